Source: an optimization exercise on an open RTL-to-GDS flow (aim: small area). Production flows keep margins and buffers that such runs may drop.
At most, simulation tests tie the RTL to the original design; equivalence was not proved.
Order is by start time. A run may have started before the one above it ended, and the first run may already hold edits.
Some runs may be left out. An edit can pass the tests and still lose a function that they never use.
For runs 2 to 6, 9 to 11, 23 to 25, 28, 30, 31, 34, 36, 37, 40, 46 and 57, only the layout was checked, not whether the RTL still works.
No driver is modelled on the clock port, so clocking that relies on it looks cheaper here than on a real chip.
No activity file was given, so power comes from the tool's default toggle rates.

$ cat flow/design.v
module cordic_step ( clock, ce, sin_in, cos_in, angle_in, t_angle, atan,
sin_out, cos_out, angle_out, t_angle_out );
parameter integer step = 0;  
parameter integer W = 12;  
input clock, ce;
input signed [W-1:0] sin_in, cos_in, angle_in, t_angle, atan;
output reg signed [W-1:0] sin_out, cos_out, angle_out, t_angle_out;
always @ (posedge clock)
begin
if( ce == 1'b1 )
begin
if(t_angle >= angle_in)
begin
cos_out <= cos_in - (sin_in >>> step);
sin_out <= ((cos_in >>> step) + sin_in);
angle_out <= angle_in + atan;
end
else if (t_angle < angle_in)
begin
cos_out <= cos_in + (sin_in >>> step);
sin_out <= -(cos_in >>> step) + sin_in;
angle_out <= angle_in - atan;
end
t_angle_out <= t_angle;
end  
end
endmodule
module mul_Kn(clock, ce, value_in, value_out, t_angle );
parameter integer W = 12;  
parameter FXP_SHIFT = 10;  
input clock, ce;
input signed[W-1:0] value_in, t_angle;
output reg signed[W-1:0] value_out;
reg signed [2*W-1:0] val, val_0, val_2, val_4, val_5, val_7, val_7_9_d, val_9;  
reg signed [2*W-1:0] val_0_2, val_4_5, val_7_9, val_0_2_4_5, val_0_2_4_5_7_9;  
always @ (posedge clock)
begin
if( ce == 1'b1 )
begin
val = value_in; val_0 <= val; val_2 <= val << 2; val_4 <= val << 4;
val_5 <= val << 5; val_7 <= val << 7; val_9 <= val << 9;
val_0_2 <= val_0 - val_2; val_4_5 <= val_4 - val_5; val_7_9 <= val_7 + val_9;
val_0_2_4_5 <= val_0_2 + val_4_5;
val_7_9_d <= val_7_9;  
val_0_2_4_5_7_9 = val_0_2_4_5 + val_7_9_d;
value_out <= val_0_2_4_5_7_9 >>> FXP_SHIFT;
end
end
endmodule
module cordic_pipeline_rtl( clock, reset, ce, angle_in, sin_out, cos_out, valid_out );
parameter integer W = 12;  
parameter FXP_MUL = 1024;  
parameter PIPE_LATENCY = 15;  
input clock, reset, ce;
input signed [W-1:0] angle_in;  
output signed [W-1:0] sin_out, cos_out;
output valid_out;
wire signed [11:0] atan[0:10];  
assign atan[0] = 12'sd804;
assign atan[1] = 12'sd475;
assign atan[2] = 12'sd251;
assign atan[3] = 12'sd127;
assign atan[4] = 12'sd64;
assign atan[5] = 12'sd32;
assign atan[6] = 12'sd16;
assign atan[7] = 12'sd8;
assign atan[8] = 12'sd4;
assign atan[9] = 12'sd2;
assign atan[10] = 12'sd1;
wire signed [W-1:0] sin_tab [0:11];
wire signed [W-1:0] cos_tab [0:11];
wire signed [W-1:0] t_angle_tab [0:11];  
wire signed [W-1:0] angle_tab [0:11];
reg unsigned [4:0] valid_cnt;  
always@(posedge clock)
begin
if ( reset == 1'b0 )
valid_cnt <= PIPE_LATENCY;  
else
if( ( valid_cnt != 0 ) && ( ce == 1'b1 ) )
valid_cnt <= valid_cnt - 1;  
end
assign valid_out = ( valid_cnt == 0 )? 1'b1 : 1'b0;  
assign cos_tab[0] = 1.0 * FXP_MUL;
assign sin_tab[0] = 0;
assign angle_tab[0] = 0;
assign t_angle_tab[0] = angle_in;
cordic_step #(0) cordic_step_0 ( clock, ce, sin_tab[0], cos_tab[0], angle_tab[0], t_angle_tab[0], atan[0],
sin_tab[1], cos_tab[1], angle_tab[1], t_angle_tab[1] );
cordic_step #(1) cordic_step_1 ( clock, ce, sin_tab[1], cos_tab[1], angle_tab[1], t_angle_tab[1], atan[1],
sin_tab[2], cos_tab[2], angle_tab[2], t_angle_tab[2] );
cordic_step #(2) cordic_step_2 ( clock, ce, sin_tab[2], cos_tab[2], angle_tab[2], t_angle_tab[2], atan[2],
sin_tab[3], cos_tab[3], angle_tab[3], t_angle_tab[3] );
cordic_step #(3) cordic_step_3 ( clock, ce, sin_tab[3], cos_tab[3], angle_tab[3], t_angle_tab[3], atan[3],
sin_tab[4], cos_tab[4], angle_tab[4], t_angle_tab[4] );
cordic_step #(4) cordic_step_4 ( clock, ce, sin_tab[4], cos_tab[4], angle_tab[4], t_angle_tab[4], atan[4],
sin_tab[5], cos_tab[5], angle_tab[5], t_angle_tab[5] );
cordic_step #(5) cordic_step_5 ( clock, ce, sin_tab[5], cos_tab[5], angle_tab[5], t_angle_tab[5], atan[5],
sin_tab[6], cos_tab[6], angle_tab[6], t_angle_tab[6] );
cordic_step #(6) cordic_step_6 ( clock, ce, sin_tab[6], cos_tab[6], angle_tab[6], t_angle_tab[6], atan[6],
sin_tab[7], cos_tab[7], angle_tab[7], t_angle_tab[7] );
cordic_step #(7) cordic_step_7 ( clock, ce, sin_tab[7], cos_tab[7], angle_tab[7], t_angle_tab[7], atan[7],
sin_tab[8], cos_tab[8], angle_tab[8], t_angle_tab[8] );
cordic_step #(8) cordic_step_8 ( clock, ce, sin_tab[8], cos_tab[8], angle_tab[8], t_angle_tab[8], atan[8],
sin_tab[9], cos_tab[9], angle_tab[9], t_angle_tab[9] );
cordic_step #(9) cordic_step_9 ( clock, ce, sin_tab[9], cos_tab[9], angle_tab[9], t_angle_tab[9], atan[9],
sin_tab[10], cos_tab[10], angle_tab[10], t_angle_tab[10] );
cordic_step #(10)cordic_step_10( clock, ce, sin_tab[10], cos_tab[10], angle_tab[10], t_angle_tab[10],
atan[10], sin_tab[11], cos_tab[11], angle_tab[11], t_angle_tab[11] );
mul_Kn mul_Kn_sin ( clock, ce, sin_tab[11], sin_out, t_angle_tab[11] );
mul_Kn mul_Kn_cos ( clock, ce, cos_tab[11], cos_out, t_angle_tab[11] );
endmodule
$ cat flow/run.sh
#!/bin/bash
# synth_recipe.tcl (not shown) runs the flow's synth.tcl, then flattens the netlist and writes it again
# the make line also repeats each setting of config.mk as NAME=value (left out here)
make -C /OpenROAD-flow-scripts/flow DESIGN_CONFIG=/design/flow/config.mk WORK_HOME=/design/flow/orfs CLKGATE_MAP_FILE= SYNTH_SCRIPT=/design/flow/synth_recipe.tcl finish
$ cat flow/config.mk
export PLATFORM = sky130hd
export DESIGN_NAME = cordic_pipeline_rtl
export DESIGN_NICKNAME = cordic_pipeline_rtl
export VERILOG_FILES = /design/flow/design.v
export SDC_FILE = /design/flow/constraint.sdc
export NUM_CORES = 4
export LEC_CHECK = 0
export CAP_MARGIN = 20
export CORE_MARGIN = 2
export CORE_UTILIZATION = 40
export SLEW_MARGIN = 20
$ cat flow/constraint.sdc
create_clock -name core_clock -period 4.5 [get_ports {clock}]
set_input_delay 0.9000 -clock core_clock [delete_from_list [all_inputs] [get_ports {clock}]]
set_output_delay 0.9000 -clock core_clock [all_outputs]
set_load 0.01 [all_outputs]
==> qor.yml, run 1 <==
synthSimpleGateAreaFrac: 0.0726
synth_area_per_cell_sq_um: 11.9
hp-class: "flop to flop"
drc: 0
maxSlewViolCount: 0
cts_setup_buffers: 0
synth_top_family_by_area: "adder cells"
dp_slack_ns: 0.00841
clock_latency_ns: 0.62
dp_hpwl_um: 42800
slew_headroom: 0.499
yosysWarnings: 15
die_y_um: 301
vias_per_cell: 4.82
synth_area_sq_um: 35400
die_w_um: 301
synth_edf_count: 591
synth-xor-area-share: 0.0826
drt-pass1-iter-count: 5
cts_made_buffers: 70
clk_pin_slew_ns: 0.06
timing.fmax_mhz: 239
finalCritPeriodShare: 0.931
core_area_sq_um: 88000
rsz0062_at_grt: "yes"
path_cells: "ha_1 -> a21o_1 -> a21o_1 -> a2111oi_2 -> nor4b_1 -> o21ai_1 -> a31o_4 -> buf_4 -> nor2_1 -> a21oi_1 -> ha_1 -> inv_1 -> o21bai_1 -> a21oi_1 -> o21bai_1 -> nand4_1 -> a31oi_1 -> xnor3_1"
die-area_sq_um: 90800
synth.distinct_cells: 98
synth-main-ff-cell: "edfxtp_1"
cp_max_fo: 15
grt-ovfl-total: 0
synth_compound_area_frac: 0.114
ant_nets: 0
cts.sinks: 596
end_kind: "flop"
cp.arrival_ns: 4.53
first_global_vias: 21100
period_needed_ns: 4.19
dp.cells: 4186
cts_tree: "done"
worstMarginPinSlew_ns: 0.751
synthAdderAreaFrac: 0.178
stdcell_count: 4312
io_pins: 40
cp_data_required_time_ns: 4.84
grt_pass1_wl_um: 97000
syn_to_final_growth_pct: 12.3
fin_nets: 3592
port_buffers: 39
max_stage_delay_ns: 0.41
fin_ws_ns: 0.310
wl_per_cell_um: 13.3
cts_root_buffer: "clkbuf_16"
utilization: 0.451
grt.total_usage: 0.129
critPathSlowestCell: "edfxtp_1"
ys_async_sr_fraction: 0
cp-start-kind: "flop"
muxShareOfSynthArea: 0.00615
drt_iter0_drc: 771
antenna_found_initial: 0
synthCells: 2975
finalSetupViolCount: 0
gp_congestion: 0.805
rows: 109
hold_viol: 0
postRouteWirelength_um: 57100
max_cap_violations: 0
path_class: "flop to flop"
ys_seq_area_frac: 0.505
clockBufferDepth: 3
antennaDiodeCount: 0
skew_ns: 0.0263
synth-seq-cells: 596
drive_above_1_share: 0.0705
crit_buf_inv: 2
status: "no timing/DRC/antenna violations"
routed-via-count: 20800
grt_max_degree: 138
start_util: 0.402
ctsHtreeMaxLevel: 3
cp_top_family: "compound AO/OA/AOI/OAI gates"
synth_nets: 3474
-- metal layers --
layer  GRT usage  routed length, um
met3      0.0229               1620
met4      0.0477               1910
met1       0.141              23500
met5           0                  0
met2       0.248              30100
-- worst register-to-register path, delay by kind of cell (launching register included) --
kind | cells | cell delay (ns)
xor+xnor | 1 | 0.34
simple gates | 3 | 0.34
flops | 1 | 0.41
buf+inv | 2 | 0.28
compound gates | 10 | 2.07
fa+ha+maj | 2 | 0.51
-- final timing paths --
check                               start                   endpoint  slack [ns]  cells after the start
max          cordic_step_7.t_angle_out[1]  cordic_step_8.sin_out[11]        0.31                     18
max reg2reg  cordic_step_7.t_angle_out[1]  cordic_step_8.sin_out[11]        0.31                     18
min reg2reg     cordic_step_10.cos_out[0]        mul_Kn_cos.val_7[7]        0.40                      0
min             cordic_step_10.cos_out[0]        mul_Kn_cos.val_7[7]        0.40                      0
-- what timing repair did --
item | in CTS | in global routing
pin swaps | 0 | 4
resized for setup | 1 | 31
setup endpoints to repair | 1 | 30
gates cloned | 0 | 0
hold buffers | 0 | 0
-- cell usage after synthesis (4+ instances only) --
master | count | share of area
and3_1 | 10 | 0.0018
a21oi_1 | 197 | 0.028
o21ai_0 | 100 | 0.014
xor2_1 | 79 | 0.020
o21bai_1 | 63 | 0.013
nand2b_1 | 15 | 0.0027
mux2i_1 | 15 | 0.0042
o31ai_1 | 6 | 0.0013
dfxtp_1 | 5 | 0.0028
a21boi_0 | 21 | 0.0045
a21oi_2 | 4 | 0.00099
or3_1 | 7 | 0.0012
ha_1 | 455 | 0.16
a211oi_1 | 6 | 0.0013
a211o_1 | 5 | 0.0012
clkbuf_1 | 30 | 0.0032
mux2_2 | 6 | 0.0019
fa_1 | 29 | 0.016
nor4_1 | 4 | 0.00071
o21a_1 | 26 | 0.0055
nand3_1 | 29 | 0.0041
a21boi_1 | 4 | 0.00085
nand2_1 | 115 | 0.012
o211ai_1 | 5 | 0.0011
a221oi_1 | 7 | 0.0017
xnor2_1 | 240 | 0.059
inv_1 | 347 | 0.037
and3b_1 | 4 | 0.00099
nand4_1 | 11 | 0.0019
and2_1 | 9 | 0.0016
or2_2 | 11 | 0.0019
nor2_1 | 200 | 0.021
inv_2 | 5 | 0.00053
o2111ai_1 | 6 | 0.0015
and4_1 | 6 | 0.0015
nor3_1 | 70 | 0.0099
nor2b_1 | 37 | 0.0065
a31o_2 | 7 | 0.0017
a31oi_1 | 24 | 0.0042
a21o_1 | 72 | 0.015
o31a_1 | 6 | 0.0015
edfxtp_1 | 591 | 0.50
-- placed cells by master (no fill, tap or decap), drive strengths merged, types with 7 or more instances in the layout --
cell / Yosys / layout
nand2b: 15 / 15
a211oi: 7 / 7
nor2: 200 / 200
clkinv: 0 / 35
o21a: 26 / 26
nor3: 71 / 71
and3: 10 / 10
nor2b: 39 / 39
inv: 352 / 357
a31o: 9 / 9
o21bai: 64 / 64
a21o: 73 / 73
or2: 11 / 11
a221oi: 7 / 7
ha: 455 / 455
nand3: 29 / 29
or3: 8 / 8
a21boi: 25 / 25
a21oi: 201 / 201
buf: 7 / 45
and2: 12 / 12
fa: 29 / 29
xor2: 81 / 81
clkbuf: 30 / 81
nand4: 11 / 11
o31ai: 7 / 7
edfxtp: 591 / 591
clkdlybuf4s50: 0 / 38
xnor2: 241 / 241
o21ai: 105 / 105
a31oi: 25 / 25
mux2i: 15 / 15
nand2: 118 / 118
-- cell families after synthesis --
group / Yosys count
adder cells (fa/ha/maj): 486
buffers and inverters: 389
AND/OR/NAND/NOR: 545
flip-flops: 596
multiplexers: 21
XOR/XNOR: 325
AO/OA/AOI/OAI: 613
-- sequential cells by signal, indices dropped and copies added, names as in the netlist, 13 cells and up --
register,flops
mul_Kn_cos.val_4_5,13
mul_Kn_cos.val_7_9,13
mul_Kn_sin.val_7_9_d,13
mul_Kn_sin.val_7_9,13
mul_Kn_sin.val_4_5,13
mul_Kn_sin.val_0_2,13
mul_Kn_cos.val_0_2_4_5,14
mul_Kn_sin.val_0_2_4_5,14
mul_Kn_cos.val_7_9_d,13
mul_Kn_cos.val_0_2,13
-- metrics by stage --
stage | cell area, sq um | setup TNS [ns] | hold WS [ns]
6_report | 39700 | 0 | 0.397
3_5_place_dp | 37500 | 0 | 0.405
3_3_place_gp | 37500 | 0 | 0.401
2_1_floorplan | 35400 | 0 | 0.400
5_1_grt | 39700 | -0.319 | 0.399
4_1_cts | 39600 | 0 | 0.391
-- cell type report --
| class | count | area, sq um |
|---|---|---|
| Sequential cell | 596 | 17800 |
| Fill cell | 8026 | 48300 |
| Multi-Input combinational cell | 1990 | 16100 |
| Clock buffer | 81 | 1790 |
| Timing Repair Buffer | 83 | 776 |
| Inverter | 352 | 1320 |
| Tap cell | 1165 | 1460 |
| Clock inverter | 45 | 375 |
Power of run 1 is not shown: default switching activity piles up to over one toggle a cycle in this logic, so the estimate is an artifact.
==> inputs of run 2 (changes only) <==
==> flow/design.v (replaced) <==
module cordic_pipeline_rtl( clock, reset, ce, angle_in, sin_out, cos_out, valid_out );
input clock, reset, ce;
input signed [11:0] angle_in;
output signed [11:0] sin_out, cos_out;
output valid_out;
reg [3:0] valid_cnt;
always @(posedge clock)
  if (reset == 1'b0) valid_cnt <= 4'd15;
  else if (ce && valid_cnt != 4'd0) valid_cnt <= valid_cnt - 4'd1;
assign valid_out = (valid_cnt == 4'd0);
wire [10:0] d_1;
wire dd_2 = ~angle_in[11];
assign d_1[0] = dd_2;
wire signed [12:0] a_3 = 13'sd0 + (dd_2 ? 13'sd804 : -13'sd804);
wire dd_4 = ($signed(angle_in) >= a_3);
assign d_1[1] = dd_4;
wire signed [12:0] a_5 = a_3 + (dd_4 ? 13'sd475 : -13'sd475);
wire dd_6 = ($signed(angle_in) >= a_5);
assign d_1[2] = dd_6;
wire signed [12:0] a_7 = a_5 + (dd_6 ? 13'sd251 : -13'sd251);
wire dd_8 = ($signed(angle_in) >= a_7);
assign d_1[3] = dd_8;
wire signed [12:0] a_9 = a_7 + (dd_8 ? 13'sd127 : -13'sd127);
wire signed [13:0] z_10 = $signed(angle_in) - a_9 + 14'sd128;
wire [6:0] sv_11 = z_10[13] ? 7'd0 : (|z_10[12:8]) ? 7'd127 : z_10[7:1];
assign d_1[4] = sv_11[6];
assign d_1[5] = sv_11[5];
assign d_1[6] = sv_11[4];
assign d_1[7] = sv_11[3];
assign d_1[8] = sv_11[2];
assign d_1[9] = sv_11[1];
assign d_1[10] = sv_11[0];
reg [10:0] l1_d;
reg [10:0] l2_d;
reg [10:0] l3_d;
reg [10:0] l4_d;
reg [10:0] l5_d;
reg [10:0] l6_d;
reg [10:0] l7_d;
reg [10:0] l8_d;
reg [10:0] l9_d;
reg [10:0] l10_d;
reg [10:0] l11_d;
reg [10:0] l12_d;
reg signed [11:0] x_12, y_13;
always @* case (l12_d[3:0])
  4'd0: begin x_12 = 12'hfb0; y_13 = 12'h970; end
  4'd1: begin x_12 = 12'h690; y_13 = 12'hfb0; end
  4'd2: begin x_12 = 12'h510; y_13 = 12'hbd0; end
  4'd3: begin x_12 = 12'h430; y_13 = 12'h510; end
  4'd4: begin x_12 = 12'h2d0; y_13 = 12'ha10; end
  4'd5: begin x_12 = 12'h5f0; y_13 = 12'h2d0; end
  4'd6: begin x_12 = 12'h670; y_13 = 12'heb0; end
  4'd7: begin x_12 = 12'h150; y_13 = 12'h670; end
  4'd8: begin x_12 = 12'h150; y_13 = 12'h990; end
  4'd9: begin x_12 = 12'h670; y_13 = 12'h150; end
  4'd10: begin x_12 = 12'h5f0; y_13 = 12'hd30; end
  4'd11: begin x_12 = 12'h2d0; y_13 = 12'h5f0; end
  4'd12: begin x_12 = 12'h430; y_13 = 12'haf0; end
  4'd13: begin x_12 = 12'h510; y_13 = 12'h430; end
  4'd14: begin x_12 = 12'h690; y_13 = 12'h050; end
  4'd15: begin x_12 = 12'hfb0; y_13 = 12'h690; end
  default: begin x_12 = 12'h000; y_13 = 12'h000; end
endcase
wire signed [11:0] sy_x_14 = y_13 >>> 4;
wire signed [11:0] sx_x_14 = x_12 >>> 4;
wire [12:0] tx_16 = {x_12, l12_d[4]} + {sy_x_14 ^ {12{l12_d[4]}}, l12_d[4]};
wire [12:0] ty_17 = {y_13, ~l12_d[4]} + {sx_x_14 ^ {12{~l12_d[4]}}, ~l12_d[4]};
wire signed [11:0] x_14 = tx_16[12:1];
wire signed [11:0] y_15 = ty_17[12:1];
wire signed [11:0] sy_x_18 = y_15 >>> 5;
wire signed [11:0] sx_x_18 = x_14 >>> 5;
wire [12:0] tx_20 = {x_14, l12_d[5]} + {sy_x_18 ^ {12{l12_d[5]}}, l12_d[5]};
wire [12:0] ty_21 = {y_15, ~l12_d[5]} + {sx_x_18 ^ {12{~l12_d[5]}}, ~l12_d[5]};
wire signed [11:0] x_18 = tx_20[12:1];
wire signed [11:0] y_19 = ty_21[12:1];
wire signed [11:0] sy_x_22 = y_19 >>> 6;
wire signed [11:0] sx_x_22 = x_18 >>> 6;
wire [12:0] tx_24 = {x_18, l12_d[6]} + {sy_x_22 ^ {12{l12_d[6]}}, l12_d[6]};
wire [12:0] ty_25 = {y_19, ~l12_d[6]} + {sx_x_22 ^ {12{~l12_d[6]}}, ~l12_d[6]};
wire signed [11:0] x_22 = tx_24[12:1];
wire signed [11:0] y_23 = ty_25[12:1];
reg signed [11:0] l13_x;
reg signed [11:0] l13_y;
reg [10:7] l13_d;
wire [10:0] dw_26 = {l13_d, 7'd0};
wire signed [11:0] sy_x_27 = l13_y >>> 7;
wire signed [11:0] sx_x_27 = l13_x >>> 7;
wire [12:0] tx_29 = {l13_x, dw_26[7]} + {sy_x_27 ^ {12{dw_26[7]}}, dw_26[7]};
wire [12:0] ty_30 = {l13_y, ~dw_26[7]} + {sx_x_27 ^ {12{~dw_26[7]}}, ~dw_26[7]};
wire signed [11:0] x_27 = tx_29[12:1];
wire signed [11:0] y_28 = ty_30[12:1];
wire signed [11:0] sy_x_31 = y_28 >>> 8;
wire signed [11:0] sx_x_31 = x_27 >>> 8;
wire [12:0] tx_33 = {x_27, dw_26[8]} + {sy_x_31 ^ {12{dw_26[8]}}, dw_26[8]};
wire [12:0] ty_34 = {y_28, ~dw_26[8]} + {sx_x_31 ^ {12{~dw_26[8]}}, ~dw_26[8]};
wire signed [11:0] x_31 = tx_33[12:1];
wire signed [11:0] y_32 = ty_34[12:1];
wire signed [11:0] sy_x_35 = y_32 >>> 9;
wire signed [11:0] sx_x_35 = x_31 >>> 9;
wire [12:0] tx_37 = {x_31, dw_26[9]} + {sy_x_35 ^ {12{dw_26[9]}}, dw_26[9]};
wire [12:0] ty_38 = {y_32, ~dw_26[9]} + {sx_x_35 ^ {12{~dw_26[9]}}, ~dw_26[9]};
wire signed [11:0] x_35 = tx_37[12:1];
wire signed [11:0] y_36 = ty_38[12:1];
wire signed [11:0] sy_x_39 = y_36 >>> 10;
wire signed [11:0] sx_x_39 = x_35 >>> 10;
wire [12:0] tx_41 = {x_35, dw_26[10]} + {sy_x_39 ^ {12{dw_26[10]}}, dw_26[10]};
wire [12:0] ty_42 = {y_36, ~dw_26[10]} + {sx_x_39 ^ {12{~dw_26[10]}}, ~dw_26[10]};
wire signed [11:0] x_39 = tx_41[12:1];
wire signed [11:0] y_40 = ty_42[12:1];
reg signed [11:0] l14_x;
reg signed [11:0] l14_y;
wire signed [23:0] ex_43 = l14_x;
wire signed [23:0] px_44 = ex_43 - (ex_43<<<2) + (ex_43<<<4) - (ex_43<<<5) + (ex_43<<<7) + (ex_43<<<9);
wire signed [11:0] rx_45 = px_44[21:10];
wire signed [23:0] ey_46 = l14_y;
wire signed [23:0] py_47 = ey_46 - (ey_46<<<2) + (ey_46<<<4) - (ey_46<<<5) + (ey_46<<<7) + (ey_46<<<9);
wire signed [11:0] ry_48 = py_47[21:10];
reg signed [11:0] l15_c;
reg signed [11:0] l15_s;
assign cos_out = l15_c;
assign sin_out = l15_s;
always @(posedge clock)
  if (ce) begin
    l1_d <= d_1;
    l2_d <= l1_d;
    l3_d <= l2_d;
    l4_d <= l3_d;
    l5_d <= l4_d;
    l6_d <= l5_d;
    l7_d <= l6_d;
    l8_d <= l7_d;
    l9_d <= l8_d;
    l10_d <= l9_d;
    l11_d <= l10_d;
    l12_d <= l11_d;
    l13_x <= x_22;
    l13_y <= y_23;
    l13_d <= l12_d[10:7];
    l14_x <= x_39;
    l14_y <= y_40;
    l15_c <= rx_45;
    l15_s <= ry_48;
  end
endmodule
==> run 2 against run 1 <==
Net effect: the layout now fails its checks (negative setup slack); critical path depth up 35; via count down 24%; wire length down 20%; design area down 25%.
==> qor.yml, run 2 <==
status: "complete, but fails checks"
so_faults: "negative setup slack"
cp-start-kind: "input pin"
holdBufCountCts: 0
synth-main-ff-cell: "edfxtp_1"
finalCritPeriodShare: 2.04
slew_headroom: 0.344
hold_viol: 0
rows: 81
drt_iter0_drc: 498
hp-class: "flop to flop"
worstMarginPinSlew_ns: 0.985
cts_made_buffers: 26
die_y_um: 226
cp.arrival_ns: 9.49
synth.distinct_cells: 84
vias_per_cell: 4.82
synth_area_per_cell_sq_um: 10.8
drt-pass1-iter-count: 6
synth.most_common_cell: "ha_1"
rsz0062_at_grt: "yes"
max_stage_delay_ns: 0.52
max_cap_violations: 0
postRouteWirelength_um: 45800
clk_pin_slew_ns: 0.06
timing.fmax_mhz: 109
die-area_sq_um: 51300
yosysWarnings: 1
synth_area_leaders: "edfxtp_1 (32%), ha_1 (19%), fa_1 (8.8%)"
skew_ns: 0.0182
end_kind: "flop"
ant_nets: 0
cts.sinks: 226
multi_input_area_sq_um: 15000
ys_seq_area_frac: 0.334
ctsHtreeMaxLevel: 1
drc: 0
start_util: 0.405
dp_hpwl_um: 34000
clockBufferDepth: 3
antennaDiodeCount: 0
fillers: 3890
mostFrequentLayoutCell: "buf_4"
synthTopCellsByCount: "ha_1 (307), edfxtp_1 (208), xnor2_1 (177)"
fin_nets: 2997
synthCells: 1841
cts_root_buffer: "clkbuf_16"
io_pins: 40
synth_area_sq_um: 19800
crit_path_frequent_cell: "buf_4"
wl_per_cell_um: 14.0
grt_pass1_wl_um: 76000
fin_ws_ns: -4.68
ys_async_sr_fraction: 0
cts_tree: "done"
syn_to_final_growth_pct: 50.9
die_w_um: 226
crit_buf_inv: 16
period_needed_ns: 9.18
synth-seq-cells: 226
cp_max_fo: 10
synth_nets: 2250
seqCellArea_sq_um: 6610
core_area_sq_um: 49000
mostFrequentLayoutCells: "buf_4 (636), ha_1 (249), edfxtp_1 (208)"
grt.total_usage: 0.179
routed-via-count: 15800
gp_congestion: 0.846
drive_above_1_share: 0.430
clock_latency_ns: 0.57
timing.setup.tns_ns: -125.67
critPathSlowestCell: "fa_2"
maxSlewViolCount: 0
grt_max_degree: 170
path_class: "input pin to flop"
finalSetupViolCount: 55
cp_top_family: "compound AO/OA/AOI/OAI gates"
synth_edf_count: 208
first_global_vias: 16500
yosysTopAreaCellShare: 0.315
port_buffers: 39
grt-ovfl-total: 0
antenna_found_initial: 0
cp_data_required_time_ns: 4.81
yosys.area.top_type: "edfxtp_1"
==> run 2: cell count changes after synthesis, sizes merged, moves of 45 or more <==
| cell | delta |
|---|---|
| inv | -208 |
| fa | +58 |
| ha | -148 |
| a21oi | -84 |
| xnor2 | -64 |
| nor3 | -45 |
| nor2 | -78 |
| edfxtp | -383 |
==> run 2: cells by family after synthesis <==
| group | synth area share |
|---|---|
| multiplexers | 0.00676 |
| adder cells (fa/ha/maj) | 0.282 |
| AO/OA/AOI/OAI | 0.144 |
| flip-flops | 0.334 |
| buffers and inverters | 0.0314 |
| AND/OR/NAND/NOR | 0.0893 |
| XOR/XNOR | 0.113 |
==> run 2: metrics by stage <==
step | cell area (sq um) | hold slack [ns] | instances | util | worst slack, ns
after floorplan | 20800 | 0.400 | 1841 | - | -5.15
after global placement | 26000 | 0.401 | 3075 | 0.531 | -5.86
after detailed placement | 26000 | 0.405 | 3075 | 0.531 | -6.18
after CTS | 29000 | 0.415 | 3250 | 0.593 | -4.69
after global routing | 29900 | 0.420 | 3272 | 0.610 | -5.09
final | 29900 | 0.408 | 3272 | 0.610 | -4.68
==> run 2: metal layers <==
metal  track usage  routed length (um)
met4        0.0480                 944
met5             0                   0
met1         0.217               19900
met3        0.0184                 806
met2         0.338               24100
==> run 2: layout make-up <==
cell class                 instances  area share
multi-input combinational       1452       0.502
sequential                       226       0.221
timing repair buffer             737       0.198
tap                              664      0.0278
clock buffer                      29      0.0222
inverter                         145      0.0187
clock inverter                    19     0.00934
==> run 2: worst paths after layout <==
check               start        end  slack, ns  depth (start not counted)
max reg2reg      l13_d[7]  l14_y[11]      -3.84                         42
min reg2reg       l7_d[4]    l8_d[4]       0.41                          0
max          angle_in[11]    l1_d[4]      -4.68                         53
min               l7_d[4]    l8_d[4]       0.41                          0
==> run 2: repair_timing <==
action / 4_1_cts / 5_1_grt
endpoints found under the setup margin: 58 / 61
gates resized for setup: 243 / 157
buffers inserted: 155 / 51
pin swaps: 208 / 217
endpoints found under the hold margin: 0 / 0
Power of run 2 is left out for the same reason.
==> inputs of run 3 (changes only) <==
==> flow/design.v (replaced) <==
module cordic_pipeline_rtl( clock, reset, ce, angle_in, sin_out, cos_out, valid_out );
input clock, reset, ce;
input signed [11:0] angle_in;
output signed [11:0] sin_out, cos_out;
output valid_out;
reg [3:0] valid_cnt;
always @(posedge clock)
  if (reset == 1'b0) valid_cnt <= 4'd15;
  else if (ce && valid_cnt != 4'd0) valid_cnt <= valid_cnt - 4'd1;
assign valid_out = (valid_cnt == 4'd0);
reg signed [11:0] l1_t;
wire [10:0] d_1;
wire dd_2 = ~l1_t[11];
assign d_1[0] = dd_2;
wire signed [12:0] a_3 = 13'sd0 + (dd_2 ? 13'sd804 : -13'sd804);
wire dd_4 = ($signed(l1_t) >= a_3);
assign d_1[1] = dd_4;
wire signed [12:0] a_5 = a_3 + (dd_4 ? 13'sd475 : -13'sd475);
wire dd_6 = ($signed(l1_t) >= a_5);
assign d_1[2] = dd_6;
wire signed [12:0] a_7 = a_5 + (dd_6 ? 13'sd251 : -13'sd251);
wire dd_8 = ($signed(l1_t) >= a_7);
assign d_1[3] = dd_8;
wire signed [12:0] a_9 = a_7 + (dd_8 ? 13'sd127 : -13'sd127);
wire signed [13:0] z_10 = $signed(l1_t) - a_9 + 14'sd128;
wire [6:0] sv_11 = z_10[13] ? 7'd0 : (|z_10[12:8]) ? 7'd127 : z_10[7:1];
assign d_1[4] = sv_11[6];
assign d_1[5] = sv_11[5];
assign d_1[6] = sv_11[4];
assign d_1[7] = sv_11[3];
assign d_1[8] = sv_11[2];
assign d_1[9] = sv_11[1];
assign d_1[10] = sv_11[0];
reg [10:0] l2_d;
reg [10:0] l3_d;
reg [10:0] l4_d;
reg [10:0] l5_d;
reg [10:0] l6_d;
reg [10:0] l7_d;
reg [10:0] l8_d;
reg [10:0] l9_d;
reg [10:0] l10_d;
reg [10:0] l11_d;
reg signed [11:0] x_12, y_13;
always @* case (l11_d[3:0])
  4'd0: begin x_12 = 12'hfb0; y_13 = 12'h970; end
  4'd1: begin x_12 = 12'h690; y_13 = 12'hfb0; end
  4'd2: begin x_12 = 12'h510; y_13 = 12'hbd0; end
  4'd3: begin x_12 = 12'h430; y_13 = 12'h510; end
  4'd4: begin x_12 = 12'h2d0; y_13 = 12'ha10; end
  4'd5: begin x_12 = 12'h5f0; y_13 = 12'h2d0; end
  4'd6: begin x_12 = 12'h670; y_13 = 12'heb0; end
  4'd7: begin x_12 = 12'h150; y_13 = 12'h670; end
  4'd8: begin x_12 = 12'h150; y_13 = 12'h990; end
  4'd9: begin x_12 = 12'h670; y_13 = 12'h150; end
  4'd10: begin x_12 = 12'h5f0; y_13 = 12'hd30; end
  4'd11: begin x_12 = 12'h2d0; y_13 = 12'h5f0; end
  4'd12: begin x_12 = 12'h430; y_13 = 12'haf0; end
  4'd13: begin x_12 = 12'h510; y_13 = 12'h430; end
  4'd14: begin x_12 = 12'h690; y_13 = 12'h050; end
  4'd15: begin x_12 = 12'hfb0; y_13 = 12'h690; end
  default: begin x_12 = 12'h000; y_13 = 12'h000; end
endcase
wire signed [11:0] sy_x_14 = y_13 >>> 4;
wire signed [11:0] sx_x_14 = x_12 >>> 4;
wire [12:0] tx_16 = {x_12, l11_d[4]} + {sy_x_14 ^ {12{l11_d[4]}}, l11_d[4]};
wire [12:0] ty_17 = {y_13, ~l11_d[4]} + {sx_x_14 ^ {12{~l11_d[4]}}, ~l11_d[4]};
wire signed [11:0] x_14 = tx_16[12:1];
wire signed [11:0] y_15 = ty_17[12:1];
wire signed [11:0] sy_x_18 = y_15 >>> 5;
wire signed [11:0] sx_x_18 = x_14 >>> 5;
wire [12:0] tx_20 = {x_14, l11_d[5]} + {sy_x_18 ^ {12{l11_d[5]}}, l11_d[5]};
wire [12:0] ty_21 = {y_15, ~l11_d[5]} + {sx_x_18 ^ {12{~l11_d[5]}}, ~l11_d[5]};
wire signed [11:0] x_18 = tx_20[12:1];
wire signed [11:0] y_19 = ty_21[12:1];
reg signed [11:0] l12_x;
reg signed [11:0] l12_y;
reg [10:6] l12_d;
wire [10:0] dw_22 = {l12_d, 6'd0};
wire signed [11:0] sy_x_23 = l12_y >>> 6;
wire signed [11:0] sx_x_23 = l12_x >>> 6;
wire [12:0] tx_25 = {l12_x, dw_22[6]} + {sy_x_23 ^ {12{dw_22[6]}}, dw_22[6]};
wire [12:0] ty_26 = {l12_y, ~dw_22[6]} + {sx_x_23 ^ {12{~dw_22[6]}}, ~dw_22[6]};
wire signed [11:0] x_23 = tx_25[12:1];
wire signed [11:0] y_24 = ty_26[12:1];
wire signed [11:0] sy_x_27 = y_24 >>> 7;
wire signed [11:0] sx_x_27 = x_23 >>> 7;
wire [12:0] tx_29 = {x_23, dw_22[7]} + {sy_x_27 ^ {12{dw_22[7]}}, dw_22[7]};
wire [12:0] ty_30 = {y_24, ~dw_22[7]} + {sx_x_27 ^ {12{~dw_22[7]}}, ~dw_22[7]};
wire signed [11:0] x_27 = tx_29[12:1];
wire signed [11:0] y_28 = ty_30[12:1];
reg signed [11:0] l13_x;
reg signed [11:0] l13_y;
reg [10:8] l13_d;
wire [10:0] dw_31 = {l13_d, 8'd0};
wire signed [11:0] sy_x_32 = l13_y >>> 8;
wire signed [11:0] sx_x_32 = l13_x >>> 8;
wire [12:0] tx_34 = {l13_x, dw_31[8]} + {sy_x_32 ^ {12{dw_31[8]}}, dw_31[8]};
wire [12:0] ty_35 = {l13_y, ~dw_31[8]} + {sx_x_32 ^ {12{~dw_31[8]}}, ~dw_31[8]};
wire signed [11:0] x_32 = tx_34[12:1];
wire signed [11:0] y_33 = ty_35[12:1];
wire signed [11:0] sy_x_36 = y_33 >>> 9;
wire signed [11:0] sx_x_36 = x_32 >>> 9;
wire [12:0] tx_38 = {x_32, dw_31[9]} + {sy_x_36 ^ {12{dw_31[9]}}, dw_31[9]};
wire [12:0] ty_39 = {y_33, ~dw_31[9]} + {sx_x_36 ^ {12{~dw_31[9]}}, ~dw_31[9]};
wire signed [11:0] x_36 = tx_38[12:1];
wire signed [11:0] y_37 = ty_39[12:1];
wire signed [11:0] sy_x_40 = y_37 >>> 10;
wire signed [11:0] sx_x_40 = x_36 >>> 10;
wire [12:0] tx_42 = {x_36, dw_31[10]} + {sy_x_40 ^ {12{dw_31[10]}}, dw_31[10]};
wire [12:0] ty_43 = {y_37, ~dw_31[10]} + {sx_x_40 ^ {12{~dw_31[10]}}, ~dw_31[10]};
wire signed [11:0] x_40 = tx_42[12:1];
wire signed [11:0] y_41 = ty_43[12:1];
reg signed [11:0] l14_x;
reg signed [11:0] l14_y;
wire signed [23:0] ex_44 = l14_x;
wire signed [23:0] px_45 = ex_44 - (ex_44<<<2) + (ex_44<<<4) - (ex_44<<<5) + (ex_44<<<7) + (ex_44<<<9);
wire signed [11:0] rx_46 = px_45[21:10];
wire signed [23:0] ey_47 = l14_y;
wire signed [23:0] py_48 = ey_47 - (ey_47<<<2) + (ey_47<<<4) - (ey_47<<<5) + (ey_47<<<7) + (ey_47<<<9);
wire signed [11:0] ry_49 = py_48[21:10];
reg signed [11:0] l15_c;
reg signed [11:0] l15_s;
assign cos_out = l15_c;
assign sin_out = l15_s;
always @(posedge clock)
  if (ce) begin
    l1_t <= angle_in;
    l2_d <= d_1;
    l3_d <= l2_d;
    l4_d <= l3_d;
    l5_d <= l4_d;
    l6_d <= l5_d;
    l7_d <= l6_d;
    l8_d <= l7_d;
    l9_d <= l8_d;
    l10_d <= l9_d;
    l11_d <= l10_d;
    l12_x <= x_18;
    l12_y <= y_19;
    l12_d <= l11_d[10:6];
    l13_x <= x_27;
    l13_y <= y_28;
    l13_d <= dw_22[10:8];
    l14_x <= x_40;
    l14_y <= y_41;
    l15_c <= rx_46;
    l15_s <= ry_49;
  end
endmodule
==> run 3 against run 2 <==
Net effect: largest cell class unchanged; critical endpoint is now l2_d[5]; the layout still fails its checks (negative setup slack); sequential share of layout area increased by 3.2 points; non-clock buffer count decreased by 181; highest routed layer unchanged; clock skew decreased by 0.0093 ns; synthesized cell count increased by 1.7%; worst setup slack got worse by 0.37 ns.
==> qor.yml, run 3 <==
top_usage_layer: "met2"
wl_per_cell_um: 13.8
synth.distinct_cells: 69
dp_hpwl_um: 32400
cp_data_required_time_ns: 4.81
cts_made_buffers: 29
path_class: "flop to flop"
clock_latency_ns: 0.56
status: "complete, but fails checks"
grt.total_usage: 0.161
cp-start-kind: "flop"
clockBufferDepth: 3
cp_max_fo: 7
drt-pass1-iter-count: 5
synth_edf_count: 226
io_pins: 40
mostFrequentLayoutCells: "buf_4 (481), ha_1 (260), edfxtp_1 (226)"
finalCritPeriodShare: 2.12
antennaDiodeCount: 0
synthCells: 1872
routed-via-count: 15300
yosysWarnings: 1
ys_async_sr_fraction: 0
worstMarginPinSlew_ns: 1.12
synth.most_common_cell: "ha_1"
clk_pin_slew_ns: 0.06
start_util: 0.405
synth-main-ff-cell: "edfxtp_1"
ant_nets: 0
ctsHtreeMaxLevel: 1
port_buffers: 39
crit_buf_inv: 4
drt_iter0_drc: 531
mostFrequentLayoutCell: "buf_4"
drive_above_1_share: 0.340
yosys.area.top_type: "edfxtp_1"
yosysTopAreaCellShare: 0.335
seqCellArea_sq_um: 7150
rsz0062_at_grt: "yes"
gp_congestion: 0.823
timing.fmax_mhz: 105
hold_path_startpoint: "l8_d[5]"
cts_tree: "done"
timing.rr.start: "l1_t[11]"
cp.arrival_ns: 9.87
cts_root_buffer: "clkbuf_16"
hold_viol: 0
critPathSlowestCell: "a221o_2"
grt_pass1_wl_um: 71700
met3WireLength_um: 883
vias_per_cell: 4.85
crit_start: "l1_t[11]"
grt_use_met2: 0.312
postRouteWirelength_um: 43500
maxSlewViolCount: 0
antenna_found_initial: 0
cp_top_family: "compound AO/OA/AOI/OAI gates"
cts.sinks: 244
drc: 0
crit_path_frequent_cell: "a21oi_2"
end_kind: "flop"
synthTopCellsByCount: "ha_1 (307), edfxtp_1 (226), inv_1 (186)"
fillers: 4230
first_global_vias: 15800
finalSetupViolCount: 33
multi_input_area_sq_um: 14100
max_stage_delay_ns: 0.48
route.met2.wl_um: 23400
syn_to_final_growth_pct: 39.4
slew_headroom: 0.256
ys_seq_area_frac: 0.353
hp-class: "flop to flop"
grt_max_degree: 196
die-area_sq_um: 52500
wl_met1_um: 18100
fin_nets: 2857
die_y_um: 229
core_area_sq_um: 50100
timing.setup.tns_ns: -63.50
highest_layer: "met4"
synth-seq-cells: 244
synth_area_leaders: "edfxtp_1 (34%), ha_1 (19%), fa_1 (8.6%)"
synth_nets: 2281
so_faults: "negative setup slack"
synth_area_sq_um: 20300
die_w_um: 229
max_cap_violations: 0
period_needed_ns: 9.55
skew_ns: 0.00891
synth_area_per_cell_sq_um: 10.8
grtUsageMet1: 0.185
grt_use_met3: 0.0192
fin_ws_ns: -5.05
holdBufCountCts: 0
rows: 82
grt-ovfl-total: 0
==> run 3: cell types whose count changed after synthesis, moves of 7 or more <==
| cell | change |
|---|---|
| a21boi_0 | -12 |
| a21boi_1 | +8 |
| a21o_1 | -13 |
| edfxtp_1 | +18 |
| inv_1 | +43 |
| nand2_1 | -9 |
| nor2b_1 | +8 |
| o21a_1 | -10 |
| o21ai_0 | -29 |
| o21ai_1 | +30 |
| xnor2_1 | +7 |
==> run 3: what timing repair did <==
item	4_1_cts	5_1_grt
resized for setup	118	152
setup buffers	81	63
pin swaps	119	143
cloned	1	0
setup endpoints to repair	43	55
==> run 3: cells by family (layout without fill, tap and decap cells) <==
| kind of cell | count (synthesis) | after routing | share of synthesized area |
|---|---|---|---|
| AND/OR/NAND/NOR | 366 | 366 | 0.0881 |
| XOR/XNOR | 260 | 261 | 0.114 |
| multiplexers | 17 | 17 | 0.00858 |
| flip-flops | 244 | 244 | 0.353 |
| adder cells (fa/ha/maj) | 394 | 394 | 0.276 |
| buffers and inverters | 200 | 798 | 0.0374 |
| AO/OA/AOI/OAI | 391 | 391 | 0.124 |
==> run 3: area by class of cell <==
| cell class | count | share of cell area |
|---|---|---|
| well taps | 672 | 0.0298 |
| flip-flops and latches | 244 | 0.253 |
| repair buffers | 556 | 0.157 |
| inverters | 188 | 0.0253 |
| clock inverters | 21 | 0.00881 |
| multi-input cells | 1429 | 0.499 |
| clock buffers | 33 | 0.0262 |
==> run 3: worst paths after layout <==
path / slack [ns] / end / cells past startpoint
max: -5.05 / l2_d[5] / 53
min: 0.41 / l9_d[5] / 0
max reg2reg: -5.05 / l2_d[5] / 53
min reg2reg: 0.41 / l9_d[5] / 0
==> run 3: per-stage QoR <==
step           hold slack, ns   util  setup slack (ns)  std cells  area [sq um]
2_1_floorplan           0.400      -             -5.24       1872         20900
5_1_grt                 0.424  0.564             -5.63       3143         28200
6_report                0.414  0.564             -5.05       3143         28200
3_3_place_gp            0.403  0.501             -5.06       2967         25100
4_1_cts                 0.416  0.544             -4.98       3100         27200
3_5_place_dp            0.405  0.501             -5.30       2967         25100
Power of run 3 is left out for the same reason.
==> inputs of run 4 (changes only) <==
--- a/flow/design.v
+++ b/flow/design.v
@@ -64,12 +64,36 @@
 wire signed [11:0] sy_x_14 = y_13 >>> 4;
 wire signed [11:0] sx_x_14 = x_12 >>> 4;
-wire [12:0] tx_16 = {x_12, l11_d[4]} + {sy_x_14 ^ {12{l11_d[4]}}, l11_d[4]};
-wire [12:0] ty_17 = {y_13, ~l11_d[4]} + {sx_x_14 ^ {12{~l11_d[4]}}, ~l11_d[4]};
+wire [12:0] tx_16;
+wire [12:0] ty_17;
+wire [11:0] tx_16_b = (sy_x_14 ^ {12{l11_d[4]}});
+wire [12:0] tx_16_c;
+assign tx_16_c[0] = l11_d[4];
+assign tx_16[0] = 1'b0;
+assign tx_16[12:1] = x_12 ^ tx_16_b ^ tx_16_c[11:0];
+assign tx_16_c[12:1] = (x_12 & tx_16_b) | (x_12 & tx_16_c[11:0]) | (tx_16_b & tx_16_c[11:0]);
+wire [11:0] ty_17_b = (sx_x_14 ^ {12{~l11_d[4]}});
+wire [12:0] ty_17_c;
+assign ty_17_c[0] = ~l11_d[4];
+assign ty_17[0] = 1'b0;
+assign ty_17[12:1] = y_13 ^ ty_17_b ^ ty_17_c[11:0];
+assign ty_17_c[12:1] = (y_13 & ty_17_b) | (y_13 & ty_17_c[11:0]) | (ty_17_b & ty_17_c[11:0]);
 wire signed [11:0] x_14 = tx_16[12:1];
 wire signed [11:0] y_15 = ty_17[12:1];
 wire signed [11:0] sy_x_18 = y_15 >>> 5;
 wire signed [11:0] sx_x_18 = x_14 >>> 5;
-wire [12:0] tx_20 = {x_14, l11_d[5]} + {sy_x_18 ^ {12{l11_d[5]}}, l11_d[5]};
-wire [12:0] ty_21 = {y_15, ~l11_d[5]} + {sx_x_18 ^ {12{~l11_d[5]}}, ~l11_d[5]};
+wire [12:0] tx_20;
+wire [12:0] ty_21;
+wire [11:0] tx_20_b = (sy_x_18 ^ {12{l11_d[5]}});
+wire [12:0] tx_20_c;
+assign tx_20_c[0] = l11_d[5];
+assign tx_20[0] = 1'b0;
+assign tx_20[12:1] = x_14 ^ tx_20_b ^ tx_20_c[11:0];
+assign tx_20_c[12:1] = (x_14 & tx_20_b) | (x_14 & tx_20_c[11:0]) | (tx_20_b & tx_20_c[11:0]);
+wire [11:0] ty_21_b = (sx_x_18 ^ {12{~l11_d[5]}});
+wire [12:0] ty_21_c;
+assign ty_21_c[0] = ~l11_d[5];
+assign ty_21[0] = 1'b0;
+assign ty_21[12:1] = y_15 ^ ty_21_b ^ ty_21_c[11:0];
+assign ty_21_c[12:1] = (y_15 & ty_21_b) | (y_15 & ty_21_c[11:0]) | (ty_21_b & ty_21_c[11:0]);
 wire signed [11:0] x_18 = tx_20[12:1];
 wire signed [11:0] y_19 = ty_21[12:1];
@@ -80,12 +104,36 @@
 wire signed [11:0] sy_x_23 = l12_y >>> 6;
 wire signed [11:0] sx_x_23 = l12_x >>> 6;
-wire [12:0] tx_25 = {l12_x, dw_22[6]} + {sy_x_23 ^ {12{dw_22[6]}}, dw_22[6]};
-wire [12:0] ty_26 = {l12_y, ~dw_22[6]} + {sx_x_23 ^ {12{~dw_22[6]}}, ~dw_22[6]};
+wire [12:0] tx_25;
+wire [12:0] ty_26;
+wire [11:0] tx_25_b = (sy_x_23 ^ {12{dw_22[6]}});
+wire [12:0] tx_25_c;
+assign tx_25_c[0] = dw_22[6];
+assign tx_25[0] = 1'b0;
+assign tx_25[12:1] = l12_x ^ tx_25_b ^ tx_25_c[11:0];
+assign tx_25_c[12:1] = (l12_x & tx_25_b) | (l12_x & tx_25_c[11:0]) | (tx_25_b & tx_25_c[11:0]);
+wire [11:0] ty_26_b = (sx_x_23 ^ {12{~dw_22[6]}});
+wire [12:0] ty_26_c;
+assign ty_26_c[0] = ~dw_22[6];
+assign ty_26[0] = 1'b0;
+assign ty_26[12:1] = l12_y ^ ty_26_b ^ ty_26_c[11:0];
+assign ty_26_c[12:1] = (l12_y & ty_26_b) | (l12_y & ty_26_c[11:0]) | (ty_26_b & ty_26_c[11:0]);
 wire signed [11:0] x_23 = tx_25[12:1];
 wire signed [11:0] y_24 = ty_26[12:1];
 wire signed [11:0] sy_x_27 = y_24 >>> 7;
 wire signed [11:0] sx_x_27 = x_23 >>> 7;
-wire [12:0] tx_29 = {x_23, dw_22[7]} + {sy_x_27 ^ {12{dw_22[7]}}, dw_22[7]};
-wire [12:0] ty_30 = {y_24, ~dw_22[7]} + {sx_x_27 ^ {12{~dw_22[7]}}, ~dw_22[7]};
+wire [12:0] tx_29;
+wire [12:0] ty_30;
+wire [11:0] tx_29_b = (sy_x_27 ^ {12{dw_22[7]}});
+wire [12:0] tx_29_c;
+assign tx_29_c[0] = dw_22[7];
+assign tx_29[0] = 1'b0;
+assign tx_29[12:1] = x_23 ^ tx_29_b ^ tx_29_c[11:0];
+assign tx_29_c[12:1] = (x_23 & tx_29_b) | (x_23 & tx_29_c[11:0]) | (tx_29_b & tx_29_c[11:0]);
+wire [11:0] ty_30_b = (sx_x_27 ^ {12{~dw_22[7]}});
+wire [12:0] ty_30_c;
+assign ty_30_c[0] = ~dw_22[7];
+assign ty_30[0] = 1'b0;
+assign ty_30[12:1] = y_24 ^ ty_30_b ^ ty_30_c[11:0];
+assign ty_30_c[12:1] = (y_24 & ty_30_b) | (y_24 & ty_30_c[11:0]) | (ty_30_b & ty_30_c[11:0]);
 wire signed [11:0] x_27 = tx_29[12:1];
 wire signed [11:0] y_28 = ty_30[12:1];
@@ -96,18 +144,54 @@
 wire signed [11:0] sy_x_32 = l13_y >>> 8;
 wire signed [11:0] sx_x_32 = l13_x >>> 8;
-wire [12:0] tx_34 = {l13_x, dw_31[8]} + {sy_x_32 ^ {12{dw_31[8]}}, dw_31[8]};
-wire [12:0] ty_35 = {l13_y, ~dw_31[8]} + {sx_x_32 ^ {12{~dw_31[8]}}, ~dw_31[8]};
+wire [12:0] tx_34;
+wire [12:0] ty_35;
+wire [11:0] tx_34_b = (sy_x_32 ^ {12{dw_31[8]}});
+wire [12:0] tx_34_c;
+assign tx_34_c[0] = dw_31[8];
+assign tx_34[0] = 1'b0;
+assign tx_34[12:1] = l13_x ^ tx_34_b ^ tx_34_c[11:0];
+assign tx_34_c[12:1] = (l13_x & tx_34_b) | (l13_x & tx_34_c[11:0]) | (tx_34_b & tx_34_c[11:0]);
+wire [11:0] ty_35_b = (sx_x_32 ^ {12{~dw_31[8]}});
+wire [12:0] ty_35_c;
+assign ty_35_c[0] = ~dw_31[8];
+assign ty_35[0] = 1'b0;
+assign ty_35[12:1] = l13_y ^ ty_35_b ^ ty_35_c[11:0];
+assign ty_35_c[12:1] = (l13_y & ty_35_b) | (l13_y & ty_35_c[11:0]) | (ty_35_b & ty_35_c[11:0]);
 wire signed [11:0] x_32 = tx_34[12:1];
 wire signed [11:0] y_33 = ty_35[12:1];
 wire signed [11:0] sy_x_36 = y_33 >>> 9;
 wire signed [11:0] sx_x_36 = x_32 >>> 9;
-wire [12:0] tx_38 = {x_32, dw_31[9]} + {sy_x_36 ^ {12{dw_31[9]}}, dw_31[9]};
-wire [12:0] ty_39 = {y_33, ~dw_31[9]} + {sx_x_36 ^ {12{~dw_31[9]}}, ~dw_31[9]};
+wire [12:0] tx_38;
+wire [12:0] ty_39;
+wire [11:0] tx_38_b = (sy_x_36 ^ {12{dw_31[9]}});
+wire [12:0] tx_38_c;
+assign tx_38_c[0] = dw_31[9];
+assign tx_38[0] = 1'b0;
+assign tx_38[12:1] = x_32 ^ tx_38_b ^ tx_38_c[11:0];
+assign tx_38_c[12:1] = (x_32 & tx_38_b) | (x_32 & tx_38_c[11:0]) | (tx_38_b & tx_38_c[11:0]);
+wire [11:0] ty_39_b = (sx_x_36 ^ {12{~dw_31[9]}});
+wire [12:0] ty_39_c;
+assign ty_39_c[0] = ~dw_31[9];
+assign ty_39[0] = 1'b0;
+assign ty_39[12:1] = y_33 ^ ty_39_b ^ ty_39_c[11:0];
+assign ty_39_c[12:1] = (y_33 & ty_39_b) | (y_33 & ty_39_c[11:0]) | (ty_39_b & ty_39_c[11:0]);
 wire signed [11:0] x_36 = tx_38[12:1];
 wire signed [11:0] y_37 = ty_39[12:1];
 wire signed [11:0] sy_x_40 = y_37 >>> 10;
 wire signed [11:0] sx_x_40 = x_36 >>> 10;
-wire [12:0] tx_42 = {x_36, dw_31[10]} + {sy_x_40 ^ {12{dw_31[10]}}, dw_31[10]};
-wire [12:0] ty_43 = {y_37, ~dw_31[10]} + {sx_x_40 ^ {12{~dw_31[10]}}, ~dw_31[10]};
+wire [12:0] tx_42;
+wire [12:0] ty_43;
+wire [11:0] tx_42_b = (sy_x_40 ^ {12{dw_31[10]}});
+wire [12:0] tx_42_c;
+assign tx_42_c[0] = dw_31[10];
+assign tx_42[0] = 1'b0;
+assign tx_42[12:1] = x_36 ^ tx_42_b ^ tx_42_c[11:0];
+assign tx_42_c[12:1] = (x_36 & tx_42_b) | (x_36 & tx_42_c[11:0]) | (tx_42_b & tx_42_c[11:0]);
+wire [11:0] ty_43_b = (sx_x_40 ^ {12{~dw_31[10]}});
+wire [12:0] ty_43_c;
+assign ty_43_c[0] = ~dw_31[10];
+assign ty_43[0] = 1'b0;
+assign ty_43[12:1] = y_37 ^ ty_43_b ^ ty_43_c[11:0];
+assign ty_43_c[12:1] = (y_37 & ty_43_b) | (y_37 & ty_43_c[11:0]) | (ty_43_b & ty_43_c[11:0]);
 wire signed [11:0] x_40 = tx_42[12:1];
 wire signed [11:0] y_41 = ty_43[12:1];
==> run 4 against run 3 <==
Net effect: the layout still fails its checks (negative setup slack); highest routed layer unchanged; register-to-register slack worse by 2.7 ns; sequential share of layout area up 5.2 points; design area decreased by 17%; worst setup slack worse by 2.7 ns; die area decreased by 12%; first-iteration DRC count fell by 35%; count of clock-buffer cells in the layout is 2 higher.
==> qor.yml, run 4 <==
drc: 0
vias_per_cell: 4.63
synth_edf_count: 226
crit_path_frequent_cell: "fa_2"
max_cap_violations: 0
core_area_sq_um: 44000
so_faults: "negative setup slack"
yosysTopAreaCellShare: 0.382
fillers: 3759
die-area_sq_um: 46100
end_kind: "flop"
ant_nets: 0
drive_above_1_share: 0.358
timing.setup.tns_ns: -208.05
first_global_vias: 11800
cp-start-kind: "flop"
skew_ns: 0.0136
finalCritPeriodShare: 2.72
ys_seq_area_frac: 0.402
synth_nets: 1742
ys_async_sr_fraction: 0
cts_made_buffers: 28
crit_cells: 37
holdPathStages: 0
holdBufCountCts: 0
die_w_um: 215
crit_buf_inv: 2
fin_ws_ns: -7.72
cp_data_required_time_ns: 4.77
ctsHtreeMaxLevel: 1
utilization: 0.532
synth_area_leaders: "edfxtp_1 (38%), fa_1 (23%), ha_1 (11%)"
cts_root_buffer: "clkbuf_16"
critPathSlowestCell: "fa_2"
port_buffers: 39
drt-pass1-iter-count: 4
antennaDiodeCount: 0
path_class: "flop to flop"
cp_top_family: "adder cells"
clockBufferDepth: 3
seqCellArea_sq_um: 7150
worstMarginPinSlew_ns: 0.859
fin_area_sq_um: 23400
timing.fmax_mhz: 81.8
slew_headroom: 0.427
hp-class: "flop to flop"
syn_to_final_growth_pct: 31.9
cts_tree: "done"
fin_nets: 2110
maxSlewViolCount: 0
synth_area_per_cell_sq_um: 13.0
synth-main-ff-cell: "edfxtp_1"
yosysWarnings: 1
io_pins: 40
rsz0062_at_grt: "yes"
grt_max_degree: 163
routed-via-count: 10900
dp.cells: 2238
yosys.area.top_type: "edfxtp_1"
cp_max_fo: 3
grt.total_usage: 0.145
status: "complete, but fails checks"
drt_iter0_drc: 343
synth.distinct_cells: 73
antenna_found_initial: 0
mostFrequentLayoutCell: "buf_4"
synthTopCellsByCount: "edfxtp_1 (226), inv_1 (209), fa_1 (201)"
clk_pin_slew_ns: 0.06
max_stage_delay_ns: 0.58
period_needed_ns: 12.22
start_util: 0.404
clock_latency_ns: 0.55
cts.sinks: 244
placed_area_sq_um: 21500
reg2reg_depth: 37
hold_viol: 0
synthCells: 1363
mostFrequentLayoutCells: "buf_4 (297), edfxtp_1 (226), inv_1 (195)"
grt_pass1_wl_um: 55200
gp_congestion: 0.800
stdcell_count: 2345
synth-seq-cells: 244
grt-ovfl-total: 0
dp_hpwl_um: 25200
die_y_um: 215
synth.most_common_cell: "edfxtp_1"
cp.arrival_ns: 12.49
rows: 77
postRouteWirelength_um: 32500
finalSetupViolCount: 64
multi_input_area_sq_um: 10900
synth_area_sq_um: 17800
wl_per_cell_um: 13.8
## run 4: cell types whose count changed after synthesis, sizes merged, moves of 20 or more
cell   delta
o21ai    -55
nor2b    -25
xnor2    -77
o21a     -32
xor2     -21
nor2     -84
a21oi    -55
ha      -144
a21o     -20
inv      +23
nand2    -35
fa      +114
## run 4: path summary, 6_finish.rpt
path | startpoint | endpoint | slack, ns
min reg2reg | l6_d[10] | l7_d[10] | 0.42
max reg2reg | l13_d[8] | l14_x[11] | -7.72
max | l13_d[8] | l14_x[11] | -7.72
min | l6_d[10] | l7_d[10] | 0.42
## run 4: cell families after synthesis
logic type | Yosys count | synth area share
XOR/XNOR | 163 | 0.0827
multiplexers | 15 | 0.00859
flip-flops | 244 | 0.402
AO/OA/AOI/OAI | 188 | 0.0688
AND/OR/NAND/NOR | 162 | 0.0479
buffers and inverters | 227 | 0.0486
adder cells (fa/ha/maj) | 364 | 0.341
## run 4: final cells by class
cell class	count	share of cell area
clock buffers	35	0.0328
clock inverters	17	0.00673
inverters	211	0.0343
multi-input cells	892	0.467
flip-flops and latches	244	0.305
well taps	592	0.0316
repair buffers	354	0.123
## run 4: stage by stage
step / worst slack (ns) / hold slack (ns)
5_1_grt: -7.99 / 0.423
6_report: -7.72 / 0.415
2_1_floorplan: -7.62 / 0.400
3_5_place_dp: -7.84 / 0.405
4_1_cts: -7.76 / 0.411
3_3_place_gp: -7.75 / 0.401
## run 4: metal layers
layer / part of all wire / vias up / global-route usage
met3: 0.021 / 36 / 0.0167
met1: 0.41 / 5412 / 0.170
met5: 0 / - / 0
met4: 0.016 / 0 / 0.0322
li1: - / 5342 / -
met2: 0.55 / 62 / 0.283
## run 4: timing repair
action / 4_1_cts / 5_1_grt
pin swaps: 41 / 49
buffers inserted: 24 / 34
setup endpoints to repair: 64 / 69
resized for setup: 79 / 57
Power of run 4 is left out for the same reason.
==> inputs of run 5 (changes only) <==
==> flow/design.v (replaced) <==
module cordic_pipeline_rtl( clock, reset, ce, angle_in, sin_out, cos_out, valid_out );
input clock, reset, ce;
input signed [11:0] angle_in;
output signed [11:0] sin_out, cos_out;
output valid_out;
reg [3:0] valid_cnt;
always @(posedge clock)
  if (reset == 1'b0) valid_cnt <= 4'd15;
  else if (ce && valid_cnt != 4'd0) valid_cnt <= valid_cnt - 4'd1;
assign valid_out = (valid_cnt == 4'd0);
reg signed [11:0] l1_t;
wire [10:0] d_1;
wire sg_3 = l1_t[11];
wire [10:0] u_2 = l1_t[10:0] ^ {11{sg_3}};
wire e_4 = (u_2 >= 11'd804);
wire e_5 = e_4 ? (u_2 >= 11'd1279) : (u_2 >= 11'd329);
wire e_6 = e_4 ? (e_5 ? (u_2 >= 11'd1530) : (u_2 >= 11'd1028)) : (e_5 ? (u_2 >= 11'd580) : (u_2 >= 11'd78));
reg [9:0] k_7;
always @* case ({e_4,e_5,e_6})
  3'd0: k_7 = 10'd177;
  3'd1: k_7 = 10'd947;
  3'd2: k_7 = 10'd699;
  3'd3: k_7 = 10'd445;
  3'd4: k_7 = 10'd251;
  3'd5: k_7 = 10'd1021;
  3'd6: k_7 = 10'd773;
  3'd7: k_7 = 10'd519;
  default: k_7 = 10'd0;
endcase
wire [9:0] w_8 = u_2[9:0] + k_7;
wire [6:0] sv_9 = (|w_8[9:8]) ? 7'd127 : w_8[7:1];
assign d_1[0] = ~sg_3;
assign d_1[1] = e_4 ^ sg_3;
assign d_1[2] = e_5 ^ sg_3;
assign d_1[3] = e_6 ^ sg_3;
assign d_1[4] = sv_9[6] ^ sg_3;
assign d_1[5] = sv_9[5] ^ sg_3;
assign d_1[6] = sv_9[4] ^ sg_3;
assign d_1[7] = sv_9[3] ^ sg_3;
assign d_1[8] = sv_9[2] ^ sg_3;
assign d_1[9] = sv_9[1] ^ sg_3;
assign d_1[10] = sv_9[0] ^ sg_3;
reg [10:0] l2_d;
reg [10:0] l3_d;
reg [10:0] l4_d;
reg [10:0] l5_d;
reg [10:0] l6_d;
reg [10:0] l7_d;
reg [10:0] l8_d;
reg [10:0] l9_d;
reg [10:0] l10_d;
reg [10:0] l11_d;
reg signed [11:0] x_10, y_11;
always @* case (l11_d[4:0])
  5'd0: begin x_10 = 12'hf47; y_11 = 12'h975; end
  5'd1: begin x_10 = 12'h68b; y_11 = 12'hf47; end
  5'd2: begin x_10 = 12'h4cd; y_11 = 12'hb7f; end
  5'd3: begin x_10 = 12'h481; y_11 = 12'h4cd; end
  5'd4: begin x_10 = 12'h271; y_11 = 12'h9e3; end
  5'd5: begin x_10 = 12'h61d; y_11 = 12'h271; end
  5'd6: begin x_10 = 12'h65b; y_11 = 12'he49; end
  5'd7: begin x_10 = 12'h1b7; y_11 = 12'h65b; end
  5'd8: begin x_10 = 12'h0e9; y_11 = 12'h97b; end
  5'd9: begin x_10 = 12'h685; y_11 = 12'h0e9; end
  5'd10: begin x_10 = 12'h5c3; y_11 = 12'hcd1; end
  5'd11: begin x_10 = 12'h32f; y_11 = 12'h5c3; end
  5'd12: begin x_10 = 12'h3df; y_11 = 12'haad; end
  5'd13: begin x_10 = 12'h553; y_11 = 12'h3df; end
  5'd14: begin x_10 = 12'h695; y_11 = 12'hfe7; end
  5'd15: begin x_10 = 12'h019; y_11 = 12'h695; end
  5'd16: begin x_10 = 12'h019; y_11 = 12'h96b; end
  5'd17: begin x_10 = 12'h695; y_11 = 12'h019; end
  5'd18: begin x_10 = 12'h553; y_11 = 12'hc21; end
  5'd19: begin x_10 = 12'h3df; y_11 = 12'h553; end
  5'd20: begin x_10 = 12'h32f; y_11 = 12'ha3d; end
  5'd21: begin x_10 = 12'h5c3; y_11 = 12'h32f; end
  5'd22: begin x_10 = 12'h685; y_11 = 12'hf17; end
  5'd23: begin x_10 = 12'h0e9; y_11 = 12'h685; end
  5'd24: begin x_10 = 12'h1b7; y_11 = 12'h9a5; end
  5'd25: begin x_10 = 12'h65b; y_11 = 12'h1b7; end
  5'd26: begin x_10 = 12'h61d; y_11 = 12'hd8f; end
  5'd27: begin x_10 = 12'h271; y_11 = 12'h61d; end
  5'd28: begin x_10 = 12'h481; y_11 = 12'hb33; end
  5'd29: begin x_10 = 12'h4cd; y_11 = 12'h481; end
  5'd30: begin x_10 = 12'h68b; y_11 = 12'h0b9; end
  5'd31: begin x_10 = 12'hf47; y_11 = 12'h68b; end
  default: begin x_10 = 12'h000; y_11 = 12'h000; end
endcase
wire signed [11:0] sy_x_12 = y_11 >>> 5;
wire signed [11:0] sx_x_12 = x_10 >>> 5;
wire [12:0] tx_14 = {x_10, l11_d[5]} + {sy_x_12 ^ {12{l11_d[5]}}, l11_d[5]};
wire [12:0] ty_15 = {y_11, ~l11_d[5]} + {sx_x_12 ^ {12{~l11_d[5]}}, ~l11_d[5]};
wire signed [11:0] x_12 = tx_14[12:1];
wire signed [11:0] y_13 = ty_15[12:1];
wire signed [11:0] sy_x_16 = y_13 >>> 6;
wire signed [11:0] sx_x_16 = x_12 >>> 6;
wire [12:0] tx_18 = {x_12, l11_d[6]} + {sy_x_16 ^ {12{l11_d[6]}}, l11_d[6]};
wire [12:0] ty_19 = {y_13, ~l11_d[6]} + {sx_x_16 ^ {12{~l11_d[6]}}, ~l11_d[6]};
wire signed [11:0] x_16 = tx_18[12:1];
wire signed [11:0] y_17 = ty_19[12:1];
reg signed [11:0] l12_x;
reg signed [11:0] l12_y;
reg [10:7] l12_d;
wire [10:0] dw_20 = {l12_d, 7'd0};
wire signed [11:0] sy_x_21 = l12_y >>> 7;
wire signed [11:0] sx_x_21 = l12_x >>> 7;
wire [12:0] tx_23 = {l12_x, dw_20[7]} + {sy_x_21 ^ {12{dw_20[7]}}, dw_20[7]};
wire [12:0] ty_24 = {l12_y, ~dw_20[7]} + {sx_x_21 ^ {12{~dw_20[7]}}, ~dw_20[7]};
wire signed [11:0] x_21 = tx_23[12:1];
wire signed [11:0] y_22 = ty_24[12:1];
wire signed [11:0] sy_x_25 = y_22 >>> 8;
wire signed [11:0] sx_x_25 = x_21 >>> 8;
wire [12:0] tx_27 = {x_21, dw_20[8]} + {sy_x_25 ^ {12{dw_20[8]}}, dw_20[8]};
wire [12:0] ty_28 = {y_22, ~dw_20[8]} + {sx_x_25 ^ {12{~dw_20[8]}}, ~dw_20[8]};
wire signed [11:0] x_25 = tx_27[12:1];
wire signed [11:0] y_26 = ty_28[12:1];
reg signed [11:0] l13_x;
reg signed [11:0] l13_y;
reg [10:9] l13_d;
wire [10:0] dw_29 = {l13_d, 9'd0};
wire signed [11:0] sy_x_30 = l13_y >>> 9;
wire signed [11:0] sx_x_30 = l13_x >>> 9;
wire [12:0] tx_32 = {l13_x, dw_29[9]} + {sy_x_30 ^ {12{dw_29[9]}}, dw_29[9]};
wire [12:0] ty_33 = {l13_y, ~dw_29[9]} + {sx_x_30 ^ {12{~dw_29[9]}}, ~dw_29[9]};
wire signed [11:0] x_30 = tx_32[12:1];
wire signed [11:0] y_31 = ty_33[12:1];
wire signed [11:0] sy_x_34 = y_31 >>> 10;
wire signed [11:0] sx_x_34 = x_30 >>> 10;
wire [12:0] tx_36 = {x_30, dw_29[10]} + {sy_x_34 ^ {12{dw_29[10]}}, dw_29[10]};
wire [12:0] ty_37 = {y_31, ~dw_29[10]} + {sx_x_34 ^ {12{~dw_29[10]}}, ~dw_29[10]};
wire signed [11:0] x_34 = tx_36[12:1];
wire signed [11:0] y_35 = ty_37[12:1];
reg signed [11:0] l14_x;
reg signed [11:0] l14_y;
wire signed [23:0] ex_38 = l14_x;
wire signed [23:0] px_39 = ex_38 - (ex_38<<<2) + (ex_38<<<4) - (ex_38<<<5) + (ex_38<<<7) + (ex_38<<<9);
wire signed [11:0] rx_40 = px_39[21:10];
wire signed [23:0] ey_41 = l14_y;
wire signed [23:0] py_42 = ey_41 - (ey_41<<<2) + (ey_41<<<4) - (ey_41<<<5) + (ey_41<<<7) + (ey_41<<<9);
wire signed [11:0] ry_43 = py_42[21:10];
reg signed [11:0] l15_c;
reg signed [11:0] l15_s;
assign cos_out = l15_c;
assign sin_out = l15_s;
always @(posedge clock)
  if (ce) begin
    l1_t <= angle_in;
    l2_d <= d_1;
    l3_d <= l2_d;
    l4_d <= l3_d;
    l5_d <= l4_d;
    l6_d <= l5_d;
    l7_d <= l6_d;
    l8_d <= l7_d;
    l9_d <= l8_d;
    l10_d <= l9_d;
    l11_d <= l10_d;
    l12_x <= x_16;
    l12_y <= y_17;
    l12_d <= l11_d[10:7];
    l13_x <= x_25;
    l13_y <= y_26;
    l13_d <= dw_20[10:9];
    l14_x <= x_34;
    l14_y <= y_35;
    l15_c <= rx_40;
    l15_s <= ry_43;
  end
endmodule
==> run 5 against run 4 <==
Net effect: sequential share of layout area shrank 1.5 points; count of clock-buffer cells in the layout rose by 1; the layout still fails its checks (negative setup slack); register-to-register slack better by 6.9 ns; final cell count increased by 18%; sequential cell count up 6; via count is 29% higher; area after synthesis up 7.0%.
==> qor.yml, run 5 <==
mostFrequentLayoutCell: "buf_4"
grt_pass1_wl_um: 65100
synth_edf_count: 224
vias_per_cell: 5.08
maxSlewViolCount: 0
met3WireLength_um: 960
cp_max_fo: 8
cp-start-kind: "flop"
synthCells: 1743
port_buffers: 39
synth_area_leaders: "edfxtp_1 (35%), ha_1 (14%), fa_1 (8.5%)"
cp_data_required_time_ns: 4.82
holdBufCountCts: 0
core_area_sq_um: 46800
finalCritPeriodShare: 1.17
synth-main-ff-cell: "edfxtp_1"
die_w_um: 222
synth_nets: 2058
cts_tree: "done"
hold_path_startpoint: "l4_d[5]"
placed_area_sq_um: 22300
grt-ovfl-total: 0
dp_slack_ns: -0.805
synth_area_sq_um: 19000
drive_above_1_share: 0.283
end_kind: "flop"
die_y_um: 222
timing.rr.start: "l1_t[11]"
clockBufferDepth: 3
cts_made_buffers: 29
syn_to_final_growth_pct: 31.3
postRouteWirelength_um: 39800
yosys.area.top_type: "edfxtp_1"
highest_layer: "met4"
timing.fmax_mhz: 189
io_pins: 40
worst_r2r_endpoint: "l2_d[8]"
grt_use_met3: 0.0179
dp_hpwl_um: 29200
fin_ws_ns: -0.786
top_usage_layer: "met2"
synthTopCellsByCount: "edfxtp_1 (224), ha_1 (219), xnor2_1 (161)"
cts.sinks: 250
wl_per_cell_um: 14.4
min_to: "l5_d[5]"
stdcell_count: 2762
ys_async_sr_fraction: 0
grtUsageMet1: 0.191
grt_max_degree: 160
ys_seq_area_frac: 0.381
utilization: 0.534
rsz0062_at_grt: "yes"
route.met2.wl_um: 20800
synth.most_common_cell: "edfxtp_1"
skew_ns: 0.0148
hp-class: "flop to flop"
holdWs_ns: 0.410
rows: 79
drt_iter0_drc: 538
cp.arrival_ns: 5.61
so_faults: "negative setup slack"
first_global_vias: 14100
yosysTopAreaCellShare: 0.354
wl_met1_um: 17200
antennaDiodeCount: 0
synth.distinct_cells: 85
crit_start: "l1_t[11]"
path_class: "flop to flop"
clk_pin_slew_ns: 0.06
finalSetupViolCount: 8
clock_latency_ns: 0.59
slew_headroom: 0.351
max_cap_violations: 0
die-area_sq_um: 49300
worstMarginPinSlew_ns: 0.974
timing.setup.tns_ns: -5.44
routed-via-count: 14000
period_needed_ns: 5.29
fin_nets: 2448
reg2reg_setup_slack_ns: -0.79
synth-seq-cells: 250
yosysWarnings: 1
drc: 0
holdPathStages: 0
cts_root_buffer: "clkbuf_16"
antenna_found_initial: 0
grt_use_met2: 0.289
status: "complete, but fails checks"
reg2reg_depth: 25
synth_area_per_cell_sq_um: 10.9
ant_nets: 0
grt.total_usage: 0.156
fin_area_sq_um: 25000
start_util: 0.407
gp_congestion: 0.844
ctsHtreeMaxLevel: 1
drt-pass1-iter-count: 5
mostFrequentLayoutCells: "buf_4 (333), edfxtp_1 (224), ha_1 (200)"
dp.cells: 2639
hold_viol: 0
## run 5: cell types whose count changed in the layout (fill, tap and decap cells not counted), moves of 50 or more
cell	previous run	this run
inv_1	195	104
ha_1	144	200
fa_2	111	1
nand2_1	25	75
nor2_1	34	126
xnor2_1	87	140
## run 5: what timing repair did
action                     4_1_cts  5_1_grt
gates resized for setup         50      196
pin swaps                       27      130
setup endpoints to repair       28       42
setup buffers                   26       47
cloned                           0        0
## run 5: worst max-delay path, stage by stage, from the launching register on
cell and delay, ns:
edfxtp_1 0.38, or4_4 0.56, a32oi_4 0.27, buf_6 0.13, nor2_2 0.04, a221oi_2 0.31
o221ai_2 0.19, buf_4 0.17, nand2b_4 0.13, o311ai_4 0.09, a31oi_4 0.14, ha_4 0.31
inv_4 0.04, xnor2_4 0.12, fa_2 0.38, a21o_1 0.17, a21oi_2 0.15, o21bai_1 0.09
a21oi_2 0.17, o21ai_2 0.12, a2111oi_1 0.47, a211o_1 0.21, nor3_4 0.06, buf_6 0.14
nor2_1 0.12, xnor2_1 0.07
## run 5: cell families (layout without fill, tap and decap cells)
kind of cell | count (synthesis) | count (layout) | share of synthesized area
AOI/OAI and AO/OA | 352 | 352 | 0.123
xor gates and xnor gates | 238 | 238 | 0.110
adders and majority gates | 300 | 300 | 0.229
buffers and inverters | 138 | 550 | 0.0282
DFF | 250 | 250 | 0.381
muxes | 22 | 22 | 0.0126
and+or+nand+nor | 443 | 443 | 0.115
## run 5: worst max-delay path by stage
stage | depth (start not counted) | end
2_1_floorplan | 24 | l2_d[10]
3_3_place_gp | 23 | l2_d[10]
3_5_place_dp | 23 | l2_d[10]
4_1_cts | 23 | l2_d[7]
5_1_grt | 26 | l2_d[4]
6_report | 25 | l2_d[8]
## run 5: area by class of cell
| class | instances | area [sq um] |
|---|---|---|
| flip-flops and latches | 250 | 7250 |
| repair buffers | 387 | 3100 |
| inverters | 110 | 415 |
| well taps | 607 | 759 |
| clock inverters | 17 | 150 |
| fillers | 4036 | 21800 |
| multi-input cells | 1355 | 12500 |
| clock buffers | 36 | 827 |
Power of run 5 is left out for the same reason.
==> inputs of run 6 (changes only) <==
==> flow/design.v (replaced) <==
module cordic_pipeline_rtl( clock, reset, ce, angle_in, sin_out, cos_out, valid_out );
input clock, reset, ce;
input signed [11:0] angle_in;
output signed [11:0] sin_out, cos_out;
output valid_out;
reg [3:0] valid_cnt;
always @(posedge clock)
  if (reset == 1'b0) valid_cnt <= 4'd15;
  else if (ce && valid_cnt != 4'd0) valid_cnt <= valid_cnt - 4'd1;
assign valid_out = (valid_cnt == 4'd0);
reg signed [11:0] l1_t;
wire [10:0] d_1;
wire sg_3 = l1_t[11];
wire [10:0] u_2 = l1_t[10:0] ^ {11{sg_3}};
wire e_4 = (u_2 >= 11'd804);
wire e_5 = e_4 ? (u_2 >= 11'd1279) : (u_2 >= 11'd329);
wire e_6 = e_4 ? (e_5 ? (u_2 >= 11'd1530) : (u_2 >= 11'd1028)) : (e_5 ? (u_2 >= 11'd580) : (u_2 >= 11'd78));
reg [9:0] k_7;
always @* case ({e_4,e_5,e_6})
  3'd0: k_7 = 10'd177;
  3'd1: k_7 = 10'd947;
  3'd2: k_7 = 10'd699;
  3'd3: k_7 = 10'd445;
  3'd4: k_7 = 10'd251;
  3'd5: k_7 = 10'd1021;
  3'd6: k_7 = 10'd773;
  3'd7: k_7 = 10'd519;
  default: k_7 = 10'd0;
endcase
wire [9:0] w_8 = u_2[9:0] + k_7;
wire [6:0] sv_9 = (|w_8[9:8]) ? 7'd127 : w_8[7:1];
assign d_1[0] = ~sg_3;
assign d_1[1] = e_4 ^ sg_3;
assign d_1[2] = e_5 ^ sg_3;
assign d_1[3] = e_6 ^ sg_3;
assign d_1[4] = sv_9[6] ^ sg_3;
assign d_1[5] = sv_9[5] ^ sg_3;
assign d_1[6] = sv_9[4] ^ sg_3;
assign d_1[7] = sv_9[3] ^ sg_3;
assign d_1[8] = sv_9[2] ^ sg_3;
assign d_1[9] = sv_9[1] ^ sg_3;
assign d_1[10] = sv_9[0] ^ sg_3;
reg [10:0] l2_d;
reg [10:0] l3_d;
reg [10:0] l4_d;
reg [10:0] l5_d;
reg [10:0] l6_d;
reg [10:0] l7_d;
reg [10:0] l8_d;
reg [10:0] l9_d;
reg [10:0] l10_d;
reg [10:0] l11_d;
reg signed [11:0] x_10, y_11;
always @* case (l11_d[3:0])
  4'd0: begin x_10 = 12'hfb0; y_11 = 12'h970; end
  4'd1: begin x_10 = 12'h690; y_11 = 12'hfb0; end
  4'd2: begin x_10 = 12'h510; y_11 = 12'hbd0; end
  4'd3: begin x_10 = 12'h430; y_11 = 12'h510; end
  4'd4: begin x_10 = 12'h2d0; y_11 = 12'ha10; end
  4'd5: begin x_10 = 12'h5f0; y_11 = 12'h2d0; end
  4'd6: begin x_10 = 12'h670; y_11 = 12'heb0; end
  4'd7: begin x_10 = 12'h150; y_11 = 12'h670; end
  4'd8: begin x_10 = 12'h150; y_11 = 12'h990; end
  4'd9: begin x_10 = 12'h670; y_11 = 12'h150; end
  4'd10: begin x_10 = 12'h5f0; y_11 = 12'hd30; end
  4'd11: begin x_10 = 12'h2d0; y_11 = 12'h5f0; end
  4'd12: begin x_10 = 12'h430; y_11 = 12'haf0; end
  4'd13: begin x_10 = 12'h510; y_11 = 12'h430; end
  4'd14: begin x_10 = 12'h690; y_11 = 12'h050; end
  4'd15: begin x_10 = 12'hfb0; y_11 = 12'h690; end
  default: begin x_10 = 12'h000; y_11 = 12'h000; end
endcase
wire signed [11:0] sy_x_12 = y_11 >>> 4;
wire signed [11:0] sx_x_12 = x_10 >>> 4;
wire [12:0] tx_14 = {x_10, l11_d[4]} + {sy_x_12 ^ {12{l11_d[4]}}, l11_d[4]};
wire [12:0] ty_15 = {y_11, ~l11_d[4]} + {sx_x_12 ^ {12{~l11_d[4]}}, ~l11_d[4]};
wire signed [11:0] x_12 = tx_14[12:1];
wire signed [11:0] y_13 = ty_15[12:1];
wire signed [11:0] sy_x_16 = y_13 >>> 5;
wire signed [11:0] sx_x_16 = x_12 >>> 5;
wire [12:0] tx_18 = {x_12, l11_d[5]} + {sy_x_16 ^ {12{l11_d[5]}}, l11_d[5]};
wire [12:0] ty_19 = {y_13, ~l11_d[5]} + {sx_x_16 ^ {12{~l11_d[5]}}, ~l11_d[5]};
wire signed [11:0] x_16 = tx_18[12:1];
wire signed [11:0] y_17 = ty_19[12:1];
reg signed [11:0] l12_x;
reg signed [11:0] l12_y;
reg [10:6] l12_d;
wire [10:0] dw_20 = {l12_d, 6'd0};
wire signed [11:0] sy_x_21 = l12_y >>> 6;
wire signed [11:0] sx_x_21 = l12_x >>> 6;
wire [12:0] tx_23 = {l12_x, dw_20[6]} + {sy_x_21 ^ {12{dw_20[6]}}, dw_20[6]};
wire [12:0] ty_24 = {l12_y, ~dw_20[6]} + {sx_x_21 ^ {12{~dw_20[6]}}, ~dw_20[6]};
wire signed [11:0] x_21 = tx_23[12:1];
wire signed [11:0] y_22 = ty_24[12:1];
wire signed [11:0] sy_x_25 = y_22 >>> 7;
wire signed [11:0] sx_x_25 = x_21 >>> 7;
wire [12:0] tx_27 = {x_21, dw_20[7]} + {sy_x_25 ^ {12{dw_20[7]}}, dw_20[7]};
wire [12:0] ty_28 = {y_22, ~dw_20[7]} + {sx_x_25 ^ {12{~dw_20[7]}}, ~dw_20[7]};
wire signed [11:0] x_25 = tx_27[12:1];
wire signed [11:0] y_26 = ty_28[12:1];
reg signed [11:0] l13_x;
reg signed [11:0] l13_y;
reg [10:8] l13_d;
wire [10:0] dw_29 = {l13_d, 8'd0};
wire signed [11:0] sy_x_30 = l13_y >>> 8;
wire signed [11:0] sx_x_30 = l13_x >>> 8;
wire [12:0] tx_32 = {l13_x, dw_29[8]} + {sy_x_30 ^ {12{dw_29[8]}}, dw_29[8]};
wire [12:0] ty_33 = {l13_y, ~dw_29[8]} + {sx_x_30 ^ {12{~dw_29[8]}}, ~dw_29[8]};
wire signed [11:0] x_30 = tx_32[12:1];
wire signed [11:0] y_31 = ty_33[12:1];
wire signed [11:0] sy_x_34 = y_31 >>> 9;
wire signed [11:0] sx_x_34 = x_30 >>> 9;
wire [12:0] tx_36 = {x_30, dw_29[9]} + {sy_x_34 ^ {12{dw_29[9]}}, dw_29[9]};
wire [12:0] ty_37 = {y_31, ~dw_29[9]} + {sx_x_34 ^ {12{~dw_29[9]}}, ~dw_29[9]};
wire signed [11:0] x_34 = tx_36[12:1];
wire signed [11:0] y_35 = ty_37[12:1];
wire signed [11:0] sy_x_38 = y_35 >>> 10;
wire signed [11:0] sx_x_38 = x_34 >>> 10;
wire [12:0] tx_40 = {x_34, dw_29[10]} + {sy_x_38 ^ {12{dw_29[10]}}, dw_29[10]};
wire [12:0] ty_41 = {y_35, ~dw_29[10]} + {sx_x_38 ^ {12{~dw_29[10]}}, ~dw_29[10]};
wire signed [11:0] x_38 = tx_40[12:1];
wire signed [11:0] y_39 = ty_41[12:1];
reg signed [11:0] l14_x;
reg signed [11:0] l14_y;
wire signed [23:0] ex_42 = l14_x;
wire signed [23:0] px_43 = ex_42 - (ex_42<<<2) + (ex_42<<<4) - (ex_42<<<5) + (ex_42<<<7) + (ex_42<<<9);
wire signed [11:0] rx_44 = px_43[21:10];
wire signed [23:0] ey_45 = l14_y;
wire signed [23:0] py_46 = ey_45 - (ey_45<<<2) + (ey_45<<<4) - (ey_45<<<5) + (ey_45<<<7) + (ey_45<<<9);
wire signed [11:0] ry_47 = py_46[21:10];
reg signed [11:0] l15_c;
reg signed [11:0] l15_s;
assign cos_out = l15_c;
assign sin_out = l15_s;
always @(posedge clock)
  if (ce) begin
    l1_t <= angle_in;
    l2_d <= d_1;
    l3_d <= l2_d;
    l4_d <= l3_d;
    l5_d <= l4_d;
    l6_d <= l5_d;
    l7_d <= l6_d;
    l8_d <= l7_d;
    l9_d <= l8_d;
    l10_d <= l9_d;
    l11_d <= l10_d;
    l12_x <= x_16;
    l12_y <= y_17;
    l12_d <= l11_d[10:6];
    l13_x <= x_25;
    l13_y <= y_26;
    l13_d <= dw_20[10:8];
    l14_x <= x_38;
    l14_y <= y_39;
    l15_c <= rx_44;
    l15_s <= ry_47;
  end
endmodule
==> run 6 against run 5 <==
Net effect: still fails the layout checks on negative setup slack; synthesized cell count increased by 1.1%; via count grew 8.0%; die area increased by 2.1%; critical path type unchanged; global-route usage grew 1.4 points.
==> qor.yml, run 6 <==
die-area_sq_um: 50300
port_buffers: 39
fin_ws_ns: -1.47
io_pins: 40
yosys.area.top_type: "edfxtp_1"
multi_input_area_sq_um: 13100
holdPathStages: 0
die_y_um: 224
seqCellArea_sq_um: 7150
cp_top_family: "compound AO/OA/AOI/OAI gates"
cp_max_fo: 7
syn_to_final_growth_pct: 40.2
cp_data_required_time_ns: 4.95
muxShareOfSynthArea: 0.0108
cp.arrival_ns: 6.42
wl_per_cell_um: 14.8
synth-main-ff-cell: "edfxtp_1"
ys_async_sr_fraction: 0
hp-class: "flop to flop"
grt-ovfl-total: 0
drive_above_1_share: 0.370
cts_root_buffer: "clkbuf_16"
synthAdderAreaFrac: 0.229
synth.distinct_cells: 93
synth_edf_count: 226
cts_tree: "done"
core_area_sq_um: 47800
cp-start-kind: "flop"
fin_nets: 2672
ctsHtreeMaxLevel: 1
fillers: 3968
synth_nets: 2082
hold_path_startpoint: "l9_d[2]"
gp_congestion: 0.856
path_class: "flop to flop"
status: "complete, but fails checks"
reg2reg_depth: 30
drc: 0
maxSlewViolCount: 0
max_cap_violations: 0
synth.most_common_cell: "edfxtp_1"
rows: 80
vias_per_cell: 5.06
max_stage_delay_ns: 0.44
first_global_vias: 15600
timing.rr.start: "l13_d[8]"
grt.total_usage: 0.171
clockBufferDepth: 3
period_needed_ns: 5.97
hold_viol: 0
routed-via-count: 15100
dp_hpwl_um: 32400
grt_max_degree: 88
clock_latency_ns: 0.59
start_util: 0.406
ys_seq_area_frac: 0.368
postRouteWirelength_um: 44200
end_kind: "flop"
worstMarginPinSlew_ns: 1.04
mostFrequentLayoutCells: "buf_4 (511), edfxtp_1 (226), ha_1 (211)"
die_w_um: 224
synth_area_per_cell_sq_um: 11.0
drt_iter0_drc: 556
min_to: "l10_d[2]"
synth_compound_area_frac: 0.137
cts_made_buffers: 29
critPathSlowestCell: "edfxtp_1"
antenna_found_initial: 0
ant_nets: 0
synthCells: 1762
so_faults: "negative setup slack"
worst_r2r_endpoint: "l14_y[11]"
cts.sinks: 244
synthSimpleGateAreaFrac: 0.105
holdBufCountCts: 0
grt_pass1_wl_um: 71800
reg2reg_setup_slack_ns: -1.47
synth-seq-cells: 244
synth_top_family_by_area: "adder cells"
finalCritPeriodShare: 1.33
clk_pin_slew_ns: 0.06
synthTopCellsByCount: "edfxtp_1 (226), ha_1 (222), xnor2_1 (182)"
antennaDiodeCount: 0
rsz0062_at_grt: "yes"
drt-pass1-iter-count: 4
mostFrequentLayoutCell: "buf_4"
synth_area_sq_um: 19400
timing.setup.tns_ns: -34.00
crit_start: "l13_d[8]"
timing.fmax_mhz: 167
slew_headroom: 0.304
yosysTopAreaCellShare: 0.350
finalSetupViolCount: 38
synth_area_leaders: "edfxtp_1 (35%), ha_1 (14%), fa_1 (8.6%)"
synth-xor-area-share: 0.120
skew_ns: 0.00976
yosysWarnings: 1
crit_buf_inv: 3
==> run 6: cell count changes after synthesis, sizes merged, moves of 9 or more <==
cell / previous run / this run
a21o: 25 / 51
a21oi: 107 / 98
inv: 110 / 125
nor2: 135 / 114
nor3: 52 / 38
o21ai: 63 / 74
o21bai: 14 / 23
xnor2: 161 / 184
==> run 6: area by class of cell <==
type	count	area share
clock buffers	36	0.0284
clock inverters	18	0.00919
inverters	127	0.0181
multi-input cells	1368	0.482
flip-flops and latches	244	0.263
well taps	615	0.0283
repair buffers	582	0.171
==> run 6: worst max path at each step <==
stage,end,slack [ns],cells after the start
floorplan,l14_y[11],-1.40,32
global placement,l14_y[11],-1.49,30
detailed placement,l14_y[11],-1.64,30
CTS,l14_y[11],-1.41,30
global route,l14_y[11],-1.86,33
finish,l14_y[11],-1.47,30
==> run 6: timing repair <==
item,CTS,global route
pin swaps,94,191
resized for setup,115,155
hold endpoints to repair,0,0
cloned,1,0
buffers inserted,79,62
endpoints found under the setup margin,55,60
==> run 6: routing by layer <==
metal	vias to the layer above	GRT usage	wire [um]
met5	-	0	0
met1	7308	0.192	17800
met4	0	0.0577	1490
li1	7563	-	-
met2	171	0.330	23900
met3	99	0.0206	985
==> run 6: cell families after synthesis <==
group / count (synthesis)
and+or+nand+nor: 397
AOI/OAI and AO/OA: 385
DFF: 244
adders and majority gates: 306
xor gates and xnor gates: 260
buffers and inverters: 150
muxes: 20
==> run 6: per-stage QoR <==
| step | hold WS [ns] | utilization | cells | cell area (sq um) | setup WS (ns) |
|---|---|---|---|---|---|
| 4_1_cts | 0.413 | 0.546 | 2939 | 26100 | -1.41 |
| 3_3_place_gp | 0.401 | 0.501 | 2806 | 24000 | -1.49 |
| 5_1_grt | 0.418 | 0.569 | 2990 | 27200 | -1.86 |
| 3_5_place_dp | 0.405 | 0.501 | 2806 | 24000 | -1.64 |
| 2_1_floorplan | 0.400 | - | 1762 | 19800 | -1.40 |
| 6_report | 0.412 | 0.569 | 2990 | 27200 | -1.47 |
Power of run 6 is left out for the same reason.
==> inputs of run 7 (changes only) <==
==> flow/design.v (replaced) <==
module cordic_pipeline_rtl( clock, reset, ce, angle_in, sin_out, cos_out, valid_out );
input clock, reset, ce;
input signed [11:0] angle_in;
output signed [11:0] sin_out, cos_out;
output valid_out;
reg [3:0] valid_cnt;
always @(posedge clock)
  if (reset == 1'b0) valid_cnt <= 4'd15;
  else if (ce && valid_cnt != 4'd0) valid_cnt <= valid_cnt - 4'd1;
assign valid_out = (valid_cnt == 4'd0);
wire sg_1 = angle_in[11];
wire [10:0] u_2 = angle_in[10:0] ^ {11{sg_1}};
wire e_3 = (u_2 >= 11'd804);
wire e_4 = e_3 ? (u_2 >= 11'd1279) : (u_2 >= 11'd329);
wire e_5 = e_3 ? (e_4 ? (u_2 >= 11'd1530) : (u_2 >= 11'd1028)) : (e_4 ? (u_2 >= 11'd580) : (u_2 >= 11'd78));
wire [13:0] E_6 = {sg_1, e_3, e_4, e_5, u_2[9:0]};
reg [13:0] l1_e;
wire [10:0] d_7;
reg [9:0] k_8;
always @* case ({l1_e[12],l1_e[11],l1_e[10]})
  3'd0: k_8 = 10'd177;
  3'd1: k_8 = 10'd947;
  3'd2: k_8 = 10'd699;
  3'd3: k_8 = 10'd445;
  3'd4: k_8 = 10'd251;
  3'd5: k_8 = 10'd1021;
  3'd6: k_8 = 10'd773;
  3'd7: k_8 = 10'd519;
  default: k_8 = 10'd0;
endcase
wire [9:0] w_9 = l1_e[9:0] + k_8;
wire [6:0] sv_10 = (|w_9[9:8]) ? 7'd127 : w_9[7:1];
assign d_7[0] = ~l1_e[13];
assign d_7[1] = l1_e[12] ^ l1_e[13];
assign d_7[2] = l1_e[11] ^ l1_e[13];
assign d_7[3] = l1_e[10] ^ l1_e[13];
assign d_7[4] = sv_10[6] ^ l1_e[13];
assign d_7[5] = sv_10[5] ^ l1_e[13];
assign d_7[6] = sv_10[4] ^ l1_e[13];
assign d_7[7] = sv_10[3] ^ l1_e[13];
assign d_7[8] = sv_10[2] ^ l1_e[13];
assign d_7[9] = sv_10[1] ^ l1_e[13];
assign d_7[10] = sv_10[0] ^ l1_e[13];
reg [10:0] l2_d;
reg [10:0] l3_d;
reg [10:0] l4_d;
reg [10:0] l5_d;
reg [10:0] l6_d;
reg [10:0] l7_d;
reg [10:0] l8_d;
reg [10:0] l9_d;
reg [10:0] l10_d;
reg [10:0] l11_d;
reg signed [11:0] x_11, y_12;
always @* case (l11_d[4:0])
  5'd0: begin x_11 = 12'hf47; y_12 = 12'h975; end
  5'd1: begin x_11 = 12'h68b; y_12 = 12'hf47; end
  5'd2: begin x_11 = 12'h4cd; y_12 = 12'hb7f; end
  5'd3: begin x_11 = 12'h481; y_12 = 12'h4cd; end
  5'd4: begin x_11 = 12'h271; y_12 = 12'h9e3; end
  5'd5: begin x_11 = 12'h61d; y_12 = 12'h271; end
  5'd6: begin x_11 = 12'h65b; y_12 = 12'he49; end
  5'd7: begin x_11 = 12'h1b7; y_12 = 12'h65b; end
  5'd8: begin x_11 = 12'h0e9; y_12 = 12'h97b; end
  5'd9: begin x_11 = 12'h685; y_12 = 12'h0e9; end
  5'd10: begin x_11 = 12'h5c3; y_12 = 12'hcd1; end
  5'd11: begin x_11 = 12'h32f; y_12 = 12'h5c3; end
  5'd12: begin x_11 = 12'h3df; y_12 = 12'haad; end
  5'd13: begin x_11 = 12'h553; y_12 = 12'h3df; end
  5'd14: begin x_11 = 12'h695; y_12 = 12'hfe7; end
  5'd15: begin x_11 = 12'h019; y_12 = 12'h695; end
  5'd16: begin x_11 = 12'h019; y_12 = 12'h96b; end
  5'd17: begin x_11 = 12'h695; y_12 = 12'h019; end
  5'd18: begin x_11 = 12'h553; y_12 = 12'hc21; end
  5'd19: begin x_11 = 12'h3df; y_12 = 12'h553; end
  5'd20: begin x_11 = 12'h32f; y_12 = 12'ha3d; end
  5'd21: begin x_11 = 12'h5c3; y_12 = 12'h32f; end
  5'd22: begin x_11 = 12'h685; y_12 = 12'hf17; end
  5'd23: begin x_11 = 12'h0e9; y_12 = 12'h685; end
  5'd24: begin x_11 = 12'h1b7; y_12 = 12'h9a5; end
  5'd25: begin x_11 = 12'h65b; y_12 = 12'h1b7; end
  5'd26: begin x_11 = 12'h61d; y_12 = 12'hd8f; end
  5'd27: begin x_11 = 12'h271; y_12 = 12'h61d; end
  5'd28: begin x_11 = 12'h481; y_12 = 12'hb33; end
  5'd29: begin x_11 = 12'h4cd; y_12 = 12'h481; end
  5'd30: begin x_11 = 12'h68b; y_12 = 12'h0b9; end
  5'd31: begin x_11 = 12'hf47; y_12 = 12'h68b; end
  default: begin x_11 = 12'h000; y_12 = 12'h000; end
endcase
wire signed [11:0] sy_x_13 = y_12 >>> 5;
wire signed [11:0] sx_x_13 = x_11 >>> 5;
wire [12:0] tx_15 = {x_11, l11_d[5]} + {sy_x_13 ^ {12{l11_d[5]}}, l11_d[5]};
wire [12:0] ty_16 = {y_12, ~l11_d[5]} + {sx_x_13 ^ {12{~l11_d[5]}}, ~l11_d[5]};
wire signed [11:0] x_13 = tx_15[12:1];
wire signed [11:0] y_14 = ty_16[12:1];
wire signed [11:0] sy_x_17 = y_14 >>> 6;
wire signed [11:0] sx_x_17 = x_13 >>> 6;
wire [12:0] tx_19 = {x_13, l11_d[6]} + {sy_x_17 ^ {12{l11_d[6]}}, l11_d[6]};
wire [12:0] ty_20 = {y_14, ~l11_d[6]} + {sx_x_17 ^ {12{~l11_d[6]}}, ~l11_d[6]};
wire signed [11:0] x_17 = tx_19[12:1];
wire signed [11:0] y_18 = ty_20[12:1];
reg signed [11:0] l12_x;
reg signed [11:0] l12_y;
reg [10:7] l12_d;
wire [10:0] dw_21 = {l12_d, 7'd0};
wire signed [11:0] sy_x_22 = l12_y >>> 7;
wire signed [11:0] sx_x_22 = l12_x >>> 7;
wire [12:0] tx_24 = {l12_x, dw_21[7]} + {sy_x_22 ^ {12{dw_21[7]}}, dw_21[7]};
wire [12:0] ty_25 = {l12_y, ~dw_21[7]} + {sx_x_22 ^ {12{~dw_21[7]}}, ~dw_21[7]};
wire signed [11:0] x_22 = tx_24[12:1];
wire signed [11:0] y_23 = ty_25[12:1];
wire signed [11:0] sy_x_26 = y_23 >>> 8;
wire signed [11:0] sx_x_26 = x_22 >>> 8;
wire [12:0] tx_28 = {x_22, dw_21[8]} + {sy_x_26 ^ {12{dw_21[8]}}, dw_21[8]};
wire [12:0] ty_29 = {y_23, ~dw_21[8]} + {sx_x_26 ^ {12{~dw_21[8]}}, ~dw_21[8]};
wire signed [11:0] x_26 = tx_28[12:1];
wire signed [11:0] y_27 = ty_29[12:1];
reg signed [11:0] l13_x;
reg signed [11:0] l13_y;
reg [10:9] l13_d;
wire [10:0] dw_30 = {l13_d, 9'd0};
wire signed [11:0] sy_x_31 = l13_y >>> 9;
wire signed [11:0] sx_x_31 = l13_x >>> 9;
wire [12:0] tx_33 = {l13_x, dw_30[9]} + {sy_x_31 ^ {12{dw_30[9]}}, dw_30[9]};
wire [12:0] ty_34 = {l13_y, ~dw_30[9]} + {sx_x_31 ^ {12{~dw_30[9]}}, ~dw_30[9]};
wire signed [11:0] x_31 = tx_33[12:1];
wire signed [11:0] y_32 = ty_34[12:1];
wire signed [11:0] sy_x_35 = y_32 >>> 10;
wire signed [11:0] sx_x_35 = x_31 >>> 10;
wire [12:0] tx_37 = {x_31, dw_30[10]} + {sy_x_35 ^ {12{dw_30[10]}}, dw_30[10]};
wire [12:0] ty_38 = {y_32, ~dw_30[10]} + {sx_x_35 ^ {12{~dw_30[10]}}, ~dw_30[10]};
wire signed [11:0] x_35 = tx_37[12:1];
wire signed [11:0] y_36 = ty_38[12:1];
reg signed [11:0] l14_x;
reg signed [11:0] l14_y;
wire signed [23:0] ex_39 = l14_x;
wire signed [23:0] px_40 = ex_39 - (ex_39<<<2) + (ex_39<<<4) - (ex_39<<<5) + (ex_39<<<7) + (ex_39<<<9);
wire signed [11:0] rx_41 = px_40[21:10];
wire signed [23:0] ey_42 = l14_y;
wire signed [23:0] py_43 = ey_42 - (ey_42<<<2) + (ey_42<<<4) - (ey_42<<<5) + (ey_42<<<7) + (ey_42<<<9);
wire signed [11:0] ry_44 = py_43[21:10];
reg signed [11:0] l15_c;
reg signed [11:0] l15_s;
assign cos_out = l15_c;
assign sin_out = l15_s;
always @(posedge clock)
  if (ce) begin
    l1_e <= E_6;
    l2_d <= d_7;
    l3_d <= l2_d;
    l4_d <= l3_d;
    l5_d <= l4_d;
    l6_d <= l5_d;
    l7_d <= l6_d;
    l8_d <= l7_d;
    l9_d <= l8_d;
    l10_d <= l9_d;
    l11_d <= l10_d;
    l12_x <= x_17;
    l12_y <= y_18;
    l12_d <= l11_d[10:7];
    l13_x <= x_26;
    l13_y <= y_27;
    l13_d <= dw_21[10:9];
    l14_x <= x_35;
    l14_y <= y_36;
    l15_c <= rx_41;
    l15_s <= ry_44;
  end
endmodule
--- a/flow/config.mk
+++ b/flow/config.mk
@@ -6,6 +6,7 @@
 export NUM_CORES = 4
 export LEC_CHECK = 0
-export CAP_MARGIN = 20
+export CAP_MARGIN = 0
 export CORE_MARGIN = 2
-export CORE_UTILIZATION = 40
-export SLEW_MARGIN = 20
+export CORE_UTILIZATION = 60
+export GPL_TIMING_DRIVEN = 0
+export SLEW_MARGIN = 0
==> run 7 against run 6 <==
Net effect: still fails the layout checks on negative setup slack; sequential cell count up 15; sequential share of layout area up 5.4 points; wire length down 12%; highest routed layer unchanged.
==> qor.yml, run 7 <==
synth_nets: 2182
gp_congestion: 0.890
hp-class: "flop to flop"
fillers: 2358
io_pins: 40
rsz0062_at_grt: "yes"
cp_max_fo: 6
cts.sinks: 259
drt-pass1-iter-count: 5
die-area_sq_um: 34500
wl_per_cell_um: 15.4
hold_viol: 0
multi_input_area_sq_um: 12300
grt_pass1_wl_um: 63100
postRouteWirelength_um: 38800
utilization: 0.723
holdBufCountCts: 0
critPathSlowestCell: "edfxtp_1"
reg2reg_setup_slack_ns: -0.13
vias_per_cell: 5.52
fin_nets: 2358
cp.arrival_ns: 4.92
timing.rr.start: "l11_d[5]"
synth-seq-cells: 259
routed-via-count: 13900
ant_nets: 0
port_buffers: 33
clockBufferDepth: 3
yosysWarnings: 1
worst_r2r_endpoint: "l12_y[11]"
holdWs_ns: 0.416
reg2reg_depth: 23
grt.total_usage: 0.224
status: "complete, but fails checks"
drc: 0
holdPathStages: 0
grt-ovfl-total: 0
period_needed_ns: 4.63
synth_edf_count: 226
mostFrequentLayoutCell: "edfxtp_1"
synth-main-ff-cell: "edfxtp_1"
finalSetupViolCount: 6
cts_root_buffer: "clkbuf_16"
cp_top_family: "compound AO/OA/AOI/OAI gates"
largest_reg_flops: 14
yosysTopAreaCellShare: 0.343
first_global_vias: 13700
timing.fmax_mhz: 216
so_faults: "negative setup slack"
start_util: 0.609
synth.most_common_cell: "edfxtp_1"
top_register: "l1_e"
die_y_um: 186
cts_tree: "done"
die_w_um: 186
drt_iter0_drc: 638
path_cells: "buf_6 -> buf_12 -> buf_8 -> xor2_2 -> ha_1 -> o21a_1 -> a2bb2oi_4 -> a21o_1 -> a21oi_1 -> o21bai_1 -> a21oi_2 -> buf_4 -> xnor2_4 -> xnor2_2 -> ha_1 -> buf_6 -> nand2_2 -> or2_1 -> a31o_4 -> o21ai_4 -> nand3_2 -> o21a_1 -> xor2_1"
syn_to_final_growth_pct: 18.8
clk_pin_slew_ns: 0.06
cts_made_buffers: 28
end_kind: "flop"
hold_path_startpoint: "l8_d[5]"
max_cap_violations: 0
ys_seq_area_frac: 0.376
clock_latency_ns: 0.56
crit_buf_inv: 5
slew_headroom: 0.312
antennaDiodeCount: 0
grt_max_degree: 100
path_class: "flop to flop"
dp_hpwl_um: 27800
max_stage_delay_ns: 0.51
yosys.area.top_type: "edfxtp_1"
drive_above_1_share: 0.168
worstMarginPinSlew_ns: 1.00
cp-start-kind: "flop"
synthCells: 1880
finalCritPeriodShare: 1.03
fin_ws_ns: -0.127
min_to: "l9_d[5]"
antenna_found_initial: 0
maxSlewViolCount: 0
ys_async_sr_fraction: 0
rows: 66
synth_area_per_cell_sq_um: 10.5
synth_area_sq_um: 19800
mostFrequentLayoutCells: "edfxtp_1 (226), ha_1 (193), inv_1 (190)"
synth.distinct_cells: 96
synthTopCellsByCount: "edfxtp_1 (226), ha_1 (206), inv_1 (204)"
cp_data_required_time_ns: 4.79
synth_area_leaders: "edfxtp_1 (34%), ha_1 (13%), fa_1 (8.2%)"
ctsHtreeMaxLevel: 1
seqCellArea_sq_um: 7450
core_area_sq_um: 32500
skew_ns: 0.00797
==> run 7: how the worst max path moves through the flow <==
stage / startpoint / endpoint / slack (ns) / cells past startpoint
6_report: l11_d[5] / l12_y[11] / -0.13 / 23
5_1_grt: l12_d[7] / l13_y[11] / -0.30 / 18
4_1_cts: l12_d[7] / l13_x[10] / -0.08 / 21
3_5_place_dp: l11_d[5] / l12_y[10] / -0.73 / 21
3_3_place_gp: ce / sy_x_13[2] / -7.12 / 10
2_1_floorplan: l12_d[7] / l13_x[10] / 0.03 / 20
==> run 7: cell families after synthesis <==
kind of cell               after synthesis  share of synthesized area
DFF                                    259                      0.376
AOI/OAI and AO/OA                      394                      0.134
adders and majority gates              289                      0.213
and+or+nand+nor                        427                      0.108
xor gates and xnor gates               246                      0.110
muxes                                   22                     0.0115
buffers and inverters                  243                     0.0479
==> run 7: through the flow <==
step / instance area (sq um) / std cells / setup slack (ns) / setup TNS [ns]
after global placement: 20700 / 2355 / -7.12 / -1235.79
after global routing: 23500 / 2517 / -0.304 / -2.35
final: 23500 / 2517 / -0.127 / -0.309
after CTS: 22500 / 2462 / -0.0760 / -0.173
after detailed placement: 20800 / 2357 / -0.732 / -10.72
after floorplan: 19800 / 1880 / 0.0293 / 0
==> run 7: cell type report <==
cell class                      instances  share of cell area
Buffer                                 32             0.00792
Clock buffer                           36              0.0335
Clock inverter                         13             0.00745
Inverter                              208              0.0338
Multi-Input combinational cell       1378               0.523
Sequential cell                       259               0.317
Tap cell                              442              0.0235
Timing Repair Buffer                  149              0.0546
==> run 7: layer usage <==
| metal | part of all wire | vias up | track usage |
|---|---|---|---|
| li1 | - | 6996 | - |
| met1 | 0.43 | 6635 | 0.270 |
| met2 | 0.51 | 200 | 0.411 |
| met3 | 0.030 | 70 | 0.0288 |
| met4 | 0.030 | 0 | 0.0743 |
| met5 | 0 | - | 0 |
==> run 7: repair_timing <==
item,4_1_cts,5_1_grt
setup endpoints to repair,37,32
cloned,1,0
pin swaps,51,102
gates resized for setup,76,131
setup buffers,56,58
Power of run 7 is left out for the same reason.
==> inputs of run 8 (changes only) <==
--- a/flow/config.mk
+++ b/flow/config.mk
@@ -6,4 +6,5 @@
 export NUM_CORES = 4
 export LEC_CHECK = 0
+export ABC_AREA = 1
 export CAP_MARGIN = 0
 export CORE_MARGIN = 2
==> run 8 against run 7 <==
Net effect: the run now finishes clean; clock skew increased by 0.011 ns; synthesized cell count increased by 33%; first-iteration DRC count increased by 46%; wire length increased by 11%; count of clock-buffer cells in the layout increased by 6; critical path type unchanged; critical endpoint is now l15_s[10].
==> qor.yml, run 8 <==
antennaDiodeCount: 0
antenna_found_initial: 0
nonClockBufferCount: 81
hold_path_startpoint: "l3_d[1]"
layout.nonclk_buf_frac: 0.0316
min_to: "l4_d[1]"
grt-ovfl-total: 0
core_area_sq_um: 34600
cp_max_fo: 4
yosysTopAreaCellShare: 0.321
synth_nets: 2806
n_sequential_cell: 259
cp_top_family: "adder cells"
gp_congestion: 0.920
yosysWarnings: 1
grt_max_degree: 134
grt.total_usage: 0.239
holdWs_ns: 0.413
io_pins: 40
fin_ws_ns: 0.161
dp_hpwl_um: 34000
synth-seq-cells: 259
cp_data_required_time_ns: 4.83
clock_latency_ns: 0.58
synth.most_common_cell: "nand2_1"
cts_made_buffers: 29
start_util: 0.610
postRouteWirelength_um: 43100
holdPathStages: 0
syn_to_final_growth_pct: 10.7
drt_iter0_drc: 932
synthTopCellsByCount: "nand2_1 (628), inv_1 (402), edfxtp_1 (226)"
hp-class: "flop to flop"
reg2reg_depth: 18
cts_tree: "done"
synth.distinct_cells: 53
vias_per_cell: 5.25
rsz0062_at_grt: "no"
worstMarginPinSlew_ns: 0.794
synthCells: 2504
synth_area_leaders: "edfxtp_1 (32%), ha_1 (12%), nand2_1 (11%)"
dp_slack_ns: -0.0882
mostFrequentLayoutCells: "nand2_1 (628), inv_1 (401), edfxtp_1 (226)"
fin_nets: 2902
cp-start-kind: "flop"
clk_share: 0.0406
ctsHtreeMaxLevel: 1
nNonClkInverters: 412
top_register: "l1_e"
drc: 0
sh_seq_area: 0.318
timing.rr.start: "l14_y[4]"
port_buffers: 39
wl_per_cell_um: 14.0
crit_path_frequent_cell: "nand2_1"
end_kind: "flop"
max_cap_violations: 0
dp.cells: 3000
status: "no timing/DRC/antenna violations"
max_stage_delay_ns: 0.54
synth_area_per_cell_sq_um: 8.44
clk_pin_slew_ns: 0.06
slew_headroom: 0.465
stdcell_count: 3078
ys_async_sr_fraction: 0
period_needed_ns: 4.34
cts.sinks: 259
synth_area_sq_um: 21100
holdBufCountCts: 0
multi_input_gates: 1817
top_area_cell_class: "multi-input gates"
synth-main-ff-cell: "edfxtp_1"
utilization: 0.676
maxSlewViolCount: 0
skew_ns: 0.0190
multi_input_area_share: 0.519
grt_pass1_wl_um: 72000
seqCellArea_sq_um: 7450
die_w_um: 192
cp.arrival_ns: 4.67
die_y_um: 192
clockBufferCount: 42
cts_root_buffer: "clkbuf_16"
mostFrequentLayoutCell: "nand2_1"
path_cells: "buf_4 -> fa_1 -> inv_1 -> fa_1 -> inv_1 -> fa_1 -> inv_1 -> ha_1 -> a21o_1 -> a21boi_0 -> nand3_1 -> a21oi_2 -> o21ai_2 -> nand2_1 -> nand2_1 -> nand2_1 -> nand2_1 -> xor2_1"
reg2reg_setup_slack_ns: 0.16
critPathSlowestCell: "fa_1"
path_class: "flop to flop"
timing.fmax_mhz: 230
rows: 68
drive_above_1_share: 0.0541
finalSetupViolCount: 0
yosys.area.top_type: "edfxtp_1"
drt-pass1-iter-count: 6
ant_nets: 0
die-area_sq_um: 36700
ys_seq_area_frac: 0.352
routed-via-count: 16200
worst_r2r_endpoint: "l15_s[10]"
hold_viol: 0
finalCritPeriodShare: 0.964
multi_input_area_sq_um: 12100
fillers: 2835
crit_buf_inv: 4
clockBufferDepth: 3
synth_edf_count: 226
first_global_vias: 15600
n_tap_cell: 455
largest_reg_flops: 14
run 8: changes by cell type in the layout (fill, tap and decap cells not counted), moves of 40 or more:
cell	before	now
nor2_1	120	160
a21oi_1	83	135
xnor2_1	140	91
inv_1	190	401
buf_4	108	27
nand2_1	83	628
nand3_1	26	153
run 8: worst max path at each step:
stage,cells past startpoint,endpoint,slack (ns),startpoint
after floorplan,18,l15_s[10],0.47,l14_y[11]
after global placement,11,sx_x_13[2],-8.12,ce
after detailed placement,25,l12_x[10],-0.09,l11_d[5]
after CTS,19,l15_s[10],0.01,l14_y[10]
after global routing,18,l15_s[11],0.005,l14_y[4]
final,18,l15_s[10],0.16,l14_y[4]
run 8: worst register-to-register path, cell delays in order, from the launching register on:
cell,delay (ns)
edfxtp_1,0.47
buf_4,0.19
fa_1,0.51
inv_1,0.06
fa_1,0.54
inv_1,0.06
fa_1,0.53
inv_1,0.04
ha_1,0.33
a21o_1,0.19
a21boi_0,0.18
nand3_1,0.18
a21oi_2,0.27
o21ai_2,0.10
nand2_1,0.07
nand2_1,0.10
nand2_1,0.08
nand2_1,0.06
xor2_1,0.14
run 8: timing repair:
action / in CTS / in global routing
gates cloned: 0 / 0
gates resized for setup: 2 / 20
pin swaps: 0 / 4
hold endpoints to repair: 0 / 0
endpoints found under the setup margin: 7 / 19
buffers inserted: 2 / 22
run 8: logic make-up (layout without fill, tap and decap cells):
kind of cell	after synthesis	in the layout	synth area share
adder cells (fa/ha/maj)	287	287	0.199
buffers and inverters	428	547	0.0784
AND/OR/NAND/NOR	1055	1055	0.212
XOR/XNOR	211	211	0.0888
flip-flops	259	259	0.352
AO/OA/AOI/OAI	264	264	0.0704
run 8: layer usage:
metal  GRT usage  part of all wire  wire (um)
met1       0.295              0.44      19000
met3      0.0241             0.029       1250
met2       0.434              0.50      21400
met5           0                 0          0
met4      0.0852             0.032       1390
run 8: stage by stage:
stage	setup TNS, ns	cell area [sq um]
floorplan	0	21100
global placement	-1262.67	22100
detailed placement	-0.296	22200
CTS	0	23100
global route	0	23400
finish	0	23400
Power of run 8 is left out for the same reason.
## Run 9: large edit since run 8, in outline
flow/design.v: 170 -> 288 lines; modules unchanged: 0
  cordic_pipeline_rtl: edited, 170 -> 288 lines, not shown
==> run 9 against run 8 <==
Net effect: critical path depth decreased by 4; first-iteration DRC count is 36% lower; wire length down 17%; count of clock-buffer cells in the layout down 1; clock skew fell by 0.0045 ns; synthesized cell count fell by 17%; via count fell by 16%; die area fell by 5.8%; hold slack better by 0.00099 ns; maximum frequency up 1.2%; critical path type unchanged.
==> qor.yml, run 9 <==
status: "no timing/DRC/antenna violations"
antennaDiodeCount: 0
synth_nets: 2339
start_util: 0.609
drc: 0
rsz0062_at_grt: "yes"
synthCells: 2089
wl_per_cell_um: 13.6
cp.arrival_ns: 4.55
drt_iter0_drc: 593
hold_viol: 0
hp-class: "flop to flop"
synth_area_sq_um: 19900
io_pins: 40
stdcell_count: 2635
synth-main-ff-cell: "edfxtp_1"
yosysTopAreaCellShare: 0.393
fin_ws_ns: 0.210
top_register: "l1_e"
crit_path_frequent_cell: "fa_1"
syn_to_final_growth_pct: 10.4
grt-ovfl-total: 0
dp_hpwl_um: 27400
cts_tree: "done"
routed-via-count: 13500
die_y_um: 186
grt_max_degree: 137
gp_congestion: 0.894
die-area_sq_um: 34600
synth_edf_count: 260
die_w_um: 186
slew_headroom: 0.337
yosys.area.top_type: "edfxtp_1"
cts_made_buffers: 34
skew_ns: 0.0145
fillers: 2552
grt_pass1_wl_um: 60500
clock_latency_ns: 0.51
ys_async_sr_fraction: 0
cts.sinks: 293
ys_seq_area_frac: 0.426
mostFrequentLayoutCells: "nand2_1 (427), inv_1 (402), edfxtp_1 (260)"
path_cells: "clkbuf_4 -> xnor2_1 -> fa_1 -> fa_1 -> inv_1 -> fa_1 -> fa_1 -> fa_1 -> fa_1 -> inv_1 -> nand2_1 -> o41ai_1 -> xor2_1 -> inv_1"
port_buffers: 39
fin_area_sq_um: 21900
clockBufferDepth: 3
vias_per_cell: 5.13
first_global_vias: 13300
maxSlewViolCount: 0
utilization: 0.673
timing.setup.tns_ns: 0
period_needed_ns: 4.29
cp-start-kind: "flop"
placed_area_sq_um: 20900
crit_buf_inv: 4
ant_nets: 0
synth_area_per_cell_sq_um: 9.52
rows: 66
finalSetupViolCount: 0
dp_slack_ns: -0.207
antenna_found_initial: 0
synth_area_leaders: "edfxtp_1 (39%), fa_1 (12%), nand2_1 (8.1%)"
mostFrequentLayoutCell: "nand2_1"
core_area_sq_um: 32600
drt-pass1-iter-count: 5
synthTopCellsByCount: "nand2_1 (428), inv_1 (403), edfxtp_1 (260)"
dp.cells: 2571
clk_pin_slew_ns: 0.06
ctsHtreeMaxLevel: 2
cp_max_fo: 15
max_cap_violations: 0
worstMarginPinSlew_ns: 0.994
cp_top_family: "adder cells"
timing.fmax_mhz: 233
synth.distinct_cells: 52
yosysWarnings: 1
fin_nets: 2418
critPathSlowestCell: "edfxtp_1"
max_stage_delay_ns: 0.48
holdWs_ns: 0.414
postRouteWirelength_um: 35900
drive_above_1_share: 0.0579
synth.most_common_cell: "nand2_1"
cts_root_buffer: "clkbuf_16"
grt.total_usage: 0.216
cp_data_required_time_ns: 4.76
synth-seq-cells: 293
largest_reg_flops: 14
end_kind: "flop"
finalCritPeriodShare: 0.953
path_class: "flop to flop"
==> run 9: cell type report <==
type | count | area, sq um | area share
clock buffers | 41 | 898 | 0.0409
multi-input cells | 1354 | 9700 | 0.442
plain buffers | 28 | 188 | 0.00855
flip-flops and latches | 293 | 8470 | 0.386
repair buffers | 46 | 468 | 0.0213
inverters | 411 | 1540 | 0.0703
clock inverters | 20 | 126 | 0.00576
well taps | 442 | 553 | 0.0252
==> run 9: kinds of logic after synthesis <==
group / count (synthesis) / synth area share
AOI/OAI and AO/OA: 215 / 0.0629
muxes: 2 / 0.00107
xor gates and xnor gates: 158 / 0.0707
DFF: 293 / 0.426
adders and majority gates: 235 / 0.194
buffers and inverters: 442 / 0.0873
and+or+nand+nor: 744 / 0.158
==> run 9: per-layer routing <==
layer  global-route usage  share of wire
met5                    0              0
met4               0.0583          0.023
met3               0.0270          0.030
met2                0.415           0.53
met1                0.252           0.42
==> run 9: worst reg2reg max path: stages, from the launching register on <==
cell and delay (ns):
edfxtp_1 0.48, clkbuf_4 0.30, xnor2_1 0.25, fa_1 0.23
fa_1 0.19, inv_1 0.06, fa_1 0.38, fa_1 0.42
fa_1 0.39, fa_1 0.44, inv_1 0.16, nand2_1 0.10
o41ai_1 0.43, xor2_1 0.17, inv_1 0.05
==> run 9: final timing paths <==
| check | cells after the start | slack [ns] | from | endpoint |
|---|---|---|---|---|
| max | 14 | 0.21 | l9_d[5] | l10_y[10] |
| min | 0 | 0.41 | l6_d[0] | l7_d[0] |
| max reg2reg | 14 | 0.21 | l9_d[5] | l10_y[10] |
| min reg2reg | 0 | 0.41 | l6_d[0] | l7_d[0] |
==> run 9: timing repair <==
action / 4_1_cts / 5_1_grt
buffers inserted: 0 / 6
pin swaps: 0 / 1
setup endpoints to repair: 4 / 17
hold endpoints to repair: 0 / 0
gates resized for setup: 1 / 13
hold buffers: 0 / 0
Power of run 9 is left out for the same reason.
==> inputs of run 10 (changes only) <==
--- a/flow/config.mk
+++ b/flow/config.mk
@@ -6,5 +6,4 @@
 export NUM_CORES = 4
 export LEC_CHECK = 0
-export ABC_AREA = 1
 export CAP_MARGIN = 0
 export CORE_MARGIN = 2
==> run 10 against run 9 <==
Net effect: still clean; worst setup slack got worse by 0.0042 ns; wire length fell by 13%; clock skew fell by 0.0066 ns; core utilization rose by 0.54 points; via count fell by 15%; maximum frequency barely moved; register-to-register slack barely moved; count of clock-buffer cells in the layout rose by 6; die area fell by 4.6%; sequential share of layout area rose by 1.3 points; synthesized cell count fell by 21%; area after synthesis fell by 4.7%; critical path type unchanged; critical endpoint is now l15_c[10]; largest cell class unchanged; highest routed layer unchanged.
==> qor.yml, run 10 <==
status: "no timing/DRC/antenna violations"
top_register: "l1_e"
crit_path_frequent_cell: "inv_1"
drive_above_1_share: 0.0751
skew_ns: 0.00794
clk_pin_slew_ns: 0.06
port_buffers: 36
rows: 65
yosys.area.top_type: "edfxtp_1"
synth.most_common_cell: "edfxtp_1"
die_y_um: 182
cts_made_buffers: 34
synth_edf_count: 260
cp_data_required_time_ns: 4.74
max_stage_delay_ns: 0.56
route.met2.wl_um: 16800
path_class: "flop to flop"
synth_area_sq_um: 18900
mostFrequentLayoutCell: "edfxtp_1"
vias_per_cell: 5.34
io_pins: 40
die_w_um: 182
drt_iter0_drc: 428
clock_latency_ns: 0.50
yosysWarnings: 1
synthAdderAreaFrac: 0.205
ys_seq_area_frac: 0.447
synth_top_family_by_area: "adder cells"
cts.sinks: 293
ant_nets: 0
grt-ovfl-total: 0
clockBufferDepth: 3
synth.distinct_cells: 82
utilization: 0.678
hp-class: "flop to flop"
synth-xor-area-share: 0.0957
yosysTopAreaCellShare: 0.412
finalSetupViolCount: 0
antenna_found_initial: 0
synth_area_per_cell_sq_um: 11.5
die-area_sq_um: 33000
synthSimpleGateAreaFrac: 0.0961
synth_compound_area_frac: 0.0757
timing.fmax_mhz: 233
core_area_sq_um: 31300
cp_top_family: "adder cells"
highest_layer: "met4"
antennaDiodeCount: 0
max_cap_violations: 0
synthCells: 1646
fin_area_sq_um: 21200
worstMarginPinSlew_ns: 1.03
maxSlewViolCount: 0
wl_met1_um: 12800
rsz0062_at_grt: "no"
routed-via-count: 11500
synth-main-ff-cell: "edfxtp_1"
synth_nets: 1896
drt-pass1-iter-count: 5
grt_pass1_wl_um: 53000
drc: 0
finalCritPeriodShare: 0.954
cts_tree: "done"
ys_async_sr_fraction: 0
fin_ws_ns: 0.206
synth_area_leaders: "edfxtp_1 (41%), fa_1 (13%), ha_1 (7.4%)"
end_kind: "flop"
placed_area_sq_um: 19900
muxShareOfSynthArea: 0.0172
cp.arrival_ns: 4.54
synthTopCellsByCount: "edfxtp_1 (260), inv_1 (258), xnor2_1 (127)"
crit_buf_inv: 4
first_global_vias: 11500
mostFrequentLayoutCells: "edfxtp_1 (260), inv_1 (258), xnor2_1 (124)"
path_cells: "inv_1 -> fa_1 -> inv_1 -> fa_1 -> inv_1 -> fa_1 -> inv_1 -> ha_1 -> a211o_1 -> o31ai_4 -> a21oi_1 -> a21oi_2 -> o21bai_1 -> xor2_1"
cp-start-kind: "flop"
start_util: 0.605
synth-seq-cells: 293
cp_max_fo: 4
met3WireLength_um: 879
hold_viol: 0
wl_per_cell_um: 14.5
dp_slack_ns: -0.479
critPathSlowestCell: "fa_1"
grt_max_degree: 128
postRouteWirelength_um: 31400
dp_hpwl_um: 23200
syn_to_final_growth_pct: 12.1
fillers: 2342
ctsHtreeMaxLevel: 2
slew_headroom: 0.291
largest_reg_flops: 14
period_needed_ns: 4.29
timing.setup.tns_ns: 0
fin_nets: 1982
grt.total_usage: 0.196
gp_congestion: 0.862
cts_root_buffer: "clkbuf_16"
## run 10: cell types whose count changed after synthesis, sizes merged, moves of 11 or more
| cell | change |
|---|---|
| nor2 | -35 |
| o21ai | -46 |
| o21a | +15 |
| nor3 | +22 |
| nand3 | -96 |
| nand2 | -363 |
| xnor2 | +73 |
| nor4 | +15 |
| and3 | +13 |
| clkbuf | +26 |
| xor2 | -31 |
| inv | -151 |
| mux2i | +21 |
| nand2b | +11 |
## run 10: area by class of cell
class | count | area (sq um) | share of cell area
multi-input cells | 1040 | 9420 | 0.444
flip-flops and latches | 293 | 8470 | 0.399
inverters | 260 | 978 | 0.0461
clock buffers | 47 | 952 | 0.0448
repair buffers | 56 | 556 | 0.0262
well taps | 402 | 503 | 0.0237
plain buffers | 47 | 208 | 0.00978
clock inverters | 14 | 149 | 0.00701
## run 10: final timing paths
| kind | startpoint | slack, ns | endpoint | depth (start not counted) |
|---|---|---|---|---|
| max | l14_x[3] | 0.21 | l15_c[10] | 14 |
| min | l8_d[7] | 0.41 | l9_d[7] | 0 |
| max reg2reg | l14_x[3] | 0.21 | l15_c[10] | 14 |
| min reg2reg | l8_d[7] | 0.41 | l9_d[7] | 0 |
## run 10: stage by stage
stage / hold slack [ns] / std cells
3_5_place_dp: 0.405 / 2086
2_1_floorplan: 0.400 / 1646
4_1_cts: 0.417 / 2147
5_1_grt: 0.423 / 2159
3_3_place_gp: 0.400 / 2084
6_report: 0.414 / 2159
## run 10: cell families (layout without fill, tap and decap cells)
logic type	Yosys count	after routing
compound gates	218	218
xor+xnor	202	202
fa+ha+maj	237	237
buf+inv	313	424
flops	293	293
mux	31	31
simple gates	352	352
## run 10: what timing repair did
item / in CTS / in global routing
endpoints found under the setup margin: 25 / 22
pin swaps: 4 / 3
setup buffers: 5 / 13
gates resized for setup: 15 / 17
hold buffers: 0 / 0
## run 10: per-layer routing
layer  track usage  vias up
met5             0        -
met4        0.0611        0
met3        0.0263       65
met2         0.377      133
met1         0.225     5557
li1              -     5782
Power of run 10 is left out for the same reason.
==> inputs of run 11 (changes only) <==
--- a/flow/design.v
+++ b/flow/design.v
@@ -17,16 +17,5 @@
 reg [13:0] l1_e;
 wire [10:0] d_7;
-reg [9:0] k_8;
-always @* case ({l1_e[12],l1_e[11],l1_e[10]})
-  3'd0: k_8 = 10'd177;
-  3'd1: k_8 = 10'd947;
-  3'd2: k_8 = 10'd699;
-  3'd3: k_8 = 10'd445;
-  3'd4: k_8 = 10'd251;
-  3'd5: k_8 = 10'd1021;
-  3'd6: k_8 = 10'd773;
-  3'd7: k_8 = 10'd519;
-  default: k_8 = 10'd0;
-endcase
+wire [9:0] k_8 = (l1_e[12] ? (l1_e[11] ? (l1_e[10] ? 10'h207 : 10'h305) : (l1_e[10] ? 10'h3fd : 10'hfb)) : (l1_e[11] ? (l1_e[10] ? 10'h1bd : 10'h2bb) : (l1_e[10] ? 10'h3b3 : 10'hb1)));
 wire [9:0] w_9 = l1_e[9:0] + k_8;
 wire [6:0] sv_10 = (|w_9[9:8]) ? 7'd127 : w_9[7:1];
@@ -50,40 +39,6 @@
 reg [10:0] l8_d;
 reg [10:0] l9_d;
-reg signed [11:0] x_11, y_12;
-always @* case (l9_d[4:0])
-  5'd0: begin x_11 = 12'hf47; y_12 = 12'h975; end
-  5'd1: begin x_11 = 12'h68b; y_12 = 12'hf47; end
-  5'd2: begin x_11 = 12'h4cd; y_12 = 12'hb7f; end
-  5'd3: begin x_11 = 12'h481; y_12 = 12'h4cd; end
-  5'd4: begin x_11 = 12'h271; y_12 = 12'h9e3; end
-  5'd5: begin x_11 = 12'h61d; y_12 = 12'h271; end
-  5'd6: begin x_11 = 12'h65b; y_12 = 12'he49; end
-  5'd7: begin x_11 = 12'h1b7; y_12 = 12'h65b; end
-  5'd8: begin x_11 = 12'h0e9; y_12 = 12'h97b; end
-  5'd9: begin x_11 = 12'h685; y_12 = 12'h0e9; end
-  5'd10: begin x_11 = 12'h5c3; y_12 = 12'hcd1; end
-  5'd11: begin x_11 = 12'h32f; y_12 = 12'h5c3; end
-  5'd12: begin x_11 = 12'h3df; y_12 = 12'haad; end
-  5'd13: begin x_11 = 12'h553; y_12 = 12'h3df; end
-  5'd14: begin x_11 = 12'h695; y_12 = 12'hfe7; end
-  5'd15: begin x_11 = 12'h019; y_12 = 12'h695; end
-  5'd16: begin x_11 = 12'h019; y_12 = 12'h96b; end
-  5'd17: begin x_11 = 12'h695; y_12 = 12'h019; end
-  5'd18: begin x_11 = 12'h553; y_12 = 12'hc21; end
-  5'd19: begin x_11 = 12'h3df; y_12 = 12'h553; end
-  5'd20: begin x_11 = 12'h32f; y_12 = 12'ha3d; end
-  5'd21: begin x_11 = 12'h5c3; y_12 = 12'h32f; end
-  5'd22: begin x_11 = 12'h685; y_12 = 12'hf17; end
-  5'd23: begin x_11 = 12'h0e9; y_12 = 12'h685; end
-  5'd24: begin x_11 = 12'h1b7; y_12 = 12'h9a5; end
-  5'd25: begin x_11 = 12'h65b; y_12 = 12'h1b7; end
-  5'd26: begin x_11 = 12'h61d; y_12 = 12'hd8f; end
-  5'd27: begin x_11 = 12'h271; y_12 = 12'h61d; end
-  5'd28: begin x_11 = 12'h481; y_12 = 12'hb33; end
-  5'd29: begin x_11 = 12'h4cd; y_12 = 12'h481; end
-  5'd30: begin x_11 = 12'h68b; y_12 = 12'h0b9; end
-  5'd31: begin x_11 = 12'hf47; y_12 = 12'h68b; end
-  default: begin x_11 = 12'h000; y_12 = 12'h000; end
-endcase
+wire signed [11:0] x_11 = (l9_d[4] ? (l9_d[3] ? (l9_d[2] ? (l9_d[1] ? (l9_d[0] ? 12'hf47 : 12'h68b) : (l9_d[0] ? 12'h4cd : 12'h481)) : (l9_d[1] ? (l9_d[0] ? 12'h271 : 12'h61d) : (l9_d[0] ? 12'h65b : 12'h1b7))) : (l9_d[2] ? (l9_d[1] ? (l9_d[0] ? 12'he9 : 12'h685) : (l9_d[0] ? 12'h5c3 : 12'h32f)) : (l9_d[1] ? (l9_d[0] ? 12'h3df : 12'h553) : (l9_d[0] ? 12'h695 : 12'h19)))) : (l9_d[3] ? (l9_d[2] ? (l9_d[1] ? (l9_d[0] ? 12'h19 : 12'h695) : (l9_d[0] ? 12'h553 : 12'h3df)) : (l9_d[1] ? (l9_d[0] ? 12'h32f : 12'h5c3) : (l9_d[0] ? 12'h685 : 12'he9))) : (l9_d[2] ? (l9_d[1] ? (l9_d[0] ? 12'h1b7 : 12'h65b) : (l9_d[0] ? 12'h61d : 12'h271)) : (l9_d[1] ? (l9_d[0] ? 12'h481 : 12'h4cd) : (l9_d[0] ? 12'h68b : 12'hf47)))));
+wire signed [11:0] y_12 = (l9_d[4] ? (l9_d[3] ? (l9_d[2] ? (l9_d[1] ? (l9_d[0] ? 12'h68b : 12'hb9) : (l9_d[0] ? 12'h481 : 12'hb33)) : (l9_d[1] ? (l9_d[0] ? 12'h61d : 12'hd8f) : (l9_d[0] ? 12'h1b7 : 12'h9a5))) : (l9_d[2] ? (l9_d[1] ? (l9_d[0] ? 12'h685 : 12'hf17) : (l9_d[0] ? 12'h32f : 12'ha3d)) : (l9_d[1] ? (l9_d[0] ? 12'h553 : 12'hc21) : (l9_d[0] ? 12'h19 : 12'h96b)))) : (l9_d[3] ? (l9_d[2] ? (l9_d[1] ? (l9_d[0] ? 12'h695 : 12'hfe7) : (l9_d[0] ? 12'h3df : 12'haad)) : (l9_d[1] ? (l9_d[0] ? 12'h5c3 : 12'hcd1) : (l9_d[0] ? 12'he9 : 12'h97b))) : (l9_d[2] ? (l9_d[1] ? (l9_d[0] ? 12'h65b : 12'he49) : (l9_d[0] ? 12'h271 : 12'h9e3)) : (l9_d[1] ? (l9_d[0] ? 12'h4cd : 12'hb7f) : (l9_d[0] ? 12'hf47 : 12'h975)))));
 wire signed [11:0] sy_x_13 = y_12 >>> 5;
 wire signed [11:0] sx_x_13 = x_11 >>> 5;
==> run 11 against run 10 <==
Net effect: now fails the layout checks on negative setup slack; final cell count shrank 5.8%; core utilization grew 1.3 points; first-iteration DRC count grew 35%; via count shrank 3.2%; design area shrank 3.2%; sequential cell count shrank 29; die area shrank 4.2%.
==> qor.yml, run 11 <==
path_class: "flop to flop"
grtUsageMet1: 0.238
cts_root_buffer: "clkbuf_16"
finalCritPeriodShare: 1.00
seqCellArea_sq_um: 7890
fillers: 2205
start_util: 0.610
wl_per_cell_um: 15.1
yosysWarnings: 1
synth.most_common_cell: "edfxtp_1"
synth-main-ff-cell: "edfxtp_1"
critPathSlowestCell: "or4b_4"
met3WireLength_um: 857
fin_ws_ns: -0.00360
yosysTopAreaCellShare: 0.431
synthTopCellsByCount: "edfxtp_1 (260), inv_1 (168), xnor2_1 (128)"
ys_async_sr_fraction: 0
clk_pin_slew_ns: 0.07
drc: 0
drt-pass1-iter-count: 5
timing.fmax_mhz: 222
crit_start: "l13_d[9]"
skew_ns: 0.0198
port_buffers: 33
hp-class: "flop to flop"
postRouteWirelength_um: 30600
ys_seq_area_frac: 0.435
highest_layer: "met4"
cp-start-kind: "flop"
synth_nets: 1777
antenna_found_initial: 0
top_usage_layer: "met2"
clock_latency_ns: 0.54
ant_nets: 0
critPathCapture: "l14_y[10]"
grt_use_met2: 0.370
antennaDiodeCount: 0
synthSimpleGateAreaFrac: 0.0951
largest_reg_flops: 14
finalSetupViolCount: 1
io_pins: 40
synth_top_family_by_area: "adder cells"
path_cells: "buf_6 -> mux2i_4 -> fa_2 -> inv_2 -> fa_2 -> or4b_4 -> nor4_4 -> a21oi_2 -> xnor3_2 -> buf_6 -> inv_4 -> fa_2 -> buf_6 -> nand3b_1 -> or4_4 -> o32ai_4 -> xor2_1"
fin_nets: 1878
timing.rr.start: "l13_d[9]"
core_area_sq_um: 29700
multi_input_area_sq_um: 9640
reg2reg_setup_slack_ns: -0.004
cp_max_fo: 6
route.met2.wl_um: 16300
period_needed_ns: 4.50
muxShareOfSynthArea: 0.0116
reg2reg_depth: 17
dp_hpwl_um: 22500
slew_headroom: 0.401
ctsHtreeMaxLevel: 1
max_cap_violations: 0
cp.arrival_ns: 4.79
worstMarginPinSlew_ns: 0.892
maxSlewViolCount: 0
synthCells: 1521
die_y_um: 178
synth_edf_count: 260
synthAdderAreaFrac: 0.220
synth.distinct_cells: 83
rows: 63
mostFrequentLayoutCells: "edfxtp_1 (260), inv_1 (162), xnor2_1 (122)"
end_kind: "flop"
routed-via-count: 11200
clockBufferDepth: 3
grt-ovfl-total: 0
max_stage_delay_ns: 0.59
syn_to_final_growth_pct: 13.4
cts.sinks: 264
cts_tree: "done"
yosys.area.top_type: "edfxtp_1"
vias_per_cell: 5.49
grt_max_degree: 110
first_global_vias: 11000
grt.total_usage: 0.199
status: "complete, but fails checks"
grt_pass1_wl_um: 51300
synth_area_per_cell_sq_um: 11.9
worst_r2r_endpoint: "l14_y[10]"
so_faults: "negative setup slack"
synth-seq-cells: 264
gp_congestion: 0.861
hold_viol: 0
synth_area_sq_um: 18100
synth_compound_area_frac: 0.0865
wl_met1_um: 12700
rsz0062_at_grt: "yes"
die_w_um: 178
die-area_sq_um: 31600
holdWs_ns: 0.415
cp_data_required_time_ns: 4.79
drive_above_1_share: 0.115
synth-xor-area-share: 0.103
grt_use_met3: 0.0257
cts_made_buffers: 28
mostFrequentLayoutCell: "edfxtp_1"
drt_iter0_drc: 579
synth_area_leaders: "edfxtp_1 (43%), fa_1 (14%), ha_1 (8.1%)"
top_register: "l1_e"
## run 11: worst min-delay path by stage
stage / from / to / slack [ns] / depth (start not counted)
after floorplan: l9_d[10] / l10_d[10] / 0.40 / 0
after global placement: l6_d[9] / l7_d[9] / 0.40 / 0
after detailed placement: l5_d[7] / l6_d[7] / 0.40 / 0
after CTS: l8_d[9] / l9_d[9] / 0.42 / 0
after global routing: l4_d[8] / l5_d[8] / 0.42 / 0
final: l10_d[9] / l11_d[9] / 0.42 / 0
## run 11: cell type report
class	count	area share
multi-input cells	1034	0.469
flip-flops and latches	264	0.384
clock buffers	31	0.0346
repair buffers	75	0.0335
inverters	175	0.0330
well taps	390	0.0237
plain buffers	44	0.0124
clock inverters	21	0.00986
## run 11: repair_timing
action,4_1_cts,5_1_grt
pin swaps,5,24
setup buffers,11,28
resized for setup,42,49
endpoints found under the setup margin,28,26
endpoints found under the hold margin,0,0
hold buffers,0,0
cloned,0,1
## run 11: stage by stage
step,cells,setup slack (ns),TNS (ns),cell area (sq um),utilization
final,2034,-0.00360,-0.00360,20600,0.692
after global routing,2034,-0.178,-0.727,20600,0.692
after CTS,2005,-0.0171,-0.0171,20200,0.678
after detailed placement,1946,-0.756,-10.67,19000,0.640
after global placement,1944,-6.80,-1490.03,18900,0.638
after floorplan,1521,0.0254,0,18100,-
## run 11: critical path: cells and delay by family (launching register included)
family | cells | cell delay [ns]
adder cells (fa/ha/maj) | 3 | 1.00
XOR/XNOR | 2 | 0.36
AO/OA/AOI/OAI | 2 | 0.30
multiplexers | 1 | 0.17
buffers and inverters | 5 | 0.49
flip-flops | 1 | 0.38
AND/OR/NAND/NOR | 4 | 1.52
## run 11: logic make-up after synthesis
family                   count (synthesis)
AND/OR/NAND/NOR                        334
flip-flops                             264
multiplexers                            18
adder cells (fa/ha/maj)                246
buffers and inverters                  223
XOR/XNOR                               206
AO/OA/AOI/OAI                          230
Power of run 11 is left out for the same reason.
--- run 12: outline of the changes from run 11 ---
flow/design.v: 243 -> 433 lines; modules unchanged: 0
  cordic_pipeline_rtl: edited, 243 -> 433 lines, not shown
==> run 12 against run 11 <==
Net effect: count of clock-buffer cells in the layout increased by 3; core utilization increased by 0.17 points; design area decreased by 5.5%; clock skew is 0.0056 ns higher; non-clock buffer count decreased by 23; synthesized cell count shrank 3.0%; critical path depth grew 1; sequential cell count is the same; die area fell by 5.0%; critical endpoint is now l14_x[10]; the run now finishes clean; maximum frequency rose by 4.4%; hold slack worse by 0.00098 ns; highest routed layer unchanged.
==> qor.yml, run 12 <==
postRouteWirelength_um: 28800
start_util: 0.614
cp.arrival_ns: 4.63
top_usage_layer: "met2"
ys_seq_area_frac: 0.459
dp_slack_ns: -0.390
antenna_found_initial: 0
seqCellArea_sq_um: 7890
path_class: "flop to flop"
wl_per_cell_um: 14.6
dp.cells: 1893
synth_edf_count: 260
ant_nets: 0
synth.distinct_cells: 79
grt_use_met3: 0.0254
period_needed_ns: 4.32
gp_congestion: 0.887
status: "no timing/DRC/antenna violations"
crit_path_frequent_cell: "buf_4"
end_kind: "flop"
cts_tree: "done"
cp_max_fo: 10
port_buffers: 39
synth_area_leaders: "edfxtp_1 (45%), fa_1 (13%), xnor2_1 (7.2%)"
holdWs_ns: 0.414
reg2reg_depth: 18
finalCritPeriodShare: 0.959
cp-start-kind: "flop"
synth_nets: 1682
cp_top_family: "simple AND/OR/NAND/NOR gates"
fin_area_sq_um: 19400
synth.most_common_cell: "edfxtp_1"
rows: 61
grt_use_met2: 0.377
route.met2.wl_um: 15600
synth_area_per_cell_sq_um: 11.7
top_register: "l1_e"
synth-seq-cells: 264
io_pins: 40
die_w_um: 173
slew_headroom: 0.329
maxSlewViolCount: 0
hold_viol: 0
crit_buf_inv: 6
largest_reg_flops: 14
drt_iter0_drc: 383
finalSetupViolCount: 0
mostFrequentLayoutCells: "edfxtp_1 (260), inv_1 (197), xnor2_1 (140)"
max_cap_violations: 0
ctsHtreeMaxLevel: 1
drc: 0
die_y_um: 173
timing.rr.start: "l13_x[9]"
clock_latency_ns: 0.56
grt-ovfl-total: 0
grt_max_degree: 134
drt-pass1-iter-count: 5
grt_pass1_wl_um: 48700
vias_per_cell: 5.38
grtUsageMet1: 0.226
skew_ns: 0.0254
yosysTopAreaCellShare: 0.454
cp_data_required_time_ns: 4.81
antennaDiodeCount: 0
hp-class: "flop to flop"
core_area_sq_um: 28000
timing.fmax_mhz: 232
yosys.area.top_type: "edfxtp_1"
holdPathStages: 0
drive_above_1_share: 0.0895
cts_made_buffers: 30
placed_area_sq_um: 18100
worstMarginPinSlew_ns: 0.999
clk_pin_slew_ns: 0.06
routed-via-count: 10600
multi_input_area_sq_um: 8530
clockBufferDepth: 3
synth_area_sq_um: 17200
reg2reg_setup_slack_ns: 0.18
die-area_sq_um: 30000
critPathSlowestCell: "or4_4"
fin_ws_ns: 0.184
stdcell_count: 1964
fillers: 2029
dp_hpwl_um: 21200
first_global_vias: 10500
cts.sinks: 264
highest_layer: "met4"
hold_path_startpoint: "l11_d[10]"
met3WireLength_um: 915
worst_r2r_endpoint: "l14_x[10]"
wl_met1_um: 11600
yosysWarnings: 1
mostFrequentLayoutCell: "edfxtp_1"
cts_root_buffer: "clkbuf_16"
synthTopCellsByCount: "edfxtp_1 (260), inv_1 (204), xnor2_1 (142)"
timing.setup.tns_ns: 0
utilization: 0.693
grt.total_usage: 0.195
max_stage_delay_ns: 0.45
syn_to_final_growth_pct: 13.0
ys_async_sr_fraction: 0
path_cells: "buf_6 -> nand2_1 -> o21ai_0 -> fa_2 -> fa_1 -> clkbuf_4 -> nand2b_1 -> or4_4 -> a22oi_4 -> xnor3_2 -> buf_4 -> buf_4 -> buf_4 -> nor4_4 -> buf_4 -> nand3_2 -> a22oi_2 -> xor2_1"
synth-main-ff-cell: "edfxtp_1"
fin_nets: 1773
synthCells: 1475
min_to: "l12_d[10]"
run 12: changes by cell type after synthesis, sizes merged, moves of 8 or more:
cell | previous run | this run
nand4 | 20 | 11
ha | 118 | 82
xnor2 | 130 | 144
inv | 169 | 207
o32ai | 8 | 0
nand2 | 62 | 86
buf | 17 | 8
a21o | 16 | 7
fa | 123 | 110
run 12: cells by family (layout without fill, tap and decap cells):
group,Yosys count,after routing,share of synthesized area
XOR/XNOR,215,215,0.113
buffers and inverters,245,356,0.0551
AO/OA/AOI/OAI,195,195,0.0743
multiplexers,10,10,0.00612
AND/OR/NAND/NOR,349,349,0.102
adder cells (fa/ha/maj),197,197,0.191
flip-flops,264,264,0.459
run 12: worst register-to-register path, stage by stage (launching register included):
cell	delay (ns)
edfxtp_1	0.37
buf_6	0.15
nand2_1	0.07
o21ai_0	0.13
fa_2	0.37
fa_1	0.35
clkbuf_4	0.17
nand2b_1	0.15
or4_4	0.45
a22oi_4	0.25
xnor3_2	0.31
buf_4	0.15
buf_4	0.16
buf_4	0.16
nor4_4	0.32
buf_4	0.17
nand3_2	0.08
a22oi_2	0.20
xor2_1	0.08
run 12: area by class of cell:
type                       count  share of cell area
buffer                        31             0.00825
clock buffer                  34              0.0394
clock inverter                18              0.0108
inverter                     208              0.0403
multi-input combinational    966               0.439
sequential                   264               0.406
tap                          378              0.0244
timing repair buffer          65              0.0314
run 12: worst max-delay path by stage:
stage / depth (start not counted) / slack, ns / start / end
2_1_floorplan: 17 / 0.03 / l13_d[9] / l14_x[11]
5_1_grt: 16 / -0.009 / l14_x[8] / l15_c[10]
4_1_cts: 17 / 0.009 / l13_d[9] / l14_x[10]
6_report: 18 / 0.18 / l13_x[9] / l14_x[10]
3_5_place_dp: 17 / -0.39 / l13_d[9] / l14_x[11]
3_3_place_gp: 5 / -6.90 / ce / valid_cnt[3]
run 12: timing repair:
| action | in CTS | in global routing |
|---|---|---|
| pin swaps | 5 | 4 |
| gates resized for setup | 14 | 40 |
| buffers inserted | 12 | 13 |
| hold buffers | 0 | 0 |
| endpoints found under the setup margin | 26 | 30 |
Power of run 12 is not shown: the default activity estimate is doubtful for this run.
==> inputs of run 13 (changes only) <==
--- a/flow/config.mk
+++ b/flow/config.mk
@@ -8,5 +8,8 @@
 export CAP_MARGIN = 0
 export CORE_MARGIN = 2
-export CORE_UTILIZATION = 60
+export CORE_UTILIZATION = 70
+export CTS_CLUSTER_DIAMETER = 60
+export CTS_CLUSTER_SIZE = 36
 export GPL_TIMING_DRIVEN = 0
+export PLACE_DENSITY = 0.75
 export SLEW_MARGIN = 0
==> run 13 against run 12 <==
Net effect: hold slack got worse by 0.038 ns; core utilization increased by 11 points; via count increased by 3.7%; final cell count decreased by 3.0%; synthesized cell count unchanged; register-to-register slack got worse by 0.09 ns; critical path depth decreased by 3; area after synthesis unchanged; worst setup slack got worse by 0.093 ns; global-route usage increased by 5.5 points; sequential share of layout area about the same.
==> qor.yml, run 13 <==
status: "no timing/DRC/antenna violations"
mostFrequentLayoutCells: "edfxtp_1 (260), inv_1 (194), xnor2_1 (139)"
synth-xor-area-share: 0.113
synth_area_sq_um: 17200
period_needed_ns: 4.41
synth_compound_area_frac: 0.0743
port_buffers: 39
synth_area_per_cell_sq_um: 11.7
cts_resized: 33
critPathSlowestCell: "fa_1"
cp_data_required_time_ns: 4.81
syn_to_final_growth_pct: 13.1
vias_per_cell: 5.75
cts_made_buffers: 22
hp-class: "flop to flop"
clock_latency_ns: 0.56
grt_pass1_wl_um: 52100
synth.distinct_cells: 79
antenna_found_initial: 0
synth-main-ff-cell: "edfxtp_1"
grt_max_degree: 108
max_stage_delay_ns: 0.54
io_pins: 40
cp_max_fo: 5
postRouteWirelength_um: 32400
core_area_sq_um: 24200
end_kind: "flop"
finalCritPeriodShare: 0.980
synthAdderAreaFrac: 0.191
yosysWarnings: 1
drt_iter0_drc: 759
slew_headroom: 0.321
fillers: 1379
max_cap_violations: 0
ys_async_sr_fraction: 0
synth-seq-cells: 264
synth_top_family_by_area: "adder cells"
die_w_um: 161
multi_input_area_sq_um: 8570
die-area_sq_um: 25800
synth_nets: 1682
path_class: "flop to flop"
grt.total_usage: 0.250
synthTopCellsByCount: "edfxtp_1 (260), inv_1 (204), xnor2_1 (142)"
holdBufCountCts: 0
ctsHtreeMaxLevel: 1
finalSetupViolCount: 0
cp-start-kind: "flop"
synthCells: 1475
drive_above_1_share: 0.0980
gp_congestion: 0.897
routed-via-count: 11000
cts.sinks: 264
yosys.area.top_type: "edfxtp_1"
mostFrequentLayoutCell: "edfxtp_1"
worstMarginPinSlew_ns: 1.01
clk_pin_slew_ns: 0.11
drt-pass1-iter-count: 7
drc: 0
cp_top_family: "adder cells"
crit_buf_inv: 4
cts_root_buffer: "clkbuf_16"
start_util: 0.711
path_cells: "buf_4 -> fa_1 -> inv_1 -> fa_1 -> inv_1 -> fa_1 -> inv_1 -> fa_2 -> fa_2 -> nand3b_1 -> nor4_4 -> nor3_2 -> o21ba_2 -> or3_1 -> xnor2_1"
hold_viol: 0
cts_setup_buffers: 16
synthSimpleGateAreaFrac: 0.102
seqCellArea_sq_um: 7890
yosysTopAreaCellShare: 0.454
muxShareOfSynthArea: 0.00612
antennaDiodeCount: 0
die_y_um: 161
fin_nets: 1774
maxSlewViolCount: 0
clockBufferDepth: 3
wl_per_cell_um: 17.0
synth_area_leaders: "edfxtp_1 (45%), fa_1 (13%), xnor2_1 (7.2%)"
dp.cells: 1840
synth.most_common_cell: "edfxtp_1"
grt-ovfl-total: 0
timing.fmax_mhz: 227
cp.arrival_ns: 4.72
top_register: "l1_e"
stdcell_count: 1906
synth_edf_count: 260
rows: 57
cts_tree: "done"
ys_seq_area_frac: 0.459
ant_nets: 0
dp_hpwl_um: 21900
first_global_vias: 11000
largest_reg_flops: 14
skew_ns: 0.0615
## run 13: final timing paths
check | start | end | slack, ns | cells after the start
setup / recovery | l14_x[8] | l15_c[10] | 0.09 | 15
hold / removal | l2_d[0] | l3_d[0] | 0.38 | 0
setup reg to reg | l14_x[8] | l15_c[10] | 0.09 | 15
hold reg to reg | l2_d[0] | l3_d[0] | 0.38 | 0
## run 13: cell families (layout without fill, tap and decap cells)
kind of cell,after synthesis,count (layout)
simple gates,349,349
flops,264,264
buf+inv,245,352
xor+xnor,215,215
compound gates,195,195
mux,10,10
fa+ha+maj,197,197
## run 13: stage by stage
| step | hold WS, ns | setup WS (ns) | TNS (ns) | area (sq um) | utilization |
|---|---|---|---|---|---|
| finish | 0.376 | 0.0912 | 0 | 19400 | 0.804 |
| global route | 0.389 | -0.0381 | -0.0979 | 19400 | 0.804 |
| detailed placement | 0.405 | -0.441 | -3.89 | 18000 | 0.746 |
| global placement | 0.402 | -6.71 | -1463.00 | 18000 | 0.744 |
| CTS | 0.386 | 0.00158 | 0 | 19200 | 0.795 |
| floorplan | 0.400 | 0.0323 | 0 | 17200 | - |
## run 13: area by class of cell
type	instances	share of cell area
sequential	264	0.406
inverter	208	0.0404
clock inverter	17	0.0189
tap	324	0.0209
timing repair buffer	72	0.0354
multi-input combinational	966	0.441
buffer	33	0.00927
clock buffer	22	0.0283
## run 13: worst register-to-register path, cell delays in order, from the launching register on
cell and delay [ns]:
edfxtp_1 0.41, buf_4 0.17, fa_1 0.54, inv_1 0.05, fa_1 0.48, inv_1 0.05
fa_1 0.37, inv_1 0.11, fa_2 0.23, fa_2 0.46, nand3b_1 0.23, nor4_4 0.27
nor3_2 0.10, o21ba_2 0.23, or3_1 0.33, xnor2_1 0.14
## run 13: per-layer routing
| metal | global-route usage | vias to the layer above | share of wire |
|---|---|---|---|
| li1 | - | 5255 | - |
| met1 | 0.284 | 5361 | 0.38 |
| met2 | 0.492 | 262 | 0.56 |
| met3 | 0.0227 | 73 | 0.030 |
| met4 | 0.0803 | 0 | 0.030 |
| met5 | 0 | - | 0 |
Power of run 13 is left out: the tool's default activity adds up to more than one toggle a clock period on the data nets, which glitch-free logic cannot reach.
==> inputs of run 14 (changes only) <==
--- a/flow/config.mk
+++ b/flow/config.mk
@@ -9,6 +9,6 @@
 export CORE_MARGIN = 2
 export CORE_UTILIZATION = 70
-export CTS_CLUSTER_DIAMETER = 60
-export CTS_CLUSTER_SIZE = 36
+export CTS_CLUSTER_DIAMETER = 100
+export CTS_CLUSTER_SIZE = 30
 export GPL_TIMING_DRIVEN = 0
 export PLACE_DENSITY = 0.75
==> run 14 against run 13 <==
Net effect: maximum frequency fell by 0.59%; hold slack improved by 0.041 ns; critical path depth did not move; critical endpoint is now l14_y[10]; highest routed layer unchanged.
==> qor.yml, run 14 <==
status: "no timing/DRC/antenna violations"
synth-seq-cells: 264
synthTopCellsByCount: "edfxtp_1 (260), inv_1 (204), xnor2_1 (142)"
die-area_sq_um: 25800
synth.distinct_cells: 79
routed-via-count: 10700
timing.rr.start: "l13_d[9]"
yosys.area.top_type: "edfxtp_1"
vias_per_cell: 5.64
synth_compound_area_frac: 0.0743
critPathSlowestCell: "or4_1"
yosysWarnings: 1
reg2reg_setup_slack_ns: 0.07
io_pins: 40
holdPathStages: 0
fin_ws_ns: 0.0651
hp-class: "flop to flop"
hold_viol: 0
slew_headroom: 0.363
synth-xor-area-share: 0.113
synth-main-ff-cell: "edfxtp_1"
drive_above_1_share: 0.0796
clk_pin_slew_ns: 0.11
mostFrequentLayoutCells: "edfxtp_1 (260), inv_1 (199), xnor2_1 (139)"
synth_nets: 1682
ys_async_sr_fraction: 0
synthAdderAreaFrac: 0.191
cts_made_buffers: 13
synth_top_family_by_area: "adder cells"
clock_latency_ns: 0.50
grt-ovfl-total: 0
max_stage_delay_ns: 0.56
grt.total_usage: 0.236
maxSlewViolCount: 0
cp.arrival_ns: 4.67
hold_path_startpoint: "l2_d[5]"
top_register: "l1_e"
dp_slack_ns: -0.441
cts.sinks: 264
min_to: "l3_d[5]"
syn_to_final_growth_pct: 10.1
crit_path_frequent_cell: "fa_1"
yosysTopAreaCellShare: 0.454
fillers: 1459
antennaDiodeCount: 0
reg2reg_depth: 15
first_global_vias: 10700
cp-start-kind: "flop"
wl_per_cell_um: 15.9
ant_nets: 0
max_cap_violations: 0
synthCells: 1475
synth_area_per_cell_sq_um: 11.7
clockBufferDepth: 3
synth_edf_count: 260
period_needed_ns: 4.43
timing.setup.tns_ns: 0
ctsHtreeMaxLevel: 1
die_w_um: 161
synth_area_leaders: "edfxtp_1 (45%), fa_1 (13%), xnor2_1 (7.2%)"
holdBufCountCts: 0
postRouteWirelength_um: 30200
fin_nets: 1770
drc: 0
finalCritPeriodShare: 0.986
timing.fmax_mhz: 225
cp_data_required_time_ns: 4.74
grt_pass1_wl_um: 49500
path_cells: "buf_6 -> xnor2_1 -> fa_1 -> inv_1 -> fa_1 -> or4_1 -> nor2_1 -> a21oi_1 -> xnor2_2 -> mux2i_1 -> fa_1 -> nor2_1 -> nand3_1 -> o22ai_1 -> xor2_1"
core_area_sq_um: 24200
synth.most_common_cell: "edfxtp_1"
drt_iter0_drc: 616
rows: 57
skew_ns: 0.0359
worst_r2r_endpoint: "l14_y[10]"
end_kind: "flop"
path_class: "flop to flop"
grt_max_degree: 108
drt-pass1-iter-count: 4
synth_area_sq_um: 17200
port_buffers: 39
cts_tree: "done"
worstMarginPinSlew_ns: 0.948
largest_reg_flops: 14
die_y_um: 161
finalSetupViolCount: 0
synthSimpleGateAreaFrac: 0.102
ys_seq_area_frac: 0.459
dp_hpwl_um: 21900
start_util: 0.711
antenna_found_initial: 0
cp_max_fo: 7
muxShareOfSynthArea: 0.00612
cts_root_buffer: "clkbuf_16"
mostFrequentLayoutCell: "edfxtp_1"
gp_congestion: 0.897
rsz0062_at_grt: "yes"
[run 14: logic make-up after synthesis]
| logic type | after synthesis |
|---|---|
| AOI/OAI and AO/OA | 195 |
| xor gates and xnor gates | 215 |
| adders and majority gates | 197 |
| buffers and inverters | 245 |
| DFF | 264 |
| muxes | 10 |
| and+or+nand+nor | 349 |
[run 14: how the worst max path moves through the flow]
stage	slack [ns]	to	depth (start not counted)	startpoint
global placement	-6.71	valid_cnt[3]	5	ce
finish	0.07	l14_y[10]	15	l13_d[9]
detailed placement	-0.44	l15_s[11]	14	l14_y[5]
global route	-0.11	l15_c[10]	16	l14_x[9]
floorplan	0.03	l14_x[11]	17	l13_d[9]
CTS	0.003	l15_c[10]	14	l14_x[7]
[run 14: metal layers]
| layer | GRT usage | wire length, um |
|---|---|---|
| met1 | 0.272 | 11700 |
| met2 | 0.459 | 16800 |
| met3 | 0.0204 | 768 |
| met4 | 0.0807 | 886 |
| met5 | 0 | 0 |
[run 14: timing repair]
item,in CTS,in global routing
setup endpoints to repair,23,29
pin swaps,7,11
resized for setup,24,33
setup buffers,12,25
[run 14: area by class of cell]
cell class              instances  area, sq um  area share
plain buffers                  32          170     0.00900
clock buffers                  18          344      0.0182
clock inverters                 4         52.6     0.00278
inverters                     208          785      0.0415
multi-input cells             966         8530       0.451
flip-flops and latches        264         7890       0.417
well taps                     324          405      0.0214
repair buffers                 78          744      0.0394
[run 14: worst max-delay path, delay by kind of cell, from the launching register on]
family	cells	cell delay (ns)
simple gates	4	1.19
mux	1	0.14
flops	1	0.39
fa+ha+maj	3	1.21
xor+xnor	3	0.66
buf+inv	2	0.21
compound gates	2	0.37
[run 14: metrics by stage]
stage / hold WS, ns / std cells / utilization / instance area, sq um
3_3_place_gp: 0.402 / 1838 / 0.744 / 18000
3_5_place_dp: 0.405 / 1840 / 0.746 / 18000
4_1_cts: 0.425 / 1872 / 0.770 / 18600
6_report: 0.417 / 1894 / 0.782 / 18900
5_1_grt: 0.433 / 1894 / 0.782 / 18900
2_1_floorplan: 0.400 / 1475 / - / 17200
Power of run 14 is not shown: the default activity estimate is doubtful for this run.
--- run 15: outline of the changes from run 14 ---
flow/design.v: 433 -> 384 lines; modules unchanged: 0
  cordic_pipeline_rtl: edited, 433 -> 384 lines, not shown
==> run 15 against run 14 <==
Net effect: now fails the layout checks on negative setup slack; non-clock buffer count increased by 26; wire length increased by 8.0%; clock skew decreased by 0.012 ns.
==> qor.yml, run 15 <==
worst_r2r_endpoint: "l13_y[11]"
mostFrequentLayoutCell: "edfxtp_1"
rsz0062_at_grt: "yes"
start_util: 0.709
die_y_um: 158
die_w_um: 158
antenna_found_initial: 0
reg2reg_setup_slack_ns: -0.21
status: "complete, but fails checks"
drive_above_1_share: 0.128
first_global_vias: 10800
core_area_sq_um: 23300
min_to: "l10_d[3]"
vias_per_cell: 5.81
synth.most_common_cell: "edfxtp_1"
ys_async_sr_fraction: 0
synth_area_sq_um: 16600
cp-start-kind: "flop"
critPathCapture: "l13_y[11]"
drt-pass1-iter-count: 5
top_register: "l1_e"
cts_tree: "done"
maxSlewViolCount: 0
yosys.area.top_type: "edfxtp_1"
drc: 0
io_pins: 40
holdBufCountCts: 0
cp_data_required_time_ns: 4.74
fin_area_sq_um: 18900
cts_root_buffer: "clkbuf_16"
synth_nets: 1671
syn_to_final_growth_pct: 13.9
grt_pass1_wl_um: 49200
holdPathStages: 0
finalCritPeriodShare: 1.05
rows: 56
crit_start: "l12_d[7]"
cp_max_fo: 6
cts_made_buffers: 13
fin_ws_ns: -0.207
mostFrequentLayoutCells: "edfxtp_1 (244), inv_1 (165), xnor2_1 (139)"
placed_area_sq_um: 17400
synth_area_leaders: "edfxtp_1 (44%), fa_1 (9.1%), ha_1 (7.9%)"
hold_viol: 0
cp.arrival_ns: 4.95
routed-via-count: 11100
synth_edf_count: 244
gp_congestion: 0.901
reg2reg_depth: 20
grt_max_degree: 138
yosysWarnings: 1
hp-class: "flop to flop"
synth_area_per_cell_sq_um: 11.2
path_class: "flop to flop"
timing.rr.start: "l12_d[7]"
end_kind: "flop"
postRouteWirelength_um: 32600
so_faults: "negative setup slack"
period_needed_ns: 4.71
max_cap_violations: 0
worstMarginPinSlew_ns: 0.802
grt.total_usage: 0.246
antennaDiodeCount: 0
clk_pin_slew_ns: 0.11
hold_path_startpoint: "l9_d[3]"
dp_hpwl_um: 21800
slew_headroom: 0.462
ys_seq_area_frac: 0.447
synth.distinct_cells: 74
finalSetupViolCount: 16
clock_latency_ns: 0.49
fillers: 1325
synth-main-ff-cell: "edfxtp_1"
synthCells: 1477
clockBufferDepth: 3
drt_iter0_drc: 656
synthTopCellsByCount: "edfxtp_1 (244), inv_1 (171), xnor2_1 (141)"
grt-ovfl-total: 0
port_buffers: 38
timing.fmax_mhz: 212
cts.sinks: 248
ant_nets: 0
largest_reg_flops: 14
wl_per_cell_um: 17.0
fin_nets: 1784
synth-seq-cells: 248
skew_ns: 0.0238
ctsHtreeMaxLevel: 1
yosysTopAreaCellShare: 0.443
die-area_sq_um: 24900
run 15: area by class of cell:
cell class	instances	area, sq um	share of cell area
plain buffers	31	166	0.00882
clock buffers	17	340	0.0180
clock inverters	5	50.0	0.00265
inverters	173	649	0.0344
multi-input cells	1018	8880	0.471
flip-flops and latches	248	7410	0.393
well taps	319	399	0.0212
repair buffers	105	961	0.0510
run 15: worst max-delay path: stages, from the launching register on:
cell	delay, ns
edfxtp_1	0.48
buf_8	0.20
buf_12	0.15
xor2_4	0.18
ha_4	0.28
a2111o_1	0.40
a31oi_4	0.26
buf_6	0.15
nor2_4	0.04
mux2i_2	0.24
xor2_2	0.21
xnor2_1	0.14
ha_1	0.27
a21o_1	0.17
a21o_1	0.21
a21o_1	0.20
a21o_4	0.23
nor3_4	0.15
and3_4	0.22
a32oi_2	0.11
xnor2_1	0.15
run 15: kinds of logic (layout without fill, tap and decap cells):
family	Yosys count	after routing	share of synthesized area
compound gates	239	239	0.0921
xor+xnor	232	232	0.128
fa+ha+maj	179	179	0.169
buf+inv	211	331	0.0486
flops	248	248	0.447
mux	18	18	0.0113
simple gates	350	350	0.103
run 15: metrics by stage:
stage	setup TNS [ns]	hold WS, ns	instances	utilization	setup slack (ns)
5_1_grt	-4.53	0.401	1916	0.808	-0.346
3_5_place_dp	-12.86	0.405	1836	0.747	-0.744
3_3_place_gp	-1232.75	0.402	1834	0.744	-6.06
6_report	-1.27	0.411	1916	0.808	-0.207
4_1_cts	0	0.415	1880	0.785	0.00242
2_1_floorplan	0	0.400	1477	-	0.00467
run 15: repair_timing:
action,4_1_cts,5_1_grt
buffers inserted,27,37
pin swaps,15,31
resized for setup,63,59
gates cloned,0,1
endpoints found under the setup margin,49,42
run 15: per-layer routing:
layer  track usage  part of all wire
met5             0                 0
met1         0.270              0.38
met4         0.103             0.045
met3        0.0263             0.035
met2         0.480              0.54
Power of run 15 is left out: the tool's default activity adds up to more than one toggle a clock period on the data nets, which glitch-free logic cannot reach.
--- run 16: outline of the changes from run 15 ---
flow/design.v: 384 -> 409 lines; modules unchanged: 0
  cordic_pipeline_rtl: edited, 384 -> 409 lines, not shown
==> run 16 against run 15 <==
Net effect: highest routed layer unchanged; design area is 0.94% lower; area after synthesis is 3.0% higher; core utilization is 3.3 points lower; critical path type unchanged; via count is 2.5% lower; first-iteration DRC count is 1.5% higher; count of clock-buffer cells in the layout is 4 lower; now clean on timing, DRC and antenna.
==> qor.yml, run 16 <==
finalSetupViolCount: 0
crit_buf_inv: 3
postRouteWirelength_um: 30900
cp_max_fo: 10
mostFrequentLayoutCells: "edfxtp_1 (260), inv_1 (193), xnor2_1 (117)"
route.met2.wl_um: 16400
cp-start-kind: "flop"
placed_area_sq_um: 17900
mostFrequentLayoutCell: "edfxtp_1"
worstMarginPinSlew_ns: 0.928
fillers: 1568
wl_met1_um: 12600
antennaDiodeCount: 0
io_pins: 40
period_needed_ns: 4.42
start_util: 0.708
status: "no timing/DRC/antenna violations"
antenna_found_initial: 0
fin_area_sq_um: 18700
synthCells: 1477
die-area_sq_um: 25600
port_buffers: 33
cp.arrival_ns: 4.65
drt_iter0_drc: 666
end_kind: "flop"
yosysWarnings: 1
synth.distinct_cells: 80
gp_congestion: 0.921
synthAdderAreaFrac: 0.170
yosysTopAreaCellShare: 0.458
highest_layer: "met4"
synth-main-ff-cell: "edfxtp_1"
clockBufferDepth: 3
maxSlewViolCount: 0
max_stage_delay_ns: 0.53
clock_latency_ns: 0.48
timing.setup.tns_ns: 0
synth_area_leaders: "edfxtp_1 (46%), fa_1 (10%), ha_1 (6.3%)"
drt-pass1-iter-count: 5
grt-ovfl-total: 0
largest_reg_flops: 14
drc: 0
synth_compound_area_frac: 0.0854
crit_path_frequent_cell: "xnor2_1"
synth_nets: 1667
cts_tree: "done"
syn_to_final_growth_pct: 9.53
clk_pin_slew_ns: 0.11
routed-via-count: 10900
cp_data_required_time_ns: 4.74
path_cells: "buf_4 -> xnor2_1 -> clkinv_2 -> fa_1 -> or4b_4 -> nor4b_2 -> a31oi_2 -> xor3_2 -> buf_6 -> fa_2 -> nor3_4 -> nand4_1 -> o2bb2ai_1 -> xnor2_1"
critPathSlowestCell: "or4b_4"
dp_hpwl_um: 22100
hp-class: "flop to flop"
die_y_um: 160
grt.total_usage: 0.238
ant_nets: 0
grt_pass1_wl_um: 50100
fin_ws_ns: 0.0848
ctsHtreeMaxLevel: 1
synth_edf_count: 260
multi_input_area_sq_um: 8410
synthSimpleGateAreaFrac: 0.103
synth-xor-area-share: 0.112
vias_per_cell: 5.76
holdWs_ns: 0.421
met3WireLength_um: 987
path_class: "flop to flop"
slew_headroom: 0.377
first_global_vias: 10700
synth_area_per_cell_sq_um: 11.5
max_cap_violations: 0
cts_made_buffers: 13
synth_top_family_by_area: "adder cells"
core_area_sq_um: 24100
drive_above_1_share: 0.0833
finalCritPeriodShare: 0.981
rows: 57
fin_nets: 1747
muxShareOfSynthArea: 0.0103
top_register: "l1_e"
hold_viol: 0
synth_area_sq_um: 17100
grt_max_degree: 116
die_w_um: 160
synthTopCellsByCount: "edfxtp_1 (260), inv_1 (196), xnor2_1 (118)"
synth.most_common_cell: "edfxtp_1"
synth-seq-cells: 264
dp_slack_ns: -0.477
timing.fmax_mhz: 226
cts_root_buffer: "clkbuf_16"
ys_async_sr_fraction: 0
wl_per_cell_um: 16.4
cp_top_family: "simple AND/OR/NAND/NOR gates"
yosys.area.top_type: "edfxtp_1"
seqCellArea_sq_um: 7890
cts.sinks: 264
skew_ns: 0.0148
ys_seq_area_frac: 0.462
[run 16: cell count changes in the layout (fill, tap and decap cells not counted), moves of 10 or more]
cell and change:
inv_1 +28, buf_4 -26, nand2_1 -22, xnor2_1 -22
edfxtp_1 +16, nand3_1 -16, ha_1 -15, fa_1 +14
o21ai_0 -13, xor2_1 +11, clkbuf_1 +10
[run 16: cell type report]
class / instances / share of cell area
multi-input combinational: 963 / 0.450
sequential: 264 / 0.422
inverter: 202 / 0.0407
timing repair buffer: 69 / 0.0346
tap: 324 / 0.0217
clock buffer: 13 / 0.0174
buffer: 44 / 0.0106
clock inverter: 5 / 0.00261
[run 16: worst paths after layout]
path	startpoint	to	slack, ns	depth (start not counted)
min	l3_d[0]	l4_d[0]	0.42	0
max	l13_d[9]	l14_y[11]	0.08	14
max reg2reg	l13_d[9]	l14_y[11]	0.08	14
min reg2reg	l3_d[0]	l4_d[0]	0.42	0
[run 16: cell families after synthesis]
kind of cell,Yosys count
AO/OA/AOI/OAI,219
XOR/XNOR,211
adder cells (fa/ha/maj),180
buffers and inverters,250
flip-flops,264
multiplexers,17
AND/OR/NAND/NOR,336
[run 16: timing repair]
action                                  CTS  global route
buffers inserted                          4            31
hold buffers                              0             0
pin swaps                                 3            10
endpoints found under the setup margin   22            30
gates resized for setup                  16            32
[run 16: per-stage QoR]
step           utilization  instances
2_1_floorplan            -       1477
3_3_place_gp         0.738       1834
3_5_place_dp         0.741       1836
4_1_cts              0.760       1855
5_1_grt              0.775       1884
6_report             0.775       1884
[run 16: per-layer routing]
| metal | global-route usage | up-vias |
|---|---|---|
| li1 | - | 5291 |
| met1 | 0.293 | 5284 |
| met2 | 0.441 | 203 |
| met3 | 0.0294 | 73 |
| met4 | 0.0696 | 0 |
| met5 | 0 | - |
Power of run 16 is not shown: the default activity estimate is doubtful for this run.
==> inputs of run 17 (changes only) <==
==> flow/design.v: back to that of run 15 <==
--- a/flow/config.mk
+++ b/flow/config.mk
@@ -11,5 +11,5 @@
 export CTS_CLUSTER_DIAMETER = 100
 export CTS_CLUSTER_SIZE = 30
-export GPL_TIMING_DRIVEN = 0
+export GPL_TIMING_DRIVEN = 1
 export PLACE_DENSITY = 0.75
 export SLEW_MARGIN = 0
==> run 17 against run 16 <==
Net effect: via count shrank 0.56%; sequential share of layout area shrank 2.1 points; hold slack is essentially flat; final cell count grew 0.58%; count of clock-buffer cells in the layout grew 3; design area shrank 1.3%; clock skew grew 0.0072 ns.
==> qor.yml, run 17 <==
muxShareOfSynthArea: 0.0113
mostFrequentLayoutCell: "edfxtp_1"
timing.fmax_mhz: 227
slew_headroom: 0.411
path_cells: "buf_12 -> xor2_1 -> ha_1 -> a2111o_1 -> a31oi_4 -> nor2_2 -> mux2i_2 -> xor2_2 -> xnor2_1 -> ha_1 -> a21o_1 -> a21o_1 -> a21o_1 -> a21o_1 -> nand3_1 -> or3b_2 -> o21ai_1 -> xnor2_1"
antennaDiodeCount: 0
rsz0062_at_grt: "yes"
cp_max_fo: 9
end_kind: "flop"
max_cap_violations: 0
drt-pass1-iter-count: 5
drc: 0
cts_tree: "done"
rows: 56
port_buffers: 39
maxSlewViolCount: 0
top_register: "l1_e"
die_y_um: 158
cp-start-kind: "flop"
dp_slack_ns: 0.0260
cp_top_family: "compound AO/OA/AOI/OAI gates"
finalCritPeriodShare: 0.981
yosys.area.top_type: "edfxtp_1"
wl_per_cell_um: 16.0
fin_ws_ns: 0.0863
core_area_sq_um: 23300
ys_seq_area_frac: 0.447
gp_congestion: 0.892
die_w_um: 158
synth_compound_area_frac: 0.0921
crit_path_frequent_cell: "a21o_1"
clock_latency_ns: 0.49
status: "no timing/DRC/antenna violations"
worstMarginPinSlew_ns: 0.883
ys_async_sr_fraction: 0
antenna_found_initial: 0
synth-xor-area-share: 0.128
synthSimpleGateAreaFrac: 0.103
grt-ovfl-total: 0
postRouteWirelength_um: 30400
cp.arrival_ns: 4.67
synthTopCellsByCount: "edfxtp_1 (244), inv_1 (171), xnor2_1 (141)"
dp_hpwl_um: 22700
vias_per_cell: 5.69
synth_edf_count: 244
fin_nets: 1764
die-area_sq_um: 24900
synthCells: 1477
syn_to_final_growth_pct: 11.4
grt_max_degree: 123
synth_area_sq_um: 16600
synth-main-ff-cell: "edfxtp_1"
synth_area_leaders: "edfxtp_1 (44%), fa_1 (9.1%), ha_1 (7.9%)"
start_util: 0.709
drive_above_1_share: 0.100
skew_ns: 0.0221
drt_iter0_drc: 661
mostFrequentLayoutCells: "edfxtp_1 (244), inv_1 (170), xnor2_1 (138)"
crit_buf_inv: 1
ant_nets: 0
first_global_vias: 10500
routed-via-count: 10800
finalSetupViolCount: 0
cts_root_buffer: "clkbuf_16"
synth_nets: 1671
clk_pin_slew_ns: 0.11
grt.total_usage: 0.245
yosysWarnings: 1
path_class: "flop to flop"
synthAdderAreaFrac: 0.169
grt_pass1_wl_um: 49000
cts_made_buffers: 13
synth-seq-cells: 248
clockBufferDepth: 3
synth_top_family_by_area: "adder cells"
io_pins: 40
hold_viol: 0
period_needed_ns: 4.41
hp-class: "flop to flop"
cts.sinks: 248
ctsHtreeMaxLevel: 1
synth.most_common_cell: "edfxtp_1"
timing.setup.tns_ns: 0
yosysTopAreaCellShare: 0.443
largest_reg_flops: 14
fillers: 1481
synth.distinct_cells: 74
synth_area_per_cell_sq_um: 11.2
cp_data_required_time_ns: 4.75
max_stage_delay_ns: 0.49
critPathSlowestCell: "or3b_2"
[run 17: kinds of logic after synthesis]
family,after synthesis
compound gates,239
xor+xnor,232
flops,248
mux,18
fa+ha+maj,179
buf+inv,211
simple gates,350
[run 17: metrics by stage]
| stage | cell area (sq um) | instances | utilization | hold slack (ns) |
|---|---|---|---|---|
| floorplan | 16600 | 1477 | - | 0.400 |
| global placement | 17700 | 1854 | 0.758 | 0.401 |
| detailed placement | 17700 | 1854 | 0.758 | 0.405 |
| CTS | 18100 | 1875 | 0.775 | 0.424 |
| global route | 18400 | 1895 | 0.790 | 0.434 |
| finish | 18400 | 1895 | 0.790 | 0.421 |
[run 17: timing repair]
item	in CTS	in global routing
gates cloned	0	0
hold buffers	0	0
pin swaps	0	18
resized for setup	2	44
setup buffers	0	20
setup endpoints to repair	2	35
[run 17: final cells by class]
cell class,instances,area [sq um],share of cell area
Timing Repair Buffer,116,1010,0.0548
Clock buffer,16,337,0.0183
Sequential cell,248,7410,0.402
Tap cell,319,399,0.0216
Multi-Input combinational cell,1018,8570,0.465
Inverter,173,649,0.0352
Clock inverter,5,65.1,0.00353
[run 17: worst paths after layout]
kind	startpoint	to	slack, ns	cells after the start
worst max-delay path	l12_d[7]	l13_y[10]	0.09	18
worst min-delay path	l8_d[7]	l9_d[7]	0.42	0
worst max register to register	l12_d[7]	l13_y[10]	0.09	18
worst min register to register	l8_d[7]	l9_d[7]	0.42	0
[run 17: per-layer routing]
| layer | vias up | GRT usage | wire length [um] |
|---|---|---|---|
| li1 | 5321 | - | - |
| met1 | 5181 | 0.296 | 12500 |
| met2 | 231 | 0.461 | 16100 |
| met3 | 57 | 0.0285 | 1030 |
| met4 | 0 | 0.0732 | 756 |
| met5 | - | 0 | 0 |
Power of run 17 is left out: the tool's default activity adds up to more than one toggle a clock period on the data nets, which glitch-free logic cannot reach.
--- run 18: outline of the changes from run 17 ---
flow/design.v: 384 -> 469 lines; modules unchanged: 0
  cordic_pipeline_rtl: edited, 384 -> 469 lines, not shown
==> run 18 against run 17 <==
Net effect: still clean; maximum frequency up 2.9%; register-to-register slack improved by 0.12 ns; worst setup slack improved by 0.12 ns; clock skew shrank 0.0059 ns; final cell count fell by 5.5%; count of clock-buffer cells in the layout increased by 1; global-route usage fell by 1.6 points; die area rose by 2.1%; first-iteration DRC count shrank 12%; critical path type unchanged; largest cell class unchanged.
==> qor.yml, run 18 <==
status: "no timing/DRC/antenna violations"
ys_async_sr_fraction: 0
timing.fmax_mhz: 233
top_usage_layer: "met2"
placed_area_sq_um: 17700
yosysTopAreaCellShare: 0.462
timing.rr.start: "l13_d[9]"
die_w_um: 159
skew_ns: 0.0161
vias_per_cell: 5.68
timing.setup.tns_ns: 0
hp-class: "flop to flop"
finalCritPeriodShare: 0.953
holdWs_ns: 0.421
grtUsageMet1: 0.283
period_needed_ns: 4.29
grt_use_met2: 0.432
synth-seq-cells: 264
path_class: "flop to flop"
stdcell_count: 1791
rows: 56
highest_layer: "met4"
grt_use_met3: 0.0274
synth.distinct_cells: 88
dp_hpwl_um: 21100
synth-main-ff-cell: "edfxtp_1"
cts.sinks: 264
gp_congestion: 0.889
yosys.area.top_type: "edfxtp_1"
route.met2.wl_um: 15200
largest_reg_flops: 14
grt.total_usage: 0.230
start_util: 0.716
fin_nets: 1656
finalSetupViolCount: 0
mostFrequentLayoutCells: "edfxtp_1 (260), inv_1 (178), xnor2_1 (129)"
slew_headroom: 0.401
wl_met1_um: 11700
synth_edf_count: 260
end_kind: "flop"
postRouteWirelength_um: 28500
clockBufferDepth: 3
cp.arrival_ns: 4.52
holdPathStages: 0
antenna_found_initial: 0
first_global_vias: 10300
ant_nets: 0
cts_made_buffers: 13
fin_area_sq_um: 18100
synth_area_leaders: "edfxtp_1 (46%), fa_1 (11%), xnor2_1 (6.7%)"
ctsHtreeMaxLevel: 1
die-area_sq_um: 25400
holdBufCountCts: 0
hold_viol: 0
top_register: "l1_e"
routed-via-count: 10200
min_to: "l10_d[9]"
cp_max_fo: 4
dp.cells: 1765
syn_to_final_growth_pct: 7.28
mostFrequentLayoutCell: "edfxtp_1"
ys_seq_area_frac: 0.466
max_cap_violations: 0
synthTopCellsByCount: "edfxtp_1 (260), inv_1 (178), xnor2_1 (130)"
synthCells: 1433
grt_max_degree: 120
reg2reg_setup_slack_ns: 0.21
yosysWarnings: 1
clock_latency_ns: 0.49
cp-start-kind: "flop"
port_buffers: 39
hold_path_startpoint: "l9_d[9]"
worstMarginPinSlew_ns: 0.898
cts_tree: "done"
cts_root_buffer: "clkbuf_16"
wl_per_cell_um: 15.9
maxSlewViolCount: 0
drt_iter0_drc: 582
clk_pin_slew_ns: 0.11
synth_nets: 1623
core_area_sq_um: 23600
synth_area_per_cell_sq_um: 11.8
worst_r2r_endpoint: "l14_y[5]"
io_pins: 40
drc: 0
cp_data_required_time_ns: 4.74
synth.most_common_cell: "edfxtp_1"
antennaDiodeCount: 0
drt-pass1-iter-count: 5
grt_pass1_wl_um: 48200
drive_above_1_share: 0.0605
reg2reg_depth: 15
met3WireLength_um: 1030
die_y_um: 159
grt-ovfl-total: 0
synth_area_sq_um: 16900
-- run 18: per-stage QoR --
| step | setup slack [ns] | util |
|---|---|---|
| floorplan | 0.184 | - |
| global placement | 0.206 | 0.749 |
| detailed placement | 0.0882 | 0.749 |
| CTS | 0.0732 | 0.765 |
| global route | -0.0148 | 0.768 |
| finish | 0.210 | 0.768 |
-- run 18: worst max-delay path by stage --
stage          slack, ns  depth (start not counted)     start   endpoint
2_1_floorplan       0.18                         18  l13_d[9]  l14_y[10]
3_3_place_gp        0.21                         14  l13_d[9]   l14_y[7]
3_5_place_dp        0.09                         15  l13_d[9]  l14_x[10]
4_1_cts             0.07                         15  l13_d[9]  l14_x[10]
5_1_grt            -0.01                         15  l13_d[9]   l14_y[7]
6_report            0.21                         15  l13_d[9]   l14_y[5]
-- run 18: repair_timing --
item | CTS | global route
gates resized for setup | 0 | 10
setup buffers | 0 | 5
endpoints found under the setup margin | 0 | 15
-- run 18: cell families after synthesis --
logic type | Yosys count | share of synthesized area
mux | 22 | 0.0143
simple gates | 319 | 0.0963
xor+xnor | 217 | 0.119
flops | 264 | 0.466
buf+inv | 234 | 0.0543
fa+ha+maj | 176 | 0.170
compound gates | 201 | 0.0804
-- run 18: critical path, stage by stage, from the launching register on --
cell	delay [ns]
edfxtp_1	0.48
buf_4	0.20
mux2i_1	0.16
fa_1	0.19
inv_1	0.06
fa_1	0.38
or4_4	0.53
nor2_2	0.14
a31oi_1	0.17
xnor2_2	0.26
mux2i_1	0.13
fa_2	0.38
or3_1	0.45
or2_1	0.25
o22ai_1	0.17
xnor2_1	0.09
-- run 18: final cells by class --
| class | count | area (sq um) |
|---|---|---|
| Multi-Input combinational cell | 935 | 8150 |
| Sequential cell | 264 | 7890 |
| Fill cell | 1556 | 5470 |
| Inverter | 182 | 688 |
| Timing Repair Buffer | 70 | 641 |
| Tap cell | 319 | 399 |
| Clock buffer | 17 | 340 |
| Clock inverter | 4 | 40.0 |
Power of run 18 is not shown: the default activity estimate is doubtful for this run.
==> inputs of run 19 (changes only) <==
--- a/flow/config.mk
+++ b/flow/config.mk
@@ -8,8 +8,8 @@
 export CAP_MARGIN = 0
 export CORE_MARGIN = 2
-export CORE_UTILIZATION = 70
+export CORE_UTILIZATION = 80
 export CTS_CLUSTER_DIAMETER = 100
 export CTS_CLUSTER_SIZE = 30
 export GPL_TIMING_DRIVEN = 1
-export PLACE_DENSITY = 0.75
+export PLACE_DENSITY = 0.85
 export SLEW_MARGIN = 0
==> run 19 against run 18 <==
Net effect: still clean on timing, DRC and antenna; final cell count fell by 2.2%; wire length rose by 12%; core utilization rose by 10 points; area after synthesis did not move; register-to-register slack got worse by 0.06 ns; maximum frequency fell by 1.4%; sequential cell count did not move; worst setup slack got worse by 0.061 ns; clock skew fell by 0.0021 ns; first-iteration DRC count rose by 28%; via count rose by 6.0%.
==> qor.yml, run 19 <==
status: "no timing/DRC/antenna violations"
grt_pass1_wl_um: 52200
cts.sinks: 264
rows: 53
port_buffers: 39
route.met2.wl_um: 17500
maxSlewViolCount: 0
cts_tree: "done"
synth_area_leaders: "edfxtp_1 (46%), fa_1 (11%), xnor2_1 (6.7%)"
synth_edf_count: 260
finalCritPeriodShare: 0.967
antenna_found_initial: 0
holdWs_ns: 0.422
cp_data_required_time_ns: 4.73
fillers: 1003
drive_above_1_share: 0.0677
max_cap_violations: 0
fin_nets: 1662
first_global_vias: 11000
mostFrequentLayoutCell: "edfxtp_1"
clk_pin_slew_ns: 0.11
synth_area_sq_um: 16900
end_kind: "flop"
yosysTopAreaCellShare: 0.462
gp_congestion: 0.892
io_pins: 40
synth_nets: 1623
synthCells: 1433
grt.total_usage: 0.293
timing.fmax_mhz: 230
dp.cells: 1725
syn_to_final_growth_pct: 7.68
skew_ns: 0.0140
path_class: "flop to flop"
synth.distinct_cells: 88
routed-via-count: 10800
mostFrequentLayoutCells: "edfxtp_1 (260), inv_1 (178), xnor2_1 (128)"
cp-start-kind: "flop"
start_util: 0.810
met3WireLength_um: 1480
cp_max_fo: 5
wl_met1_um: 11800
stdcell_count: 1752
antennaDiodeCount: 0
die_w_um: 149
rsz0062_at_grt: "yes"
die-area_sq_um: 22300
cp.arrival_ns: 4.58
yosys.area.top_type: "edfxtp_1"
clockBufferDepth: 3
synth-seq-cells: 264
grt-ovfl-total: 0
cts_root_buffer: "clkbuf_16"
cts_made_buffers: 12
vias_per_cell: 6.15
ant_nets: 0
highest_layer: "met4"
drt_iter0_drc: 745
drc: 0
synth-main-ff-cell: "edfxtp_1"
ctsHtreeMaxLevel: 1
period_needed_ns: 4.35
slew_headroom: 0.392
ys_async_sr_fraction: 0
worstMarginPinSlew_ns: 0.912
drt-pass1-iter-count: 6
synth.most_common_cell: "edfxtp_1"
finalSetupViolCount: 0
dp_hpwl_um: 23800
grt_max_degree: 117
yosysWarnings: 1
largest_reg_flops: 14
top_register: "l1_e"
core_area_sq_um: 20900
synthTopCellsByCount: "edfxtp_1 (260), inv_1 (178), xnor2_1 (130)"
wl_per_cell_um: 18.3
die_y_um: 149
postRouteWirelength_um: 32000
hp-class: "flop to flop"
ys_seq_area_frac: 0.466
clock_latency_ns: 0.48
hold_viol: 0
synth_area_per_cell_sq_um: 11.8
==> run 19: cells by family after synthesis <==
group           share of synthesized area
mux                                0.0143
compound gates                     0.0804
buf+inv                            0.0543
xor+xnor                            0.119
simple gates                       0.0963
flops                               0.466
fa+ha+maj                           0.170
==> run 19: through the flow <==
stage	utilization	setup slack, ns	setup TNS (ns)	cell area (sq um)
4_1_cts	0.864	0.0226	0	18100
5_1_grt	0.872	-0.0568	-0.230	18200
2_1_floorplan	-	0.184	0	16900
3_5_place_dp	0.846	-0.106	-0.224	17700
3_3_place_gp	0.846	0.178	0	17700
6_report	0.872	0.149	0	18200
==> run 19: area by class of cell <==
type	instances	area, sq um	area share
Clock inverter	2	33.8	0.00186
Sequential cell	264	7890	0.433
Multi-Input combinational cell	935	8210	0.451
Clock buffer	17	340	0.0187
Inverter	182	688	0.0378
Timing Repair Buffer	77	709	0.0390
Tap cell	275	344	0.0189
==> run 19: final timing paths <==
path / cells past startpoint / slack, ns / endpoint / from
setup reg to reg: 14 / 0.15 / l15_s[11] / l14_y[3]
hold reg to reg: 0 / 0.42 / l5_d[5] / l4_d[5]
setup / recovery: 14 / 0.15 / l15_s[11] / l14_y[3]
hold / removal: 0 / 0.42 / l5_d[5] / l4_d[5]
==> run 19: what timing repair did <==
item / in CTS / in global routing
setup endpoints to repair: 5 / 18
gates resized for setup: 2 / 20
endpoints found under the hold margin: 0 / 0
setup buffers: 0 / 8
pin swaps: 0 / 7
hold buffers: 0 / 0
==> run 19: routing by layer <==
metal	global-route usage	up-vias
li1	-	5009
met1	0.338	5282
met2	0.556	392
met3	0.0318	100
met4	0.115	0
met5	0	-
==> run 19: worst max-delay path: stages, from the launching register on <==
cell and delay [ns]:
edfxtp_1 0.52, fa_1 0.61, fa_1 0.45, fa_1 0.42, fa_1 0.43, inv_1 0.06, ha_1 0.13, inv_1 0.04
ha_1 0.30, and3b_1 0.20, nand3_1 0.10, o21ai_2 0.23, a22oi_2 0.12, o31ai_1 0.35, a31oi_1 0.13
Power of run 19 is not shown: the default activity estimate is doubtful for this run.
==> inputs of run 20 (changes only) <==
==> flow/flow/run.sh (new file) <==
#!/bin/bash
# Own layout flow: the standard flow, with the port buffers made of the
# smallest buffer cell instead of the default choice.
cp standard.sh standard_sh_copy.log
export BUFFER_PORTS_ARGS="-buffer_cell sky130_fd_sc_hd__buf_1"
bash standard.sh > standard_run.log 2>&1
==> flow/standard.sh (new file) <==
#!/bin/bash
# synth_recipe.tcl (not shown) runs the flow's synth.tcl, then flattens the netlist and writes it again
# the make line also repeats each setting of config.mk as NAME=value (left out here)
make -C /OpenROAD-flow-scripts/flow DESIGN_CONFIG=/design/flow/config.mk WORK_HOME=/design/flow/orfs CLKGATE_MAP_FILE= SYNTH_SCRIPT=/design/flow/synth_recipe.tcl "${@:-finish}"
--- a/flow/config.mk
+++ b/flow/config.mk
@@ -8,8 +8,8 @@
 export CAP_MARGIN = 0
 export CORE_MARGIN = 2
-export CORE_UTILIZATION = 80
+export CORE_UTILIZATION = 70
 export CTS_CLUSTER_DIAMETER = 100
 export CTS_CLUSTER_SIZE = 30
 export GPL_TIMING_DRIVEN = 1
-export PLACE_DENSITY = 0.85
+export PLACE_DENSITY = 0.75
 export SLEW_MARGIN = 0
removed: flow/run.sh
==> run 20 against run 19 <==
Net effect: core utilization down 11 points; worst setup slack better by 0.027 ns; critical endpoint is now l14_y[5]; global-route usage down 6.5 points; critical path depth unchanged; count of clock-buffer cells in the layout down 1; register-to-register slack better by 0.03 ns; sequential cell count unchanged; sequential share of layout area up 0.63 points.
==> qor.yml, run 20 <==
status: "no timing/DRC/antenna violations"
placed_area_sq_um: 17500
cp_data_required_time_ns: 4.72
worstMarginPinSlew_ns: 0.890
synth_top_family_by_area: "adder cells"
ys_seq_area_frac: 0.466
synth.most_common_cell: "edfxtp_1"
dp_hpwl_um: 21400
vias_per_cell: 5.65
mostFrequentLayoutCell: "edfxtp_1"
syn_to_final_growth_pct: 6.13
skew_ns: 0.0122
wl_per_cell_um: 15.8
finalSetupViolCount: 0
antennaDiodeCount: 0
min_to: "l5_d[3]"
finalCritPeriodShare: 0.961
postRouteWirelength_um: 28300
holdBufCountCts: 0
holdPathStages: 0
synth_compound_area_frac: 0.0803
antenna_found_initial: 0
timing.rr.start: "l13_d[9]"
hp-class: "flop to flop"
seqCellArea_sq_um: 7890
dp.cells: 1768
synthSimpleGateAreaFrac: 0.0963
io_pins: 40
muxShareOfSynthArea: 0.0143
ys_async_sr_fraction: 0
maxSlewViolCount: 0
clock_latency_ns: 0.48
die_w_um: 159
clockBufferDepth: 3
grt.total_usage: 0.228
dp_slack_ns: 0.0347
rows: 56
synth-main-ff-cell: "edfxtp_1"
hold_viol: 0
fin_ws_ns: 0.176
fillers: 1573
largest_reg_flops: 14
cp_max_fo: 9
core_area_sq_um: 23600
cts.sinks: 264
clk_pin_slew_ns: 0.11
port_buffers: 39
cts_root_buffer: "clkbuf_16"
grt_pass1_wl_um: 47900
max_cap_violations: 0
synth_nets: 1623
synth-seq-cells: 264
reg2reg_depth: 14
cp-start-kind: "flop"
worst_r2r_endpoint: "l14_y[5]"
synth_area_sq_um: 16900
multi_input_area_sq_um: 8150
slew_headroom: 0.407
rsz0062_at_grt: "yes"
grt_max_degree: 99
reg2reg_setup_slack_ns: 0.18
ant_nets: 0
cts_tree: "done"
yosysTopAreaCellShare: 0.462
start_util: 0.716
cp.arrival_ns: 4.55
synth_edf_count: 260
stdcell_count: 1796
synthTopCellsByCount: "edfxtp_1 (260), inv_1 (178), xnor2_1 (130)"
period_needed_ns: 4.32
yosysWarnings: 1
utilization: 0.760
timing.fmax_mhz: 231
fin_area_sq_um: 17900
gp_congestion: 0.867
synthCells: 1433
synth_area_leaders: "edfxtp_1 (46%), fa_1 (11%), xnor2_1 (6.7%)"
end_kind: "flop"
synthAdderAreaFrac: 0.170
synth_area_per_cell_sq_um: 11.8
drt-pass1-iter-count: 5
ctsHtreeMaxLevel: 1
synth.distinct_cells: 88
drt_iter0_drc: 536
yosys.area.top_type: "edfxtp_1"
drc: 0
mostFrequentLayoutCells: "edfxtp_1 (260), inv_1 (178), xnor2_1 (129)"
die_y_um: 159
grt-ovfl-total: 0
synth-xor-area-share: 0.119
path_class: "flop to flop"
first_global_vias: 10300
cts_made_buffers: 13
fin_nets: 1663
hold_path_startpoint: "l4_d[3]"
routed-via-count: 10100
drive_above_1_share: 0.0650
top_register: "l1_e"
die-area_sq_um: 25400
-- run 20: cell counts after synthesis --
Identical to the previous run, type by type.
-- run 20: worst max-delay path: stages, from the launching register on --
cell      delay [ns]
edfxtp_1        0.48
buf_4           0.19
xnor2_4         0.29
inv_6           0.10
fa_1            0.42
or4_4           0.53
nor2_2          0.13
a31oi_1         0.14
xnor2_1         0.33
mux2i_1         0.15
fa_2            0.38
or3_4           0.41
or2_1           0.24
o22ai_1         0.17
xnor2_1         0.09
-- run 20: kinds of logic (layout without fill, tap and decap cells) --
family | Yosys count | after routing
and+or+nand+nor | 319 | 319
buffers and inverters | 234 | 278
AOI/OAI and AO/OA | 201 | 201
xor gates and xnor gates | 217 | 217
muxes | 22 | 22
adders and majority gates | 176 | 176
DFF | 264 | 264
-- run 20: cell type report --
class	count	area share
multi-input combinational	935	0.454
clock inverter	3	0.00237
inverter	182	0.0383
tap	319	0.0222
sequential	264	0.439
timing repair buffer	77	0.0250
clock buffer	16	0.0188
-- run 20: routing by layer --
metal,GRT usage,part of all wire
met1,0.278,0.41
met5,0,0
met3,0.0242,0.027
met4,0.0612,0.023
met2,0.433,0.54
-- run 20: stage by stage --
step / hold slack, ns / TNS, ns
floorplan: 0.400 / 0
global placement: 0.402 / 0
detailed placement: 0.405 / 0
CTS: 0.416 / 0
global route: 0.434 / -0.159
finish: 0.418 / 0
-- run 20: timing repair --
| item | CTS | global route |
|---|---|---|
| setup buffers | 0 | 9 |
| gates resized for setup | 0 | 9 |
| endpoints found under the setup margin | 0 | 17 |
-- run 20: worst max-delay path by stage --
stage	from	end	slack [ns]
2_1_floorplan	l13_d[9]	l14_y[10]	0.18
3_3_place_gp	l13_d[9]	l14_y[7]	0.18
3_5_place_dp	l13_x[10]	l14_x[10]	0.03
4_1_cts	l13_x[10]	l14_x[10]	0.01
5_1_grt	l13_d[9]	l14_y[10]	-0.05
6_report	l13_d[9]	l14_y[5]	0.18
Power of run 20 is not shown: the default activity estimate is doubtful for this run.
==> run 21: too many edits to list; what changed since run 20 <==
new, not shown: flow/flow/fixinv.py
new, not shown: flow/flow/remap.py
new, not shown: flow/flow/simcheck.py
==> flow/flow/run.sh (replaced) <==
#!/bin/bash
set -uo pipefail
export BUFFER_PORTS_ARGS="-buffer_cell sky130_fd_sc_hd__buf_1"
RES="$PWD/orfs/results/sky130hd/cordic_pipeline_rtl/base"
bash standard.sh "$RES/1_2_yosys.v" > standard_synth.log 2>&1 || exit 1
cp "$RES/1_2_yosys.v" "$PWD/netlist_standard.v"
CUR="$PWD/netlist_standard.v"
if python3 flow/remap.py "$CUR" "$PWD/netlist_remap.v" "$PWD" > remap.log 2>&1 \
   && python3 flow/simcheck.py "$PWD/netlist_standard.v" "$PWD/netlist_remap.v" > simcheck_remap.log 2>&1; then
  CUR="$PWD/netlist_remap.v"; echo "remap: used" >> remap.log
else
  echo "remap: dropped" >> remap.log
fi
if python3 flow/fixinv.py "$CUR" "$PWD/netlist_fixinv.v" > fixinv.log 2>&1 \
   && python3 flow/simcheck.py "$PWD/netlist_standard.v" "$PWD/netlist_fixinv.v" > simcheck_fixinv.log 2>&1; then
  CUR="$PWD/netlist_fixinv.v"; echo "fixinv: used" >> fixinv.log
else
  echo "fixinv: dropped" >> fixinv.log
fi
cp "$CUR" "$RES/1_2_yosys.v"
bash standard.sh > standard_layout.log 2>&1
==> run 21 against run 20 <==
Net effect: now fails the layout checks on negative setup slack; non-clock buffer count grew 60; largest cell class is now flip-flops and latches; critical endpoint is now l14_y[9]; critical path depth grew 5; design area shrank 5.0%; die area shrank 10%; via count shrank 6.2%; global-route usage grew 0.91 points; wire length shrank 3.5%; sequential share of layout area grew 2.3 points; maximum frequency shrank 11%; register-to-register slack lost 0.52 ns; count of clock-buffer cells in the layout grew 2.
==> qor.yml, run 21 <==
status: "complete, but fails checks"
so_faults: "negative setup slack"
cp-start-kind: "flop"
grt_pass1_wl_um: 43000
antenna_found_initial: 0
cp_data_required_time_ns: 4.74
ant_nets: 0
placed_area_sq_um: 16300
path_cells: "buf_4 -> buf_6 -> mux2i_1 -> inv_1 -> fa_2 -> fa_2 -> nor2_4 -> nand4bb_1 -> or4_4 -> or2_4 -> mux2i_4 -> xnor3_2 -> fa_2 -> nor3b_2 -> nand2b_1 -> buf_4 -> nor2_4 -> o21ai_1 -> xnor2_1"
hp-class: "flop to flop"
grt.total_usage: 0.237
ctsHtreeMaxLevel: 1
fin_nets: 1480
drc: 0
max_cap_violations: 0
die_w_um: 151
maxSlewViolCount: 0
vias_per_cell: 5.74
cts_made_buffers: 12
clockBufferDepth: 3
synth_nets: 1329
clk_pin_slew_ns: 0.11
rsz0062_at_grt: "yes"
rows: 53
syn_to_final_growth_pct: 12.3
drive_above_1_share: 0.120
cts_root_buffer: "clkbuf_16"
die_y_um: 151
fillers: 1205
cts.sinks: 264
crit_path_frequent_cell: "fa_2"
yosysWarnings: 1
critPathSlowestCell: "edfxtp_1"
top_register: "l1_e"
antennaDiodeCount: 0
dp_hpwl_um: 19100
cp.arrival_ns: 5.08
port_buffers: 39
start_util: 0.718
timing.fmax_mhz: 206
core_area_sq_um: 21200
mostFrequentLayoutCells: "edfxtp_1 (260), xnor2_1 (133), nor2_1 (96)"
holdWs_ns: 0.422
die-area_sq_um: 22900
worstMarginPinSlew_ns: 1.12
holdBufCountCts: 0
finalCritPeriodShare: 1.08
period_needed_ns: 4.85
skew_ns: 0.0185
wl_per_cell_um: 16.5
cp_max_fo: 5
max_stage_delay_ns: 0.52
io_pins: 40
synth_area_per_cell_sq_um: 12.4
synth_area_sq_um: 15200
drt-pass1-iter-count: 6
dp.cells: 1602
mostFrequentLayoutCell: "edfxtp_1"
cts_tree: "done"
slew_headroom: 0.244
synthCells: 1225
routed-via-count: 9513
end_kind: "flop"
postRouteWirelength_um: 27300
grt_max_degree: 148
cp_top_family: "simple AND/OR/NAND/NOR gates"
reg2reg_setup_slack_ns: -0.35
hold_viol: 0
stdcell_count: 1656
fin_area_sq_um: 17000
crit_buf_inv: 4
gp_congestion: 0.881
drt_iter0_drc: 578
utilization: 0.806
fin_ws_ns: -0.347
path_class: "flop to flop"
finalSetupViolCount: 16
clock_latency_ns: 0.49
largest_reg_flops: 14
first_global_vias: 9263
grt-ovfl-total: 0
[run 21: path summary, 6_finish.rpt]
path	from	end	depth (start not counted)
worst max-delay path	l13_d[9]	l14_y[9]	19
worst min-delay path	l2_d[3]	l3_d[3]	0
worst max register to register	l13_d[9]	l14_y[9]	19
worst min register to register	l2_d[3]	l3_d[3]	0
[run 21: per-layer routing]
layer / GRT usage / share of wire
met1: 0.277 / 0.39
met2: 0.463 / 0.55
met3: 0.0250 / 0.033
met4: 0.0621 / 0.027
met5: 0 / 0
[run 21: through the flow]
stage	TNS, ns	setup WS (ns)
4_1_cts	-0.350	-0.0870
3_5_place_dp	-0.986	-0.209
5_1_grt	-5.98	-0.467
2_1_floorplan	-0.134	-0.0875
6_report	-3.21	-0.347
3_3_place_gp	0	0.0100
[run 21: what timing repair did]
| action | 4_1_cts | 5_1_grt |
|---|---|---|
| gates resized for setup | 16 | 31 |
| pin swaps | 13 | 14 |
| buffers inserted | 26 | 10 |
| endpoints found under the setup margin | 11 | 24 |
[run 21: area by class of cell]
type | count | area [sq um] | area share
sequential | 264 | 7890 | 0.463
tap | 275 | 344 | 0.0202
clock inverter | 1 | 5.00 | 0.000294
multi-input combinational | 878 | 7220 | 0.424
timing repair buffer | 137 | 918 | 0.0539
inverter | 83 | 312 | 0.0183
clock buffer | 18 | 354 | 0.0208
[run 21: worst reg2reg max path: stages, from the launching register on]
cell	delay, ns
edfxtp_1	0.52
buf_4	0.19
buf_6	0.11
mux2i_1	0.12
inv_1	0.11
fa_2	0.39
fa_2	0.39
nor2_4	0.11
nand4bb_1	0.14
or4_4	0.45
or2_4	0.28
mux2i_4	0.18
xnor3_2	0.32
fa_2	0.41
nor3b_2	0.23
nand2b_1	0.14
buf_4	0.17
nor2_4	0.11
o21ai_1	0.10
xnor2_1	0.14
Power of run 21 is not shown: the default activity estimate is doubtful for this run.
==> inputs of run 22 (changes only) <==
==> flow/flow/run.sh (replaced) <==
#!/bin/bash
# Own layout flow: the standard flow (standard.sh) with two changes:
#  1. the port buffers use the smallest buffer cell (buf_1);
#  2. after the standard synthesis, full adders are flipped in polarity
#     (FA(~a,~b,~c) = ~FA(a,b,c)) where that removes inverters. The registers are
#     untouched; the rewritten netlist is checked against the original one by
#     bit-parallel random simulation of every register input and output port, and
#     the original netlist is kept if the check fails.
set -uo pipefail
export BUFFER_PORTS_ARGS="-buffer_cell sky130_fd_sc_hd__buf_1"
RES="$PWD/orfs/results/sky130hd/cordic_pipeline_rtl/base"
bash standard.sh "$RES/1_2_yosys.v" > standard_synth.log 2>&1 || exit 1
cp "$RES/1_2_yosys.v" "$PWD/yosys_standard_netlist.v"
if python3 flow/fixinv.py "$RES/1_2_yosys.v" "$PWD/fixinv_netlist.v" > fixinv.log 2>&1 \
   && python3 flow/simcheck.py "$RES/1_2_yosys.v" "$PWD/fixinv_netlist.v" > simcheck.log 2>&1; then
  cp "$PWD/fixinv_netlist.v" "$RES/1_2_yosys.v"
  echo "using the rewritten netlist" >> fixinv.log
else
  echo "keeping the standard netlist" >> fixinv.log
fi
bash standard.sh > standard_layout.log 2>&1
removed: flow/flow/remap.py
==> run 22 against run 21 <==
Net effect: maximum frequency rose by 12%; critical path depth fell by 3; now clean on timing, DRC and antenna; hold slack improved by 0.0048 ns; non-clock buffer count fell by 66; synthesized cell count rose by 12%; area after synthesis rose by 9.8%; first-iteration DRC count fell by 7.3%; wire length rose by 3.2%.
==> qor.yml, run 22 <==
slew_headroom: 0.469
gp_congestion: 0.893
antennaDiodeCount: 0
end_kind: "flop"
drt-pass1-iter-count: 5
synth_area_sq_um: 16700
reg2reg_setup_slack_ns: 0.19
grt-ovfl-total: 0
die_y_um: 158
worstMarginPinSlew_ns: 0.796
cts.sinks: 264
yosysWarnings: 1
start_util: 0.712
cp.arrival_ns: 4.58
top_register: "l1_e"
die-area_sq_um: 25100
grt_max_degree: 123
timing.fmax_mhz: 232
wl_per_cell_um: 16.3
clk_pin_slew_ns: 0.11
maxSlewViolCount: 0
cts_root_buffer: "clkbuf_16"
path_cells: "xnor2_1 -> inv_1 -> fa_1 -> fa_1 -> or4_4 -> nor2_2 -> a31oi_1 -> xnor2_2 -> mux2i_1 -> fa_2 -> o31ai_1 -> nor4_1 -> buf_4 -> nand3_1 -> a2bb2oi_1 -> xnor2_1"
die_w_um: 158
grt.total_usage: 0.229
drive_above_1_share: 0.0631
rows: 56
synth_nets: 1560
io_pins: 40
grt_pass1_wl_um: 45800
dp_hpwl_um: 21000
skew_ns: 0.0376
synthCells: 1370
placed_area_sq_um: 17200
largest_reg_flops: 14
vias_per_cell: 5.79
mostFrequentLayoutCell: "edfxtp_1"
fin_ws_ns: 0.186
hold_path_startpoint: "l9_d[9]"
routed-via-count: 10000
ctsHtreeMaxLevel: 1
period_needed_ns: 4.31
fin_area_sq_um: 17700
cts_made_buffers: 13
max_cap_violations: 0
port_buffers: 39
finalSetupViolCount: 0
cts_tree: "done"
finalCritPeriodShare: 0.959
cp-start-kind: "flop"
cp_data_required_time_ns: 4.76
holdPathStages: 0
clockBufferDepth: 3
rsz0062_at_grt: "yes"
reg2reg_depth: 16
timing.rr.start: "l13_d[9]"
max_stage_delay_ns: 0.53
drt_iter0_drc: 536
syn_to_final_growth_pct: 6.34
ant_nets: 0
hp-class: "flop to flop"
postRouteWirelength_um: 28200
core_area_sq_um: 23400
status: "no timing/DRC/antenna violations"
clock_latency_ns: 0.50
first_global_vias: 9713
utilization: 0.757
mostFrequentLayoutCells: "edfxtp_1 (260), xnor2_1 (128), inv_1 (119)"
hold_viol: 0
antenna_found_initial: 0
synth_area_per_cell_sq_um: 12.2
worst_r2r_endpoint: "l14_y[9]"
critPathSlowestCell: "or4_4"
min_to: "l10_d[9]"
drc: 0
path_class: "flop to flop"
fin_nets: 1594
cp_max_fo: 4
dp_slack_ns: 0.0293
## run 22: timing repair
action | in CTS | in global routing
buffers inserted | 0 | 2
setup endpoints to repair | 0 | 17
hold buffers | 0 | 0
gates resized for setup | 0 | 12
## run 22: worst max path at each step
stage,startpoint,endpoint,slack (ns),cells after the start
2_1_floorplan,l13_d[9],l14_y[10],0.008,18
3_3_place_gp,l13_d[9],l14_y[7],0.16,14
3_5_place_dp,l13_d[9],l14_y[7],0.03,14
4_1_cts,l13_d[9],l14_y[7],0.007,14
5_1_grt,l13_d[9],l14_x[6],-0.02,15
6_report,l13_d[9],l14_y[9],0.19,16
## run 22: cell type report
class	count	area (sq um)
Multi-Input combinational cell	935	8150
Sequential cell	264	7890
Fill cell	1555	5680
Inverter	119	447
Timing Repair Buffer	71	415
Tap cell	319	399
Clock buffer	18	344
Clock inverter	4	85.1
## run 22: per-layer routing
metal	vias to the layer above	GRT usage	wire length, um
met3	44	0.0245	879
met1	4914	0.281	11600
met2	185	0.432	15100
met4	0	0.0592	616
li1	4877	-	-
met5	-	0	0
## run 22: critical path, delay by kind of cell, from the launching register on
family | cells | cell delay (ns)
adders and majority gates | 3 | 1.07
and+or+nand+nor | 4 | 1.03
xor gates and xnor gates | 3 | 0.54
DFF | 1 | 0.46
AOI/OAI and AO/OA | 3 | 0.43
muxes | 1 | 0.28
buffers and inverters | 2 | 0.26
## run 22: stage by stage
| step | hold slack [ns] | instances | setup TNS, ns |
|---|---|---|---|
| floorplan | 0.400 | 1370 | 0 |
| global placement | 0.401 | 1706 | 0 |
| detailed placement | 0.405 | 1706 | 0 |
| CTS | 0.425 | 1728 | 0 |
| global route | 0.435 | 1730 | -0.0430 |
| finish | 0.427 | 1730 | 0 |
Power of run 22 is not shown: the default activity estimate is doubtful for this run.
--- run 23: outline of the changes from run 22 ---
flow/design.v: 469 -> 452 lines; modules unchanged: 0
  cordic_pipeline_rtl: edited, 469 -> 452 lines, not shown
==> flow/flow/run.sh (replaced) <==
#!/bin/bash
set -uo pipefail
export BUFFER_PORTS_ARGS="-buffer_cell sky130_fd_sc_hd__buf_1"
RES="$PWD/orfs/results/sky130hd/cordic_pipeline_rtl/base"
bash standard.sh "$RES/1_2_yosys.v" > standard_synth.log 2>&1 || exit 1
cp "$RES/1_2_yosys.v" "$PWD/netlist_standard.v"
CUR="$PWD/netlist_standard.v"
if python3 flow/remap.py "$CUR" "$PWD/netlist_remap.v" "$PWD" > remap.log 2>&1 \
   && python3 flow/simcheck.py "$PWD/netlist_standard.v" "$PWD/netlist_remap.v" > simcheck_remap.log 2>&1; then
  CUR="$PWD/netlist_remap.v"; echo "remap: used" >> remap.log
else
  echo "remap: dropped" >> remap.log
fi
if python3 flow/fixinv.py "$CUR" "$PWD/netlist_fixinv.v" > fixinv.log 2>&1 \
   && python3 flow/simcheck.py "$PWD/netlist_standard.v" "$PWD/netlist_fixinv.v" > simcheck_fixinv.log 2>&1; then
  CUR="$PWD/netlist_fixinv.v"; echo "fixinv: used" >> fixinv.log
else
  echo "fixinv: dropped" >> fixinv.log
fi
cp "$CUR" "$RES/1_2_yosys.v"
bash standard.sh > standard_layout.log 2>&1
==> flow/flow/remap.py: back to that of run 21 <==
==> run 23 against run 22 <==
Net effect: the layout now fails its checks (negative setup slack); final cell count fell by 5.8%; count of clock-buffer cells in the layout fell by 5; die area fell by 8.9%; clock skew fell by 0.018 ns; first-iteration DRC count fell by 6.3%; hold slack got worse by 0.0069 ns; core utilization rose by 4.1 points; critical path type unchanged.
==> qor.yml, run 23 <==
status: "complete, but fails checks"
grtUsageMet1: 0.280
cp.arrival_ns: 4.79
vias_per_cell: 5.71
antenna_found_initial: 0
holdBufCountCts: 0
syn_to_final_growth_pct: 11.5
path_class: "flop to flop"
cp-start-kind: "flop"
grt.total_usage: 0.230
hp-class: "flop to flop"
timing.fmax_mhz: 220
finalSetupViolCount: 1
grt_max_degree: 122
routed-via-count: 9304
dp_slack_ns: -0.153
clockBufferDepth: 3
core_area_sq_um: 21200
clock_latency_ns: 0.48
slew_headroom: 0.317
cts_setup_buffers: 4
drt_iter0_drc: 502
max_cap_violations: 0
start_util: 0.716
ant_nets: 0
so_faults: "negative setup slack"
synth_area_per_cell_sq_um: 12.3
wl_per_cell_um: 16.0
die_w_um: 151
grt_pass1_wl_um: 41700
postRouteWirelength_um: 26100
die-area_sq_um: 22800
synthCells: 1227
grt_use_met2: 0.443
mostFrequentLayoutCells: "edfxtp_1 (260), xnor2_1 (108), nor2_1 (93)"
yosysWarnings: 1
drc: 0
mostFrequentLayoutCell: "edfxtp_1"
dp.cells: 1597
cts_resized: 9
die_y_um: 151
worstMarginPinSlew_ns: 1.02
grt-ovfl-total: 0
gp_congestion: 0.888
cp_data_required_time_ns: 4.75
cts_tree: "done"
cp_max_fo: 5
cts_made_buffers: 12
cts_root_buffer: "clkbuf_16"
drive_above_1_share: 0.0982
clk_pin_slew_ns: 0.12
top_register: "l1_e"
finalCritPeriodShare: 1.01
first_global_vias: 9075
stdcell_count: 1630
antennaDiodeCount: 0
top_usage_layer: "met2"
rsz0062_at_grt: "yes"
largest_reg_flops: 14
dp_hpwl_um: 18800
io_pins: 40
end_kind: "flop"
cts.sinks: 264
ctsHtreeMaxLevel: 1
synth_area_sq_um: 15200
fin_ws_ns: -0.0390
fin_nets: 1459
hold_viol: 0
rows: 53
maxSlewViolCount: 0
period_needed_ns: 4.54
fillers: 1240
grt_use_met3: 0.0211
drt-pass1-iter-count: 4
port_buffers: 39
synth_nets: 1332
skew_ns: 0.0197
run 23: changes by cell type in the layout (fill, tap and decap cells not counted), moves of 9 or more:
cell / change
nand2_1: +14
a31oi_1: -16
nor2_1: +14
a21oi_1: +12
and2_0: +18
nor2b_1: +9
xor2_1: +9
inv_1: -33
buf_4: +42
nor3_1: -10
ha_1: -86
or2_0: +15
xnor2_1: -20
run 23: worst max-delay path, cell delays in order (launching register included):
cell       delay [ns]
edfxtp_1         0.48
o21ai_4          0.29
xnor2_4          0.11
a22o_1           0.29
a2111oi_4        0.43
nor3_2           0.13
or3_4            0.36
and2_4           0.17
o21bai_4         0.16
fa_1             0.48
and2_4           0.18
fa_2             0.39
a211o_4          0.39
o31a_1           0.29
xnor2_2          0.15
run 23: cell type report:
type / instances / area, sq um / area share
Clock inverter: 2 / 33.8 / 0.00200
Multi-Input combinational cell: 874 / 7230 / 0.428
Timing Repair Buffer: 113 / 731 / 0.0433
Inverter: 89 / 334 / 0.0198
Sequential cell: 264 / 7890 / 0.467
Clock buffer: 13 / 325 / 0.0193
Tap cell: 275 / 344 / 0.0204
run 23: through the flow:
step	util	hold slack [ns]	instance area, sq um	setup TNS [ns]
2_1_floorplan	-	0.400	15200	-0.0339
3_3_place_gp	0.763	0.401	16100	0
3_5_place_dp	0.763	0.405	16100	-1.20
4_1_cts	0.783	0.421	16600	-0.0178
5_1_grt	0.798	0.424	16900	-0.721
6_report	0.798	0.420	16900	-0.0390
run 23: layer usage:
layer	wire, um	vias up
li1	-	4600
met2	14300	185
met3	782	43
met1	10500	4476
met5	0	-
met4	554	0
run 23: worst paths after layout:
| check | start | endpoint | slack (ns) | cells after the start |
|---|---|---|---|---|
| setup / recovery | l13_y[10] | l14_y[6] | -0.04 | 14 |
| hold / removal | l7_d[10] | l8_d[10] | 0.42 | 0 |
| setup reg to reg | l13_y[10] | l14_y[6] | -0.04 | 14 |
| hold reg to reg | l7_d[10] | l8_d[10] | 0.42 | 0 |
Power of run 23 is not shown: the default activity estimate is doubtful for this run.
==> inputs of run 24 (changes only) <==
--- a/flow/config.mk
+++ b/flow/config.mk
@@ -13,3 +13,4 @@
 export GPL_TIMING_DRIVEN = 1
 export PLACE_DENSITY = 0.75
+export SETUP_SLACK_MARGIN = 0.3
 export SLEW_MARGIN = 0
==> run 24 against run 23 <==
Net effect: now clean on timing, DRC and antenna; clock skew barely moved; synthesized cell count did not move; core utilization rose by 2.1 points; critical path type unchanged; maximum frequency rose by 2.4%.
==> qor.yml, run 24 <==
routed-via-count: 9664
clock_latency_ns: 0.48
start_util: 0.716
status: "no timing/DRC/antenna violations"
clk_pin_slew_ns: 0.12
placed_area_sq_um: 16100
postRouteWirelength_um: 27400
vias_per_cell: 5.82
hold_viol: 0
timing.fmax_mhz: 226
cts_made_buffers: 12
rsz0062_at_grt: "yes"
largest_reg_flops: 14
finalCritPeriodShare: 0.985
synth_area_per_cell_sq_um: 12.3
antennaDiodeCount: 0
ctsHtreeMaxLevel: 1
drive_above_1_share: 0.152
hp-class: "flop to flop"
ant_nets: 0
first_global_vias: 9288
max_cap_violations: 0
end_kind: "flop"
fin_area_sq_um: 17300
drc: 0
rows: 53
dp_hpwl_um: 19000
die_w_um: 151
synthCells: 1227
slew_headroom: 0.312
core_area_sq_um: 21200
io_pins: 40
grt.total_usage: 0.237
yosysWarnings: 1
drt-pass1-iter-count: 5
cp_data_required_time_ns: 4.75
antenna_found_initial: 0
timing.setup.tns_ns: 0
cts_root_buffer: "clkbuf_16"
maxSlewViolCount: 0
synth_nets: 1332
top_register: "l1_e"
skew_ns: 0.0199
cp_max_fo: 5
mostFrequentLayoutCells: "edfxtp_1 (260), xnor2_1 (108), buf_4 (95)"
wl_per_cell_um: 16.5
grt_max_degree: 154
period_needed_ns: 4.43
drt_iter0_drc: 429
holdWs_ns: 0.413
worstMarginPinSlew_ns: 1.03
cts.sinks: 264
mostFrequentLayoutCell: "edfxtp_1"
clockBufferDepth: 3
utilization: 0.819
die_y_um: 151
cp-start-kind: "flop"
cts_tree: "done"
synth_area_sq_um: 15200
syn_to_final_growth_pct: 14.3
fillers: 1207
fin_nets: 1485
gp_congestion: 0.891
finalSetupViolCount: 0
grt_pass1_wl_um: 43000
grt-ovfl-total: 0
path_class: "flop to flop"
port_buffers: 39
cp.arrival_ns: 4.68
die-area_sq_um: 22800
[run 24: layer usage]
layer	global-route usage	part of all wire	vias up
met5	0	0	-
met4	0.0645	0.022	0
met3	0.0295	0.038	56
met2	0.451	0.54	217
met1	0.285	0.40	4740
li1	-	-	4651
[run 24: critical path, cell delays in order, from the launching register on]
cell and delay, ns:
edfxtp_1 0.48, o21ai_4 0.27, xnor2_4 0.13, o211ai_1 0.41
a2111oi_4 0.15, o21a_1 0.27, or3_4 0.38, and2_4 0.17
o21bai_4 0.16, fa_1 0.46, and2_4 0.18, fa_2 0.39
a211o_4 0.38, o31a_1 0.26, xnor2_1 0.12
[run 24: through the flow]
stage                     instances  setup slack [ns]
after floorplan                1227            0.0943
after global placement         1592             0.137
after detailed placement       1592           -0.0828
after CTS                      1637             0.148
after global routing           1661           -0.0709
final                          1661            0.0687
[run 24: path summary, 6_finish.rpt]
| check | start | cells past startpoint | slack, ns | to |
|---|---|---|---|---|
| max reg2reg | l13_y[10] | 14 | 0.07 | l14_y[6] |
| max | l13_y[10] | 14 | 0.07 | l14_y[6] |
| min | l9_d[9] | 0 | 0.41 | l10_d[9] |
| min reg2reg | l9_d[9] | 0 | 0.41 | l10_d[9] |
[run 24: final cells by class]
cell class / instances / area [sq um] / share of cell area
sequential: 264 / 7890 / 0.455
multi-input combinational: 875 / 7450 / 0.430
timing repair buffer: 138 / 926 / 0.0534
clock buffer: 19 / 348 / 0.0201
tap: 275 / 344 / 0.0199
inverter: 89 / 334 / 0.0193
clock inverter: 1 / 30.0 / 0.00173
[run 24: repair_timing]
action	in CTS	in global routing
setup endpoints to repair	28	36
buffers inserted	25	23
pin swaps	19	23
hold buffers	0	0
gates resized for setup	55	50
gates cloned	0	1
Power of run 24 is not shown: the default activity estimate is doubtful for this run.
==> inputs of run 25 (changes only) <==
--- a/flow/config.mk
+++ b/flow/config.mk
@@ -13,4 +13,4 @@
 export GPL_TIMING_DRIVEN = 1
 export PLACE_DENSITY = 0.75
-export SETUP_SLACK_MARGIN = 0.3
+export SETUP_SLACK_MARGIN = 0.15
 export SLEW_MARGIN = 0
==> run 25 against run 24 <==
Net effect: the layout now fails its checks (negative setup slack); via count shrank 3.9%; first-iteration DRC count grew 21%; register-to-register slack lost 0.11 ns; non-clock buffer count shrank 23; hold slack gained 0.0055 ns; die area is the same; synthesized cell count is the same; maximum frequency shrank 2.5%; area after synthesis is the same; core utilization shrank 1.5 points.
==> qor.yml, run 25 <==
mostFrequentLayoutCell: "edfxtp_1"
critPathCapture: "l14_y[6]"
worst_r2r_endpoint: "l14_y[6]"
mostFrequentLayoutCells: "edfxtp_1 (260), xnor2_1 (108), nor2_1 (92)"
reg2reg_depth: 14
vias_per_cell: 5.68
crit_cells: 14
grt-ovfl-total: 0
seqCellArea_sq_um: 7890
top_usage_layer: "met2"
syn_to_final_growth_pct: 12.2
cp_data_required_time_ns: 4.74
antenna_found_initial: 0
utilization: 0.804
synth_area_sq_um: 15200
max_stage_delay_ns: 0.51
synth_area_per_cell_sq_um: 12.3
dp_hpwl_um: 19000
grt_use_met3: 0.0235
period_needed_ns: 4.54
crit_start: "l13_y[10]"
antennaDiodeCount: 0
rows: 53
fin_ws_ns: -0.0431
drc: 0
die_w_um: 151
crit_path_frequent_cell: "and2_4"
ctsHtreeMaxLevel: 1
path_cells: "o21ai_4 -> xnor2_4 -> o211ai_1 -> a211oi_2 -> o21a_1 -> o41ai_2 -> and2_4 -> o21bai_4 -> fa_1 -> and2_4 -> fa_2 -> a211o_4 -> o31a_1 -> xnor2_1"
holdWs_ns: 0.418
skew_ns: 0.0152
cts.sinks: 264
die-area_sq_um: 22800
cp_top_family: "compound AO/OA/AOI/OAI gates"
worstMarginPinSlew_ns: 1.03
rsz0062_at_grt: "yes"
max_cap_violations: 0
cts_tree: "done"
hp-class: "flop to flop"
synthCells: 1227
hold_path_startpoint: "l8_d[7]"
drive_above_1_share: 0.116
hold_viol: 0
routed-via-count: 9286
fin_nets: 1461
ant_nets: 0
end_kind: "flop"
reg2reg_setup_slack_ns: -0.04
clock_latency_ns: 0.48
grt.total_usage: 0.234
finalSetupViolCount: 5
grt_use_met2: 0.445
grt_max_degree: 181
path_class: "flop to flop"
grtUsageMet1: 0.285
cts_made_buffers: 12
fillers: 1214
maxSlewViolCount: 0
cp_max_fo: 5
core_area_sq_um: 21200
grt_pass1_wl_um: 42400
cp-start-kind: "flop"
status: "complete, but fails checks"
first_global_vias: 9256
cp.arrival_ns: 4.78
drt_iter0_drc: 520
holdBufCountCts: 0
largest_reg_flops: 14
top_register: "l1_e"
so_faults: "negative setup slack"
wl_per_cell_um: 16.2
io_pins: 40
finalCritPeriodShare: 1.01
clockBufferDepth: 3
start_util: 0.716
crit_buf_inv: 0
port_buffers: 39
timing.setup.tns_ns: -0.105
critPathSlowestCell: "edfxtp_1"
timing.rr.start: "l13_y[10]"
multi_input_area_sq_um: 7330
drt-pass1-iter-count: 5
slew_headroom: 0.314
cts_root_buffer: "clkbuf_16"
postRouteWirelength_um: 26500
timing.fmax_mhz: 220
dp_slack_ns: -0.102
gp_congestion: 0.898
synth_nets: 1332
die_y_um: 151
yosysWarnings: 1
clk_pin_slew_ns: 0.12
run 25: cell count changes in the layout (fill, tap and decap cells not counted), moves of 4 or more:
cell and change:
buf_4 -22, fa_1 +7, fa_2 -7, nor2_1 +4, nor2_2 -4
run 25: area by class of cell:
class,instances,share of cell area
Clock buffer,17,0.0200
Clock inverter,2,0.00199
Inverter,89,0.0196
Multi-Input combinational cell,874,0.431
Sequential cell,264,0.464
Tap cell,275,0.0202
Timing Repair Buffer,115,0.0436
run 25: stage by stage:
stage               std cells  instance area [sq um]
finish                   1636                  17000
global route             1636                  17000
CTS                      1620                  16700
detailed placement       1592                  16100
global placement         1592                  16100
floorplan                1227                  15200
run 25: per-layer routing:
layer / up-vias / routed length (um)
met5: - / 0
met4: 0 / 522
met3: 49 / 694
met2: 150 / 14400
met1: 4481 / 10900
li1: 4606 / -
run 25: worst min path at each step:
stage                     end  depth (start not counted)
floorplan           l10_d[10]                          0
global placement      l4_d[5]                          0
detailed placement  l13_d[10]                          0
CTS                   l8_d[9]                          0
global route         l10_d[9]                          0
finish                l9_d[7]                          0
run 25: repair_timing:
item	CTS	global route
pin swaps	4	23
setup endpoints to repair	20	30
resized for setup	21	55
buffers inserted	9	16
endpoints found under the hold margin	0	0
Power of run 25 is not shown: the default activity estimate is doubtful for this run.
==> inputs of run 26 (changes only) <==
--- a/flow/design.v
+++ b/flow/design.v
@@ -204,30 +204,29 @@
 wire [10:0] dw_32 = {l13_d, 9'd0};
 wire x_33_d9 = dw_32[9], x_33_d10 = dw_32[10];
-wire [3:0] x_33_fy9 = {l13_y[11], l13_y[11:9]};
-wire [3:0] x_33_fx9 = {l13_x[11], l13_x[11:9]};
-wire [3:0] x_33_ex9 = x_33_d9 ? (4'd0 - x_33_fy9) : x_33_fy9;
-wire [3:0] x_33_ey9 = x_33_d9 ? x_33_fx9 : (4'd0 - x_33_fx9);
-wire [4:0] x_33_lx = {2'b00, l13_x[2:0]} + {x_33_ex9[3], x_33_ex9};
+wire x_33_mx9 = x_33_d9, x_33_my9 = ~x_33_d9, x_33_mx10 = x_33_d10, x_33_my10 = ~x_33_d10;
+wire [2:0] x_33_fy9 = l13_y[11:9];
+wire [2:0] x_33_fx9 = l13_x[11:9];
+wire [3:0] x_33_gx = {x_33_fy9[2], x_33_fy9} ^ {4{x_33_mx9}};
+wire [4:0] x_33_lx = {2'b00, l13_x[2:0]} + {x_33_gx[3], x_33_gx} + {4'd0, x_33_mx9};
 wire x_33_upx = ~x_33_lx[4] & x_33_lx[3] & (&l13_x[9:3]);
 wire x_33_dnx = x_33_lx[4] & ~(|l13_x[9:3]);
 wire [1:0] x_33_tx = l13_x[11:10];
 wire [1:0] x_33_fx10 = x_33_upx ? x_33_tx + 2'd1 : x_33_dnx ? x_33_tx - 2'd1 : x_33_tx;
-wire [4:0] x_33_ly = {2'b00, l13_y[2:0]} + {x_33_ey9[3], x_33_ey9};
+wire [3:0] x_33_gy = {x_33_fx9[2], x_33_fx9} ^ {4{x_33_my9}};
+wire [4:0] x_33_ly = {2'b00, l13_y[2:0]} + {x_33_gy[3], x_33_gy} + {4'd0, x_33_my9};
 wire x_33_upy = ~x_33_ly[4] & x_33_ly[3] & (&l13_y[9:3]);
 wire x_33_dny = x_33_ly[4] & ~(|l13_y[9:3]);
 wire [1:0] x_33_ty = l13_y[11:10];
 wire [1:0] x_33_fy10 = x_33_upy ? x_33_ty + 2'd1 : x_33_dny ? x_33_ty - 2'd1 : x_33_ty;
-wire [2:0] x_33_fy10s = {x_33_fy10[1], x_33_fy10};
-wire [2:0] x_33_fx10s = {x_33_fx10[1], x_33_fx10};
-wire [2:0] x_33_ex10 = x_33_d10 ? (3'd0 - x_33_fy10s) : x_33_fy10s;
-wire [2:0] x_33_ey10 = x_33_d10 ? x_33_fx10s : (3'd0 - x_33_fx10s);
-wire [4:0] x_33_Ex = {x_33_ex9[3], x_33_ex9} + {{2{x_33_ex10[2]}}, x_33_ex10};
-wire [5:0] x_33_Lx = {2'b00, l13_x[3:0]} + {x_33_Ex[4], x_33_Ex};
+wire [5:0] x_33_ax = {{3{x_33_fy9[2]}}, x_33_fy9} ^ {6{x_33_mx9}};
+wire [5:0] x_33_bx = {{4{x_33_fy10[1]}}, x_33_fy10} ^ {6{x_33_mx10}};
+wire [5:0] x_33_Lx = {2'b00, l13_x[3:0]} + x_33_ax + x_33_bx + {5'd0, x_33_mx9} + {5'd0, x_33_mx10};
 wire x_33_Ux = ~x_33_Lx[5] & x_33_Lx[4];
 wire x_33_Nx = x_33_Lx[5];
 wire [7:0] x_33_Hx = x_33_Ux ? l13_x[11:4] + 8'd1 : x_33_Nx ? l13_x[11:4] - 8'd1 : l13_x[11:4];
 wire [11:0] x_33 = {x_33_Hx, x_33_Lx[3:0]};
-wire [4:0] x_33_Ey = {x_33_ey9[3], x_33_ey9} + {{2{x_33_ey10[2]}}, x_33_ey10};
-wire [5:0] x_33_Ly = {2'b00, l13_y[3:0]} + {x_33_Ey[4], x_33_Ey};
+wire [5:0] x_33_ay = {{3{x_33_fx9[2]}}, x_33_fx9} ^ {6{x_33_my9}};
+wire [5:0] x_33_by = {{4{x_33_fx10[1]}}, x_33_fx10} ^ {6{x_33_my10}};
+wire [5:0] x_33_Ly = {2'b00, l13_y[3:0]} + x_33_ay + x_33_by + {5'd0, x_33_my9} + {5'd0, x_33_my10};
 wire x_33_Uy = ~x_33_Ly[5] & x_33_Ly[4];
 wire x_33_Ny = x_33_Ly[5];
==> run 26 against run 25 <==
Net effect: largest cell class unchanged; sequential share of layout area rose by 0.26 points; design area fell by 0.57%; now clean on timing, DRC and antenna; sequential cell count is the same; first-iteration DRC count is 3.8% lower; final cell count decreased by 0.12%; core utilization is essentially flat; highest routed layer unchanged; wire length decreased by 2.8%; area after synthesis decreased by 0.76%.
==> qor.yml, run 26 <==
drive_above_1_share: 0.121
die-area_sq_um: 22700
synth_area_sq_um: 15000
yosysWarnings: 1
postRouteWirelength_um: 25800
cts_tree: "done"
grt.total_usage: 0.225
syn_to_final_growth_pct: 12.5
utilization: 0.804
clockBufferDepth: 3
first_global_vias: 9002
top_register: "l1_e"
largest_reg_flops: 14
finalSetupViolCount: 0
ctsHtreeMaxLevel: 1
timing.fmax_mhz: 232
cp.arrival_ns: 4.56
synth_nets: 1311
synthCells: 1203
antennaDiodeCount: 0
ant_nets: 0
cp_data_required_time_ns: 4.74
hold_path_startpoint: "l5_d[10]"
wl_per_cell_um: 15.8
fin_area_sq_um: 16900
grt_pass1_wl_um: 40600
max_stage_delay_ns: 0.58
timing.rr.start: "l14_x[5]"
finalCritPeriodShare: 0.959
reg2reg_setup_slack_ns: 0.18
mostFrequentLayoutCell: "edfxtp_1"
holdBufCountCts: 0
critPathSlowestCell: "fa_2"
fillers: 1216
clock_latency_ns: 0.48
path_cells: "buf_4 -> fa_1 -> fa_1 -> fa_2 -> fa_2 -> xor2_2 -> inv_2 -> o41ai_4 -> and2_4 -> a21oi_4 -> nor3_2 -> o211ai_1 -> maj3_2"
worst_r2r_endpoint: "l15_c[11]"
start_util: 0.715
hold_viol: 0
grt-ovfl-total: 0
cp-start-kind: "flop"
cp_top_family: "adder cells"
holdPathStages: 0
period_needed_ns: 4.32
cts.sinks: 264
fin_nets: 1462
maxSlewViolCount: 0
path_class: "flop to flop"
reg2reg_depth: 13
crit_buf_inv: 2
stdcell_count: 1634
status: "no timing/DRC/antenna violations"
rows: 53
max_cap_violations: 0
end_kind: "flop"
die_y_um: 151
routed-via-count: 9127
core_area_sq_um: 21000
cts_made_buffers: 12
dp_hpwl_um: 18400
fin_ws_ns: 0.185
slew_headroom: 0.402
mostFrequentLayoutCells: "edfxtp_1 (260), xnor2_1 (115), nor2_1 (98)"
drt-pass1-iter-count: 4
dp_slack_ns: -0.0365
worstMarginPinSlew_ns: 0.897
drc: 0
clk_pin_slew_ns: 0.11
drt_iter0_drc: 500
vias_per_cell: 5.59
hp-class: "flop to flop"
cts_root_buffer: "clkbuf_16"
port_buffers: 39
dp.cells: 1573
cp_max_fo: 3
die_w_um: 151
skew_ns: 0.0116
placed_area_sq_um: 16000
synth_area_per_cell_sq_um: 12.5
antenna_found_initial: 0
io_pins: 40
grt_max_degree: 155
min_to: "l6_d[10]"
rsz0062_at_grt: "yes"
gp_congestion: 0.896
## run 26: area by class of cell
| cell class | count | area (sq um) | share of cell area |
|---|---|---|---|
| clock inverters | 2 | 8.76 | 0.000518 |
| inverters | 92 | 345 | 0.0204 |
| clock buffers | 17 | 340 | 0.0201 |
| well taps | 275 | 344 | 0.0203 |
| repair buffers | 137 | 927 | 0.0548 |
| multi-input cells | 847 | 7060 | 0.417 |
| flip-flops and latches | 264 | 7890 | 0.466 |
## run 26: worst max path at each step
stage	to	startpoint	cells past startpoint	slack, ns
final	l15_c[11]	l14_x[5]	13	0.18
after global routing	l2_d[5]	l1_e[11]	13	0.003
after CTS	l14_x[6]	l13_y[5]	17	0.15
after detailed placement	l14_y[7]	l13_d[9]	18	-0.04
after global placement	l15_c[11]	l14_x[5]	14	0.12
after floorplan	l15_s[10]	l14_y[5]	14	0.16
## run 26: worst register-to-register path: stages (launching register included)
cell,delay [ns]
edfxtp_1,0.45
buf_4,0.17
fa_1,0.51
fa_1,0.43
fa_2,0.35
fa_2,0.58
xor2_2,0.17
inv_2,0.07
o41ai_4,0.36
and2_4,0.22
a21oi_4,0.06
nor3_2,0.21
o211ai_1,0.16
maj3_2,0.31
## run 26: layer usage
layer / track usage / share of wire / vias up
met2: 0.427 / 0.54 / 177
met3: 0.0261 / 0.030 / 54
met4: 0.0774 / 0.030 / 0
met1: 0.264 / 0.40 / 4405
met5: 0 / 0 / -
li1: - / - / 4491
## run 26: timing repair
action	4_1_cts	5_1_grt
setup endpoints to repair	17	29
buffers inserted	17	25
resized for setup	11	55
pin swaps	1	29
gates cloned	0	0
## run 26: through the flow
stage                     hold slack (ns)  TNS, ns
after floorplan                     0.400        0
after global placement              0.402        0
after detailed placement            0.405  -0.0860
after CTS                           0.428        0
after global routing                0.434        0
final                               0.424        0
Power of run 26 is not shown: the default activity estimate is doubtful for this run.
==> inputs of run 27 (changes only) <==
--- a/flow/config.mk
+++ b/flow/config.mk
@@ -13,4 +13,3 @@
 export GPL_TIMING_DRIVEN = 1
 export PLACE_DENSITY = 0.75
-export SETUP_SLACK_MARGIN = 0.15
 export SLEW_MARGIN = 0
==> run 27 against run 26 <==
Net effect: still clean; register-to-register slack barely moved; final cell count fell by 1.9%; sequential cell count did not move; via count fell by 2.0%; hold slack got worse by 0.0084 ns; maximum frequency barely moved; design area fell by 2.0%; sequential share of layout area rose by 0.94 points; critical endpoint unchanged.
==> qor.yml, run 27 <==
max_cap_violations: 0
max_stage_delay_ns: 0.55
hp-class: "flop to flop"
wl_per_cell_um: 15.3
start_util: 0.715
top_register: "l1_e"
vias_per_cell: 5.58
mostFrequentLayoutCells: "edfxtp_1 (260), xnor2_1 (115), nor2_1 (99)"
cp-start-kind: "flop"
clock_latency_ns: 0.48
synth_nets: 1311
largest_reg_flops: 14
grt_pass1_wl_um: 40700
worstMarginPinSlew_ns: 0.881
grt-ovfl-total: 0
fin_nets: 1431
ctsHtreeMaxLevel: 1
core_area_sq_um: 21000
finalCritPeriodShare: 0.959
dp_hpwl_um: 18100
yosysWarnings: 1
end_kind: "flop"
cp_data_required_time_ns: 4.74
grt.total_usage: 0.225
dp_slack_ns: -0.112
synth_area_per_cell_sq_um: 12.5
port_buffers: 39
postRouteWirelength_um: 24600
first_global_vias: 8983
path_cells: "fa_1 -> fa_1 -> fa_2 -> fa_1 -> nand2b_4 -> xor2_1 -> inv_1 -> o41ai_4 -> and2_4 -> a21oi_1 -> nor3_2 -> o211ai_1 -> maj3_1"
critPathSlowestCell: "fa_1"
clk_pin_slew_ns: 0.11
maxSlewViolCount: 0
crit_path_frequent_cell: "fa_1"
rows: 53
cts_made_buffers: 13
rsz0062_at_grt: "yes"
antennaDiodeCount: 0
path_class: "flop to flop"
die-area_sq_um: 22700
placed_area_sq_um: 16000
drt-pass1-iter-count: 5
skew_ns: 0.0185
timing.fmax_mhz: 232
drive_above_1_share: 0.0828
slew_headroom: 0.413
gp_congestion: 0.853
synthCells: 1203
cts_tree: "done"
hold_viol: 0
cp.arrival_ns: 4.56
cts_root_buffer: "clkbuf_16"
status: "no timing/DRC/antenna violations"
mostFrequentLayoutCell: "edfxtp_1"
grt_max_degree: 126
die_w_um: 151
holdWs_ns: 0.415
ant_nets: 0
fillers: 1274
routed-via-count: 8949
syn_to_final_growth_pct: 10.3
fin_area_sq_um: 16600
timing.setup.tns_ns: 0
clockBufferDepth: 3
drc: 0
antenna_found_initial: 0
finalSetupViolCount: 0
period_needed_ns: 4.32
io_pins: 40
synth_area_sq_um: 15000
drt_iter0_drc: 404
cp_max_fo: 4
fin_ws_ns: 0.182
die_y_um: 151
cts.sinks: 264
run 27: what timing repair did:
action	4_1_cts	5_1_grt
setup endpoints to repair	7	24
hold buffers	0	0
setup buffers	1	12
pin swaps	0	6
hold endpoints to repair	0	0
gates resized for setup	6	29
run 27: critical path, delay by kind of cell (launching register included):
family / cells / cell delay [ns]
adders and majority gates: 5 / 2.23
and+or+nand+nor: 3 / 0.58
DFF: 1 / 0.51
AOI/OAI and AO/OA: 3 / 0.50
xor gates and xnor gates: 1 / 0.15
buffers and inverters: 1 / 0.11
run 27: layout make-up:
type | count | area [sq um] | area share
Timing Repair Buffer | 105 | 671 | 0.0405
Inverter | 92 | 345 | 0.0208
Sequential cell | 264 | 7890 | 0.476
Clock buffer | 16 | 337 | 0.0203
Clock inverter | 4 | 42.5 | 0.00257
Tap cell | 275 | 344 | 0.0208
Multi-Input combinational cell | 847 | 6950 | 0.419
run 27: per-stage QoR:
step                cells   util
floorplan            1203      -
global placement     1570  0.759
detailed placement   1570  0.759
CTS                  1591  0.778
global route         1603  0.789
finish               1603  0.789
run 27: worst paths after layout:
path | startpoint | endpoint | slack [ns] | cells past startpoint
max | l14_x[0] | l15_c[11] | 0.18 | 13
min | l10_d[9] | l11_d[9] | 0.42 | 0
min reg2reg | l10_d[9] | l11_d[9] | 0.42 | 0
max reg2reg | l14_x[0] | l15_c[11] | 0.18 | 13
run 27: layer usage:
| layer | GRT usage | part of all wire | vias to the layer above | routed length (um) |
|---|---|---|---|---|
| met5 | 0 | 0 | - | 0 |
| met4 | 0.0708 | 0.025 | 0 | 604 |
| met1 | 0.260 | 0.40 | 4328 | 9770 |
| li1 | - | - | 4431 | - |
| met2 | 0.436 | 0.55 | 145 | 13500 |
| met3 | 0.0224 | 0.028 | 45 | 694 |
Power of run 27 is not shown: the default activity estimate is doubtful for this run.
==> run 28: too many edits to list; what changed since run 27 <==
flow/design.v: 451 -> 404 lines; modules unchanged: 0
  cordic_pipeline_rtl: edited, 451 -> 404 lines, not shown
==> run 28 against run 27 <==
Net effect: the layout now fails its checks (negative setup slack); worst setup slack lost 0.83 ns; synthesized cell count grew 6.4%; count of clock-buffer cells in the layout grew 1; via count grew 31%; highest routed layer unchanged.
==> qor.yml, run 28 <==
max_cap_violations: 0
fin_nets: 1578
cts_made_buffers: 12
start_util: 0.706
cp-start-kind: "flop"
fin_area_sq_um: 17100
top_register: "l1_e"
critPathCapture: "l14_x[10]"
first_global_vias: 11500
clockBufferDepth: 3
cp_data_required_time_ns: 4.73
gp_congestion: 0.943
grt-ovfl-total: 0
path_class: "flop to flop"
dp_slack_ns: -0.422
cp.arrival_ns: 5.38
status: "complete, but fails checks"
multi_input_area_sq_um: 7420
placed_area_sq_um: 16100
grt.total_usage: 0.333
die_w_um: 149
timing.rr.start: "l13_x[11]"
reg2reg_depth: 18
vias_per_cell: 6.65
drc: 0
hp-class: "flop to flop"
yosysWarnings: 1
reg2reg_setup_slack_ns: -0.65
clk_pin_slew_ns: 0.12
wl_per_cell_um: 23.8
clock_latency_ns: 0.50
rsz0062_at_grt: "yes"
worstMarginPinSlew_ns: 0.869
rows: 53
period_needed_ns: 5.15
antennaDiodeCount: 0
ctsHtreeMaxLevel: 1
syn_to_final_growth_pct: 15.9
utilization: 0.819
largest_reg_flops: 14
cp_max_fo: 3
synth_area_per_cell_sq_um: 11.5
ant_nets: 0
io_pins: 40
die_y_um: 149
port_buffers: 39
fin_ws_ns: -0.649
finalCritPeriodShare: 1.14
timing.fmax_mhz: 194
antenna_found_initial: 0
finalSetupViolCount: 20
core_area_sq_um: 20900
grt_max_degree: 105
hold_viol: 0
worst_r2r_endpoint: "l14_x[10]"
synthCells: 1280
skew_ns: 0.0398
grt_pass1_wl_um: 58000
so_faults: "negative setup slack"
mostFrequentLayoutCell: "edfxtp_1"
cts_tree: "done"
slew_headroom: 0.415
mostFrequentLayoutCells: "edfxtp_1 (242), buf_4 (138), nand2_1 (117)"
synth_area_sq_um: 14800
cts_root_buffer: "clkbuf_16"
dp_hpwl_um: 24500
routed-via-count: 11700
fillers: 1076
die-area_sq_um: 22300
seqCellArea_sq_um: 7350
drt-pass1-iter-count: 10
end_kind: "flop"
drive_above_1_share: 0.155
timing.setup.tns_ns: -6.98
crit_start: "l13_x[11]"
maxSlewViolCount: 0
synth_nets: 1378
drt_iter0_drc: 1329
cts.sinks: 246
postRouteWirelength_um: 41900
run 28: final cells by class:
type                            instances  area share
Clock buffer                           17      0.0199
Sequential cell                       246       0.430
Tap cell                              275      0.0201
Multi-Input combinational cell        955       0.434
Inverter                               79      0.0173
Clock inverter                          3     0.00183
Timing Repair Buffer                  186      0.0773
run 28: worst min path at each step:
stage / start / endpoint / cells past startpoint
after floorplan: l9_d[0] / l10_d[0] / 0
after global placement: l2_d[6] / l3_d[6] / 0
after detailed placement: l6_d[2] / l7_d[2] / 0
after CTS: l9_d[3] / l10_d[3] / 0
after global routing: l8_d[4] / l9_d[4] / 0
final: l9_d[3] / l10_d[3] / 0
run 28: worst max-delay path, stage by stage (launching register included):
cell	delay, ns
edfxtp_1	0.47
xor2_2	0.23
inv_2	0.07
or4_4	0.53
or3_4	0.36
mux2i_4	0.19
xnor2_2	0.18
buf_4	0.16
buf_4	0.14
fa_1	0.50
nor2_1	0.39
a311o_1	0.21
nand3_2	0.09
mux2i_2	0.17
or4_4	0.43
or4_4	0.44
buf_4	0.15
nand2_2	0.09
xnor2_2	0.09
run 28: stage by stage:
step,std cells,hold slack (ns)
after CTS,1741,0.415
after global placement,1704,0.400
after global routing,1761,0.405
after floorplan,1280,0.400
final,1761,0.399
after detailed placement,1704,0.405
run 28: metal layers:
metal	vias up	track usage	wire length, um
li1	5003	-	-
met1	5573	0.389	14400
met2	871	0.609	21100
met3	269	0.0434	3660
met4	0	0.154	2760
met5	-	0	0
run 28: timing repair:
action                                  in CTS  in global routing
endpoints found under the hold margin        0                  0
hold buffers                                 0                  0
setup buffers                               17                 21
endpoints found under the setup margin      20                 24
gates resized for setup                     30                 50
cloned                                       0                  0
pin swaps                                   13                 19
Power of run 28 is not shown: the default activity estimate is doubtful for this run.
==> inputs of run 29 (changes only) <==
==> flow/design.v: back to that of run 26 <==
--- a/flow/flow/fixinv.py
+++ b/flow/flow/fixinv.py
@@ -74,4 +74,6 @@
         if d and isfa(d[0]): return flip[faid[d[0]["name"]]]
         return 0
+    def keepall(r):
+        return frozen(r) or drv.get(r) is None
     def cost(r):
         f0 = drvflip(r)
@@ -79,7 +81,8 @@
         for (c, p, q) in cons[r]:
             need.add(q ^ (flip[faid[c["name"]]] if isfa(c) else 0))
-        if frozen(r):
-            # every original member polarity must stay available under its own name
-            need |= {pol[n] for n in members[r]}
+        if keepall(r):
+            # all original inverters stay; count only missing polarities
+            have = {pol[n] for n in members[r]}
+            return 100 * f0 + len(need - have)
         return 1 if (need - {f0}) else 0
     # classes touched by each fa
@@ -132,7 +135,9 @@
     newwires = []
     cnt = [0]
+    tag = 0
+    while ("fixinv%d_" % tag) in text: tag += 1
     def newnet():
         cnt[0] += 1
-        nm = "_fixinv_%d_" % cnt[0]
+        nm = "_fixinv%d_%d_" % (tag, cnt[0])
         newwires.append(nm)
         return nm
@@ -149,17 +154,19 @@
         if frozen(r): need |= {pol[n] for n in members[r]}
         d = drv.get(r)
-        if d is None:
-            # undriven (input port / constant): keep the original inverters, they drive pinned nets
+        if keepall(r):
+            # undriven (port, constant, assign) or pinned class: keep its inverters and nets;
+            # only flipped adders reading it are moved to the complement
+            assert f0 == 0
             for n in members[r]:
                 dd = drv.get(n)
                 if dd and isinv(dd[0]): drop.discard(dd[0]["name"])
+            for (c, p, q) in cons[r]:
+                if isfa(c) and flip[faid[c["name"]]]:
+                    want = q ^ 1
+                    if want not in polnet:
+                        polnet[want] = newnet()
+                        addcells.append(("sky130_fd_sc_hd__inv_1", polnet[1 ^ want], polnet[want]))
+                    c["pins"][p] = polnet[want]
             continue
-        if frozen(r) and f0 == 0:
-            # keep everything as is for frozen classes whose driver is not flipped
-            for n in members[r]:
-                dd = drv.get(n)
-                if dd and isinv(dd[0]): drop.discard(dd[0]["name"])
-            continue
-        assert not frozen(r)
         net = {}
         net[f0] = polnet.get(f0) or newnet()
@@ -182,5 +189,5 @@
     extra = "".join("\n  wire %s;" % nm for nm in newwires)
     for k, (t, a, y) in enumerate(addcells):
-        extra += "\n  %s _fixinv_cell_%d_ (\n    .A(%s%s),\n    .Y(%s%s)\n  );" % (t, k, a, " " if a.startswith("\\") else "", y, " " if y.startswith("\\") else "")
+        extra += "\n  %s _fixinv%d_cell_%d_ (\n    .A(%s%s),\n    .Y(%s%s)\n  );" % (t, tag, k, a, " " if a.startswith("\\") else "", y, " " if y.startswith("\\") else "")
     res = head + extra + "".join(out) + "\n" + tail
     open(dst, "w").write(res)
--- a/flow/config.mk
+++ b/flow/config.mk
@@ -11,5 +11,5 @@
 export CTS_CLUSTER_DIAMETER = 100
 export CTS_CLUSTER_SIZE = 30
-export GPL_TIMING_DRIVEN = 1
+export GPL_TIMING_DRIVEN = 0
 export PLACE_DENSITY = 0.75
 export SLEW_MARGIN = 0
==> run 29 against run 28 <==
Net effect: design area is 1.8% lower; die area is 1.9% higher; now clean on timing, DRC and antenna; largest cell class is now flip-flops and latches; via count is 23% lower; first-iteration DRC count is 67% lower; critical path depth is 5 lower; worst setup slack better by 0.77 ns; register-to-register slack better by 0.77 ns; highest routed layer unchanged; wire length is 41% lower; clock skew is 0.025 ns lower; hold slack better by 0.024 ns.
==> qor.yml, run 29 <==
grt_pass1_wl_um: 38800
clock_latency_ns: 0.48
port_buffers: 39
cp-start-kind: "flop"
gp_congestion: 0.894
finalSetupViolCount: 0
cp.arrival_ns: 4.61
cp_data_required_time_ns: 4.74
die_y_um: 151
vias_per_cell: 5.62
maxSlewViolCount: 0
first_global_vias: 8592
rows: 53
die_w_um: 151
top_register: "l1_e"
cp_max_fo: 4
wl_per_cell_um: 15.3
mostFrequentLayoutCell: "edfxtp_1"
period_needed_ns: 4.38
finalCritPeriodShare: 0.973
path_cells: "fa_1 -> fa_1 -> fa_2 -> fa_1 -> nand2b_1 -> xor2_1 -> inv_2 -> o41ai_4 -> and2_4 -> a21oi_2 -> nor3_2 -> o211ai_1 -> maj3_2"
cts.sinks: 264
grt_use_met2: 0.410
syn_to_final_growth_pct: 11.6
drc: 0
postRouteWirelength_um: 24500
ant_nets: 0
routed-via-count: 9014
clk_pin_slew_ns: 0.12
synthCells: 1204
critPathSlowestCell: "fa_1"
crit_buf_inv: 1
path_class: "flop to flop"
cts_tree: "done"
synth_area_sq_um: 15000
cp_top_family: "adder cells"
drt-pass1-iter-count: 4
timing.fmax_mhz: 228
synth_nets: 1312
top_usage_layer: "met2"
mostFrequentLayoutCells: "edfxtp_1 (260), xnor2_1 (113), nor2_1 (98)"
core_area_sq_um: 21000
max_cap_violations: 0
yosysWarnings: 1
cts_made_buffers: 12
fin_nets: 1433
grt-ovfl-total: 0
clockBufferDepth: 3
hp-class: "flop to flop"
grtUsageMet1: 0.256
crit_path_frequent_cell: "fa_1"
fin_area_sq_um: 16800
holdBufCountCts: 0
antennaDiodeCount: 0
dp_hpwl_um: 17300
ctsHtreeMaxLevel: 1
skew_ns: 0.0149
grt_use_met3: 0.0197
placed_area_sq_um: 15700
largest_reg_flops: 14
grt.total_usage: 0.213
io_pins: 40
end_kind: "flop"
drt_iter0_drc: 441
synth_area_per_cell_sq_um: 12.5
status: "no timing/DRC/antenna violations"
grt_max_degree: 46
worstMarginPinSlew_ns: 0.911
antenna_found_initial: 0
slew_headroom: 0.393
drive_above_1_share: 0.102
die-area_sq_um: 22700
start_util: 0.715
hold_viol: 0
max_stage_delay_ns: 0.59
cts_root_buffer: "clkbuf_16"
-- run 29: cell count changes in the layout (fill, tap and decap cells not counted), moves of 7 or more --
cell      delta
fa_1        +12
xor2_1       +7
a21oi_1     -20
nand3_1     -14
nor4_1       -8
edfxtp_1    +18
buf_4       -77
xnor2_1     +22
a31oi_1      -9
o21ai_0     -16
inv_1       +16
nand2_1     -37
and2_0      +17
-- run 29: final cells by class --
cell class | instances | area, sq um
flip-flops and latches | 264 | 7890
clock buffers | 17 | 340
multi-input cells | 847 | 7110
inverters | 93 | 349
clock inverters | 1 | 8.76
repair buffers | 107 | 746
well taps | 275 | 344
fillers | 1234 | 4240
-- run 29: what timing repair did --
| action | 4_1_cts | 5_1_grt |
|---|---|---|
| buffers inserted | 12 | 50 |
| endpoints found under the setup margin | 26 | 33 |
| pin swaps | 1 | 17 |
| gates resized for setup | 24 | 44 |
| cloned | 0 | 0 |
-- run 29: path summary, 6_finish.rpt --
path / startpoint / to / slack, ns / cells after the start
setup / recovery: l14_x[1] / l15_c[11] / 0.12 / 13
hold / removal: l6_d[5] / l7_d[5] / 0.42 / 0
hold reg to reg: l6_d[5] / l7_d[5] / 0.42 / 0
setup reg to reg: l14_x[1] / l15_c[11] / 0.12 / 13
-- run 29: through the flow --
step | worst slack [ns] | hold slack (ns) | util | setup TNS, ns | std cells
6_report | 0.122 | 0.422 | 0.798 | 0 | 1604
2_1_floorplan | 0.142 | 0.400 | - | 0 | 1204
3_5_place_dp | -0.313 | 0.405 | 0.745 | -4.19 | 1524
5_1_grt | -0.113 | 0.432 | 0.798 | -0.229 | 1604
4_1_cts | -0.0422 | 0.428 | 0.771 | -0.0422 | 1554
3_3_place_gp | -6.88 | 0.402 | 0.739 | -1678.79 | 1518
-- run 29: per-layer routing --
metal	routed length, um	vias to the layer above
met2	13600	141
met3	607	44
met4	585	0
met1	9760	4398
met5	0	-
li1	-	4431
Power of run 29 is not shown: the default activity estimate is doubtful for this run.
## Run 30: large edit since run 29, in outline
flow/design.v: 451 -> 410 lines; modules unchanged: 0
  cordic_pipeline_rtl: edited, 451 -> 410 lines, not shown
--- a/flow/config.mk
+++ b/flow/config.mk
@@ -11,5 +11,6 @@
 export CTS_CLUSTER_DIAMETER = 100
 export CTS_CLUSTER_SIZE = 30
-export GPL_TIMING_DRIVEN = 0
+export GPL_TIMING_DRIVEN = 1
 export PLACE_DENSITY = 0.75
+export SETUP_SLACK_MARGIN = 0.15
 export SLEW_MARGIN = 0
==> run 30 against run 29 <==
Net effect: the layout now fails its checks (negative setup slack); highest routed layer is now met5; core utilization rose by 2.7 points; count of clock-buffer cells in the layout shrank 1; maximum frequency fell by 5.9%; die area is 0.52% lower; global-route usage up 11 points; first-iteration DRC count grew to 3.5 times the previous value; via count grew 33%; synthesized cell count increased by 9.1%; hold slack worse by 0.0037 ns; register-to-register slack worse by 0.27 ns; sequential share of layout area shrank 4.7 points; area after synthesis fell by 0.54%.
==> qor.yml, run 30 <==
status: "complete, but fails checks"
so_faults: "negative setup slack"
gp_congestion: 0.998
placed_area_sq_um: 16400
clockBufferDepth: 3
reg2reg_depth: 15
drc: 0
path_class: "flop to flop"
core_area_sq_um: 21000
synthCells: 1314
ctsHtreeMaxLevel: 1
routed-via-count: 12000
vias_per_cell: 6.73
syn_to_final_growth_pct: 16.1
rows: 53
hold_viol: 0
cp.arrival_ns: 4.99
dp_hpwl_um: 25500
worstMarginPinSlew_ns: 1.17
grt-ovfl-total: 0
drive_above_1_share: 0.155
ant_nets: 0
min_to: "l11_d[8]"
cts_root_buffer: "clkbuf_16"
grt.total_usage: 0.320
yosysWarnings: 1
fin_ws_ns: -0.152
die_y_um: 150
io_pins: 40
synth_nets: 1410
synth_area_sq_um: 15000
cts_tree: "done"
holdWs_ns: 0.418
grt_pass1_wl_um: 56600
dp.cells: 1727
die_w_um: 150
synth_area_per_cell_sq_um: 11.4
fillers: 1020
mostFrequentLayoutCells: "edfxtp_1 (242), buf_4 (135), nor2_1 (110)"
hp-class: "flop to flop"
holdBufCountCts: 0
seqCellArea_sq_um: 7350
cp_data_required_time_ns: 4.83
grt_max_degree: 114
drt_iter0_drc: 1542
timing.setup.tns_ns: -0.468
die-area_sq_um: 22600
reg2reg_setup_slack_ns: -0.15
timing.fmax_mhz: 215
holdPathStages: 0
stdcell_count: 1789
cts_made_buffers: 12
finalSetupViolCount: 8
mostFrequentLayoutCell: "edfxtp_1"
skew_ns: 0.0190
wl_per_cell_um: 23.7
start_util: 0.712
port_buffers: 39
finalCritPeriodShare: 1.03
drt-pass1-iter-count: 6
postRouteWirelength_um: 42400
largest_reg_flops: 14
cts.sinks: 246
maxSlewViolCount: 0
timing.rr.start: "l13_d[9]"
cp-start-kind: "flop"
cp_max_fo: 6
worst_r2r_endpoint: "l14_y[11]"
hold_path_startpoint: "l10_d[8]"
antenna_found_initial: 2
first_global_vias: 11400
fin_area_sq_um: 17400
clk_pin_slew_ns: 0.12
top_register: "l1_e"
fin_nets: 1604
clock_latency_ns: 0.48
multi_input_area_sq_um: 7690
slew_headroom: 0.218
end_kind: "flop"
rsz0062_at_grt: "yes"
period_needed_ns: 4.65
max_cap_violations: 0
==> run 30: critical path, stage by stage, from the launching register on <==
cell and delay (ns):
edfxtp_1 0.47, buf_6 0.19, xnor2_2 0.31, inv_1 0.18
fa_2 0.55, o22ai_1 0.23, a2bb2oi_2 0.32, xnor2_2 0.19
nand2_1 0.17, a2111oi_4 0.43, xnor2_2 0.17, or3_4 0.41
or2_4 0.29, nor4_4 0.20, mux2_4 0.22, xor2_1 0.17
==> run 30: how the worst max path moves through the flow <==
stage | from | to | slack (ns) | cells past startpoint
6_report | l13_d[9] | l14_y[11] | -0.15 | 15
4_1_cts | l14_y[5] | l15_s[10] | 0.1 | 13
3_5_place_dp | l14_y[6] | l15_s[10] | -0.16 | 15
3_3_place_gp | l14_x[2] | l15_c[10] | 0.08 | 15
5_1_grt | l14_x[2] | l15_c[9] | -0.18 | 15
2_1_floorplan | l10_d[1] | l11_x[9] | 0.12 | 13
==> run 30: through the flow <==
step	util	setup WS, ns
after floorplan	-	0.124
after detailed placement	0.778	-0.159
after global routing	0.826	-0.181
after global placement	0.778	0.0837
final	0.826	-0.152
after CTS	0.806	0.0978
==> run 30: timing repair <==
action	in CTS	in global routing
endpoints found under the setup margin	15	24
resized for setup	26	49
setup buffers	17	25
pin swaps	11	30
==> run 30: final cells by class <==
class	instances	share of cell area
multi-input combinational	981	0.443
clock inverter	3	0.00180
sequential	246	0.423
clock buffer	16	0.0194
timing repair buffer	180	0.0734
tap	275	0.0198
antenna	1	0.000144
inverter	87	0.0190
==> run 30: metal layers <==
| layer | vias to the layer above | track usage | wire (um) |
|---|---|---|---|
| li1 | 5094 | - | - |
| met1 | 5665 | 0.374 | 14100 |
| met2 | 964 | 0.597 | 21400 |
| met3 | 307 | 0.0403 | 3850 |
| met4 | 2 | 0.132 | 2980 |
| met5 | - | 0 | 12 |
Power of run 30 is not shown: the default activity estimate is doubtful for this run.
==> inputs of run 31 (changes only) <==
--- a/flow/config.mk
+++ b/flow/config.mk
@@ -13,4 +13,3 @@
 export GPL_TIMING_DRIVEN = 1
 export PLACE_DENSITY = 0.75
-export SETUP_SLACK_MARGIN = 0.15
 export SLEW_MARGIN = 0
==> run 31 against run 30 <==
Net effect: still fails the layout checks on negative setup slack; core utilization decreased by 0.49 points; final cell count fell by 0.50%; design area decreased by 0.60%; via count fell by 5.8%; die area stayed put; register-to-register slack improved by 0.06 ns; first-iteration DRC count down 32%; sequential share of layout area increased by 0.25 points; critical path type unchanged.
==> qor.yml, run 31 <==
clockBufferDepth: 3
drt_iter0_drc: 1042
cp_data_required_time_ns: 4.75
cts.sinks: 246
synthCells: 1314
cts_made_buffers: 12
fin_nets: 1597
reg2reg_setup_slack_ns: -0.09
clk_pin_slew_ns: 0.12
syn_to_final_growth_pct: 15.4
io_pins: 40
die_w_um: 150
cp_max_fo: 10
cts_root_buffer: "clkbuf_16"
maxSlewViolCount: 0
mostFrequentLayoutCells: "edfxtp_1 (242), buf_4 (125), nor2_1 (111)"
crit_start: "l13_d[10]"
start_util: 0.712
cp.arrival_ns: 4.84
max_cap_violations: 0
core_area_sq_um: 21000
grt_max_degree: 67
ant_nets: 0
gp_congestion: 0.978
cp-start-kind: "flop"
grt-ovfl-total: 0
largest_reg_flops: 14
postRouteWirelength_um: 38000
worst_r2r_endpoint: "l14_x[11]"
worstMarginPinSlew_ns: 1.16
ctsHtreeMaxLevel: 1
dp_slack_ns: -0.0698
drive_above_1_share: 0.142
finalCritPeriodShare: 1.02
finalSetupViolCount: 4
holdBufCountCts: 0
top_register: "l1_e"
clock_latency_ns: 0.49
reg2reg_depth: 16
slew_headroom: 0.227
rsz0062_at_grt: "yes"
drt-pass1-iter-count: 5
yosysWarnings: 1
antennaDiodeCount: 0
routed-via-count: 11300
port_buffers: 39
fin_ws_ns: -0.0939
fillers: 1075
status: "complete, but fails checks"
skew_ns: 0.0331
grt.total_usage: 0.313
hp-class: "flop to flop"
synth_nets: 1410
critPathCapture: "l14_x[11]"
die-area_sq_um: 22600
synth_area_sq_um: 15000
timing.rr.start: "l13_d[10]"
die_y_um: 150
timing.fmax_mhz: 218
rows: 53
so_faults: "negative setup slack"
end_kind: "flop"
first_global_vias: 11000
cts_tree: "done"
dp_hpwl_um: 25800
seqCellArea_sq_um: 7350
wl_per_cell_um: 21.3
synth_area_per_cell_sq_um: 11.4
vias_per_cell: 6.37
period_needed_ns: 4.59
multi_input_area_sq_um: 7590
hold_viol: 0
mostFrequentLayoutCell: "edfxtp_1"
drc: 0
grt_pass1_wl_um: 55000
antenna_found_initial: 0
path_class: "flop to flop"
run 31: layer usage:
| layer | part of all wire | global-route usage |
|---|---|---|
| met2 | 0.53 | 0.584 |
| met3 | 0.062 | 0.0373 |
| met4 | 0.059 | 0.146 |
| met5 | 0 | 0 |
| met1 | 0.35 | 0.358 |
run 31: final cells by class:
type	instances	area share
well taps	275	0.0199
repair buffers	173	0.0738
multi-input cells	981	0.440
clock inverters	1	0.00174
clock buffers	17	0.0197
flip-flops and latches	246	0.426
inverters	87	0.0189
run 31: worst max-delay path, cell delays in order, from the launching register on:
cell and delay (ns):
edfxtp_1 0.47, buf_4 0.22, xnor2_2 0.20, inv_1 0.12, fa_1 0.57, inv_1 0.11, fa_2 0.51, or2_1 0.29
nand3b_1 0.21, or3_4 0.41, mux2i_4 0.17, xnor2_2 0.14, nand2b_1 0.23, nor3_2 0.21, nand4_1 0.20, a21oi_2 0.20
xor2_1 0.09
run 31: what timing repair did:
action                                  4_1_cts  5_1_grt
gates cloned                                  0        1
setup buffers                                 6       12
endpoints found under the setup margin        7       25
pin swaps                                     3       22
resized for setup                            12       58
run 31: how the worst min path moves through the flow:
| stage | startpoint | endpoint | slack [ns] | cells after the start |
|---|---|---|---|---|
| finish | l7_d[2] | l8_d[2] | 0.41 | 0 |
| CTS | l7_d[2] | l8_d[2] | 0.42 | 0 |
| floorplan | l9_d[0] | l10_d[0] | 0.40 | 0 |
| global placement | l2_d[3] | l3_d[3] | 0.40 | 0 |
| detailed placement | l6_d[1] | l7_d[1] | 0.40 | 0 |
| global route | l6_d[1] | l7_d[1] | 0.43 | 0 |
run 31: metrics by stage:
step	setup TNS (ns)	hold WS, ns	instance area [sq um]	utilization	std cells
2_1_floorplan	-0.0612	0.400	15000	-	1314
3_3_place_gp	0	0.401	16400	0.782	1743
3_5_place_dp	-0.156	0.405	16400	0.782	1743
4_1_cts	0	0.416	16900	0.804	1767
5_1_grt	-1.37	0.433	17300	0.821	1780
6_report	-0.202	0.412	17300	0.821	1780
Power of run 31 is not shown: the default activity estimate is doubtful for this run.
==> inputs of run 32 (changes only) <==
==> flow/design.v: back to that of run 26 <==
--- a/flow/flow/run.sh
+++ b/flow/flow/run.sh
@@ -6,5 +6,7 @@
 cp "$RES/1_2_yosys.v" "$PWD/netlist_standard.v"
 CUR="$PWD/netlist_standard.v"
-if python3 flow/remap.py "$CUR" "$PWD/netlist_remap.v" "$PWD" > remap.log 2>&1 \
+ABCSCRIPT=""
+if [ -f flow/remap.abc ]; then ABCSCRIPT="-script $PWD/flow/remap.abc"; fi
+if python3 flow/remap.py "$CUR" "$PWD/netlist_remap.v" "$PWD" "$ABCSCRIPT" > remap.log 2>&1 \
    && python3 flow/simcheck.py "$PWD/netlist_standard.v" "$PWD/netlist_remap.v" > simcheck_remap.log 2>&1; then
   CUR="$PWD/netlist_remap.v"; echo "remap: used" >> remap.log
==> flow/flow/remap.abc (new file) <==
strash
&get -n
&fraig -x
&put
scorr
dc2
dretime
strash
&get -n
&dch -f
&nf -R 1000
&put
--- a/flow/flow/remap.py
+++ b/flow/flow/remap.py
@@ -10,4 +10,5 @@
 lib = flow + "/platforms/sky130hd/lib/sky130_fd_sc_hd__tt_025C_1v80.lib"
 src, dst, wd = sys.argv[1], sys.argv[2], sys.argv[3]
+abcextra = sys.argv[4] if len(sys.argv) > 4 else ""
 txt = open(lib).read()
 models = []
@@ -42,5 +43,5 @@
 techmap
 opt -purge
-abc -liberty {lib} {dont}
+abc -liberty {lib} {dont} ABCEXTRA
 opt_clean -purge
 hilomap -singleton -hicell sky130_fd_sc_hd__conb_1 HI -locell sky130_fd_sc_hd__conb_1 LO
@@ -50,5 +51,5 @@
 stat -liberty {lib}
 write_verilog -noattr -nohex -nodec {dst}
-""".format(lib=lib, wd=wd, src=src, dst=dst, dont=dont)
+""".format(lib=lib, wd=wd, src=src, dst=dst, dont=dont).replace("ABCEXTRA", abcextra)
 open(wd + "/remap.ys", "w").write(ys)
 r = subprocess.run(["yosys", "-s", wd + "/remap.ys"], stdout=open(wd + "/remap_yosys.log", "w"), stderr=subprocess.STDOUT)
==> run 32 against run 31 <==
Net effect: now clean on timing, DRC and antenna; worst setup slack better by 0.17 ns; hold slack better by 0.0067 ns; sequential cell count is 18 higher; clock skew is 0.012 ns lower; design area is 4.0% lower; critical endpoint is now l15_s[11]; highest routed layer unchanged.
==> qor.yml, run 32 <==
status: "no timing/DRC/antenna violations"
max_cap_violations: 0
grt_pass1_wl_um: 39600
cts_root_buffer: "clkbuf_16"
mostFrequentLayoutCell: "edfxtp_1"
grt.total_usage: 0.221
antenna_found_initial: 0
hold_viol: 0
fin_area_sq_um: 16600
synth_area_per_cell_sq_um: 12.5
clockBufferDepth: 3
io_pins: 40
critPathSlowestCell: "fa_1"
drive_above_1_share: 0.110
ant_nets: 0
routed-via-count: 8924
ctsHtreeMaxLevel: 1
cp_data_required_time_ns: 4.75
clock_latency_ns: 0.50
holdWs_ns: 0.419
die-area_sq_um: 22400
cp.arrival_ns: 4.67
dp_hpwl_um: 17700
finalSetupViolCount: 0
dp.cells: 1563
fin_nets: 1436
period_needed_ns: 4.43
path_cells: "fa_1 -> fa_1 -> fa_2 -> and2_4 -> nor4_4 -> o21ai_1 -> nand2b_4 -> nand2b_4 -> a21oi_4 -> and3_4 -> nor2_2 -> or2_1 -> nor2_2 -> maj3_2 -> o21bai_1 -> o21ai_1"
synth_area_sq_um: 14800
grt-ovfl-total: 0
path_class: "flop to flop"
port_buffers: 39
cp_max_fo: 3
synthCells: 1189
rsz0062_at_grt: "yes"
drc: 0
core_area_sq_um: 20900
cp-start-kind: "flop"
cts_tree: "done"
top_register: "l1_e"
postRouteWirelength_um: 25100
route.met2.wl_um: 13800
synth_nets: 1297
fin_ws_ns: 0.0728
worstMarginPinSlew_ns: 0.938
finalCritPeriodShare: 0.984
largest_reg_flops: 14
holdBufCountCts: 0
wl_met1_um: 10100
rows: 53
stdcell_count: 1609
clk_pin_slew_ns: 0.11
gp_congestion: 0.909
dp_slack_ns: -0.115
grt_max_degree: 160
start_util: 0.709
cts.sinks: 264
die_w_um: 150
met3WireLength_um: 659
syn_to_final_growth_pct: 11.8
mostFrequentLayoutCells: "edfxtp_1 (260), xnor2_1 (109), xor2_1 (106)"
end_kind: "flop"
drt_iter0_drc: 499
antennaDiodeCount: 0
hp-class: "flop to flop"
first_global_vias: 8775
maxSlewViolCount: 0
die_y_um: 150
fillers: 1225
drt-pass1-iter-count: 5
slew_headroom: 0.375
timing.fmax_mhz: 226
skew_ns: 0.0208
cts_made_buffers: 13
highest_layer: "met4"
wl_per_cell_um: 15.6
vias_per_cell: 5.55
placed_area_sq_um: 15800
max_stage_delay_ns: 0.55
yosysWarnings: 1
## run 32: repair_timing
item	4_1_cts	5_1_grt
setup buffers	5	20
resized for setup	7	48
pin swaps	4	14
setup endpoints to repair	6	24
## run 32: metrics by stage
| stage | TNS [ns] | util |
|---|---|---|
| 5_1_grt | -0.276 | 0.793 |
| 6_report | 0 | 0.793 |
| 4_1_cts | -0.00743 | 0.778 |
| 2_1_floorplan | 0 | - |
| 3_3_place_gp | 0 | 0.756 |
| 3_5_place_dp | -0.262 | 0.756 |
## run 32: worst max-delay path: cells and delay by family, from the launching register on
kind                     cells  cell delay (ns)
adder cells (fa/ha/maj)      4             1.77
AND/OR/NAND/NOR              8             1.38
AO/OA/AOI/OAI                4             0.51
flip-flops                   1             0.49
## run 32: final cells by class
type                    count  area (sq um)  share of cell area
clock buffers              17           340              0.0205
flip-flops and latches    264          7890               0.476
repair buffers            124           813              0.0491
well taps                 275           344              0.0208
inverters                  90           338              0.0204
clock inverters             4          52.6             0.00317
multi-input cells         835          6790               0.410
## run 32: final timing paths
check | slack, ns | depth (start not counted) | start | end
hold reg to reg | 0.42 | 0 | l2_d[3] | l3_d[3]
setup reg to reg | 0.07 | 16 | l14_y[1] | l15_s[11]
setup / recovery | 0.07 | 16 | l14_y[1] | l15_s[11]
hold / removal | 0.42 | 0 | l2_d[3] | l3_d[3]
## run 32: metal layers
metal,GRT usage,vias up
li1,-,4402
met1,0.262,4330
met2,0.429,145
met3,0.0220,47
met4,0.0576,0
met5,0,-
Power of run 32 is not shown: the default activity estimate is doubtful for this run.
==> inputs of run 33 (changes only) <==
==> flow/flow/remap.abc (replaced) <==
strash
&get -n
&fraig -x
&put
scorr
dc2
dretime
strash
dch -f
map -a
==> run 33 against run 32 <==
Net effect: design area is 1.0% lower; core utilization is 1.5 points lower; synthesized cell count increased by 18%; sequential cell count did not move; via count grew 8.5%; count of clock-buffer cells in the layout is the same; wire length is 5.2% higher; area after synthesis up 2.0%.
==> qor.yml, run 33 <==
finalCritPeriodShare: 0.963
grt_pass1_wl_um: 41700
max_cap_violations: 0
fin_nets: 1608
io_pins: 40
cp_data_required_time_ns: 4.74
die-area_sq_um: 22800
period_needed_ns: 4.33
max_stage_delay_ns: 0.56
syn_to_final_growth_pct: 8.49
cp-start-kind: "flop"
drc: 0
ant_nets: 0
cp.arrival_ns: 4.58
first_global_vias: 9452
gp_congestion: 0.882
antennaDiodeCount: 0
hp-class: "flop to flop"
start_util: 0.717
die_y_um: 151
vias_per_cell: 5.45
path_class: "flop to flop"
core_area_sq_um: 21100
routed-via-count: 9687
antenna_found_initial: 0
mostFrequentLayoutCell: "edfxtp_1"
clk_pin_slew_ns: 0.12
cts_made_buffers: 12
wl_per_cell_um: 14.8
die_w_um: 151
skew_ns: 0.0184
maxSlewViolCount: 0
rows: 53
cp_top_family: "simple AND/OR/NAND/NOR gates"
grt-ovfl-total: 0
finalSetupViolCount: 0
clockBufferDepth: 3
drt_iter0_drc: 485
utilization: 0.778
ctsHtreeMaxLevel: 1
fillers: 1358
synth_nets: 1515
crit_buf_inv: 6
cp_max_fo: 6
timing.fmax_mhz: 231
dp_hpwl_um: 19800
worstMarginPinSlew_ns: 0.734
largest_reg_flops: 14
grt_max_degree: 111
drt-pass1-iter-count: 5
end_kind: "flop"
top_register: "l1_e"
grt.total_usage: 0.231
slew_headroom: 0.511
synth_area_sq_um: 15100
postRouteWirelength_um: 26400
hold_viol: 0
reg2reg_setup_slack_ns: 0.17
yosysWarnings: 1
synth_area_per_cell_sq_um: 10.7
port_buffers: 39
status: "no timing/DRC/antenna violations"
cts.sinks: 264
synthCells: 1407
drive_above_1_share: 0.0731
clock_latency_ns: 0.49
critPathSlowestCell: "fa_1"
cts_root_buffer: "clkbuf_16"
mostFrequentLayoutCells: "edfxtp_1 (260), inv_1 (222), nor2_1 (183)"
cts_tree: "done"
-- run 33: metrics by stage --
stage	cell area [sq um]	cells	setup slack [ns]	hold WS (ns)	setup TNS [ns]
global route	16400	1779	-0.0945	0.435	-0.329
finish	16400	1779	0.166	0.415	0
CTS	16200	1760	0.00436	0.423	0
detailed placement	15800	1742	-0.0834	0.405	-0.144
floorplan	15100	1407	0.273	0.400	0
global placement	15800	1742	0.104	0.402	0
-- run 33: metal layers --
layer | global-route usage | vias to the layer above | part of all wire
met3 | 0.0235 | 82 | 0.034
met4 | 0.0748 | 0 | 0.035
met2 | 0.465 | 224 | 0.56
met5 | 0 | - | 0
li1 | - | 4775 | -
met1 | 0.250 | 4606 | 0.37
-- run 33: worst paths after layout --
check / from / end / depth (start not counted)
setup / recovery: l13_d[9] / l14_y[11] / 25
hold / removal: l5_d[9] / l6_d[9] / 0
setup reg to reg: l13_d[9] / l14_y[11] / 25
hold reg to reg: l5_d[9] / l6_d[9] / 0
-- run 33: cell type report --
cell class | count | area (sq um) | area share
Multi-Input combinational cell | 903 | 6440 | 0.393
Tap cell | 275 | 344 | 0.0210
Inverter | 240 | 901 | 0.0549
Sequential cell | 264 | 7890 | 0.481
Clock buffer | 17 | 340 | 0.0208
Timing Repair Buffer | 79 | 475 | 0.0290
Clock inverter | 1 | 8.76 | 0.000534
-- run 33: what timing repair did --
| item | CTS | global route |
|---|---|---|
| buffers inserted | 0 | 19 |
| endpoints found under the setup margin | 4 | 18 |
| gates resized for setup | 5 | 39 |
| endpoints found under the hold margin | 0 | 0 |
| hold buffers | 0 | 0 |
| pin swaps | 0 | 15 |
Power of run 33 is not shown: the default activity estimate is doubtful for this run.
==> inputs of run 34 (changes only) <==
==> flow/design.v: back to that of run 30 <==
==> run 34 against run 33 <==
Net effect: the layout now fails its checks (negative setup slack); via count up 31%; sequential cell count down 18; area after synthesis down 0.26%; count of clock-buffer cells in the layout down 1; non-clock buffer count up 96; design area up 4.8%; critical path depth down 5; maximum frequency down 8.0%; critical path type unchanged.
==> qor.yml, run 34 <==
gp_congestion: 1.02
hold_viol: 0
first_global_vias: 12100
rsz0062_at_grt: "yes"
grt_max_degree: 86
cp.arrival_ns: 4.95
core_area_sq_um: 21100
grt.total_usage: 0.340
path_class: "flop to flop"
grtUsageMet1: 0.392
top_usage_layer: "met2"
timing.fmax_mhz: 212
die-area_sq_um: 22700
max_cap_violations: 0
grt-ovfl-total: 0
largest_reg_flops: 14
finalCritPeriodShare: 1.05
maxSlewViolCount: 0
fin_nets: 1825
ctsHtreeMaxLevel: 1
io_pins: 40
drt-pass1-iter-count: 8
routed-via-count: 12700
reg2reg_setup_slack_ns: -0.21
fin_ws_ns: -0.213
die_y_um: 151
clockBufferDepth: 3
grt_pass1_wl_um: 59600
grt_use_met3: 0.0491
reg2reg_depth: 20
drc: 0
die_w_um: 151
finalSetupViolCount: 9
grt_use_met2: 0.624
antenna_found_initial: 0
drt_iter0_drc: 1510
postRouteWirelength_um: 42500
cp-start-kind: "flop"
synthCells: 1540
worstMarginPinSlew_ns: 0.945
holdWs_ns: 0.426
timing.rr.start: "l13_d[9]"
antennaDiodeCount: 0
yosysWarnings: 1
so_faults: "negative setup slack"
top_register: "l1_e"
cp_data_required_time_ns: 4.74
synth_area_per_cell_sq_um: 9.79
worst_r2r_endpoint: "l14_x[9]"
status: "complete, but fails checks"
min_to: "l4_d[2]"
holdBufCountCts: 0
mostFrequentLayoutCells: "edfxtp_1 (242), nor2_1 (222), inv_1 (216)"
wl_per_cell_um: 21.2
cts_root_buffer: "clkbuf_16"
syn_to_final_growth_pct: 14.0
clk_pin_slew_ns: 0.12
drive_above_1_share: 0.136
vias_per_cell: 6.30
end_kind: "flop"
port_buffers: 39
synth_area_sq_um: 15100
ant_nets: 0
cts_made_buffers: 12
cts_tree: "done"
period_needed_ns: 4.71
clock_latency_ns: 0.49
holdPathStages: 0
cts.sinks: 246
hold_path_startpoint: "l3_d[2]"
slew_headroom: 0.370
synth_nets: 1636
cp_max_fo: 4
utilization: 0.815
start_util: 0.715
dp_hpwl_um: 28000
hp-class: "flop to flop"
rows: 53
mostFrequentLayoutCell: "edfxtp_1"
skew_ns: 0.0201
-- run 34: layout make-up --
type	count	area (sq um)
repair buffers	175	1200
fillers	1142	3900
inverters	238	893
clock buffers	16	337
multi-input cells	1056	7030
flip-flops and latches	246	7350
clock inverters	3	30.0
well taps	275	344
-- run 34: worst max path at each step --
stage / end / slack (ns) / start
after floorplan: l15_c[11] / 0.0001 / l14_x[6]
after global placement: l15_c[11] / 0.06 / l14_x[1]
after detailed placement: l15_c[11] / -0.11 / l14_x[1]
after CTS: l14_x[9] / 0.009 / l13_d[10]
after global routing: l14_x[9] / -0.32 / l13_d[9]
final: l14_x[9] / -0.21 / l13_d[9]
-- run 34: routing by layer --
| layer | up-vias | wire length [um] |
|---|---|---|
| met5 | - | 0 |
| met3 | 278 | 3580 |
| met2 | 923 | 21700 |
| met1 | 5928 | 14300 |
| li1 | 5534 | - |
| met4 | 0 | 2980 |
-- run 34: critical path: stages, from the launching register on --
cell	delay (ns)
edfxtp_1	0.49
buf_4	0.18
buf_6	0.12
xnor2_1	0.22
inv_1	0.13
fa_1	0.48
and2_2	0.23
o21a_1	0.17
nor2_1	0.36
nand4_1	0.29
o21ai_0	0.32
nand2_1	0.13
or2_2	0.30
nand2_1	0.13
inv_1	0.12
nor2_1	0.16
inv_1	0.12
nor3_4	0.17
nand2_1	0.10
o21ai_0	0.12
xor2_1	0.10
-- run 34: stage by stage --
| step | setup WS (ns) | cells | cell area [sq um] | setup TNS [ns] |
|---|---|---|---|---|
| after floorplan | 0.000105 | 1540 | 15100 | 0 |
| after global routing | -0.322 | 2009 | 17200 | -2.33 |
| after CTS | 0.00934 | 1990 | 16900 | 0 |
| after detailed placement | -0.106 | 1961 | 16400 | -0.221 |
| after global placement | 0.0566 | 1961 | 16400 | 0 |
| final | -0.213 | 2009 | 17200 | -0.901 |
-- run 34: what timing repair did --
action / 4_1_cts / 5_1_grt
gates resized for setup: 13 / 58
setup endpoints to repair: 4 / 20
buffers inserted: 10 / 19
pin swaps: 7 / 23
Power of run 34 is not shown: the default activity estimate is doubtful for this run.
==> inputs of run 35 (changes only) <==
==> flow/design.v: back to that of run 26 <==
--- a/flow/flow/fixinv.py
+++ b/flow/flow/fixinv.py
@@ -9,5 +9,5 @@
 rewritten. Usage: fixinv.py in.v out.v
 """
-import re, sys, collections
+import os, re, sys, collections
 
 INV_RE = re.compile(r"sky130_fd_sc_hd__(inv|clkinv)_\d+$")
@@ -105,4 +105,6 @@
         for a in ks:
             adj[a] |= ks - {a}
+    base_cost = {r: cost(r) for r in classes}
+    strict = os.environ.get("FIXINV_STRICT", "1") == "1"
     def try_flip(group):
         cls = set()
@@ -110,6 +112,9 @@
         before = sum(cost(r) for r in cls)
         for k in group: flip[k] ^= 1
-        after = sum(cost(r) for r in cls)
-        if after < before: return before - after
+        costs = {r: cost(r) for r in cls}
+        after = sum(costs.values())
+        # strict: never add an inverter where the standard netlist had none
+        if after < before and not (strict and any(costs[r] > base_cost[r] for r in cls)):
+            return before - after
         for k in group: flip[k] ^= 1
         return 0
--- a/flow/config.mk
+++ b/flow/config.mk
@@ -13,3 +13,4 @@
 export GPL_TIMING_DRIVEN = 1
 export PLACE_DENSITY = 0.75
+export SETUP_SLACK_MARGIN = 0.1
 export SLEW_MARGIN = 0
==> run 35 against run 34 <==
Net effect: now clean on timing, DRC and antenna; non-clock buffer count shrank 98; core utilization shrank 3.6 points; first-iteration DRC count shrank 61%; area after synthesis grew 1.0%; final cell count shrank 10%; synthesized cell count shrank 6.6%; clock skew shrank 0.0023 ns; largest cell class unchanged; highest routed layer unchanged.
==> qor.yml, run 35 <==
die-area_sq_um: 23000
grt-ovfl-total: 0
dp_hpwl_um: 19800
largest_reg_flops: 14
timing.setup.tns_ns: 0
clock_latency_ns: 0.49
drive_above_1_share: 0.0685
holdBufCountCts: 0
start_util: 0.718
cp_data_required_time_ns: 4.73
antenna_found_initial: 0
placed_area_sq_um: 15900
timing.rr.start: "l13_d[9]"
finalSetupViolCount: 0
ctsHtreeMaxLevel: 1
skew_ns: 0.0178
mostFrequentLayoutCell: "edfxtp_1"
ant_nets: 0
stdcell_count: 1808
syn_to_final_growth_pct: 8.60
worstMarginPinSlew_ns: 0.973
max_cap_violations: 0
synthCells: 1438
path_class: "flop to flop"
seqCellArea_sq_um: 7890
routed-via-count: 9730
dp.cells: 1773
rsz0062_at_grt: "yes"
port_buffers: 39
multi_input_area_sq_um: 6470
die_w_um: 152
top_usage_layer: "met2"
grt_use_met2: 0.446
end_kind: "flop"
synth_nets: 1546
synth_area_sq_um: 15200
holdPathStages: 0
grt_use_met3: 0.0243
mostFrequentLayoutCells: "edfxtp_1 (260), inv_1 (257), nor2_1 (183)"
yosysWarnings: 1
gp_congestion: 0.878
top_register: "l1_e"
drt_iter0_drc: 596
cts_made_buffers: 12
hp-class: "flop to flop"
cp.arrival_ns: 4.60
period_needed_ns: 4.37
holdWs_ns: 0.423
hold_viol: 0
cts_tree: "done"
critPathCapture: "l14_x[8]"
antennaDiodeCount: 0
grtUsageMet1: 0.261
maxSlewViolCount: 0
wl_per_cell_um: 14.5
clockBufferDepth: 3
drt-pass1-iter-count: 7
worst_r2r_endpoint: "l14_x[8]"
fin_area_sq_um: 16500
io_pins: 40
reg2reg_depth: 25
crit_start: "l13_d[9]"
first_global_vias: 9637
die_y_um: 152
slew_headroom: 0.352
fillers: 1346
vias_per_cell: 5.38
finalCritPeriodShare: 0.972
core_area_sq_um: 21200
cts.sinks: 264
cp-start-kind: "flop"
grt_max_degree: 68
status: "no timing/DRC/antenna violations"
timing.fmax_mhz: 229
cts_root_buffer: "clkbuf_16"
clk_pin_slew_ns: 0.11
grt.total_usage: 0.231
drc: 0
fin_nets: 1637
cp_max_fo: 5
reg2reg_setup_slack_ns: 0.13
postRouteWirelength_um: 26200
rows: 53
grt_pass1_wl_um: 42100
synth_area_per_cell_sq_um: 10.6
## run 35: worst min path at each step
stage	slack, ns	startpoint	end
after floorplan	0.40	l9_d[10]	l10_d[10]
after global placement	0.40	l2_d[9]	l3_d[9]
after detailed placement	0.40	l4_d[6]	l5_d[6]
after CTS	0.43	l6_d[7]	l7_d[7]
after global routing	0.43	l5_d[5]	l6_d[5]
final	0.42	l5_d[5]	l6_d[5]
## run 35: critical path, stage by stage (launching register included)
cell      delay [ns]
edfxtp_1        0.45
buf_4           0.20
xor2_4          0.18
inv_1           0.08
nand2_1         0.10
nand3_1         0.11
nor2_1          0.13
nand4_1         0.11
nand2_1         0.09
nand2_1         0.08
xnor2_2         0.21
inv_2           0.11
fa_1            0.47
nand2_1         0.13
inv_1           0.07
a21oi_1         0.14
a21oi_1         0.12
o211ai_1        0.30
inv_1           0.10
nand2_1         0.07
nand2_1         0.11
nor3_2          0.22
nand2_1         0.15
inv_1           0.11
o21ai_0         0.10
xor2_1          0.16
## run 35: repair_timing
item / CTS / global route
pin swaps: 1 / 16
gates resized for setup: 10 / 38
cloned: 0 / 0
buffers inserted: 5 / 12
endpoints found under the setup margin: 12 / 20
endpoints found under the hold margin: 0 / 0
## run 35: final cells by class
type | count | share of cell area
clock buffers | 17 | 0.0206
flip-flops and latches | 264 | 0.477
multi-input cells | 903 | 0.391
clock inverters | 1 | 0.000529
well taps | 275 | 0.0208
inverters | 271 | 0.0615
repair buffers | 77 | 0.0288
## run 35: per-layer routing
metal	share of wire	wire length, um	vias to the layer above
li1	-	-	4839
met1	0.38	10000	4626
met2	0.55	14400	199
met3	0.033	857	66
met4	0.035	910	0
met5	0	0	-
## run 35: stage by stage
stage,utilization,worst slack [ns]
final,0.779,0.128
after global routing,0.779,-0.175
after CTS,0.771,0.0923
after detailed placement,0.750,-0.0253
after global placement,0.750,0.110
after floorplan,-,0.273
Power of run 35 is not shown: the default activity estimate is doubtful for this run.
--- run 36: outline of the changes from run 35 ---
flow/design.v: 451 -> 412 lines; modules unchanged: 0
  cordic_pipeline_rtl: edited, 451 -> 412 lines, not shown
--- a/flow/config.mk
+++ b/flow/config.mk
@@ -13,4 +13,3 @@
 export GPL_TIMING_DRIVEN = 1
 export PLACE_DENSITY = 0.75
-export SETUP_SLACK_MARGIN = 0.1
 export SLEW_MARGIN = 0
==> run 36 against run 35 <==
Net effect: now fails the layout checks on negative setup slack; non-clock buffer count increased by 72; first-iteration DRC count is 140% higher; critical path depth down 5; largest cell class unchanged; hold slack worse by 0.017 ns; critical endpoint is now l14_x[11]; count of clock-buffer cells in the layout down 1.
==> qor.yml, run 36 <==
status: "complete, but fails checks"
so_faults: "negative setup slack"
postRouteWirelength_um: 39700
reg2reg_setup_slack_ns: -0.09
power_frac_comb: 0.589
cts.sinks: 248
fin_nets: 1847
gp_congestion: 0.965
yosysWarnings: 1
port_buffers: 39
hold_viol: 0
p_sw_frac: 0.436
synthCells: 1586
leakage_nw: 7.28
clk_pin_slew_ns: 0.12
skew_ns: 0.0336
drive_above_1_share: 0.102
irDropWorstVdd_v: 0.000927
internal_power_mw: 7.15
synth_area_per_cell_sq_um: 9.60
worstMarginPinSlew_ns: 0.966
power.switching_mw: 5.54
fin_ws_ns: -0.0932
wl_per_cell_um: 19.6
routed-via-count: 12500
reg2reg_depth: 20
max_cap_violations: 0
slew_headroom: 0.350
dp.cells: 1990
seq_power_share: 0.311
cp_max_fo: 4
drc: 0
grt.total_usage: 0.328
holdPathStages: 0
ant_nets: 0
cp_data_required_time_ns: 4.81
dp_slack_ns: -0.0492
largest_reg_flops: 14
p_clk_frac: 0.100
syn_to_final_growth_pct: 11.6
timing.setup.tns_ns: -0.187
mostFrequentLayoutCell: "inv_1"
timing.fmax_mhz: 218
grt-ovfl-total: 0
antennaDiodeCount: 0
cp-start-kind: "flop"
drt-pass1-iter-count: 6
maxSlewViolCount: 0
power.total_mw: 12.7
finalCritPeriodShare: 1.02
vias_per_cell: 6.15
rows: 53
dp_hpwl_um: 26900
clock_latency_ns: 0.50
core_area_sq_um: 21200
die-area_sq_um: 23000
grt_pass1_wl_um: 58700
utilization: 0.801
cts_root_buffer: "clkbuf_16"
die_y_um: 152
ctsHtreeMaxLevel: 1
hp-class: "flop to flop"
die_w_um: 152
path_class: "flop to flop"
mostFrequentLayoutCells: "inv_1 (267), nor2_1 (248), edfxtp_1 (244)"
cts_made_buffers: 12
finalSetupViolCount: 3
clockBufferDepth: 3
period_needed_ns: 4.59
end_kind: "flop"
io_pins: 40
drt_iter0_drc: 1457
top_register: "l1_e"
antenna_found_initial: 0
first_global_vias: 12200
cp.arrival_ns: 4.90
grt_max_degree: 144
synth_nets: 1684
holdBufCountCts: 0
start_util: 0.718
pwr_density_cell_nw_per_um2: 747
synth_area_sq_um: 15200
cts_tree: "done"
stdcell_count: 2028
==> run 36: path summary, 6_finish.rpt <==
check,start,to
setup / recovery,l13_y[11],l14_x[11]
hold reg to reg,l7_d[10],l8_d[10]
setup reg to reg,l13_y[11],l14_x[11]
hold / removal,l7_d[10],l8_d[10]
==> run 36: per-stage QoR <==
step                hold WS (ns)  instance area, sq um
global placement           0.400                 16400
CTS                        0.411                 16800
floorplan                  0.400                 15200
finish                     0.406                 17000
detailed placement         0.405                 16400
global route               0.432                 17000
==> run 36: layout make-up <==
cell class	instances	area, sq um
Sequential cell	248	7410
Multi-Input combinational cell	1062	6840
Tap cell	275	344
Inverter	276	1040
Clock buffer	16	337
Clock inverter	2	25.0
Timing Repair Buffer	149	1000
Fill cell	1174	4230
==> run 36: metal layers <==
metal  track usage  share of wire  vias to the layer above
li1              -              -                     5575
met5             0              0                        -
met4         0.157          0.066                        0
met1         0.386           0.34                     5800
met2         0.602           0.51                      854
met3        0.0365          0.078                      234
==> run 36: critical path: stages (launching register included) <==
cell and delay [ns]:
edfxtp_1 0.44, inv_1 0.14, nand2_1 0.09, nand2_2 0.11, inv_1 0.11, fa_1 0.56, inv_1 0.07, fa_1 0.56
inv_1 0.11, nand2_1 0.10, nor2_1 0.20, nand2_1 0.16, o31ai_1 0.37, or2_2 0.21, nand2_1 0.08, nor2_1 0.14
inv_1 0.11, nor2_1 0.29, nand3_1 0.18, o31ai_2 0.14, xor2_1 0.25
==> run 36: power by group through the flow <==
stage | clock network [mW] | logic, mW | registers (mW)
after floorplan | 0 | 5.19 | 3.96
after global placement | 0 | 6.36 | 3.95
after detailed placement | 0 | 6.91 | 3.99
after CTS | 1.26 | 7.05 | 3.94
after global routing | 1.34 | 8.35 | 4.00
final | 1.27 | 7.47 | 3.95
==> run 36: timing repair <==
action | in CTS | in global routing
pin swaps | 0 | 4
setup buffers | 1 | 19
gates resized for setup | 2 | 25
endpoints found under the setup margin | 2 | 21
==> inputs of run 37 (changes only) <==
==> flow/flow/run.sh (replaced) <==
#!/bin/bash
set -uo pipefail
export BUFFER_PORTS_ARGS="-buffer_cell sky130_fd_sc_hd__buf_1"
RES="$PWD/orfs/results/sky130hd/cordic_pipeline_rtl/base"
bash standard.sh "$RES/1_2_yosys.v" > standard_synth.log 2>&1 || exit 1
cp "$RES/1_2_yosys.v" "$PWD/netlist_standard.v"
BEST="$PWD/netlist_standard.v"; BESTAREA=""
for S in default flow/abc_*.abc; do
  N=$(basename "$S" .abc)
  ARG=""; [ "$S" != default ] && ARG="-script $PWD/$S"
  mkdir -p "remap_$N"
  if python3 flow/remap.py "$PWD/netlist_standard.v" "$PWD/remap_$N/remap.v" "$PWD/remap_$N" "$ARG" > "remap_$N/remap.log" 2>&1 \
     && python3 flow/fixinv.py "$PWD/remap_$N/remap.v" "$PWD/remap_$N/fixinv.v" > "remap_$N/fixinv.log" 2>&1 \
     && python3 flow/simcheck.py "$PWD/netlist_standard.v" "$PWD/remap_$N/fixinv.v" > "remap_$N/simcheck.log" 2>&1; then
    NETLIST="$PWD/remap_$N/fixinv.v" openroad -no_init -exit flow/sta.tcl > "remap_$N/sta.log" 2>&1
    WNS=$(grep -oE "^WNS \S+" "remap_$N/sta.log" | awk '{print $2}')
    AREA=$(python3 flow/area.py "$PWD/remap_$N/fixinv.v")
    echo "$N area $AREA wns $WNS" >> choose.log
    if [ -n "$WNS" ] && python3 -c "import sys; sys.exit(0 if float('$WNS') >= -0.05e-9 and ('$BESTAREA'=='' or float('$AREA') < float('$BESTAREA')) else 1)"; then
      BEST="$PWD/remap_$N/fixinv.v"; BESTAREA=$AREA
    fi
  else
    echo "$N failed" >> choose.log
  fi
done
echo "chosen: $BEST" >> choose.log
cp "$BEST" "$RES/1_2_yosys.v"
bash standard.sh > standard_layout.log 2>&1
==> flow/flow/abc_s3.abc (new file) <==
strash
&get -n
&fraig -x
&put
scorr
dc2
dretime
strash
&get -n
&dch -f
&nf -R 1000
&put
==> flow/flow/abc_s6.abc (new file) <==
strash
&get -n
&fraig -x
&put
scorr
dc2
dretime
strash
dch -f
map -a
==> flow/flow/abc_s8.abc (new file) <==
strash
&get -n
&fraig -x
&put
scorr
dc2
dretime
strash
dch -f
map -a
strash
dch -f
map -a
==> flow/flow/abc_s9.abc (new file) <==
strash
&get -n
&fraig -x
&put
scorr
dc2
dretime
strash
&get -n
&dch -f
&nf -R 1000
&put
strash
dch -f
map -a
==> flow/flow/area.py (new file) <==
#!/usr/bin/env python3
"""Total liberty cell area of a flat netlist. Usage: area.py netlist.v"""
import os, re, sys
lib = os.environ.get("FLOW_HOME", "/OpenROAD-flow-scripts/flow") + "/platforms/sky130hd/lib/sky130_fd_sc_hd__tt_025C_1v80.lib"
L = open(lib).read()
area = {m.group(1): float(m.group(2)) for m in re.finditer(r'\n    cell \("(\w+)"\) \{\s*\n(?:.*?\n)*?\s*area : ([\d.]+)', L)}
t = open(sys.argv[1]).read()
print("%.2f" % sum(area[c] for c in re.findall(r'^\s*(sky130_fd_sc_hd__\w+)\s', t, re.M)))
==> flow/flow/sta.tcl (new file) <==
# worst setup slack of a netlist with ideal clocks (used to choose among re-mapped netlists)
set flow $::env(FLOW_HOME)
read_lef $flow/platforms/sky130hd/lef/sky130_fd_sc_hd.tlef
read_lef $flow/platforms/sky130hd/lef/sky130_fd_sc_hd_merged.lef
read_liberty $flow/platforms/sky130hd/lib/sky130_fd_sc_hd__tt_025C_1v80.lib
read_verilog $::env(NETLIST)
link_design $::env(FLOW_TOP)
read_sdc $::env(FLOW_SDC)
puts "WNS [sta::worst_slack -max]"
removed: flow/flow/remap.abc
==> run 37 against run 36 <==
Net effect: now clean on timing, DRC and antenna; sequential share of layout area grew 0.90 points; worst setup slack better by 0.27 ns; maximum frequency increased by 6.2%; clock skew fell by 0.0065 ns; wire length shrank 15%; non-clock buffer count shrank 28; clock power about the same; via count down 7.4%; register-to-register slack gained 0.27 ns; final cell count fell by 3.1%; synthesized cell count is 2.2% lower; area after synthesis down 1.1%.
==> qor.yml, run 37 <==
cts_made_buffers: 12
wl_met1_um: 12300
start_util: 0.714
antennaDiodeCount: 0
ctsHtreeMaxLevel: 1
die-area_sq_um: 22700
grt-ovfl-total: 0
timing.fmax_mhz: 231
timing.setup.tns_ns: 0
irDropWorstVdd_v: 0.000614
hp-class: "flop to flop"
cp-start-kind: "flop"
drive_above_1_share: 0.0846
fin_nets: 1784
route.met2.wl_um: 17800
rows: 53
cp_max_fo: 4
grt_max_degree: 121
drt-pass1-iter-count: 8
fin_area_sq_um: 16600
mostFrequentLayoutCells: "inv_1 (263), edfxtp_1 (244), nor2_1 (228)"
cp.arrival_ns: 4.56
synthCells: 1551
hold_viol: 0
end_kind: "flop"
crit_path_frequent_cell: "nor2_1"
cts_root_buffer: "clkbuf_16"
path_cells: "or2_2 -> nand2_1 -> fa_1 -> fa_1 -> nor2_1 -> inv_1 -> a2111oi_4 -> nand3_1 -> a21oi_2 -> nand3_1 -> nand2_1 -> nand2_1 -> nor2_1 -> inv_1 -> nor2_1 -> inv_1 -> nor2_1 -> a21oi_1 -> xor2_1"
max_stage_delay_ns: 0.54
grt.total_usage: 0.303
leakage_nw: 7.05
placed_area_sq_um: 16100
dp.cells: 1937
die_w_um: 151
status: "no timing/DRC/antenna violations"
min_to: "l10_d[10]"
top_register: "l1_e"
postRouteWirelength_um: 33900
largest_reg_flops: 14
max_cap_violations: 0
grt_pass1_wl_um: 54000
cp_data_required_time_ns: 4.73
pwr_density_cell_nw_per_um2: 718
clockBufferDepth: 3
clock_latency_ns: 0.49
clk_pin_slew_ns: 0.12
cts.sinks: 248
synth_area_per_cell_sq_um: 9.71
synth_nets: 1649
skew_ns: 0.0271
drt_iter0_drc: 955
holdPathStages: 0
core_area_sq_um: 21100
maxSlewViolCount: 0
reg2reg_setup_slack_ns: 0.17
holdBufCountCts: 0
slew_headroom: 0.469
highest_layer: "met4"
crit_start: "l13_dn[10]"
dp_hpwl_um: 25500
drc: 0
cts_tree: "done"
vias_per_cell: 5.87
period_needed_ns: 4.33
wl_per_cell_um: 17.2
finalCritPeriodShare: 0.961
port_buffers: 39
met3WireLength_um: 1970
routed-via-count: 11500
synth_area_sq_um: 15100
first_global_vias: 11600
ant_nets: 0
hold_path_startpoint: "l9_d[10]"
worstMarginPinSlew_ns: 0.794
gp_congestion: 1.00
reg2reg_depth: 19
timing.rr.start: "l13_dn[10]"
die_y_um: 151
finalSetupViolCount: 0
mostFrequentLayoutCell: "inv_1"
critPathSlowestCell: "fa_1"
stdcell_count: 1965
io_pins: 40
syn_to_final_growth_pct: 10.6
path_class: "flop to flop"
worst_r2r_endpoint: "l14_y[10]"
antenna_found_initial: 0
yosysWarnings: 1
run 37: changes by cell type in the layout (fill, tap and decap cells not counted), moves of 5 or more:
| cell | change |
|---|---|
| o21ai_0 | -8 |
| nor2_1 | -20 |
| a21oi_1 | +8 |
| nor3_1 | +7 |
| buf_4 | -28 |
| xor2_1 | +9 |
| or2_2 | -5 |
| o22ai_1 | -6 |
| a22oi_1 | -6 |
run 37: routing by layer:
layer / vias up / track usage
met1: 5445 / 0.347
met4: 0 / 0.140
met5: - / 0
met2: 526 / 0.563
met3: 159 / 0.0376
li1: 5409 / -
run 37: power breakdown:
group	switching, mW	internal, mW
Combinational	4.05	2.74
Sequential	0.323	3.60
Clock	0.700	0.546
run 37: worst max-delay path by stage:
stage                      endpoint  depth (start not counted)
after floorplan           l14_y[10]                         19
final                     l14_y[10]                         19
after global placement    l15_c[11]                         14
after global routing      l14_y[10]                         21
after CTS                 l14_y[10]                         18
after detailed placement  l14_y[10]                         18
run 37: worst max-delay path: cells and delay by family, from the launching register on:
kind	cells	cell delay, ns
buffers and inverters	3	0.28
AOI/OAI and AO/OA	3	0.72
xor gates and xnor gates	1	0.16
DFF	1	0.40
adders and majority gates	2	1.02
and+or+nand+nor	10	1.47
run 37: through the flow:
step	hold slack (ns)	setup WS [ns]	util	power, mW
after detailed placement	0.405	0.0348	0.764	10.5
after CTS	0.418	0.00880	0.781	11.8
after floorplan	0.400	0.280	-	8.91
final	0.413	0.174	0.789	12.0
after global placement	0.401	0.232	0.764	10.0
after global routing	0.426	-0.0594	0.789	13.0
run 37: timing repair:
action,in CTS,in global routing
setup endpoints to repair,0,20
resized for setup,0,28
setup buffers,0,10
run 37: final cells by class:
cell class	count	area (sq um)
Clock buffer	16	337
Clock inverter	2	25.0
Fill cell	1254	4440
Inverter	267	1000
Multi-Input combinational cell	1036	6740
Sequential cell	248	7410
Tap cell	275	344
Timing Repair Buffer	121	791
==> inputs of run 38 (changes only) <==
==> flow/design.v: back to that of run 26 <==
==> flow/flow/abc_s5.abc (new file) <==
strash
dc2
dch -f
amap
==> run 38 against run 37 <==
Net effect: now fails the layout checks on negative setup slack; die area down 1.8%; core utilization up 0.68 points; via count down 5.3%; clock skew down 0.012 ns; critical path depth up 4; register-to-register slack worse by 0.26 ns; critical endpoint is now l14_x[9]; largest cell class unchanged.
==> qor.yml, run 38 <==
cts_made_buffers: 12
grt_max_degree: 160
cp-start-kind: "flop"
postRouteWirelength_um: 29700
maxSlewViolCount: 0
drive_above_1_share: 0.111
routed-via-count: 10900
finalSetupViolCount: 4
min_to: "l8_d[6]"
skew_ns: 0.0147
status: "complete, but fails checks"
port_buffers: 39
rsz0062_at_grt: "yes"
mostFrequentLayoutCells: "edfxtp_1 (260), inv_1 (220), nor2_1 (216)"
stdcell_count: 1865
vias_per_cell: 5.86
start_util: 0.707
period_needed_ns: 4.59
fin_ws_ns: -0.0855
grt.total_usage: 0.254
die_w_um: 149
drt-pass1-iter-count: 5
holdPathStages: 0
first_global_vias: 10300
max_cap_violations: 0
route.met2.wl_um: 16100
fin_nets: 1692
rows: 53
antennaDiodeCount: 0
die_y_um: 149
drc: 0
cts_tree: "done"
ctsHtreeMaxLevel: 1
synth_area_per_cell_sq_um: 10.3
slew_headroom: 0.340
wl_met1_um: 11300
cp_max_fo: 4
drt_iter0_drc: 588
reg2reg_setup_slack_ns: -0.09
clk_pin_slew_ns: 0.12
synth_nets: 1544
die-area_sq_um: 22300
clockBufferDepth: 3
core_area_sq_um: 20900
timing.rr.start: "l13_y[4]"
gp_congestion: 0.909
dp_hpwl_um: 20500
highest_layer: "met4"
syn_to_final_growth_pct: 12.6
mostFrequentLayoutCell: "edfxtp_1"
io_pins: 40
cts_root_buffer: "clkbuf_16"
utilization: 0.796
yosysWarnings: 1
timing.fmax_mhz: 218
worst_r2r_endpoint: "l14_x[9]"
ant_nets: 0
synth_area_sq_um: 14800
grt-ovfl-total: 0
path_class: "flop to flop"
met3WireLength_um: 1380
fillers: 1301
cp_data_required_time_ns: 4.74
top_register: "l1_e"
end_kind: "flop"
antenna_found_initial: 0
grt_pass1_wl_um: 45700
cts.sinks: 264
finalCritPeriodShare: 1.02
holdWs_ns: 0.416
hp-class: "flop to flop"
reg2reg_depth: 23
so_faults: "negative setup slack"
hold_path_startpoint: "l7_d[6]"
clock_latency_ns: 0.48
largest_reg_flops: 14
hold_viol: 0
dp.cells: 1811
worstMarginPinSlew_ns: 0.965
synthCells: 1436
cp.arrival_ns: 4.83
wl_per_cell_um: 15.9
## run 38: layout make-up
class                           instances  area [sq um]  share of cell area
Multi-Input combinational cell        931          6250               0.376
Sequential cell                       264          7890               0.474
Timing Repair Buffer                  134           892              0.0536
Clock inverter                          2          8.76            0.000527
Tap cell                              275           344              0.0207
Clock buffer                           18           344              0.0207
Inverter                              241           905              0.0544
## run 38: repair_timing
action / in CTS / in global routing
resized for setup: 19 / 73
gates cloned: 0 / 0
pin swaps: 4 / 31
hold buffers: 0 / 0
buffers inserted: 5 / 29
setup endpoints to repair: 11 / 28
## run 38: how the worst max path moves through the flow
stage | startpoint | slack, ns | end | depth (start not counted)
after CTS | l13_d[9] | -0.02 | l14_y[11] | 23
after global routing | l13_d[9] | -0.40 | l14_x[9] | 27
after floorplan | l13_x[9] | 0.07 | l14_x[9] | 26
final | l13_y[4] | -0.09 | l14_x[9] | 23
after detailed placement | l13_d[9] | -0.28 | l14_y[11] | 20
after global placement | l13_d[9] | -0.02 | l14_y[11] | 20
## run 38: layer usage
metal / global-route usage / vias up
li1: - / 5300
met2: 0.489 / 366
met4: 0.0752 / 0
met5: 0 / -
met3: 0.0223 / 89
met1: 0.302 / 5168
## run 38: critical path: stages (launching register included)
cell      delay (ns)
edfxtp_1        0.47
buf_4           0.17
nor3_2          0.19
nand4_1         0.17
nor2_2          0.16
nand4_1         0.18
o22ai_2         0.25
a21oi_2         0.12
buf_4           0.17
fa_1            0.53
inv_1           0.07
a222oi_1        0.39
nor2_1          0.10
nor3_2          0.26
nor3_2          0.08
a21oi_2         0.16
nand2_2         0.12
nor4_4          0.17
nor2b_4         0.19
nor2_1          0.07
inv_1           0.10
o21ai_2         0.08
nor2_1          0.10
a21oi_1         0.05
## run 38: metrics by stage
stage | cell area [sq um] | setup TNS (ns) | worst slack (ns)
6_report | 16600 | -0.205 | -0.0855
5_1_grt | 16600 | -2.99 | -0.401
4_1_cts | 16200 | -0.0191 | -0.0191
3_5_place_dp | 15800 | -1.38 | -0.277
3_3_place_gp | 15800 | -0.0150 | -0.0150
2_1_floorplan | 14800 | 0 | 0.0746
Power of run 38 is not shown: the default activity estimate is doubtful for this run.
==> inputs of run 39 (changes only) <==
--- a/flow/flow/run.sh
+++ b/flow/flow/run.sh
@@ -17,5 +17,5 @@
     AREA=$(python3 flow/area.py "$PWD/remap_$N/fixinv.v")
     echo "$N area $AREA wns $WNS" >> choose.log
-    if [ -n "$WNS" ] && python3 -c "import sys; sys.exit(0 if float('$WNS') >= -0.05e-9 and ('$BESTAREA'=='' or float('$AREA') < float('$BESTAREA')) else 1)"; then
+    if [ -n "$WNS" ] && python3 -c "import sys; sys.exit(0 if float('$WNS') >= 0.25 and ('$BESTAREA'=='' or float('$AREA') < float('$BESTAREA')) else 1)"; then
       BEST="$PWD/remap_$N/fixinv.v"; BESTAREA=$AREA
     fi
==> run 39 against run 38 <==
Net effect: now clean on timing, DRC and antenna; global-route usage shrank 2.5 points; register-to-register slack better by 0.23 ns; wire length is 13% lower; core utilization shrank 1.8 points; via count shrank 11%; final cell count fell by 3.8%; die area rose by 2.6%; non-clock buffer count decreased by 61; area after synthesis grew 2.7%; maximum frequency rose by 5.2%; count of clock-buffer cells in the layout fell by 1; largest cell class unchanged; sequential share of layout area up 0.51 points.
==> qor.yml, run 39 <==
drive_above_1_share: 0.0678
cp_data_required_time_ns: 4.74
postRouteWirelength_um: 25900
antennaDiodeCount: 0
maxSlewViolCount: 0
gp_congestion: 0.909
nNonClkInverters: 266
path_class: "flop to flop"
first_global_vias: 9543
clockBufferCount: 17
skew_ns: 0.0154
grt.total_usage: 0.228
grt_pass1_wl_um: 41700
die-area_sq_um: 22900
multi_input_area_share: 0.392
worstMarginPinSlew_ns: 0.821
top_register: "l1_e"
antenna_found_initial: 0
n_tap_cell: 275
multi_input_area_sq_um: 6450
mostFrequentLayoutCells: "edfxtp_1 (260), inv_1 (252), nand2_1 (178)"
grt-ovfl-total: 0
grt_max_degree: 158
die_w_um: 151
reg2reg_setup_slack_ns: 0.14
cp.arrival_ns: 4.60
die_y_um: 151
ctsHtreeMaxLevel: 1
synth_area_per_cell_sq_um: 10.6
core_area_sq_um: 21200
period_needed_ns: 4.36
syn_to_final_growth_pct: 8.43
yosysWarnings: 1
routed-via-count: 9729
mostFrequentLayoutCell: "edfxtp_1"
cts_root_buffer: "clkbuf_16"
vias_per_cell: 5.42
top_area_cell_class: "flip-flops and latches"
finalCritPeriodShare: 0.968
clk_share: 0.0212
cts.sinks: 264
fin_ws_ns: 0.143
port_buffers: 39
rows: 53
n_sequential_cell: 264
hp-class: "flop to flop"
drc: 0
fin_nets: 1623
synth_area_sq_um: 15200
largest_reg_flops: 14
cts_made_buffers: 12
hold_viol: 0
wl_per_cell_um: 14.4
clk_pin_slew_ns: 0.12
fillers: 1351
io_pins: 40
clockBufferDepth: 3
finalSetupViolCount: 0
sh_seq_area: 0.479
slew_headroom: 0.453
dp_hpwl_um: 19000
status: "no timing/DRC/antenna violations"
timing.fmax_mhz: 230
layout.nonclk_buf_frac: 0.0262
seqCellArea_sq_um: 7890
cp_max_fo: 7
max_cap_violations: 0
synthCells: 1428
multi_input_gates: 898
start_util: 0.717
end_kind: "flop"
cts_tree: "done"
ant_nets: 0
drt_iter0_drc: 604
synth_nets: 1536
nonClockBufferCount: 73
clock_latency_ns: 0.49
drt-pass1-iter-count: 5
cp-start-kind: "flop"
dp_slack_ns: -0.140
[run 39: cell types whose count changed in the layout (fill, tap and decap cells not counted), moves of 37 or more]
cell / delta
nand2_1: +37
o21ai_0: -49
xnor2_1: +45
o22ai_1: -74
xor2_1: +118
nor2_1: -39
buf_4: -60
[run 39: routing by layer]
| layer | share of wire | wire, um | vias up | track usage |
|---|---|---|---|---|
| met3 | 0.033 | 843 | 65 | 0.0208 |
| li1 | - | - | 4818 | - |
| met4 | 0.028 | 714 | 0 | 0.0724 |
| met5 | 0 | 0 | - | 0 |
| met1 | 0.40 | 10400 | 4643 | 0.273 |
| met2 | 0.54 | 13900 | 203 | 0.434 |
[run 39: per-stage QoR]
stage | cell area (sq um) | std cells | hold WS, ns | util | setup TNS, ns
after floorplan | 15200 | 1428 | 0.400 | - | 0
after global placement | 15800 | 1762 | 0.401 | 0.749 | 0
after detailed placement | 15800 | 1762 | 0.405 | 0.749 | -0.435
after CTS | 16200 | 1780 | 0.430 | 0.767 | -0.0192
after global routing | 16500 | 1794 | 0.437 | 0.778 | -0.794
final | 16500 | 1794 | 0.428 | 0.778 | 0
[run 39: timing repair]
item / 4_1_cts / 5_1_grt
resized for setup: 5 / 39
pin swaps: 0 / 12
setup endpoints to repair: 7 / 20
hold buffers: 0 / 0
buffers inserted: 0 / 14
[run 39: worst max-delay path: stages (launching register included)]
cell	delay, ns
edfxtp_1	0.56
xnor2_2	0.25
o21ai_0	0.12
o21ai_1	0.10
inv_1	0.10
nor4_4	0.24
nand2_1	0.11
o21ai_2	0.10
xor2_2	0.29
buf_4	0.18
inv_1	0.05
fa_1	0.46
and2_2	0.24
nor2_1	0.11
nor3_1	0.06
or3b_2	0.48
nand2_4	0.12
nor3_2	0.07
buf_4	0.15
a32oi_1	0.22
xor2_1	0.10
[run 39: path summary, 6_finish.rpt]
check,start,to,depth (start not counted)
min reg2reg,l8_d[2],l9_d[2],0
min,l8_d[2],l9_d[2],0
max reg2reg,l13_d[9],l14_x[10],20
max,l13_d[9],l14_x[10],20
Power of run 39 is not shown: the default activity estimate is doubtful for this run.
==> inputs of run 40 (changes only) <==
==> flow/design.v: back to that of run 36 <==
==> run 40 against run 39 <==
Net effect: design area is 1.9% higher; die area is 0.75% lower; clock skew is 0.0020 ns higher; global-route usage is 9.3 points higher; synthesized cell count is 8.6% higher; still clean on timing, DRC and antenna; sequential cell count is 16 lower; critical path depth is 4 lower; highest routed layer unchanged; core utilization is 1.7 points higher; critical endpoint is now l12_y[11]; worst setup slack better by 0.021 ns; first-iteration DRC count is 95% higher; largest cell class unchanged.
==> qor.yml, run 40 <==
status: "no timing/DRC/antenna violations"
dp.cells: 1949
die_y_um: 151
rows: 53
top_register: "l1_e"
wl_per_cell_um: 18.5
leakage_nw: 7.13
synthCells: 1551
finalSetupViolCount: 0
path_class: "flop to flop"
cts_tree: "done"
clock_latency_ns: 0.49
finalCritPeriodShare: 0.964
path_cells: "inv_1 -> o21ai_0 -> fa_1 -> fa_1 -> fa_1 -> fa_1 -> nor2_2 -> and2_2 -> nand2_1 -> nor2_1 -> inv_1 -> nor2_2 -> and2_2 -> nand2_1 -> o21ai_0 -> xor2_1"
timing.fmax_mhz: 231
hp-class: "flop to flop"
core_area_sq_um: 21100
fin_nets: 1802
cp.arrival_ns: 4.56
antenna_found_initial: 0
drive_above_1_share: 0.0967
postRouteWirelength_um: 36700
start_util: 0.714
clk_pin_slew_ns: 0.12
cts.sinks: 248
grt_pass1_wl_um: 56800
holdWs_ns: 0.415
route.met2.wl_um: 19400
ant_nets: 0
cp_top_family: "adder cells"
period_needed_ns: 4.34
power.total_mw: 12.1
mostFrequentLayoutCell: "inv_1"
critPathSlowestCell: "edfxtp_1"
slew_headroom: 0.416
cts_root_buffer: "clkbuf_16"
vias_per_cell: 6.01
die-area_sq_um: 22700
synth_area_sq_um: 15100
synth_nets: 1649
reg2reg_setup_slack_ns: 0.16
fin_ws_ns: 0.164
mostFrequentLayoutCells: "inv_1 (260), edfxtp_1 (244), nor2_1 (228)"
gp_congestion: 0.962
antennaDiodeCount: 0
routed-via-count: 11900
grt-ovfl-total: 0
grt_max_degree: 162
hold_viol: 0
cts_made_buffers: 12
cp_max_fo: 5
timing.setup.tns_ns: 0
wl_met1_um: 13100
largest_reg_flops: 14
ctsHtreeMaxLevel: 1
yosysWarnings: 1
met3WireLength_um: 2370
first_global_vias: 11800
worstMarginPinSlew_ns: 0.876
dp_hpwl_um: 26500
fillers: 1231
drt-pass1-iter-count: 6
io_pins: 40
synth_area_per_cell_sq_um: 9.71
highest_layer: "met4"
stdcell_count: 1982
end_kind: "flop"
maxSlewViolCount: 0
grt.total_usage: 0.322
rsz0062_at_grt: "yes"
die_w_um: 151
clockBufferDepth: 3
syn_to_final_growth_pct: 11.3
dp_slack_ns: -0.0182
max_cap_violations: 0
port_buffers: 39
cp-start-kind: "flop"
skew_ns: 0.0174
crit_path_frequent_cell: "fa_1"
drc: 0
pwr_density_cell_nw_per_um2: 723
irDropWorstVdd_v: 0.000747
max_stage_delay_ns: 0.53
drt_iter0_drc: 1179
crit_buf_inv: 2
cp_data_required_time_ns: 4.72
## run 40: timing repair
| action | 4_1_cts | 5_1_grt |
|---|---|---|
| pin swaps | 0 | 1 |
| endpoints found under the setup margin | 4 | 24 |
| gates resized for setup | 4 | 28 |
| buffers inserted | 0 | 16 |
| hold buffers | 0 | 0 |
| cloned | 0 | 0 |
## run 40: worst register-to-register path: cells and delay by family, from the launching register on
family	cells	cell delay (ns)
xor gates and xnor gates	1	0.15
adders and majority gates	4	1.72
AOI/OAI and AO/OA	2	0.32
DFF	1	0.53
buffers and inverters	2	0.29
and+or+nand+nor	7	1.07
## run 40: area by class of cell
class / count / area [sq um] / area share
Clock buffer: 15 / 333 / 0.0199
Tap cell: 275 / 344 / 0.0205
Sequential cell: 248 / 7410 / 0.442
Multi-Input combinational cell: 1036 / 6740 / 0.402
Clock inverter: 2 / 25.0 / 0.00149
Timing Repair Buffer: 139 / 913 / 0.0545
Inverter: 267 / 1010 / 0.0600
## run 40: power breakdown
part           leakage (nW)  internal [mW]  switching (mW)  total [mW]
Combinational          4.53           2.78            4.15        6.93
Sequential             2.42           3.60           0.327        3.93
Clock                 0.174          0.544           0.717        1.26
Total                  7.13           6.93            5.19        12.1
## run 40: final timing paths
path | start | to | cells after the start
worst max register to register | l11_d[7] | l12_y[11] | 16
worst min register to register | l9_d[10] | l10_d[10] | 0
worst max-delay path | l11_d[7] | l12_y[11] | 16
worst min-delay path | l9_d[10] | l10_d[10] | 0
## run 40: routing by layer
metal	vias up	GRT usage
met4	0	0.158
met1	5684	0.361
met3	176	0.0376
met5	-	0
li1	5430	-
met2	614	0.605
## run 40: through the flow
| stage | area, sq um | util |
|---|---|---|
| 6_report | 16800 | 0.795 |
| 5_1_grt | 16800 | 0.795 |
| 4_1_cts | 16600 | 0.785 |
| 3_5_place_dp | 16200 | 0.768 |
| 3_3_place_gp | 16200 | 0.768 |
| 2_1_floorplan | 15100 | - |
==> inputs of run 41 (changes only) <==
==> flow/design.v: back to that of run 26 <==
--- a/flow/config.mk
+++ b/flow/config.mk
@@ -13,3 +13,4 @@
 export GPL_TIMING_DRIVEN = 1
 export PLACE_DENSITY = 0.75
+export SETUP_SLACK_MARGIN = 0.1
 export SLEW_MARGIN = 0
==> run 41 against run 40 <==
Net effect: the layout now fails its checks (negative setup slack); final cell count fell by 8.5%; wire length decreased by 25%; hold slack better by 0.0081 ns; core utilization shrank 0.46 points; synthesized cell count shrank 7.9%; register-to-register slack worse by 0.21 ns; via count is 16% lower; worst setup slack lost 0.21 ns; count of clock-buffer cells in the layout increased by 2; global-route usage decreased by 8.6 points; maximum frequency fell by 4.6%; largest cell class unchanged.
==> qor.yml, run 41 <==
status: "complete, but fails checks"
so_faults: "negative setup slack"
path_cells: "inv_1 -> nor4_4 -> nand2_2 -> nor2_2 -> inv_1 -> nor4_2 -> nand2_1 -> o21ai_1 -> xor2_1 -> buf_4 -> buf_4 -> inv_1 -> fa_1 -> and2_2 -> nor2_1 -> nor3_1 -> or3b_2 -> nand2_4 -> inv_1 -> nor2_1 -> o21ai_0 -> xnor2_1"
multi_input_area_sq_um: 6570
skew_ns: 0.0280
cp.arrival_ns: 4.79
drive_above_1_share: 0.0969
fin_nets: 1642
slew_headroom: 0.443
max_stage_delay_ns: 0.50
port_buffers: 39
top_usage_layer: "met2"
cts_tree: "done"
dp_slack_ns: -0.0795
holdBufCountCts: 0
rows: 53
grtUsageMet1: 0.281
rsz0062_at_grt: "yes"
worstMarginPinSlew_ns: 0.836
holdPathStages: 0
seqCellArea_sq_um: 7890
drt-pass1-iter-count: 7
cts.sinks: 264
wl_per_cell_um: 15.2
gp_congestion: 0.901
reg2reg_setup_slack_ns: -0.04
period_needed_ns: 4.54
finalSetupViolCount: 3
top_register: "l1_e"
io_pins: 40
maxSlewViolCount: 0
timing.fmax_mhz: 220
grt.total_usage: 0.236
grt_use_met2: 0.453
clock_latency_ns: 0.50
fin_ws_ns: -0.0444
finalCritPeriodShare: 1.01
cp-start-kind: "flop"
grt_use_met3: 0.0223
clk_pin_slew_ns: 0.11
core_area_sq_um: 21200
hold_viol: 0
end_kind: "flop"
critPathSlowestCell: "or3b_2"
timing.setup.tns_ns: -0.0916
die-area_sq_um: 22900
first_global_vias: 9687
grt-ovfl-total: 0
dp_hpwl_um: 19600
crit_path_frequent_cell: "inv_1"
syn_to_final_growth_pct: 10.2
vias_per_cell: 5.51
synth_nets: 1536
cts_root_buffer: "clkbuf_16"
postRouteWirelength_um: 27600
synth_area_per_cell_sq_um: 10.6
utilization: 0.790
die_w_um: 151
cp_data_required_time_ns: 4.74
max_cap_violations: 0
path_class: "flop to flop"
clockBufferDepth: 3
ant_nets: 0
synth_area_sq_um: 15200
grt_pass1_wl_um: 43200
yosysWarnings: 1
fillers: 1284
grt_max_degree: 111
start_util: 0.717
drt_iter0_drc: 653
mostFrequentLayoutCells: "edfxtp_1 (260), inv_1 (246), nand2_1 (172)"
cp_max_fo: 5
antenna_found_initial: 0
largest_reg_flops: 14
routed-via-count: 9996
reg2reg_depth: 22
ctsHtreeMaxLevel: 1
hp-class: "flop to flop"
synthCells: 1428
die_y_um: 151
cts_made_buffers: 12
antennaDiodeCount: 0
drc: 0
mostFrequentLayoutCell: "edfxtp_1"
[run 41: layer usage]
layer  wire length, um  up-vias
met3               961       69
met5                 0        -
met4               810        0
li1                  -     4841
met1             10600     4795
met2             15200      291
[run 41: worst max-delay path: cells and delay by family (launching register included)]
kind	cells	cell delay, ns
XOR/XNOR	2	0.35
adder cells (fa/ha/maj)	1	0.48
AO/OA/AOI/OAI	2	0.23
AND/OR/NAND/NOR	11	2.23
buffers and inverters	6	0.64
flip-flops	1	0.41
[run 41: layout make-up]
| type | count | share of cell area |
|---|---|---|
| well taps | 275 | 0.0206 |
| clock buffers | 17 | 0.0204 |
| clock inverters | 1 | 0.000524 |
| multi-input cells | 898 | 0.393 |
| repair buffers | 92 | 0.0343 |
| flip-flops and latches | 264 | 0.472 |
| inverters | 266 | 0.0597 |
[run 41: final timing paths]
kind	start	endpoint
worst max register to register	l13_y[6]	l14_x[8]
worst max-delay path	l13_y[6]	l14_x[8]
worst min register to register	l8_d[9]	l9_d[9]
worst min-delay path	l8_d[9]	l9_d[9]
[run 41: what timing repair did]
action | 4_1_cts | 5_1_grt
gates cloned | 0 | 0
pin swaps | 1 | 25
resized for setup | 10 | 73
setup buffers | 3 | 28
setup endpoints to repair | 8 | 22
[run 41: through the flow]
stage	cells	hold WS [ns]	area, sq um
after floorplan	1428	0.400	15200
after global placement	1764	0.401	15900
after detailed placement	1764	0.405	15900
after CTS	1785	0.431	16300
after global routing	1813	0.433	16700
final	1813	0.423	16700
Power of run 41 is not shown: the default activity estimate is doubtful for this run.
==> inputs of run 42 (changes only) <==
--- a/flow/flow/run.sh
+++ b/flow/flow/run.sh
@@ -2,4 +2,7 @@
 set -uo pipefail
 export BUFFER_PORTS_ARGS="-buffer_cell sky130_fd_sc_hd__buf_1"
+# the layout runs on one thread so that it is reproducible
+sed 's/^make -C \(.*\) "\${@:-finish}"$/make -C \1 NUM_CORES=1 "${@:-finish}"/' standard.sh > standard1.sh
+grep -q "NUM_CORES=1" standard1.sh || cp standard.sh standard1.sh
 RES="$PWD/orfs/results/sky130hd/cordic_pipeline_rtl/base"
 bash standard.sh "$RES/1_2_yosys.v" > standard_synth.log 2>&1 || exit 1
@@ -26,3 +29,3 @@
 echo "chosen: $BEST" >> choose.log
 cp "$BEST" "$RES/1_2_yosys.v"
-bash standard.sh > standard_layout.log 2>&1
+bash standard1.sh > standard_layout.log 2>&1
--- a/flow/config.mk
+++ b/flow/config.mk
@@ -13,4 +13,3 @@
 export GPL_TIMING_DRIVEN = 1
 export PLACE_DENSITY = 0.75
-export SETUP_SLACK_MARGIN = 0.1
 export SLEW_MARGIN = 0
==> run 42 against run 41 <==
Net effect: the run now finishes clean; core utilization is 1.7 points lower; hold slack better by 0.00095 ns; register-to-register slack better by 0.29 ns; first-iteration DRC count is 21% lower; worst setup slack better by 0.29 ns; design area is 2.1% lower; area after synthesis stayed put; clock skew is 0.011 ns lower; die area stayed put; critical path type unchanged; critical endpoint is now l15_c[10].
==> qor.yml, run 42 <==
drt-pass1-iter-count: 4
synth_area_sq_um: 15200
hp-class: "flop to flop"
cts.sinks: 264
crit_buf_inv: 3
hold_viol: 0
gp_congestion: 0.895
drc: 0
rows: 53
die_y_um: 151
maxSlewViolCount: 0
cts_tree: "done"
cp_data_required_time_ns: 4.74
crit_path_frequent_cell: "fa_1"
antenna_found_initial: 0
vias_per_cell: 5.38
drive_above_1_share: 0.0602
cp-start-kind: "flop"
rsz0062_at_grt: "yes"
timing.rr.start: "l14_x[3]"
clockBufferDepth: 3
skew_ns: 0.0169
utilization: 0.774
slew_headroom: 0.570
start_util: 0.717
mostFrequentLayoutCell: "edfxtp_1"
path_class: "flop to flop"
placed_area_sq_um: 15800
mostFrequentLayoutCells: "edfxtp_1 (260), inv_1 (253), nor2_1 (177)"
cp_max_fo: 3
reg2reg_depth: 18
synth_nets: 1536
max_cap_violations: 0
die_w_um: 151
finalCritPeriodShare: 0.944
routed-via-count: 9610
status: "no timing/DRC/antenna violations"
clock_latency_ns: 0.49
first_global_vias: 9389
dp_hpwl_um: 18800
cts_root_buffer: "clkbuf_16"
grt.total_usage: 0.227
top_register: "l1_e"
synthCells: 1428
grt-ovfl-total: 0
grt_pass1_wl_um: 41600
postRouteWirelength_um: 25500
io_pins: 40
cp_top_family: "adder cells"
drt_iter0_drc: 513
critPathCapture: "l15_c[10]"
grt_max_degree: 120
ant_nets: 0
port_buffers: 39
max_stage_delay_ns: 0.57
timing.fmax_mhz: 235
core_area_sq_um: 21200
antennaDiodeCount: 0
worst_r2r_endpoint: "l15_c[10]"
finalSetupViolCount: 0
fin_nets: 1618
cp.arrival_ns: 4.49
timing.setup.tns_ns: 0
clk_pin_slew_ns: 0.12
reg2reg_setup_slack_ns: 0.25
cts_made_buffers: 12
end_kind: "flop"
die-area_sq_um: 22900
worstMarginPinSlew_ns: 0.640
ctsHtreeMaxLevel: 1
path_cells: "buf_4 -> fa_1 -> fa_1 -> fa_1 -> xor2_1 -> inv_1 -> o21a_1 -> inv_2 -> nand2_2 -> nor2_4 -> a21oi_2 -> o31ai_2 -> nand2_1 -> nor2_2 -> nand2_2 -> a21oi_2 -> a31oi_1 -> xor2_1"
yosysWarnings: 1
period_needed_ns: 4.25
synth_area_per_cell_sq_um: 10.6
syn_to_final_growth_pct: 7.87
crit_cells: 18
critPathSlowestCell: "fa_1"
wl_per_cell_um: 14.3
fin_area_sq_um: 16400
largest_reg_flops: 14
crit_start: "l14_x[3]"
-- run 42: cell type report --
class,count,area [sq um]
multi-input cells,898,6410
inverters,266,998
fillers,1369,4780
repair buffers,68,393
clock buffers,14,329
flip-flops and latches,264,7890
well taps,275,344
clock inverters,2,8.76
-- run 42: worst min-delay path by stage --
stage                         from         to  slack (ns)  depth (start not counted)
final                      l8_d[7]    l9_d[7]        0.42                          0
after global routing       l3_d[4]    l4_d[4]        0.43                          0
after CTS                  l8_d[1]    l9_d[1]        0.42                          0
after detailed placement   l9_d[9]   l10_d[9]        0.40                          0
after global placement     l3_d[5]    l4_d[5]        0.40                          0
after floorplan           l9_d[10]  l10_d[10]        0.40                          0
-- run 42: routing by layer --
layer  vias to the layer above  share of wire  GRT usage
met5                         -              0          0
met4                         0          0.020     0.0570
met3                        40          0.027     0.0205
met2                       163           0.54      0.438
met1                      4599           0.41      0.274
li1                       4808              -          -
-- run 42: through the flow --
stage | setup WS [ns] | cells | hold slack (ns)
CTS | 0.0141 | 1779 | 0.423
floorplan | 0.288 | 1428 | 0.400
global route | -0.0561 | 1787 | 0.429
finish | 0.250 | 1787 | 0.424
detailed placement | -0.0278 | 1762 | 0.405
global placement | 0.146 | 1762 | 0.402
-- run 42: timing repair --
| item | CTS | global route |
|---|---|---|
| gates resized for setup | 2 | 35 |
| hold buffers | 0 | 0 |
| endpoints found under the setup margin | 3 | 20 |
| hold endpoints to repair | 0 | 0 |
| gates cloned | 0 | 0 |
| buffers inserted | 1 | 8 |
| pin swaps | 0 | 16 |
-- run 42: worst register-to-register path: stages, from the launching register on --
cell,delay (ns)
edfxtp_1,0.41
buf_4,0.17
fa_1,0.52
fa_1,0.44
fa_1,0.57
xor2_1,0.18
inv_1,0.09
o21a_1,0.21
inv_2,0.07
nand2_2,0.07
nor2_4,0.14
a21oi_2,0.09
o31ai_2,0.28
nand2_1,0.13
nor2_2,0.16
nand2_2,0.09
a21oi_2,0.17
a31oi_1,0.07
xor2_1,0.15
Power of run 42 is not shown: the default activity estimate is doubtful for this run.
==> inputs of run 43 (changes only) <==
--- a/flow/flow/run.sh
+++ b/flow/flow/run.sh
@@ -1,4 +1,5 @@
 #!/bin/bash
 set -uo pipefail
+export PYTHONHASHSEED=0
 export BUFFER_PORTS_ARGS="-buffer_cell sky130_fd_sc_hd__buf_1"
 # the layout runs on one thread so that it is reproducible
--- a/flow/config.mk
+++ b/flow/config.mk
@@ -13,3 +13,4 @@
 export GPL_TIMING_DRIVEN = 1
 export PLACE_DENSITY = 0.75
+export SETUP_SLACK_MARGIN = 0.2
 export SLEW_MARGIN = 0
==> run 43 against run 42 <==
Net effect: area after synthesis unchanged; wire length increased by 13%; largest cell class unchanged; design area increased by 3.1%; hold slack got worse by 0.0024 ns; critical path depth increased by 4; worst setup slack got worse by 0.15 ns; maximum frequency decreased by 3.3%; die area unchanged; sequential cell count unchanged; sequential share of layout area decreased by 1.5 points; non-clock buffer count increased by 37.
==> qor.yml, run 43 <==
largest_reg_flops: 14
crit_buf_inv: 4
cts_tree: "done"
wl_per_cell_um: 15.8
dp.cells: 1761
cp_data_required_time_ns: 4.75
io_pins: 40
finalSetupViolCount: 0
drt-pass1-iter-count: 5
ctsHtreeMaxLevel: 1
port_buffers: 39
cts_made_buffers: 12
finalCritPeriodShare: 0.977
max_stage_delay_ns: 0.49
drc: 0
status: "no timing/DRC/antenna violations"
timing.rr.start: "l13_y[4]"
cts_root_buffer: "clkbuf_16"
critPathSlowestCell: "or3b_2"
hold_viol: 0
cp.arrival_ns: 4.64
reg2reg_setup_slack_ns: 0.10
skew_ns: 0.0209
dp_hpwl_um: 19500
worstMarginPinSlew_ns: 0.651
end_kind: "flop"
hold_path_startpoint: "l2_d[7]"
mostFrequentLayoutCell: "edfxtp_1"
cp-start-kind: "flop"
yosysWarnings: 1
clockBufferDepth: 3
routed-via-count: 10100
syn_to_final_growth_pct: 11.2
synth_area_sq_um: 15200
drive_above_1_share: 0.111
critPathCapture: "l14_x[6]"
synth_nets: 1536
mostFrequentLayoutCells: "edfxtp_1 (260), inv_1 (245), nor2_1 (170)"
top_register: "l1_e"
rows: 53
cts.sinks: 264
crit_cells: 22
antenna_found_initial: 0
grt_max_degree: 115
holdBufCountCts: 0
start_util: 0.717
core_area_sq_um: 21200
timing.fmax_mhz: 227
dp_slack_ns: -0.0999
die_w_um: 151
reg2reg_depth: 22
ant_nets: 0
synthCells: 1428
clock_latency_ns: 0.49
die_y_um: 151
cp_max_fo: 5
period_needed_ns: 4.40
first_global_vias: 9738
fillers: 1244
max_cap_violations: 0
drt_iter0_drc: 650
fin_ws_ns: 0.104
stdcell_count: 1827
antennaDiodeCount: 0
hp-class: "flop to flop"
path_cells: "inv_1 -> nor4_4 -> nand2_2 -> nor2_2 -> inv_1 -> nor4_4 -> nand2_1 -> o21ai_2 -> xor2_2 -> buf_4 -> fa_2 -> o211ai_1 -> a21oi_2 -> nor2_1 -> nor3_1 -> or3b_2 -> nand2_4 -> nor3_4 -> buf_4 -> nor2_1 -> nor2_1 -> xor2_1"
fin_nets: 1655
crit_path_frequent_cell: "nor2_1"
gp_congestion: 0.888
maxSlewViolCount: 0
die-area_sq_um: 22900
slew_headroom: 0.566
postRouteWirelength_um: 28900
grt_pass1_wl_um: 43400
crit_start: "l13_y[4]"
rsz0062_at_grt: "yes"
synth_area_per_cell_sq_um: 10.6
clk_pin_slew_ns: 0.12
grt.total_usage: 0.239
grt-ovfl-total: 0
path_class: "flop to flop"
worst_r2r_endpoint: "l14_x[6]"
timing.setup.tns_ns: 0
vias_per_cell: 5.53
cp_top_family: "simple AND/OR/NAND/NOR gates"
utilization: 0.798
## run 43: metal layers
layer | vias up | GRT usage | wire, um | share of wire
li1 | 4880 | - | - | -
met1 | 4863 | 0.278 | 11000 | 0.38
met2 | 276 | 0.466 | 16000 | 0.55
met3 | 90 | 0.0214 | 1030 | 0.036
met4 | 0 | 0.0715 | 940 | 0.033
met5 | - | 0 | 0 | 0
## run 43: final cells by class
class                      count  area [sq um]  area share
multi-input combinational    898          6620       0.392
sequential                   264          7890       0.467
timing repair buffer         105           674      0.0400
inverter                     266           998      0.0592
tap                          275           344      0.0204
clock inverter                 1          7.51    0.000445
clock buffer                  18           344      0.0204
## run 43: metrics by stage
stage / hold WS, ns / area, sq um
CTS: 0.429 / 16300
finish: 0.422 / 16900
detailed placement: 0.405 / 15800
global placement: 0.402 / 15800
global route: 0.434 / 16900
floorplan: 0.400 / 15200
## run 43: worst min-delay path by stage
stage / cells past startpoint / endpoint
global placement: 0 / l6_d[9]
global route: 0 / l3_d[7]
floorplan: 0 / l10_d[10]
CTS: 0 / l9_d[10]
detailed placement: 0 / l4_d[10]
finish: 0 / l3_d[7]
## run 43: repair_timing
action                     in CTS  in global routing
setup endpoints to repair      17                 27
pin swaps                       3                 32
buffers inserted                5                 42
resized for setup              21                 77
Power of run 43 is not shown: the default activity estimate is doubtful for this run.
==> inputs of run 44 (changes only) <==
--- a/flow/config.mk
+++ b/flow/config.mk
@@ -8,9 +8,9 @@
 export CAP_MARGIN = 0
 export CORE_MARGIN = 2
-export CORE_UTILIZATION = 70
+export CORE_UTILIZATION = 75
 export CTS_CLUSTER_DIAMETER = 100
 export CTS_CLUSTER_SIZE = 30
 export GPL_TIMING_DRIVEN = 1
-export PLACE_DENSITY = 0.75
-export SETUP_SLACK_MARGIN = 0.2
+export PLACE_DENSITY = 0.8
+export SETUP_SLACK_MARGIN = 0.1
 export SLEW_MARGIN = 0
==> run 44 against run 43 <==
Net effect: the layout now fails its checks (negative setup slack); first-iteration DRC count fell by 2.8%; die area is 6.5% lower; wire length decreased by 2.9%; via count rose by 0.80%; count of clock-buffer cells in the layout decreased by 1; core utilization is 3.1 points higher; final cell count decreased by 1.4%; hold slack worse by 0.0020 ns; critical path type unchanged; highest routed layer unchanged.
==> qor.yml, run 44 <==
slew_headroom: 0.551
start_util: 0.757
drt-pass1-iter-count: 6
clock_latency_ns: 0.48
synth_nets: 1536
yosysWarnings: 1
placed_area_sq_um: 15800
max_stage_delay_ns: 0.51
cts_tree: "done"
mostFrequentLayoutCells: "edfxtp_1 (260), inv_1 (249), nand2_1 (175)"
wl_per_cell_um: 15.6
cts_made_buffers: 12
fin_area_sq_um: 16600
skew_ns: 0.0125
grt_max_degree: 96
io_pins: 40
synth_area_per_cell_sq_um: 10.6
die_w_um: 146
drive_above_1_share: 0.0856
grt-ovfl-total: 0
critPathSlowestCell: "edfxtp_1"
rows: 52
gp_congestion: 0.926
cp_max_fo: 4
grt_pass1_wl_um: 43900
mostFrequentLayoutCell: "edfxtp_1"
ant_nets: 0
finalCritPeriodShare: 1.01
end_kind: "flop"
core_area_sq_um: 20000
die-area_sq_um: 21400
clk_pin_slew_ns: 0.11
hold_viol: 0
top_register: "l1_e"
utilization: 0.829
synth_area_sq_um: 15200
worstMarginPinSlew_ns: 0.673
largest_reg_flops: 14
crit_start: "l13_y[9]"
period_needed_ns: 4.53
syn_to_final_growth_pct: 9.51
cp_data_required_time_ns: 4.73
cts.sinks: 264
postRouteWirelength_um: 28100
dp_hpwl_um: 19400
top_usage_layer: "met2"
clockBufferDepth: 3
die_y_um: 146
drc: 0
synthCells: 1428
holdBufCountCts: 0
grtUsageMet1: 0.293
so_faults: "negative setup slack"
hold_path_startpoint: "l6_d[1]"
ctsHtreeMaxLevel: 1
antennaDiodeCount: 0
timing.rr.start: "l13_y[9]"
reg2reg_setup_slack_ns: -0.03
path_cells: "o21ai_2 -> o21ai_1 -> a21boi_2 -> nor2_1 -> nand4_1 -> mux2i_2 -> xnor2_2 -> buf_4 -> fa_1 -> inv_1 -> nor2_1 -> o21ai_0 -> a21oi_1 -> o21ai_1 -> inv_1 -> o21ai_2 -> nand2_1 -> nor2_1 -> inv_1 -> o21ai_1 -> nand2_1 -> xnor2_1"
path_class: "flop to flop"
vias_per_cell: 5.66
rsz0062_at_grt: "yes"
port_buffers: 39
maxSlewViolCount: 0
timing.fmax_mhz: 221
antenna_found_initial: 0
timing.setup.tns_ns: -0.0368
first_global_vias: 9939
max_cap_violations: 0
holdWs_ns: 0.420
routed-via-count: 10200
grt_use_met3: 0.0244
status: "complete, but fails checks"
fin_nets: 1635
cp.arrival_ns: 4.76
cp-start-kind: "flop"
grt.total_usage: 0.250
hp-class: "flop to flop"
grt_use_met2: 0.478
drt_iter0_drc: 632
cts_root_buffer: "clkbuf_16"
fin_ws_ns: -0.0259
finalSetupViolCount: 2
-- run 44: cell count changes in the layout (fill, tap and decap cells not counted), sizes merged --
cell,change
clkinv,+1
buf,-20
clkinvlp,-1
clkbuf,-1
-- run 44: path summary, 6_finish.rpt --
| check | end | cells past startpoint |
|---|---|---|
| setup / recovery | l14_y[11] | 22 |
| hold / removal | l7_d[1] | 0 |
| setup reg to reg | l14_y[11] | 22 |
| hold reg to reg | l7_d[1] | 0 |
-- run 44: metal layers --
layer,wire (um),vias to the layer above
li1,-,4844
met1,10400,4857
met2,15400,370
met3,1090,119
met4,1190,0
met5,0,-
-- run 44: final cells by class --
class,count,area (sq um)
clock buffers,17,340
clock inverters,1,8.76
fillers,1134,3420
inverters,266,998
multi-input cells,898,6530
flip-flops and latches,264,7890
well taps,270,338
repair buffers,85,520
-- run 44: worst max-delay path, delay by kind of cell (launching register included) --
| kind | cells | cell delay [ns] |
|---|---|---|
| AO/OA/AOI/OAI | 8 | 1.58 |
| XOR/XNOR | 2 | 0.31 |
| adder cells (fa/ha/maj) | 1 | 0.51 |
| buffers and inverters | 4 | 0.46 |
| flip-flops | 1 | 0.51 |
| multiplexers | 1 | 0.26 |
| AND/OR/NAND/NOR | 6 | 0.64 |
-- run 44: through the flow --
step                      setup slack, ns  instances
after floorplan                     0.288       1428
after global placement              0.236       1756
after detailed placement          -0.0987       1756
after CTS                           0.105       1782
after global routing               -0.275       1801
final                             -0.0259       1801
-- run 44: what timing repair did --
item                                    4_1_cts  5_1_grt
gates resized for setup                      11       56
pin swaps                                     1       15
setup buffers                                 8       19
endpoints found under the setup margin       15       23
endpoints found under the hold margin         0        0
cloned                                        0        0
Power of run 44 is not shown: the default activity estimate is doubtful for this run.
==> inputs of run 45 (changes only) <==
--- a/flow/config.mk
+++ b/flow/config.mk
@@ -8,9 +8,9 @@
 export CAP_MARGIN = 0
 export CORE_MARGIN = 2
-export CORE_UTILIZATION = 75
+export CORE_UTILIZATION = 70
 export CTS_CLUSTER_DIAMETER = 100
 export CTS_CLUSTER_SIZE = 30
 export GPL_TIMING_DRIVEN = 1
-export PLACE_DENSITY = 0.8
+export PLACE_DENSITY = 0.75
 export SETUP_SLACK_MARGIN = 0.1
 export SLEW_MARGIN = 0
==> run 45 against run 44 <==
Net effect: now clean on timing, DRC and antenna; critical path depth grew 5; first-iteration DRC count increased by 1.1%; non-clock buffer count is 3 lower; clock skew rose by 0.0068 ns.
==> qor.yml, run 45 <==
rsz0062_at_grt: "yes"
mostFrequentLayoutCells: "edfxtp_1 (260), inv_1 (249), nand2_1 (178)"
cts_setup_buffers: 4
grt-ovfl-total: 0
first_global_vias: 9707
timing.setup.tns_ns: 0
grt.total_usage: 0.239
cts_tree: "done"
end_kind: "flop"
cp_max_fo: 4
slew_headroom: 0.569
holdBufCountCts: 0
fin_nets: 1632
maxSlewViolCount: 0
cts.sinks: 264
routed-via-count: 9867
cts_made_buffers: 12
clock_latency_ns: 0.49
drive_above_1_share: 0.0778
clk_pin_slew_ns: 0.12
drt_iter0_drc: 639
skew_ns: 0.0193
ant_nets: 0
grt_max_degree: 115
gp_congestion: 0.888
core_area_sq_um: 21200
reg2reg_setup_slack_ns: 0.19
synthCells: 1428
syn_to_final_growth_pct: 9.38
min_to: "l9_d[10]"
mostFrequentLayoutCell: "edfxtp_1"
top_register: "l1_e"
hold_path_startpoint: "l8_d[10]"
yosysWarnings: 1
hold_viol: 0
start_util: 0.717
holdPathStages: 0
cts_root_buffer: "clkbuf_16"
rows: 53
die-area_sq_um: 22900
postRouteWirelength_um: 27500
wl_per_cell_um: 15.2
hp-class: "flop to flop"
reg2reg_depth: 27
synth_area_per_cell_sq_um: 10.6
path_class: "flop to flop"
max_cap_violations: 0
largest_reg_flops: 14
dp_slack_ns: -0.0999
port_buffers: 39
cts_resized: 9
worst_r2r_endpoint: "l14_y[11]"
synth_area_sq_um: 15200
cp.arrival_ns: 4.56
worstMarginPinSlew_ns: 0.646
vias_per_cell: 5.47
period_needed_ns: 4.31
finalCritPeriodShare: 0.958
ctsHtreeMaxLevel: 1
die_w_um: 151
antennaDiodeCount: 0
antenna_found_initial: 0
finalSetupViolCount: 0
drc: 0
clockBufferDepth: 3
synth_nets: 1536
status: "no timing/DRC/antenna violations"
fin_ws_ns: 0.191
timing.rr.start: "l13_y[10]"
grt_pass1_wl_um: 43400
drt-pass1-iter-count: 5
timing.fmax_mhz: 232
die_y_um: 151
cp-start-kind: "flop"
io_pins: 40
dp_hpwl_um: 19500
cp_data_required_time_ns: 4.75
[run 45: layer usage]
metal | vias up | GRT usage | share of wire
met5 | - | 0 | 0
met4 | 0 | 0.0720 | 0.028
met3 | 72 | 0.0208 | 0.031
met2 | 219 | 0.465 | 0.55
met1 | 4754 | 0.279 | 0.39
li1 | 4822 | - | -
[run 45: how the worst max path moves through the flow]
| stage | from | end | slack, ns | depth (start not counted) |
|---|---|---|---|---|
| CTS | l13_d[9] | l14_x[9] | 0.07 | 22 |
| global route | l13_y[10] | l14_y[10] | -0.05 | 27 |
| global placement | l13_d[9] | l14_x[9] | 0.19 | 22 |
| floorplan | l13_d[9] | l14_x[9] | 0.29 | 22 |
| detailed placement | l13_d[9] | l14_x[9] | -0.1 | 22 |
| finish | l13_y[10] | l14_y[11] | 0.19 | 27 |
[run 45: final cells by class]
class                           count  area [sq um]
Inverter                          266           998
Sequential cell                   264          7890
Clock buffer                       18           344
Clock inverter                      1          7.51
Multi-Input combinational cell    898          6520
Tap cell                          275           344
Fill cell                        1315          4550
Timing Repair Buffer               82           498
[run 45: through the flow]
step                      std cells  hold WS (ns)  area (sq um)   util
final                          1804         0.423         16600  0.785
after global routing           1804         0.434         16600  0.785
after CTS                      1784         0.429         16300  0.769
after detailed placement       1761         0.405         15800  0.749
after global placement         1761         0.402         15800  0.749
after floorplan                1428         0.400         15200      -
[run 45: worst max-delay path: stages, from the launching register on]
cell	delay (ns)
edfxtp_1	0.49
inv_1	0.15
nand2_1	0.09
nand2_2	0.10
o21ai_0	0.08
a21boi_1	0.16
nor2_1	0.11
nand4_1	0.15
mux2i_2	0.23
xnor2_2	0.15
buf_4	0.17
fa_1	0.43
inv_1	0.08
nor2_2	0.05
nor2_2	0.14
o211ai_1	0.13
nor4_1	0.26
o21ai_1	0.10
inv_1	0.08
nand2_1	0.05
o21ai_1	0.09
buf_4	0.15
nand2_1	0.06
nor2_1	0.10
inv_1	0.08
o21ai_0	0.16
nand2_1	0.09
xnor2_1	0.12
Power of run 45 is not shown: the default activity estimate is doubtful for this run.
==> inputs of run 46 (changes only) <==
==> flow/design.v: back to that of run 36 <==
==> run 46 against run 45 <==
Net effect: final cell count is 8.8% higher; count of clock-buffer cells in the layout is 2 lower; global-route usage is 5.7 points higher; worst setup slack better by 0.051 ns; sequential cell count is 16 lower; design area is 0.28% higher; clock skew is 0.0027 ns lower; hold slack hardly changed; wire length is 22% higher.
==> qor.yml, run 46 <==
rsz0062_at_grt: "yes"
yosysWarnings: 1
clockBufferDepth: 3
drt-pass1-iter-count: 5
wl_per_cell_um: 17.1
ant_nets: 0
stdcell_count: 1963
cp.arrival_ns: 4.49
rows: 53
fin_ws_ns: 0.242
power.switching_mw: 5.10
holdWs_ns: 0.423
first_global_vias: 11100
utilization: 0.789
max_cap_violations: 0
port_buffers: 39
die-area_sq_um: 22700
drive_above_1_share: 0.0900
p_sw_frac: 0.424
mostFrequentLayoutCell: "inv_1"
gp_congestion: 0.965
hp-class: "flop to flop"
status: "no timing/DRC/antenna violations"
synth_area_per_cell_sq_um: 9.71
timing.fmax_mhz: 235
cp-start-kind: "flop"
cts_tree: "done"
fin_area_sq_um: 16600
ctsHtreeMaxLevel: 1
irDropWorstVdd_v: 0.000770
power.total_mw: 12.0
cts_root_buffer: "clkbuf_16"
die_y_um: 151
cp_max_fo: 3
fin_nets: 1781
slew_headroom: 0.478
multi_input_area_sq_um: 6760
hold_viol: 0
end_kind: "flop"
synthCells: 1551
placed_area_sq_um: 16100
cp_data_required_time_ns: 4.74
grt_pass1_wl_um: 52500
finalSetupViolCount: 0
antenna_found_initial: 0
seqCellArea_sq_um: 7410
grt.total_usage: 0.296
dp_slack_ns: -0.0247
seq_power_share: 0.326
cts.sinks: 248
routed-via-count: 11400
hold_path_startpoint: "l4_d[3]"
cts_made_buffers: 12
vias_per_cell: 5.82
crit_start: "l14_y[3]"
maxSlewViolCount: 0
leakage_nw: 7.04
internal_power_mw: 6.93
synth_nets: 1649
dp_hpwl_um: 24900
drc: 0
holdBufCountCts: 0
grt_max_degree: 119
path_class: "flop to flop"
synth_area_sq_um: 15100
power_frac_comb: 0.571
skew_ns: 0.0166
drt_iter0_drc: 881
worstMarginPinSlew_ns: 0.783
dp.cells: 1930
timing.setup.tns_ns: 0
fillers: 1289
clock_latency_ns: 0.48
pwr_density_cell_nw_per_um2: 723
core_area_sq_um: 21100
timing.rr.start: "l14_y[3]"
io_pins: 40
top_register: "l1_e"
p_clk_frac: 0.103
syn_to_final_growth_pct: 10.5
postRouteWirelength_um: 33500
clk_pin_slew_ns: 0.11
largest_reg_flops: 14
period_needed_ns: 4.26
grt-ovfl-total: 0
antennaDiodeCount: 0
die_w_um: 151
finalCritPeriodShare: 0.946
mostFrequentLayoutCells: "inv_1 (259), edfxtp_1 (244), nor2_1 (227)"
start_util: 0.714
run 46: cell type report:
type,count,share of cell area
well taps,275,0.0207
flip-flops and latches,248,0.445
clock inverters,3,0.00173
clock buffers,16,0.0202
repair buffers,118,0.0462
inverters,267,0.0602
multi-input cells,1036,0.406
run 46: worst paths after layout:
path               end  slack [ns]  cells past startpoint
max          l15_s[10]        0.24                     14
min            l5_d[3]        0.42                      0
max reg2reg  l15_s[10]        0.24                     14
min reg2reg    l5_d[3]        0.42                      0
run 46: what timing repair did:
| action | in CTS | in global routing |
|---|---|---|
| setup endpoints to repair | 7 | 28 |
| buffers inserted | 2 | 12 |
| resized for setup | 7 | 33 |
| gates cloned | 0 | 0 |
| pin swaps | 0 | 5 |
run 46: worst max-delay path: stages (launching register included):
cell	delay [ns]
edfxtp_1	0.41
inv_2	0.09
fa_1	0.58
fa_1	0.44
fa_1	0.41
fa_1	0.47
fa_1	0.55
nor2_2	0.18
nand2_1	0.08
o21ai_0	0.13
nand2_1	0.16
nor2_2	0.14
a21oi_1	0.13
a21oi_2	0.16
a21oi_1	0.08
run 46: power groups by stage:
stage	Clock [mW]	Combinational, mW	Sequential [mW]
after global routing	1.32	7.78	3.99
after global placement	0	6.05	3.95
after CTS	1.25	6.64	3.92
after floorplan	0	4.95	3.96
after detailed placement	0	6.50	3.99
final	1.24	6.87	3.92
run 46: metal layers:
layer / wire, um / vias to the layer above / track usage
met5: 0 / - / 0
met2: 17500 / 509 / 0.549
li1: - / 5399 / -
met3: 2030 / 120 / 0.0291
met4: 1610 / 0 / 0.137
met1: 12300 / 5405 / 0.346
==> inputs of run 47 (changes only) <==
==> flow/design.v: back to that of run 26 <==
--- a/flow/config.mk
+++ b/flow/config.mk
@@ -9,6 +9,6 @@
 export CORE_MARGIN = 2
 export CORE_UTILIZATION = 70
-export CTS_CLUSTER_DIAMETER = 100
-export CTS_CLUSTER_SIZE = 30
+export CTS_CLUSTER_DIAMETER = 90
+export CTS_CLUSTER_SIZE = 26
 export GPL_TIMING_DRIVEN = 1
 export PLACE_DENSITY = 0.75
==> run 47 against run 46 <==
Net effect: now fails the layout checks on negative setup slack; final cell count shrank 7.9%; worst setup slack lost 0.33 ns; via count shrank 13%; wire length shrank 17%; global-route usage shrank 5.8 points; hold slack lost 0.00065 ns; design area grew 0.18%; critical path depth grew 7; maximum frequency shrank 7.1%; critical endpoint is now l14_x[6].
==> qor.yml, run 47 <==
status: "complete, but fails checks"
placed_area_sq_um: 15800
fin_ws_ns: -0.0858
ctsHtreeMaxLevel: 1
gp_congestion: 0.888
port_buffers: 39
period_needed_ns: 4.59
hold_viol: 0
so_faults: "negative setup slack"
fin_nets: 1634
timing.fmax_mhz: 218
rows: 53
mostFrequentLayoutCell: "edfxtp_1"
synth_area_sq_um: 15200
io_pins: 40
max_cap_violations: 0
grt-ovfl-total: 0
end_kind: "flop"
finalSetupViolCount: 6
routed-via-count: 9904
skew_ns: 0.0189
drt_iter0_drc: 687
die-area_sq_um: 22900
maxSlewViolCount: 0
syn_to_final_growth_pct: 9.89
cp_max_fo: 5
cp_data_required_time_ns: 4.76
synth_area_per_cell_sq_um: 10.6
start_util: 0.717
cts.sinks: 264
clk_pin_slew_ns: 0.11
largest_reg_flops: 14
stdcell_count: 1807
fin_area_sq_um: 16700
grt.total_usage: 0.238
grt_pass1_wl_um: 43200
dp.cells: 1761
drc: 0
synth_nets: 1536
cts_tree: "done"
postRouteWirelength_um: 27800
clockBufferDepth: 3
antennaDiodeCount: 0
holdBufCountCts: 0
vias_per_cell: 5.48
die_w_um: 151
drive_above_1_share: 0.0816
die_y_um: 151
cp-start-kind: "flop"
yosysWarnings: 1
first_global_vias: 9711
antenna_found_initial: 0
fillers: 1297
wl_per_cell_um: 15.4
finalCritPeriodShare: 1.02
grt_max_degree: 115
synthCells: 1428
reg2reg_setup_slack_ns: -0.09
cts_root_buffer: "clkbuf_16"
worstMarginPinSlew_ns: 0.649
top_register: "l1_e"
core_area_sq_um: 21200
slew_headroom: 0.567
path_class: "flop to flop"
dp_hpwl_um: 19500
clock_latency_ns: 0.49
ant_nets: 0
mostFrequentLayoutCells: "edfxtp_1 (260), inv_1 (250), nand2_1 (177)"
rsz0062_at_grt: "yes"
hp-class: "flop to flop"
cp.arrival_ns: 4.84
utilization: 0.788
cts_made_buffers: 14
drt-pass1-iter-count: 6
[run 47: path summary, 6_finish.rpt]
kind / from / endpoint / cells past startpoint
setup / recovery: l13_d[9] / l14_x[6] / 21
hold / removal: l8_d[8] / l9_d[8] / 0
setup reg to reg: l13_d[9] / l14_x[6] / 21
hold reg to reg: l8_d[8] / l9_d[8] / 0
[run 47: repair_timing]
| action | in CTS | in global routing |
|---|---|---|
| endpoints found under the setup margin | 14 | 24 |
| buffers inserted | 5 | 19 |
| gates resized for setup | 10 | 52 |
| endpoints found under the hold margin | 0 | 0 |
| pin swaps | 1 | 13 |
| cloned | 0 | 0 |
[run 47: layout make-up]
type / count / area, sq um / area share
multi-input combinational: 898 / 6530 / 0.391
inverter: 266 / 998 / 0.0599
sequential: 264 / 7890 / 0.473
clock buffer: 19 / 390 / 0.0234
tap: 275 / 344 / 0.0206
clock inverter: 3 / 31.3 / 0.00188
timing repair buffer: 82 / 498 / 0.0299
[run 47: worst max-delay path: stages, from the launching register on]
cell	delay [ns]
edfxtp_1	0.46
buf_4	0.19
xnor2_4	0.18
o21ai_0	0.14
o21ai_1	0.16
inv_1	0.12
nor4_4	0.28
nand2_1	0.13
o21ai_2	0.12
xor2_4	0.14
fa_1	0.57
inv_1	0.07
fa_1	0.45
nor2_1	0.16
nor2_1	0.07
a21oi_1	0.21
xor2_1	0.39
nor3_4	0.08
buf_4	0.15
nor2_1	0.09
nor2_1	0.06
xor2_1	0.14
[run 47: stage by stage]
stage          setup WS (ns)  hold WS [ns]  TNS [ns]
2_1_floorplan          0.288         0.400         0
4_1_cts                0.101         0.425         0
5_1_grt               -0.246         0.431     -1.37
3_5_place_dp         -0.0999         0.405    -0.259
6_report             -0.0858         0.423    -0.152
3_3_place_gp           0.190         0.402         0
[run 47: layer usage]
metal  wire length, um  vias up  GRT usage
met5                 0        -          0
met4               765        0     0.0710
met3               957       75     0.0286
met2             15100      230      0.462
met1             10900     4769      0.275
li1                  -     4830          -
Power of run 47 is not shown: the default activity estimate is doubtful for this run.
==> inputs of run 48 (changes only) <==
--- a/flow/config.mk
+++ b/flow/config.mk
@@ -8,9 +8,9 @@
 export CAP_MARGIN = 0
 export CORE_MARGIN = 2
-export CORE_UTILIZATION = 70
-export CTS_CLUSTER_DIAMETER = 90
-export CTS_CLUSTER_SIZE = 26
+export CORE_UTILIZATION = 65
+export CTS_CLUSTER_DIAMETER = 100
+export CTS_CLUSTER_SIZE = 30
 export GPL_TIMING_DRIVEN = 1
-export PLACE_DENSITY = 0.75
+export PLACE_DENSITY = 0.7
 export SETUP_SLACK_MARGIN = 0.1
 export SLEW_MARGIN = 0
==> run 48 against run 47 <==
Net effect: the run now finishes clean; maximum frequency rose by 7.7%; die area rose by 7.5%; clock skew fell by 0.0024 ns; sequential share of layout area barely moved; sequential cell count did not move; critical path type unchanged; highest routed layer unchanged.
==> qor.yml, run 48 <==
port_buffers: 39
io_pins: 40
cts_root_buffer: "clkbuf_16"
cp_max_fo: 7
dp_hpwl_um: 18800
synth_area_sq_um: 15200
ctsHtreeMaxLevel: 1
clk_pin_slew_ns: 0.12
crit_buf_inv: 5
synthCells: 1428
finalCritPeriodShare: 0.946
highest_layer: "met4"
wl_met1_um: 10400
grt_max_degree: 134
hp-class: "flop to flop"
drt-pass1-iter-count: 7
skew_ns: 0.0165
grt_pass1_wl_um: 42200
finalSetupViolCount: 0
synth_area_per_cell_sq_um: 10.6
timing.setup.tns_ns: 0
yosysWarnings: 1
wl_per_cell_um: 14.0
first_global_vias: 9566
hold_viol: 0
top_register: "l1_e"
drt_iter0_drc: 567
grt.total_usage: 0.212
rows: 55
cp-start-kind: "flop"
fin_nets: 1643
clockBufferDepth: 3
die-area_sq_um: 24600
cp_top_family: "simple AND/OR/NAND/NOR gates"
status: "no timing/DRC/antenna violations"
path_class: "flop to flop"
mostFrequentLayoutCells: "edfxtp_1 (260), inv_1 (247), nand2_1 (174)"
grt-ovfl-total: 0
drive_above_1_share: 0.0871
cts_tree: "done"
fillers: 1598
core_area_sq_um: 22800
maxSlewViolCount: 0
rsz0062_at_grt: "yes"
cp.arrival_ns: 4.51
route.met2.wl_um: 14300
slew_headroom: 0.508
cts_made_buffers: 12
critPathSlowestCell: "or3b_2"
timing.fmax_mhz: 235
met3WireLength_um: 753
antenna_found_initial: 0
syn_to_final_growth_pct: 9.96
postRouteWirelength_um: 25900
crit_path_frequent_cell: "nor2_1"
die_w_um: 157
vias_per_cell: 5.27
mostFrequentLayoutCell: "edfxtp_1"
max_cap_violations: 0
placed_area_sq_um: 15900
clock_latency_ns: 0.49
period_needed_ns: 4.26
end_kind: "flop"
die_y_um: 157
start_util: 0.666
largest_reg_flops: 14
routed-via-count: 9756
cts.sinks: 264
antennaDiodeCount: 0
max_stage_delay_ns: 0.50
ant_nets: 0
synth_nets: 1536
cp_data_required_time_ns: 4.75
worstMarginPinSlew_ns: 0.739
drc: 0
path_cells: "inv_2 -> nor4_4 -> nand2_1 -> nor2_2 -> inv_1 -> nor4_2 -> nand2_1 -> o21ai_1 -> xor2_1 -> buf_4 -> fa_1 -> nand2_2 -> inv_1 -> a21oi_1 -> a21oi_1 -> nor2_1 -> nor3_1 -> or3b_2 -> nand2_4 -> nor3_2 -> buf_4 -> nor2_1 -> nor2_1 -> xor2_1"
gp_congestion: 0.884
fin_area_sq_um: 16700
==> run 48: metal layers <==
layer / vias to the layer above / track usage
met1: 4732 / 0.252
met3: 39 / 0.0199
li1: 4854 / -
met2: 131 / 0.412
met5: - / 0
met4: 0 / 0.0516
==> run 48: worst paths after layout <==
kind,slack (ns),startpoint,cells after the start,endpoint
worst min register to register,0.43,l9_d[8],0,l10_d[8]
worst max-delay path,0.24,l13_y[7],24,l14_x[6]
worst min-delay path,0.43,l9_d[8],0,l10_d[8]
worst max register to register,0.24,l13_y[7],24,l14_x[6]
==> run 48: layout make-up <==
class                   instances  area, sq um  area share
multi-input cells             898         6480       0.388
well taps                     313          392      0.0235
clock buffers                  17          340      0.0204
flip-flops and latches        264         7890       0.473
repair buffers                 93          578      0.0346
inverters                     266          998      0.0598
clock inverters                 1         8.76    0.000525
==> run 48: what timing repair did <==
| action | 4_1_cts | 5_1_grt |
|---|---|---|
| buffers inserted | 5 | 29 |
| endpoints found under the setup margin | 13 | 23 |
| pin swaps | 1 | 26 |
| hold buffers | 0 | 0 |
| gates resized for setup | 5 | 55 |
==> run 48: through the flow <==
stage / hold WS, ns / setup slack, ns / utilization / instances
after floorplan: 0.400 / 0.288 / - / 1428
after global placement: 0.402 / 0.141 / 0.698 / 1800
after global routing: 0.436 / 0.0180 / 0.733 / 1852
after CTS: 0.430 / 0.152 / 0.715 / 1823
after detailed placement: 0.405 / -0.0555 / 0.698 / 1800
final: 0.426 / 0.243 / 0.733 / 1852
Power of run 48 is not shown: the default activity estimate is doubtful for this run.
==> inputs of run 49 (changes only) <==
--- a/flow/flow/run.sh
+++ b/flow/flow/run.sh
@@ -2,4 +2,5 @@
 set -uo pipefail
 export PYTHONHASHSEED=0
+export FIXINV_STRICT=0
 export BUFFER_PORTS_ARGS="-buffer_cell sky130_fd_sc_hd__buf_1"
 # the layout runs on one thread so that it is reproducible
--- a/flow/config.mk
+++ b/flow/config.mk
@@ -8,9 +8,9 @@
 export CAP_MARGIN = 0
 export CORE_MARGIN = 2
-export CORE_UTILIZATION = 65
+export CORE_UTILIZATION = 70
 export CTS_CLUSTER_DIAMETER = 100
 export CTS_CLUSTER_SIZE = 30
 export GPL_TIMING_DRIVEN = 1
-export PLACE_DENSITY = 0.7
+export PLACE_DENSITY = 0.75
 export SETUP_SLACK_MARGIN = 0.1
 export SLEW_MARGIN = 0
==> run 49 against run 48 <==
Net effect: critical endpoint is now l14_y[11]; clock skew down 0.0042 ns; non-clock buffer count down 5; worst setup slack got worse by 0.062 ns; synthesized cell count down 1.5%; count of clock-buffer cells in the layout stayed put.
==> qor.yml, run 49 <==
clk_pin_slew_ns: 0.12
clock_latency_ns: 0.48
hold_viol: 0
end_kind: "flop"
cp.arrival_ns: 4.56
worstMarginPinSlew_ns: 0.740
synth_area_sq_um: 15100
cts_made_buffers: 12
drive_above_1_share: 0.0846
met3WireLength_um: 726
path_class: "flop to flop"
grt-ovfl-total: 0
rows: 53
routed-via-count: 9658
skew_ns: 0.0123
grt.total_usage: 0.232
period_needed_ns: 4.32
cp_data_required_time_ns: 4.74
synth_area_per_cell_sq_um: 10.7
fillers: 1356
holdPathStages: 0
ctsHtreeMaxLevel: 1
hp-class: "flop to flop"
reg2reg_depth: 26
holdWs_ns: 0.425
min_to: "l6_d[10]"
fin_nets: 1617
stdcell_count: 1788
die_w_um: 151
syn_to_final_growth_pct: 9.03
dp_slack_ns: -0.0547
timing.rr.start: "l13_d[9]"
status: "no timing/DRC/antenna violations"
hold_path_startpoint: "l5_d[10]"
grt_pass1_wl_um: 42000
max_cap_violations: 0
maxSlewViolCount: 0
utilization: 0.781
port_buffers: 39
fin_ws_ns: 0.180
timing.fmax_mhz: 232
fin_area_sq_um: 16500
slew_headroom: 0.507
rsz0062_at_grt: "yes"
ant_nets: 0
timing.setup.tns_ns: 0
clockBufferDepth: 3
synthCells: 1407
postRouteWirelength_um: 26100
largest_reg_flops: 14
drt-pass1-iter-count: 5
gp_congestion: 0.880
vias_per_cell: 5.40
cp-start-kind: "flop"
antennaDiodeCount: 0
worst_r2r_endpoint: "l14_y[11]"
wl_met1_um: 10200
synth_nets: 1515
holdBufCountCts: 0
io_pins: 40
finalCritPeriodShare: 0.960
die-area_sq_um: 22800
reg2reg_setup_slack_ns: 0.18
first_global_vias: 9497
highest_layer: "met4"
start_util: 0.717
route.met2.wl_um: 14400
core_area_sq_um: 21100
placed_area_sq_um: 15800
die_y_um: 151
cts_tree: "done"
antenna_found_initial: 0
wl_per_cell_um: 14.6
top_register: "l1_e"
mostFrequentLayoutCell: "edfxtp_1"
dp_hpwl_um: 19500
cp_max_fo: 5
yosysWarnings: 1
mostFrequentLayoutCells: "edfxtp_1 (260), inv_1 (223), nor2_1 (183)"
drc: 0
finalSetupViolCount: 0
cts_root_buffer: "clkbuf_16"
drt_iter0_drc: 406
dp.cells: 1745
grt_max_degree: 110
cts.sinks: 264
==> run 49: changes by cell type in the layout (fill, tap and decap cells not counted), moves of 5 or more <==
cell     delta
nand3_1    +13
fa_2        +5
a21oi_1    -17
inv_1      -24
xnor2_1     -5
xor2_1     +13
o21ai_0     +5
nor2_1     +10
fa_1        -5
nor3_1      -8
==> run 49: worst max-delay path, cell delays in order (launching register included) <==
cell      delay [ns]
edfxtp_1        0.42
buf_6           0.16
xnor2_2         0.13
inv_2           0.11
nand2_2         0.06
nand2_2         0.08
o21ai_2         0.06
or3_4           0.34
mux2i_1         0.17
xnor2_1         0.17
inv_2           0.10
fa_1            0.56
nor2_1          0.06
inv_1           0.11
nand2_2         0.08
a21oi_2         0.11
nand2_1         0.10
nor4_2          0.29
o21ai_1         0.13
o21ai_1         0.21
inv_2           0.10
nand2_2         0.09
inv_2           0.04
nand2_2         0.06
nor2_1          0.04
a31oi_1         0.19
xnor2_1         0.10
==> run 49: layout make-up <==
| class | count | area (sq um) | share of cell area |
|---|---|---|---|
| timing repair buffer | 88 | 534 | 0.0324 |
| sequential | 264 | 7890 | 0.479 |
| clock buffer | 17 | 340 | 0.0207 |
| tap | 275 | 344 | 0.0209 |
| clock inverter | 1 | 8.76 | 0.000531 |
| multi-input combinational | 903 | 6460 | 0.392 |
| inverter | 240 | 901 | 0.0547 |
==> run 49: what timing repair did <==
item | CTS | global route
buffers inserted | 7 | 18
resized for setup | 10 | 45
endpoints found under the hold margin | 0 | 0
endpoints found under the setup margin | 15 | 21
pin swaps | 1 | 22
==> run 49: worst max path at each step <==
stage                     depth (start not counted)   endpoint     start
after floorplan                                  18  l15_s[10]  l14_y[5]
after global placement                           21   l14_x[8]  l13_x[9]
after detailed placement                         23   l14_y[7]  l13_d[9]
after CTS                                        24   l14_y[7]  l13_d[9]
after global routing                             26  l14_y[11]  l13_d[9]
final                                            26  l14_y[11]  l13_d[9]
==> run 49: per-layer routing <==
metal	vias up	GRT usage
met4	0	0.0822
met3	73	0.0229
li1	4797	-
met5	-	0
met2	190	0.459
met1	4598	0.258
Power of run 49 is not shown: the default activity estimate is doubtful for this run.
==> inputs of run 50 (changes only) <==
--- a/flow/config.mk
+++ b/flow/config.mk
@@ -13,4 +13,4 @@
 export GPL_TIMING_DRIVEN = 1
 export PLACE_DENSITY = 0.75
-export SETUP_SLACK_MARGIN = 0.1
+export SETUP_SLACK_MARGIN = 0.05
 export SLEW_MARGIN = 0
==> run 50 against run 49 <==
Net effect: still clean; die area did not move; wire length fell by 0.21%; worst setup slack improved by 0.021 ns; largest cell class unchanged.
==> qor.yml, run 50 <==
antennaDiodeCount: 0
cts_made_buffers: 12
antenna_found_initial: 0
period_needed_ns: 4.30
postRouteWirelength_um: 26100
utilization: 0.780
cp.arrival_ns: 4.54
ant_nets: 0
cp_max_fo: 5
worstMarginPinSlew_ns: 0.740
syn_to_final_growth_pct: 8.78
cts_tree: "done"
clk_pin_slew_ns: 0.12
crit_start: "l13_d[9]"
holdPathStages: 0
synth_nets: 1515
ctsHtreeMaxLevel: 1
grt.total_usage: 0.231
gp_congestion: 0.880
drive_above_1_share: 0.0815
status: "no timing/DRC/antenna violations"
yosysWarnings: 1
rows: 53
drt-pass1-iter-count: 4
slew_headroom: 0.507
dp_hpwl_um: 19500
cp-start-kind: "flop"
routed-via-count: 9678
hp-class: "flop to flop"
io_pins: 40
clockBufferDepth: 3
mostFrequentLayoutCell: "edfxtp_1"
hold_viol: 0
maxSlewViolCount: 0
timing.fmax_mhz: 233
end_kind: "flop"
timing.setup.tns_ns: 0
path_class: "flop to flop"
drt_iter0_drc: 379
die-area_sq_um: 22800
timing.rr.start: "l13_d[9]"
rsz0062_at_grt: "yes"
mostFrequentLayoutCells: "edfxtp_1 (260), inv_1 (223), nor2_1 (183)"
grt_max_degree: 110
finalCritPeriodShare: 0.955
hold_path_startpoint: "l5_d[10]"
grt-ovfl-total: 0
synth_area_per_cell_sq_um: 10.7
vias_per_cell: 5.42
fin_nets: 1613
die_w_um: 151
cts.sinks: 264
cp_data_required_time_ns: 4.74
core_area_sq_um: 21100
cts_root_buffer: "clkbuf_16"
drc: 0
synth_area_sq_um: 15100
clock_latency_ns: 0.48
finalSetupViolCount: 0
die_y_um: 151
start_util: 0.717
skew_ns: 0.0144
top_register: "l1_e"
largest_reg_flops: 14
first_global_vias: 9446
port_buffers: 39
grt_pass1_wl_um: 41800
wl_per_cell_um: 14.6
max_cap_violations: 0
synthCells: 1407
reg2reg_depth: 24
## run 50: path summary, 6_finish.rpt
check               to  slack (ns)
max          l14_y[10]        0.20
min           l6_d[10]        0.42
max reg2reg  l14_y[10]        0.20
min reg2reg   l6_d[10]        0.42
## run 50: repair_timing
| action | in CTS | in global routing |
|---|---|---|
| hold endpoints to repair | 0 | 0 |
| resized for setup | 6 | 48 |
| hold buffers | 0 | 0 |
| buffers inserted | 5 | 16 |
| pin swaps | 1 | 20 |
| setup endpoints to repair | 14 | 20 |
## run 50: layout make-up
type | instances | area [sq um]
Multi-Input combinational cell | 903 | 6460
Clock inverter | 1 | 8.76
Sequential cell | 264 | 7890
Tap cell | 275 | 344
Fill cell | 1361 | 4650
Clock buffer | 17 | 340
Inverter | 240 | 901
Timing Repair Buffer | 84 | 504
## run 50: routing by layer
| layer | track usage | vias up | part of all wire |
|---|---|---|---|
| met5 | 0 | - | 0 |
| met4 | 0.0776 | 0 | 0.033 |
| met3 | 0.0223 | 74 | 0.028 |
| met2 | 0.459 | 197 | 0.55 |
| met1 | 0.257 | 4613 | 0.39 |
| li1 | - | 4794 | - |
## run 50: worst max-delay path, stage by stage, from the launching register on
cell,delay [ns]
edfxtp_1,0.42
buf_6,0.16
xnor2_2,0.13
inv_2,0.11
nand2_2,0.06
nand2_2,0.08
o21ai_2,0.06
or3_4,0.34
mux2i_1,0.17
xnor2_1,0.17
inv_2,0.10
fa_1,0.56
nor2_1,0.06
inv_1,0.11
nand2_2,0.08
a21oi_2,0.11
nand2_1,0.10
nor4_2,0.28
o21ai_1,0.12
o21ai_1,0.21
inv_2,0.10
nor2_4,0.14
inv_1,0.08
o21ai_0,0.20
xor2_1,0.09
## run 50: through the flow
stage | hold slack [ns] | instances | setup slack [ns] | instance area (sq um)
floorplan | 0.400 | 1407 | 0.273 | 15100
global placement | 0.402 | 1745 | 0.0303 | 15800
detailed placement | 0.405 | 1745 | -0.0547 | 15800
CTS | 0.425 | 1768 | 0.0505 | 16200
global route | 0.434 | 1784 | -0.0627 | 16400
finish | 0.424 | 1784 | 0.201 | 16400
Power of run 50 is not shown: the default activity estimate is doubtful for this run.
==> inputs of run 51 (changes only) <==
--- a/flow/config.mk
+++ b/flow/config.mk
@@ -13,4 +13,4 @@
 export GPL_TIMING_DRIVEN = 1
 export PLACE_DENSITY = 0.75
-export SETUP_SLACK_MARGIN = 0.05
+export SETUP_SLACK_MARGIN = 0.0
 export SLEW_MARGIN = 0
==> run 51 against run 50 <==
Net effect: global-route usage down 0.10 points; first-iteration DRC count decreased by 0.79%; critical path depth is 7 lower; wire length is 0.53% lower; count of clock-buffer cells in the layout unchanged; sequential share of layout area is 0.073 points higher; worst setup slack got worse by 0.037 ns; register-to-register slack worse by 0.04 ns; core utilization is 0.12 points lower; area after synthesis is the same; final cell count unchanged; critical endpoint is now l15_s[10].
==> qor.yml, run 51 <==
fin_area_sq_um: 16400
die-area_sq_um: 22800
highest_layer: "met4"
rows: 53
dp_slack_ns: -0.0547
top_register: "l1_e"
clock_latency_ns: 0.48
worst_r2r_endpoint: "l15_s[10]"
clk_pin_slew_ns: 0.11
cp_max_fo: 4
end_kind: "flop"
clockBufferDepth: 3
max_cap_violations: 0
met3WireLength_um: 671
mostFrequentLayoutCell: "edfxtp_1"
route.met2.wl_um: 14300
drt_iter0_drc: 376
holdBufCountCts: 0
largest_reg_flops: 14
slew_headroom: 0.507
finalCritPeriodShare: 0.963
synthCells: 1407
ant_nets: 0
critPathCapture: "l15_s[10]"
cts_made_buffers: 12
drc: 0
wl_met1_um: 10100
first_global_vias: 9419
placed_area_sq_um: 15800
wl_per_cell_um: 14.5
drt-pass1-iter-count: 4
holdWs_ns: 0.426
port_buffers: 39
routed-via-count: 9644
grt-ovfl-total: 0
worstMarginPinSlew_ns: 0.740
grt_pass1_wl_um: 41700
multi_input_area_sq_um: 6430
core_area_sq_um: 21100
timing.rr.start: "l14_y[2]"
timing.fmax_mhz: 231
fin_nets: 1613
die_w_um: 151
antennaDiodeCount: 0
fillers: 1357
finalSetupViolCount: 0
seqCellArea_sq_um: 7890
skew_ns: 0.0126
reg2reg_setup_slack_ns: 0.16
crit_start: "l14_y[2]"
fin_ws_ns: 0.164
grt.total_usage: 0.230
gp_congestion: 0.880
status: "no timing/DRC/antenna violations"
path_class: "flop to flop"
cts_tree: "done"
start_util: 0.717
maxSlewViolCount: 0
hold_viol: 0
drive_above_1_share: 0.0762
grt_max_degree: 110
die_y_um: 151
io_pins: 40
postRouteWirelength_um: 25900
cp_data_required_time_ns: 4.75
reg2reg_depth: 17
period_needed_ns: 4.34
dp_hpwl_um: 19500
synth_area_sq_um: 15100
timing.setup.tns_ns: 0
cts.sinks: 264
synth_area_per_cell_sq_um: 10.7
vias_per_cell: 5.41
cp.arrival_ns: 4.59
mostFrequentLayoutCells: "edfxtp_1 (260), inv_1 (225), nor2_1 (183)"
synth_nets: 1515
ctsHtreeMaxLevel: 1
antenna_found_initial: 0
hp-class: "flop to flop"
cts_root_buffer: "clkbuf_16"
yosysWarnings: 1
cp-start-kind: "flop"
syn_to_final_growth_pct: 8.62
run 51: through the flow:
step                      std cells   util
after floorplan                1407      -
after global placement         1745  0.749
after detailed placement       1745  0.749
after CTS                      1764  0.767
after global routing           1784  0.779
final                          1784  0.779
run 51: area by class of cell:
cell class,count,share of cell area
inverters,240,0.0549
flip-flops and latches,264,0.480
well taps,275,0.0210
repair buffers,84,0.0307
multi-input cells,903,0.392
clock inverters,1,0.000533
clock buffers,17,0.0207
run 51: worst max-delay path: stages (launching register included):
cell and delay, ns:
edfxtp_1 0.53, fa_2 0.44, fa_1 0.49, fa_2 0.37, fa_1 0.44, or2_2 0.35, nand2_1 0.09, and3_2 0.22
maj3_2 0.22, nand3_1 0.09, o21ai_2 0.09, nand2_1 0.11, nor2_2 0.16, nand2_1 0.07, o21ai_0 0.11, inv_1 0.09
nor2_2 0.15, xor2_1 0.08
run 51: how the worst min path moves through the flow:
stage	startpoint	to	slack (ns)	cells after the start
6_report	l5_d[10]	l6_d[10]	0.43	0
5_1_grt	l5_d[10]	l6_d[10]	0.43	0
4_1_cts	l4_d[9]	l5_d[9]	0.43	0
3_5_place_dp	l5_d[0]	l6_d[0]	0.40	0
3_3_place_gp	l2_d[9]	l3_d[9]	0.40	0
2_1_floorplan	l9_d[10]	l10_d[10]	0.40	0
run 51: timing repair:
| item | CTS | global route |
|---|---|---|
| endpoints found under the setup margin | 8 | 19 |
| resized for setup | 4 | 38 |
| pin swaps | 1 | 15 |
| buffers inserted | 1 | 20 |
run 51: layer usage:
layer / track usage / vias to the layer above
met5: 0 / -
met4: 0.0748 / 0
met3: 0.0214 / 66
met2: 0.458 / 180
met1: 0.257 / 4609
li1: - / 4789
Power of run 51 is not shown: the default activity estimate is doubtful for this run.
==> inputs of run 52 (changes only) <==
--- a/flow/flow/run.sh
+++ b/flow/flow/run.sh
@@ -22,5 +22,5 @@
     AREA=$(python3 flow/area.py "$PWD/remap_$N/fixinv.v")
     echo "$N area $AREA wns $WNS" >> choose.log
-    if [ -n "$WNS" ] && python3 -c "import sys; sys.exit(0 if float('$WNS') >= 0.25 and ('$BESTAREA'=='' or float('$AREA') < float('$BESTAREA')) else 1)"; then
+    if [ -n "$WNS" ] && python3 -c "import sys; sys.exit(0 if float('$WNS') >= 0.1 and ('$BESTAREA'=='' or float('$AREA') < float('$BESTAREA')) else 1)"; then
       BEST="$PWD/remap_$N/fixinv.v"; BESTAREA=$AREA
     fi
==> run 52 against run 51 <==
Net effect: first-iteration DRC count grew 34%; global-route usage shrank 0.84 points; register-to-register slack lost 0.06 ns; synthesized cell count shrank 14%; hold slack lost 0.0017 ns; sequential share of layout area shrank 0.79 points; design area grew 1.7%; highest routed layer unchanged; largest cell class unchanged.
==> qor.yml, run 52 <==
ant_nets: 0
fin_nets: 1444
die_w_um: 151
utilization: 0.794
mostFrequentLayoutCell: "edfxtp_1"
grt-ovfl-total: 0
crit_start: "l14_x[4]"
grt_max_degree: 157
path_class: "flop to flop"
critPathSlowestCell: "fa_1"
synth_nets: 1311
cts_made_buffers: 12
port_buffers: 39
seqCellArea_sq_um: 7890
worstMarginPinSlew_ns: 0.926
status: "no timing/DRC/antenna violations"
clockBufferDepth: 3
synthCells: 1203
largest_reg_flops: 14
timing.rr.start: "l14_x[4]"
gp_congestion: 0.893
drt_iter0_drc: 504
dp_hpwl_um: 18200
finalSetupViolCount: 0
core_area_sq_um: 21000
synth_area_per_cell_sq_um: 12.5
period_needed_ns: 4.40
crit_cells: 13
critPathCapture: "l15_c[11]"
multi_input_area_sq_um: 6980
drc: 0
reg2reg_setup_slack_ns: 0.10
cts.sinks: 264
postRouteWirelength_um: 25300
path_cells: "buf_4 -> fa_1 -> fa_2 -> fa_2 -> fa_1 -> xor2_1 -> inv_1 -> o41ai_4 -> and2_4 -> a21oi_2 -> nor3_2 -> o211ai_1 -> maj3_1"
yosysWarnings: 1
grt.total_usage: 0.222
cp.arrival_ns: 4.63
first_global_vias: 8904
die-area_sq_um: 22700
rows: 53
worst_r2r_endpoint: "l15_c[11]"
start_util: 0.715
rsz0062_at_grt: "yes"
maxSlewViolCount: 0
fillers: 1277
syn_to_final_growth_pct: 11.0
vias_per_cell: 5.60
clk_pin_slew_ns: 0.12
cp_top_family: "adder cells"
reg2reg_depth: 13
finalCritPeriodShare: 0.977
wl_per_cell_um: 15.7
cts_tree: "done"
hold_viol: 0
hp-class: "flop to flop"
max_stage_delay_ns: 0.56
grt_pass1_wl_um: 40100
synth_area_sq_um: 15000
clock_latency_ns: 0.48
max_cap_violations: 0
ctsHtreeMaxLevel: 1
cp_data_required_time_ns: 4.73
top_register: "l1_e"
drive_above_1_share: 0.100
mostFrequentLayoutCells: "edfxtp_1 (260), xnor2_1 (115), nor2_1 (98)"
crit_buf_inv: 2
slew_headroom: 0.383
antenna_found_initial: 2
end_kind: "flop"
drt-pass1-iter-count: 5
timing.fmax_mhz: 228
skew_ns: 0.0196
cp_max_fo: 3
io_pins: 40
routed-via-count: 9036
die_y_um: 151
cts_root_buffer: "clkbuf_16"
holdWs_ns: 0.424
cp-start-kind: "flop"
==> run 52: area by class of cell <==
type	count	area share
Tap cell	275	0.0206
Clock inverter	1	0.00180
Antenna cell	1	0.000150
Inverter	92	0.0207
Sequential cell	264	0.473
Multi-Input combinational cell	847	0.418
Timing Repair Buffer	119	0.0457
Clock buffer	15	0.0199
==> run 52: worst min path at each step <==
stage,endpoint,slack [ns],cells past startpoint,start
5_1_grt,l8_d[7],0.44,0,l7_d[7]
4_1_cts,l6_d[10],0.43,0,l5_d[10]
6_report,l10_d[9],0.42,0,l9_d[9]
3_3_place_gp,l9_d[10],0.40,0,l8_d[10]
2_1_floorplan,l10_d[10],0.40,0,l9_d[10]
3_5_place_dp,l3_d[10],0.40,0,l2_d[10]
==> run 52: per-stage QoR <==
stage	setup WS (ns)	cells	cell area, sq um	TNS, ns
2_1_floorplan	0.146	1203	15000	0
5_1_grt	-0.125	1613	16700	-0.708
4_1_cts	0.0160	1584	16300	0
3_5_place_dp	-0.0856	1568	15900	-0.0945
3_3_place_gp	0.110	1568	15900	0
6_report	0.105	1614	16700	0
==> run 52: routing by layer <==
metal | wire length (um) | GRT usage | up-vias
li1 | - | - | 4451
met1 | 9970 | 0.261 | 4385
met2 | 14000 | 0.426 | 151
met3 | 689 | 0.0258 | 49
met4 | 604 | 0.0637 | 0
met5 | 0 | 0 | -
==> run 52: repair_timing <==
item,in CTS,in global routing
resized for setup,4,43
pin swaps,0,17
setup endpoints to repair,5,23
setup buffers,0,29
hold buffers,0,0
Power of run 52 is not shown: the default activity estimate is doubtful for this run.
==> inputs of run 53 (changes only) <==
--- a/flow/flow/run.sh
+++ b/flow/flow/run.sh
@@ -22,5 +22,5 @@
     AREA=$(python3 flow/area.py "$PWD/remap_$N/fixinv.v")
     echo "$N area $AREA wns $WNS" >> choose.log
-    if [ -n "$WNS" ] && python3 -c "import sys; sys.exit(0 if float('$WNS') >= 0.1 and ('$BESTAREA'=='' or float('$AREA') < float('$BESTAREA')) else 1)"; then
+    if [ -n "$WNS" ] && python3 -c "import sys; sys.exit(0 if float('$WNS') >= 0.25 and ('$BESTAREA'=='' or float('$AREA') < float('$BESTAREA')) else 1)"; then
       BEST="$PWD/remap_$N/fixinv.v"; BESTAREA=$AREA
     fi
--- a/flow/config.mk
+++ b/flow/config.mk
@@ -8,9 +8,9 @@
 export CAP_MARGIN = 0
 export CORE_MARGIN = 2
-export CORE_UTILIZATION = 70
+export CORE_UTILIZATION = 65
 export CTS_CLUSTER_DIAMETER = 100
 export CTS_CLUSTER_SIZE = 30
 export GPL_TIMING_DRIVEN = 1
-export PLACE_DENSITY = 0.75
+export PLACE_DENSITY = 0.7
 export SETUP_SLACK_MARGIN = 0.0
 export SLEW_MARGIN = 0
==> run 53 against run 52 <==
Net effect: final cell count is 11% higher; area after synthesis is 0.52% higher; largest cell class unchanged; clock skew is 0.0031 ns higher; still clean on timing, DRC and antenna; critical endpoint is now l14_y[10]; design area is 2.1% lower.
==> qor.yml, run 53 <==
max_stage_delay_ns: 0.56
dp_slack_ns: -0.0188
drt_iter0_drc: 434
grt_use_met2: 0.428
routed-via-count: 9482
clock_latency_ns: 0.49
drc: 0
end_kind: "flop"
fin_area_sq_um: 16300
grt-ovfl-total: 0
cp_max_fo: 5
grt_use_met3: 0.0183
yosysWarnings: 1
finalSetupViolCount: 0
syn_to_final_growth_pct: 8.13
cts_tree: "done"
antennaDiodeCount: 0
mostFrequentLayoutCells: "edfxtp_1 (260), inv_1 (221), nor2_1 (183)"
synth_nets: 1515
dp_hpwl_um: 19300
mostFrequentLayoutCell: "edfxtp_1"
drive_above_1_share: 0.0667
die-area_sq_um: 24500
dp.cells: 1754
vias_per_cell: 5.31
gp_congestion: 0.858
placed_area_sq_um: 15800
worstMarginPinSlew_ns: 0.758
timing.fmax_mhz: 234
period_needed_ns: 4.28
antenna_found_initial: 0
cp_data_required_time_ns: 4.74
rows: 55
core_area_sq_um: 22700
holdBufCountCts: 0
ant_nets: 0
cp.arrival_ns: 4.52
skew_ns: 0.0227
status: "no timing/DRC/antenna violations"
die_y_um: 156
synthCells: 1407
fin_nets: 1603
top_register: "l1_e"
slew_headroom: 0.495
cp-start-kind: "flop"
cts_made_buffers: 12
grtUsageMet1: 0.248
largest_reg_flops: 14
ctsHtreeMaxLevel: 1
hp-class: "flop to flop"
grt.total_usage: 0.214
cts_root_buffer: "clkbuf_16"
clockBufferDepth: 3
top_usage_layer: "met2"
maxSlewViolCount: 0
stdcell_count: 1785
path_cells: "buf_6 -> xor2_1 -> inv_1 -> nand3_1 -> or3_2 -> mux2i_1 -> xnor2_1 -> inv_2 -> fa_1 -> inv_1 -> fa_1 -> inv_1 -> o21ai_0 -> o21ai_0 -> xor2_1 -> nor2_4 -> inv_1 -> o21ai_0 -> xor2_1"
start_util: 0.666
postRouteWirelength_um: 25300
port_buffers: 39
fin_ws_ns: 0.224
cts.sinks: 264
first_global_vias: 9433
io_pins: 40
clk_pin_slew_ns: 0.12
synth_area_per_cell_sq_um: 10.7
synth_area_sq_um: 15100
wl_per_cell_um: 14.2
path_class: "flop to flop"
drt-pass1-iter-count: 7
crit_path_frequent_cell: "inv_1"
critPathSlowestCell: "fa_1"
grt_pass1_wl_um: 42100
hold_viol: 0
grt_max_degree: 105
finalCritPeriodShare: 0.950
die_w_um: 156
max_cap_violations: 0
run 53: cell types whose count changed in the layout (fill, tap and decap cells not counted), moves of 29 or more:
cell,change
xor2_1,+41
inv_1,+136
nand2_1,+100
buf_4,-47
nand2b_1,-29
nor2_1,+85
xnor2_1,-73
run 53: worst max-delay path, delay by kind of cell (launching register included):
| kind | cells | cell delay, ns |
|---|---|---|
| compound gates | 3 | 0.33 |
| fa+ha+maj | 2 | 0.97 |
| flops | 1 | 0.47 |
| buf+inv | 6 | 0.63 |
| mux | 1 | 0.18 |
| simple gates | 3 | 0.64 |
| xor+xnor | 4 | 0.84 |
run 53: stage by stage:
| step | hold WS (ns) | util | TNS (ns) |
|---|---|---|---|
| 5_1_grt | 0.434 | 0.720 | -0.846 |
| 3_5_place_dp | 0.405 | 0.697 | -0.0304 |
| 3_3_place_gp | 0.402 | 0.697 | 0 |
| 2_1_floorplan | 0.400 | - | 0 |
| 6_report | 0.410 | 0.720 | 0 |
| 4_1_cts | 0.414 | 0.713 | 0 |
run 53: path summary, 6_finish.rpt:
check                start   endpoint  slack [ns]  depth (start not counted)
hold / removal    l10_d[8]   l11_d[8]        0.41                          0
setup reg to reg  l13_d[9]  l14_y[10]        0.22                         19
hold reg to reg   l10_d[8]   l11_d[8]        0.41                          0
setup / recovery  l13_d[9]  l14_y[10]        0.22                         19
run 53: per-layer routing:
metal	vias to the layer above	wire, um
met5	-	0
met4	0	420
met3	31	537
met2	119	14300
met1	4563	10000
li1	4769	-
run 53: what timing repair did:
item                       in CTS  in global routing
buffers inserted                0                 12
cloned                          0                  0
gates resized for setup         3                 33
pin swaps                       0                  8
setup endpoints to repair       2                 20
hold endpoints to repair        0                  0
run 53: final cells by class:
class,instances,area [sq um]
clock buffers,18,344
clock inverters,1,7.51
fillers,1629,6370
inverters,240,901
multi-input cells,903,6400
flip-flops and latches,264,7890
well taps,285,357
repair buffers,74,442
Power of run 53 is not shown: the default activity estimate is doubtful for this run.
==> inputs of run 54 (changes only) <==
--- a/flow/config.mk
+++ b/flow/config.mk
@@ -12,5 +12,5 @@
 export CTS_CLUSTER_SIZE = 30
 export GPL_TIMING_DRIVEN = 1
-export PLACE_DENSITY = 0.7
+export PLACE_DENSITY = 0.65
 export SETUP_SLACK_MARGIN = 0.0
 export SLEW_MARGIN = 0
==> run 54 against run 53 <==
Net effect: design area unchanged; synthesized cell count unchanged; first-iteration DRC count unchanged; critical path type unchanged; count of clock-buffer cells in the layout unchanged; worst setup slack unchanged; clock skew unchanged; still clean; largest cell class unchanged; highest routed layer unchanged.
==> qor.yml, run 54 <==
antennaDiodeCount: 0
period_needed_ns: 4.28
cts.sinks: 264
slew_headroom: 0.495
cts_made_buffers: 12
skew_ns: 0.0227
cp.arrival_ns: 4.52
largest_reg_flops: 14
rows: 55
wl_per_cell_um: 14.2
grt_pass1_wl_um: 42100
cts_root_buffer: "clkbuf_16"
timing.fmax_mhz: 234
fillers: 1629
dp.cells: 1754
holdBufCountCts: 0
cp_max_fo: 5
grt_max_degree: 105
hp-class: "flop to flop"
finalCritPeriodShare: 0.950
synth_area_per_cell_sq_um: 10.7
worstMarginPinSlew_ns: 0.758
clockBufferDepth: 3
synthCells: 1407
io_pins: 40
postRouteWirelength_um: 25300
drc: 0
synth_area_sq_um: 15100
multi_input_area_sq_um: 6400
grt.total_usage: 0.214
first_global_vias: 9433
timing.setup.tns_ns: 0
clk_pin_slew_ns: 0.12
end_kind: "flop"
core_area_sq_um: 22700
seqCellArea_sq_um: 7890
top_register: "l1_e"
vias_per_cell: 5.31
mostFrequentLayoutCell: "edfxtp_1"
die_w_um: 156
maxSlewViolCount: 0
port_buffers: 39
ctsHtreeMaxLevel: 1
start_util: 0.666
yosysWarnings: 1
path_class: "flop to flop"
placed_area_sq_um: 15800
ant_nets: 0
holdWs_ns: 0.410
syn_to_final_growth_pct: 8.13
routed-via-count: 9482
status: "no timing/DRC/antenna violations"
synth_nets: 1515
reg2reg_setup_slack_ns: 0.22
dp_hpwl_um: 19300
cp_data_required_time_ns: 4.74
stdcell_count: 1785
cts_tree: "done"
antenna_found_initial: 0
cp-start-kind: "flop"
grt-ovfl-total: 0
drt-pass1-iter-count: 7
clock_latency_ns: 0.49
hold_viol: 0
drt_iter0_drc: 434
die-area_sq_um: 24500
finalSetupViolCount: 0
gp_congestion: 0.858
fin_nets: 1603
die_y_um: 156
max_cap_violations: 0
fin_area_sq_um: 16300
drive_above_1_share: 0.0667
mostFrequentLayoutCells: "edfxtp_1 (260), inv_1 (221), nor2_1 (183)"
## run 54: metal layers
layer,global-route usage,up-vias,routed length [um]
li1,-,4769,-
met1,0.248,4563,10000
met2,0.428,119,14300
met3,0.0183,31,537
met4,0.0446,0,420
met5,0,-,0
## run 54: final timing paths
check,from,to,cells past startpoint
min reg2reg,l10_d[8],l11_d[8],0
max reg2reg,l13_d[9],l14_y[10],19
min,l10_d[8],l11_d[8],0
max,l13_d[9],l14_y[10],19
## run 54: layout make-up
type                    instances  share of cell area
well taps                     285              0.0218
multi-input cells             903               0.392
repair buffers                 74              0.0270
clock inverters                 1            0.000459
inverters                     240              0.0551
clock buffers                  18              0.0211
flip-flops and latches        264               0.483
## run 54: repair_timing
item,in CTS,in global routing
resized for setup,3,33
pin swaps,0,8
setup endpoints to repair,2,20
buffers inserted,0,12
endpoints found under the hold margin,0,0
## run 54: through the flow
step                setup slack [ns]  utilization
finish                         0.224        0.720
CTS                           0.0247        0.713
floorplan                      0.273            -
detailed placement           -0.0188        0.697
global placement              0.0936        0.697
global route                  -0.142        0.720
## run 54: worst max-delay path: stages (launching register included)
cell,delay [ns]
edfxtp_1,0.47
buf_6,0.18
xor2_1,0.17
inv_1,0.10
nand3_1,0.07
or3_2,0.47
mux2i_1,0.18
xnor2_1,0.18
inv_2,0.10
fa_1,0.56
inv_1,0.07
fa_1,0.41
inv_1,0.09
o21ai_0,0.10
o21ai_0,0.13
xor2_1,0.34
nor2_4,0.10
inv_1,0.09
o21ai_0,0.10
xor2_1,0.15
Power of run 54 is not shown: the default activity estimate is doubtful for this run.
==> inputs of run 55 (changes only) <==
--- a/flow/config.mk
+++ b/flow/config.mk
@@ -8,5 +8,5 @@
 export CAP_MARGIN = 0
 export CORE_MARGIN = 2
-export CORE_UTILIZATION = 65
+export CORE_UTILIZATION = 60
 export CTS_CLUSTER_DIAMETER = 100
 export CTS_CLUSTER_SIZE = 30
==> run 55 against run 54 <==
Net effect: sequential share of layout area fell by 0.63 points; count of clock-buffer cells in the layout is 3 lower; design area up 1.3%; wire length up 1.6%; sequential cell count is the same; non-clock buffer count is 7 higher; via count down 0.94%; area after synthesis stayed put; global-route usage is 1.6 points lower.
==> qor.yml, run 55 <==
status: "no timing/DRC/antenna violations"
path_class: "flop to flop"
port_buffers: 39
maxSlewViolCount: 0
end_kind: "flop"
cp_max_fo: 4
first_global_vias: 9159
top_register: "l1_e"
fillers: 1955
utilization: 0.663
critPathSlowestCell: "fa_1"
holdBufCountCts: 0
cts_tree: "done"
fin_nets: 1611
timing.fmax_mhz: 233
grt.total_usage: 0.198
mostFrequentLayoutCells: "edfxtp_1 (260), inv_1 (221), nor2_1 (183)"
cts.sinks: 264
drt-pass1-iter-count: 5
path_cells: "inv_1 -> fa_1 -> fa_1 -> fa_1 -> fa_1 -> fa_1 -> xor2_1 -> nand3_1 -> o21ai_2 -> nand2_2 -> nor2_2 -> nand2_1 -> o21ai_0 -> inv_1 -> nor2_2 -> xor2_1"
ctsHtreeMaxLevel: 1
hp-class: "flop to flop"
synthCells: 1407
die-area_sq_um: 26500
antenna_found_initial: 0
placed_area_sq_um: 15900
yosysWarnings: 1
clock_latency_ns: 0.50
drt_iter0_drc: 453
crit_path_frequent_cell: "fa_1"
dp.cells: 1800
antennaDiodeCount: 0
io_pins: 40
routed-via-count: 9393
largest_reg_flops: 14
drive_above_1_share: 0.0789
mostFrequentLayoutCell: "edfxtp_1"
clk_pin_slew_ns: 0.11
syn_to_final_growth_pct: 9.57
cts_made_buffers: 13
slew_headroom: 0.475
finalCritPeriodShare: 0.956
drc: 0
met3WireLength_um: 689
postRouteWirelength_um: 25700
gp_congestion: 0.878
rows: 58
max_cap_violations: 0
stdcell_count: 1838
vias_per_cell: 5.11
cp.arrival_ns: 4.55
grt_pass1_wl_um: 42100
start_util: 0.605
dp_hpwl_um: 19200
cp-start-kind: "flop"
cp_top_family: "adder cells"
hold_viol: 0
highest_layer: "met4"
grt-ovfl-total: 0
max_stage_delay_ns: 0.48
wl_met1_um: 10300
worstMarginPinSlew_ns: 0.787
synth_area_per_cell_sq_um: 10.7
route.met2.wl_um: 13900
cts_root_buffer: "clkbuf_16"
die_y_um: 163
grt_max_degree: 112
finalSetupViolCount: 0
wl_per_cell_um: 14.0
skew_ns: 0.0317
fin_area_sq_um: 16600
synth_area_sq_um: 15100
clockBufferDepth: 3
ant_nets: 0
crit_buf_inv: 2
core_area_sq_um: 25000
period_needed_ns: 4.30
die_w_um: 163
synth_nets: 1515
cp_data_required_time_ns: 4.75
## run 55: changes by cell type in the layout (fill, tap and decap cells not counted), moves of 2 or more
cell      change
nand2_1       -4
xor2_1        -3
xor2_2        +2
buf_4         +8
inv_6         +2
clkbuf_1      -3
nand2_2       +4
## run 55: what timing repair did
action | in CTS | in global routing
gates resized for setup | 3 | 43
gates cloned | 0 | 0
pin swaps | 0 | 16
buffers inserted | 0 | 18
setup endpoints to repair | 5 | 21
## run 55: cell type report
| cell class | instances | area (sq um) | area share |
|---|---|---|---|
| flip-flops and latches | 264 | 7890 | 0.476 |
| clock inverters | 5 | 76.3 | 0.00461 |
| inverters | 240 | 901 | 0.0544 |
| well taps | 330 | 413 | 0.0249 |
| repair buffers | 81 | 490 | 0.0296 |
| multi-input cells | 903 | 6460 | 0.390 |
| clock buffers | 15 | 333 | 0.0201 |
## run 55: routing by layer
| layer | up-vias | track usage |
|---|---|---|
| met1 | 4421 | 0.227 |
| met2 | 144 | 0.382 |
| li1 | 4776 | - |
| met3 | 52 | 0.0214 |
| met5 | - | 0 |
| met4 | 0 | 0.0664 |
## run 55: worst paths after layout
path | slack (ns) | endpoint | from | cells past startpoint
setup / recovery | 0.20 | l15_s[10] | l14_y[3] | 16
hold / removal | 0.41 | l6_d[4] | l5_d[4] | 0
setup reg to reg | 0.20 | l15_s[10] | l14_y[3] | 16
hold reg to reg | 0.41 | l6_d[4] | l5_d[4] | 0
## run 55: per-stage QoR
stage	setup TNS [ns]	hold WS (ns)	setup slack, ns
detailed placement	-0.177	0.405	-0.0871
global route	-0.169	0.416	-0.0431
CTS	0	0.409	0.000477
global placement	0	0.402	0.000641
floorplan	0	0.400	0.273
finish	0	0.408	0.199
Power of run 55 is not shown: the default activity estimate is doubtful for this run.
==> inputs of run 56 (changes only) <==
--- a/flow/config.mk
+++ b/flow/config.mk
@@ -8,9 +8,9 @@
 export CAP_MARGIN = 0
 export CORE_MARGIN = 2
-export CORE_UTILIZATION = 60
+export CORE_UTILIZATION = 65
 export CTS_CLUSTER_DIAMETER = 100
 export CTS_CLUSTER_SIZE = 30
 export GPL_TIMING_DRIVEN = 1
-export PLACE_DENSITY = 0.65
+export PLACE_DENSITY = 0.75
 export SETUP_SLACK_MARGIN = 0.0
 export SLEW_MARGIN = 0
==> run 56 against run 55 <==
Net effect: still clean on timing, DRC and antenna; core utilization is 6.2 points higher; critical path depth grew 10; maximum frequency shrank 1.8%; wire length fell by 0.58%; critical endpoint is now l14_y[11].
==> qor.yml, run 56 <==
status: "no timing/DRC/antenna violations"
cts_root_buffer: "clkbuf_16"
die-area_sq_um: 24500
antennaDiodeCount: 0
rows: 55
mostFrequentLayoutCell: "edfxtp_1"
clockBufferDepth: 3
die_w_um: 156
timing.rr.start: "l13_d[9]"
worstMarginPinSlew_ns: 0.926
path_class: "flop to flop"
finalSetupViolCount: 0
fillers: 1616
synth_area_per_cell_sq_um: 10.7
cts.sinks: 264
period_needed_ns: 4.38
reg2reg_setup_slack_ns: 0.12
clock_latency_ns: 0.48
fin_nets: 1614
drt_iter0_drc: 451
timing.fmax_mhz: 228
drt-pass1-iter-count: 6
cp.arrival_ns: 4.62
antenna_found_initial: 0
grt_pass1_wl_um: 41700
ant_nets: 0
hold_path_startpoint: "l6_d[10]"
reg2reg_depth: 26
ctsHtreeMaxLevel: 1
critPathSlowestCell: "fa_1"
min_to: "l7_d[10]"
wl_per_cell_um: 14.2
maxSlewViolCount: 0
cp_top_family: "simple AND/OR/NAND/NOR gates"
synth_area_sq_um: 15100
drive_above_1_share: 0.0789
worst_r2r_endpoint: "l14_y[11]"
yosysWarnings: 1
hp-class: "flop to flop"
cp_max_fo: 5
cts_made_buffers: 12
crit_buf_inv: 6
core_area_sq_um: 22700
synthCells: 1407
finalCritPeriodShare: 0.973
grt.total_usage: 0.211
utilization: 0.725
routed-via-count: 9513
top_register: "l1_e"
grt_max_degree: 83
postRouteWirelength_um: 25500
io_pins: 40
vias_per_cell: 5.31
holdPathStages: 0
end_kind: "flop"
max_cap_violations: 0
skew_ns: 0.0190
dp_hpwl_um: 19300
syn_to_final_growth_pct: 8.96
synth_nets: 1515
crit_path_frequent_cell: "inv_2"
die_y_um: 156
port_buffers: 39
max_stage_delay_ns: 0.57
cp_data_required_time_ns: 4.74
cp-start-kind: "flop"
grt-ovfl-total: 0
hold_viol: 0
first_global_vias: 9393
largest_reg_flops: 14
start_util: 0.666
clk_pin_slew_ns: 0.11
holdBufCountCts: 0
gp_congestion: 0.891
cts_tree: "done"
drc: 0
mostFrequentLayoutCells: "edfxtp_1 (260), inv_1 (220), nor2_1 (182)"
timing.setup.tns_ns: 0
slew_headroom: 0.383
run 56: per-layer routing:
metal	vias up	share of wire	track usage	wire, um
met1	4550	0.40	0.239	10100
met5	-	0	0	0
met2	147	0.56	0.417	14300
met4	0	0.023	0.0642	575
li1	4776	-	-	-
met3	40	0.024	0.0210	600
run 56: how the worst max path moves through the flow:
stage / startpoint / end / slack, ns / depth (start not counted)
3_3_place_gp: l13_x[9] / l14_x[8] / 0.07 / 21
5_1_grt: l13_d[9] / l14_y[11] / -0.17 / 26
6_report: l13_d[9] / l14_y[11] / 0.12 / 26
2_1_floorplan: l14_y[5] / l15_s[10] / 0.27 / 18
3_5_place_dp: l13_d[9] / l14_x[8] / -0.04 / 19
4_1_cts: l14_y[1] / l15_s[10] / 0.01 / 17
run 56: final cells by class:
type	instances	area [sq um]	area share
Sequential cell	264	7890	0.479
Clock inverter	2	8.76	0.000532
Multi-Input combinational cell	903	6460	0.392
Inverter	240	901	0.0547
Tap cell	285	357	0.0217
Clock buffer	14	329	0.0200
Timing Repair Buffer	85	524	0.0318
run 56: metrics by stage:
step                      hold slack [ns]  cell area, sq um  setup WS [ns]  instances
after floorplan                     0.400             15100          0.273       1407
after global placement              0.401             15800         0.0695       1758
after detailed placement            0.405             15800        -0.0388       1758
after CTS                           0.428             16200         0.0147       1776
after global routing                0.435             16500         -0.174       1793
final                               0.427             16500          0.119       1793
run 56: what timing repair did:
action | CTS | global route
gates resized for setup | 4 | 49
pin swaps | 1 | 18
endpoints found under the setup margin | 5 | 20
setup buffers | 2 | 17
Power of run 56 is not shown: the default activity estimate is doubtful for this run.
==> inputs of run 57 (changes only) <==
==> flow/design.v: back to that of run 36 <==
--- a/flow/config.mk
+++ b/flow/config.mk
@@ -12,5 +12,5 @@
 export CTS_CLUSTER_SIZE = 30
 export GPL_TIMING_DRIVEN = 1
-export PLACE_DENSITY = 0.75
+export PLACE_DENSITY = 0.7
 export SETUP_SLACK_MARGIN = 0.0
 export SLEW_MARGIN = 0
==> run 57 against run 56 <==
Net effect: still clean; clock skew about the same; non-clock buffer count increased by 28; area after synthesis decreased by 0.75%; worst setup slack improved by 0.079 ns; critical path depth decreased by 11; final cell count increased by 9.0%; critical path type unchanged; highest routed layer unchanged.
==> qor.yml, run 57 <==
skew_ns: 0.0191
finalCritPeriodShare: 0.956
finalSetupViolCount: 0
crit_buf_inv: 1
critPathSlowestCell: "fa_1"
clk_pin_slew_ns: 0.11
timing.rr.start: "l14_y[3]"
antenna_found_initial: 0
dp_hpwl_um: 23700
yosysWarnings: 1
drt-pass1-iter-count: 6
port_buffers: 39
die_y_um: 156
cp-start-kind: "flop"
end_kind: "flop"
cp.arrival_ns: 4.55
pwr_density_cell_nw_per_um2: 715
start_util: 0.663
die-area_sq_um: 24300
cts_root_buffer: "clkbuf_16"
first_global_vias: 10900
synth_area_sq_um: 15000
syn_to_final_growth_pct: 10.1
grt_use_met3: 0.0267
drt_iter0_drc: 889
grt-ovfl-total: 0
cp_max_fo: 4
hold_path_startpoint: "l7_d[9]"
wl_per_cell_um: 16.0
ctsHtreeMaxLevel: 1
fin_area_sq_um: 16500
top_register: "l1_e"
grt_use_met2: 0.484
holdWs_ns: 0.423
fin_nets: 1761
antennaDiodeCount: 0
met3WireLength_um: 1340
synth_nets: 1634
gp_congestion: 1.00
route.met2.wl_um: 16400
leakage_nw: 6.93
cp_top_family: "adder cells"
grt.total_usage: 0.258
wl_met1_um: 12500
drc: 0
synth_area_per_cell_sq_um: 9.77
status: "no timing/DRC/antenna violations"
routed-via-count: 11000
die_w_um: 156
cts_made_buffers: 12
cts.sinks: 248
slew_headroom: 0.494
postRouteWirelength_um: 31200
rows: 55
io_pins: 40
period_needed_ns: 4.30
crit_path_frequent_cell: "fa_1"
worstMarginPinSlew_ns: 0.756
timing.setup.tns_ns: 0
crit_start: "l14_y[3]"
path_cells: "inv_1 -> fa_1 -> fa_1 -> fa_1 -> fa_1 -> fa_1 -> nor2_2 -> nand2_1 -> o21ai_0 -> nand2_1 -> nor2_2 -> a21oi_1 -> nor2_1 -> nor2_1 -> a21oi_1"
timing.fmax_mhz: 232
clock_latency_ns: 0.48
hp-class: "flop to flop"
cp_data_required_time_ns: 4.75
largest_reg_flops: 14
grtUsageMet1: 0.308
fillers: 1620
hold_viol: 0
mostFrequentLayoutCell: "inv_1"
ant_nets: 0
max_stage_delay_ns: 0.61
synthCells: 1536
irDropWorstVdd_v: 0.000821
grt_pass1_wl_um: 50100
max_cap_violations: 0
drive_above_1_share: 0.0785
fin_ws_ns: 0.198
mostFrequentLayoutCells: "inv_1 (249), edfxtp_1 (244), nor2_1 (230)"
clockBufferDepth: 3
grt_max_degree: 104
core_area_sq_um: 22600
vias_per_cell: 5.64
cts_tree: "done"
highest_layer: "met4"
placed_area_sq_um: 16000
path_class: "flop to flop"
top_usage_layer: "met2"
maxSlewViolCount: 0
dp_slack_ns: 0.0287
[run 57: cell types whose count changed in the layout (fill, tap and decap cells not counted), moves of 23 or more]
| cell | before | now |
|---|---|---|
| a21oi_1 | 65 | 88 |
| buf_4 | 43 | 72 |
| inv_1 | 220 | 249 |
| nand2_1 | 179 | 217 |
| nor2_1 | 182 | 230 |
| o21ai_0 | 53 | 80 |
| xor2_1 | 134 | 111 |
[run 57: worst register-to-register path: stages (launching register included)]
cell	delay, ns
edfxtp_1	0.43
inv_1	0.14
fa_1	0.57
fa_1	0.43
fa_1	0.41
fa_1	0.48
fa_1	0.61
nor2_2	0.07
nand2_1	0.05
o21ai_0	0.13
nand2_1	0.15
nor2_2	0.06
a21oi_1	0.31
nor2_1	0.09
nor2_1	0.10
a21oi_1	0.04
[run 57: worst paths after layout]
kind                     to  slack [ns]  depth (start not counted)
hold reg to reg     l8_d[9]        0.42                          0
setup reg to reg  l15_s[10]        0.20                         15
setup / recovery  l15_s[10]        0.20                         15
hold / removal      l8_d[9]        0.42                          0
[run 57: layout make-up]
| type | count | area (sq um) | share of cell area |
|---|---|---|---|
| well taps | 285 | 357 | 0.0216 |
| clock inverters | 2 | 20.0 | 0.00121 |
| multi-input cells | 1036 | 6710 | 0.406 |
| clock buffers | 18 | 344 | 0.0208 |
| flip-flops and latches | 248 | 7410 | 0.449 |
| inverters | 252 | 946 | 0.0573 |
| repair buffers | 113 | 731 | 0.0442 |
[run 57: through the flow]
step / power [mW] / util / std cells
floorplan: 8.87 / - / 1536
global placement: 9.99 / 0.708 / 1926
detailed placement: 10.4 / 0.708 / 1926
CTS: 11.6 / 0.724 / 1946
global route: 12.9 / 0.729 / 1954
finish: 11.8 / 0.729 / 1954
[run 57: timing repair]
action | 4_1_cts | 5_1_grt
hold buffers | 0 | 0
endpoints found under the setup margin | 0 | 12
buffers inserted | 0 | 8
resized for setup | 0 | 21
[run 57: power breakdown]
group          internal, mW  total (mW)  leakage, nW  switching, mW
combinational          2.71        6.63         4.33           3.92
sequential             3.60        3.94         2.42          0.337
clock                 0.549        1.23        0.177          0.682
==> inputs of run 58 (changes only) <==
==> flow/design.v: back to that of run 26 <==
--- a/flow/config.mk
+++ b/flow/config.mk
@@ -8,5 +8,5 @@
 export CAP_MARGIN = 0
 export CORE_MARGIN = 2
-export CORE_UTILIZATION = 65
+export CORE_UTILIZATION = 62
 export CTS_CLUSTER_DIAMETER = 100
 export CTS_CLUSTER_SIZE = 30
==> run 58 against run 57 <==
Net effect: still clean on timing, DRC and antenna; first-iteration DRC count fell by 49%; count of clock-buffer cells in the layout shrank 3; register-to-register slack hardly changed; area after synthesis is 0.75% higher; critical path depth grew 9; wire length is 19% lower; via count decreased by 15%; clock skew is 0.0011 ns lower; final cell count down 6.4%; design area shrank 0.37%.
==> qor.yml, run 58 <==
path_class: "flop to flop"
start_util: 0.627
cp.arrival_ns: 4.56
antennaDiodeCount: 0
grt_pass1_wl_um: 43100
timing.fmax_mhz: 232
status: "no timing/DRC/antenna violations"
gp_congestion: 0.891
grt.total_usage: 0.204
vias_per_cell: 5.12
fillers: 1852
period_needed_ns: 4.30
holdWs_ns: 0.413
hold_viol: 0
die_w_um: 160
skew_ns: 0.0180
finalSetupViolCount: 0
port_buffers: 39
largest_reg_flops: 14
cts.sinks: 264
antenna_found_initial: 0
synthCells: 1407
maxSlewViolCount: 0
core_area_sq_um: 24100
synth_area_per_cell_sq_um: 10.7
top_register: "l1_e"
routed-via-count: 9355
dp.cells: 1797
cts_root_buffer: "clkbuf_16"
cts_tree: "done"
clk_pin_slew_ns: 0.11
fin_nets: 1609
yosysWarnings: 1
cts_made_buffers: 13
end_kind: "flop"
mostFrequentLayoutCell: "edfxtp_1"
drt-pass1-iter-count: 5
worstMarginPinSlew_ns: 0.744
ant_nets: 0
max_cap_violations: 0
synth_nets: 1515
synth_area_sq_um: 15100
critPathSlowestCell: "edfxtp_1"
grt_use_met2: 0.402
drt_iter0_drc: 455
die_y_um: 160
stdcell_count: 1828
slew_headroom: 0.504
multi_input_area_sq_um: 6410
hp-class: "flop to flop"
rows: 57
drc: 0
first_global_vias: 9560
grt_use_met3: 0.0187
ctsHtreeMaxLevel: 1
grt_max_degree: 108
cp_top_family: "simple AND/OR/NAND/NOR gates"
cp-start-kind: "flop"
top_usage_layer: "met2"
seqCellArea_sq_um: 7890
postRouteWirelength_um: 25300
clock_latency_ns: 0.49
grtUsageMet1: 0.238
dp_slack_ns: -0.0238
rsz0062_at_grt: "yes"
clockBufferDepth: 3
grt-ovfl-total: 0
max_stage_delay_ns: 0.52
utilization: 0.683
dp_hpwl_um: 19100
wl_per_cell_um: 13.9
path_cells: "buf_4 -> xor2_1 -> inv_1 -> nand3_1 -> or3_4 -> mux2i_4 -> xnor2_2 -> inv_2 -> fa_1 -> nor2_1 -> inv_1 -> nand2_1 -> a21oi_1 -> nand2_1 -> nor4_2 -> o21ai_1 -> o21ai_1 -> inv_2 -> nand2_1 -> inv_1 -> nand2_1 -> nor2_1 -> a31oi_1 -> xnor2_1"
syn_to_final_growth_pct: 8.86
io_pins: 40
crit_buf_inv: 6
cp_max_fo: 6
mostFrequentLayoutCells: "edfxtp_1 (260), inv_1 (223), nor2_1 (183)"
fin_ws_ns: 0.197
reg2reg_setup_slack_ns: 0.20
crit_path_frequent_cell: "nand2_1"
die-area_sq_um: 25600
drive_above_1_share: 0.0691
finalCritPeriodShare: 0.956
cp_data_required_time_ns: 4.75
==> run 58: worst paths after layout <==
| path | startpoint | endpoint | cells after the start |
|---|---|---|---|
| worst min-delay path | l10_d[9] | l11_d[9] | 0 |
| worst max register to register | l13_d[9] | l14_y[11] | 24 |
| worst max-delay path | l13_d[9] | l14_y[11] | 24 |
| worst min register to register | l10_d[9] | l11_d[9] | 0 |
==> run 58: area by class of cell <==
cell class                      count  share of cell area
Sequential cell                   264               0.479
Clock buffer                       15              0.0202
Clock inverter                      3             0.00266
Tap cell                          324              0.0246
Timing Repair Buffer               79              0.0289
Multi-Input combinational cell    903               0.389
Inverter                          240              0.0548
==> run 58: timing repair <==
action                     4_1_cts  5_1_grt
gates resized for setup          2       33
setup buffers                    2       11
setup endpoints to repair        5       20
hold buffers                     0        0
pin swaps                        0        6
==> run 58: through the flow <==
step / instance area (sq um) / setup TNS (ns)
after detailed placement: 15900 / -0.0286
after global routing: 16500 / -0.503
after floorplan: 15100 / 0
after CTS: 16300 / 0
after global placement: 15900 / 0
final: 16500 / 0
==> run 58: per-layer routing <==
layer | vias to the layer above | routed length [um]
met2 | 99 | 14000
met5 | - | 0
li1 | 4783 | -
met3 | 37 | 566
met4 | 0 | 584
met1 | 4436 | 10200
Power of run 58 is not shown: the default activity estimate is doubtful for this run.
==> inputs of run 59 (changes only) <==
--- a/flow/config.mk
+++ b/flow/config.mk
@@ -8,7 +8,7 @@
 export CAP_MARGIN = 0
 export CORE_MARGIN = 2
-export CORE_UTILIZATION = 62
+export CORE_UTILIZATION = 65
 export CTS_CLUSTER_DIAMETER = 100
-export CTS_CLUSTER_SIZE = 30
+export CTS_CLUSTER_SIZE = 25
 export GPL_TIMING_DRIVEN = 1
 export PLACE_DENSITY = 0.7
==> run 59 against run 58 <==
Net effect: still clean on timing, DRC and antenna; non-clock buffer count fell by 4; final cell count shrank 2.2%; worst setup slack worse by 0.014 ns; wire length rose by 1.3%; highest routed layer unchanged.
==> qor.yml, run 59 <==
rows: 55
hold_viol: 0
slew_headroom: 0.503
grt-ovfl-total: 0
timing.rr.start: "l13_d[9]"
gp_congestion: 0.858
cp.arrival_ns: 4.56
skew_ns: 0.0218
reg2reg_setup_slack_ns: 0.18
yosysWarnings: 1
finalCritPeriodShare: 0.959
first_global_vias: 9484
stdcell_count: 1788
synth_area_per_cell_sq_um: 10.7
die_w_um: 156
antenna_found_initial: 0
routed-via-count: 9554
drive_above_1_share: 0.0712
fin_nets: 1606
timing.fmax_mhz: 232
critPathCapture: "l14_y[9]"
drt_iter0_drc: 421
holdBufCountCts: 0
ant_nets: 0
die_y_um: 156
cp_max_fo: 5
largest_reg_flops: 14
synth_area_sq_um: 15100
crit_start: "l13_d[9]"
finalSetupViolCount: 0
postRouteWirelength_um: 25700
cts_made_buffers: 14
dp_hpwl_um: 19300
cts.sinks: 264
mostFrequentLayoutCell: "edfxtp_1"
syn_to_final_growth_pct: 8.63
grt_pass1_wl_um: 42500
synthCells: 1407
wl_per_cell_um: 14.4
grtUsageMet1: 0.249
drt-pass1-iter-count: 5
cts_root_buffer: "clkbuf_16"
reg2reg_depth: 19
maxSlewViolCount: 0
dp.cells: 1754
core_area_sq_um: 22700
antennaDiodeCount: 0
grt_use_met2: 0.429
cp_top_family: "adder cells"
clockBufferDepth: 3
period_needed_ns: 4.32
crit_buf_inv: 5
utilization: 0.723
grt_use_met3: 0.0216
max_stage_delay_ns: 0.59
vias_per_cell: 5.34
port_buffers: 39
cp-start-kind: "flop"
end_kind: "flop"
grt.total_usage: 0.216
hold_path_startpoint: "l10_d[8]"
cp_data_required_time_ns: 4.75
hp-class: "flop to flop"
critPathSlowestCell: "fa_1"
io_pins: 40
synth_nets: 1515
cts_tree: "done"
path_cells: "buf_6 -> xor2_1 -> inv_1 -> nand3_1 -> or3_2 -> mux2i_1 -> xnor2_1 -> inv_2 -> fa_1 -> inv_1 -> fa_1 -> inv_1 -> o21ai_0 -> o21ai_1 -> xor2_1 -> nor2_4 -> nand3_1 -> o21ai_2 -> xor2_1"
worst_r2r_endpoint: "l14_y[9]"
holdWs_ns: 0.413
status: "no timing/DRC/antenna violations"
die-area_sq_um: 24500
max_cap_violations: 0
drc: 0
top_usage_layer: "met2"
grt_max_degree: 105
worstMarginPinSlew_ns: 0.746
start_util: 0.666
mostFrequentLayoutCells: "edfxtp_1 (260), inv_1 (220), nor2_1 (183)"
top_register: "l1_e"
path_class: "flop to flop"
clock_latency_ns: 0.50
clk_pin_slew_ns: 0.10
crit_cells: 19
ctsHtreeMaxLevel: 1
[run 59: through the flow]
stage	setup WS (ns)	TNS [ns]	area, sq um
finish	0.184	0	16400
global route	-0.0751	-0.257	16400
CTS	0.0245	0	16200
detailed placement	-0.0188	-0.0304	15800
global placement	0.0936	0	15800
floorplan	0.273	0	15100
[run 59: cell type report]
class                      instances  area (sq um)
tap                              285           357
clock inverter                     1          16.3
sequential                       264          7890
fill                            1617          6290
multi-input combinational        903          6410
inverter                         240           901
clock buffer                      20           394
timing repair buffer              75           449
[run 59: worst min path at each step]
stage                           end  slack [ns]  cells past startpoint
after detailed placement   l10_d[9]        0.40                      0
after global routing        l3_d[7]        0.43                      0
final                      l11_d[8]        0.41                      0
after floorplan           l10_d[10]        0.40                      0
after CTS                  l11_d[8]        0.42                      0
after global placement      l9_d[9]        0.40                      0
[run 59: per-layer routing]
layer | part of all wire | routed length [um]
met5 | 0 | 0
met4 | 0.018 | 468
met3 | 0.023 | 584
met2 | 0.56 | 14400
met1 | 0.40 | 10200
[run 59: what timing repair did]
action                                  CTS  global route
pin swaps                                 0            10
gates resized for setup                   3            39
endpoints found under the setup margin    2            20
setup buffers                             0            13
Power of run 59 is not shown: the default activity estimate is doubtful for this run.

[port drivers added, routing unchanged]
How much do the figures lean on ideal ports? The routed layouts below were timed once more, with nothing changed but the port constraints.
Step 1 (the two cells are an assumption about what drives the block):
set clk [get_ports {clock}]
set_driving_cell -lib_cell sky130_fd_sc_hd__clkbuf_16 $clk
set_driving_cell -lib_cell sky130_fd_sc_hd__buf_2 [delete_from_list [all_inputs] $clk]
Step 2, shift: input delay + t, output delay - t, t = (earliest + latest rising clock arrival at the registers) / 2. This alone moves slack from input paths to output paths.
Three values: no drivers, after step 1, after step 2; two values: the first two.
| run | t, ns | setup WS [ns] | worst hold slack (ns) | worst register clock-pin slew, ns | pins driven straight from the clock port |
|---|---|---|---|---|---|
| run 1 | 0.661 | 0.310 / 0.310 / 0.310 | 0.397 / 0.397 / 0.397 | 0.06 / 0.06 | 1 |
| run 2 | 0.617 | -4.679 / -4.671 / -5.289 | 0.408 / 0.408 / 0.408 | 0.07 / 0.07 | 1 |
| run 3 | 0.613 | -5.051 / -5.051 / -5.051 | 0.414 / 0.414 / 0.414 | 0.06 / 0.06 | 1 |
| run 4 | 0.593 | -7.721 / -7.721 / -7.721 | 0.415 / 0.415 / 0.415 | 0.06 / 0.06 | 1 |
| run 5 | 0.633 | -0.786 / -0.786 / -0.786 | 0.410 / 0.410 / 0.410 | 0.07 / 0.07 | 1 |
| run 6 | 0.635 | -1.471 / -1.471 / -1.471 | 0.412 / 0.412 / 0.412 | 0.06 / 0.06 | 1 |
| run 7 | 0.605 | -0.127 / -0.127 / -0.127 | 0.416 / 0.416 / 0.416 | 0.06 / 0.06 | 1 |
| run 8 | 0.624 | 0.161 / 0.161 / 0.161 | 0.413 / 0.413 / 0.413 | 0.06 / 0.06 | 1 |
| run 9 | 0.555 | 0.210 / 0.210 / 0.210 | 0.414 / 0.414 / 0.414 | 0.06 / 0.06 | 1 |
| run 10 | 0.544 | 0.206 / 0.206 / 0.062 | 0.414 / 0.414 / 0.414 | 0.06 / 0.06 | 1 |
| run 11 | 0.582 | -0.004 / -0.004 / -0.004 | 0.415 / 0.415 / 0.415 | 0.07 / 0.07 | 1 |
| run 12 | 0.597 | 0.184 / 0.184 / 0.184 | 0.414 / 0.414 / 0.414 | 0.06 / 0.06 | 1 |
| run 13 | 0.581 | 0.091 / 0.091 / 0.091 | 0.376 / 0.376 / 0.376 | 0.11 / 0.11 | 1 |
| run 14 | 0.532 | 0.065 / 0.065 / 0.065 | 0.417 / 0.417 / 0.417 | 0.11 / 0.11 | 1 |
| run 15 | 0.531 | -0.207 / -0.207 / -0.207 | 0.411 / 0.411 / 0.411 | 0.11 / 0.11 | 1 |
| run 16 | 0.522 | 0.085 / 0.085 / 0.085 | 0.421 / 0.421 / 0.421 | 0.11 / 0.11 | 1 |
| run 17 | 0.525 | 0.086 / 0.086 / 0.086 | 0.421 / 0.421 / 0.421 | 0.11 / 0.11 | 1 |
| run 18 | 0.524 | 0.210 / 0.210 / 0.210 | 0.421 / 0.421 / 0.421 | 0.11 / 0.11 | 1 |
| run 19 | 0.516 | 0.149 / 0.149 / 0.149 | 0.422 / 0.422 / 0.422 | 0.11 / 0.11 | 1 |
| run 20 | 0.524 | 0.176 / 0.176 / 0.176 | 0.418 / 0.418 / 0.418 | 0.11 / 0.11 | 1 |
| run 21 | 0.524 | -0.347 / -0.347 / -0.347 | 0.422 / 0.422 / 0.422 | 0.11 / 0.11 | 1 |
| run 22 | 0.530 | 0.186 / 0.186 / 0.186 | 0.427 / 0.427 / 0.427 | 0.11 / 0.11 | 1 |
| run 23 | 0.520 | -0.039 / -0.039 / -0.039 | 0.420 / 0.420 / 0.420 | 0.12 / 0.12 | 1 |
| run 24 | 0.518 | 0.069 / 0.069 / 0.069 | 0.413 / 0.413 / 0.413 | 0.12 / 0.12 | 1 |
| run 25 | 0.521 | -0.043 / -0.043 / -0.043 | 0.418 / 0.418 / 0.418 | 0.12 / 0.12 | 1 |
| run 26 | 0.516 | 0.185 / 0.185 / 0.185 | 0.424 / 0.424 / 0.424 | 0.11 / 0.11 | 1 |
| run 27 | 0.525 | 0.182 / 0.182 / 0.182 | 0.415 / 0.415 / 0.415 | 0.11 / 0.11 | 1 |
| run 28 | 0.529 | -0.649 / -0.649 / -0.649 | 0.399 / 0.399 / 0.399 | 0.12 / 0.12 | 1 |
| run 29 | 0.518 | 0.122 / 0.122 / 0.122 | 0.422 / 0.422 / 0.422 | 0.12 / 0.12 | 1 |
| run 30 | 0.520 | -0.152 / -0.152 / -0.152 | 0.418 / 0.418 / 0.418 | 0.12 / 0.12 | 1 |
| run 31 | 0.518 | -0.094 / -0.094 / -0.094 | 0.412 / 0.412 / 0.412 | 0.12 / 0.12 | 1 |
| run 32 | 0.530 | 0.073 / 0.073 / 0.073 | 0.419 / 0.419 / 0.419 | 0.11 / 0.11 | 1 |
| run 33 | 0.522 | 0.166 / 0.166 / 0.166 | 0.415 / 0.415 / 0.415 | 0.12 / 0.12 | 1 |
| run 34 | 0.525 | -0.213 / -0.213 / -0.213 | 0.426 / 0.426 / 0.426 | 0.12 / 0.12 | 1 |
| run 35 | 0.523 | 0.128 / 0.128 / 0.128 | 0.423 / 0.423 / 0.423 | 0.11 / 0.11 | 1 |
| run 36 | 0.528 | -0.093 / -0.093 / -0.093 | 0.406 / 0.406 / 0.406 | 0.12 / 0.12 | 1 |
| run 37 | 0.518 | 0.174 / 0.174 / 0.174 | 0.413 / 0.413 / 0.413 | 0.12 / 0.12 | 1 |
| run 38 | 0.516 | -0.086 / -0.086 / -0.086 | 0.416 / 0.416 / 0.416 | 0.12 / 0.12 | 1 |
| run 39 | 0.522 | 0.143 / 0.143 / 0.143 | 0.428 / 0.428 / 0.428 | 0.12 / 0.12 | 1 |
| run 40 | 0.532 | 0.164 / 0.164 / 0.164 | 0.415 / 0.415 / 0.415 | 0.12 / 0.12 | 1 |
| run 41 | 0.530 | -0.044 / -0.044 / -0.044 | 0.423 / 0.423 / 0.423 | 0.13 / 0.13 | 1 |
| run 42 | 0.528 | 0.250 / 0.250 / 0.250 | 0.424 / 0.424 / 0.424 | 0.12 / 0.12 | 1 |
| run 43 | 0.526 | 0.104 / 0.104 / 0.104 | 0.422 / 0.422 / 0.422 | 0.12 / 0.12 | 1 |
| run 44 | 0.521 | -0.026 / -0.026 / -0.026 | 0.420 / 0.420 / 0.420 | 0.11 / 0.11 | 1 |
| run 45 | 0.525 | 0.191 / 0.191 / 0.191 | 0.423 / 0.423 / 0.423 | 0.12 / 0.12 | 1 |
| run 46 | 0.524 | 0.242 / 0.242 / 0.242 | 0.423 / 0.423 / 0.423 | 0.11 / 0.11 | 1 |
| run 47 | 0.534 | -0.086 / -0.086 / -0.086 | 0.423 / 0.423 / 0.423 | 0.11 / 0.11 | 1 |
| run 48 | 0.526 | 0.243 / 0.243 / 0.243 | 0.426 / 0.426 / 0.426 | 0.12 / 0.12 | 1 |
| run 49 | 0.516 | 0.180 / 0.180 / 0.180 | 0.425 / 0.425 / 0.425 | 0.12 / 0.12 | 1 |
| run 50 | 0.516 | 0.201 / 0.201 / 0.201 | 0.424 / 0.424 / 0.424 | 0.12 / 0.12 | 1 |
| run 51 | 0.518 | 0.164 / 0.164 / 0.164 | 0.426 / 0.426 / 0.426 | 0.11 / 0.11 | 1 |
| run 52 | 0.514 | 0.105 / 0.105 / 0.105 | 0.424 / 0.424 / 0.424 | 0.12 / 0.12 | 1 |
| run 53 | 0.520 | 0.224 / 0.224 / 0.224 | 0.410 / 0.410 / 0.410 | 0.12 / 0.12 | 1 |
| run 54 | 0.520 | 0.224 / 0.224 / 0.224 | 0.410 / 0.410 / 0.410 | 0.12 / 0.12 | 1 |
| run 55 | 0.530 | 0.199 / 0.199 / 0.199 | 0.408 / 0.408 / 0.408 | 0.11 / 0.11 | 1 |
| run 56 | 0.518 | 0.119 / 0.119 / 0.119 | 0.427 / 0.427 / 0.427 | 0.11 / 0.11 | 1 |
| run 57 | 0.520 | 0.198 / 0.198 / 0.198 | 0.423 / 0.423 / 0.423 | 0.11 / 0.11 | 1 |
| run 58 | 0.528 | 0.197 / 0.197 / 0.197 | 0.413 / 0.413 / 0.413 | 0.11 / 0.11 | 1 |
| run 59 | 0.529 | 0.184 / 0.184 / 0.184 | 0.413 / 0.413 / 0.413 | 0.10 / 0.10 | 1 |
The setup slack of run 2, which loses most, moves by +0.008 ns with the drivers and by -0.610 ns with both steps.
